Background: an optimization exercise with open tools, aiming at small area and a short achievable clock period. Do not read the settings as production practice. RTL that was checked went through simulation tests only; none was proved equivalent to the original. Order is by start time. A run may have started before the one above it ended, and the first run may already hold edits. Some runs may be left out. An edit can pass the tests and still lose a function that they never use. No functional check of the RTL was part of runs 2 to 14 and 18 to 23.

==> flow/design.v <==
module pe#(
parameter DW = 8
)(
input clk,
input rst_n,
input clr,
input signed[DW-1:0] x_i,y_i,
output signed[DW-1:0] x_o,y_o,
output signed[2*DW:0] pe_out
);
reg signed[DW-1:0] x_reg,y_reg;
reg signed[2*DW:0] pe_reg;
wire signed[2*DW-1:0] x_mul_y = x_i * y_i ;
wire signed[2*DW:0] pe_t = x_mul_y + pe_reg;
always @(posedge clk , negedge rst_n )
	begin
		if (!rst_n) begin
			pe_reg <= 0;
			x_reg <= 0;
			y_reg <= 0;
			end
			else if (clr) begin
				pe_reg <= 0;
				x_reg <= 0;
				y_reg <= 0;
				end 
				else begin
					pe_reg <= pe_t;
					x_reg <= x_i;
					y_reg <= y_i;
					end
	end
assign x_o = x_reg;
assign y_o = y_reg;
assign pe_out = pe_reg;
endmodule
module matrix_mul_sa_pipe#(
parameter DW = 8
)(
input 				clk,
input 				rst_n,
input				start,
input signed[DW-1:0]		x_1,x_2,x_3,y_1,y_2,y_3,
output				p11_v,p1221_v,p132231_v,p3223_v,p33_v,
output signed[2*DW:0]	p_1_1,p_1_2,p_1_3,p_2_1,p_2_2,p_2_3,p_3_1,p_3_2,p_3_3
);
reg[3:0] counter,counter_1,counter_2,counter_3,counter_4;
wire signed[2*DW:0]	p_1_1_t,p_1_2_t,p_1_3_t,p_2_1_t,p_2_2_t,p_2_3_t,p_3_1_t,p_3_2_t,p_3_3_t;
wire signed[DW-1:0] p11_x,p11_y;
wire signed[DW-1:0] p12_x,p12_y;
wire signed[DW-1:0] p21_x,p21_y;
wire signed[DW-1:0] p22_x,p22_y;
wire signed[DW-1:0] p31_x;
wire signed[DW-1:0] p32_x;
wire signed[DW-1:0] p13_y;
wire signed[DW-1:0] p23_y;
always @(posedge clk , negedge rst_n)
	begin
		if (!rst_n) begin
		counter <= 0;
		counter_1 <= 0;
		counter_2 <= 0;
		counter_3 <= 0;
		counter_4 <= 0;
		end
			else if (start) 
				begin
				    counter_1 <= counter;
					counter_2 <= counter_1;
					counter_3 <= counter_2;
					counter_4 <= counter_3;
				if (counter == 3)
					counter <= 0;
						else
							counter <= counter + 1;
				end
				else
				counter <= 0;
end
assign p11_v = (counter == 3);
assign p1221_v = (counter_1 == 3);
assign p132231_v = (counter_2 == 3);
assign p3223_v = (counter_3 == 3);
assign p33_v = (counter_4 == 3);
wire p11_clr = (counter == 3) ;
wire p1221_clr = (counter_1 == 3);
wire p132231_clr = (counter_2 == 3);
wire p3223_clr = (counter_3 == 3);
wire p33_clr =  (counter_4 == 3);
pe#(.DW(DW))
    pe_11
    (
    .clk(clk),
    .rst_n(rst_n),
    .clr(p11_clr),
    .x_i(x_1),
    .y_i(y_1),
    .x_o(p11_x),
    .y_o(p11_y),
    .pe_out(p_1_1_t)
    );
pe#(.DW(DW))
    pe_12
    (
    .clk(clk),
    .rst_n(rst_n),
    .clr(p1221_clr),
    .x_i(p11_x),
    .y_i(y_2),
    .x_o(p12_x),
    .y_o(p12_y),
    .pe_out(p_1_2_t)
    );
pe#(.DW(DW))
    pe_13
    (
    .clk(clk),
    .rst_n(rst_n),
    .clr(p132231_clr),
    .x_i(p12_x),
    .y_i(y_3),
    .x_o(),
    .y_o(p13_y),
    .pe_out(p_1_3_t)
    );
pe#(.DW(DW))
    pe_21
    (
    .clk(clk),
    .rst_n(rst_n),
    .clr(p1221_clr),
    .x_i(x_2),
    .y_i(p11_y),
    .x_o(p21_x),
    .y_o(p21_y),
    .pe_out(p_2_1_t)
    );
pe#(.DW(DW))
    pe_22
    (
    .clk(clk),
    .rst_n(rst_n),
    .clr(p132231_clr),
    .x_i(p21_x),
    .y_i(p12_y),
    .x_o(p22_x),
    .y_o(p22_y),
    .pe_out(p_2_2_t)
    );
pe#(.DW(DW))
    pe_23
    (
    .clk(clk),
    .rst_n(rst_n),
    .clr(p3223_clr),
    .x_i(p22_x),
    .y_i(p13_y),
    .x_o(),
    .y_o(p23_y),
    .pe_out(p_2_3_t)
    );
pe#(.DW(DW))
    pe_31
    (
    .clk(clk),
    .rst_n(rst_n),
    .clr(p132231_clr),
    .x_i(x_3),
    .y_i(p21_y),
    .x_o(p31_x),
    .y_o(),
    .pe_out(p_3_1_t)
    );
pe#(.DW(DW))
    pe_32
    (
    .clk(clk),
    .rst_n(rst_n),
    .clr(p3223_clr),
    .x_i(p31_x),
    .y_i(p22_y),
    .x_o(p32_x),
    .y_o(),
    .pe_out(p_3_2_t)
    );
pe#(.DW(DW))
    pe_33
    (
    .clk(clk),
    .rst_n(rst_n),
    .clr(p33_clr),
    .x_i(p32_x),
    .y_i(p23_y),
    .x_o(),
    .y_o(),
    .pe_out(p_3_3_t)
    );
assign p_1_1 = (p11_v) ? p_1_1_t : 17'sb0;
assign p_1_2 = (p1221_v) ? p_1_2_t : 17'sb0;
assign p_1_3 = (p132231_v) ? p_1_3_t : 17'sb0;
assign p_2_1 = (p1221_v) ? p_2_1_t : 17'sb0;
assign p_2_2 = (p132231_v) ? p_2_2_t : 17'sb0;
assign p_2_3 = (p3223_v) ? p_2_3_t : 17'sb0;
assign p_3_1 = (p132231_v) ? p_3_1_t : 17'sb0;
assign p_3_2 = (p3223_v) ? p_3_2_t : 17'sb0;
assign p_3_3 = (p33_v) ? p_3_3_t : 17'sb0;
endmodule
==> flow/run.sh <==
#!/bin/bash
# synth_recipe.tcl (not shown) runs the flow's synth.tcl, then flattens the netlist and writes it again
# the make line also repeats each setting of config.mk as NAME=value (left out here)
make -C /OpenROAD-flow-scripts/flow DESIGN_CONFIG=/design/flow/config.mk WORK_HOME=/design/flow/orfs CLKGATE_MAP_FILE= SYNTH_SCRIPT=/design/flow/synth_recipe.tcl finish
==> flow/config.mk <==
export PLATFORM = sky130hd
export DESIGN_NAME = matrix_mul_sa_pipe
export DESIGN_NICKNAME = matrix_mul_sa_pipe
export VERILOG_FILES = /design/flow/design.v
export SDC_FILE = /design/flow/constraint.sdc
export NUM_CORES = 4
export LEC_CHECK = 0
export CAP_MARGIN = 20
export CORE_MARGIN = 2
export CORE_UTILIZATION = 40
export SLEW_MARGIN = 20
==> flow/constraint.sdc <==
create_clock -name core_clock -period 5.5 [get_ports {clk}]
set_input_delay 1.1000 -clock core_clock [delete_from_list [all_inputs] [get_ports {clk}]]
set_output_delay 1.1000 -clock core_clock [all_outputs]
set_load 0.01 [all_outputs]
==> results of run 1 <==
final cells by class:
cell class	count	area, µm²	area share [%]
clock inverters	23	294.0	0.6776
clock buffers	50	1100	2.535
well taps	1186	1484	3.420
multi-input cells	2539	27090	62.44
flip-flops and latches	269	6731	15.51
repair buffers	444	3944	9.089
inverters	730	2744	6.324
worst paths after layout:
kind | start | endpoint | depth (start not counted)
worst max-delay path | y_2[0] | pe_12.pe_reg[16]$_DFF_PN0_ | 16
worst min-delay path | counter[0]$_DFF_PN0_ | counter[0]$_DFF_PN0_ | 1
worst max register to register | pe_32.x_reg[7]$_DFF_PN0_ | pe_33.pe_reg[15]$_DFF_PN0_ | 13
worst min register to register | counter[0]$_DFF_PN0_ | counter[0]$_DFF_PN0_ | 1
max in group asynchronous | rst_n | pe_21.pe_reg[0]$_DFF_PN0_ | 2
min in group asynchronous | rst_n | pe_33.pe_reg[14]$_DFF_PN0_ | 1
cells by family after synthesis:
kind of cell / count (synthesis) / share of synthesized area (%)
AND/OR/NAND/NOR: 1106 / 15.96
XOR/XNOR: 140 / 3.327
AO/OA/AOI/OAI: 239 / 4.481
adder cells (fa/ha/maj): 1036 / 49.10
flip-flops: 269 / 18.26
multiplexers: 18 / 0.5466
buffers and inverters: 815 / 8.324
per-stage QoR:
step,TNS (ns),setup WS (ns),hold slack (ns)
2_1_floorplan,-0.03179,-0.03179,0.4546
3_3_place_gp,-9.343,-0.3920,0.4946
3_5_place_dp,-10.06,-0.4242,0.4969
4_1_cts,0,0.1883,0.5058
5_1_grt,-0.007267,-0.007267,0.5184
6_report,0,0.1893,0.5003
worst reg2reg max path: stages (launching register included):
cell and delay (ns):
dfrtp_1 0.49, and2_1 0.55, fa_1 0.56, fa_1 0.50
fa_1 0.58, fa_1 0.43, ha_1 0.29, ha_1 0.34
o211a_1 0.26, o21a_1 0.22, a21boi_1 0.15, a311o_1 0.35
a21oi_1 0.20, nor3_2 0.06
layout by cell type, fill, tap and decap left out, types with 12 or more instances in the layout:
cell type,n
a21o_1,19
a21oi_1,56
a311o_1,12
and2_1,435
and3_1,12
buf_4,230
clkbuf_16,41
clkdlybuf4s50_1,203
dfrtp_1,269
fa_1,684
ha_1,352
inv_1,720
mux2_2,16
nand2_1,234
nand2b_1,30
nand3_1,14
nor2_1,175
nor2b_1,106
nor3_1,30
nor4_1,32
o21a_1,42
o21ai_0,31
o21bai_1,17
xnor2_1,106
xor2_1,34
repair_timing:
item | in CTS | in global routing
hold buffers | 0 | 0
endpoints found under the hold margin | 0 | 0
gates resized for setup | 0 | 6
endpoints found under the setup margin | 0 | 5
per-layer routing:
metal	wire length, µm	GRT usage, %	part of all wire [%]	vias up
li1	-	-	-	11820
met4	2407	5.491	2.9	6
met2	41400	32.80	49	357
met1	37300	25.18	44	12510
met5	33	0	0.039	-
met3	3103	2.773	3.7	116
==> results.cfg, run 1 <==
[outcome]
status = complete, no violations

[synth]
yosysWarnings = 2
ys_types = 50
netlist_instances = 3623
synth-seq-cells = 269
synthArstFlopShare_pct = 100.0
yosysTopAreaCell = fa_1
synth-edff-count = 0
synth_most_common_cell = inv_1
synth_common_cells = 720 x inv_1, 684 x fa_1, 441 x and2_1
syn_area_per_cell_um2 = 10.17
synth_flop_cell = dfrtp_1
yosys-top-cells-area = fa_1 37%, dfrtp_1 18%, ha_1 12%, and2_1 7.5%, inv_1 7.3%
syn-num-nets = 4710
synth_seq_area_share_pct = 18.26
synth_top_area_share_pct = 37.15
syn-cell-area_um2 = 36860

[worst_setup_path]
worstSetupPathType = in2reg
crit_arrival_ns = 5.74
cpPeakStageDelay_ns = 0.58
critical_path_buf_inv_count = 3
reg2reg_slack_ns = 0.41
path_cells = clkdlybuf4s50_1 -> and2_2 -> inv_1 -> fa_1 -> inv_1 -> fa_1 -> fa_1 -> fa_1 -> fa_1 -> ha_1 -> o21a_1 -> o31a_1 -> o21a_1 -> o211ai_1 -> nand3_1 -> nor3b_1
end_kind = register
required_ns = 5.93
critical_path.slowest_cell = clkdlybuf4s50_1
crit_path_start_kind = input pin
cpMostUsedCell = fa_1
critical_path.max_fanout = 4
cp_top_family = adder cells

[finish]
diodes = 0
design_area_um2 = 43390
instances_no_fill = 5241
postLayoutCoreUtil_pct = 47.41
fillerInstances = 8567
area_delta_synth_final_pct = 17.73
drive_gt1_share_pct = 8.533
finalNetCount = 5111

[sta]
slew_violations = 0
finalSetupViolCount = 0
tightest_slew_ns = 0.9644
fmax_mhz = 188.3
finalCritPeriodShare_pct = 96.56
slew_headroom_pct = 35.51
min_period_ns = 5.311
grt_setup_unrepaired = true
fin_skew_ns = 0.02716
hold_viol_final = 0

[drt]
wirelength_mm = 84.24
via_per_inst = 4.733
ant_nets = 0
wl_per_cell_um = 16.07
drt_iter0_markers = 1055
dr_total_vias = 24810
drt_first_pass_iters = 5
route.detailed.drc = 0

[floorplan]
die_width_um = 307.6
initial_core_util_pct = 40.27
coreArea_um2 = 91520
die_y_um = 307.6
num_io_pins = 209
die_area_um2 = 94590
num_rows = 111

[placed_design]
gp_congestion = 0.8613
io_buffers = 208
dpl-instance-area_um2 = 41980
place_hpwl_mm = 71.26
dpl.cell_count = 5168

[clock_network]
cts_buffer_depth = 3
clk_latency_ns = 0.59
cts_sinks = 269
clock-root-buffer = clkbuf_16
cts_setup_buffers = 0
cts-htree-levels = 2
clkTransAtPathRegs_ns = 0.06
cts_tree = done
numCtsBuffers = 40

[grt]
antenna_found_initial = 5
track_usage_pct = 19.12
overflow = 0
grt_max_degree = 98
grt_pass1_vias = 27770
grt_first_pass_wirelength_mm = 144.4

[job]
max_cap_viol_count = 0

[worst_hold_path]
hold_class = reg2reg
Power of run 1 is left out: the tool's default activity adds up to more than one toggle a clock period on the data nets, which glitch-free logic cannot reach.
==> inputs of run 2 (changes only) <==
==> flow/design.v (replaced) <==
module pe (
    input                    clk,
    input                    load,
    input  signed [7:0]      a,
    input  signed [7:0]      b,
    output reg signed [16:0] acc
);
    localparam [16:0] K3 = 17'b01000001100000000;
    wire [16:0] base = load ? K3 : acc;
    wire pp1;
    wire pp2;
    wire pp3;
    wire pp4;
    wire pp5;
    wire pp6;
    wire pp7;
    wire pp8;
    wire pp9;
    wire pp10;
    wire pp11;
    wire pp12;
    wire pp13;
    wire pp14;
    wire pp15;
    wire pp16;
    wire pp17;
    wire pp18;
    wire pp19;
    wire pp20;
    wire pp21;
    wire pp22;
    wire pp23;
    wire pp24;
    wire pp25;
    wire pp26;
    wire pp27;
    wire pp28;
    wire pp29;
    wire pp30;
    wire pp31;
    wire pp32;
    wire pp33;
    wire pp34;
    wire pp35;
    wire pp36;
    wire pp37;
    wire pp38;
    wire pp39;
    wire pp40;
    wire pp41;
    wire pp42;
    wire pp43;
    wire pp44;
    wire pp45;
    wire pp46;
    wire pp47;
    wire pp48;
    wire pp49;
    wire pp50;
    wire pp51;
    wire pp52;
    wire pp53;
    wire pp54;
    wire pp55;
    wire pp56;
    wire pp57;
    wire pp58;
    wire pp59;
    wire pp60;
    wire pp61;
    wire pp62;
    wire pp63;
    wire pp64;
    wire s65;
    wire c66;
    wire s67;
    wire c68;
    wire s69;
    wire c70;
    wire s71;
    wire c72;
    wire s73;
    wire c74;
    wire s75;
    wire c76;
    wire s77;
    wire c78;
    wire s79;
    wire c80;
    wire s81;
    wire c82;
    wire s83;
    wire c84;
    wire s85;
    wire c86;
    wire s87;
    wire c88;
    wire s89;
    wire c90;
    wire s91;
    wire c92;
    wire s93;
    wire c94;
    wire s95;
    wire c96;
    wire s97;
    wire c98;
    wire s99;
    wire c100;
    wire s101;
    wire c102;
    wire s103;
    wire c104;
    wire s105;
    wire c106;
    wire s107;
    wire c108;
    wire s109;
    wire c110;
    wire s111;
    wire c112;
    wire s113;
    wire c114;
    wire s115;
    wire c116;
    wire s117;
    wire c118;
    wire s119;
    wire c120;
    wire s121;
    wire c122;
    wire s123;
    wire c124;
    wire s125;
    wire c126;
    wire s127;
    wire c128;
    wire s129;
    wire c130;
    wire s131;
    wire c132;
    wire s133;
    wire c134;
    wire s135;
    wire c136;
    wire s137;
    wire c138;
    wire s139;
    wire c140;
    wire s141;
    wire c142;
    wire s143;
    wire c144;
    wire s145;
    wire c146;
    wire s147;
    wire c148;
    wire s149;
    wire c150;
    wire s151;
    wire c152;
    wire s153;
    wire c154;
    wire s155;
    wire c156;
    wire s157;
    wire c158;
    wire s159;
    wire c160;
    wire s161;
    wire c162;
    wire s163;
    wire c164;
    wire s165;
    wire c166;
    wire s167;
    wire c168;
    wire s169;
    wire c170;
    wire s171;
    wire c172;
    wire s173;
    wire c174;
    wire s175;
    wire c176;
    assign pp1 = (a[0] & b[0]);
    assign pp2 = (a[0] & b[1]);
    assign pp3 = (a[1] & b[0]);
    assign pp4 = (a[0] & b[2]);
    assign pp5 = (a[1] & b[1]);
    assign pp6 = (a[2] & b[0]);
    assign pp7 = (a[0] & b[3]);
    assign pp8 = (a[1] & b[2]);
    assign pp9 = (a[2] & b[1]);
    assign pp10 = (a[3] & b[0]);
    assign pp11 = (a[0] & b[4]);
    assign pp12 = (a[1] & b[3]);
    assign pp13 = (a[2] & b[2]);
    assign pp14 = (a[3] & b[1]);
    assign pp15 = (a[4] & b[0]);
    assign pp16 = (a[0] & b[5]);
    assign pp17 = (a[1] & b[4]);
    assign pp18 = (a[2] & b[3]);
    assign pp19 = (a[3] & b[2]);
    assign pp20 = (a[4] & b[1]);
    assign pp21 = (a[5] & b[0]);
    assign pp22 = (a[0] & b[6]);
    assign pp23 = (a[1] & b[5]);
    assign pp24 = (a[2] & b[4]);
    assign pp25 = (a[3] & b[3]);
    assign pp26 = (a[4] & b[2]);
    assign pp27 = (a[5] & b[1]);
    assign pp28 = (a[6] & b[0]);
    assign pp29 = ~(a[0] & b[7]);
    assign pp30 = (a[1] & b[6]);
    assign pp31 = (a[2] & b[5]);
    assign pp32 = (a[3] & b[4]);
    assign pp33 = (a[4] & b[3]);
    assign pp34 = (a[5] & b[2]);
    assign pp35 = (a[6] & b[1]);
    assign pp36 = ~(a[7] & b[0]);
    assign pp37 = ~(a[1] & b[7]);
    assign pp38 = (a[2] & b[6]);
    assign pp39 = (a[3] & b[5]);
    assign pp40 = (a[4] & b[4]);
    assign pp41 = (a[5] & b[3]);
    assign pp42 = (a[6] & b[2]);
    assign pp43 = ~(a[7] & b[1]);
    assign pp44 = ~(a[2] & b[7]);
    assign pp45 = (a[3] & b[6]);
    assign pp46 = (a[4] & b[5]);
    assign pp47 = (a[5] & b[4]);
    assign pp48 = (a[6] & b[3]);
    assign pp49 = ~(a[7] & b[2]);
    assign pp50 = ~(a[3] & b[7]);
    assign pp51 = (a[4] & b[6]);
    assign pp52 = (a[5] & b[5]);
    assign pp53 = (a[6] & b[4]);
    assign pp54 = ~(a[7] & b[3]);
    assign pp55 = ~(a[4] & b[7]);
    assign pp56 = (a[5] & b[6]);
    assign pp57 = (a[6] & b[5]);
    assign pp58 = ~(a[7] & b[4]);
    assign pp59 = ~(a[5] & b[7]);
    assign pp60 = (a[6] & b[6]);
    assign pp61 = ~(a[7] & b[5]);
    assign pp62 = ~(a[6] & b[7]);
    assign pp63 = ~(a[7] & b[6]);
    assign pp64 = (a[7] & b[7]);
    assign s65 = base[5] ^ pp16;
    assign c66 = base[5] & pp16;
    assign s67 = base[6] ^ pp22 ^ pp23;
    assign c68 = (base[6] & pp22) | (base[6] & pp23) | (pp22 & pp23);
    assign s69 = pp24 ^ pp25;
    assign c70 = pp24 & pp25;
    assign s71 = base[7] ^ pp29 ^ pp30;
    assign c72 = (base[7] & pp29) | (base[7] & pp30) | (pp29 & pp30);
    assign s73 = pp31 ^ pp32 ^ pp33;
    assign c74 = (pp31 & pp32) | (pp31 & pp33) | (pp32 & pp33);
    assign s75 = pp34 ^ pp35;
    assign c76 = pp34 & pp35;
    assign s77 = base[8] ^ pp37 ^ pp38;
    assign c78 = (base[8] & pp37) | (base[8] & pp38) | (pp37 & pp38);
    assign s79 = pp39 ^ pp40 ^ pp41;
    assign c80 = (pp39 & pp40) | (pp39 & pp41) | (pp40 & pp41);
    assign s81 = pp42 ^ pp43;
    assign c82 = pp42 & pp43;
    assign s83 = base[9] ^ pp44 ^ pp45;
    assign c84 = (base[9] & pp44) | (base[9] & pp45) | (pp44 & pp45);
    assign s85 = pp46 ^ pp47 ^ pp48;
    assign c86 = (pp46 & pp47) | (pp46 & pp48) | (pp47 & pp48);
    assign s87 = base[10] ^ pp50 ^ pp51;
    assign c88 = (base[10] & pp50) | (base[10] & pp51) | (pp50 & pp51);
    assign s89 = base[3] ^ pp7;
    assign c90 = base[3] & pp7;
    assign s91 = base[4] ^ pp11 ^ pp12;
    assign c92 = (base[4] & pp11) | (base[4] & pp12) | (pp11 & pp12);
    assign s93 = pp13 ^ pp14;
    assign c94 = pp13 & pp14;
    assign s95 = pp17 ^ pp18 ^ pp19;
    assign c96 = (pp17 & pp18) | (pp17 & pp19) | (pp18 & pp19);
    assign s97 = pp20 ^ pp21 ^ s65;
    assign c98 = (pp20 & pp21) | (pp20 & s65) | (pp21 & s65);
    assign s99 = pp26 ^ pp27 ^ pp28;
    assign c100 = (pp26 & pp27) | (pp26 & pp28) | (pp27 & pp28);
    assign s101 = s67 ^ s69 ^ c66;
    assign c102 = (s67 & s69) | (s67 & c66) | (s69 & c66);
    assign s103 = pp36 ^ s71 ^ s73;
    assign c104 = (pp36 & s71) | (pp36 & s73) | (s71 & s73);
    assign s105 = s75 ^ c68 ^ c70;
    assign c106 = (s75 & c68) | (s75 & c70) | (c68 & c70);
    assign s107 = s77 ^ s79 ^ s81;
    assign c108 = (s77 & s79) | (s77 & s81) | (s79 & s81);
    assign s109 = c72 ^ c74 ^ c76;
    assign c110 = (c72 & c74) | (c72 & c76) | (c74 & c76);
    assign s111 = pp49 ^ s83 ^ s85;
    assign c112 = (pp49 & s83) | (pp49 & s85) | (s83 & s85);
    assign s113 = c78 ^ c80 ^ c82;
    assign c114 = (c78 & c80) | (c78 & c82) | (c80 & c82);
    assign s115 = pp52 ^ pp53 ^ pp54;
    assign c116 = (pp52 & pp53) | (pp52 & pp54) | (pp53 & pp54);
    assign s117 = s87 ^ c84 ^ c86;
    assign c118 = (s87 & c84) | (s87 & c86) | (c84 & c86);
    assign s119 = base[11] ^ pp55 ^ pp56;
    assign c120 = (base[11] & pp55) | (base[11] & pp56) | (pp55 & pp56);
    assign s121 = pp57 ^ pp58 ^ c88;
    assign c122 = (pp57 & pp58) | (pp57 & c88) | (pp58 & c88);
    assign s123 = base[12] ^ pp59 ^ pp60;
    assign c124 = (base[12] & pp59) | (base[12] & pp60) | (pp59 & pp60);
    assign s125 = base[2] ^ pp4;
    assign c126 = base[2] & pp4;
    assign s127 = pp8 ^ pp9 ^ pp10;
    assign c128 = (pp8 & pp9) | (pp8 & pp10) | (pp9 & pp10);
    assign s129 = pp15 ^ s91 ^ s93;
    assign c130 = (pp15 & s91) | (pp15 & s93) | (s91 & s93);
    assign s131 = s95 ^ s97 ^ c92;
    assign c132 = (s95 & s97) | (s95 & c92) | (s97 & c92);
    assign s133 = s99 ^ s101 ^ c96;
    assign c134 = (s99 & s101) | (s99 & c96) | (s101 & c96);
    assign s135 = s103 ^ s105 ^ c100;
    assign c136 = (s103 & s105) | (s103 & c100) | (s105 & c100);
    assign s137 = s107 ^ s109 ^ c104;
    assign c138 = (s107 & s109) | (s107 & c104) | (s109 & c104);
    assign s139 = s111 ^ s113 ^ c108;
    assign c140 = (s111 & s113) | (s111 & c108) | (s113 & c108);
    assign s141 = s115 ^ s117 ^ c112;
    assign c142 = (s115 & s117) | (s115 & c112) | (s117 & c112);
    assign s143 = s119 ^ s121 ^ c116;
    assign c144 = (s119 & s121) | (s119 & c116) | (s121 & c116);
    assign s145 = pp61 ^ s123 ^ c120;
    assign c146 = (pp61 & s123) | (pp61 & c120) | (s123 & c120);
    assign s147 = base[13] ^ pp62 ^ pp63;
    assign c148 = (base[13] & pp62) | (base[13] & pp63) | (pp62 & pp63);
    assign s149 = base[1] ^ pp2;
    assign c150 = base[1] & pp2;
    assign s151 = pp5 ^ pp6 ^ s125;
    assign c152 = (pp5 & pp6) | (pp5 & s125) | (pp6 & s125);
    assign s153 = s89 ^ s127 ^ c126;
    assign c154 = (s89 & s127) | (s89 & c126) | (s127 & c126);
    assign s155 = c90 ^ s129 ^ c128;
    assign c156 = (c90 & s129) | (c90 & c128) | (s129 & c128);
    assign s157 = c94 ^ s131 ^ c130;
    assign c158 = (c94 & s131) | (c94 & c130) | (s131 & c130);
    assign s159 = c98 ^ s133 ^ c132;
    assign c160 = (c98 & s133) | (c98 & c132) | (s133 & c132);
    assign s161 = c102 ^ s135 ^ c134;
    assign c162 = (c102 & s135) | (c102 & c134) | (s135 & c134);
    assign s163 = c106 ^ s137 ^ c136;
    assign c164 = (c106 & s137) | (c106 & c136) | (s137 & c136);
    assign s165 = c110 ^ s139 ^ c138;
    assign c166 = (c110 & s139) | (c110 & c138) | (s139 & c138);
    assign s167 = c114 ^ s141 ^ c140;
    assign c168 = (c114 & s141) | (c114 & c140) | (s141 & c140);
    assign s169 = c118 ^ s143 ^ c142;
    assign c170 = (c118 & s143) | (c118 & c142) | (s143 & c142);
    assign s171 = c122 ^ s145 ^ c144;
    assign c172 = (c122 & s145) | (c122 & c144) | (s145 & c144);
    assign s173 = c124 ^ s147 ^ c146;
    assign c174 = (c124 & s147) | (c124 & c146) | (s147 & c146);
    assign s175 = base[14] ^ pp64 ^ c148;
    assign c176 = (base[14] & pp64) | (base[14] & c148) | (pp64 & c148);
    wire [16:0] r0 = {base[16], base[15], s175, s173, s171, s169, s167, s165, s163, s161, s159, s157, s155, s153, s151, pp3, base[0]};
    wire [16:0] r1 = {1'b0, c176, c174, c172, c170, c168, c166, c164, c162, c160, c158, c156, c154, c152, c150, s149, pp1};
    always @(posedge clk)
        acc <= r0 + r1;
endmodule
module matrix_mul_sa_pipe #(
    parameter DW = 8
)(
    input                    clk,
    input                    rst_n,
    input                    start,
    input  signed [DW-1:0]   x_1, x_2, x_3, y_1, y_2, y_3,
    output                   p11_v, p1221_v, p132231_v, p3223_v, p33_v,
    output signed [2*DW:0]   p_1_1, p_1_2, p_1_3, p_2_1, p_2_2, p_2_3, p_3_1, p_3_2, p_3_3
);
    reg [1:0] ph;
    reg       run;
    reg       v0, v1, v2;
    always @(posedge clk or negedge rst_n) begin
        if (!rst_n) begin
            ph  <= 2'd0;
            run <= 1'b0;
            v0  <= 1'b0;
            v1  <= 1'b0;
            v2  <= 1'b0;
        end else if (start) begin
            ph  <= ph + 2'd1;
            if (ph == 2'd3) run <= 1'b1;
            v0  <= (ph == 2'd3);
            v1  <= run && (ph == 2'd0);
            v2  <= run && (ph == 2'd1);
        end
    end
    assign p11_v     = v0;
    assign p1221_v   = v1;
    assign p132231_v = v2;
    assign p3223_v   = v2;
    assign p33_v     = v2;
    reg signed [DW-1:0] x1d1, x1d2, x1d3, x2d1, x2d2, x3d1;
    reg signed [DW-1:0] y1d1, y1d2, y1d3, y2d1, y2d2, y3d1;
    always @(posedge clk) begin
        x1d1 <= x_1; x1d2 <= x1d1; x1d3 <= x1d2;
        x2d1 <= x_2; x2d2 <= x2d1;
        x3d1 <= x_3;
        y1d1 <= y_1; y1d2 <= y1d1; y1d3 <= y1d2;
        y2d1 <= y_2; y2d2 <= y2d1;
        y3d1 <= y_3;
    end
    wire ld1 = (ph == 2'd1);
    wire ld2 = (ph == 2'd2);
    wire ld3 = (ph == 2'd3);
    pe pe_11 (.clk(clk), .load(ld1), .a(x1d1), .b(y1d1), .acc(p_1_1));
    pe pe_12 (.clk(clk), .load(ld2), .a(x1d2), .b(y2d1), .acc(p_1_2));
    pe pe_13 (.clk(clk), .load(ld3), .a(x1d3), .b(y3d1), .acc(p_1_3));
    pe pe_21 (.clk(clk), .load(ld2), .a(x2d1), .b(y1d2), .acc(p_2_1));
    pe pe_22 (.clk(clk), .load(ld3), .a(x2d2), .b(y2d2), .acc(p_2_2));
    pe pe_23 (.clk(clk), .load(ld3), .a(x2d2), .b(y3d1), .acc(p_2_3));
    pe pe_31 (.clk(clk), .load(ld3), .a(x3d1), .b(y1d3), .acc(p_3_1));
    pe pe_32 (.clk(clk), .load(ld3), .a(x3d1), .b(y2d2), .acc(p_3_2));
    pe pe_33 (.clk(clk), .load(ld3), .a(x3d1), .b(y3d1), .acc(p_3_3));
endmodule
==> run 2 against run 1 <==
Net effect: still clean on timing, DRC and antenna; critical path depth decreased by 2; final cell count decreased by 24%; routed wire length decreased by 16%; area after synthesis decreased by 26%; fmax increased by 1.6%; non-clock buffer count decreased by 193; final area decreased by 27%.
==> results.cfg, run 2 <==
[clock_network]
numCtsBuffers = 36
hold_buffers = 0
cts_sinks = 255
clock-root-buffer = clkbuf_16
ctsResizeCount = 0
cts_tree = done
cts_setup_buffers = 0
clkTransAtPathRegs_ns = 0.06
cts-htree-levels = 2
clk_latency_ns = 0.56
cts_buffer_depth = 3

[placed_design]
io_buffers = 208
gp_congestion = 0.8778
place_hpwl_mm = 56.08

[synth]
synth-edff-count = 0
synth_top_area_share_pct = 32.55
syn-num-nets = 3600
yosysWarnings = 2
synth_common_cells = 452 x inv_1, 441 x fa_1, 324 x nand2_1
netlist_instances = 2888
yosys-top-cells-area = fa_1 33%, dfxtp_1 18%, ha_1 10%, and2_1 6.9%, inv_1 6.3%
ys_types = 64
synth_flop_cell = dfxtp_1
yosysTopAreaCell = fa_1
synth-seq-cells = 255
syn-cell-area_um2 = 27120
syn_area_per_cell_um2 = 9.392
synthArstFlopShare_pct = 2.353
synth_seq_area_share_pct = 18.93
synth_most_common_cell = inv_1

[sta]
min_period_ns = 5.228
tns_ns = 0
tightest_slew_ns = 1.003
finalCritPeriodShare_pct = 95.05
slew_violations = 0
slew_headroom_pct = 33.02
fin_skew_ns = 0.01965
grt_setup_unrepaired = false
fmax_mhz = 191.3
finalSetupViolCount = 0
hold_viol_final = 0

[drt]
wirelength_mm = 70.48
drt_first_pass_iters = 5
drt_iter0_markers = 1071
via_per_inst = 5.073
dr_total_vias = 20280
wl_per_cell_um = 17.63
route.detailed.drc = 0
ant_nets = 0

[worst_setup_path]
crit_path_start_kind = register
end_kind = register
crit_arrival_ns = 5.65
required_ns = 5.93
worstSetupPathType = reg2reg
reg2regPathDepth = 14
critical_path.max_fanout = 41

[floorplan]
num_io_pins = 209
initial_core_util_pct = 40.39
die_area_um2 = 69910
die_y_um = 264.4
num_rows = 95
coreArea_um2 = 67160
die_width_um = 264.4

[job]
max_cap_viol_count = 0

[finish]
drive_gt1_share_pct = 4.291
fillerInstances = 6364
finalNetCount = 3809
final_cell_mix = 452 x inv_1, 441 x fa_1, 324 x nand2_1
final_common_cell = inv_1
area_delta_synth_final_pct = 16.45

[worst_hold_path]
hold_depth = 0
hold_class = reg2reg

[grt]
grt_first_pass_wirelength_mm = 116.9
grt_max_degree = 41
track_usage_pct = 20.85
antenna_found_initial = 5
overflow = 0
grt_pass1_vias = 22030

[outcome]
status = complete, no violations
run 2: final cells by class:
| type | instances | area [µm²] | share of cell area, % |
|---|---|---|---|
| Clock buffer | 40 | 925.9 | 2.932 |
| Sequential cell | 255 | 5135 | 16.26 |
| Multi-Input combinational cell | 2101 | 19990 | 63.29 |
| Tap cell | 873 | 1092 | 3.458 |
| Inverter | 452 | 1697 | 5.372 |
| Antenna cell | 1 | 2.502 | 0.007923 |
| Timing Repair Buffer | 251 | 2430 | 7.693 |
| Clock inverter | 24 | 312.8 | 0.9904 |
run 2: critical path: stages (launching register included):
cell and delay, ns:
dfrtp_1 0.47, ha_4 0.56, buf_4 0.30, nand2b_1 0.15, fa_1 0.41, inv_1 0.09
fa_1 0.43, fa_1 0.52, fa_1 0.42, ha_1 0.39, a2111oi_0 0.44, o21ai_0 0.22
a21boi_0 0.35, o21ai_0 0.17, xor2_1 0.16
run 2: per-stage QoR:
| step | area (µm²) | setup slack [ns] | hold WS [ns] | cells | util, % |
|---|---|---|---|---|---|
| after CTS | 31580 | 0.3018 | 0.4932 | 3996 | 47.03 |
| after global placement | 30340 | 0.5132 | 0.4793 | 3932 | 45.18 |
| after floorplan | 27120 | 0.5385 | 0.3975 | 2888 | - |
| after global routing | 31580 | 0.01141 | 0.5076 | 3996 | 47.03 |
| after detailed placement | 30340 | 0.3245 | 0.4827 | 3932 | 45.18 |
| final | 31580 | 0.2722 | 0.4854 | 3997 | 47.03 |
run 2: cell families (layout without fill, tap and decap cells):
group / count (synthesis) / count (layout) / synth area share [%]
buf+inv: 532 / 767 / 7.418
xor+xnor: 120 / 120 / 3.875
fa+ha+maj: 661 / 661 / 42.70
compound gates: 373 / 373 / 8.898
simple gates: 943 / 943 / 18.03
mux: 4 / 4 / 0.1522
flops: 255 / 255 / 18.93
other cells: 0 / 1 / 0
run 2: layer usage:
metal	vias to the layer above	track usage, %	share of wire [%]
li1	9481	-	-
met1	10150	27.54	44
met2	520	34.44	47
met3	119	4.004	6.1
met4	6	6.834	3.1
met5	-	0	0.058
run 2: final timing paths:
path	slack [ns]	endpoint	start
min in group asynchronous	0.79	ph[1]$_DFFE_PN0P_	rst_n
hold reg to reg	0.49	x1d2[0]$_DFF_P_	x1d1[0]$_DFF_P_
setup / recovery	0.27	pe_13.acc[14]$_DFF_P_	ph[0]$_DFFE_PN0P_
max in group asynchronous	4.48	v2$_DFFE_PN0P_	rst_n
hold / removal	0.49	x1d2[0]$_DFF_P_	x1d1[0]$_DFF_P_
setup reg to reg	0.27	pe_13.acc[14]$_DFF_P_	ph[0]$_DFFE_PN0P_
Power of run 2 is left out for the same reason.
==> inputs of run 3 (changes only) <==
--- a/flow/design.v
+++ b/flow/design.v
@@ -407,9 +407,13 @@
         y2d1 <= y_2; y2d2 <= y2d1;
         y3d1 <= y_3;
     end
-    wire ld1 = (ph == 2'd1);
-    wire ld2 = (ph == 2'd2);
-    wire ld3 = (ph == 2'd3);
+    wire [1:0] ph_nx = start ? ph + 2'd1 : ph;
+    reg ld1, ld2, ld3;
+    always @(posedge clk) begin
+        ld1 <= (ph_nx == 2'd1);
+        ld2 <= (ph_nx == 2'd2);
+        ld3 <= (ph_nx == 2'd3);
+    end
     pe pe_11 (.clk(clk), .load(ld1), .a(x1d1), .b(y1d1), .acc(p_1_1));
     pe pe_12 (.clk(clk), .load(ld2), .a(x1d2), .b(y2d1), .acc(p_1_2));
     pe pe_13 (.clk(clk), .load(ld3), .a(x1d3), .b(y3d1), .acc(p_1_3));
--- a/flow/config.mk
+++ b/flow/config.mk
@@ -5,6 +5,7 @@
 export SDC_FILE = /design/flow/constraint.sdc
 export NUM_CORES = 4
 export LEC_CHECK = 0
+export ABC_CLOCK_PERIOD_IN_PS = 2000
 export CAP_MARGIN = 20
 export CORE_MARGIN = 2
 export CORE_UTILIZATION = 40
==> run 3 against run 2 <==
Net effect: still clean on timing, DRC and antenna; non-clock buffer count increased by 3; clock skew increased by 0.0030 ns; register-to-register slack improved by 0.37 ns; largest cell class unchanged; highest routed layer is now met4.
==> results.cfg, run 3 <==
[synth]
syn-num-nets = 3611
synthMuxAreaShare_pct = 0.07809
synth-edff-count = 0
syn-cell-area_um2 = 27240
yosysWarnings = 2
synth_flop_cell = dfxtp_1
synth_top_family_by_area = adder cells
yosys.area_share.simple_pct = 18.47
yosys-top-cells-area = fa_1 32%, dfxtp_1 19%, ha_1 10%, and2_1 6.9%, inv_1 6.0%
netlist_instances = 2900
synth_most_common_cell = fa_1
synth-seq-cells = 258
synth-xor-area-share_pct = 3.762
synth_top_area_share_pct = 32.41
synth_common_cells = 441 x fa_1, 434 x inv_1, 341 x nand2_1
yosysTopAreaCell = fa_1
ys_types = 67
synth_compound_area_share_pct = 8.939
synth_seq_area_share_pct = 19.07
yosys.area_share.adder_pct = 42.47
synthArstFlopShare_pct = 2.326
syn_area_per_cell_um2 = 9.392

[floorplan]
die_y_um = 264.9
num_io_pins = 209
die_width_um = 264.9
initial_core_util_pct = 40.49
coreArea_um2 = 67280
die_area_um2 = 70200
num_rows = 95

[placed_design]
gp_congestion = 0.8946
place_hpwl_mm = 57.83
io_buffers = 208

[clock_network]
numCtsBuffers = 36
clk_latency_ns = 0.57
cts-htree-levels = 2
cts_setup_buffers = 0
hold_buffers = 0
cts_tree = done
ctsResizeCount = 0
cts_buffer_depth = 3
clock-root-buffer = clkbuf_16
cts_sinks = 258
clkTransAtPathRegs_ns = 0.06

[sta]
grt_setup_unrepaired = false
finalCritPeriodShare_pct = 88.35
hold_viol_final = 0
tns_ns = 0
slew_violations = 0
tightest_slew_ns = 0.9774
finalSetupViolCount = 0
slew_headroom_pct = 34.75
min_period_ns = 4.859
fin_skew_ns = 0.02269
fmax_mhz = 205.8

[finish]
area_delta_synth_final_pct = 16.18
finalNetCount = 3816
final_cell_mix = 441 x fa_1, 434 x inv_1, 341 x nand2_1
drive_gt1_share_pct = 4.601
final_common_cell = fa_1

[worst_setup_path]
cpMostUsedCell = fa_1
critical_path.slowest_cell = dfxtp_1
cp_top_family = adder cells
critical_path_buf_inv_count = 2
path_cells = buf_4 -> buf_4 -> and2_1 -> ha_1 -> fa_1 -> fa_1 -> fa_1 -> ha_1 -> a21o_1 -> o41ai_1 -> o21ai_0 -> a21oi_1 -> xnor2_1
cpPeakStageDelay_ns = 0.85
worstSetupPathType = reg2reg
cp_num_cells = 13
required_ns = 6.01
critical_path.max_fanout = 17
crit_arrival_ns = 5.36
end_kind = register
crit_path_start_kind = register
reg2regPathDepth = 13

[drt]
route.detailed.drc = 0
drt_iter0_markers = 1027
via_per_inst = 5.081
drt_first_pass_iters = 5
wirelength_mm = 71.76
ant_nets = 0
wl_per_cell_um = 17.92
dr_total_vias = 20350

[grt]
grt_pass1_vias = 21980
antenna_found_initial = 0
grt_first_pass_wirelength_mm = 118.6
grt_max_degree = 49
overflow = 0
track_usage_pct = 21.16

[job]
max_cap_viol_count = 0

[worst_hold_path]
hold_class = reg2reg
hold_depth = 0

[outcome]
status = complete, no violations
[run 3: through the flow]
stage	util (%)	area [µm²]	hold WS, ns	setup slack [ns]	instances
2_1_floorplan	-	27240	0.3290	0.9367	2900
3_3_place_gp	45.23	30430	0.4613	0.7173	3940
3_5_place_dp	45.23	30430	0.4808	0.6596	3940
4_1_cts	47.03	31640	0.4848	0.6756	4003
5_1_grt	47.03	31640	0.5119	0.2922	4003
6_report	47.04	31650	0.4832	0.6406	4004
[run 3: routing by layer]
layer / track usage, % / routed length, µm / up-vias
li1: - / - / 9535
met1: 27.95 / 31520 / 10240
met2: 35.92 / 34990 / 461
met3: 3.103 / 3185 / 112
met4: 6.413 / 2061 / 0
met5: 0 / 0 / -
[run 3: worst register-to-register path, cell delays in order, from the launching register on]
cell	delay, ns
dfxtp_1	0.85
buf_4	0.26
buf_4	0.12
and2_1	0.12
ha_1	0.24
fa_1	0.50
fa_1	0.55
fa_1	0.43
ha_1	0.39
a21o_1	0.22
o41ai_1	0.59
o21ai_0	0.20
a21oi_1	0.21
xnor2_1	0.13
[run 3: worst paths after layout]
kind                            startpoint                     to  slack, ns
setup / recovery           x3d1[2]$_DFF_P_  pe_32.acc[15]$_DFF_P_       0.64
hold / removal             y2d1[6]$_DFF_P_        y2d2[6]$_DFF_P_       0.48
setup reg to reg           x3d1[2]$_DFF_P_  pe_32.acc[15]$_DFF_P_       0.64
hold reg to reg            y2d1[6]$_DFF_P_        y2d2[6]$_DFF_P_       0.48
max in group asynchronous            rst_n         v0$_DFFE_PN0P_       4.51
min in group asynchronous            rst_n        run$_DFFE_PN0P_       0.77
[run 3: cell type report]
type | count | area, µm²
timing repair buffer | 254 | 2427
fill | 6366 | 35630
sequential | 258 | 5199
inverter | 434 | 1629
clock buffer | 52 | 1031
antenna | 1 | 2.502
multi-input combinational | 2121 | 20080
clock inverter | 11 | 185.2
tap | 873 | 1092
[run 3: cell families after synthesis]
| kind of cell | count (synthesis) |
|---|---|
| AND/OR/NAND/NOR | 972 |
| adder cells (fa/ha/maj) | 660 |
| buffers and inverters | 521 |
| AO/OA/AOI/OAI | 370 |
| flip-flops | 258 |
| XOR/XNOR | 117 |
| multiplexers | 2 |
Power of run 3 is left out for the same reason.
==> inputs of run 4 (changes only) <==
--- a/flow/config.mk
+++ b/flow/config.mk
@@ -5,7 +5,6 @@
 export SDC_FILE = /design/flow/constraint.sdc
 export NUM_CORES = 4
 export LEC_CHECK = 0
-export ABC_CLOCK_PERIOD_IN_PS = 2000
 export CAP_MARGIN = 20
 export CORE_MARGIN = 2
 export CORE_UTILIZATION = 40
==> run 4 against run 3 <==
Net effect: critical path depth is the same; sequential share of layout area is the same; non-clock buffer count stayed put; die area unchanged; clock skew is the same; first-iteration DRC count stayed put; highest routed layer unchanged.
==> results.cfg, run 4 <==
[outcome]
status = complete, no violations

[drt]
drt_first_pass_iters = 5
dr_total_vias = 20350
wirelength_mm = 71.76
wl_per_cell_um = 17.92
ant_nets = 0
drt_iter0_markers = 1027
route.detailed.drc = 0
via_per_inst = 5.081

[clock_network]
cts_buffer_depth = 3
clkTransAtPathRegs_ns = 0.06
ctsResizeCount = 0
cts-htree-levels = 2
clk_latency_ns = 0.57
numCtsBuffers = 36
cts_sinks = 258
clock-root-buffer = clkbuf_16
cts_setup_buffers = 0
cts_tree = done
hold_buffers = 0

[placed_design]
gp_congestion = 0.8946
place_hpwl_mm = 57.83
io_buffers = 208

[worst_setup_path]
end_kind = register
crit_arrival_ns = 5.36
worstSetupPathType = reg2reg
required_ns = 6.01
crit_path_start_kind = register
critical_path.max_fanout = 17

[synth]
synth_common_cells = 441 x fa_1, 434 x inv_1, 341 x nand2_1
yosysTopAreaCell = fa_1
synth_top_family_by_area = adder cells
netlist_instances = 2900
yosys-top-cells-area = fa_1 32%, dfxtp_1 19%, ha_1 10%, and2_1 6.9%, inv_1 6.0%
synth_seq_area_share_pct = 19.07
synth-seq-cells = 258
synth_top_area_share_pct = 32.41
syn_area_per_cell_um2 = 9.392
syn-num-nets = 3611
syn-cell-area_um2 = 27240
synth_compound_area_share_pct = 8.939
synth-edff-count = 0
yosysWarnings = 2
synth_most_common_cell = fa_1
synth_flop_cell = dfxtp_1
synthArstFlopShare_pct = 2.326
yosys.area_share.adder_pct = 42.47
synth-xor-area-share_pct = 3.762
synthMuxAreaShare_pct = 0.07809
yosys.area_share.simple_pct = 18.47
ys_types = 67

[floorplan]
num_io_pins = 209
coreArea_um2 = 67280
initial_core_util_pct = 40.49
die_area_um2 = 70200
num_rows = 95
die_y_um = 264.9
die_width_um = 264.9

[worst_hold_path]
hold_class = reg2reg

[finish]
finalNetCount = 3816
final_cell_mix = 441 x fa_1, 434 x inv_1, 341 x nand2_1
postLayoutCoreUtil_pct = 47.04
fillerInstances = 6366
final_common_cell = fa_1
area_delta_synth_final_pct = 16.18
drive_gt1_share_pct = 4.601

[sta]
grt_setup_unrepaired = false
hold_viol_final = 0
fin_skew_ns = 0.02269
slew_violations = 0
finalCritPeriodShare_pct = 88.35
min_period_ns = 4.859
tns_ns = 0
finalSetupViolCount = 0
tightest_slew_ns = 0.9774
fmax_mhz = 205.8
holdWs_ns = 0.4832
slew_headroom_pct = 34.75

[grt]
overflow = 0
grt_max_degree = 49
grt_pass1_vias = 21980
antenna_found_initial = 0
track_usage_pct = 21.16
grt_first_pass_wirelength_mm = 118.6

[job]
max_cap_viol_count = 0
[run 4: logic make-up after synthesis]
| kind of cell | count (synthesis) |
|---|---|
| compound gates | 370 |
| xor+xnor | 117 |
| fa+ha+maj | 660 |
| buf+inv | 521 |
| flops | 258 |
| mux | 2 |
| simple gates | 972 |
[run 4: path summary, 6_finish.rpt]
check	depth (start not counted)	start	slack [ns]	to
max	13	x3d1[2]$_DFF_P_	0.64	pe_32.acc[15]$_DFF_P_
min reg2reg	0	y2d1[6]$_DFF_P_	0.48	y2d2[6]$_DFF_P_
max in group asynchronous	1	rst_n	4.51	v0$_DFFE_PN0P_
min in group asynchronous	1	rst_n	0.77	run$_DFFE_PN0P_
min	0	y2d1[6]$_DFF_P_	0.48	y2d2[6]$_DFF_P_
max reg2reg	13	x3d1[2]$_DFF_P_	0.64	pe_32.acc[15]$_DFF_P_
[run 4: area by class of cell]
| class | count | area [µm²] | area share [%] |
|---|---|---|---|
| Multi-Input combinational cell | 2121 | 20080 | 63.45 |
| Sequential cell | 258 | 5199 | 16.43 |
| Timing Repair Buffer | 254 | 2427 | 7.670 |
| Inverter | 434 | 1629 | 5.148 |
| Tap cell | 873 | 1092 | 3.452 |
| Clock buffer | 52 | 1031 | 3.258 |
| Clock inverter | 11 | 185.2 | 0.5852 |
| Antenna cell | 1 | 2.502 | 0.007908 |
[run 4: metal layers]
| layer | vias up | GRT usage (%) | wire, µm |
|---|---|---|---|
| met2 | 461 | 35.92 | 34990 |
| met4 | 0 | 6.413 | 2061 |
| li1 | 9535 | - | - |
| met5 | - | 0 | 0 |
| met1 | 10240 | 27.95 | 31520 |
| met3 | 112 | 3.103 | 3185 |
[run 4: worst max-delay path, cell delays in order (launching register included)]
cell,delay (ns)
dfxtp_1,0.85
buf_4,0.25
buf_4,0.12
and2_1,0.12
ha_1,0.24
fa_1,0.50
fa_1,0.55
fa_1,0.43
ha_1,0.39
a21o_1,0.22
o41ai_1,0.59
o21ai_0,0.20
a21oi_1,0.21
xnor2_1,0.13
[run 4: metrics by stage]
| stage | std cells | instance area (µm²) | setup slack (ns) |
|---|---|---|---|
| after floorplan | 2900 | 27240 | 0.9367 |
| after global placement | 3940 | 30430 | 0.7173 |
| after detailed placement | 3940 | 30430 | 0.6596 |
| after CTS | 4003 | 31640 | 0.6756 |
| after global routing | 4003 | 31640 | 0.2922 |
| final | 4004 | 31650 | 0.6406 |
Power of run 4 is left out for the same reason.
==> inputs of run 5 (changes only) <==
--- a/flow/config.mk
+++ b/flow/config.mk
@@ -8,4 +8,6 @@
 export CAP_MARGIN = 20
 export CORE_MARGIN = 2
 export CORE_UTILIZATION = 40
+export SETUP_SLACK_MARGIN = 2.0
 export SLEW_MARGIN = 20
+export TNS_END_PERCENT = 100
==> run 5 against run 4 <==
Net effect: sequential cell count is the same; routed wire length is 10% higher; largest cell class unchanged; worst setup slack better by 0.56 ns.
==> results.cfg, run 5 <==
[outcome]
status = complete, no violations

[sta]
fin_skew_ns = 0.02917
finalCritPeriodShare_pct = 78.25
tightest_slew_ns = 0.7008
fmax_mhz = 232.4
finalSetupViolCount = 0
slew_headroom_pct = 52.07
min_period_ns = 4.304
slew_violations = 0
holdWs_ns = 0.4251
grt_setup_unrepaired = true
tns_ns = 0
hold_viol_final = 0

[synth]
synth_seq_area_share_pct = 19.07
ys_types = 67
synth-edff-count = 0
yosys-top-cells-area = fa_1 32%, dfxtp_1 19%, ha_1 10%, and2_1 6.9%, inv_1 6.0%
synth_common_cells = 441 x fa_1, 434 x inv_1, 341 x nand2_1
synth_flop_cell = dfxtp_1
syn-num-nets = 3611
syn-cell-area_um2 = 27240
synth_most_common_cell = fa_1
synthArstFlopShare_pct = 2.326
synth-seq-cells = 258
syn_area_per_cell_um2 = 9.392
yosysTopAreaCell = fa_1
synth_top_area_share_pct = 32.41
netlist_instances = 2900
yosysWarnings = 2

[floorplan]
initial_core_util_pct = 40.49
coreArea_um2 = 67280
die_area_um2 = 70200
num_io_pins = 209
die_width_um = 264.9
num_rows = 95
die_y_um = 264.9

[worst_setup_path]
end_kind = register
critical_path.max_fanout = 7
crit_path_start_kind = register
required_ns = 6.00
crit_arrival_ns = 4.81
worstSetupPathType = reg2reg

[finish]
drive_gt1_share_pct = 22.56
area_delta_synth_final_pct = 32.38
finalNetCount = 3989
diodes = 0
fillerInstances = 5868
final_common_cell = fa_1
postLayoutCoreUtil_pct = 53.59
final_cell_mix = 417 x fa_1, 414 x inv_1, 323 x nand2_1

[placed_design]
gp_congestion = 0.8686
place_hpwl_mm = 57.61
io_buffers = 208

[worst_hold_path]
hold_class = reg2reg

[drt]
route.detailed.drc = 0
drt_iter0_markers = 1110
dr_total_vias = 21550
ant_nets = 0
wl_per_cell_um = 18.93
via_per_inst = 5.160
drt_first_pass_iters = 5
wirelength_mm = 79.05

[grt]
grt_max_degree = 28
grt_first_pass_wirelength_mm = 126.4
track_usage_pct = 22.66
grt_pass1_vias = 23510
overflow = 0
antenna_found_initial = 1

[clock_network]
numCtsBuffers = 36
cts_buffer_depth = 3
clkTransAtPathRegs_ns = 0.06
cts-htree-levels = 2
clock-root-buffer = clkbuf_16
cts_tree = done
clk_latency_ns = 0.59
cts_sinks = 258

[job]
max_cap_viol_count = 0
-- run 5: cell counts after synthesis --
Identical to the previous run, type by type.
-- run 5: worst paths after layout --
check                                     start               endpoint  slack [ns]  depth (start not counted)
worst max-delay path                ld3$_DFF_P_  pe_32.acc[15]$_DFF_P_        1.20                         15
worst min-delay path            x1d1[0]$_DFF_P_        x1d2[0]$_DFF_P_        0.43                          0
worst max register to register      ld3$_DFF_P_  pe_32.acc[15]$_DFF_P_        1.20                         15
worst min register to register  x1d1[0]$_DFF_P_        x1d2[0]$_DFF_P_        0.43                          0
max in group asynchronous                 rst_n         v0$_DFFE_PN0P_        4.53                          1
min in group asynchronous                 rst_n        ph[1]$_DFF_PN0_        0.76                          1
-- run 5: cell families after synthesis --
logic type | synth area share, %
and+or+nand+nor | 18.47
adders and majority gates | 42.47
buffers and inverters | 7.207
AOI/OAI and AO/OA | 8.939
muxes | 0.07809
DFF | 19.07
xor gates and xnor gates | 3.762
-- run 5: cell type report --
type / instances / area, µm² / area share [%]
multi-input cells: 2121 / 22590 / 62.66
repair buffers: 427 / 4179 / 11.59
well taps: 873 / 1092 / 3.029
flip-flops and latches: 258 / 5368 / 14.89
clock buffers: 48 / 1017 / 2.821
inverters: 434 / 1634 / 4.532
clock inverters: 15 / 172.7 / 0.4789
-- run 5: through the flow --
stage	worst slack [ns]	instances	instance area, µm²
6_report	1.196	4176	36060
5_1_grt	1.084	4176	36060
4_1_cts	1.226	4128	34970
3_5_place_dp	0.6857	3927	31170
3_3_place_gp	0.6937	3927	31170
2_1_floorplan	1.243	2900	28280
-- run 5: what timing repair did --
item                       in CTS  in global routing
setup endpoints to repair     108                104
gates cloned                    1                  1
setup buffers                 137                 47
hold buffers                    0                  0
pin swaps                     254                180
resized for setup             373                153
-- run 5: per-layer routing --
metal	routed length, µm	global-route usage, %
met5	11	0
met4	2577	7.421
met3	4551	4.552
met2	39600	39.64
met1	32320	27.94
-- run 5: worst max-delay path, stage by stage, from the launching register on --
cell	delay, ns
dfxtp_4	0.37
buf_12	0.15
buf_12	0.14
buf_12	0.12
or2_4	0.25
fa_1	0.46
fa_2	0.55
fa_2	0.44
fa_2	0.56
ha_4	0.22
a21oi_4	0.22
a21boi_2	0.10
o22ai_1	0.22
o21ai_1	0.12
a21oi_2	0.17
xnor2_1	0.12
Power of run 5 is left out for the same reason.
==> inputs of run 6 (changes only) <==
--- a/flow/config.mk
+++ b/flow/config.mk
@@ -8,6 +8,6 @@
 export CAP_MARGIN = 20
 export CORE_MARGIN = 2
 export CORE_UTILIZATION = 40
-export SETUP_SLACK_MARGIN = 2.0
+export SETUP_SLACK_MARGIN = 3.0
 export SLEW_MARGIN = 20
 export TNS_END_PERCENT = 100
==> run 6 against run 5 <==
Net effect: clock-buffer cell count rose by 1; hold slack improved by 0.0021 ns; final cell count fell by 0.41%; fmax fell by 0.30%; still clean; routed wire length fell by 0.42%; sequential share of layout area rose by 0.27 points; via count fell by 1.5%; register-to-register slack barely moved; first-iteration DRC count fell by 17%; largest cell class unchanged; clock skew rose by 0.0046 ns; sequential cell count did not move; utilization fell by 0.18 points.
==> results.cfg, run 6 <==
[drt]
route.detailed.drc = 0
via_per_inst = 5.102
dr_total_vias = 21220
drt_iter0_markers = 916
wirelength_mm = 78.72
ant_nets = 0
wl_per_cell_um = 18.93
drt_first_pass_iters = 5

[synth]
netlist_instances = 2900
syn-num-nets = 3611
ys_types = 67
synth-seq-cells = 258
synth_top_area_share_pct = 32.41
synth-edff-count = 0
yosys-top-cells-area = fa_1 32%, dfxtp_1 19%, ha_1 10%, and2_1 6.9%, inv_1 6.0%
synthArstFlopShare_pct = 2.326
synth_flop_cell = dfxtp_1
synth_seq_area_share_pct = 19.07
yosysTopAreaCell = fa_1
synth_common_cells = 441 x fa_1, 434 x inv_1, 341 x nand2_1
synth_most_common_cell = fa_1
syn-cell-area_um2 = 27240
yosysWarnings = 2
syn_area_per_cell_um2 = 9.392

[worst_setup_path]
cp_top_family = adder cells
crit_path_start_kind = register
critical_path.slowest_cell = fa_1
crit_arrival_ns = 4.80
cpMostUsedCell = fa_1
worstSetupPathType = reg2reg
reg2regPathDepth = 15
path_cells = buf_4 -> nand2_1 -> fa_1 -> inv_1 -> fa_1 -> inv_1 -> fa_1 -> fa_1 -> ha_2 -> and4_1 -> nand2_1 -> nor2_1 -> a2111oi_4 -> or4_1 -> o21ai_1
end_kind = register
critical_path.max_fanout = 9
cpPeakStageDelay_ns = 0.52
critical_path_buf_inv_count = 3
required_ns = 5.98
cp_num_cells = 15

[sta]
slew_headroom_pct = 63.66
tightest_slew_ns = 0.5313
slew_violations = 0
finalSetupViolCount = 0
finalCritPeriodShare_pct = 78.48
hold_viol_final = 0
fmax_mhz = 231.7
grt_setup_unrepaired = true
tns_ns = 0
fin_skew_ns = 0.03374
min_period_ns = 4.317

[clock_network]
cts_buffer_depth = 3
clkTransAtPathRegs_ns = 0.06
cts-htree-levels = 2
cts_tree = done
cts_sinks = 258
hold_buffers = 0
clock-root-buffer = clkbuf_16
clk_latency_ns = 0.58
numCtsBuffers = 35

[worst_hold_path]
hold_depth = 0
hold_class = reg2reg

[finish]
area_delta_synth_final_pct = 31.93
diodes = 0
fillerInstances = 5989
drive_gt1_share_pct = 23.95
finalNetCount = 3973
final_common_cell = fa_1
final_cell_mix = 415 x fa_1, 407 x inv_1, 327 x nand2_1

[grt]
grt_max_degree = 27
overflow = 0
grt_pass1_vias = 23130
antenna_found_initial = 2
grt_first_pass_wirelength_mm = 123.7
track_usage_pct = 22.16

[outcome]
status = complete, no violations

[placed_design]
place_hpwl_mm = 58.09
io_buffers = 208
gp_congestion = 0.8854

[job]
max_cap_viol_count = 0

[floorplan]
die_y_um = 264.9
die_width_um = 264.9
initial_core_util_pct = 40.49
coreArea_um2 = 67280
num_rows = 95
die_area_um2 = 70200
num_io_pins = 209
[run 6: metal layers]
metal  global-route usage [%]  up-vias  share of wire, %
li1                         -     9868                 -
met1                    28.09    10770                42
met2                    38.77      465                50
met3                    3.846      118               5.5
met4                    6.230        0               2.9
met5                        0        -                 0
[run 6: what timing repair did]
action                     CTS  global route
pin swaps                  127           178
setup endpoints to repair  289           126
gates cloned                 0             2
setup buffers               83            84
resized for setup          453           260
[run 6: cells by family after synthesis]
group                      synth area share [%]
AOI/OAI and AO/OA                         8.939
and+or+nand+nor                           18.47
muxes                                   0.07809
xor gates and xnor gates                  3.762
DFF                                       19.07
adders and majority gates                 42.47
buffers and inverters                     7.207
[run 6: metrics by stage]
stage | cells | setup slack, ns | utilization [%] | area, µm² | hold WS, ns
6_report | 4159 | 1.183 | 53.41 | 35930 | 0.4273
5_1_grt | 4159 | 1.026 | 53.41 | 35930 | 0.4331
4_1_cts | 4073 | 1.214 | 50.66 | 34080 | 0.4254
3_5_place_dp | 3929 | 0.7521 | 46.86 | 31530 | 0.4847
3_3_place_gp | 3929 | 0.8338 | 46.86 | 31530 | 0.4538
2_1_floorplan | 2900 | 1.243 | - | 28650 | 0.3290
[run 6: final timing paths]
kind                       slack (ns)               endpoint             from
setup / recovery                 1.18  pe_33.acc[16]$_DFF_P_  y3d1[7]$_DFF_P_
hold / removal                   0.43        x2d2[3]$_DFF_P_  x2d1[3]$_DFF_P_
setup reg to reg                 1.18  pe_33.acc[16]$_DFF_P_  y3d1[7]$_DFF_P_
hold reg to reg                  0.43        x2d2[3]$_DFF_P_  x2d1[3]$_DFF_P_
max in group asynchronous        4.51        run$_DFFE_PN0P_            rst_n
min in group asynchronous        0.78        ph[0]$_DFF_PN0_            rst_n
[run 6: cell type report]
class                           instances  area [µm²]  area share, %
Multi-Input combinational cell       2121       22800          63.44
Sequential cell                       258        5448          15.16
Timing Repair Buffer                  412        3835          10.67
Inverter                              434        1629          4.533
Tap cell                              873        1092          3.040
Clock buffer                           49       968.4          2.695
Clock inverter                         12       165.2         0.4596
[run 6: worst register-to-register path: cells and delay by family (launching register included)]
family                   cells  cell delay (ns)
AND/OR/NAND/NOR              5             1.15
buffers and inverters        3             0.29
adder cells (fa/ha/maj)      5             2.21
AO/OA/AOI/OAI                2             0.17
flip-flops                   1             0.40
Power of run 6 is left out for the same reason.
==> inputs of run 7 (changes only) <==
--- a/flow/config.mk
+++ b/flow/config.mk
@@ -8,6 +8,5 @@
 export CAP_MARGIN = 20
 export CORE_MARGIN = 2
 export CORE_UTILIZATION = 40
-export SETUP_SLACK_MARGIN = 3.0
+export CTS_BUF_LIST = sky130_fd_sc_hd__clkbuf_4
 export SLEW_MARGIN = 20
-export TNS_END_PERCENT = 100
==> run 7 against run 6 <==
Net effect: final cell count down 1.9%; routed wire length down 8.2%; worst setup slack worse by 0.55 ns; critical endpoint is now pe_32.acc[15]$_DFF_P_; clock-buffer cell count up 61; sequential share of layout area up 1.4 points; still clean; sequential cell count unchanged; critical path depth down 2.
==> results.cfg, run 7 <==
[worst_hold_path]
hold_class = reg2reg

[worst_setup_path]
worstSetupPathType = reg2reg
cp_top_family = adder cells
crit_arrival_ns = 5.66
critical_path_buf_inv_count = 2
reg2reg_slack_ns = 0.64
crit_path_start_kind = register
critical_path.max_fanout = 17
cpPeakStageDelay_ns = 0.86
end_kind = register
critical_path.slowest_cell = dfxtp_1
path_cells = buf_4 -> buf_4 -> and2_1 -> ha_1 -> fa_1 -> fa_1 -> fa_1 -> ha_1 -> a21o_1 -> o41ai_1 -> o21ai_0 -> a21oi_1 -> xnor2_1
cpMostUsedCell = fa_1
required_ns = 6.30

[clock_network]
cts_setup_buffers = 0
clk_latency_ns = 0.87
ctsResizeCount = 0
cts_tree = done
clock-root-buffer = clkbuf_4
cts-htree-levels = 3
numCtsBuffers = 80
cts_sinks = 258
clkTransAtPathRegs_ns = 0.07
cts_buffer_depth = 3
hold_buffers = 0

[grt]
grt_first_pass_wirelength_mm = 119.5
track_usage_pct = 21.41
antenna_found_initial = 2
grt_max_degree = 49
grt_pass1_vias = 22420
overflow = 0

[synth]
synth_flop_cell = dfxtp_1
ys_types = 67
synth_top_family_by_area = adder cells
synth-edff-count = 0
synth_common_cells = 441 x fa_1, 434 x inv_1, 341 x nand2_1
yosys-top-cells-area = fa_1 32%, dfxtp_1 19%, ha_1 10%, and2_1 6.9%, inv_1 6.0%
yosys.area_share.simple_pct = 18.47
yosysTopAreaCell = fa_1
synth-seq-cells = 258
yosysWarnings = 2
synth_top_area_share_pct = 32.41
syn-num-nets = 3611
synth-xor-area-share_pct = 3.762
netlist_instances = 2900
synthMuxAreaShare_pct = 0.07809
syn_area_per_cell_um2 = 9.392
yosys.area_share.adder_pct = 42.47
synth_compound_area_share_pct = 8.939
syn-cell-area_um2 = 27240
synth_seq_area_share_pct = 19.07
synthArstFlopShare_pct = 2.326
synth_most_common_cell = fa_1

[drt]
wl_per_cell_um = 17.70
route.detailed.drc = 0
drt_first_pass_iters = 5
drt_iter0_markers = 1049
wirelength_mm = 72.27
dr_total_vias = 20610
via_per_inst = 5.049
ant_nets = 0

[outcome]
status = complete, no violations

[sta]
slew_violations = 0
grt_setup_unrepaired = false
min_period_ns = 4.862
finalCritPeriodShare_pct = 88.41
slew_headroom_pct = 33.06
fin_ws_ns = 0.6376
fmax_mhz = 205.7
fin_skew_ns = 0.07150
finalSetupViolCount = 0
tns_ns = 0
tightest_slew_ns = 1.003
hold_viol_final = 0

[finish]
finalNetCount = 3860
drive_gt1_share_pct = 6.642
multi_input_area_um2 = 20080
area_delta_synth_final_pct = 15.29
instances_no_fill = 4082
final_common_cell = fa_1
fillerInstances = 6461
final_cell_mix = 441 x fa_1, 434 x inv_1, 341 x nand2_1
ff_latch_area_um2 = 5199

[floorplan]
die_width_um = 264.9
die_area_um2 = 70200
initial_core_util_pct = 40.49
num_io_pins = 209
num_rows = 95
die_y_um = 264.9
coreArea_um2 = 67280

[placed_design]
place_hpwl_mm = 57.83
gp_congestion = 0.8946
io_buffers = 208
dpl.cell_count = 3940
post-place-ws_ns = 0.6596

[job]
max_cap_viol_count = 0
-- run 7: changes by cell type in the layout (fill, tap and decap cells not counted), moves of 49 or more --
cell / before / now
dlygate4sd2_1: 158 / 0
dfxtp_1: 148 / 251
buf_6: 55 / 0
a21oi_1: 50 / 99
o21ai_0: 20 / 77
clkdlybuf4s50_1: 50 / 208
dfxtp_2: 55 / 0
ha_1: 135 / 219
ha_4: 78 / 0
buf_4: 128 / 46
clkbuf_4: 0 / 110
-- run 7: final timing paths --
path / cells after the start / start / to
max: 13 / x3d1[2]$_DFF_P_ / pe_32.acc[15]$_DFF_P_
min: 0 / y2d1[6]$_DFF_P_ / y2d2[6]$_DFF_P_
max reg2reg: 13 / x3d1[2]$_DFF_P_ / pe_32.acc[15]$_DFF_P_
min reg2reg: 0 / y2d1[6]$_DFF_P_ / y2d2[6]$_DFF_P_
max in group asynchronous: 1 / rst_n / ph[0]$_DFF_PN0_
min in group asynchronous: 1 / rst_n / v0$_DFFE_PN0P_
-- run 7: final cells by class --
cell class | instances | area share [%]
Multi-Input combinational cell | 2121 | 63.94
Clock inverter | 30 | 0.4622
Sequential cell | 258 | 16.56
Inverter | 434 | 5.188
Timing Repair Buffer | 254 | 7.730
Antenna cell | 2 | 0.01594
Clock buffer | 110 | 2.630
Tap cell | 873 | 3.478
-- run 7: layer usage --
layer	GRT usage [%]	share of wire, %
met1	27.67	43
met2	36.06	49
met3	3.614	4.9
met4	7.864	3.0
met5	0	0
-- run 7: cell families (layout without fill, tap and decap cells) --
group | after synthesis | after routing
fa+ha+maj | 660 | 660
simple gates | 972 | 972
buf+inv | 521 | 828
mux | 2 | 2
flops | 258 | 258
xor+xnor | 117 | 117
compound gates | 370 | 370
other cells | 0 | 2
-- run 7: metrics by stage --
| step | util (%) | instance area (µm²) | hold slack (ns) |
|---|---|---|---|
| 4_1_cts | 46.67 | 31400 | 0.4082 |
| 6_report | 46.68 | 31400 | 0.4637 |
| 3_5_place_dp | 45.23 | 30430 | 0.4808 |
| 5_1_grt | 46.68 | 31400 | 0.4621 |
| 2_1_floorplan | - | 27240 | 0.3290 |
| 3_3_place_gp | 45.23 | 30430 | 0.4613 |
Power of run 7 is left out for the same reason.
==> inputs of run 8 (changes only) <==
--- a/flow/config.mk
+++ b/flow/config.mk
@@ -7,6 +7,8 @@
 export LEC_CHECK = 0
 export CAP_MARGIN = 20
 export CORE_MARGIN = 2
-export CORE_UTILIZATION = 40
-export CTS_BUF_LIST = sky130_fd_sc_hd__clkbuf_4
+export CORE_UTILIZATION = 60
+export CTS_BUF_LIST = sky130_fd_sc_hd__clkbuf_8
+export CTS_CLUSTER_SIZE = 30
+export PLACE_DENSITY = 0.7
 export SLEW_MARGIN = 20
==> run 8 against run 7 <==
Net effect: still clean; die area fell by 33%; clock-buffer cell count fell by 48; final cell count fell by 8.2%; routed wire length fell by 6.9%; critical path depth rose by 2; worst setup slack got worse by 0.052 ns; hold slack got worse by 0.011 ns; sequential cell count did not move; clock skew fell by 0.054 ns; critical path type unchanged.
==> results.cfg, run 8 <==
[drt]
drt_iter0_markers = 1147
via_per_inst = 5.474
wirelength_mm = 67.27
drt_first_pass_iters = 7
route.detailed.drc = 0
ant_nets = 0
wl_per_cell_um = 17.94
dr_total_vias = 20520

[sta]
finalSetupViolCount = 0
min_period_ns = 4.914
grt_setup_unrepaired = false
tightest_slew_ns = 0.9514
finalCritPeriodShare_pct = 89.34
slew_headroom_pct = 36.49
hold_viol_final = 0
fmax_mhz = 203.5
fin_skew_ns = 0.01736
tns_ns = 0
slew_violations = 0

[clock_network]
cts_sinks = 258
ctsResizeCount = 0
clk_latency_ns = 0.66
numCtsBuffers = 49
cts_tree = done
cts_buffer_depth = 3
clock-root-buffer = clkbuf_8
clkTransAtPathRegs_ns = 0.06
hold_buffers = 0
cts-htree-levels = 2
cts_setup_buffers = 0

[synth]
yosys.area_share.simple_pct = 18.47
synth_top_family_by_area = adder cells
syn-cell-area_um2 = 27240
synth-seq-cells = 258
synth_most_common_cell = fa_1
synth_seq_area_share_pct = 19.07
ys_types = 67
synthMuxAreaShare_pct = 0.07809
syn_area_per_cell_um2 = 9.392
synth-xor-area-share_pct = 3.762
yosys.area_share.adder_pct = 42.47
yosysTopAreaCell = fa_1
netlist_instances = 2900
yosys-top-cells-area = fa_1 32%, dfxtp_1 19%, ha_1 10%, and2_1 6.9%, inv_1 6.0%
synth_top_area_share_pct = 32.41
synth-edff-count = 0
synth_common_cells = 441 x fa_1, 434 x inv_1, 341 x nand2_1
yosysWarnings = 2
synth_flop_cell = dfxtp_1
synth_compound_area_share_pct = 8.939
synthArstFlopShare_pct = 2.326
syn-num-nets = 3611

[placed_design]
gp_congestion = 0.9066
place_hpwl_mm = 52.90
io_buffers = 208

[floorplan]
initial_core_util_pct = 60.41
die_area_um2 = 47120
die_width_um = 217.1
num_rows = 78
coreArea_um2 = 45090
die_y_um = 217.1
num_io_pins = 209

[finish]
final_common_cell = inv_1
area_delta_synth_final_pct = 14.19
drive_gt1_share_pct = 4.987
finalNetCount = 3820
multi_input_area_um2 = 20080
fillerInstances = 3606
final_cell_mix = 448 x inv_1, 441 x fa_1, 341 x nand2_1
ff_latch_area_um2 = 5199

[worst_setup_path]
worstSetupPathType = reg2reg
critical_path.max_fanout = 24
crit_path_start_kind = register
end_kind = register
required_ns = 6.08
reg2regPathDepth = 15
crit_arrival_ns = 5.49

[grt]
grt_max_degree = 58
grt_pass1_vias = 21810
overflow = 0
track_usage_pct = 29.93
antenna_found_initial = 0
grt_first_pass_wirelength_mm = 112.6

[worst_hold_path]
hold_class = reg2reg
hold_depth = 0

[outcome]
status = complete, no violations

[job]
max_cap_viol_count = 0
==> run 8: cell counts after synthesis <==
Identical to the previous run, type by type.
==> run 8: final cells by class <==
| cell class | instances | area share, % |
|---|---|---|
| Multi-Input combinational cell | 2121 | 64.56 |
| Antenna cell | 1 | 0.008045 |
| Sequential cell | 258 | 16.71 |
| Clock buffer | 62 | 2.743 |
| Tap cell | 600 | 2.414 |
| Clock inverter | 28 | 0.6999 |
| Inverter | 434 | 5.238 |
| Timing Repair Buffer | 245 | 7.627 |
==> run 8: routing by layer <==
layer | GRT usage, % | share of wire [%]
met2 | 49.76 | 48
met3 | 4.780 | 6.2
met5 | 0 | 0
met1 | 40.41 | 43
met4 | 9.315 | 2.7
==> run 8: metrics by stage <==
step	std cells	cell area, µm²	worst slack (ns)	util [%]	hold WS [ns]
after floorplan	2900	27240	0.9367	-	0.3290
after global placement	3658	30030	0.8087	66.60	0.4373
after detailed placement	3658	30030	0.6618	66.60	0.4335
after CTS	3748	31100	0.6164	68.98	0.4561
after global routing	3748	31100	0.3320	68.98	0.4619
final	3749	31100	0.5861	68.98	0.4530
==> run 8: kinds of logic (layout without fill, tap and decap cells) <==
family | Yosys count | count (layout)
compound gates | 370 | 370
xor+xnor | 117 | 117
fa+ha+maj | 660 | 660
buf+inv | 521 | 769
flops | 258 | 258
mux | 2 | 2
other cells | 0 | 1
simple gates | 972 | 972
==> run 8: worst max-delay path, cell delays in order, from the launching register on <==
cell	delay (ns)
dfxtp_1	0.94
nand2_1	0.17
fa_1	0.54
inv_1	0.06
fa_1	0.47
fa_1	0.50
inv_1	0.06
fa_1	0.52
inv_1	0.05
ha_1	0.38
a21oi_1	0.22
nor2_1	0.06
o21ai_0	0.22
o21ai_0	0.18
a211oi_1	0.31
xnor2_1	0.14
==> run 8: final timing paths <==
kind,start,end,slack [ns]
max,x3d1[4]$_DFF_P_,pe_31.acc[15]$_DFF_P_,0.59
min,y2d1[4]$_DFF_P_,y2d2[4]$_DFF_P_,0.45
max reg2reg,x3d1[4]$_DFF_P_,pe_31.acc[15]$_DFF_P_,0.59
min reg2reg,y2d1[4]$_DFF_P_,y2d2[4]$_DFF_P_,0.45
max in group asynchronous,rst_n,ph[0]$_DFF_PN0_,4.59
min in group asynchronous,rst_n,v2$_DFFE_PN0P_,0.68
Power of run 8 is left out for the same reason.
==> inputs of run 9 (changes only) <==
==> flow/design.v (replaced) <==
module pe (
    input                    clk,
    input                    load,
    input  signed [7:0]      a,
    input  signed [7:0]      b,
    output reg signed [16:0] acc
);
    localparam [16:0] K3 = 17'b01000001100000000;
    wire pp1;
    wire pp2;
    wire pp3;
    wire pp4;
    wire pp5;
    wire pp6;
    wire pp7;
    wire pp8;
    wire pp9;
    wire pp10;
    wire pp11;
    wire pp12;
    wire pp13;
    wire pp14;
    wire pp15;
    wire pp16;
    wire pp17;
    wire pp18;
    wire pp19;
    wire pp20;
    wire pp21;
    wire pp22;
    wire pp23;
    wire pp24;
    wire pp25;
    wire pp26;
    wire pp27;
    wire pp28;
    wire pp29;
    wire pp30;
    wire pp31;
    wire pp32;
    wire pp33;
    wire pp34;
    wire pp35;
    wire pp36;
    wire pp37;
    wire pp38;
    wire pp39;
    wire pp40;
    wire pp41;
    wire pp42;
    wire pp43;
    wire pp44;
    wire pp45;
    wire pp46;
    wire pp47;
    wire pp48;
    wire pp49;
    wire pp50;
    wire pp51;
    wire pp52;
    wire pp53;
    wire pp54;
    wire pp55;
    wire pp56;
    wire pp57;
    wire pp58;
    wire pp59;
    wire pp60;
    wire pp61;
    wire pp62;
    wire pp63;
    wire pp64;
    wire s65;
    wire c66;
    wire s67;
    wire c68;
    wire s69;
    wire c70;
    wire s71;
    wire c72;
    wire s73;
    wire c74;
    wire s75;
    wire c76;
    wire s77;
    wire c78;
    wire s79;
    wire c80;
    wire s81;
    wire c82;
    wire s83;
    wire c84;
    wire s85;
    wire c86;
    wire s87;
    wire c88;
    wire s89;
    wire c90;
    wire s91;
    wire c92;
    wire s93;
    wire c94;
    wire s95;
    wire c96;
    wire s97;
    wire c98;
    wire s99;
    wire c100;
    wire s101;
    wire c102;
    wire s103;
    wire c104;
    wire s105;
    wire c106;
    wire s107;
    wire c108;
    wire s109;
    wire c110;
    wire s111;
    wire c112;
    wire s113;
    wire c114;
    wire s115;
    wire c116;
    wire s117;
    wire c118;
    wire s119;
    wire c120;
    wire s121;
    wire c122;
    wire s123;
    wire c124;
    wire s125;
    wire c126;
    wire s127;
    wire c128;
    wire s129;
    wire c130;
    wire s131;
    wire c132;
    wire s133;
    wire c134;
    wire s135;
    wire c136;
    wire s137;
    wire c138;
    wire s139;
    wire c140;
    wire s141;
    wire c142;
    wire s143;
    wire c144;
    wire s145;
    wire c146;
    wire s147;
    wire c148;
    wire s149;
    wire c150;
    wire s151;
    wire c152;
    wire s153;
    wire c154;
    wire s155;
    wire c156;
    wire s157;
    wire c158;
    wire s159;
    wire c160;
    wire s161;
    wire c162;
    wire s163;
    wire c164;
    wire s165;
    wire c166;
    wire s167;
    wire c168;
    wire s169;
    wire c170;
    wire s171;
    wire c172;
    wire s173;
    wire c174;
    wire s175;
    wire c176;
    reg q0_0;
    reg q0_1;
    reg q1_1;
    reg q0_2;
    reg q1_2;
    reg q0_3;
    reg q1_3;
    reg q0_4;
    reg q1_4;
    reg q0_5;
    reg q1_5;
    reg q0_6;
    reg q1_6;
    reg q0_7;
    reg q1_7;
    reg q0_8;
    reg q1_8;
    reg q0_9;
    reg q1_9;
    reg q0_10;
    reg q1_10;
    reg q0_11;
    reg q1_11;
    reg q0_12;
    reg q1_12;
    reg q0_13;
    reg q1_13;
    reg q0_14;
    reg q1_14;
    assign pp1 = a[0] & b[0];
    assign pp2 = a[0] & b[1];
    assign pp3 = a[0] & b[2];
    assign pp4 = a[0] & b[3];
    assign pp5 = a[0] & b[4];
    assign pp6 = a[0] & b[5];
    assign pp7 = a[0] & b[6];
    assign pp8 = ~(a[0] & b[7]);
    assign pp9 = a[1] & b[0];
    assign pp10 = a[1] & b[1];
    assign pp11 = a[1] & b[2];
    assign pp12 = a[1] & b[3];
    assign pp13 = a[1] & b[4];
    assign pp14 = a[1] & b[5];
    assign pp15 = a[1] & b[6];
    assign pp16 = ~(a[1] & b[7]);
    assign pp17 = a[2] & b[0];
    assign pp18 = a[2] & b[1];
    assign pp19 = a[2] & b[2];
    assign pp20 = a[2] & b[3];
    assign pp21 = a[2] & b[4];
    assign pp22 = a[2] & b[5];
    assign pp23 = a[2] & b[6];
    assign pp24 = ~(a[2] & b[7]);
    assign pp25 = a[3] & b[0];
    assign pp26 = a[3] & b[1];
    assign pp27 = a[3] & b[2];
    assign pp28 = a[3] & b[3];
    assign pp29 = a[3] & b[4];
    assign pp30 = a[3] & b[5];
    assign pp31 = a[3] & b[6];
    assign pp32 = ~(a[3] & b[7]);
    assign pp33 = a[4] & b[0];
    assign pp34 = a[4] & b[1];
    assign pp35 = a[4] & b[2];
    assign pp36 = a[4] & b[3];
    assign pp37 = a[4] & b[4];
    assign pp38 = a[4] & b[5];
    assign pp39 = a[4] & b[6];
    assign pp40 = ~(a[4] & b[7]);
    assign pp41 = a[5] & b[0];
    assign pp42 = a[5] & b[1];
    assign pp43 = a[5] & b[2];
    assign pp44 = a[5] & b[3];
    assign pp45 = a[5] & b[4];
    assign pp46 = a[5] & b[5];
    assign pp47 = a[5] & b[6];
    assign pp48 = ~(a[5] & b[7]);
    assign pp49 = a[6] & b[0];
    assign pp50 = a[6] & b[1];
    assign pp51 = a[6] & b[2];
    assign pp52 = a[6] & b[3];
    assign pp53 = a[6] & b[4];
    assign pp54 = a[6] & b[5];
    assign pp55 = a[6] & b[6];
    assign pp56 = ~(a[6] & b[7]);
    assign pp57 = ~(a[7] & b[0]);
    assign pp58 = ~(a[7] & b[1]);
    assign pp59 = ~(a[7] & b[2]);
    assign pp60 = ~(a[7] & b[3]);
    assign pp61 = ~(a[7] & b[4]);
    assign pp62 = ~(a[7] & b[5]);
    assign pp63 = ~(a[7] & b[6]);
    assign pp64 = a[7] & b[7];
    assign s65 = pp7 ^ pp14;
    assign c66 = pp7 & pp14;
    assign s67 = pp8 ^ pp15 ^ pp22;
    assign c68 = (pp8 & pp15) | (pp8 & pp22) | (pp15 & pp22);
    assign s69 = pp29 ^ pp36;
    assign c70 = pp29 & pp36;
    assign s71 = pp16 ^ pp23 ^ pp30;
    assign c72 = (pp16 & pp23) | (pp16 & pp30) | (pp23 & pp30);
    assign s73 = pp37 ^ pp44;
    assign c74 = pp37 & pp44;
    assign s75 = pp24 ^ pp31 ^ pp38;
    assign c76 = (pp24 & pp31) | (pp24 & pp38) | (pp31 & pp38);
    assign s77 = pp5 ^ pp12;
    assign c78 = pp5 & pp12;
    assign s79 = pp6 ^ pp13 ^ pp20;
    assign c80 = (pp6 & pp13) | (pp6 & pp20) | (pp13 & pp20);
    assign s81 = pp27 ^ pp34;
    assign c82 = pp27 & pp34;
    assign s83 = pp21 ^ pp28 ^ pp35;
    assign c84 = (pp21 & pp28) | (pp21 & pp35) | (pp28 & pp35);
    assign s85 = pp42 ^ pp49 ^ s65;
    assign c86 = (pp42 & pp49) | (pp42 & s65) | (pp49 & s65);
    assign s87 = pp43 ^ pp50 ^ pp57;
    assign c88 = (pp43 & pp50) | (pp43 & pp57) | (pp50 & pp57);
    assign s89 = s67 ^ s69 ^ c66;
    assign c90 = (s67 & s69) | (s67 & c66) | (s69 & c66);
    assign s91 = pp51 ^ pp58 ^ s71;
    assign c92 = (pp51 & pp58) | (pp51 & s71) | (pp58 & s71);
    assign s93 = s73 ^ c68 ^ c70;
    assign c94 = (s73 & c68) | (s73 & c70) | (c68 & c70);
    assign s95 = pp45 ^ pp52 ^ pp59;
    assign c96 = (pp45 & pp52) | (pp45 & pp59) | (pp52 & pp59);
    assign s97 = s75 ^ c72 ^ c74;
    assign c98 = (s75 & c72) | (s75 & c74) | (c72 & c74);
    assign s99 = pp32 ^ pp39 ^ pp46;
    assign c100 = (pp32 & pp39) | (pp32 & pp46) | (pp39 & pp46);
    assign s101 = pp53 ^ pp60 ^ c76;
    assign c102 = (pp53 & pp60) | (pp53 & c76) | (pp60 & c76);
    assign s103 = pp40 ^ pp47 ^ pp54;
    assign c104 = (pp40 & pp47) | (pp40 & pp54) | (pp47 & pp54);
    assign s105 = pp4 ^ pp11;
    assign c106 = pp4 & pp11;
    assign s107 = pp19 ^ pp26 ^ pp33;
    assign c108 = (pp19 & pp26) | (pp19 & pp33) | (pp26 & pp33);
    assign s109 = pp41 ^ s79 ^ s81;
    assign c110 = (pp41 & s79) | (pp41 & s81) | (s79 & s81);
    assign s111 = s83 ^ s85 ^ c80;
    assign c112 = (s83 & s85) | (s83 & c80) | (s85 & c80);
    assign s113 = s87 ^ s89 ^ c84;
    assign c114 = (s87 & s89) | (s87 & c84) | (s89 & c84);
    assign s115 = s91 ^ s93 ^ c88;
    assign c116 = (s91 & s93) | (s91 & c88) | (s93 & c88);
    assign s117 = s95 ^ s97 ^ c92;
    assign c118 = (s95 & s97) | (s95 & c92) | (s97 & c92);
    assign s119 = s99 ^ s101 ^ c96;
    assign c120 = (s99 & s101) | (s99 & c96) | (s101 & c96);
    assign s121 = pp61 ^ s103 ^ c100;
    assign c122 = (pp61 & s103) | (pp61 & c100) | (s103 & c100);
    assign s123 = pp48 ^ pp55 ^ pp62;
    assign c124 = (pp48 & pp55) | (pp48 & pp62) | (pp55 & pp62);
    assign s125 = pp3 ^ pp10;
    assign c126 = pp3 & pp10;
    assign s127 = pp18 ^ pp25 ^ s105;
    assign c128 = (pp18 & pp25) | (pp18 & s105) | (pp25 & s105);
    assign s129 = s77 ^ s107 ^ c106;
    assign c130 = (s77 & s107) | (s77 & c106) | (s107 & c106);
    assign s131 = c78 ^ s109 ^ c108;
    assign c132 = (c78 & s109) | (c78 & c108) | (s109 & c108);
    assign s133 = c82 ^ s111 ^ c110;
    assign c134 = (c82 & s111) | (c82 & c110) | (s111 & c110);
    assign s135 = c86 ^ s113 ^ c112;
    assign c136 = (c86 & s113) | (c86 & c112) | (s113 & c112);
    assign s137 = c90 ^ s115 ^ c114;
    assign c138 = (c90 & s115) | (c90 & c114) | (s115 & c114);
    assign s139 = c94 ^ s117 ^ c116;
    assign c140 = (c94 & s117) | (c94 & c116) | (s117 & c116);
    assign s141 = c98 ^ s119 ^ c118;
    assign c142 = (c98 & s119) | (c98 & c118) | (s119 & c118);
    assign s143 = c102 ^ s121 ^ c120;
    assign c144 = (c102 & s121) | (c102 & c120) | (s121 & c120);
    assign s145 = c104 ^ s123 ^ c122;
    assign c146 = (c104 & s123) | (c104 & c122) | (s123 & c122);
    assign s147 = pp56 ^ pp63 ^ c124;
    assign c148 = (pp56 & pp63) | (pp56 & c124) | (pp63 & c124);
    always @(posedge clk) begin
        q0_0 <= pp1;
        q0_1 <= pp2;
        q1_1 <= pp9;
        q0_2 <= pp17;
        q1_2 <= s125;
        q0_3 <= s127;
        q1_3 <= c126;
        q0_4 <= s129;
        q1_4 <= c128;
        q0_5 <= s131;
        q1_5 <= c130;
        q0_6 <= s133;
        q1_6 <= c132;
        q0_7 <= s135;
        q1_7 <= c134;
        q0_8 <= s137;
        q1_8 <= c136;
        q0_9 <= s139;
        q1_9 <= c138;
        q0_10 <= s141;
        q1_10 <= c140;
        q0_11 <= s143;
        q1_11 <= c142;
        q0_12 <= s145;
        q1_12 <= c144;
        q0_13 <= s147;
        q1_13 <= c146;
        q0_14 <= pp64;
        q1_14 <= c148;
    end
    wire [16:0] base = load ? K3 : acc;
    assign s149 = base[1] ^ q0_1;
    assign c150 = base[1] & q0_1;
    assign s151 = base[2] ^ q0_2 ^ q1_2;
    assign c152 = (base[2] & q0_2) | (base[2] & q1_2) | (q0_2 & q1_2);
    assign s153 = base[3] ^ q0_3 ^ q1_3;
    assign c154 = (base[3] & q0_3) | (base[3] & q1_3) | (q0_3 & q1_3);
    assign s155 = base[4] ^ q0_4 ^ q1_4;
    assign c156 = (base[4] & q0_4) | (base[4] & q1_4) | (q0_4 & q1_4);
    assign s157 = base[5] ^ q0_5 ^ q1_5;
    assign c158 = (base[5] & q0_5) | (base[5] & q1_5) | (q0_5 & q1_5);
    assign s159 = base[6] ^ q0_6 ^ q1_6;
    assign c160 = (base[6] & q0_6) | (base[6] & q1_6) | (q0_6 & q1_6);
    assign s161 = base[7] ^ q0_7 ^ q1_7;
    assign c162 = (base[7] & q0_7) | (base[7] & q1_7) | (q0_7 & q1_7);
    assign s163 = base[8] ^ q0_8 ^ q1_8;
    assign c164 = (base[8] & q0_8) | (base[8] & q1_8) | (q0_8 & q1_8);
    assign s165 = base[9] ^ q0_9 ^ q1_9;
    assign c166 = (base[9] & q0_9) | (base[9] & q1_9) | (q0_9 & q1_9);
    assign s167 = base[10] ^ q0_10 ^ q1_10;
    assign c168 = (base[10] & q0_10) | (base[10] & q1_10) | (q0_10 & q1_10);
    assign s169 = base[11] ^ q0_11 ^ q1_11;
    assign c170 = (base[11] & q0_11) | (base[11] & q1_11) | (q0_11 & q1_11);
    assign s171 = base[12] ^ q0_12 ^ q1_12;
    assign c172 = (base[12] & q0_12) | (base[12] & q1_12) | (q0_12 & q1_12);
    assign s173 = base[13] ^ q0_13 ^ q1_13;
    assign c174 = (base[13] & q0_13) | (base[13] & q1_13) | (q0_13 & q1_13);
    assign s175 = base[14] ^ q0_14 ^ q1_14;
    assign c176 = (base[14] & q0_14) | (base[14] & q1_14) | (q0_14 & q1_14);
    wire [16:0] r0 = {base[16], base[15], s175, s173, s171, s169, s167, s165, s163, s161, s159, s157, s155, s153, s151, q1_1, base[0]};
    wire [16:0] r1 = {1'b0, c176, c174, c172, c170, c168, c166, c164, c162, c160, c158, c156, c154, c152, c150, s149, q0_0};
    always @(posedge clk)
        acc <= r0 + r1;
endmodule
module matrix_mul_sa_pipe #(
    parameter DW = 8
)(
    input                    clk,
    input                    rst_n,
    input                    start,
    input  signed [DW-1:0]   x_1, x_2, x_3, y_1, y_2, y_3,
    output                   p11_v, p1221_v, p132231_v, p3223_v, p33_v,
    output signed [2*DW:0]   p_1_1, p_1_2, p_1_3, p_2_1, p_2_2, p_2_3, p_3_1, p_3_2, p_3_3
);
    reg [1:0] ph;
    reg       run;
    reg       v0, v1, v2;
    always @(posedge clk or negedge rst_n) begin
        if (!rst_n) begin
            ph  <= 2'd0;
            run <= 1'b0;
            v0  <= 1'b0;
            v1  <= 1'b0;
            v2  <= 1'b0;
        end else if (start) begin
            ph  <= ph + 2'd1;
            if (ph == 2'd3) run <= 1'b1;
            v0  <= run && (ph == 2'd0);
            v1  <= run && (ph == 2'd1);
            v2  <= run && (ph == 2'd2);
        end
    end
    assign p11_v     = v0;
    assign p1221_v   = v1;
    assign p132231_v = v2;
    assign p3223_v   = v2;
    assign p33_v     = v2;
    reg signed [DW-1:0] x1d1, x1d2, x1d3, x2d1, x2d2, x3d1;
    reg signed [DW-1:0] y1d1, y1d2, y1d3, y2d1, y2d2, y3d1;
    always @(posedge clk) begin
        x1d1 <= x_1; x1d2 <= x1d1; x1d3 <= x1d2;
        x2d1 <= x_2; x2d2 <= x2d1;
        x3d1 <= x_3;
        y1d1 <= y_1; y1d2 <= y1d1; y1d3 <= y1d2;
        y2d1 <= y_2; y2d2 <= y2d1;
        y3d1 <= y_3;
    end
    wire [1:0] ph_nx = start ? ph + 2'd1 : ph;
    reg ld1, ld2, ld3;
    always @(posedge clk) begin
        ld1 <= (ph_nx == 2'd2);
        ld2 <= (ph_nx == 2'd3);
        ld3 <= (ph_nx == 2'd0);
    end
    pe pe_11 (.clk(clk), .load(ld1), .a(x1d1), .b(y1d1), .acc(p_1_1));
    pe pe_12 (.clk(clk), .load(ld2), .a(x1d2), .b(y2d1), .acc(p_1_2));
    pe pe_13 (.clk(clk), .load(ld3), .a(x1d3), .b(y3d1), .acc(p_1_3));
    pe pe_21 (.clk(clk), .load(ld2), .a(x2d1), .b(y1d2), .acc(p_2_1));
    pe pe_22 (.clk(clk), .load(ld3), .a(x2d2), .b(y2d2), .acc(p_2_2));
    pe pe_23 (.clk(clk), .load(ld3), .a(x2d2), .b(y3d1), .acc(p_2_3));
    pe pe_31 (.clk(clk), .load(ld3), .a(x3d1), .b(y1d3), .acc(p_3_1));
    pe pe_32 (.clk(clk), .load(ld3), .a(x3d1), .b(y2d2), .acc(p_3_2));
    pe pe_33 (.clk(clk), .load(ld3), .a(x3d1), .b(y3d1), .acc(p_3_3));
endmodule
--- a/flow/config.mk
+++ b/flow/config.mk
@@ -7,8 +7,5 @@
 export LEC_CHECK = 0
 export CAP_MARGIN = 20
 export CORE_MARGIN = 2
-export CORE_UTILIZATION = 60
-export CTS_BUF_LIST = sky130_fd_sc_hd__clkbuf_8
-export CTS_CLUSTER_SIZE = 30
-export PLACE_DENSITY = 0.7
+export CORE_UTILIZATION = 40
 export SLEW_MARGIN = 20
==> run 9 against run 8 <==
Net effect: final cell count is 27% higher; still clean; critical path depth is 4 lower; largest cell class unchanged; global-route usage is 12 points lower.
==> results.cfg, run 9 <==
[worst_setup_path]
crit_path_start_kind = register
end_kind = register
critical_path.slowest_cell = dfxtp_1
worstSetupPathType = reg2reg
cpPeakStageDelay_ns = 1.01
crit_arrival_ns = 4.17
path_cells = nand2b_1 -> fa_1 -> inv_1 -> ha_1 -> nor2b_1 -> o31a_1 -> o31a_1 -> o21a_1 -> o21a_1 -> or4_1 -> o311ai_1
required_ns = 5.99
critical_path.max_fanout = 29

[sta]
grt_setup_unrepaired = false
fmax_mhz = 271.3
tns_ns = 0
hold_viol_final = 0
tightest_slew_ns = 1.059
slew_violations = 0
finalCritPeriodShare_pct = 67.01
min_period_ns = 3.686
slew_headroom_pct = 29.28
finalSetupViolCount = 0
fin_skew_ns = 0.02188

[clock_network]
hold_buffers = 0
cts-htree-levels = 3
clk_latency_ns = 0.60
cts_buffer_depth = 3
clock-root-buffer = clkbuf_16
numCtsBuffers = 66
cts_sinks = 519
ctsResizeCount = 0
clkTransAtPathRegs_ns = 0.06
cts_tree = done
cts_setup_buffers = 0

[finish]
area_delta_synth_final_pct = 16.04
final_common_cell = inv_1
drive_gt1_share_pct = 3.416
finalNetCount = 4356
diodes = 0
final_cell_mix = 764 x inv_1, 511 x dfxtp_1, 441 x fa_1

[grt]
overflow = 0
grt_max_degree = 51
grt_first_pass_wirelength_mm = 122.6
grt_pass1_vias = 23230
antenna_found_initial = 5
track_usage_pct = 17.85

[synth]
synth_common_cells = 764 x inv_1, 513 x dfxtp_1, 441 x fa_1
yosysWarnings = 2
netlist_instances = 3423
syn-num-nets = 4135
ys_types = 63
yosys-top-cells-area = dfxtp_1 31%, fa_1 26%, inv_1 8.6%, ha_1 8.2%, and2_1 7.1%
synth_seq_area_share_pct = 31.15
synth-seq-cells = 519
syn-cell-area_um2 = 33450
synth-edff-count = 0
synthArstFlopShare_pct = 1.156
synth_most_common_cell = inv_1
synth_flop_cell = dfxtp_1
syn_area_per_cell_um2 = 9.773
synth_top_area_share_pct = 30.70
yosysTopAreaCell = dfxtp_1

[floorplan]
initial_core_util_pct = 40.16
coreArea_um2 = 83290
die_width_um = 293.2
num_io_pins = 209
num_rows = 106
die_y_um = 293.2
die_area_um2 = 85960

[drt]
dr_total_vias = 22060
drt_iter0_markers = 955
wl_per_cell_um = 15.39
ant_nets = 0
via_per_inst = 4.626
route.detailed.drc = 0
wirelength_mm = 73.40
drt_first_pass_iters = 7

[placed_design]
gp_congestion = 0.8555
io_buffers = 208
place_hpwl_mm = 55.40

[job]
max_cap_viol_count = 0

[worst_hold_path]
hold_class = reg2reg

[outcome]
status = complete, no violations
## run 9: cell types whose count changed in the layout (fill, tap and decap cells not counted), sizes merged, moves of 14 or more
cell,before,now
xnor2,78,92
buf,37,12
and2,302,377
or2,30,12
nor2b,93,50
nand2,341,255
a211oi,30,7
dfxtp,252,513
nor2,70,92
clkbuf,62,93
inv,450,765
nand2b,48,111
o21ai,78,63
## run 9: worst paths after layout
kind | from | endpoint | slack [ns] | depth (start not counted)
worst max-delay path | ld2$_DFF_P_ | pe_21.acc[10]$_DFF_P_ | 1.81 | 11
worst min-delay path | pe_33.q0_0$_DFF_P_ | pe_33.acc[0]$_DFF_P_ | 0.45 | 1
worst max register to register | ld2$_DFF_P_ | pe_21.acc[10]$_DFF_P_ | 1.81 | 11
worst min register to register | pe_33.q0_0$_DFF_P_ | pe_33.acc[0]$_DFF_P_ | 0.45 | 1
max in group asynchronous | rst_n | ph[0]$_DFF_PN0_ | 4.53 | 1
min in group asynchronous | rst_n | v1$_DFFE_PN0P_ | 0.75 | 1
## run 9: layout make-up
cell class | count | area (µm²)
Multi-Input combinational cell | 2073 | 19910
Fill cell | 7951 | 44470
Timing Repair Buffer | 220 | 2172
Clock buffer | 93 | 1897
Clock inverter | 20 | 198.9
Inverter | 764 | 2868
Sequential cell | 519 | 10430
Tap cell | 1080 | 1351
## run 9: logic make-up after synthesis
group	count (synthesis)	synth area share (%)
flops	519	31.15
buf+inv	831	9.347
xor+xnor	120	3.142
simple gates	969	15.47
compound gates	323	6.272
fa+ha+maj	661	34.62
## run 9: layer usage
metal	wire length, µm	vias to the layer above	track usage [%]
met5	14	-	0.1702
met1	35110	10830	24.84
met3	3032	100	2.700
met4	1680	2	4.754
met2	33560	389	29.02
li1	-	10740	-
## run 9: metrics by stage
step / worst slack [ns] / area, µm² / instances / utilization [%] / hold WS (ns)
after floorplan: 2.090 / 33450 / 3423 / - / 0.3892
after global placement: 1.784 / 36720 / 4656 / 44.09 / 0.4388
after detailed placement: 1.795 / 36720 / 4656 / 44.09 / 0.4424
after CTS: 1.719 / 38820 / 4769 / 46.61 / 0.4540
after global routing: 1.511 / 38820 / 4769 / 46.61 / 0.4676
final: 1.814 / 38820 / 4769 / 46.61 / 0.4513
## run 9: critical path, delay by kind of cell, from the launching register on
kind            cells  cell delay (ns)
simple gates        3             0.77
fa+ha+maj           2             0.67
compound gates      5             1.05
flops               1             1.01
buf+inv             1             0.06
Power of run 9 is not shown: the default activity estimate is doubtful for this run.
==> run 10: too many edits to list; what changed since run 9 <==
flow/design.v: 486 -> 522 lines; modules unchanged: 0
  pe: edited, 426 -> 459 lines, shown in part
  matrix_mul_sa_pipe: edited, 60 -> 63 lines, not shown
==> module pe as of run 10, first 82 of 459 lines <==
module pe (
    input                    clk,
    input                    load,
    input                    nload,
    input  signed [7:0]      a,
    input  signed [7:0]      b,
    output reg signed [16:0] acc
);
    wire p2;
    wire p4;
    wire p6;
    wire p8;
    wire p10;
    wire p12;
    wire p14;
    wire p16;
    wire p18;
    wire p20;
    wire p22;
    wire p24;
    wire p26;
    wire p28;
    wire p30;
    wire p32;
    wire p34;
    wire p36;
    wire p38;
    wire p40;
    wire p42;
    wire p44;
    wire p46;
    wire p48;
    wire p50;
    wire p52;
    wire p54;
    wire p56;
    wire p58;
    wire p60;
    wire p62;
    wire p64;
    wire p66;
    wire p68;
    wire p70;
    wire p72;
    wire p74;
    wire p76;
    wire p78;
    wire p80;
    wire p82;
    wire p84;
    wire p86;
    wire p88;
    wire p90;
    wire p92;
    wire p94;
    wire p96;
    wire p98;
    wire p100;
    wire p102;
    wire p104;
    wire p106;
    wire p108;
    wire p110;
    wire p112;
    wire p114;
    wire p116;
    wire p118;
    wire p120;
    wire p122;
    wire p124;
    wire p126;
    wire p128;
    wire s131;
    wire c132;
    wire s135;
    wire c136;
    wire s139;
    wire c140;
    wire s143;
    wire c144;
    wire s147;
    wire c148;
new, not shown: flow/flow/gen.py
removed: flow/run.sh
==> flow/flow/run.sh (new file) <==
#!/bin/bash
# Layout flow: the standard synthesis, then the synthesized netlist is
# replaced by the gate-level netlist that flow/gen.py builds for the same RTL
# (same registers, names and cell types, taken from the standard synthesis),
# then the standard flow from floorplan to finish. Port buffers use
# buf_1. Falls back to the standard flow if the netlist cannot be built.
set -u
R=orfs/results/sky130hd/matrix_mul_sa_pipe/base
export BUFFER_PORTS_ARGS="-buffer_cell sky130_fd_sc_hd__buf_1"
if bash standard.sh synth > synth.log 2>&1 \
   && cp $R/1_2_yosys.v std_synth.v \
   && python3 flow/gen.py net std_synth.v gen_netlist.v > gen.log 2>&1; then
    cp gen_netlist.v $R/1_2_yosys.v
    rm -f $R/1_synth.odb $R/1_synth.sdc
    echo "using generated netlist" > flow_choice.log
else
    echo "generated netlist failed; standard flow" > flow_choice.log
fi
bash standard.sh > layout.log 2>&1
==> flow/standard.sh (new file) <==
#!/bin/bash
# synth_recipe.tcl (not shown) runs the flow's synth.tcl, then flattens the netlist and writes it again
# the make line also repeats each setting of config.mk as NAME=value (left out here)
make -C /OpenROAD-flow-scripts/flow DESIGN_CONFIG=/design/flow/config.mk WORK_HOME=/design/flow/orfs CLKGATE_MAP_FILE= SYNTH_SCRIPT=/design/flow/synth_recipe.tcl "${@:-finish}"
==> run 10 against run 9 <==
Net effect: fmax rose by 11%; critical path depth fell by 6; via count fell by 1.9%; routed wire length rose by 4.2%; highest routed layer is now met4; register-to-register slack improved by 0.37 ns; worst setup slack improved by 0.37 ns.
==> results.cfg, run 10 <==
[outcome]
status = complete, no violations

[finish]
final_common_cell = nand2_1
finalNetCount = 3829
final_cell_mix = 775 x nand2_1, 515 x dfxtp_1, 432 x fa_1
fillerInstances = 7193
area_delta_synth_final_pct = 14.18
design_area_um2 = 34160
drive_gt1_share_pct = 3.711
multi_input_area_um2 = 19300
instances_no_fill = 4367
ff_latch_area_um2 = 10480

[drt]
drt_iter0_markers = 1188
ant_nets = 0
via_per_inst = 4.957
wirelength_mm = 76.52
wl_per_cell_um = 17.52
route.detailed.drc = 0
drt_first_pass_iters = 5
dr_total_vias = 21650

[placed_design]
gp_congestion = 0.9032
dpl.cell_count = 4253
post-place-ws_ns = 2.195
io_buffers = 208
dpl-instance-area_um2 = 32070
place_hpwl_mm = 59.19

[sta]
slew_violations = 0
finalCritPeriodShare_pct = 60.21
slew_headroom_pct = 25.63
tightest_slew_ns = 1.114
finalSetupViolCount = 0
tns_ns = 0
hold_viol_final = 0
fmax_mhz = 302.0
fin_ws_ns = 2.188
grt_setup_unrepaired = false
fin_skew_ns = 0.02713
min_period_ns = 3.312

[floorplan]
initial_core_util_pct = 40.33
die_width_um = 277.5
num_io_pins = 209
coreArea_um2 = 74200
die_y_um = 277.5
die_area_um2 = 77000
num_rows = 100

[synth]
netlist_instances = 3057
yosysWarnings = 2
syn-cell-area_um2 = 29920
syn_area_per_cell_um2 = 9.787
syn-num-nets = 3540

[worst_setup_path]
crit_arrival_ns = 3.83
crit_path_start_kind = register
cpPeakStageDelay_ns = 1.05
path_cells = nand2_1 -> fa_1 -> fa_1 -> fa_1 -> fa_1
r2r_start = y3d1[5]$_DFF_P_
critical_path.max_fanout = 24
crit_path_start = y3d1[5]$_DFF_P_
required_ns = 6.02
critical_path_buf_inv_count = 0
timing.rr.end = pe_33.q0_9$_DFF_P_
worstSetupPathType = reg2reg
reg2regPathDepth = 5
end_kind = register
reg2reg_slack_ns = 2.19
cpMostUsedCell = fa_1
cp_top_family = adder cells
critical_path.slowest_cell = dfxtp_1

[clock_network]
clk_latency_ns = 0.65
cts_sinks = 522
clkTransAtPathRegs_ns = 0.06
hold_buffers = 0
cts_buffer_depth = 3
ctsResizeCount = 0
cts_tree = done
cts_setup_buffers = 0
numCtsBuffers = 60
clock-root-buffer = clkbuf_16
cts-htree-levels = 2

[grt]
grt_pass1_vias = 22980
overflow = 0
track_usage_pct = 20.20
grt_first_pass_wirelength_mm = 123.2
antenna_found_initial = 2
grt_max_degree = 33

[job]
max_cap_viol_count = 0

[worst_hold_path]
hold_class = in2async
==> run 10: stage by stage <==
stage          utilization (%)  hold slack [ns]
6_report                 46.04           0.3310
5_1_grt                  46.04           0.3244
4_1_cts                  46.03           0.3001
3_5_place_dp             43.22           0.4401
3_3_place_gp             43.22           0.4362
2_1_floorplan                -           0.3933
==> run 10: area by class of cell <==
| type | count | share of cell area [%] |
|---|---|---|
| well taps | 969 | 3.549 |
| repair buffers | 229 | 2.747 |
| clock buffers | 79 | 4.955 |
| inverters | 36 | 0.3956 |
| multi-input cells | 2497 | 56.49 |
| flip-flops and latches | 522 | 30.69 |
| clock inverters | 32 | 1.154 |
| diodes | 3 | 0.02198 |
==> run 10: worst register-to-register path, stage by stage, from the launching register on <==
cell and delay, ns:
dfxtp_1 1.05, nand2_1 0.18, fa_1 0.49, fa_1 0.55, fa_1 0.44, fa_1 0.47
==> run 10: layer usage <==
layer  track usage [%]  vias up  routed length [µm]
met5                 0        -                   0
met4             6.438        0                2336
met3             4.422      125                5102
met2             33.46      572               35980
met1             26.35    10640               33100
li1                  -    10310                   -
==> run 10: worst max-delay path by stage <==
stage / cells after the start / endpoint
finish: 5 / pe_33.q0_9$_DFF_P_
detailed placement: 5 / pe_33.q0_9$_DFF_P_
global placement: 5 / pe_33.q0_9$_DFF_P_
floorplan: 8 / pe_13.acc[15]$_DFF_P_
CTS: 5 / pe_33.q0_9$_DFF_P_
global route: 5 / pe_33.q0_9$_DFF_P_
Power of run 10 is not shown: the default activity estimate is doubtful for this run.
==> inputs of run 11 (changes only) <==
--- a/flow/config.mk
+++ b/flow/config.mk
@@ -8,4 +8,6 @@
 export CAP_MARGIN = 20
 export CORE_MARGIN = 2
 export CORE_UTILIZATION = 40
+export SETUP_SLACK_MARGIN = 2.9
 export SLEW_MARGIN = 20
+export TNS_END_PERCENT = 100
==> run 11 against run 10 <==
Net effect: still clean; worst setup slack gained 0.53 ns; sequential share of layout area is 2.2 points lower; critical path depth increased by 1; area after synthesis stayed put; via count up 4.7%; global-route usage increased by 1.5 points; highest routed layer is now met5.
==> results.cfg, run 11 <==
[outcome]
status = complete, no violations

[worst_setup_path]
crit_arrival_ns = 3.31
required_ns = 6.03
crit_path_start_kind = register
path_cells = buf_8 -> nand2_1 -> fa_2 -> fa_1 -> fa_2 -> fa_2
cpMostUsedCell = fa_2
end_kind = register
critical_path.slowest_cell = fa_2
worstSetupPathType = reg2reg
critical_path.max_fanout = 4
cpPeakStageDelay_ns = 0.55

[finish]
postLayoutCoreUtil_pct = 50.46
finalNetCount = 3986
diodes = 0
area_delta_synth_final_pct = 25.13
drive_gt1_share_pct = 18.29
final_common_cell = nand2_1
final_cell_mix = 740 x nand2_1, 450 x dfxtp_1, 391 x fa_1

[synth]
syn-num-nets = 3540
yosysWarnings = 2
netlist_instances = 3057
syn-cell-area_um2 = 29920
syn_area_per_cell_um2 = 9.787

[sta]
slew_violations = 0
tns_ns = 0
hold_viol_final = 0
fin_skew_ns = 0.03534
finalCritPeriodShare_pct = 50.56
slew_headroom_pct = 55.96
tightest_slew_ns = 0.6607
finalSetupViolCount = 0
grt_setup_unrepaired = true
min_period_ns = 2.781
fmax_mhz = 359.6

[clock_network]
cts_tree = done
numCtsBuffers = 61
cts-htree-levels = 2
clkTransAtPathRegs_ns = 0.06
clk_latency_ns = 0.66
hold_buffers = 0
cts_sinks = 522
clock-root-buffer = clkbuf_16
cts_buffer_depth = 3

[drt]
wl_per_cell_um = 19.13
wirelength_mm = 86.53
ant_nets = 0
drt_first_pass_iters = 5
dr_total_vias = 22670
drt_iter0_markers = 1394
route.detailed.drc = 0
via_per_inst = 5.013

[job]
max_cap_viol_count = 0

[grt]
antenna_found_initial = 3
overflow = 0
grt_first_pass_wirelength_mm = 130.1
track_usage_pct = 21.70
grt_pass1_vias = 23310
grt_max_degree = 47

[placed_design]
gp_congestion = 0.9113
io_buffers = 208
place_hpwl_mm = 58.93

[floorplan]
num_rows = 100
die_y_um = 277.5
num_io_pins = 209
initial_core_util_pct = 40.33
die_width_um = 277.5
coreArea_um2 = 74200
die_area_um2 = 77000

[worst_hold_path]
hold_class = in2async
run 11: final cells by class:
type,instances,area (µm²)
fill,6843,36760
tap,969,1212
multi-input combinational,2497,20790
clock inverter,29,431.7
clock buffer,85,1718
inverter,36,135.1
timing repair buffer,385,2474
sequential,522,10680
run 11: path summary, 6_finish.rpt:
kind | from | to | slack, ns | depth (start not counted)
worst max-delay path | x3d1[2]$_DFF_P_ | pe_32.q0_8$_DFF_P_ | 2.72 | 6
worst min-delay path | rst_n | v1$_DFF_PN0_ | 0.32 | 1
worst max register to register | x3d1[2]$_DFF_P_ | pe_32.q0_8$_DFF_P_ | 2.72 | 6
worst min register to register | y1d1[7]$_DFF_P_ | y1d2[7]$_DFF_P_ | 0.40 | 0
max in group asynchronous | rst_n | ph[1]$_DFF_PN0_ | 4.92 | 1
min in group core_clock | y1d1[7]$_DFF_P_ | y1d2[7]$_DFF_P_ | 0.40 | 0
run 11: worst max-delay path: cells and delay by family, from the launching register on:
| family | cells | cell delay, ns |
|---|---|---|
| flip-flops | 1 | 0.43 |
| adder cells (fa/ha/maj) | 4 | 1.96 |
| AND/OR/NAND/NOR | 1 | 0.08 |
| buffers and inverters | 1 | 0.17 |
run 11: stage by stage:
step	std cells	hold slack, ns	setup WS, ns	area, µm²
6_report	4523	0.3247	2.719	37440
2_1_floorplan	3057	0.3933	2.913	29950
5_1_grt	4523	0.3378	2.680	37440
3_3_place_gp	4247	0.4352	2.443	32060
3_5_place_dp	4247	0.4432	2.429	32060
4_1_cts	4435	0.3061	2.747	35470
run 11: repair_timing:
| item | 4_1_cts | 5_1_grt |
|---|---|---|
| pin swaps | 38 | 108 |
| resized for setup | 165 | 295 |
| endpoints found under the hold margin | 0 | 0 |
| cloned | 0 | 4 |
| setup buffers | 74 | 84 |
| endpoints found under the setup margin | 199 | 129 |
run 11: metal layers:
metal	part of all wire (%)	track usage, %
met1	43	29.37
met4	2.6	5.727
met3	6.9	4.397
met2	47	35.49
met5	0.015	0
Power of run 11 is not shown: the default activity estimate is doubtful for this run.
==> inputs of run 12 (changes only) <==
--- a/flow/config.mk
+++ b/flow/config.mk
@@ -8,6 +8,6 @@
 export CAP_MARGIN = 20
 export CORE_MARGIN = 2
 export CORE_UTILIZATION = 40
-export SETUP_SLACK_MARGIN = 2.9
+export CTS_BUF_LIST = sky130_fd_sc_hd__clkbuf_4 sky130_fd_sc_hd__clkbuf_8
+export CTS_CLUSTER_SIZE = 20
 export SLEW_MARGIN = 20
-export TNS_END_PERCENT = 100
==> run 12 against run 11 <==
Net effect: fmax decreased by 17%; final cell count is 2.0% lower; sequential cell count is the same; first-iteration DRC count down 10%; register-to-register slack worse by 0.56 ns; critical path type unchanged.
==> results.cfg, run 12 <==
[synth]
syn-cell-area_um2 = 29920
yosysWarnings = 2
syn_area_per_cell_um2 = 9.787
netlist_instances = 3057
syn-num-nets = 3540

[grt]
grt_max_degree = 33
overflow = 0
antenna_found_initial = 3
grt_first_pass_wirelength_mm = 124.4
grt_pass1_vias = 23320
track_usage_pct = 20.44

[finish]
finalNetCount = 3864
final_common_cell = nand2_1
area_delta_synth_final_pct = 14.23
final_cell_mix = 775 x nand2_1, 515 x dfxtp_1, 432 x fa_1
postLayoutCoreUtil_pct = 46.06
fillerInstances = 7222
drive_gt1_share_pct = 5.668

[clock_network]
numCtsBuffers = 95
cts_setup_buffers = 0
cts_buffer_depth = 3
cts-htree-levels = 3
cts_tree = done
clock-root-buffer = clkbuf_8
hold_buffers = 0
ctsResizeCount = 0
clk_latency_ns = 0.72
cts_sinks = 522
clkTransAtPathRegs_ns = 0.06

[worst_setup_path]
cp_num_cells = 5
r2r_start = y3d1[6]$_DFF_P_
crit_path_start = y3d1[6]$_DFF_P_
reg2regPathDepth = 5
end_kind = register
worstSetupPathType = reg2reg
timing.rr.end = pe_33.q0_9$_DFF_P_
critical_path.slowest_cell = dfxtp_1
cpMostUsedCell = fa_1
path_cells = nand2_1 -> fa_1 -> fa_1 -> fa_1 -> fa_1
critical_path.max_fanout = 24
cp_top_family = adder cells
crit_path_start_kind = register
critical_path_buf_inv_count = 0
reg2reg_slack_ns = 2.16
crit_arrival_ns = 3.92
required_ns = 6.08
cpPeakStageDelay_ns = 1.02

[placed_design]
post-place-ws_ns = 2.195
gp_congestion = 0.9032
place_hpwl_mm = 59.19
io_buffers = 208

[drt]
drt_first_pass_iters = 5
wl_per_cell_um = 17.42
dr_total_vias = 21850
via_per_inst = 4.932
wirelength_mm = 77.20
route.detailed.drc = 0
ant_nets = 0
drt_iter0_markers = 1250

[sta]
fin_skew_ns = 0.05472
grt_setup_unrepaired = false
finalCritPeriodShare_pct = 60.78
fin_ws_ns = 2.157
finalSetupViolCount = 0
slew_headroom_pct = 23.94
min_period_ns = 3.343
tns_ns = 0
tightest_slew_ns = 1.139
hold_viol_final = 0
fmax_mhz = 299.1
slew_violations = 0

[worst_hold_path]
hold_class = in2async

[floorplan]
die_area_um2 = 77000
initial_core_util_pct = 40.33
die_width_um = 277.5
num_io_pins = 209
num_rows = 100
coreArea_um2 = 74200
die_y_um = 277.5

[job]
max_cap_viol_count = 0

[outcome]
status = complete, no violations
## run 12: routing by layer
metal	up-vias	routed length [µm]	share of wire, %	GRT usage [%]
met5	-	13	0.017	0
met3	100	4971	6.4	4.801
met2	566	36660	47	33.92
li1	10420	-	-	-
met1	10770	33810	44	26.42
met4	2	1747	2.3	6.396
## run 12: how the worst max path moves through the flow
stage                                  endpoint  slack (ns)
final                        pe_33.q0_9$_DFF_P_        2.16
after global routing         pe_33.q0_9$_DFF_P_        1.99
after CTS                    pe_33.q0_9$_DFF_P_        2.17
after detailed placement     pe_33.q0_9$_DFF_P_        2.20
after global placement       pe_33.q0_9$_DFF_P_        2.25
after floorplan           pe_13.acc[15]$_DFF_P_        2.10
## run 12: stage by stage
stage / cells / hold slack, ns / cell area, µm²
after floorplan: 3057 / 0.3933 / 29920
after global routing: 4429 / 0.2435 / 34170
after CTS: 4427 / 0.2133 / 34170
after global placement: 4253 / 0.4362 / 32070
after detailed placement: 4253 / 0.4401 / 32070
final: 4431 / 0.2724 / 34180
## run 12: cell type report
cell class	instances	area, µm²	area share, %
antenna	4	10.01	0.02929
clock inverter	33	335.3	0.9811
timing repair buffer	229	938.4	2.746
sequential	522	10480	30.67
multi-input combinational	2497	19300	56.46
clock buffer	141	1765	5.165
tap	969	1212	3.547
inverter	36	135.1	0.3954
Power of run 12 is not shown: the default activity estimate is doubtful for this run.
==> inputs of run 13 (changes only) <==
==> flow/design.v (replaced) <==
module pe (
    input                    clk,
    input                    load,
    input                    nload,
    input  signed [7:0]      a,
    input         [11:0]      b,
    output reg signed [16:0] acc
);
    wire p3;
    wire p6;
    wire p9;
    wire p12;
    wire p15;
    wire p18;
    wire p21;
    wire p24;
    wire p27;
    wire p28;
    wire p31;
    wire p34;
    wire p37;
    wire p40;
    wire p43;
    wire p46;
    wire p49;
    wire p52;
    wire p55;
    wire p56;
    wire p59;
    wire p62;
    wire p65;
    wire p68;
    wire p71;
    wire p74;
    wire p77;
    wire p80;
    wire p83;
    wire p84;
    wire p87;
    wire p90;
    wire p93;
    wire p96;
    wire p99;
    wire p102;
    wire p105;
    wire p108;
    wire p111;
    wire p112;
    wire s115;
    wire c116;
    wire s119;
    wire c120;
    wire s123;
    wire c124;
    wire s127;
    wire c128;
    wire s131;
    wire c132;
    wire s135;
    wire c136;
    wire s139;
    wire c140;
    wire s143;
    wire c144;
    wire s147;
    wire c148;
    wire s151;
    wire c152;
    wire s155;
    wire c156;
    wire s159;
    wire c160;
    wire s163;
    wire c164;
    wire s167;
    wire c168;
    wire s171;
    wire c172;
    wire s175;
    wire c176;
    wire s179;
    wire c180;
    wire s183;
    wire c184;
    wire s187;
    wire c188;
    wire s191;
    wire c192;
    wire s195;
    wire c196;
    wire s199;
    wire c200;
    wire b202;
    wire b204;
    wire b206;
    wire b208;
    wire b210;
    wire b212;
    wire b214;
    wire b216;
    wire b218;
    wire b220;
    wire b222;
    wire b224;
    wire b226;
    wire b228;
    wire b230;
    wire b232;
    wire b234;
    wire s237;
    wire c238;
    wire s241;
    wire c242;
    wire s245;
    wire c246;
    wire s249;
    wire c250;
    wire s253;
    wire c254;
    wire s257;
    wire c258;
    wire s261;
    wire c262;
    wire s265;
    wire c266;
    wire s269;
    wire c270;
    wire s273;
    wire c274;
    wire s277;
    wire c278;
    wire s281;
    wire c282;
    wire s285;
    wire c286;
    wire s289;
    wire c290;
    reg q0_0;
    reg q0_1;
    reg q1_1;
    reg q0_2;
    reg q1_2;
    reg q0_3;
    reg q1_3;
    reg q0_4;
    reg q1_4;
    reg q0_5;
    reg q1_5;
    reg q0_6;
    reg q1_6;
    reg q0_7;
    reg q1_7;
    reg q0_8;
    reg q1_8;
    reg q0_9;
    reg q1_9;
    reg q0_10;
    reg q1_10;
    reg q0_11;
    reg q1_11;
    reg q0_12;
    reg q1_12;
    reg q0_13;
    reg q1_13;
    reg q0_14;
    assign p3 = (b[0] & a[0]) ^ ~b[8];
    assign p6 = ((b[0] & a[1]) | (b[4] & a[0])) ^ ~b[8];
    assign p9 = ((b[0] & a[2]) | (b[4] & a[1])) ^ ~b[8];
    assign p12 = ((b[0] & a[3]) | (b[4] & a[2])) ^ ~b[8];
    assign p15 = ((b[0] & a[4]) | (b[4] & a[3])) ^ ~b[8];
    assign p18 = ((b[0] & a[5]) | (b[4] & a[4])) ^ ~b[8];
    assign p21 = ((b[0] & a[6]) | (b[4] & a[5])) ^ ~b[8];
    assign p24 = ((b[0] & a[7]) | (b[4] & a[6])) ^ ~b[8];
    assign p27 = ~(((b[0] & a[7]) | (b[4] & a[7])) ^ ~b[8]);
    assign p28 = ~b[8];
    assign p31 = (b[1] & a[0]) ^ ~b[9];
    assign p34 = ((b[1] & a[1]) | (b[5] & a[0])) ^ ~b[9];
    assign p37 = ((b[1] & a[2]) | (b[5] & a[1])) ^ ~b[9];
    assign p40 = ((b[1] & a[3]) | (b[5] & a[2])) ^ ~b[9];
    assign p43 = ((b[1] & a[4]) | (b[5] & a[3])) ^ ~b[9];
    assign p46 = ((b[1] & a[5]) | (b[5] & a[4])) ^ ~b[9];
    assign p49 = ((b[1] & a[6]) | (b[5] & a[5])) ^ ~b[9];
    assign p52 = ((b[1] & a[7]) | (b[5] & a[6])) ^ ~b[9];
    assign p55 = ~(((b[1] & a[7]) | (b[5] & a[7])) ^ ~b[9]);
    assign p56 = ~b[9];
    assign p59 = (b[2] & a[0]) ^ ~b[10];
    assign p62 = ((b[2] & a[1]) | (b[6] & a[0])) ^ ~b[10];
    assign p65 = ((b[2] & a[2]) | (b[6] & a[1])) ^ ~b[10];
    assign p68 = ((b[2] & a[3]) | (b[6] & a[2])) ^ ~b[10];
    assign p71 = ((b[2] & a[4]) | (b[6] & a[3])) ^ ~b[10];
    assign p74 = ((b[2] & a[5]) | (b[6] & a[4])) ^ ~b[10];
    assign p77 = ((b[2] & a[6]) | (b[6] & a[5])) ^ ~b[10];
    assign p80 = ((b[2] & a[7]) | (b[6] & a[6])) ^ ~b[10];
    assign p83 = ~(((b[2] & a[7]) | (b[6] & a[7])) ^ ~b[10]);
    assign p84 = ~b[10];
    assign p87 = (b[3] & a[0]) ^ ~b[11];
    assign p90 = ((b[3] & a[1]) | (b[7] & a[0])) ^ ~b[11];
    assign p93 = ((b[3] & a[2]) | (b[7] & a[1])) ^ ~b[11];
    assign p96 = ((b[3] & a[3]) | (b[7] & a[2])) ^ ~b[11];
    assign p99 = ((b[3] & a[4]) | (b[7] & a[3])) ^ ~b[11];
    assign p102 = ((b[3] & a[5]) | (b[7] & a[4])) ^ ~b[11];
    assign p105 = ((b[3] & a[6]) | (b[7] & a[5])) ^ ~b[11];
    assign p108 = ((b[3] & a[7]) | (b[7] & a[6])) ^ ~b[11];
    assign p111 = ~(((b[3] & a[7]) | (b[7] & a[7])) ^ ~b[11]);
    assign p112 = ~b[11];
    assign s115 = p3 ^ p28;
    assign c116 = p3 & p28;
    assign s119 = p112 ^ p21;
    assign c120 = p112 & p21;
    assign s123 = p24 ^ p46;
    assign c124 = p24 & p46;
    assign s127 = p27 ^ p49;
    assign c128 = p27 & p49;
    assign s131 = p84 ^ p15;
    assign c132 = p84 & p15;
    assign s135 = p18 ^ p40;
    assign c136 = p18 & p40;
    assign s139 = p43 ^ p65 ^ p87;
    assign c140 = (p43 & p65) | (p43 & p87) | (p65 & p87);
    assign s143 = p68 ^ p90 ^ s123;
    assign c144 = (p68 & p90) | (p68 & s123) | (p90 & s123);
    assign s147 = p71 ^ p93 ^ s127;
    assign c148 = (p71 & p93) | (p71 & s127) | (p93 & s127);
    assign s151 = p52 ^ p74 ^ p96;
    assign c152 = (p52 & p74) | (p52 & p96) | (p74 & p96);
    assign s155 = p55 ^ p77;
    assign c156 = p55 & p77;
    assign s159 = p56 ^ p9;
    assign c160 = p56 & p9;
    assign s163 = p12 ^ p34;
    assign c164 = p12 & p34;
    assign s167 = p37 ^ p59 ^ s131;
    assign c168 = (p37 & p59) | (p37 & s131) | (p59 & s131);
    assign s171 = p62 ^ s135 ^ c132;
    assign c172 = (p62 & s135) | (p62 & c132) | (s135 & c132);
    assign s175 = s119 ^ c136 ^ s139;
    assign c176 = (s119 & c136) | (s119 & s139) | (c136 & s139);
    assign s179 = c120 ^ c140 ^ s143;
    assign c180 = (c120 & c140) | (c120 & s143) | (c140 & s143);
    assign s183 = c124 ^ s147 ^ c144;
    assign c184 = (c124 & s147) | (c124 & c144) | (s147 & c144);
    assign s187 = c128 ^ s151 ^ c148;
    assign c188 = (c128 & s151) | (c128 & c148) | (s151 & c148);
    assign s191 = p99 ^ s155 ^ c152;
    assign c192 = (p99 & s155) | (p99 & c152) | (s155 & c152);
    assign s195 = p80 ^ p102 ^ c156;
    assign c196 = (p80 & p102) | (p80 & c156) | (p102 & c156);
    assign s199 = p83 ^ p105;
    assign c200 = p83 & p105;
    assign b202 = acc[0] & nload;
    assign b204 = acc[1] & nload;
    assign b206 = acc[2] & nload;
    assign b208 = acc[3] & nload;
    assign b210 = acc[4] & nload;
    assign b212 = acc[5] & nload;
    assign b214 = acc[6] & nload;
    assign b216 = acc[7] & nload;
    assign b218 = acc[8] | load;
    assign b220 = acc[9] & nload;
    assign b222 = acc[10] & nload;
    assign b224 = acc[11] & nload;
    assign b226 = acc[12] & nload;
    assign b228 = acc[13] & nload;
    assign b230 = acc[14] & nload;
    assign b232 = acc[15] & nload;
    assign b234 = acc[16] | load;
    assign s237 = (~q0_1) ^ (~q1_1);
    assign c238 = (~q0_1) & (~q1_1);
    assign s241 = (~q0_2) ^ (~q1_2) ^ b206;
    assign c242 = ((~q0_2) & (~q1_2)) | ((~q0_2) & b206) | ((~q1_2) & b206);
    assign s245 = (~q0_3) ^ (~q1_3) ^ b208;
    assign c246 = ((~q0_3) & (~q1_3)) | ((~q0_3) & b208) | ((~q1_3) & b208);
    assign s249 = (~q0_4) ^ (~q1_4) ^ b210;
    assign c250 = ((~q0_4) & (~q1_4)) | ((~q0_4) & b210) | ((~q1_4) & b210);
    assign s253 = (~q0_5) ^ (~q1_5) ^ b212;
    assign c254 = ((~q0_5) & (~q1_5)) | ((~q0_5) & b212) | ((~q1_5) & b212);
    assign s257 = (~q0_6) ^ (~q1_6) ^ b214;
    assign c258 = ((~q0_6) & (~q1_6)) | ((~q0_6) & b214) | ((~q1_6) & b214);
    assign s261 = (~q0_7) ^ (~q1_7) ^ b216;
    assign c262 = ((~q0_7) & (~q1_7)) | ((~q0_7) & b216) | ((~q1_7) & b216);
    assign s265 = (~q0_8) ^ (~q1_8) ^ b218;
    assign c266 = ((~q0_8) & (~q1_8)) | ((~q0_8) & b218) | ((~q1_8) & b218);
    assign s269 = (~q0_9) ^ (~q1_9) ^ b220;
    assign c270 = ((~q0_9) & (~q1_9)) | ((~q0_9) & b220) | ((~q1_9) & b220);
    assign s273 = (~q0_10) ^ (~q1_10) ^ b222;
    assign c274 = ((~q0_10) & (~q1_10)) | ((~q0_10) & b222) | ((~q1_10) & b222);
    assign s277 = (~q0_11) ^ (~q1_11) ^ b224;
    assign c278 = ((~q0_11) & (~q1_11)) | ((~q0_11) & b224) | ((~q1_11) & b224);
    assign s281 = (~q0_12) ^ (~q1_12) ^ b226;
    assign c282 = ((~q0_12) & (~q1_12)) | ((~q0_12) & b226) | ((~q1_12) & b226);
    assign s285 = (~q0_13) ^ (~q1_13) ^ b228;
    assign c286 = ((~q0_13) & (~q1_13)) | ((~q0_13) & b228) | ((~q1_13) & b228);
    assign s289 = (~q0_14) ^ b230;
    assign c290 = (~q0_14) & b230;
    always @(posedge clk) begin
        q0_0 <= ~s115;
        q0_1 <= ~p6;
        q1_1 <= ~c116;
        q0_2 <= ~p31;
        q1_2 <= ~s159;
        q0_3 <= ~s163;
        q1_3 <= ~c160;
        q0_4 <= ~s167;
        q1_4 <= ~c164;
        q0_5 <= ~s171;
        q1_5 <= ~c168;
        q0_6 <= ~s175;
        q1_6 <= ~c172;
        q0_7 <= ~s179;
        q1_7 <= ~c176;
        q0_8 <= ~s183;
        q1_8 <= ~c180;
        q0_9 <= ~s187;
        q1_9 <= ~c184;
        q0_10 <= ~s191;
        q1_10 <= ~c188;
        q0_11 <= ~s195;
        q1_11 <= ~c192;
        q0_12 <= ~s199;
        q1_12 <= ~c196;
        q0_13 <= ~p108;
        q1_13 <= ~c200;
        q0_14 <= ~p111;
    end
    wire [16:0] r0 = {b234, b232, s289, s285, s281, s277, s273, s269, s265, s261, s257, s253, s249, s245, s241, b204, (~q0_0)};
    wire [16:0] r1 = {1'b0, c290, c286, c282, c278, c274, c270, c266, c262, c258, c254, c250, c246, c242, c238, s237, b202};
    always @(posedge clk)
        acc <= r0 + r1;
endmodule
module matrix_mul_sa_pipe #(
    parameter DW = 8
)(
    input                    clk,
    input                    rst_n,
    input                    start,
    input  signed [DW-1:0]   x_1, x_2, x_3, y_1, y_2, y_3,
    output                   p11_v, p1221_v, p132231_v, p3223_v, p33_v,
    output signed [2*DW:0]   p_1_1, p_1_2, p_1_3, p_2_1, p_2_2, p_2_3, p_3_1, p_3_2, p_3_3
);
    reg [1:0] ph;
    reg       run;
    reg       v0, v1, v2;
    always @(posedge clk or negedge rst_n) begin
        if (!rst_n) begin
            ph  <= 2'd0;
            run <= 1'b0;
            v0  <= 1'b0;
            v1  <= 1'b0;
            v2  <= 1'b0;
        end else begin
            ph  <= ph + {1'b0, start};
            run <= run | (start & (ph == 2'd3));
            v0  <= start & run & (ph == 2'd0);
            v1  <= start & run & (ph == 2'd1);
            v2  <= start & run & (ph == 2'd2);
        end
    end
    assign p11_v     = v0;
    assign p1221_v   = v1;
    assign p132231_v = v2;
    assign p3223_v   = v2;
    assign p33_v     = v2;
    reg signed [DW-1:0] x1d1, x1d2, x1d3, x2d1, x2d2, x3d1;
    reg        [11:0] y1d1, y1d2, y1d3, y2d1, y2d2, y3d1;
    wire [11:0] ye1 = {~y_1[7], ~y_1[5], ~y_1[3], ~y_1[1], ((y_1[7] ^ y_1[6]) & ~(y_1[6] ^ y_1[5])), ((y_1[5] ^ y_1[4]) & ~(y_1[4] ^ y_1[3])), ((y_1[3] ^ y_1[2]) & ~(y_1[2] ^ y_1[1])), (y_1[1] & ~y_1[0]), (y_1[6] ^ y_1[5]), (y_1[4] ^ y_1[3]), (y_1[2] ^ y_1[1]), y_1[0]};
    wire [11:0] ye2 = {~y_2[7], ~y_2[5], ~y_2[3], ~y_2[1], ((y_2[7] ^ y_2[6]) & ~(y_2[6] ^ y_2[5])), ((y_2[5] ^ y_2[4]) & ~(y_2[4] ^ y_2[3])), ((y_2[3] ^ y_2[2]) & ~(y_2[2] ^ y_2[1])), (y_2[1] & ~y_2[0]), (y_2[6] ^ y_2[5]), (y_2[4] ^ y_2[3]), (y_2[2] ^ y_2[1]), y_2[0]};
    wire [11:0] ye3 = {~y_3[7], ~y_3[5], ~y_3[3], ~y_3[1], ((y_3[7] ^ y_3[6]) & ~(y_3[6] ^ y_3[5])), ((y_3[5] ^ y_3[4]) & ~(y_3[4] ^ y_3[3])), ((y_3[3] ^ y_3[2]) & ~(y_3[2] ^ y_3[1])), (y_3[1] & ~y_3[0]), (y_3[6] ^ y_3[5]), (y_3[4] ^ y_3[3]), (y_3[2] ^ y_3[1]), y_3[0]};
    always @(posedge clk) begin
        x1d1 <= x_1; x1d2 <= x1d1; x1d3 <= x1d2;
        x2d1 <= x_2; x2d2 <= x2d1;
        x3d1 <= x_3;
        y1d1 <= ye1; y1d2 <= y1d1; y1d3 <= y1d2;
        y2d1 <= ye2; y2d2 <= y2d1;
        y3d1 <= ye3;
    end
    wire [1:0] ph_nx = ph + {1'b0, start};
    reg ld1, ld2, ld3, nld1, nld2, nld3;
    always @(posedge clk) begin
        ld1  <= (ph_nx == 2'd2);
        ld2  <= (ph_nx == 2'd3);
        ld3  <= (ph_nx == 2'd0);
        nld1 <= (ph_nx != 2'd2);
        nld2 <= (ph_nx != 2'd3);
        nld3 <= (ph_nx != 2'd0);
    end
    pe pe_11 (.clk(clk), .load(ld1), .nload(nld1), .a(x1d1), .b(y1d1), .acc(p_1_1));
    pe pe_12 (.clk(clk), .load(ld2), .nload(nld2), .a(x1d2), .b(y2d1), .acc(p_1_2));
    pe pe_13 (.clk(clk), .load(ld3), .nload(nld3), .a(x1d3), .b(y3d1), .acc(p_1_3));
    pe pe_21 (.clk(clk), .load(ld2), .nload(nld2), .a(x2d1), .b(y1d2), .acc(p_2_1));
    pe pe_22 (.clk(clk), .load(ld3), .nload(nld3), .a(x2d2), .b(y2d2), .acc(p_2_2));
    pe pe_23 (.clk(clk), .load(ld3), .nload(nld3), .a(x2d2), .b(y3d1), .acc(p_2_3));
    pe pe_31 (.clk(clk), .load(ld3), .nload(nld3), .a(x3d1), .b(y1d3), .acc(p_3_1));
    pe pe_32 (.clk(clk), .load(ld3), .nload(nld3), .a(x3d1), .b(y2d2), .acc(p_3_2));
    pe pe_33 (.clk(clk), .load(ld3), .nload(nld3), .a(x3d1), .b(y3d1), .acc(p_3_3));
endmodule
--- a/flow/flow/gen.py
+++ b/flow/flow/gen.py
@@ -21,8 +21,13 @@
 W = 17                      # accumulator width
 T1 = 2                      # rows left after stage 1
 PREFIX = "ks"                # carry-propagate adder: "ks" Kogge-Stone, "sk" Sklansky
-K = (1 << 16) + (1 << 15) + (1 << 8)
+MULT = "booth"              # "bw" Baugh-Wooley array, "booth" radix-4 Booth on b
+if MULT == "bw":
+    K = (1 << 16) + (1 << 15) + (1 << 8)          # a*b = tree + K (mod 2^17)
+else:
+    K = -((1 << 8) + (1 << 10) + (1 << 12) + (1 << 14))
 K3 = (3 * K) % (1 << W)
+BW = 12 if MULT == "booth" else 8                 # width of a stored b operand
 
 # rough delays (ns) used only to order adder inputs
 D_FA, D_HA, D_INV, D_G = 0.42, 0.25, 0.05, 0.12
@@ -155,18 +160,54 @@
     a_nets/b_nets: nets of operand bits (true polarity); acc_nets: Q nets of
     the accumulator flip-flops; regnames: callable giving register nets."""
     B = Builder(prefix)
-    # stage 1: partial products, nand2 gives a&b inverted or ~(a&b) true
     cols = [[] for _ in range(W)]
-    for i in range(8):
-        for j in range(8):
-            y = B.net()
-            if (i == 7) != (j == 7):
-                B.cell("and2_1", A=a_nets[i], B=b_nets[j], X=y)
-                r = B.rtl_assign(f"~(a[{i}] & b[{j}])", "p")
-            else:
-                B.cell("nand2_1", A=a_nets[i], B=b_nets[j], Y=y)
-                r = B.rtl_assign(f"a[{i}] & b[{j}]", "p")
-            cols[i + j].append(Sig(r, y, 1, D_G))
+    if MULT == "bw":
+        # stage 1: partial products, all carried inverted
+        for i in range(8):
+            for j in range(8):
+                y = B.net()
+                if (i == 7) != (j == 7):
+                    B.cell("and2_1", A=a_nets[i], B=b_nets[j], X=y)
+                    r = B.rtl_assign(f"~(a[{i}] & b[{j}])", "p")
+                else:
+                    B.cell("nand2_1", A=a_nets[i], B=b_nets[j], Y=y)
+                    r = B.rtl_assign(f"a[{i}] & b[{j}]", "p")
+                cols[i + j].append(Sig(r, y, 1, D_G))
+    else:
+        # radix-4 Booth: b arrives encoded as one[k] = b[k], two[k] = b[4+k],
+        # nneg[k] = b[8+k]; row k = (sel ^ neg) with sel = one & a[j] | two & a[j-1],
+        # its top bit inverted (sign extension folded into K), plus neg at 2k
+        for k in range(4):
+            one, two, nneg = b_nets[k], b_nets[4 + k], b_nets[8 + k]
+            ro, rt, rn = f"b[{k}]", f"b[{4 + k}]", f"b[{8 + k}]"
+            for j in range(9):
+                ns = B.net()
+                aj = a_nets[min(j, 7)]
+                raj = f"a[{min(j, 7)}]"
+                if j == 0:
+                    B.cell("nand2_1", A=one, B=aj, Y=ns)
+                    rsel = f"({ro} & {raj})"
+                else:
+                    am = a_nets[j - 1]
+                    B.cell("a22oi_1", A1=one, A2=aj, B1=two, B2=am, Y=ns)
+                    rsel = f"(({ro} & {raj}) | ({rt} & a[{j - 1}]))"
+                y = B.net()
+                if j < 8:
+                    # ~x = ~sel ^ neg = ~(nsel ^ nneg)
+                    B.cell("xnor2_1", A=ns, B=nneg, Y=y)
+                    r = B.rtl_assign(f"{rsel} ^ ~{rn}", "p")
+                else:
+                    # bit is ~x, carried inverted: net = x = ~sel ^ ~nneg
+                    B.cell("xor2_1", A=ns, B=nneg, X=y)
+                    r = B.rtl_assign(f"~({rsel} ^ ~{rn})", "p")
+                cols[2 * k + j].append(Sig(r, y, 1, D_G + 0.2))
+            r = B.rtl_assign(f"~{rn}", "p")
+            cols[2 * k].append(Sig(r, nneg, 1, 0.0))
+        # column 0 holds x[0][0] and neg[0]; add them here so that no stage-1
+        # register is a plain copy of an operand bit
+        s0, c0 = B.ha(cols[0][0], cols[0][1])
+        cols[0] = [s0]
+        cols[1].append(c0)
     cols = B.reduce(cols, T1)
     # registered rows: register q{k}_{c} holds the row bit, inverted when its
     # literal is inverted (so the flip-flop needs no inverter)
@@ -340,7 +381,7 @@
 def pe_template():
     """Build the PE once with placeholder nets to get its RTL."""
     a = [f"a[{i}]" for i in range(8)]
-    b = [f"b[{i}]" for i in range(8)]
+    b = [f"b[{i}]" for i in range(BW)]
     acc = [f"acc[{i}]" for i in range(W)]
     return build_pe("t_", a, b, "load", "nload", acc, lambda q: q)
 
@@ -349,10 +390,10 @@
     B, qregs, r0, r1, _ = pe_template()
     o = []
     o.append("// Generated by gen/gen.py (see gen/README.md): two-stage signed 8x8")
-    o.append("// multiply-accumulate unit. Stage 1 reduces the Baugh-Wooley partial products")
+    o.append("// multiply-accumulate unit. Stage 1 reduces the " + ("Baugh-Wooley" if MULT == "bw" else "radix-4 Booth") + " partial products")
     o.append(f"// of a*b with a Dadda tree to {T1} rows and registers them (bits marked ~ are")
     o.append("// stored inverted). Stage 2 adds the rows to base = load ? 3K : acc, where")
-    o.append("// K = 2^16 + 2^15 + 2^8 is the Baugh-Wooley constant left out of stage 1, so")
+    o.append("// K is the constant left out of stage 1, so")
     o.append("// three products after a load acc holds their exact sum (mod 2^17).")
     o.append("// nload must be ~load.")
     o.append("module pe (")
@@ -360,7 +401,7 @@
     o.append("    input                    load,")
     o.append("    input                    nload,")
     o.append("    input  signed [7:0]      a,")
-    o.append("    input  signed [7:0]      b,")
+    o.append(f"    input         [{BW - 1}:0]      b,")
     o.append("    output reg signed [16:0] acc")
     o.append(");")
     for w in B.rtl_wires:
@@ -378,7 +419,40 @@
     o.append("        acc <= r0 + r1;")
     o.append("endmodule")
     open(f"{outdir}/pe.v", "w").write("\n".join(o) + "\n")
-    open(f"{outdir}/matrix_mul_sa_pipe.v", "w").write(TOP_RTL)
+    open(f"{outdir}/matrix_mul_sa_pipe.v", "w").write(top_rtl())
+
+
+def booth_enc_exprs(y):
+    """RTL expressions of the 12 stored Booth bits of port y: one[0..3],
+    two[0..3], nneg[0..3]."""
+    one, two, nneg = [], [], []
+    for k in range(4):
+        if k == 0:
+            one.append(f"{y}[0]")
+            two.append(f"({y}[1] & ~{y}[0])")
+        else:
+            one.append(f"({y}[{2 * k}] ^ {y}[{2 * k - 1}])")
+            two.append(f"(({y}[{2 * k + 1}] ^ {y}[{2 * k}]) & ~({y}[{2 * k}] ^ {y}[{2 * k - 1}]))")
+        nneg.append(f"~{y}[{2 * k + 1}]")
+    return one + two + nneg
+
+
+def top_rtl():
+    t = TOP_RTL.replace("@BW1@", str(BW - 1))
+    if MULT == "booth":
+        enc = ["    // y operands are stored radix-4 Booth encoded: bits 3:0 one, 7:4 two,",
+               "    // 11:8 inverted sign of each digit"]
+        for i in (1, 2, 3):
+            ex = booth_enc_exprs(f"y_{i}")
+            enc.append(f"    wire [11:0] ye{i} = {{" + ", ".join(reversed(ex)) + "};")
+        t = t.replace("@YENC@", "\n".join(enc) + "\n")
+        for i in (1, 2, 3):
+            t = t.replace(f"@Y{i}@", f"ye{i}")
+    else:
+        t = t.replace("@YENC@", "")
+        for i in (1, 2, 3):
+            t = t.replace(f"@Y{i}@", f"y_{i}")
+    return t
 
 
 TOP_RTL = """// 3x3 matrix multiplier on a skewed stream, one matrix pair every 4 cycles.
@@ -420,14 +494,14 @@
 
     // operand delay lines (no reset: only values from the current stream are used)
     reg signed [DW-1:0] x1d1, x1d2, x1d3, x2d1, x2d2, x3d1;
-    reg signed [DW-1:0] y1d1, y1d2, y1d3, y2d1, y2d2, y3d1;
-    always @(posedge clk) begin
+    reg        [@BW1@:0] y1d1, y1d2, y1d3, y2d1, y2d2, y3d1;
+@YENC@    always @(posedge clk) begin
         x1d1 <= x_1; x1d2 <= x1d1; x1d3 <= x1d2;
         x2d1 <= x_2; x2d2 <= x2d1;
         x3d1 <= x_3;
-        y1d1 <= y_1; y1d2 <= y1d1; y1d3 <= y1d2;
-        y2d1 <= y_2; y2d2 <= y2d1;
-        y3d1 <= y_3;
+        y1d1 <= @Y1@; y1d2 <= y1d1; y1d3 <= y1d2;
+        y2d1 <= @Y2@; y2d2 <= y2d1;
+        y3d1 <= @Y3@;
     end
 
     // PE(i,j) accumulates from phase max(i,j) + 1 on; load strobes (and their
@@ -498,10 +572,31 @@
     # operand registers
     opq = {}
     for r, src in OPREGS:
-        opq[r] = [net(f"{r}_q{i}") for i in range(8)]
+        opq[r] = [net(f"{r}_q{i}") for i in range(BW if r[0] == "y" else 8)]
+    enc = {}
+    if MULT == "booth":
+        for yi in ("y_1", "y_2", "y_3"):
+            e = [net(f"{yi}_e{i}") for i in range(12)]
+            b = [f"{yi}[{i}]" for i in range(8)]
+            for k in range(4):
+                if k == 0:
+                    gate("buf_1", A=b[0], X=e[0])
+                    gate("nor2b_1", A=b[0], B_N=b[1], Y=e[4])
+                else:
+                    x = net(f"{yi}_x{k}")
+                    gate("xor2_1", A=b[2 * k], B=b[2 * k - 1], X=e[k])
+                    gate("xnor2_1", A=b[2 * k + 1], B=b[2 * k], Y=x)
+                    gate("nor2_1", A=e[k], B=x, Y=e[4 + k])
+                gate("inv_1", A=b[2 * k + 1], Y=e[8 + k])
+            enc[yi] = e
     for r, src in OPREGS:
-        for i in range(8):
-            d = f"{src}[{i}]" if src.startswith(("x_", "y_")) else opq[src][i]
+        for i in range(len(opq[r])):
+            if src in enc:
+                d = enc[src][i]
+            elif src.startswith(("x_", "y_")):
+                d = f"{src}[{i}]"
+            else:
+                d = opq[src][i]
             reg(f"{r}[{i}]", d, opq[r][i])
     # control
     ph = [net("ph_q0"), net("ph_q1")]
@@ -562,6 +657,19 @@
             reg(f"{name}.{q}", dnet, qnets[q])
         for c in range(W):
             reg(f"{name}.acc[{c}]", acc_d[c], acc[c])
+    # size flip-flops by fanout (the drive strength may differ from synthesis)
+    fo = {}
+    for typ, inst, pins in cells:
+        for k, v in pins.items():
+            if k not in ("X", "Y", "Q", "SUM", "COUT"):
+                fo[v] = fo.get(v, 0) + 1
+    for idx, (typ, inst, pins) in enumerate(cells):
+        if typ.startswith("dfxtp"):
+            n_ = fo.get(pins["Q"], 0)
+            if n_ > 12:
+                cells[idx] = ("dfxtp_4", inst, pins)
+            elif n_ > 5:
+                cells[idx] = ("dfxtp_2", inst, pins)
     missing = set(std) - set(regs_used)
     if missing:
         raise RuntimeError(f"standard registers not built: {sorted(missing)[:5]}")
--- a/flow/config.mk
+++ b/flow/config.mk
@@ -8,6 +8,4 @@
 export CAP_MARGIN = 20
 export CORE_MARGIN = 2
 export CORE_UTILIZATION = 40
-export CTS_BUF_LIST = sky130_fd_sc_hd__clkbuf_4 sky130_fd_sc_hd__clkbuf_8
-export CTS_CLUSTER_SIZE = 20
 export SLEW_MARGIN = 20
==> run 13 against run 12 <==
Net effect: synthesized cell count fell by 0.39%; still clean; routed wire length fell by 1.0%; fmax rose by 0.74%; die area is 0.95% lower; critical path depth rose by 4.
==> results.cfg, run 13 <==
[worst_setup_path]
path_cells = buf_4 -> nand2_1 -> fa_1 -> xor2_1 -> nand2_1 -> o21ai_1 -> a21oi_1 -> o21ai_1 -> xor2_1
cpPeakStageDelay_ns = 1.00
r2r_start = nld3$_DFF_P_
crit_path_start = nld3$_DFF_P_
critical_path.slowest_cell = dfxtp_4
critical_path_buf_inv_count = 1
timing.rr.end = pe_31.acc[15]$_DFF_P_
end_kind = register
reg2regPathDepth = 9
crit_arrival_ns = 3.84
cp_top_family = flip-flops
crit_path_start_kind = register
reg2reg_slack_ns = 2.18
critical_path.max_fanout = 80
worstSetupPathType = reg2reg
required_ns = 6.02

[outcome]
status = complete, no violations

[drt]
ant_nets = 0
dr_total_vias = 22260
wl_per_cell_um = 17.65
route.detailed.drc = 0
drt_iter0_markers = 1513
wirelength_mm = 76.41
drt_first_pass_iters = 8
via_per_inst = 5.141

[grt]
grt_first_pass_wirelength_mm = 122.3
grt_pass1_vias = 22660
track_usage_pct = 19.94
antenna_found_initial = 1
grt_max_degree = 81
overflow = 0

[clock_network]
clock-root-buffer = clkbuf_16
clk_latency_ns = 0.60
cts_sinks = 537
cts_setup_buffers = 0
cts_tree = done
hold_buffers = 0
ctsResizeCount = 0
numCtsBuffers = 66
clkTransAtPathRegs_ns = 0.06
cts_buffer_depth = 3
cts-htree-levels = 3

[job]
max_cap_viol_count = 0

[sta]
finalCritPeriodShare_pct = 60.33
fmax_mhz = 301.3
hold_viol_final = 0
tightest_slew_ns = 1.019
slew_headroom_pct = 32.09
holdWs_ns = 0.3989
grt_setup_unrepaired = false
slew_violations = 0
tns_ns = 0
fin_skew_ns = 0.02029
min_period_ns = 3.318
finalSetupViolCount = 0

[finish]
drive_gt1_share_pct = 6.768
ff_latch_area_um2 = 11050
final_cell_mix = 459 x xnor2_1, 407 x dfxtp_1, 370 x nand2_1
finalNetCount = 3584
final_common_cell = xnor2_1
area_delta_synth_final_pct = 14.12
fillerInstances = 7078
multi_input_area_um2 = 18380

[floorplan]
num_rows = 99
num_io_pins = 209
initial_core_util_pct = 40.48
die_y_um = 276.2
die_area_um2 = 76270
coreArea_um2 = 73210
die_width_um = 276.2

[synth]
syn-cell-area_um2 = 29630
syn-num-nets = 3312
yosysWarnings = 2
syn_area_per_cell_um2 = 9.731
netlist_instances = 3045

[placed_design]
gp_congestion = 0.8983
io_buffers = 208
place_hpwl_mm = 56.16

[worst_hold_path]
hold_class = in2async
## run 13: cell type report
type | instances | share of cell area (%)
antenna | 1 | 0.007400
timing repair buffer | 209 | 2.331
clock inverter | 31 | 0.9768
tap | 959 | 3.548
inverter | 48 | 0.5328
clock buffer | 89 | 5.569
sequential | 537 | 32.68
multi-input combinational | 2455 | 54.36
## run 13: through the flow
stage          instances  setup slack, ns  util (%)  area [µm²]
4_1_cts             4328            2.152     46.19       33810
5_1_grt             4328            1.852     46.19       33810
6_report            4329            2.182     46.19       33820
3_3_place_gp        4208            2.268     43.17       31600
2_1_floorplan       3045            3.030         -       29630
3_5_place_dp        4208            2.184     43.17       31600
## run 13: per-layer routing
| metal | routed length [µm] | track usage (%) | up-vias |
|---|---|---|---|
| met1 | 34150 | 26.45 | 10640 |
| met3 | 4467 | 3.558 | 123 |
| li1 | - | - | 10820 |
| met2 | 35470 | 32.65 | 672 |
| met4 | 2304 | 7.118 | 2 |
| met5 | 10 | 0 | - |
## run 13: worst reg2reg max path, delay by kind of cell, from the launching register on
| kind | cells | cell delay (ns) |
|---|---|---|
| compound gates | 3 | 0.65 |
| xor+xnor | 2 | 0.47 |
| fa+ha+maj | 1 | 0.52 |
| buf+inv | 1 | 0.38 |
| flops | 1 | 1.00 |
| simple gates | 2 | 0.23 |
## run 13: how the worst max path moves through the flow
stage,end,slack (ns),cells after the start
global route,pe_31.acc[15]$_DFF_P_,1.85,9
detailed placement,pe_31.acc[15]$_DFF_P_,2.18,9
floorplan,pe_13.acc[15]$_DFF_P_,3.03,8
CTS,pe_31.acc[15]$_DFF_P_,2.15,9
global placement,pe_31.acc[16]$_DFF_P_,2.27,9
finish,pe_31.acc[15]$_DFF_P_,2.18,9
Power of run 13 is not shown: the default activity estimate is doubtful for this run.
==> inputs of run 14 (changes only) <==
--- a/flow/config.mk
+++ b/flow/config.mk
@@ -8,4 +8,6 @@
 export CAP_MARGIN = 20
 export CORE_MARGIN = 2
 export CORE_UTILIZATION = 40
+export SETUP_SLACK_MARGIN = 3.2
 export SLEW_MARGIN = 20
+export TNS_END_PERCENT = 100
==> run 14 against run 13 <==
Net effect: area after synthesis stayed put; routed wire length is 14% higher; sequential cell count stayed put; clock skew is 0.0018 ns higher; utilization is 7.8 points higher; still clean; global-route usage is 1.1 points higher; final cell count is 4.5% higher; final area is 17% higher; non-clock buffer count is 194 higher; via count is 5.7% higher; die area stayed put; critical path type unchanged.
==> results.cfg, run 14 <==
[job]
max_cap_viol_count = 0

[clock_network]
numCtsBuffers = 66
clkTransAtPathRegs_ns = 0.06
clock-root-buffer = clkbuf_16
cts_tree = done
cts_buffer_depth = 3
clk_latency_ns = 0.61
cts-htree-levels = 3
hold_buffers = 0
cts_sinks = 537

[grt]
antenna_found_initial = 7
grt_first_pass_wirelength_mm = 127.4
grt_pass1_vias = 23020
overflow = 0
track_usage_pct = 21.02
grt_max_degree = 34

[placed_design]
io_buffers = 208
dpl.cell_count = 4208
place_hpwl_mm = 56.75
gp_congestion = 0.8713
post-place-ws_ns = 2.348

[worst_setup_path]
end_kind = register
crit_path_start_kind = register
cpPeakStageDelay_ns = 0.54
cp_num_cells = 10
path_cells = buf_4 -> buf_12 -> nand2_2 -> fa_1 -> xor2_2 -> nand2_2 -> o21ai_4 -> a21oi_4 -> o21ai_2 -> xor2_1
cpMostUsedCell = nand2_2
required_ns = 6.01
worstSetupPathType = reg2reg
crit_arrival_ns = 2.98
reg2regPathDepth = 10
critical_path.slowest_cell = fa_1
critical_path_buf_inv_count = 2
critical_path.max_fanout = 8
cp_top_family = adder cells

[sta]
finalSetupViolCount = 0
tns_ns = 0
min_period_ns = 2.464
grt_setup_unrepaired = true
fmax_mhz = 405.9
slew_headroom_pct = 48.89
holdWs_ns = 0.3515
tightest_slew_ns = 0.7641
finalCritPeriodShare_pct = 44.79
hold_viol_final = 0
fin_ws_ns = 3.036
fin_skew_ns = 0.02211
slew_violations = 0

[floorplan]
initial_core_util_pct = 40.48
coreArea_um2 = 73210
die_area_um2 = 76270
die_y_um = 276.2
die_width_um = 276.2
num_io_pins = 209
num_rows = 99

[finish]
final_common_cell = xnor2_1
diodes = 0
ff_latch_area_um2 = 11090
area_delta_synth_final_pct = 33.46
multi_input_area_um2 = 22090
finalNetCount = 3778
final_cell_mix = 454 x xnor2_1, 376 x dfxtp_1, 288 x a22oi_1
fillerInstances = 6423
instances_no_fill = 4522
drive_gt1_share_pct = 31.74

[drt]
via_per_inst = 5.203
dr_total_vias = 23530
drt_iter0_markers = 1377
route.detailed.drc = 0
drt_first_pass_iters = 6
wirelength_mm = 86.90
ant_nets = 0
wl_per_cell_um = 19.22

[worst_hold_path]
hold_class = in2async

[synth]
netlist_instances = 3045
syn-num-nets = 3312
syn_area_per_cell_um2 = 9.731
syn-cell-area_um2 = 29630
yosysWarnings = 2

[outcome]
status = complete, no violations
[run 14: what timing repair did]
item,in CTS,in global routing
pin swaps,69,209
gates cloned,4,3
endpoints found under the setup margin,163,135
resized for setup,255,550
hold endpoints to repair,0,0
buffers inserted,79,108
[run 14: worst reg2reg max path, stage by stage, from the launching register on]
cell and delay [ns]:
dfxtp_4 0.39, buf_4 0.14, buf_12 0.13, nand2_2 0.07, fa_1 0.54, xor2_2 0.31
nand2_2 0.18, o21ai_4 0.21, a21oi_4 0.06, o21ai_2 0.18, xor2_1 0.16
[run 14: per-layer routing]
| layer | share of wire, % | GRT usage, % |
|---|---|---|
| met1 | 43 | 27.83 |
| met2 | 48 | 34.82 |
| met3 | 5.7 | 4.301 |
| met4 | 2.9 | 5.969 |
| met5 | 0.079 | 0 |
[run 14: worst paths after layout]
path / startpoint / end / slack (ns)
worst max-delay path: nld3$_DFF_P_ / pe_33.acc[15]$_DFF_P_ / 3.04
worst min-delay path: rst_n / v1$_DFF_PN0_ / 0.35
worst max register to register: nld3$_DFF_P_ / pe_33.acc[15]$_DFF_P_ / 3.04
worst min register to register: y1d1[7]$_DFF_P_ / y1d2[7]$_DFF_P_ / 0.43
max in group asynchronous: rst_n / v2$_DFF_PN0_ / 4.92
min in group core_clock: y1d1[7]$_DFF_P_ / y1d2[7]$_DFF_P_ / 0.43
[run 14: stage by stage]
step / utilization [%] / area, µm²
2_1_floorplan: - / 30200
3_3_place_gp: 43.95 / 32170
3_5_place_dp: 43.95 / 32170
4_1_cts: 49.40 / 36160
5_1_grt: 54.02 / 39540
6_report: 54.02 / 39540
[run 14: area by class of cell]
type,instances,share of cell area (%)
Inverter,48,0.4556
Tap cell,959,3.034
Timing Repair Buffer,403,6.958
Clock inverter,37,1.130
Clock buffer,83,4.515
Multi-Input combinational cell,2455,55.86
Sequential cell,537,28.05
Power of run 14 is left out: the tool's default activity adds up to more than one toggle a clock period on the data nets, which glitch-free logic cannot reach.
==> inputs of run 15 (changes only) <==
--- a/flow/design.v
+++ b/flow/design.v
@@ -247,12 +247,12 @@
     assign c196 = (p80 & p102) | (p80 & c156) | (p102 & c156);
     assign s199 = p83 ^ p105;
     assign c200 = p83 & p105;
-    assign b202 = acc[0] & nload;
-    assign b204 = acc[1] & nload;
-    assign b206 = acc[2] & nload;
-    assign b208 = acc[3] & nload;
-    assign b210 = acc[4] & nload;
-    assign b212 = acc[5] & nload;
+    assign b202 = acc[0] & ~load;
+    assign b204 = acc[1] & ~load;
+    assign b206 = acc[2] & ~load;
+    assign b208 = acc[3] & ~load;
+    assign b210 = acc[4] & ~load;
+    assign b212 = acc[5] & ~load;
     assign b214 = acc[6] & nload;
     assign b216 = acc[7] & nload;
     assign b218 = acc[8] | load;
--- a/flow/flow/gen.py
+++ b/flow/flow/gen.py
@@ -223,11 +223,22 @@
             qsigs[c].append(Sig(f"({'~' if s.pol else ''}{name})", qnet, s.pol, 0.0))
     # stage 2: base, nand2/nor2 give base inverted
     cols2 = [[] for _ in range(W)]
+    # split the gates between load and nload so that each drives about half
+    ones = [c for c in range(W) if (K3 >> c) & 1]
+    zeros = [c for c in range(W) if not (K3 >> c) & 1]
+    use_ld = set(ones + zeros[:max(0, W // 2 - len(ones))])
     for c in range(W):
         y = B.net()
-        if (K3 >> c) & 1:
+        one = (K3 >> c) & 1
+        if one and c in use_ld:
             B.cell("nor2_1", A=acc_nets[c], B=ld_net, Y=y)
             r = B.rtl_assign(f"acc[{c}] | load", "b")
+        elif one:
+            B.cell("and2b_1", A_N=acc_nets[c], B=nld_net, X=y)
+            r = B.rtl_assign(f"acc[{c}] | ~nload", "b")
+        elif c in use_ld:
+            B.cell("or2b_1", A=ld_net, B_N=acc_nets[c], X=y)
+            r = B.rtl_assign(f"acc[{c}] & ~load", "b")
         else:
             B.cell("nand2_1", A=acc_nets[c], B=nld_net, Y=y)
             r = B.rtl_assign(f"acc[{c}] & nload", "b")
@@ -240,15 +251,20 @@
         bits = cols2[c]
         if len(bits) == 2:
             u, v = bits
-            gn, hn = B.net(), B.net()
+            # generate g = u & v, propagate p = u | v (prefix), half sum h = u ^ v
+            gn, pn, hn = B.net(), B.net(), B.net()
             if u.pol == 0 and v.pol == 0:
                 B.cell("nand2_1", A=u.net, B=v.net, Y=gn)
                 gs = Sig(None, gn, 1, 0)
+                B.cell("nor2_1", A=u.net, B=v.net, Y=pn)
+                ps = Sig(None, pn, 1, 0)
                 B.cell("xor2_1", A=u.net, B=v.net, X=hn)
                 hs = Sig(None, hn, 0, 0)
             elif u.pol == 1 and v.pol == 1:
                 B.cell("nor2_1", A=u.net, B=v.net, Y=gn)
                 gs = Sig(None, gn, 0, 0)
+                B.cell("nand2_1", A=u.net, B=v.net, Y=pn)
+                ps = Sig(None, pn, 0, 0)
                 B.cell("xor2_1", A=u.net, B=v.net, X=hn)
                 hs = Sig(None, hn, 0, 0)
             else:
@@ -256,10 +272,12 @@
                     u, v = v, u
                 B.cell("nor2b_1", A=v.net, B_N=u.net, Y=gn)
                 gs = Sig(None, gn, 0, 0)
+                B.cell("nand2b_1", A_N=u.net, B=v.net, Y=pn)
+                ps = Sig(None, pn, 0, 0)
                 B.cell("xnor2_1", A=u.net, B=v.net, Y=hn)
                 hs = Sig(None, hn, 0, 0)
             g.append(gs)
-            p.append(hs)
+            p.append(ps)
             h.append(hs)
         elif len(bits) == 1:
             g.append(None)
--- a/flow/config.mk
+++ b/flow/config.mk
@@ -8,6 +8,4 @@
 export CAP_MARGIN = 20
 export CORE_MARGIN = 2
 export CORE_UTILIZATION = 40
-export SETUP_SLACK_MARGIN = 3.2
 export SLEW_MARGIN = 20
-export TNS_END_PERCENT = 100
==> run 15 against run 14 <==
Net effect: fmax shrank 11%; final cell count down 1.2%; final area fell by 13%; clock-buffer cell count fell by 2; sequential cell count did not move; clock skew is 0.0042 ns lower.
==> results.cfg, run 15 <==
[outcome]
status = complete, no violations

[worst_hold_path]
hold_class = in2async

[grt]
grt_pass1_vias = 22840
grt_util_met1_pct = 27.72
track_usage_pct = 19.89
grt.met2_usage_pct = 32.19
busiest_layer = met2
antenna_found_initial = 1
overflow = 0
grt_util_met3_pct = 3.194
grt_first_pass_wirelength_mm = 123.6
grt_max_degree = 55

[worst_setup_path]
path_cells = nand2_1 -> fa_1 -> nand2_1 -> a21oi_1 -> o21ai_1 -> a21oi_1 -> o21ai_1 -> xnor2_1
required_ns = 6.01
worstSetupPathType = reg2reg
critical_path_buf_inv_count = 0
cpPeakStageDelay_ns = 0.88
critical_path.slowest_cell = dfxtp_4
cp_top_family = flip-flops
crit_path_start_kind = register
end_kind = register
crit_arrival_ns = 3.27
critical_path.max_fanout = 54

[clock_network]
numCtsBuffers = 61
ctsResizeCount = 0
cts_tree = done
clock-root-buffer = clkbuf_16
cts_buffer_depth = 3
clk_latency_ns = 0.62
cts_setup_buffers = 0
cts-htree-levels = 2
clkTransAtPathRegs_ns = 0.06
hold_buffers = 0
cts_sinks = 537

[synth]
netlist_instances = 3180
yosysWarnings = 2
syn_area_per_cell_um2 = 9.543
syn-cell-area_um2 = 30350
syn-num-nets = 3447

[finish]
diodes = 0
finalNetCount = 3713
fillerInstances = 7292
final_common_cell = xnor2_1
final_cell_mix = 459 x xnor2_1, 451 x nand2_1, 405 x dfxtp_1
area_delta_synth_final_pct = 13.68
drive_gt1_share_pct = 6.489

[sta]
slew_violations = 0
slew_headroom_pct = 44.14
finalCritPeriodShare_pct = 50.24
hold_viol_final = 0
tns_ns = 0
tightest_slew_ns = 0.8379
fmax_mhz = 361.9
min_period_ns = 2.763
finalSetupViolCount = 0
grt_setup_unrepaired = false
fin_skew_ns = 0.01793

[drt]
ant_nets = 0
via_per_inst = 5.104
drt_first_pass_iters = 5
wirelength_mm = 78.31
wl_per_cell_um = 17.53
drt_iter0_markers = 1742
dr_total_vias = 22800
route.detailed.drc = 0

[floorplan]
die_area_um2 = 78080
die_y_um = 279.4
num_io_pins = 209
coreArea_um2 = 74820
num_rows = 100
initial_core_util_pct = 40.56
die_width_um = 279.4

[placed_design]
place_hpwl_mm = 57.93
gp_congestion = 0.8837
io_buffers = 208

[job]
max_cap_viol_count = 0
-- run 15: metrics by stage --
stage / instance area, µm² / cells / worst slack [ns] / util [%] / hold WS (ns)
after global placement: 32320 / 4352 / 2.765 / 43.20 / 0.4157
after detailed placement: 32320 / 4352 / 2.750 / 43.20 / 0.4159
after floorplan: 30350 / 3180 / 3.385 / - / 0.3839
final: 34500 / 4467 / 2.737 / 46.10 / 0.3428
after CTS: 34500 / 4467 / 2.744 / 46.10 / 0.3148
after global routing: 34500 / 4467 / 2.518 / 46.10 / 0.3485
-- run 15: metal layers --
metal  vias to the layer above  share of wire (%)
li1                      11190                  -
met1                     10900                 47
met2                       607                 45
met3                        96                5.8
met4                         2                2.1
met5                         -              0.014
-- run 15: layout make-up --
type / instances / area (µm²) / share of cell area (%)
inverters: 48 / 180.2 / 0.5223
repair buffers: 208 / 780.7 / 2.263
well taps: 969 / 1212 / 3.515
multi-input cells: 2590 / 19090 / 55.34
clock inverters: 34 / 441.7 / 1.280
flip-flops and latches: 537 / 11060 / 32.05
clock buffers: 81 / 1734 / 5.027
-- run 15: worst reg2reg max path, stage by stage (launching register included) --
cell     delay, ns
dfxtp_4       0.88
nand2_1       0.24
fa_1          0.59
nand2_1       0.10
a21oi_1       0.20
o21ai_1       0.12
a21oi_1       0.27
o21ai_1       0.13
xnor2_1       0.13
-- run 15: path summary, 6_finish.rpt --
check,from,slack (ns),depth (start not counted),end
min in group core_clock,y1d1[7]$_DFF_P_,0.43,0,y1d2[7]$_DFF_P_
max in group asynchronous,rst_n,4.93,1,run$_DFF_PN0_
max,nld3$_DFF_P_,2.74,8,pe_23.acc[16]$_DFF_P_
min,rst_n,0.34,1,ph[0]$_DFF_PN0_
min reg2reg,y1d1[7]$_DFF_P_,0.43,0,y1d2[7]$_DFF_P_
max reg2reg,nld3$_DFF_P_,2.74,8,pe_23.acc[16]$_DFF_P_
Power of run 15 is not shown: the default activity estimate is doubtful for this run.
==> inputs of run 16 (changes only) <==
--- a/flow/config.mk
+++ b/flow/config.mk
@@ -8,4 +8,6 @@
 export CAP_MARGIN = 20
 export CORE_MARGIN = 2
 export CORE_UTILIZATION = 40
+export SETUP_SLACK_MARGIN = 3.15
 export SLEW_MARGIN = 20
+export TNS_END_PERCENT = 100
==> run 16 against run 15 <==
Net effect: utilization increased by 2.5 points; die area unchanged; via count increased by 2.5%.
==> results.cfg, run 16 <==
[clock_network]
clock-root-buffer = clkbuf_16
cts_sinks = 537
clk_latency_ns = 0.63
clkTransAtPathRegs_ns = 0.06
cts-htree-levels = 2
cts_buffer_depth = 3
numCtsBuffers = 61
hold_buffers = 0
cts_tree = done

[synth]
syn-cell-area_um2 = 30350
netlist_instances = 3180
syn-num-nets = 3447
yosysWarnings = 2
syn_area_per_cell_um2 = 9.543

[sta]
slew_violations = 0
slew_headroom_pct = 57.35
finalCritPeriodShare_pct = 44.53
grt_setup_unrepaired = true
tns_ns = 0
min_period_ns = 2.449
fmax_mhz = 408.3
finalSetupViolCount = 0
fin_skew_ns = 0.02299
tightest_slew_ns = 0.6397
hold_viol_final = 0

[grt]
grt_first_pass_wirelength_mm = 127.4
overflow = 0
grt_max_degree = 34
antenna_found_initial = 1
grt_pass1_vias = 23120
track_usage_pct = 20.69

[worst_setup_path]
worstSetupPathType = reg2reg
crit_arrival_ns = 2.95
critical_path.max_fanout = 11
end_kind = register
crit_path_start_kind = register
required_ns = 6.00

[drt]
wirelength_mm = 84.45
via_per_inst = 5.164
ant_nets = 0
drt_first_pass_iters = 6
wl_per_cell_um = 18.66
route.detailed.drc = 0
dr_total_vias = 23370
drt_iter0_markers = 1639

[finish]
ff_latch_area_um2 = 11070
drive_gt1_share_pct = 16.37
multi_input_area_um2 = 20300
final_cell_mix = 457 x xnor2_1, 417 x nand2_1, 391 x dfxtp_1
area_delta_synth_final_pct = 19.93
fillerInstances = 7127
final_common_cell = xnor2_1
instances_no_fill = 4525
finalNetCount = 3770

[outcome]
status = complete, no violations

[floorplan]
coreArea_um2 = 74820
die_area_um2 = 78080
num_io_pins = 209
initial_core_util_pct = 40.56
num_rows = 100
die_y_um = 279.4
die_width_um = 279.4

[placed_design]
place_hpwl_mm = 57.93
io_buffers = 208
gp_congestion = 0.8837
dpl.cell_count = 4352

[job]
max_cap_viol_count = 0

[worst_hold_path]
hold_class = in2async
run 16: routing by layer:
layer  routed length [µm]  track usage [%]
met1                37890            28.24
met4                 2213            6.801
met5                   13                0
met2                38990            33.37
met3                 5342            3.478
run 16: critical path, cell delays in order (launching register included):
cell     delay (ns)
dfxtp_4        0.42
buf_12         0.18
or2b_1         0.26
fa_2           0.63
nor2_4         0.08
a21oi_4        0.17
o21ai_1        0.10
a21oi_1        0.18
o21ai_1        0.13
xor2_1         0.16
run 16: final cells by class:
| type | count | area share (%) |
|---|---|---|
| Clock inverter | 34 | 1.214 |
| Timing Repair Buffer | 265 | 3.968 |
| Tap cell | 969 | 3.331 |
| Multi-Input combinational cell | 2590 | 55.79 |
| Sequential cell | 537 | 30.43 |
| Clock buffer | 81 | 4.765 |
| Inverter | 48 | 0.4951 |
| Antenna cell | 1 | 0.006876 |
run 16: path summary, 6_finish.rpt:
kind	startpoint	endpoint	slack, ns	cells after the start
min in group core_clock	y1d1[7]$_DFF_P_	y1d2[7]$_DFF_P_	0.43	0
min	rst_n	ph[0]$_DFF_PN0_	0.34	1
max reg2reg	ld3$_DFF_P_	pe_23.acc[12]$_DFF_P_	3.05	9
max in group asynchronous	rst_n	run$_DFF_PN0_	4.93	1
max	ld3$_DFF_P_	pe_23.acc[12]$_DFF_P_	3.05	9
min reg2reg	y1d1[7]$_DFF_P_	y1d2[7]$_DFF_P_	0.43	0
run 16: what timing repair did:
item,CTS,global route
buffers inserted,23,32
pin swaps,15,63
resized for setup,100,252
cloned,1,1
endpoints found under the setup margin,101,93
run 16: stage by stage:
stage	hold WS [ns]	instance area [µm²]	worst slack [ns]	util [%]
global route	0.3483	36390	2.998	48.64
global placement	0.4157	32320	2.765	43.20
detailed placement	0.4159	32320	2.750	43.20
floorplan	0.3839	30350	3.385	-
CTS	0.3148	35130	3.109	46.96
finish	0.3390	36390	3.051	48.64
Power of run 16 is not shown: the default activity estimate is doubtful for this run.
==> inputs of run 17 (changes only) <==
--- a/flow/config.mk
+++ b/flow/config.mk
@@ -8,6 +8,9 @@
 export CAP_MARGIN = 20
 export CORE_MARGIN = 2
 export CORE_UTILIZATION = 40
+export CTS_BUF_LIST = sky130_fd_sc_hd__clkbuf_16
+export CTS_CLUSTER_DIAMETER = 80
+export CTS_CLUSTER_SIZE = 25
 export SETUP_SLACK_MARGIN = 3.15
 export SLEW_MARGIN = 20
 export TNS_END_PERCENT = 100
==> run 17 against run 16 <==
Net effect: still clean; hold slack gained 0.027 ns; synthesized cell count stayed put; sequential share of layout area rose by 0.60 points; clock skew up 0.020 ns; clock-buffer cell count is 44 lower; critical path depth is the same; utilization fell by 0.97 points; sequential cell count unchanged; routed wire length decreased by 0.32%; worst setup slack improved by 0.042 ns; final cell count down 0.71%; die area is the same.
==> results.cfg, run 17 <==
[clock_network]
cts_buffer_depth = 3
clkTransAtPathRegs_ns = 0.08
cts-htree-levels = 2
cts_sinks = 537
hold_buffers = 0
clk_latency_ns = 0.59
numCtsBuffers = 36
cts_tree = done
clock-root-buffer = clkbuf_16

[worst_setup_path]
required_ns = 5.96
path_cells = buf_4 -> or2b_1 -> fa_2 -> nand2_1 -> a21oi_2 -> o21ai_1 -> a21oi_2 -> o21ai_1 -> xor2_1
r2r_start = ld2$_DFF_P_
crit_path_start = ld2$_DFF_P_
crit_arrival_ns = 2.87
end_kind = register
cpPeakStageDelay_ns = 0.57
critical_path_buf_inv_count = 1
cp_top_family = compound AO/OA/AOI/OAI gates
worstSetupPathType = reg2reg
critical_path.slowest_cell = fa_2
critical_path.max_fanout = 3
crit_path_start_kind = register

[placed_design]
dpl.cell_count = 4352
io_buffers = 208
gp_congestion = 0.8837
post-place-ws_ns = 2.750
place_hpwl_mm = 57.93

[worst_hold_path]
hold_class = in2async

[finish]
fillerInstances = 7196
finalNetCount = 3761
area_delta_synth_final_pct = 17.54
instances_no_fill = 4493
drive_gt1_share_pct = 16.24
final_cell_mix = 454 x xnor2_1, 417 x nand2_1, 398 x dfxtp_1
final_common_cell = xnor2_1

[synth]
yosysWarnings = 2
netlist_instances = 3180
syn-cell-area_um2 = 30350
syn_area_per_cell_um2 = 9.543
syn-num-nets = 3447

[grt]
track_usage_pct = 20.39
grt.met2_usage_pct = 32.74
busiest_layer = met2
grt_util_met3_pct = 3.686
grt_max_degree = 34
grt_util_met1_pct = 28.02
antenna_found_initial = 1
grt_pass1_vias = 22830
overflow = 0
grt_first_pass_wirelength_mm = 125.6

[sta]
finalSetupViolCount = 0
holdWs_ns = 0.3664
min_period_ns = 2.407
fin_skew_ns = 0.04251
hold_viol_final = 0
fmax_mhz = 415.5
slew_violations = 0
tightest_slew_ns = 0.6687
fin_ws_ns = 3.093
slew_headroom_pct = 55.42
grt_setup_unrepaired = true
finalCritPeriodShare_pct = 43.76
tns_ns = 0

[floorplan]
die_width_um = 279.4
num_io_pins = 209
die_area_um2 = 78080
die_y_um = 279.4
initial_core_util_pct = 40.56
num_rows = 100
coreArea_um2 = 74820

[drt]
via_per_inst = 5.172
wirelength_mm = 84.18
drt_iter0_markers = 1614
wl_per_cell_um = 18.74
dr_total_vias = 23240
drt_first_pass_iters = 9
route.detailed.drc = 0
ant_nets = 0

[job]
max_cap_viol_count = 0

[outcome]
status = complete, no violations
## run 17: cell count changes in the layout (fill, tap and decap cells not counted), moves of 9 or more
cell / change
clkbuf_8: -9
clkinv_2: -14
buf_4: +13
bufinv_16: -9
a21oi_1: -16
clkbuf_16: -25
a21oi_2: +18
clkbuf_1: -9
## run 17: path summary, 6_finish.rpt
kind / endpoint / slack, ns / cells after the start
max: pe_21.acc[13]$_DFF_P_ / 3.09 / 9
min: ph[0]$_DFF_PN0_ / 0.37 / 1
max reg2reg: pe_21.acc[13]$_DFF_P_ / 3.09 / 9
min reg2reg: y1d2[4]$_DFF_P_ / 0.42 / 0
max in group asynchronous: run$_DFF_PN0_ / 4.90 / 1
min in group core_clock: y1d2[4]$_DFF_P_ / 0.42 / 0
## run 17: cell type report
cell class / count / area, µm² / area share, %
multi-input combinational: 2590 / 20400 / 57.18
sequential: 537 / 11070 / 31.03
timing repair buffer: 281 / 1563 / 4.382
tap: 969 / 1212 / 3.399
clock buffer: 37 / 925.9 / 2.596
clock inverter: 29 / 317.8 / 0.8910
inverter: 48 / 180.2 / 0.5052
antenna: 2 / 5.005 / 0.01403
## run 17: stage by stage
step / util (%) / cell area [µm²]
global placement: 43.20 / 32320
finish: 47.67 / 35670
CTS: 45.66 / 34170
floorplan: - / 30350
global route: 47.66 / 35660
detailed placement: 43.20 / 32320
## run 17: repair_timing
action	CTS	global route
setup endpoints to repair	96	95
setup buffers	27	44
cloned	0	2
resized for setup	83	278
pin swaps	12	69
## run 17: metal layers
layer	share of wire, %	up-vias
met5	0.013	-
met4	2.8	2
met3	6.2	107
met2	46	655
met1	45	11180
li1	-	11290
Power of run 17 is not shown: the default activity estimate is doubtful for this run.
==> inputs of run 18 (changes only) <==
--- a/flow/design.v
+++ b/flow/design.v
@@ -247,12 +247,12 @@
     assign c196 = (p80 & p102) | (p80 & c156) | (p102 & c156);
     assign s199 = p83 ^ p105;
     assign c200 = p83 & p105;
-    assign b202 = acc[0] & ~load;
-    assign b204 = acc[1] & ~load;
-    assign b206 = acc[2] & ~load;
-    assign b208 = acc[3] & ~load;
-    assign b210 = acc[4] & ~load;
-    assign b212 = acc[5] & ~load;
+    assign b202 = acc[0] & nload;
+    assign b204 = acc[1] & nload;
+    assign b206 = acc[2] & nload;
+    assign b208 = acc[3] & nload;
+    assign b210 = acc[4] & nload;
+    assign b212 = acc[5] & nload;
     assign b214 = acc[6] & nload;
     assign b216 = acc[7] & nload;
     assign b218 = acc[8] | load;
@@ -383,13 +383,27 @@
         nld2 <= (ph_nx != 2'd3);
         nld3 <= (ph_nx != 2'd0);
     end
+    reg ld3r, nld3s, ld3s, nld3r;
+    always @(posedge clk or negedge rst_n) begin
+        if (!rst_n) begin
+            ld3r  <= 1'b0;
+            nld3s <= 1'b1;
+            ld3s  <= 1'b1;
+            nld3r <= 1'b0;
+        end else begin
+            ld3r  <= (ph_nx == 2'd0);
+            nld3s <= (ph_nx != 2'd0);
+            ld3s  <= (ph_nx == 2'd0);
+            nld3r <= (ph_nx != 2'd0);
+        end
+    end
     pe pe_11 (.clk(clk), .load(ld1), .nload(nld1), .a(x1d1), .b(y1d1), .acc(p_1_1));
     pe pe_12 (.clk(clk), .load(ld2), .nload(nld2), .a(x1d2), .b(y2d1), .acc(p_1_2));
     pe pe_13 (.clk(clk), .load(ld3), .nload(nld3), .a(x1d3), .b(y3d1), .acc(p_1_3));
     pe pe_21 (.clk(clk), .load(ld2), .nload(nld2), .a(x2d1), .b(y1d2), .acc(p_2_1));
     pe pe_22 (.clk(clk), .load(ld3), .nload(nld3), .a(x2d2), .b(y2d2), .acc(p_2_2));
-    pe pe_23 (.clk(clk), .load(ld3), .nload(nld3), .a(x2d2), .b(y3d1), .acc(p_2_3));
-    pe pe_31 (.clk(clk), .load(ld3), .nload(nld3), .a(x3d1), .b(y1d3), .acc(p_3_1));
-    pe pe_32 (.clk(clk), .load(ld3), .nload(nld3), .a(x3d1), .b(y2d2), .acc(p_3_2));
-    pe pe_33 (.clk(clk), .load(ld3), .nload(nld3), .a(x3d1), .b(y3d1), .acc(p_3_3));
+    pe pe_23 (.clk(clk), .load(ld3r), .nload(nld3s), .a(x2d2), .b(y3d1), .acc(p_2_3));
+    pe pe_31 (.clk(clk), .load(ld3r), .nload(nld3s), .a(x3d1), .b(y1d3), .acc(p_3_1));
+    pe pe_32 (.clk(clk), .load(ld3s), .nload(nld3r), .a(x3d1), .b(y2d2), .acc(p_3_2));
+    pe pe_33 (.clk(clk), .load(ld3s), .nload(nld3r), .a(x3d1), .b(y3d1), .acc(p_3_3));
 endmodule
--- a/flow/flow/gen.py
+++ b/flow/flow/gen.py
@@ -223,22 +223,11 @@
             qsigs[c].append(Sig(f"({'~' if s.pol else ''}{name})", qnet, s.pol, 0.0))
     # stage 2: base, nand2/nor2 give base inverted
     cols2 = [[] for _ in range(W)]
-    # split the gates between load and nload so that each drives about half
-    ones = [c for c in range(W) if (K3 >> c) & 1]
-    zeros = [c for c in range(W) if not (K3 >> c) & 1]
-    use_ld = set(ones + zeros[:max(0, W // 2 - len(ones))])
     for c in range(W):
         y = B.net()
-        one = (K3 >> c) & 1
-        if one and c in use_ld:
+        if (K3 >> c) & 1:
             B.cell("nor2_1", A=acc_nets[c], B=ld_net, Y=y)
             r = B.rtl_assign(f"acc[{c}] | load", "b")
-        elif one:
-            B.cell("and2b_1", A_N=acc_nets[c], B=nld_net, X=y)
-            r = B.rtl_assign(f"acc[{c}] | ~nload", "b")
-        elif c in use_ld:
-            B.cell("or2b_1", A=ld_net, B_N=acc_nets[c], X=y)
-            r = B.rtl_assign(f"acc[{c}] & ~load", "b")
         else:
             B.cell("nand2_1", A=acc_nets[c], B=nld_net, Y=y)
             r = B.rtl_assign(f"acc[{c}] & nload", "b")
@@ -379,17 +368,27 @@
 
 
 # ----------------------------------------------------------------------------
-PES = [  # name, a operand reg, b operand reg, load group
-    ("pe_11", "x1d1", "y1d1", 1),
-    ("pe_12", "x1d2", "y2d1", 2),
-    ("pe_13", "x1d3", "y3d1", 3),
-    ("pe_21", "x2d1", "y1d2", 2),
-    ("pe_22", "x2d2", "y2d2", 3),
-    ("pe_23", "x2d2", "y3d1", 3),
-    ("pe_31", "x3d1", "y1d3", 3),
-    ("pe_32", "x3d1", "y2d2", 3),
-    ("pe_33", "x3d1", "y3d1", 3),
+PES = [  # name, a operand reg, b operand reg, load strobe pair
+    ("pe_11", "x1d1", "y1d1", "1"),
+    ("pe_12", "x1d2", "y2d1", "2"),
+    ("pe_13", "x1d3", "y3d1", "3"),
+    ("pe_21", "x2d1", "y1d2", "2"),
+    ("pe_22", "x2d2", "y2d2", "3"),
+    ("pe_23", "x2d2", "y3d1", "3b"),
+    ("pe_31", "x3d1", "y1d3", "3b"),
+    ("pe_32", "x3d1", "y2d2", "3c"),
+    ("pe_33", "x3d1", "y3d1", "3c"),
 ]
+# load strobe pairs: (ld register, nld register, phase of ph_nx, ld reset kind,
+# nld reset kind); the 3b/3c copies of pair 3 differ only in their reset value
+# so that they stay separate registers, each driving two PEs
+STROBES = {
+    "1": ("ld1", "nld1", 2, None, None),
+    "2": ("ld2", "nld2", 3, None, None),
+    "3": ("ld3", "nld3", 0, None, None),
+    "3b": ("ld3r", "nld3s", 0, "r", "s"),
+    "3c": ("ld3s", "nld3r", 0, "s", "r"),
+}
 OPREGS = [("x1d1", "x_1"), ("x1d2", "x1d1"), ("x1d3", "x1d2"),
           ("x2d1", "x_2"), ("x2d2", "x2d1"), ("x3d1", "x_3"),
           ("y1d1", "y_1"), ("y1d2", "y1d1"), ("y1d3", "y1d2"),
@@ -534,16 +533,32 @@
         nld2 <= (ph_nx != 2'd3);
         nld3 <= (ph_nx != 2'd0);
     end
+    // copies of ld3/nld3 for the other four phase-0 PEs (fanout); they differ
+    // from each other only in their reset values, which no result depends on
+    reg ld3r, nld3s, ld3s, nld3r;
+    always @(posedge clk or negedge rst_n) begin
+        if (!rst_n) begin
+            ld3r  <= 1'b0;
+            nld3s <= 1'b1;
+            ld3s  <= 1'b1;
+            nld3r <= 1'b0;
+        end else begin
+            ld3r  <= (ph_nx == 2'd0);
+            nld3s <= (ph_nx != 2'd0);
+            ld3s  <= (ph_nx == 2'd0);
+            nld3r <= (ph_nx != 2'd0);
+        end
+    end
 
     pe pe_11 (.clk(clk), .load(ld1), .nload(nld1), .a(x1d1), .b(y1d1), .acc(p_1_1));
     pe pe_12 (.clk(clk), .load(ld2), .nload(nld2), .a(x1d2), .b(y2d1), .acc(p_1_2));
     pe pe_13 (.clk(clk), .load(ld3), .nload(nld3), .a(x1d3), .b(y3d1), .acc(p_1_3));
     pe pe_21 (.clk(clk), .load(ld2), .nload(nld2), .a(x2d1), .b(y1d2), .acc(p_2_1));
     pe pe_22 (.clk(clk), .load(ld3), .nload(nld3), .a(x2d2), .b(y2d2), .acc(p_2_2));
-    pe pe_23 (.clk(clk), .load(ld3), .nload(nld3), .a(x2d2), .b(y3d1), .acc(p_2_3));
-    pe pe_31 (.clk(clk), .load(ld3), .nload(nld3), .a(x3d1), .b(y1d3), .acc(p_3_1));
-    pe pe_32 (.clk(clk), .load(ld3), .nload(nld3), .a(x3d1), .b(y2d2), .acc(p_3_2));
-    pe pe_33 (.clk(clk), .load(ld3), .nload(nld3), .a(x3d1), .b(y3d1), .acc(p_3_3));
+    pe pe_23 (.clk(clk), .load(ld3r), .nload(nld3s), .a(x2d2), .b(y3d1), .acc(p_2_3));
+    pe pe_31 (.clk(clk), .load(ld3r), .nload(nld3s), .a(x3d1), .b(y1d3), .acc(p_3_1));
+    pe pe_32 (.clk(clk), .load(ld3s), .nload(nld3r), .a(x3d1), .b(y2d2), .acc(p_3_2));
+    pe pe_33 (.clk(clk), .load(ld3s), .nload(nld3r), .a(x3d1), .b(y3d1), .acc(p_3_3));
 endmodule
 """
 
@@ -564,16 +579,20 @@
     nets = set()
     regs_used = {}
 
-    def reg(base, d, q, reset=False):
+    def reg(base, d, q, reset=None):
         if base not in std:
             raise RuntimeError(f"register {base} not in standard synthesis")
         inst, cell = std[base]
-        want = "dfrtp" if reset else "dfxtp"
+        if reset is True:
+            reset = "r"
+        want = {None: "dfxtp", "r": "dfrtp", "s": "dfstp"}[reset]
         if not cell.startswith(f"sky130_fd_sc_hd__{want}"):
             raise RuntimeError(f"register {base} is {cell}, expected {want}")
         pins = {"CLK": "clk", "D": d, "Q": q}
-        if reset:
+        if reset == "r":
             pins["RESET_B"] = "rst_n"
+        elif reset == "s":
+            pins["SET_B"] = "rst_n"
         cells.append((cell[len("sky130_fd_sc_hd__"):], esc(inst), pins))
         regs_used[base] = True
 
@@ -640,20 +659,21 @@
     reg("v2", "v2_d", v2, True)
     gate("buf_1", A=v2, X="p3223_v")
     gate("buf_1", A=v2, X="p33_v")
-    ld = {k: net(f"ld{k}_q") for k in (1, 2, 3)}
-    nld = {k: net(f"nld{k}_q") for k in (1, 2, 3)}
-    for k in (1, 2, 3):
-        net(f"ld{k}_d")
-        net(f"nld{k}_d")
-    gate("nor2b_1", A=phd[0], B_N=phd[1], Y="ld1_d")       # ph_nx == 2
-    gate("nand2b_1", A_N=phd[0], B=phd[1], Y="nld1_d")
-    gate("and2_1", A=phd[0], B=phd[1], X="ld2_d")          # ph_nx == 3
-    gate("nand2_1", A=phd[0], B=phd[1], Y="nld2_d")
-    gate("nor2_1", A=phd[0], B=phd[1], Y="ld3_d")          # ph_nx == 0
-    gate("or2_1", A=phd[0], B=phd[1], X="nld3_d")
-    for k in (1, 2, 3):
-        reg(f"ld{k}", f"ld{k}_d", ld[k])
-        reg(f"nld{k}", f"nld{k}_d", nld[k])
+    # ph_nx == 2, 3, 0 and complements
+    for n_ in ("eq2", "ne2", "eq3", "ne3", "eq0", "ne0"):
+        net(n_)
+    gate("nor2b_1", A=phd[0], B_N=phd[1], Y="eq2")
+    gate("nand2b_1", A_N=phd[0], B=phd[1], Y="ne2")
+    gate("and2_1", A=phd[0], B=phd[1], X="eq3")
+    gate("nand2_1", A=phd[0], B=phd[1], Y="ne3")
+    gate("nor2_1", A=phd[0], B=phd[1], Y="eq0")
+    gate("or2_1", A=phd[0], B=phd[1], X="ne0")
+    ld, nld = {}, {}
+    for key, (lr, nr, ph_, lk, nk) in STROBES.items():
+        ld[key] = net(f"{lr}_q")
+        nld[key] = net(f"{nr}_q")
+        reg(lr, f"eq{ph_}", ld[key], lk)
+        reg(nr, f"ne{ph_}", nld[key], nk)
     # PEs
     outname = {"pe_11": "p_1_1", "pe_12": "p_1_2", "pe_13": "p_1_3",
                "pe_21": "p_2_1", "pe_22": "p_2_2", "pe_23": "p_2_3",
@@ -682,12 +702,12 @@
             if k not in ("X", "Y", "Q", "SUM", "COUT"):
                 fo[v] = fo.get(v, 0) + 1
     for idx, (typ, inst, pins) in enumerate(cells):
-        if typ.startswith("dfxtp"):
+        if typ.startswith(("dfxtp", "dfrtp", "dfstp")):
             n_ = fo.get(pins["Q"], 0)
             if n_ > 12:
-                cells[idx] = ("dfxtp_4", inst, pins)
+                cells[idx] = (typ[:5] + "_4", inst, pins)
             elif n_ > 5:
-                cells[idx] = ("dfxtp_2", inst, pins)
+                cells[idx] = (typ[:5] + "_2", inst, pins)
     missing = set(std) - set(regs_used)
     if missing:
         raise RuntimeError(f"standard registers not built: {sorted(missing)[:5]}")
--- a/flow/config.mk
+++ b/flow/config.mk
@@ -8,9 +8,6 @@
 export CAP_MARGIN = 20
 export CORE_MARGIN = 2
 export CORE_UTILIZATION = 40
-export CTS_BUF_LIST = sky130_fd_sc_hd__clkbuf_16
-export CTS_CLUSTER_DIAMETER = 80
-export CTS_CLUSTER_SIZE = 25
-export SETUP_SLACK_MARGIN = 3.15
+export SETUP_SLACK_MARGIN = 3.2
 export SLEW_MARGIN = 20
 export TNS_END_PERCENT = 100
==> run 18 against run 17 <==
Net effect: still clean; die area is 0.32% lower; utilization is 1.1 points higher; register-to-register slack worse by 0.09 ns; global-route usage is 0.50 points higher; hold slack better by 0.044 ns; clock skew is 0.0011 ns higher; synthesized cell count is 0.13% higher.
==> results.cfg, run 18 <==
[floorplan]
num_rows = 100
coreArea_um2 = 74700
die_width_um = 279.0
die_area_um2 = 77840
num_io_pins = 209
initial_core_util_pct = 40.49
die_y_um = 279.0

[synth]
syn_area_per_cell_um2 = 9.500
syn-cell-area_um2 = 30250
syn-num-nets = 3451
netlist_instances = 3184
yosysWarnings = 2

[job]
max_cap_viol_count = 0

[drt]
via_per_inst = 5.150
wirelength_mm = 83.85
drt_iter0_markers = 1509
drt_first_pass_iters = 6
route.detailed.drc = 0
wl_per_cell_um = 18.51
ant_nets = 0
dr_total_vias = 23330

[worst_setup_path]
required_ns = 5.99
reg2reg_slack_ns = 3.00
critical_path.max_fanout = 6
critical_path.slowest_cell = dfstp_4
worstSetupPathType = reg2reg
timing.rr.end = pe_23.acc[14]$_DFF_P_
cp_top_family = flip-flops
crit_arrival_ns = 2.99
critical_path_buf_inv_count = 1
reg2regPathDepth = 9
cpPeakStageDelay_ns = 0.67
crit_path_start_kind = register
path_cells = buf_6 -> nand2_1 -> fa_2 -> nand2_1 -> a21oi_2 -> o21ai_1 -> a21oi_2 -> o21ai_1 -> xor2_1
r2r_start = nld3s$_DFF_PN1_
end_kind = register

[placed_design]
place_hpwl_mm = 59.60
post-place-ws_ns = 2.777
gp_congestion = 0.9228
io_buffers = 208

[sta]
min_period_ns = 2.496
tns_ns = 0
tightest_slew_ns = 0.8456
fin_skew_ns = 0.04361
slew_headroom_pct = 43.62
slew_violations = 0
hold_viol_final = 0
finalCritPeriodShare_pct = 45.38
grt_setup_unrepaired = true
finalSetupViolCount = 0
fin_ws_ns = 3.004
fmax_mhz = 400.6

[worst_hold_path]
hold_class = reg2reg
min_from = x1d2[0]$_DFF_P_
worstHoldEndpoint = x1d3[0]$_DFF_P_
hold_depth = 0

[clock_network]
hold_buffers = 0
cts-htree-levels = 2
clock-root-buffer = clkbuf_16
cts_buffer_depth = 3
clk_latency_ns = 0.64
numCtsBuffers = 61
clkTransAtPathRegs_ns = 0.06
cts_tree = done
cts_sinks = 541

[grt]
antenna_found_initial = 1
grt_pass1_vias = 23100
grt_max_degree = 34
grt_first_pass_wirelength_mm = 128.4
track_usage_pct = 20.90
overflow = 0

[finish]
area_delta_synth_final_pct = 20.35
drive_gt1_share_pct = 19.38
final_cell_mix = 458 x xnor2_1, 448 x nand2_1, 378 x dfxtp_1
finalNetCount = 3775
final_common_cell = xnor2_1

[outcome]
status = complete, no violations
run 18: cell count changes in the layout (fill, tap and decap cells not counted), moves of 24 or more:
cell       previous run  this run
clkbuf_16            40        67
buf_4                55        31
buf_1               203       135
buf_2                 5        40
nand2_1             417       448
or2b_1               54         0
clkbuf_2              0        27
run 18: final cells by class:
type | count | area [µm²]
multi-input combinational | 2590 | 19980
inverter | 48 | 180.2
clock buffer | 80 | 1740
fill | 7054 | 38290
timing repair buffer | 266 | 1650
tap | 969 | 1212
sequential | 541 | 11200
clock inverter | 35 | 431.7
antenna | 1 | 2.502
run 18: what timing repair did:
action | in CTS | in global routing
setup buffers | 30 | 24
pin swaps | 10 | 59
gates cloned | 0 | 4
resized for setup | 134 | 311
endpoints found under the setup margin | 130 | 115
run 18: how the worst max path moves through the flow:
stage | start | to | slack, ns | depth (start not counted)
detailed placement | nld3s$_DFF_PN1_ | pe_31.acc[16]$_DFF_P_ | 2.78 | 8
floorplan | nld3s$_DFF_PN1_ | pe_23.acc[15]$_DFF_P_ | 3.24 | 8
CTS | nld3s$_DFF_PN1_ | pe_31.acc[16]$_DFF_P_ | 3.05 | 10
finish | nld3s$_DFF_PN1_ | pe_23.acc[14]$_DFF_P_ | 3.00 | 9
global route | nld3s$_DFF_PN1_ | pe_31.acc[15]$_DFF_P_ | 2.90 | 10
global placement | nld3s$_DFF_PN1_ | pe_31.acc[16]$_DFF_P_ | 2.84 | 8
run 18: through the flow:
step                      hold slack (ns)  util (%)  area [µm²]  std cells
after floorplan                    0.3839         -       30250       3184
after global placement             0.4210     43.14       32220       4356
after detailed placement           0.4200     43.14       32220       4356
after CTS                          0.4254     46.94       35060       4501
after global routing               0.4376     48.73       36400       4529
final                              0.4107     48.73       36400       4530
run 18: layer usage:
metal | track usage (%) | vias up | wire (µm)
met5 | 0 | - | 13
met2 | 34.17 | 631 | 38990
met1 | 28.38 | 11220 | 37510
li1 | - | 11350 | -
met3 | 3.255 | 129 | 4739
met4 | 6.562 | 2 | 2599
Power of run 18 is not shown: the default activity estimate is doubtful for this run.
==> inputs of run 19 (changes only) <==
--- a/flow/config.mk
+++ b/flow/config.mk
@@ -8,6 +8,9 @@
 export CAP_MARGIN = 20
 export CORE_MARGIN = 2
 export CORE_UTILIZATION = 40
+export CTS_BUF_LIST = sky130_fd_sc_hd__clkbuf_16
+export CTS_CLUSTER_DIAMETER = 80
+export CTS_CLUSTER_SIZE = 25
 export SETUP_SLACK_MARGIN = 3.2
 export SLEW_MARGIN = 20
 export TNS_END_PERCENT = 100
==> run 19 against run 18 <==
Net effect: final area shrank 1.9%; die area is the same; via count shrank 1.1%; critical path type unchanged.
==> results.cfg, run 19 <==
[synth]
netlist_instances = 3184
syn-num-nets = 3451
syn-cell-area_um2 = 30250
syn_area_per_cell_um2 = 9.500
yosysWarnings = 2

[placed_design]
io_buffers = 208
gp_congestion = 0.9228
place_hpwl_mm = 59.60

[worst_setup_path]
required_ns = 6.03
crit_path_start_kind = register
end_kind = register
critical_path.max_fanout = 7
worstSetupPathType = reg2reg
crit_arrival_ns = 3.07

[sta]
grt_setup_unrepaired = true
min_period_ns = 2.541
finalCritPeriodShare_pct = 46.20
hold_viol_final = 0
finalSetupViolCount = 0
fin_skew_ns = 0.04422
tightest_slew_ns = 0.8392
fmax_mhz = 393.5
slew_violations = 0
tns_ns = 0
slew_headroom_pct = 44.05

[worst_hold_path]
hold_class = reg2reg

[clock_network]
hold_buffers = 0
cts_sinks = 541
cts_buffer_depth = 3
numCtsBuffers = 36
cts_tree = done
clk_latency_ns = 0.61
cts-htree-levels = 2
clock-root-buffer = clkbuf_16
clkTransAtPathRegs_ns = 0.09

[drt]
ant_nets = 0
via_per_inst = 5.141
drt_first_pass_iters = 5
wirelength_mm = 82.83
route.detailed.drc = 0
drt_iter0_markers = 1544
dr_total_vias = 23070
wl_per_cell_um = 18.46

[finish]
drive_gt1_share_pct = 18.06
final_cell_mix = 456 x xnor2_1, 436 x nand2_1, 389 x dfxtp_1
final_common_cell = xnor2_1
area_delta_synth_final_pct = 18.03
fillerInstances = 7194
finalNetCount = 3756

[floorplan]
num_io_pins = 209
num_rows = 100
initial_core_util_pct = 40.49
die_area_um2 = 77840
die_y_um = 279.0
die_width_um = 279.0
coreArea_um2 = 74700

[job]
max_cap_viol_count = 0

[grt]
grt_first_pass_wirelength_mm = 127.5
grt_pass1_vias = 22760
overflow = 0
track_usage_pct = 20.76
antenna_found_initial = 1
grt_max_degree = 34

[outcome]
status = complete, no violations
[run 19: worst max-delay path, cell delays in order (launching register included)]
cell and delay (ns):
dfstp_4 0.64, buf_6 0.12, buf_12 0.16, nand2_1 0.08
fa_1 0.49, nand2_1 0.15, nand2_1 0.15, nor2_1 0.21
nand2_1 0.08, o21ai_1 0.24, xor2_1 0.16
[run 19: per-stage QoR]
step | cell area [µm²] | cells | setup slack, ns | util, % | hold slack (ns)
floorplan | 30250 | 3184 | 3.242 | - | 0.3839
global placement | 32220 | 4356 | 2.836 | 43.14 | 0.4210
detailed placement | 32220 | 4356 | 2.777 | 43.14 | 0.4200
CTS | 34180 | 4454 | 3.016 | 45.76 | 0.4374
global route | 35700 | 4486 | 2.876 | 47.79 | 0.4462
finish | 35700 | 4487 | 2.959 | 47.80 | 0.4350
[run 19: layout make-up]
type | instances | area, µm² | share of cell area [%]
multi-input cells | 2590 | 20260 | 56.74
inverters | 48 | 180.2 | 0.5047
well taps | 969 | 1212 | 3.396
diodes | 1 | 2.502 | 0.007009
clock buffers | 38 | 950.9 | 2.663
clock inverters | 28 | 336.6 | 0.9427
repair buffers | 272 | 1577 | 4.416
flip-flops and latches | 541 | 11180 | 31.33
[run 19: what timing repair did]
| item | 4_1_cts | 5_1_grt |
|---|---|---|
| pin swaps | 15 | 87 |
| cloned | 1 | 1 |
| buffers inserted | 31 | 31 |
| gates resized for setup | 101 | 337 |
| setup endpoints to repair | 107 | 91 |
[run 19: per-layer routing]
| layer | part of all wire, % | vias up | track usage [%] |
|---|---|---|---|
| met5 | 0 | - | 0 |
| li1 | - | 11280 | - |
| met4 | 2.5 | 0 | 5.735 |
| met1 | 45 | 11110 | 28.56 |
| met3 | 5.3 | 98 | 2.719 |
| met2 | 47 | 585 | 34.27 |
[run 19: path summary, 6_finish.rpt]
| kind | cells after the start | to | from | slack [ns] |
|---|---|---|---|---|
| worst min register to register | 0 | x1d3[0]$_DFF_P_ | x1d2[0]$_DFF_P_ | 0.44 |
| min in group asynchronous | 1 | v1$_DFF_PN0_ | rst_n | 0.57 |
| worst max register to register | 10 | pe_23.acc[9]$_DFF_P_ | nld3s$_DFF_PN1_ | 2.96 |
| worst max-delay path | 10 | pe_23.acc[9]$_DFF_P_ | nld3s$_DFF_PN1_ | 2.96 |
| worst min-delay path | 0 | x1d3[0]$_DFF_P_ | x1d2[0]$_DFF_P_ | 0.44 |
| max in group asynchronous | 1 | nld3r$_DFF_PN0_ | rst_n | 4.31 |
Power of run 19 is not shown: the default activity estimate is doubtful for this run.
==> inputs of run 20 (changes only) <==
--- a/flow/design.v
+++ b/flow/design.v
@@ -383,27 +383,20 @@
         nld2 <= (ph_nx != 2'd3);
         nld3 <= (ph_nx != 2'd0);
     end
-    reg ld3r, nld3s, ld3s, nld3r;
+    reg nld3r;
     always @(posedge clk or negedge rst_n) begin
-        if (!rst_n) begin
-            ld3r  <= 1'b0;
-            nld3s <= 1'b1;
-            ld3s  <= 1'b1;
+        if (!rst_n)
             nld3r <= 1'b0;
-        end else begin
-            ld3r  <= (ph_nx == 2'd0);
-            nld3s <= (ph_nx != 2'd0);
-            ld3s  <= (ph_nx == 2'd0);
+        else
             nld3r <= (ph_nx != 2'd0);
-        end
     end
     pe pe_11 (.clk(clk), .load(ld1), .nload(nld1), .a(x1d1), .b(y1d1), .acc(p_1_1));
     pe pe_12 (.clk(clk), .load(ld2), .nload(nld2), .a(x1d2), .b(y2d1), .acc(p_1_2));
     pe pe_13 (.clk(clk), .load(ld3), .nload(nld3), .a(x1d3), .b(y3d1), .acc(p_1_3));
     pe pe_21 (.clk(clk), .load(ld2), .nload(nld2), .a(x2d1), .b(y1d2), .acc(p_2_1));
     pe pe_22 (.clk(clk), .load(ld3), .nload(nld3), .a(x2d2), .b(y2d2), .acc(p_2_2));
-    pe pe_23 (.clk(clk), .load(ld3r), .nload(nld3s), .a(x2d2), .b(y3d1), .acc(p_2_3));
-    pe pe_31 (.clk(clk), .load(ld3r), .nload(nld3s), .a(x3d1), .b(y1d3), .acc(p_3_1));
-    pe pe_32 (.clk(clk), .load(ld3s), .nload(nld3r), .a(x3d1), .b(y2d2), .acc(p_3_2));
-    pe pe_33 (.clk(clk), .load(ld3s), .nload(nld3r), .a(x3d1), .b(y3d1), .acc(p_3_3));
+    pe pe_23 (.clk(clk), .load(ld3), .nload(nld3), .a(x2d2), .b(y3d1), .acc(p_2_3));
+    pe pe_31 (.clk(clk), .load(ld3), .nload(nld3r), .a(x3d1), .b(y1d3), .acc(p_3_1));
+    pe pe_32 (.clk(clk), .load(ld3), .nload(nld3r), .a(x3d1), .b(y2d2), .acc(p_3_2));
+    pe pe_33 (.clk(clk), .load(ld3), .nload(nld3r), .a(x3d1), .b(y3d1), .acc(p_3_3));
 endmodule
--- a/flow/flow/gen.py
+++ b/flow/flow/gen.py
@@ -20,7 +20,7 @@
 
 W = 17                      # accumulator width
 T1 = 2                      # rows left after stage 1
-PREFIX = "ks"                # carry-propagate adder: "ks" Kogge-Stone, "sk" Sklansky
+PREFIX = "sk"                # carry-propagate adder: "ks" Kogge-Stone, "sk" Sklansky
 MULT = "booth"              # "bw" Baugh-Wooley array, "booth" radix-4 Booth on b
 if MULT == "bw":
     K = (1 << 16) + (1 << 15) + (1 << 8)          # a*b = tree + K (mod 2^17)
@@ -374,20 +374,19 @@
     ("pe_13", "x1d3", "y3d1", "3"),
     ("pe_21", "x2d1", "y1d2", "2"),
     ("pe_22", "x2d2", "y2d2", "3"),
-    ("pe_23", "x2d2", "y3d1", "3b"),
+    ("pe_23", "x2d2", "y3d1", "3"),
     ("pe_31", "x3d1", "y1d3", "3b"),
-    ("pe_32", "x3d1", "y2d2", "3c"),
-    ("pe_33", "x3d1", "y3d1", "3c"),
+    ("pe_32", "x3d1", "y2d2", "3b"),
+    ("pe_33", "x3d1", "y3d1", "3b"),
 ]
-# load strobe pairs: (ld register, nld register, phase of ph_nx, ld reset kind,
-# nld reset kind); the 3b/3c copies of pair 3 differ only in their reset value
-# so that they stay separate registers, each driving two PEs
+# load strobe pairs: (ld register, nld register, phase of ph_nx, nld reset
+# kind); pair 3b shares ld3 and has its own copy of nld3 that differs only in
+# its reset value, so that it stays a separate register (fanout)
 STROBES = {
-    "1": ("ld1", "nld1", 2, None, None),
-    "2": ("ld2", "nld2", 3, None, None),
-    "3": ("ld3", "nld3", 0, None, None),
-    "3b": ("ld3r", "nld3s", 0, "r", "s"),
-    "3c": ("ld3s", "nld3r", 0, "s", "r"),
+    "1": ("ld1", "nld1", 2, None),
+    "2": ("ld2", "nld2", 3, None),
+    "3": ("ld3", "nld3", 0, None),
+    "3b": ("ld3", "nld3r", 0, "r"),
 }
 OPREGS = [("x1d1", "x_1"), ("x1d2", "x1d1"), ("x1d3", "x1d2"),
           ("x2d1", "x_2"), ("x2d2", "x2d1"), ("x3d1", "x_3"),
@@ -533,21 +532,14 @@
         nld2 <= (ph_nx != 2'd3);
         nld3 <= (ph_nx != 2'd0);
     end
-    // copies of ld3/nld3 for the other four phase-0 PEs (fanout); they differ
-    // from each other only in their reset values, which no result depends on
-    reg ld3r, nld3s, ld3s, nld3r;
+    // copy of nld3 for three of the six phase-0 PEs (fanout); it differs from
+    // nld3 only in its reset value, which no result depends on
+    reg nld3r;
     always @(posedge clk or negedge rst_n) begin
-        if (!rst_n) begin
-            ld3r  <= 1'b0;
-            nld3s <= 1'b1;
-            ld3s  <= 1'b1;
+        if (!rst_n)
             nld3r <= 1'b0;
-        end else begin
-            ld3r  <= (ph_nx == 2'd0);
-            nld3s <= (ph_nx != 2'd0);
-            ld3s  <= (ph_nx == 2'd0);
+        else
             nld3r <= (ph_nx != 2'd0);
-        end
     end
 
     pe pe_11 (.clk(clk), .load(ld1), .nload(nld1), .a(x1d1), .b(y1d1), .acc(p_1_1));
@@ -555,15 +547,18 @@
     pe pe_13 (.clk(clk), .load(ld3), .nload(nld3), .a(x1d3), .b(y3d1), .acc(p_1_3));
     pe pe_21 (.clk(clk), .load(ld2), .nload(nld2), .a(x2d1), .b(y1d2), .acc(p_2_1));
     pe pe_22 (.clk(clk), .load(ld3), .nload(nld3), .a(x2d2), .b(y2d2), .acc(p_2_2));
-    pe pe_23 (.clk(clk), .load(ld3r), .nload(nld3s), .a(x2d2), .b(y3d1), .acc(p_2_3));
-    pe pe_31 (.clk(clk), .load(ld3r), .nload(nld3s), .a(x3d1), .b(y1d3), .acc(p_3_1));
-    pe pe_32 (.clk(clk), .load(ld3s), .nload(nld3r), .a(x3d1), .b(y2d2), .acc(p_3_2));
-    pe pe_33 (.clk(clk), .load(ld3s), .nload(nld3r), .a(x3d1), .b(y3d1), .acc(p_3_3));
+    pe pe_23 (.clk(clk), .load(ld3), .nload(nld3), .a(x2d2), .b(y3d1), .acc(p_2_3));
+    pe pe_31 (.clk(clk), .load(ld3), .nload(nld3r), .a(x3d1), .b(y1d3), .acc(p_3_1));
+    pe pe_32 (.clk(clk), .load(ld3), .nload(nld3r), .a(x3d1), .b(y2d2), .acc(p_3_2));
+    pe pe_33 (.clk(clk), .load(ld3), .nload(nld3r), .a(x3d1), .b(y3d1), .acc(p_3_3));
 endmodule
 """
 
 
 # ----------------------------------------------------------------------------
+PORT_NETS = {"p11_v", "p1221_v", "p132231_v", "p3223_v", "p33_v"}
+
+
 def esc(name):
     return "\\" + name + " "
 
@@ -669,10 +664,11 @@
     gate("nor2_1", A=phd[0], B=phd[1], Y="eq0")
     gate("or2_1", A=phd[0], B=phd[1], X="ne0")
     ld, nld = {}, {}
-    for key, (lr, nr, ph_, lk, nk) in STROBES.items():
+    for key, (lr, nr, ph_, nk) in STROBES.items():
         ld[key] = net(f"{lr}_q")
         nld[key] = net(f"{nr}_q")
-        reg(lr, f"eq{ph_}", ld[key], lk)
+        if lr not in regs_used:
+            reg(lr, f"eq{ph_}", ld[key])
         reg(nr, f"ne{ph_}", nld[key], nk)
     # PEs
     outname = {"pe_11": "p_1_1", "pe_12": "p_1_2", "pe_13": "p_1_3",
@@ -695,6 +691,24 @@
             reg(f"{name}.{q}", dnet, qnets[q])
         for c in range(W):
             reg(f"{name}.acc[{c}]", acc_d[c], acc[c])
+    # drop gates whose outputs drive nothing (registers always stay)
+    outs = ("X", "Y", "SUM", "COUT")
+    while True:
+        used = set()
+        for typ, inst, pins in cells:
+            for k, v in pins.items():
+                if k not in outs and k != "Q":
+                    used.add(v)
+        keep = []
+        for cell in cells:
+            typ, inst, pins = cell
+            o_ = [v for k, v in pins.items() if k in outs]
+            if o_ and not typ.startswith("d") and not any(v in used or v in PORT_NETS or v.startswith("p_") for v in o_):
+                continue
+            keep.append(cell)
+        if len(keep) == len(cells):
+            break
+        cells[:] = keep
     # size flip-flops by fanout (the drive strength may differ from synthesis)
     fo = {}
     for typ, inst, pins in cells:
==> run 20 against run 19 <==
Net effect: still clean on timing, DRC and antenna; non-clock buffer count grew 42; worst setup slack gained 0.13 ns; global-route usage shrank 1.4 points; hold slack lost 0.0078 ns.
==> results.cfg, run 20 <==
[drt]
route.detailed.drc = 0
dr_total_vias = 21460
wirelength_mm = 76.50
drt_iter0_markers = 1314
ant_nets = 0
via_per_inst = 5.052
drt_first_pass_iters = 5
wl_per_cell_um = 18.00

[placed_design]
post-place-ws_ns = 2.635
io_buffers = 208
gp_congestion = 0.8253
dpl-instance-area_um2 = 31130
place_hpwl_mm = 50.24

[worst_setup_path]
reg2regPathDepth = 10
required_ns = 5.99
timing.rr.end = pe_33.acc[13]$_DFF_P_
critical_path.max_fanout = 13
reg2reg_slack_ns = 3.09
end_kind = register
crit_path_start_kind = register
crit_arrival_ns = 2.90
r2r_start = nld3r$_DFF_PN0_
worstSetupPathType = reg2reg

[floorplan]
num_rows = 98
die_y_um = 273.8
die_width_um = 273.8
coreArea_um2 = 71730
num_io_pins = 209
initial_core_util_pct = 40.60
die_area_um2 = 74970

[clock_network]
clkTransAtPathRegs_ns = 0.10
clk_latency_ns = 0.59
cts_buffer_depth = 3
numCtsBuffers = 34
cts_sinks = 538
cts_tree = done
cts-htree-levels = 2
clock-root-buffer = clkbuf_16

[sta]
fin_skew_ns = 0.03055
fmax_mhz = 415.2
hold_viol_final = 0
fin_ws_ns = 3.091
min_period_ns = 2.409
tns_ns = 0
tightest_slew_ns = 0.6556
grt_setup_unrepaired = true
slew_violations = 0
slew_headroom_pct = 56.15
finalCritPeriodShare_pct = 43.79
finalSetupViolCount = 0

[finish]
final_common_cell = xnor2_1
design_area_um2 = 34930
diodes = 0
area_delta_synth_final_pct = 19.97
final_cell_mix = 486 x xnor2_1, 393 x dfxtp_1, 345 x nand2_1
drive_gt1_share_pct = 18.01
finalNetCount = 3541

[grt]
grt_pass1_vias = 20680
overflow = 0
busiest_layer = met2
grt_util_met1_pct = 26.00
grt.met2_usage_pct = 31.78
grt_first_pass_wirelength_mm = 114.1
grt_max_degree = 37
antenna_found_initial = 10
track_usage_pct = 19.39
grt_util_met3_pct = 4.439

[synth]
syn-num-nets = 3196
netlist_instances = 2929
syn-cell-area_um2 = 29120
yosysWarnings = 2
syn_area_per_cell_um2 = 9.942

[job]
max_cap_viol_count = 0

[worst_hold_path]
worstHoldEndpoint = y1d2[5]$_DFF_P_
hold_class = reg2reg
min_from = y1d1[5]$_DFF_P_
hold_depth = 0

[outcome]
status = complete, no violations
-- run 20: critical path: stages (launching register included) --
cell     delay (ns)
dfrtp_4        0.52
buf_12         0.17
buf_16         0.16
nand2_1        0.08
fa_1           0.45
nand2_1        0.13
nand2_1        0.13
nor2_2         0.24
nand2_1        0.09
o21ai_1        0.17
xor2_1         0.19
-- run 20: final cells by class --
cell class                      instances  area (µm²)
Sequential cell                       538       11100
Clock buffer                           35       875.8
Fill cell                            6655       36800
Tap cell                              950        1189
Timing Repair Buffer                  314        2081
Multi-Input combinational cell       2284       18900
Clock inverter                         26       402.9
Inverter                              102       382.9
-- run 20: through the flow --
| step | hold WS, ns | instances | util [%] |
|---|---|---|---|
| 6_report | 0.4272 | 4249 | 48.70 |
| 3_5_place_dp | 0.4200 | 4082 | 43.40 |
| 3_3_place_gp | 0.4201 | 4082 | 43.40 |
| 4_1_cts | 0.4285 | 4193 | 46.55 |
| 5_1_grt | 0.4277 | 4249 | 48.70 |
| 2_1_floorplan | 0.3839 | 2929 | - |
-- run 20: timing repair --
action / 4_1_cts / 5_1_grt
gates resized for setup: 105 / 277
hold buffers: 0 / 0
setup endpoints to repair: 131 / 103
pin swaps: 25 / 119
buffers inserted: 47 / 55
cloned: 3 / 1
-- run 20: worst max path at each step --
stage | from | end | slack (ns) | cells after the start
4_1_cts | nld3r$_DFF_PN0_ | pe_31.acc[14]$_DFF_P_ | 3.14 | 10
3_5_place_dp | nld3$_DFF_P_ | pe_23.acc[12]$_DFF_P_ | 2.64 | 9
2_1_floorplan | nld3$_DFF_P_ | pe_13.acc[12]$_DFF_P_ | 3.24 | 9
5_1_grt | nld3r$_DFF_PN0_ | pe_32.acc[15]$_DFF_P_ | 2.98 | 12
3_3_place_gp | nld3$_DFF_P_ | pe_23.acc[12]$_DFF_P_ | 2.72 | 9
6_report | nld3r$_DFF_PN0_ | pe_33.acc[13]$_DFF_P_ | 3.09 | 10
-- run 20: layer usage --
| layer | vias up | part of all wire (%) |
|---|---|---|
| li1 | 10370 | - |
| met1 | 10420 | 45 |
| met2 | 540 | 46 |
| met3 | 116 | 6.5 |
| met4 | 18 | 2.4 |
| met5 | - | 0.13 |
Power of run 20 is not shown: the default activity estimate is doubtful for this run.
==> inputs of run 21 (changes only) <==
--- a/flow/flow/gen.py
+++ b/flow/flow/gen.py
@@ -20,7 +20,7 @@
 
 W = 17                      # accumulator width
 T1 = 2                      # rows left after stage 1
-PREFIX = "sk"                # carry-propagate adder: "ks" Kogge-Stone, "sk" Sklansky
+PREFIX = "ks"                # carry-propagate adder: "ks" Kogge-Stone, "sk" Sklansky
 MULT = "booth"              # "bw" Baugh-Wooley array, "booth" radix-4 Booth on b
 if MULT == "bw":
     K = (1 << 16) + (1 << 15) + (1 << 8)          # a*b = tree + K (mod 2^17)
==> run 21 against run 20 <==
Net effect: fmax rose by 1.8%; final area rose by 0.67%; clock skew fell by 0.0026 ns; register-to-register slack improved by 0.04 ns; via count rose by 7.8%; sequential share of layout area fell by 0.18 points; routed wire length rose by 11%; area after synthesis rose by 3.6%; sequential cell count did not move; die area rose by 3.5%; critical endpoint is now pe_33.acc[11]$_DFF_P_; largest cell class unchanged.
==> results.cfg, run 21 <==
[outcome]
status = complete, no violations

[synth]
syn-cell-area_um2 = 30170
syn_area_per_cell_um2 = 9.484
yosysWarnings = 2
syn-num-nets = 3448
netlist_instances = 3181

[finish]
design_area_um2 = 35170
finalNetCount = 3736
area_delta_synth_final_pct = 16.57
final_common_cell = nand2_1
final_cell_mix = 460 x nand2_1, 459 x xnor2_1, 387 x dfxtp_1
drive_gt1_share_pct = 15.91

[drt]
top_layer_used = met5
via_per_inst = 5.179
wirelength_mm = 84.86
wl_met2_mm = 39.08
drt-met1-wl_mm = 38.32
drt_first_pass_iters = 5
drt_iter0_markers = 1402
wl_per_cell_um = 19.00
wl_met3_mm = 5.149
ant_nets = 0
route.detailed.drc = 0
dr_total_vias = 23130

[clock_network]
cts-htree-levels = 2
cts_sinks = 538
clock-root-buffer = clkbuf_16
clkTransAtPathRegs_ns = 0.10
cts_buffer_depth = 3
hold_buffers = 0
cts_tree = done
clk_latency_ns = 0.59
numCtsBuffers = 35

[sta]
finalSetupViolCount = 0
slew_violations = 0
tightest_slew_ns = 0.6890
holdWs_ns = 0.4107
min_period_ns = 2.367
finalCritPeriodShare_pct = 43.03
grt_setup_unrepaired = true
tns_ns = 0
slew_headroom_pct = 53.91
hold_viol_final = 0
fin_skew_ns = 0.02798
fmax_mhz = 422.5
fin_ws_ns = 3.133

[worst_setup_path]
cpMostUsedCell = nand2_1
end_kind = register
required_ns = 6.00
crit_arrival_ns = 2.87
path_cells = buf_12 -> nand2_1 -> fa_2 -> nand2_2 -> nand2_1 -> o21ai_2 -> inv_1 -> o21ai_1 -> xor2_1
critical_path.slowest_cell = dfrtp_4
critical_path.max_fanout = 7
crit_path_start_kind = register
reg2reg_slack_ns = 3.13
worstSetupPathType = reg2reg
cpPeakStageDelay_ns = 0.57

[floorplan]
num_rows = 100
die_y_um = 278.6
num_io_pins = 209
coreArea_um2 = 74570
die_width_um = 278.6
die_area_um2 = 77630
initial_core_util_pct = 40.45

[placed_design]
gp_congestion = 0.9019
io_buffers = 208
dpl-instance-area_um2 = 32140
post-place-ws_ns = 2.839
place_hpwl_mm = 59.83

[worst_hold_path]
hold_class = reg2reg

[grt]
overflow = 0
grt_pass1_vias = 22590
track_usage_pct = 20.74
antenna_found_initial = 10
grt_max_degree = 37
grt_first_pass_wirelength_mm = 127.1

[job]
max_cap_viol_count = 0
run 21: path summary, 6_finish.rpt:
check	startpoint	end	cells after the start
setup / recovery	nld3r$_DFF_PN0_	pe_33.acc[11]$_DFF_P_	9
hold / removal	y1d1[7]$_DFF_P_	y1d2[7]$_DFF_P_	0
setup reg to reg	nld3r$_DFF_PN0_	pe_33.acc[11]$_DFF_P_	9
hold reg to reg	y1d1[7]$_DFF_P_	y1d2[7]$_DFF_P_	0
max in group asynchronous	rst_n	nld3r$_DFF_PN0_	1
min in group asynchronous	rst_n	nld3r$_DFF_PN0_	1
run 21: layout make-up:
cell class                      instances  area, µm²
Fill cell                            7219      39400
Multi-Input combinational cell       2590      20010
Sequential cell                       538      11110
Timing Repair Buffer                  256       1476
Tap cell                              969       1212
Clock buffer                           37      925.9
Clock inverter                         26      245.2
Inverter                               48      180.2
Antenna cell                            2      5.005
run 21: worst max-delay path: cells and delay by family (launching register included):
kind	cells	cell delay (ns)
buffers and inverters	2	0.26
DFF	1	0.57
adders and majority gates	1	0.50
xor gates and xnor gates	1	0.16
and+or+nand+nor	3	0.34
AOI/OAI and AO/OA	2	0.47
run 21: metrics by stage:
stage	utilization, %	cells
global placement	43.10	4353
finish	47.16	4466
floorplan	-	3181
CTS	45.08	4428
detailed placement	43.10	4353
global route	47.15	4464
run 21: per-layer routing:
layer,global-route usage (%),vias to the layer above
met4,5.776,16
li1,-,11250
met1,28.41,11180
met5,0,-
met2,33.28,565
met3,4.117,118
run 21: what timing repair did:
| action | in CTS | in global routing |
|---|---|---|
| setup buffers | 12 | 32 |
| cloned | 0 | 4 |
| pin swaps | 0 | 44 |
| setup endpoints to repair | 118 | 102 |
| gates resized for setup | 37 | 321 |
Power of run 21 is not shown: the default activity estimate is doubtful for this run.
==> inputs of run 22 (changes only) <==
--- a/flow/design.v
+++ b/flow/design.v
@@ -90,51 +90,34 @@
     wire c196;
     wire s199;
     wire c200;
-    wire b202;
-    wire b204;
-    wire b206;
-    wire b208;
-    wire b210;
-    wire b212;
-    wire b214;
-    wire b216;
-    wire b218;
-    wire b220;
-    wire b222;
-    wire b224;
-    wire b226;
-    wire b228;
-    wire b230;
-    wire b232;
-    wire b234;
-    wire s237;
-    wire c238;
-    wire s241;
-    wire c242;
-    wire s245;
-    wire c246;
-    wire s249;
-    wire c250;
+    wire s203;
+    wire c204;
+    wire s208;
+    wire c209;
+    wire s213;
+    wire c214;
+    wire s218;
+    wire c219;
+    wire s223;
+    wire c224;
+    wire s228;
+    wire c229;
+    wire s233;
+    wire c234;
+    wire s238;
+    wire c239;
+    wire s243;
+    wire c244;
+    wire s248;
+    wire c249;
     wire s253;
     wire c254;
-    wire s257;
-    wire c258;
-    wire s261;
-    wire c262;
-    wire s265;
-    wire c266;
-    wire s269;
-    wire c270;
-    wire s273;
-    wire c274;
-    wire s277;
-    wire c278;
-    wire s281;
-    wire c282;
-    wire s285;
-    wire c286;
-    wire s289;
-    wire c290;
+    wire s258;
+    wire c259;
+    wire s263;
+    wire c264;
+    wire s267;
+    wire c268;
     reg q0_0;
     reg q0_1;
     reg q1_1;
@@ -247,51 +230,34 @@
     assign c196 = (p80 & p102) | (p80 & c156) | (p102 & c156);
     assign s199 = p83 ^ p105;
     assign c200 = p83 & p105;
-    assign b202 = acc[0] & nload;
-    assign b204 = acc[1] & nload;
-    assign b206 = acc[2] & nload;
-    assign b208 = acc[3] & nload;
-    assign b210 = acc[4] & nload;
-    assign b212 = acc[5] & nload;
-    assign b214 = acc[6] & nload;
-    assign b216 = acc[7] & nload;
-    assign b218 = acc[8] | load;
-    assign b220 = acc[9] & nload;
-    assign b222 = acc[10] & nload;
-    assign b224 = acc[11] & nload;
-    assign b226 = acc[12] & nload;
-    assign b228 = acc[13] & nload;
-    assign b230 = acc[14] & nload;
-    assign b232 = acc[15] & nload;
-    assign b234 = acc[16] | load;
-    assign s237 = (~q0_1) ^ (~q1_1);
-    assign c238 = (~q0_1) & (~q1_1);
-    assign s241 = (~q0_2) ^ (~q1_2) ^ b206;
-    assign c242 = ((~q0_2) & (~q1_2)) | ((~q0_2) & b206) | ((~q1_2) & b206);
-    assign s245 = (~q0_3) ^ (~q1_3) ^ b208;
-    assign c246 = ((~q0_3) & (~q1_3)) | ((~q0_3) & b208) | ((~q1_3) & b208);
-    assign s249 = (~q0_4) ^ (~q1_4) ^ b210;
-    assign c250 = ((~q0_4) & (~q1_4)) | ((~q0_4) & b210) | ((~q1_4) & b210);
-    assign s253 = (~q0_5) ^ (~q1_5) ^ b212;
-    assign c254 = ((~q0_5) & (~q1_5)) | ((~q0_5) & b212) | ((~q1_5) & b212);
-    assign s257 = (~q0_6) ^ (~q1_6) ^ b214;
-    assign c258 = ((~q0_6) & (~q1_6)) | ((~q0_6) & b214) | ((~q1_6) & b214);
-    assign s261 = (~q0_7) ^ (~q1_7) ^ b216;
-    assign c262 = ((~q0_7) & (~q1_7)) | ((~q0_7) & b216) | ((~q1_7) & b216);
-    assign s265 = (~q0_8) ^ (~q1_8) ^ b218;
-    assign c266 = ((~q0_8) & (~q1_8)) | ((~q0_8) & b218) | ((~q1_8) & b218);
-    assign s269 = (~q0_9) ^ (~q1_9) ^ b220;
-    assign c270 = ((~q0_9) & (~q1_9)) | ((~q0_9) & b220) | ((~q1_9) & b220);
-    assign s273 = (~q0_10) ^ (~q1_10) ^ b222;
-    assign c274 = ((~q0_10) & (~q1_10)) | ((~q0_10) & b222) | ((~q1_10) & b222);
-    assign s277 = (~q0_11) ^ (~q1_11) ^ b224;
-    assign c278 = ((~q0_11) & (~q1_11)) | ((~q0_11) & b224) | ((~q1_11) & b224);
-    assign s281 = (~q0_12) ^ (~q1_12) ^ b226;
-    assign c282 = ((~q0_12) & (~q1_12)) | ((~q0_12) & b226) | ((~q1_12) & b226);
-    assign s285 = (~q0_13) ^ (~q1_13) ^ b228;
-    assign c286 = ((~q0_13) & (~q1_13)) | ((~q0_13) & b228) | ((~q1_13) & b228);
-    assign s289 = (~q0_14) ^ b230;
-    assign c290 = (~q0_14) & b230;
+    assign s203 = acc[1] ^ (~q0_1);
+    assign c204 = acc[1] & (~q0_1);
+    assign s208 = acc[2] ^ (~q0_2) ^ (~q1_2);
+    assign c209 = (acc[2] & (~q0_2)) | (acc[2] & (~q1_2)) | ((~q0_2) & (~q1_2));
+    assign s213 = acc[3] ^ (~q0_3) ^ (~q1_3);
+    assign c214 = (acc[3] & (~q0_3)) | (acc[3] & (~q1_3)) | ((~q0_3) & (~q1_3));
+    assign s218 = acc[4] ^ (~q0_4) ^ (~q1_4);
+    assign c219 = (acc[4] & (~q0_4)) | (acc[4] & (~q1_4)) | ((~q0_4) & (~q1_4));
+    assign s223 = acc[5] ^ (~q0_5) ^ (~q1_5);
+    assign c224 = (acc[5] & (~q0_5)) | (acc[5] & (~q1_5)) | ((~q0_5) & (~q1_5));
+    assign s228 = acc[6] ^ (~q0_6) ^ (~q1_6);
+    assign c229 = (acc[6] & (~q0_6)) | (acc[6] & (~q1_6)) | ((~q0_6) & (~q1_6));
+    assign s233 = acc[7] ^ (~q0_7) ^ (~q1_7);
+    assign c234 = (acc[7] & (~q0_7)) | (acc[7] & (~q1_7)) | ((~q0_7) & (~q1_7));
+    assign s238 = acc[8] ^ (~q0_8) ^ (~q1_8);
+    assign c239 = (acc[8] & (~q0_8)) | (acc[8] & (~q1_8)) | ((~q0_8) & (~q1_8));
+    assign s243 = acc[9] ^ (~q0_9) ^ (~q1_9);
+    assign c244 = (acc[9] & (~q0_9)) | (acc[9] & (~q1_9)) | ((~q0_9) & (~q1_9));
+    assign s248 = acc[10] ^ (~q0_10) ^ (~q1_10);
+    assign c249 = (acc[10] & (~q0_10)) | (acc[10] & (~q1_10)) | ((~q0_10) & (~q1_10));
+    assign s253 = acc[11] ^ (~q0_11) ^ (~q1_11);
+    assign c254 = (acc[11] & (~q0_11)) | (acc[11] & (~q1_11)) | ((~q0_11) & (~q1_11));
+    assign s258 = acc[12] ^ (~q0_12) ^ (~q1_12);
+    assign c259 = (acc[12] & (~q0_12)) | (acc[12] & (~q1_12)) | ((~q0_12) & (~q1_12));
+    assign s263 = acc[13] ^ (~q0_13) ^ (~q1_13);
+    assign c264 = (acc[13] & (~q0_13)) | (acc[13] & (~q1_13)) | ((~q0_13) & (~q1_13));
+    assign s267 = acc[14] ^ (~q0_14);
+    assign c268 = acc[14] & (~q0_14);
     always @(posedge clk) begin
         q0_0 <= ~s115;
         q0_1 <= ~p6;
@@ -322,10 +288,28 @@
         q1_13 <= ~c200;
         q0_14 <= ~p111;
     end
-    wire [16:0] r0 = {b234, b232, s289, s285, s281, s277, s273, s269, s265, s261, s257, s253, s249, s245, s241, b204, (~q0_0)};
-    wire [16:0] r1 = {1'b0, c290, c286, c282, c278, c274, c270, c266, c262, c258, c254, c250, c246, c242, c238, s237, b202};
-    always @(posedge clk)
-        acc <= r0 + r1;
+    wire [16:0] r0 = {acc[16], acc[15], s267, s263, s258, s253, s248, s243, s238, s233, s228, s223, s218, s213, s208, (~q1_1), acc[0]};
+    wire [16:0] r1 = {1'b0, c268, c264, c259, c254, c249, c244, c239, c234, c229, c224, c219, c214, c209, c204, s203, (~q0_0)};
+    wire [16:0] sum = r0 + r1;
+    always @(posedge clk) begin
+        acc[0] <= ~load & sum[0];
+        acc[1] <= ~load & sum[1];
+        acc[2] <= ~load & sum[2];
+        acc[3] <= ~load & sum[3];
+        acc[4] <= ~load & sum[4];
+        acc[5] <= ~load & sum[5];
+        acc[6] <= ~load & sum[6];
+        acc[7] <= ~load & sum[7];
+        acc[8] <= ~nload | sum[8];
+        acc[9] <= ~load & sum[9];
+        acc[10] <= ~load & sum[10];
+        acc[11] <= ~load & sum[11];
+        acc[12] <= ~load & sum[12];
+        acc[13] <= ~load & sum[13];
+        acc[14] <= ~load & sum[14];
+        acc[15] <= ~load & sum[15];
+        acc[16] <= ~nload | sum[16];
+    end
 endmodule
 module matrix_mul_sa_pipe #(
     parameter DW = 8
@@ -376,19 +360,12 @@
     wire [1:0] ph_nx = ph + {1'b0, start};
     reg ld1, ld2, ld3, nld1, nld2, nld3;
     always @(posedge clk) begin
-        ld1  <= (ph_nx == 2'd2);
-        ld2  <= (ph_nx == 2'd3);
-        ld3  <= (ph_nx == 2'd0);
-        nld1 <= (ph_nx != 2'd2);
-        nld2 <= (ph_nx != 2'd3);
-        nld3 <= (ph_nx != 2'd0);
-    end
-    reg nld3r;
-    always @(posedge clk or negedge rst_n) begin
-        if (!rst_n)
-            nld3r <= 1'b0;
-        else
-            nld3r <= (ph_nx != 2'd0);
+        ld1  <= (ph_nx == 2'd1);
+        ld2  <= (ph_nx == 2'd2);
+        ld3  <= (ph_nx == 2'd3);
+        nld1 <= (ph_nx != 2'd1);
+        nld2 <= (ph_nx != 2'd2);
+        nld3 <= (ph_nx != 2'd3);
     end
     pe pe_11 (.clk(clk), .load(ld1), .nload(nld1), .a(x1d1), .b(y1d1), .acc(p_1_1));
     pe pe_12 (.clk(clk), .load(ld2), .nload(nld2), .a(x1d2), .b(y2d1), .acc(p_1_2));
@@ -396,7 +373,7 @@
     pe pe_21 (.clk(clk), .load(ld2), .nload(nld2), .a(x2d1), .b(y1d2), .acc(p_2_1));
     pe pe_22 (.clk(clk), .load(ld3), .nload(nld3), .a(x2d2), .b(y2d2), .acc(p_2_2));
     pe pe_23 (.clk(clk), .load(ld3), .nload(nld3), .a(x2d2), .b(y3d1), .acc(p_2_3));
-    pe pe_31 (.clk(clk), .load(ld3), .nload(nld3r), .a(x3d1), .b(y1d3), .acc(p_3_1));
-    pe pe_32 (.clk(clk), .load(ld3), .nload(nld3r), .a(x3d1), .b(y2d2), .acc(p_3_2));
-    pe pe_33 (.clk(clk), .load(ld3), .nload(nld3r), .a(x3d1), .b(y3d1), .acc(p_3_3));
+    pe pe_31 (.clk(clk), .load(ld3), .nload(nld3), .a(x3d1), .b(y1d3), .acc(p_3_1));
+    pe pe_32 (.clk(clk), .load(ld3), .nload(nld3), .a(x3d1), .b(y2d2), .acc(p_3_2));
+    pe pe_33 (.clk(clk), .load(ld3), .nload(nld3), .a(x3d1), .b(y3d1), .acc(p_3_3));
 endmodule
--- a/flow/flow/gen.py
+++ b/flow/flow/gen.py
@@ -224,14 +224,7 @@
     # stage 2: base, nand2/nor2 give base inverted
     cols2 = [[] for _ in range(W)]
     for c in range(W):
-        y = B.net()
-        if (K3 >> c) & 1:
-            B.cell("nor2_1", A=acc_nets[c], B=ld_net, Y=y)
-            r = B.rtl_assign(f"acc[{c}] | load", "b")
-        else:
-            B.cell("nand2_1", A=acc_nets[c], B=nld_net, Y=y)
-            r = B.rtl_assign(f"acc[{c}] & nload", "b")
-        cols2[c].append(Sig(r, y, 1, D_G + 0.1))
+        cols2[c].append(Sig(f"acc[{c}]", acc_nets[c], 0, 0.0))
         cols2[c].extend(qsigs[c])
     cols2 = B.reduce(cols2, 2)
     # carry-propagate adder: Sklansky prefix with polarity tracking
@@ -313,26 +306,28 @@
         node = new
         lvl *= 2
     carry = [None] + [node[i][0] for i in range(n)]
+    # acc D = clr ? K3 : sum; ns = ~sum bit, then nor2(clr, ns) = ~clr & sum
+    # or nand2(nclr, ns) = clr | sum
     acc_d = []
     for c in range(W):
-        y = B.net()
         hs, cs = h[c], carry[c]
         if hs is None and cs is None:
             raise RuntimeError("constant sum bit")
         if cs is None:
-            if hs.pol == 0:
-                acc_d.append(hs.net)
-                continue
-            B.cell("inv_1", A=hs.net, Y=y)
+            ns = B.lit(hs, 1)
         elif hs is None:
-            if cs.pol == 0:
-                acc_d.append(cs.net)
-                continue
-            B.cell("inv_1", A=cs.net, Y=y)
-        elif hs.pol == cs.pol:
-            B.cell("xor2_1", A=hs.net, B=cs.net, X=y)
+            ns = B.lit(cs, 1)
+        else:
+            ns = B.net()
+            if hs.pol == cs.pol:
+                B.cell("xnor2_1", A=hs.net, B=cs.net, Y=ns)
+            else:
+                B.cell("xor2_1", A=hs.net, B=cs.net, X=ns)
+        y = B.net()
+        if (K3 >> c) & 1:
+            B.cell("nand2_1", A=nld_net, B=ns, Y=y)
         else:
-            B.cell("xnor2_1", A=hs.net, B=cs.net, Y=y)
+            B.cell("nor2_1", A=ld_net, B=ns, Y=y)
         acc_d.append(y)
     return B, qregs, r0, r1, acc_d
 
@@ -375,18 +370,15 @@
     ("pe_21", "x2d1", "y1d2", "2"),
     ("pe_22", "x2d2", "y2d2", "3"),
     ("pe_23", "x2d2", "y3d1", "3"),
-    ("pe_31", "x3d1", "y1d3", "3b"),
-    ("pe_32", "x3d1", "y2d2", "3b"),
-    ("pe_33", "x3d1", "y3d1", "3b"),
+    ("pe_31", "x3d1", "y1d3", "3"),
+    ("pe_32", "x3d1", "y2d2", "3"),
+    ("pe_33", "x3d1", "y3d1", "3"),
 ]
-# load strobe pairs: (ld register, nld register, phase of ph_nx, nld reset
-# kind); pair 3b shares ld3 and has its own copy of nld3 that differs only in
-# its reset value, so that it stays a separate register (fanout)
+# load strobe pairs: (ld register, nld register, phase of ph_nx, nld reset kind)
 STROBES = {
-    "1": ("ld1", "nld1", 2, None),
-    "2": ("ld2", "nld2", 3, None),
-    "3": ("ld3", "nld3", 0, None),
-    "3b": ("ld3", "nld3r", 0, "r"),
+    "1": ("ld1", "nld1", 1, None),
+    "2": ("ld2", "nld2", 2, None),
+    "3": ("ld3", "nld3", 3, None),
 }
 OPREGS = [("x1d1", "x_1"), ("x1d2", "x1d1"), ("x1d3", "x1d2"),
           ("x2d1", "x_2"), ("x2d2", "x2d1"), ("x3d1", "x_3"),
@@ -408,10 +400,9 @@
     o.append("// Generated by gen/gen.py (see gen/README.md): two-stage signed 8x8")
     o.append("// multiply-accumulate unit. Stage 1 reduces the " + ("Baugh-Wooley" if MULT == "bw" else "radix-4 Booth") + " partial products")
     o.append(f"// of a*b with a Dadda tree to {T1} rows and registers them (bits marked ~ are")
-    o.append("// stored inverted). Stage 2 adds the rows to base = load ? 3K : acc, where")
-    o.append("// K is the constant left out of stage 1, so")
+    o.append("// stored inverted). Stage 2 adds the rows to acc, or sets acc to 3K when load")
+    o.append("// (nload = ~load) is high, where K is the constant left out of stage 1, so")
     o.append("// three products after a load acc holds their exact sum (mod 2^17).")
-    o.append("// nload must be ~load.")
     o.append("module pe (")
     o.append("    input                    clk,")
     o.append("    input                    load,")
@@ -431,8 +422,14 @@
     o.append("    end")
     o.append("    wire [16:0] r0 = {" + ", ".join(reversed(r0)) + "};")
     o.append("    wire [16:0] r1 = {" + ", ".join(reversed(r1)) + "};")
-    o.append("    always @(posedge clk)")
-    o.append("        acc <= r0 + r1;")
+    o.append("    wire [16:0] sum = r0 + r1;")
+    o.append("    always @(posedge clk) begin")
+    for c in range(W):
+        if (K3 >> c) & 1:
+            o.append(f"        acc[{c}] <= ~nload | sum[{c}];")
+        else:
+            o.append(f"        acc[{c}] <= ~load & sum[{c}];")
+    o.append("    end")
     o.append("endmodule")
     open(f"{outdir}/pe.v", "w").write("\n".join(o) + "\n")
     open(f"{outdir}/matrix_mul_sa_pipe.v", "w").write(top_rtl())
@@ -520,26 +517,18 @@
         y3d1 <= @Y3@;
     end
 
-    // PE(i,j) accumulates from phase max(i,j) + 1 on; load strobes (and their
-    // complements) are registered from the next phase
+    // PE(i,j) accumulates in phases max(i,j) + 1 .. max(i,j) + 3; in phase
+    // max(i,j), after its result was shown, it is set to its start value. The
+    // load strobes (and their complements) are registered from the next phase.
     wire [1:0] ph_nx = ph + {1'b0, start};
     reg ld1, ld2, ld3, nld1, nld2, nld3;
     always @(posedge clk) begin
-        ld1  <= (ph_nx == 2'd2);
-        ld2  <= (ph_nx == 2'd3);
-        ld3  <= (ph_nx == 2'd0);
-        nld1 <= (ph_nx != 2'd2);
-        nld2 <= (ph_nx != 2'd3);
-        nld3 <= (ph_nx != 2'd0);
-    end
-    // copy of nld3 for three of the six phase-0 PEs (fanout); it differs from
-    // nld3 only in its reset value, which no result depends on
-    reg nld3r;
-    always @(posedge clk or negedge rst_n) begin
-        if (!rst_n)
-            nld3r <= 1'b0;
-        else
-            nld3r <= (ph_nx != 2'd0);
+        ld1  <= (ph_nx == 2'd1);
+        ld2  <= (ph_nx == 2'd2);
+        ld3  <= (ph_nx == 2'd3);
+        nld1 <= (ph_nx != 2'd1);
+        nld2 <= (ph_nx != 2'd2);
+        nld3 <= (ph_nx != 2'd3);
     end
 
     pe pe_11 (.clk(clk), .load(ld1), .nload(nld1), .a(x1d1), .b(y1d1), .acc(p_1_1));
@@ -548,9 +537,9 @@
     pe pe_21 (.clk(clk), .load(ld2), .nload(nld2), .a(x2d1), .b(y1d2), .acc(p_2_1));
     pe pe_22 (.clk(clk), .load(ld3), .nload(nld3), .a(x2d2), .b(y2d2), .acc(p_2_2));
     pe pe_23 (.clk(clk), .load(ld3), .nload(nld3), .a(x2d2), .b(y3d1), .acc(p_2_3));
-    pe pe_31 (.clk(clk), .load(ld3), .nload(nld3r), .a(x3d1), .b(y1d3), .acc(p_3_1));
-    pe pe_32 (.clk(clk), .load(ld3), .nload(nld3r), .a(x3d1), .b(y2d2), .acc(p_3_2));
-    pe pe_33 (.clk(clk), .load(ld3), .nload(nld3r), .a(x3d1), .b(y3d1), .acc(p_3_3));
+    pe pe_31 (.clk(clk), .load(ld3), .nload(nld3), .a(x3d1), .b(y1d3), .acc(p_3_1));
+    pe pe_32 (.clk(clk), .load(ld3), .nload(nld3), .a(x3d1), .b(y2d2), .acc(p_3_2));
+    pe pe_33 (.clk(clk), .load(ld3), .nload(nld3), .a(x3d1), .b(y3d1), .acc(p_3_3));
 endmodule
 """
 
@@ -655,14 +644,14 @@
     gate("buf_1", A=v2, X="p3223_v")
     gate("buf_1", A=v2, X="p33_v")
     # ph_nx == 2, 3, 0 and complements
-    for n_ in ("eq2", "ne2", "eq3", "ne3", "eq0", "ne0"):
+    for n_ in ("eq1", "ne1", "eq2", "ne2", "eq3", "ne3"):
         net(n_)
-    gate("nor2b_1", A=phd[0], B_N=phd[1], Y="eq2")
+    gate("nor2b_1", A=phd[1], B_N=phd[0], Y="eq1")         # ph_nx == 1
+    gate("nand2b_1", A_N=phd[1], B=phd[0], Y="ne1")
+    gate("nor2b_1", A=phd[0], B_N=phd[1], Y="eq2")         # ph_nx == 2
     gate("nand2b_1", A_N=phd[0], B=phd[1], Y="ne2")
-    gate("and2_1", A=phd[0], B=phd[1], X="eq3")
+    gate("and2_1", A=phd[0], B=phd[1], X="eq3")            # ph_nx == 3
     gate("nand2_1", A=phd[0], B=phd[1], Y="ne3")
-    gate("nor2_1", A=phd[0], B=phd[1], Y="eq0")
-    gate("or2_1", A=phd[0], B=phd[1], X="ne0")
     ld, nld = {}, {}
     for key, (lr, nr, ph_, nk) in STROBES.items():
         ld[key] = net(f"{lr}_q")
==> run 22 against run 21 <==
Net effect: synthesized cell count is 4.5% higher; clock-buffer cell count is 1 higher; worst setup slack improved by 0.12 ns; clock skew fell by 0.011 ns; sequential cell count shrank 1; final cell count up 3.9%; area after synthesis grew 2.4%; global-route usage decreased by 0.38 points.
==> results.cfg, run 22 <==
[grt]
track_usage_pct = 20.36
grt_pass1_vias = 23050
grt_first_pass_wirelength_mm = 127.0
antenna_found_initial = 12
overflow = 0
grt_max_degree = 61

[clock_network]
clock-root-buffer = clkbuf_16
cts_sinks = 537
hold_buffers = 0
cts_buffer_depth = 3
cts-htree-levels = 2
clkTransAtPathRegs_ns = 0.09
clk_latency_ns = 0.58
numCtsBuffers = 36
cts_tree = done

[finish]
final_cell_mix = 540 x xnor2_1, 393 x dfxtp_1, 352 x nand2_1
area_delta_synth_final_pct = 12.37
drive_gt1_share_pct = 9.038
multi_input_area_um2 = 19380
fillerInstances = 7449
finalNetCount = 3848
final_common_cell = xnor2_1
ff_latch_area_um2 = 11070

[worst_setup_path]
reg2regPathDepth = 5
path_cells = buf_1
crit_arrival_ns = 1.14
crit_path_start_kind = register
timing.rr.end = pe_33.q0_8$_DFF_P_
worstSetupPathType = reg2out
end_kind = primary output
critical_path_buf_inv_count = 1
cp_top_family = flip-flops
r2r_start = x3d1[6]$_DFF_P_
critical_path.max_fanout = 2
required_ns = 4.40
reg2reg_slack_ns = 3.31
cpPeakStageDelay_ns = 0.34
critical_path.slowest_cell = dfxtp_1

[floorplan]
coreArea_um2 = 76200
initial_core_util_pct = 40.53
num_rows = 101
num_io_pins = 209
die_width_um = 281.9
die_y_um = 281.9
die_area_um2 = 79450

[synth]
netlist_instances = 3324
yosysWarnings = 2
syn_area_per_cell_um2 = 9.291
syn-cell-area_um2 = 30880
syn-num-nets = 3591

[drt]
wl_met2_mm = 39.15
drt_iter0_markers = 1719
drt_first_pass_iters = 5
wirelength_mm = 82.24
route.detailed.drc = 0
via_per_inst = 4.978
wl_per_cell_um = 17.73
drt-met1-wl_mm = 35.93
dr_total_vias = 23090
top_layer_used = met5
wl_met3_mm = 5.350
ant_nets = 0

[sta]
min_period_ns = 2.245
slew_headroom_pct = 44.10
finalSetupViolCount = 0
finalCritPeriodShare_pct = 40.82
holdWs_ns = 0.3699
fin_skew_ns = 0.01701
fmax_mhz = 445.5
tightest_slew_ns = 0.8385
tns_ns = 0
slew_violations = 0
grt_setup_unrepaired = true
hold_viol_final = 0

[outcome]
status = complete, no violations

[worst_hold_path]
hold_class = in2async

[placed_design]
io_buffers = 208
gp_congestion = 0.8985
place_hpwl_mm = 60.54

[job]
max_cap_viol_count = 0
run 22: cell count changes in the layout (fill, tap and decap cells not counted), moves of 31 or more:
cell,change
nor2b_1,+73
o21ai_1,+33
a21oi_2,-45
nand2_2,-41
nor2_2,-51
xnor2_1,+81
a21oi_1,+58
xor2_1,-81
nand2_1,-108
inv_1,+145
nor2_1,+131
o21ai_2,-31
run 22: metrics by stage:
step                      util, %  cells  area, µm²  setup slack [ns]
final                       45.54   4639      34710             3.255
after global routing        45.54   4638      34700             3.156
after CTS                   44.94   4623      34240             3.186
after detailed placement    43.23   4558      32940             3.137
after global placement      43.23   4558      32940             3.149
after floorplan                 -   3324      30880             3.460
run 22: worst max-delay path by stage:
| stage | start | end | slack, ns | depth (start not counted) |
|---|---|---|---|---|
| 3_3_place_gp | pe_23.acc[2]$_DFF_P_ | pe_23.acc[15]$_DFF_P_ | 3.15 | 9 |
| 2_1_floorplan | x3d1[7]$_DFF_P_ | pe_33.q0_8$_DFF_P_ | 3.46 | 5 |
| 6_report | pe_23.acc[3]$_DFF_P_ | p_2_3[3] | 3.26 | 1 |
| 3_5_place_dp | pe_23.acc[2]$_DFF_P_ | pe_23.acc[15]$_DFF_P_ | 3.14 | 9 |
| 4_1_cts | pe_23.acc[15]$_DFF_P_ | p_2_3[15] | 3.19 | 1 |
| 5_1_grt | pe_12.acc[3]$_DFF_P_ | pe_12.acc[16]$_DFF_P_ | 3.16 | 9 |
run 22: layout make-up:
cell class / count / area share (%)
diodes: 2 / 0.01442
well taps: 1030 / 3.713
repair buffers: 224 / 2.888
inverters: 192 / 2.077
clock buffers: 38 / 2.740
flip-flops and latches: 537 / 31.89
multi-input cells: 2590 / 55.83
clock inverters: 26 / 0.8400
run 22: layer usage:
layer	vias to the layer above	GRT usage (%)
met1	10890	26.90
met5	-	0
met3	102	4.392
li1	11460	-
met4	18	4.514
met2	623	34.07
run 22: what timing repair did:
action	in CTS	in global routing
setup endpoints to repair	33	77
hold endpoints to repair	0	0
setup buffers	1	14
pin swaps	0	4
resized for setup	31	95
Power of run 22 is not shown: the default activity estimate is doubtful for this run.
==> inputs of run 23 (changes only) <==
--- a/flow/flow/run.sh
+++ b/flow/flow/run.sh
@@ -3,10 +3,10 @@
 # replaced by the gate-level netlist that flow/gen.py builds for the same RTL
 # (same registers, names and cell types, taken from the standard synthesis),
 # then the standard flow from floorplan to finish. Port buffers use
-# buf_1. Falls back to the standard flow if the netlist cannot be built.
+# buf_2. Falls back to the standard flow if the netlist cannot be built.
 set -u
 R=orfs/results/sky130hd/matrix_mul_sa_pipe/base
-export BUFFER_PORTS_ARGS="-buffer_cell sky130_fd_sc_hd__buf_1"
+export BUFFER_PORTS_ARGS="-buffer_cell sky130_fd_sc_hd__buf_2"
 if bash standard.sh synth > synth.log 2>&1 \
    && cp $R/1_2_yosys.v std_synth.v \
    && python3 flow/gen.py net std_synth.v gen_netlist.v > gen.log 2>&1; then
--- a/flow/flow/gen.py
+++ b/flow/flow/gen.py
@@ -20,7 +20,8 @@
 
 W = 17                      # accumulator width
 T1 = 2                      # rows left after stage 1
-PREFIX = "ks"                # carry-propagate adder: "ks" Kogge-Stone, "sk" Sklansky
+PREFIX = "hc"                # carry-propagate adder: "ks" Kogge-Stone, "sk" Sklansky,
+                             # "hc" Han-Carlson
 MULT = "booth"              # "bw" Baugh-Wooley array, "booth" radix-4 Booth on b
 if MULT == "bw":
     K = (1 << 16) + (1 << 15) + (1 << 8)          # a*b = tree + K (mod 2^17)
@@ -303,8 +304,14 @@
                 new[i] = combine(node[i], node[(i // lvl) * lvl - 1])
             elif PREFIX == "ks" and i >= lvl:
                 new[i] = combine(node[i], node[i - lvl])
+            elif PREFIX == "hc" and i % 2 == 1 and i >= lvl:
+                new[i] = combine(node[i], node[i - lvl])
         node = new
         lvl *= 2
+    if PREFIX == "hc":
+        # Han-Carlson: odd bits went through Kogge-Stone; even bits take one more level
+        for i in range(2, n, 2):
+            node[i] = combine(node[i], node[i - 1])
     carry = [None] + [node[i][0] for i in range(n)]
     # acc D = clr ? K3 : sum; ns = ~sum bit, then nor2(clr, ns) = ~clr & sum
     # or nand2(nclr, ns) = clr | sum
--- a/flow/config.mk
+++ b/flow/config.mk
@@ -7,10 +7,10 @@
 export LEC_CHECK = 0
 export CAP_MARGIN = 20
 export CORE_MARGIN = 2
-export CORE_UTILIZATION = 40
+export CORE_UTILIZATION = 60
 export CTS_BUF_LIST = sky130_fd_sc_hd__clkbuf_16
 export CTS_CLUSTER_DIAMETER = 80
 export CTS_CLUSTER_SIZE = 25
-export SETUP_SLACK_MARGIN = 3.2
+export SETUP_SLACK_MARGIN = 3.25
 export SLEW_MARGIN = 20
 export TNS_END_PERCENT = 100
==> run 23 against run 22 <==
Net effect: non-clock buffer count rose by 78; sequential cell count did not move; final cell count fell by 13%; sequential share of layout area rose by 0.56 points; utilization rose by 25 points; still clean; area after synthesis fell by 4.3%.
==> results.cfg, run 23 <==
[worst_setup_path]
end_kind = primary output
critical_path.slowest_cell = dfrtp_1
critical_path.max_fanout = 3
critical_path_buf_inv_count = 1
cpPeakStageDelay_ns = 0.39
crit_path_start_kind = register
path_cells = buf_2
cp_top_family = flip-flops
crit_arrival_ns = 1.17
required_ns = 4.40
worstSetupPathType = reg2out

[sta]
slew_headroom_pct = 55.75
hold_viol_final = 0
fmax_mhz = 439.9
fin_skew_ns = 0.04279
grt_setup_unrepaired = true
tightest_slew_ns = 0.6637
min_period_ns = 2.273
finalCritPeriodShare_pct = 41.33
slew_violations = 0
tns_ns = 0
finalSetupViolCount = 0

[clock_network]
hold_buffers = 0
numCtsBuffers = 31
cts_sinks = 537
clock-root-buffer = clkbuf_16
clk_latency_ns = 0.64
cts_tree = done
clkTransAtPathRegs_ns = 0.10
cts_buffer_depth = 3
cts-htree-levels = 1

[drt]
via_per_inst = 5.532
ant_nets = 0
dr_total_vias = 22350
drt_iter0_markers = 1423
wl_per_cell_um = 18.34
route.detailed.drc = 0
drt_first_pass_iters = 6
wirelength_mm = 74.08

[placed_design]
io_buffers = 208
dpl.cell_count = 3886
dpl-instance-area_um2 = 31410
place_hpwl_mm = 50.70
gp_congestion = 0.8827

[worst_hold_path]
hold_class = in2async

[finish]
final_cell_mix = 495 x xnor2_1, 297 x dfxtp_1, 288 x a22oi_1
multi_input_area_um2 = 18700
design_area_um2 = 34510
final_common_cell = xnor2_1
ff_latch_area_um2 = 11200
finalNetCount = 3615
drive_gt1_share_pct = 24.37
area_delta_synth_final_pct = 16.81
fillerInstances = 3837
instances_no_fill = 4040

[grt]
grt_max_degree = 50
track_usage_pct = 28.02
overflow = 0
antenna_found_initial = 10
grt_pass1_vias = 22250
grt_first_pass_wirelength_mm = 114.1

[floorplan]
die_width_um = 225.9
initial_core_util_pct = 60.61
coreArea_um2 = 48750
num_rows = 81
num_io_pins = 209
die_y_um = 225.9
die_area_um2 = 51030

[synth]
syn-cell-area_um2 = 29540
syn_area_per_cell_um2 = 9.789
yosysWarnings = 2
syn-num-nets = 3285
netlist_instances = 3018

[job]
max_cap_viol_count = 0

[outcome]
status = complete, no violations
## run 23: what timing repair did
action                     4_1_cts  5_1_grt
setup endpoints to repair      130      143
pin swaps                       14      163
buffers inserted                34       59
resized for setup              153      256
## run 23: layer usage
layer	GRT usage, %	wire length (µm)
met2	47.15	35430
met1	37.20	30780
met4	8.780	2902
met3	4.320	4813
met5	0	151
## run 23: layout make-up
class / instances / share of cell area, %
clock inverter: 26 / 0.6562
antenna: 3 / 0.02175
multi-input combinational: 2284 / 54.17
inverter: 192 / 2.088
clock buffer: 32 / 2.320
timing repair buffer: 302 / 5.873
sequential: 537 / 32.46
tap: 664 / 2.407
## run 23: final timing paths
kind                                      start                     to  slack [ns]  depth (start not counted)
max                                v2$_DFF_PN0_              p132231_v        3.23                          1
min                                       rst_n        ph[0]$_DFF_PN0_        0.25                          1
max reg2reg                pe_13.acc[8]$_DFF_P_  pe_13.acc[11]$_DFF_P_        3.26                         10
min reg2reg                        nld1$_DFF_P_   pe_11.acc[8]$_DFF_P_        0.43                          1
max in group asynchronous                 rst_n        ph[0]$_DFF_PN0_        5.10                          1
min in group core_clock            nld1$_DFF_P_   pe_11.acc[8]$_DFF_P_        0.43                          1
## run 23: per-stage QoR
step	util, %	hold slack, ns	setup WS [ns]
2_1_floorplan	-	0.3582	3.320
3_3_place_gp	64.42	0.3998	3.096
3_5_place_dp	64.42	0.4007	3.066
4_1_cts	67.89	0.2282	3.195
5_1_grt	70.78	0.2485	3.133
6_report	70.80	0.2492	3.227
Power of run 23 is not shown: the default activity estimate is doubtful for this run.
==> inputs of run 24 (changes only) <==
==> flow/design.v (replaced) <==
module pe (
    input                    clk,
    input                    load,
    input                    nload,
    input  signed [7:0]      a,
    input         [11:0]      b,
    output reg signed [16:0] acc
);
    wire p3;
    wire p6;
    wire p9;
    wire p12;
    wire p15;
    wire p18;
    wire p21;
    wire p24;
    wire p27;
    wire p30;
    wire p33;
    wire p36;
    wire p39;
    wire p42;
    wire p45;
    wire p48;
    wire p51;
    wire p54;
    wire p57;
    wire p60;
    wire p63;
    wire p66;
    wire p69;
    wire p72;
    wire p75;
    wire p78;
    wire p81;
    wire p84;
    wire p87;
    wire p90;
    wire p93;
    wire p96;
    wire p99;
    wire p102;
    wire p105;
    wire p108;
    wire s111;
    wire c112;
    wire s115;
    wire c116;
    wire s119;
    wire c120;
    wire s123;
    wire c124;
    wire s127;
    wire c128;
    wire s131;
    wire c132;
    wire s135;
    wire c136;
    wire s139;
    wire c140;
    wire s143;
    wire c144;
    wire s147;
    wire c148;
    wire s151;
    wire c152;
    wire s155;
    wire c156;
    wire s159;
    wire c160;
    wire s163;
    wire c164;
    wire s167;
    wire c168;
    wire s171;
    wire c172;
    wire s175;
    wire c176;
    wire s179;
    wire c180;
    wire s183;
    wire c184;
    wire s187;
    wire c188;
    wire s191;
    wire c192;
    wire s195;
    wire c196;
    wire s199;
    wire c200;
    wire s203;
    wire c204;
    wire s207;
    wire c208;
    wire s211;
    wire c212;
    wire s215;
    wire c216;
    wire s219;
    wire c220;
    wire s223;
    wire c224;
    wire s227;
    wire c228;
    wire s231;
    wire c232;
    wire s235;
    wire c236;
    wire s239;
    wire c240;
    wire s243;
    wire c244;
    wire s247;
    wire c248;
    wire s251;
    wire c252;
    reg q0_0;
    reg q0_1;
    reg q1_1;
    reg q0_2;
    reg q1_2;
    reg q0_3;
    reg q1_3;
    reg q0_4;
    reg q1_4;
    reg q0_5;
    reg q1_5;
    reg q0_6;
    reg q1_6;
    reg q0_7;
    reg q1_7;
    reg q0_8;
    reg q1_8;
    reg q0_9;
    reg q1_9;
    reg q0_10;
    reg q1_10;
    reg q0_11;
    reg q1_11;
    reg q0_12;
    reg q1_12;
    reg q0_13;
    reg q1_13;
    reg q0_14;
    assign p3 = (b[0] & a[0]) ^ b[8];
    assign p6 = ((b[0] & a[1]) | (b[4] & a[0])) ^ b[8];
    assign p9 = ((b[0] & a[2]) | (b[4] & a[1])) ^ b[8];
    assign p12 = ((b[0] & a[3]) | (b[4] & a[2])) ^ b[8];
    assign p15 = ((b[0] & a[4]) | (b[4] & a[3])) ^ b[8];
    assign p18 = ((b[0] & a[5]) | (b[4] & a[4])) ^ b[8];
    assign p21 = ((b[0] & a[6]) | (b[4] & a[5])) ^ b[8];
    assign p24 = ((b[0] & a[7]) | (b[4] & a[6])) ^ b[8];
    assign p27 = ~(((b[0] & a[7]) | (b[4] & a[7])) ^ b[8]);
    assign p30 = (b[1] & a[0]) ^ b[9];
    assign p33 = ((b[1] & a[1]) | (b[5] & a[0])) ^ b[9];
    assign p36 = ((b[1] & a[2]) | (b[5] & a[1])) ^ b[9];
    assign p39 = ((b[1] & a[3]) | (b[5] & a[2])) ^ b[9];
    assign p42 = ((b[1] & a[4]) | (b[5] & a[3])) ^ b[9];
    assign p45 = ((b[1] & a[5]) | (b[5] & a[4])) ^ b[9];
    assign p48 = ((b[1] & a[6]) | (b[5] & a[5])) ^ b[9];
    assign p51 = ((b[1] & a[7]) | (b[5] & a[6])) ^ b[9];
    assign p54 = ~(((b[1] & a[7]) | (b[5] & a[7])) ^ b[9]);
    assign p57 = (b[2] & a[0]) ^ b[10];
    assign p60 = ((b[2] & a[1]) | (b[6] & a[0])) ^ b[10];
    assign p63 = ((b[2] & a[2]) | (b[6] & a[1])) ^ b[10];
    assign p66 = ((b[2] & a[3]) | (b[6] & a[2])) ^ b[10];
    assign p69 = ((b[2] & a[4]) | (b[6] & a[3])) ^ b[10];
    assign p72 = ((b[2] & a[5]) | (b[6] & a[4])) ^ b[10];
    assign p75 = ((b[2] & a[6]) | (b[6] & a[5])) ^ b[10];
    assign p78 = ((b[2] & a[7]) | (b[6] & a[6])) ^ b[10];
    assign p81 = ~(((b[2] & a[7]) | (b[6] & a[7])) ^ b[10]);
    assign p84 = (b[3] & a[0]) ^ b[11];
    assign p87 = ((b[3] & a[1]) | (b[7] & a[0])) ^ b[11];
    assign p90 = ((b[3] & a[2]) | (b[7] & a[1])) ^ b[11];
    assign p93 = ((b[3] & a[3]) | (b[7] & a[2])) ^ b[11];
    assign p96 = ((b[3] & a[4]) | (b[7] & a[3])) ^ b[11];
    assign p99 = ((b[3] & a[5]) | (b[7] & a[4])) ^ b[11];
    assign p102 = ((b[3] & a[6]) | (b[7] & a[5])) ^ b[11];
    assign p105 = ((b[3] & a[7]) | (b[7] & a[6])) ^ b[11];
    assign p108 = ~(((b[3] & a[7]) | (b[7] & a[7])) ^ b[11]);
    assign s111 = p3 ^ b[8];
    assign c112 = p3 & b[8];
    assign s115 = b[11] ^ p21;
    assign c116 = b[11] & p21;
    assign s119 = p24 ^ p45;
    assign c120 = p24 & p45;
    assign s123 = p27 ^ p48;
    assign c124 = p27 & p48;
    assign s127 = b[10] ^ p15;
    assign c128 = b[10] & p15;
    assign s131 = p18 ^ p39;
    assign c132 = p18 & p39;
    assign s135 = p42 ^ p63 ^ p84;
    assign c136 = (p42 & p63) | (p42 & p84) | (p63 & p84);
    assign s139 = p66 ^ p87 ^ s119;
    assign c140 = (p66 & p87) | (p66 & s119) | (p87 & s119);
    assign s143 = p69 ^ p90 ^ s123;
    assign c144 = (p69 & p90) | (p69 & s123) | (p90 & s123);
    assign s147 = p51 ^ p72 ^ p93;
    assign c148 = (p51 & p72) | (p51 & p93) | (p72 & p93);
    assign s151 = p54 ^ p75;
    assign c152 = p54 & p75;
    assign s155 = b[9] ^ p9;
    assign c156 = b[9] & p9;
    assign s159 = p12 ^ p33;
    assign c160 = p12 & p33;
    assign s163 = p36 ^ p57 ^ s127;
    assign c164 = (p36 & p57) | (p36 & s127) | (p57 & s127);
    assign s167 = p60 ^ s131 ^ c128;
    assign c168 = (p60 & s131) | (p60 & c128) | (s131 & c128);
    assign s171 = s115 ^ c132 ^ s135;
    assign c172 = (s115 & c132) | (s115 & s135) | (c132 & s135);
    assign s175 = c116 ^ c136 ^ s139;
    assign c176 = (c116 & c136) | (c116 & s139) | (c136 & s139);
    assign s179 = c120 ^ s143 ^ c140;
    assign c180 = (c120 & s143) | (c120 & c140) | (s143 & c140);
    assign s183 = c124 ^ s147 ^ c144;
    assign c184 = (c124 & s147) | (c124 & c144) | (s147 & c144);
    assign s187 = p96 ^ s151 ^ c148;
    assign c188 = (p96 & s151) | (p96 & c148) | (s151 & c148);
    assign s191 = p78 ^ p99 ^ c152;
    assign c192 = (p78 & p99) | (p78 & c152) | (p99 & c152);
    assign s195 = p81 ^ p102;
    assign c196 = p81 & p102;
    assign s199 = acc[1] ^ (q0_1);
    assign c200 = acc[1] & (q0_1);
    assign s203 = acc[2] ^ (q0_2) ^ (q1_2);
    assign c204 = (acc[2] & (q0_2)) | (acc[2] & (q1_2)) | ((q0_2) & (q1_2));
    assign s207 = acc[3] ^ (q0_3) ^ (q1_3);
    assign c208 = (acc[3] & (q0_3)) | (acc[3] & (q1_3)) | ((q0_3) & (q1_3));
    assign s211 = acc[4] ^ (q0_4) ^ (q1_4);
    assign c212 = (acc[4] & (q0_4)) | (acc[4] & (q1_4)) | ((q0_4) & (q1_4));
    assign s215 = acc[5] ^ (q0_5) ^ (q1_5);
    assign c216 = (acc[5] & (q0_5)) | (acc[5] & (q1_5)) | ((q0_5) & (q1_5));
    assign s219 = acc[6] ^ (q0_6) ^ (q1_6);
    assign c220 = (acc[6] & (q0_6)) | (acc[6] & (q1_6)) | ((q0_6) & (q1_6));
    assign s223 = acc[7] ^ (q0_7) ^ (q1_7);
    assign c224 = (acc[7] & (q0_7)) | (acc[7] & (q1_7)) | ((q0_7) & (q1_7));
    assign s227 = acc[8] ^ (q0_8) ^ (q1_8);
    assign c228 = (acc[8] & (q0_8)) | (acc[8] & (q1_8)) | ((q0_8) & (q1_8));
    assign s231 = acc[9] ^ (q0_9) ^ (q1_9);
    assign c232 = (acc[9] & (q0_9)) | (acc[9] & (q1_9)) | ((q0_9) & (q1_9));
    assign s235 = acc[10] ^ (q0_10) ^ (q1_10);
    assign c236 = (acc[10] & (q0_10)) | (acc[10] & (q1_10)) | ((q0_10) & (q1_10));
    assign s239 = acc[11] ^ (q0_11) ^ (q1_11);
    assign c240 = (acc[11] & (q0_11)) | (acc[11] & (q1_11)) | ((q0_11) & (q1_11));
    assign s243 = acc[12] ^ (q0_12) ^ (q1_12);
    assign c244 = (acc[12] & (q0_12)) | (acc[12] & (q1_12)) | ((q0_12) & (q1_12));
    assign s247 = acc[13] ^ (q0_13) ^ (q1_13);
    assign c248 = (acc[13] & (q0_13)) | (acc[13] & (q1_13)) | ((q0_13) & (q1_13));
    assign s251 = acc[14] ^ (q0_14);
    assign c252 = acc[14] & (q0_14);
    always @(posedge clk) begin
        q0_0 <= s111;
        q0_1 <= p6;
        q1_1 <= c112;
        q0_2 <= p30;
        q1_2 <= s155;
        q0_3 <= s159;
        q1_3 <= c156;
        q0_4 <= s163;
        q1_4 <= c160;
        q0_5 <= s167;
        q1_5 <= c164;
        q0_6 <= s171;
        q1_6 <= c168;
        q0_7 <= s175;
        q1_7 <= c172;
        q0_8 <= s179;
        q1_8 <= c176;
        q0_9 <= s183;
        q1_9 <= c180;
        q0_10 <= s187;
        q1_10 <= c184;
        q0_11 <= s191;
        q1_11 <= c188;
        q0_12 <= s195;
        q1_12 <= c192;
        q0_13 <= p105;
        q1_13 <= c196;
        q0_14 <= p108;
    end
    wire [16:0] r0 = {acc[16], acc[15], s251, s247, s243, s239, s235, s231, s227, s223, s219, s215, s211, s207, s203, (q1_1), acc[0]};
    wire [16:0] r1 = {1'b0, c252, c248, c244, c240, c236, c232, c228, c224, c220, c216, c212, c208, c204, c200, s199, (q0_0)};
    wire [16:0] sum = r0 + r1;
    always @(posedge clk) begin
        acc[0] <= ~load & sum[0];
        acc[1] <= ~load & sum[1];
        acc[2] <= ~load & sum[2];
        acc[3] <= ~load & sum[3];
        acc[4] <= ~load & sum[4];
        acc[5] <= ~load & sum[5];
        acc[6] <= ~load & sum[6];
        acc[7] <= ~load & sum[7];
        acc[8] <= ~nload | sum[8];
        acc[9] <= ~load & sum[9];
        acc[10] <= ~load & sum[10];
        acc[11] <= ~load & sum[11];
        acc[12] <= ~load & sum[12];
        acc[13] <= ~load & sum[13];
        acc[14] <= ~load & sum[14];
        acc[15] <= ~load & sum[15];
        acc[16] <= ~nload | sum[16];
    end
endmodule
module matrix_mul_sa_pipe #(
    parameter DW = 8
)(
    input                    clk,
    input                    rst_n,
    input                    start,
    input  signed [DW-1:0]   x_1, x_2, x_3, y_1, y_2, y_3,
    output                   p11_v, p1221_v, p132231_v, p3223_v, p33_v,
    output signed [2*DW:0]   p_1_1, p_1_2, p_1_3, p_2_1, p_2_2, p_2_3, p_3_1, p_3_2, p_3_3
);
    reg [1:0] ph;
    reg       run;
    reg       v0, v1, v2;
    always @(posedge clk or negedge rst_n) begin
        if (!rst_n) begin
            ph  <= 2'd0;
            run <= 1'b0;
            v0  <= 1'b0;
            v1  <= 1'b0;
            v2  <= 1'b0;
        end else begin
            ph  <= ph + {1'b0, start};
            run <= run | (start & (ph == 2'd3));
            v0  <= start & run & (ph == 2'd0);
            v1  <= start & run & (ph == 2'd1);
            v2  <= start & run & (ph == 2'd2);
        end
    end
    assign p11_v     = v0;
    assign p1221_v   = v1;
    assign p132231_v = v2;
    assign p3223_v   = v2;
    assign p33_v     = v2;
    reg signed [DW-1:0] x1d1, x1d2, x1d3, x2d1, x2d2, x3d1;
    reg        [11:0] y1d1, y1d2, y1d3, y2d1, y2d2, y3d1;
    wire [11:0] ye1 = {y_1[7], y_1[5], y_1[3], y_1[1], ((y_1[7] ^ y_1[6]) & ~(y_1[6] ^ y_1[5])), ((y_1[5] ^ y_1[4]) & ~(y_1[4] ^ y_1[3])), ((y_1[3] ^ y_1[2]) & ~(y_1[2] ^ y_1[1])), (y_1[1] & ~y_1[0]), (y_1[6] ^ y_1[5]), (y_1[4] ^ y_1[3]), (y_1[2] ^ y_1[1]), y_1[0]};
    wire [11:0] ye2 = {y_2[7], y_2[5], y_2[3], y_2[1], ((y_2[7] ^ y_2[6]) & ~(y_2[6] ^ y_2[5])), ((y_2[5] ^ y_2[4]) & ~(y_2[4] ^ y_2[3])), ((y_2[3] ^ y_2[2]) & ~(y_2[2] ^ y_2[1])), (y_2[1] & ~y_2[0]), (y_2[6] ^ y_2[5]), (y_2[4] ^ y_2[3]), (y_2[2] ^ y_2[1]), y_2[0]};
    wire [11:0] ye3 = {y_3[7], y_3[5], y_3[3], y_3[1], ((y_3[7] ^ y_3[6]) & ~(y_3[6] ^ y_3[5])), ((y_3[5] ^ y_3[4]) & ~(y_3[4] ^ y_3[3])), ((y_3[3] ^ y_3[2]) & ~(y_3[2] ^ y_3[1])), (y_3[1] & ~y_3[0]), (y_3[6] ^ y_3[5]), (y_3[4] ^ y_3[3]), (y_3[2] ^ y_3[1]), y_3[0]};
    always @(posedge clk) begin
        x1d1 <= x_1; x1d2 <= x1d1; x1d3 <= x1d2;
        x2d1 <= x_2; x2d2 <= x2d1;
        x3d1 <= x_3;
        y1d1 <= ye1; y1d2 <= y1d1; y1d3 <= y1d2;
        y2d1 <= ye2; y2d2 <= y2d1;
        y3d1 <= ye3;
    end
    wire [1:0] ph_nx = ph + {1'b0, start};
    reg ld1, ld2, ld3, nld1, nld2, nld3;
    always @(posedge clk) begin
        ld1  <= (ph_nx == 2'd1);
        ld2  <= (ph_nx == 2'd2);
        ld3  <= (ph_nx == 2'd3);
        nld1 <= (ph_nx != 2'd1);
        nld2 <= (ph_nx != 2'd2);
        nld3 <= (ph_nx != 2'd3);
    end
    pe pe_11 (.clk(clk), .load(ld1), .nload(nld1), .a(x1d1), .b(y1d1), .acc(p_1_1));
    pe pe_12 (.clk(clk), .load(ld2), .nload(nld2), .a(x1d2), .b(y2d1), .acc(p_1_2));
    pe pe_13 (.clk(clk), .load(ld3), .nload(nld3), .a(x1d3), .b(y3d1), .acc(p_1_3));
    pe pe_21 (.clk(clk), .load(ld2), .nload(nld2), .a(x2d1), .b(y1d2), .acc(p_2_1));
    pe pe_22 (.clk(clk), .load(ld3), .nload(nld3), .a(x2d2), .b(y2d2), .acc(p_2_2));
    pe pe_23 (.clk(clk), .load(ld3), .nload(nld3), .a(x2d2), .b(y3d1), .acc(p_2_3));
    pe pe_31 (.clk(clk), .load(ld3), .nload(nld3), .a(x3d1), .b(y1d3), .acc(p_3_1));
    pe pe_32 (.clk(clk), .load(ld3), .nload(nld3), .a(x3d1), .b(y2d2), .acc(p_3_2));
    pe pe_33 (.clk(clk), .load(ld3), .nload(nld3), .a(x3d1), .b(y3d1), .acc(p_3_3));
endmodule
--- a/flow/flow/run.sh
+++ b/flow/flow/run.sh
@@ -3,10 +3,10 @@
 # replaced by the gate-level netlist that flow/gen.py builds for the same RTL
 # (same registers, names and cell types, taken from the standard synthesis),
 # then the standard flow from floorplan to finish. Port buffers use
-# buf_2. Falls back to the standard flow if the netlist cannot be built.
+# buf_1. Falls back to the standard flow if the netlist cannot be built.
 set -u
 R=orfs/results/sky130hd/matrix_mul_sa_pipe/base
-export BUFFER_PORTS_ARGS="-buffer_cell sky130_fd_sc_hd__buf_2"
+export BUFFER_PORTS_ARGS="-buffer_cell sky130_fd_sc_hd__buf_1"
 if bash standard.sh synth > synth.log 2>&1 \
    && cp $R/1_2_yosys.v std_synth.v \
    && python3 flow/gen.py net std_synth.v gen_netlist.v > gen.log 2>&1; then
--- a/flow/flow/gen.py
+++ b/flow/flow/gen.py
@@ -176,10 +176,10 @@
                 cols[i + j].append(Sig(r, y, 1, D_G))
     else:
         # radix-4 Booth: b arrives encoded as one[k] = b[k], two[k] = b[4+k],
-        # nneg[k] = b[8+k]; row k = (sel ^ neg) with sel = one & a[j] | two & a[j-1],
+        # neg[k] = b[8+k]; row k = (sel ^ neg) with sel = one & a[j] | two & a[j-1],
         # its top bit inverted (sign extension folded into K), plus neg at 2k
         for k in range(4):
-            one, two, nneg = b_nets[k], b_nets[4 + k], b_nets[8 + k]
+            one, two, neg = b_nets[k], b_nets[4 + k], b_nets[8 + k]
             ro, rt, rn = f"b[{k}]", f"b[{4 + k}]", f"b[{8 + k}]"
             for j in range(9):
                 ns = B.net()
@@ -194,16 +194,15 @@
                     rsel = f"(({ro} & {raj}) | ({rt} & a[{j - 1}]))"
                 y = B.net()
                 if j < 8:
-                    # ~x = ~sel ^ neg = ~(nsel ^ nneg)
-                    B.cell("xnor2_1", A=ns, B=nneg, Y=y)
-                    r = B.rtl_assign(f"{rsel} ^ ~{rn}", "p")
+                    # x = sel ^ neg = ~(nsel ^ neg)
+                    B.cell("xnor2_1", A=ns, B=neg, Y=y)
+                    r = B.rtl_assign(f"{rsel} ^ {rn}", "p")
                 else:
-                    # bit is ~x, carried inverted: net = x = ~sel ^ ~nneg
-                    B.cell("xor2_1", A=ns, B=nneg, X=y)
-                    r = B.rtl_assign(f"~({rsel} ^ ~{rn})", "p")
-                cols[2 * k + j].append(Sig(r, y, 1, D_G + 0.2))
-            r = B.rtl_assign(f"~{rn}", "p")
-            cols[2 * k].append(Sig(r, nneg, 1, 0.0))
+                    # the top bit enters inverted: ~x = nsel ^ neg
+                    B.cell("xor2_1", A=ns, B=neg, X=y)
+                    r = B.rtl_assign(f"~({rsel} ^ {rn})", "p")
+                cols[2 * k + j].append(Sig(r, y, 0, D_G + 0.2))
+            cols[2 * k].append(Sig(rn, neg, 0, 0.0))
         # column 0 holds x[0][0] and neg[0]; add them here so that no stage-1
         # register is a plain copy of an operand bit
         s0, c0 = B.ha(cols[0][0], cols[0][1])
@@ -444,7 +443,7 @@
 
 def booth_enc_exprs(y):
     """RTL expressions of the 12 stored Booth bits of port y: one[0..3],
-    two[0..3], nneg[0..3]."""
+    two[0..3], neg[0..3]."""
     one, two, nneg = [], [], []
     for k in range(4):
         if k == 0:
@@ -453,7 +452,7 @@
         else:
             one.append(f"({y}[{2 * k}] ^ {y}[{2 * k - 1}])")
             two.append(f"(({y}[{2 * k + 1}] ^ {y}[{2 * k}]) & ~({y}[{2 * k}] ^ {y}[{2 * k - 1}]))")
-        nneg.append(f"~{y}[{2 * k + 1}]")
+        nneg.append(f"{y}[{2 * k + 1}]")
     return one + two + nneg
 
 
@@ -461,7 +460,7 @@
     t = TOP_RTL.replace("@BW1@", str(BW - 1))
     if MULT == "booth":
         enc = ["    // y operands are stored radix-4 Booth encoded: bits 3:0 one, 7:4 two,",
-               "    // 11:8 inverted sign of each digit"]
+               "    // 11:8 sign of each digit"]
         for i in (1, 2, 3):
             ex = booth_enc_exprs(f"y_{i}")
             enc.append(f"    wire [11:0] ye{i} = {{" + ", ".join(reversed(ex)) + "};")
@@ -607,15 +606,15 @@
             e = [net(f"{yi}_e{i}") for i in range(12)]
             b = [f"{yi}[{i}]" for i in range(8)]
             for k in range(4):
+                e[8 + k] = b[2 * k + 1]          # sign bits are stored as they come
                 if k == 0:
-                    gate("buf_1", A=b[0], X=e[0])
+                    e[0] = b[0]
                     gate("nor2b_1", A=b[0], B_N=b[1], Y=e[4])
                 else:
                     x = net(f"{yi}_x{k}")
                     gate("xor2_1", A=b[2 * k], B=b[2 * k - 1], X=e[k])
                     gate("xnor2_1", A=b[2 * k + 1], B=b[2 * k], Y=x)
                     gate("nor2_1", A=e[k], B=x, Y=e[4 + k])
-                gate("inv_1", A=b[2 * k + 1], Y=e[8 + k])
             enc[yi] = e
     for r, src in OPREGS:
         for i in range(len(opq[r])):
--- a/flow/config.mk
+++ b/flow/config.mk
@@ -7,10 +7,10 @@
 export LEC_CHECK = 0
 export CAP_MARGIN = 20
 export CORE_MARGIN = 2
-export CORE_UTILIZATION = 60
+export CORE_UTILIZATION = 40
 export CTS_BUF_LIST = sky130_fd_sc_hd__clkbuf_16
 export CTS_CLUSTER_DIAMETER = 80
 export CTS_CLUSTER_SIZE = 25
-export SETUP_SLACK_MARGIN = 3.25
+export SETUP_SLACK_MARGIN = 3.2
 export SLEW_MARGIN = 20
 export TNS_END_PERCENT = 100
==> run 24 against run 23 <==
Net effect: final cell count is 1.3% lower; clock-buffer cell count rose by 6; non-clock buffer count decreased by 75; critical path depth is the same; die area increased by 44%; synthesized cell count down 8.5%; still clean.
==> results.cfg, run 24 <==
[worst_setup_path]
crit_arrival_ns = 1.15
end_kind = primary output
crit_path_start_kind = register
worstSetupPathType = reg2out
critical_path.slowest_cell = dfxtp_2
critical_path_buf_inv_count = 1
cpPeakStageDelay_ns = 0.40
path_cells = buf_1
cp_top_family = flip-flops
critical_path.max_fanout = 2
required_ns = 4.40

[drt]
drt_iter0_markers = 1400
via_per_inst = 5.071
dr_total_vias = 20230
route.detailed.drc = 0
wirelength_mm = 71.87
wl_per_cell_um = 18.02
drt_first_pass_iters = 6
ant_nets = 0

[floorplan]
coreArea_um2 = 70270
initial_core_util_pct = 40.57
num_rows = 97
die_width_um = 271.0
die_y_um = 271.0
num_io_pins = 209
die_area_um2 = 73420

[clock_network]
hold_buffers = 0
cts_sinks = 537
numCtsBuffers = 34
cts-htree-levels = 2
clk_latency_ns = 0.59
cts_buffer_depth = 3
clkTransAtPathRegs_ns = 0.09
cts_tree = done
clock-root-buffer = clkbuf_16

[synth]
syn_area_per_cell_um2 = 10.33
yosysWarnings = 2
syn-cell-area_um2 = 28510
syn-num-nets = 3135
netlist_instances = 2760

[outcome]
status = complete, no violations

[finish]
drive_gt1_share_pct = 12.21
design_area_um2 = 32280
final_common_cell = xnor2_1
fillerInstances = 6674
final_cell_mix = 387 x xnor2_1, 365 x nor2_1, 347 x dfxtp_1
finalNetCount = 3396
area_delta_synth_final_pct = 13.24

[grt]
antenna_found_initial = 5
grt_max_degree = 63
grt_first_pass_wirelength_mm = 110.6
track_usage_pct = 18.94
overflow = 0
grt_pass1_vias = 20140

[sta]
slew_headroom_pct = 48.69
tns_ns = 0
fin_skew_ns = 0.02034
grt_setup_unrepaired = true
slew_violations = 0
tightest_slew_ns = 0.7697
finalSetupViolCount = 0
finalCritPeriodShare_pct = 40.97
min_period_ns = 2.253
fmax_mhz = 443.8
hold_viol_final = 0

[placed_design]
io_buffers = 208
dpl-instance-area_um2 = 30470
gp_congestion = 0.8413
place_hpwl_mm = 50.25

[job]
max_cap_viol_count = 0

[worst_hold_path]
hold_class = in2async
-- run 24: cell count changes in the layout (fill, tap and decap cells not counted), moves of 68 or more --
cell and change:
a21oi_2 -80, buf_4 -88, buf_1 +168, xnor2_1 -108, nor2b_1 -68, o21ai_1 +123, inv_1 -145, or2_1 -90
buf_2 -146, nor2_1 +80, ha_1 +108
-- run 24: layout make-up --
class,count,area [µm²],area share [%]
Antenna cell,2,5.005,0.01550
Clock buffer,38,950.9,2.946
Clock inverter,24,216.5,0.6705
Inverter,45,168.9,0.5232
Multi-Input combinational cell,2176,17560,54.38
Sequential cell,537,11130,34.47
Tap cell,940,1176,3.643
Timing Repair Buffer,227,1084,3.356
-- run 24: metal layers --
metal  global-route usage, %  wire length (µm)  share of wire, %
met5                       0                34             0.047
met2                   31.63             33920                47
met3                   3.319              4647               6.5
met4                   4.711              1574               2.2
met1                   25.37             31690                44
-- run 24: timing repair --
action | 4_1_cts | 5_1_grt
endpoints found under the setup margin | 78 | 105
gates resized for setup | 71 | 106
pin swaps | 0 | 4
hold endpoints to repair | 0 | 0
buffers inserted | 2 | 16
-- run 24: path summary, 6_finish.rpt --
check / endpoint / slack (ns) / start / cells past startpoint
setup / recovery: p_2_1[8] / 3.25 / pe_21.acc[8]$_DFF_P_ / 1
hold / removal: v1$_DFF_PN0_ / 0.38 / rst_n / 1
setup reg to reg: pe_13.q0_8$_DFF_P_ / 3.26 / y3d1[0]$_DFF_P_ / 5
hold reg to reg: pe_11.acc[16]$_DFF_P_ / 0.41 / nld1$_DFF_P_ / 1
max in group asynchronous: ph[0]$_DFF_PN0_ / 4.86 / rst_n / 1
min in group core_clock: pe_11.acc[16]$_DFF_P_ / 0.41 / nld1$_DFF_P_ / 1
-- run 24: per-stage QoR --
stage | utilization (%) | setup slack, ns | std cells | hold slack [ns]
6_report | 45.94 | 3.247 | 3989 | 0.3752
5_1_grt | 45.93 | 3.157 | 3987 | 0.3603
4_1_cts | 45.19 | 3.189 | 3971 | 0.3366
3_5_place_dp | 43.35 | 3.119 | 3907 | 0.3932
3_3_place_gp | 43.35 | 3.165 | 3907 | 0.3908
2_1_floorplan | - | 3.349 | 2760 | 0.3582
Power of run 24 is not shown: the default activity estimate is doubtful for this run.
==> inputs of run 25 (changes only) <==
--- a/flow/flow/run.sh
+++ b/flow/flow/run.sh
@@ -3,10 +3,10 @@
 # replaced by the gate-level netlist that flow/gen.py builds for the same RTL
 # (same registers, names and cell types, taken from the standard synthesis),
 # then the standard flow from floorplan to finish. Port buffers use
-# buf_1. Falls back to the standard flow if the netlist cannot be built.
+# buf_2. Falls back to the standard flow if the netlist cannot be built.
 set -u
 R=orfs/results/sky130hd/matrix_mul_sa_pipe/base
-export BUFFER_PORTS_ARGS="-buffer_cell sky130_fd_sc_hd__buf_1"
+export BUFFER_PORTS_ARGS="-buffer_cell sky130_fd_sc_hd__buf_2"
 if bash standard.sh synth > synth.log 2>&1 \
    && cp $R/1_2_yosys.v std_synth.v \
    && python3 flow/gen.py net std_synth.v gen_netlist.v > gen.log 2>&1; then
--- a/flow/config.mk
+++ b/flow/config.mk
@@ -11,6 +11,6 @@
 export CTS_BUF_LIST = sky130_fd_sc_hd__clkbuf_16
 export CTS_CLUSTER_DIAMETER = 80
 export CTS_CLUSTER_SIZE = 25
-export SETUP_SLACK_MARGIN = 3.2
+export SETUP_SLACK_MARGIN = 3.3
 export SLEW_MARGIN = 20
 export TNS_END_PERCENT = 100
==> run 25 against run 24 <==
Net effect: still clean on timing, DRC and antenna; die area is the same; sequential share of layout area down 1.5 points; area after synthesis unchanged; final area grew 7.3%; synthesized cell count did not move; clock-buffer cell count down 1; fmax down 0.50%; non-clock buffer count grew 86; utilization rose by 3.3 points; global-route usage grew 1.3 points.
==> results.cfg, run 25 <==
[placed_design]
gp_congestion = 0.8916
io_buffers = 208
place_hpwl_mm = 52.73

[clock_network]
cts_sinks = 537
clk_latency_ns = 0.58
numCtsBuffers = 34
cts_tree = done
clkTransAtPathRegs_ns = 0.09
cts-htree-levels = 2
cts_buffer_depth = 3
hold_buffers = 0
clock-root-buffer = clkbuf_16

[worst_setup_path]
crit_path_start_kind = register
reg2regPathDepth = 6
required_ns = 5.96
critical_path.max_fanout = 6
worstSetupPathType = reg2reg
crit_path_start = x3d1[6]$_DFF_P_
r2r_start = x3d1[6]$_DFF_P_
end_kind = register
crit_arrival_ns = 2.72

[floorplan]
initial_core_util_pct = 40.57
die_width_um = 271.0
die_y_um = 271.0
num_rows = 97
num_io_pins = 209
coreArea_um2 = 70270
die_area_um2 = 73420

[synth]
yosysWarnings = 2
syn-cell-area_um2 = 28510
syn-num-nets = 3135
netlist_instances = 2760
syn_area_per_cell_um2 = 10.33

[sta]
fin_skew_ns = 0.02284
slew_violations = 0
tns_ns = 0
slew_headroom_pct = 42.71
tightest_slew_ns = 0.8594
hold_viol_final = 0
grt_setup_unrepaired = true
fmax_mhz = 441.6
finalCritPeriodShare_pct = 41.17
min_period_ns = 2.265
finalSetupViolCount = 0

[drt]
route.detailed.drc = 0
wl_per_cell_um = 18.87
drt_iter0_markers = 1297
drt_first_pass_iters = 5
ant_nets = 0
dr_total_vias = 21290
wirelength_mm = 76.88
via_per_inst = 5.226

[grt]
grt_max_degree = 70
grt_pass1_vias = 21900
grt_first_pass_wirelength_mm = 118.6
overflow = 0
antenna_found_initial = 4
track_usage_pct = 20.23

[finish]
final_common_cell = xnor2_1
area_delta_synth_final_pct = 21.47
drive_gt1_share_pct = 29.18
finalNetCount = 3482
final_cell_mix = 387 x xnor2_1, 275 x nor2_1, 275 x a22oi_1

[job]
max_cap_viol_count = 0

[worst_hold_path]
hold_class = in2async

[outcome]
status = complete, no violations
-- run 25: what timing repair did --
action                                  4_1_cts  5_1_grt
resized for setup                           304      309
endpoints found under the setup margin      214      161
pin swaps                                     1       61
setup buffers                                52       52
-- run 25: worst paths after layout --
check / end / slack, ns
setup / recovery: pe_31.q0_8$_DFF_P_ / 3.24
hold / removal: run$_DFF_PN0_ / 0.34
setup reg to reg: pe_31.q0_8$_DFF_P_ / 3.24
hold reg to reg: pe_11.acc[16]$_DFF_P_ / 0.41
max in group asynchronous: ph[0]$_DFF_PN0_ / 5.00
min in group core_clock: pe_11.acc[16]$_DFF_P_ / 0.41
-- run 25: stage by stage --
stage | hold WS [ns] | setup WS, ns | cell area (µm²) | cells | util [%]
final | 0.3436 | 3.235 | 34630 | 4074 | 49.28
after CTS | 0.3094 | 3.236 | 33200 | 4020 | 47.24
after global placement | 0.3836 | 3.116 | 30730 | 3907 | 43.72
after floorplan | 0.3582 | 3.349 | 28510 | 2760 | -
after global routing | 0.3249 | 3.134 | 34630 | 4072 | 49.27
after detailed placement | 0.3819 | 3.081 | 30730 | 3907 | 43.72
-- run 25: final cells by class --
class                      count  area, µm²
tap                          940       1176
timing repair buffer         313       2474
antenna                        2      5.005
clock inverter                24      211.5
clock buffer                  37      925.9
inverter                      45      168.9
multi-input combinational   2176      18270
sequential                   537      11400
fill                        6299      35640
-- run 25: critical path, stage by stage (launching register included) --
cell	delay, ns
dfxtp_4	0.41
buf_12	0.15
a22oi_2	0.19
xnor2_1	0.14
ha_1	0.27
fa_1	0.53
fa_2	0.44
-- run 25: layer usage --
layer	part of all wire, %	wire length, µm	GRT usage, %	vias up
li1	-	-	-	10030
met1	42	31950	25.34	10510
met2	50	38150	35.32	605
met3	5.6	4298	3.399	145
met4	3.2	2461	6.455	4
met5	0.030	23	0	-
Power of run 25 is not shown: the default activity estimate is doubtful for this run.
==> inputs of run 26 (changes only) <==
--- a/flow/flow/run.sh
+++ b/flow/flow/run.sh
@@ -3,10 +3,10 @@
 # replaced by the gate-level netlist that flow/gen.py builds for the same RTL
 # (same registers, names and cell types, taken from the standard synthesis),
 # then the standard flow from floorplan to finish. Port buffers use
-# buf_2. Falls back to the standard flow if the netlist cannot be built.
+# buf_1. Falls back to the standard flow if the netlist cannot be built.
 set -u
 R=orfs/results/sky130hd/matrix_mul_sa_pipe/base
-export BUFFER_PORTS_ARGS="-buffer_cell sky130_fd_sc_hd__buf_2"
+export BUFFER_PORTS_ARGS="-buffer_cell sky130_fd_sc_hd__buf_1"
 if bash standard.sh synth > synth.log 2>&1 \
    && cp $R/1_2_yosys.v std_synth.v \
    && python3 flow/gen.py net std_synth.v gen_netlist.v > gen.log 2>&1; then
--- a/flow/config.mk
+++ b/flow/config.mk
@@ -11,6 +11,6 @@
 export CTS_BUF_LIST = sky130_fd_sc_hd__clkbuf_16
 export CTS_CLUSTER_DIAMETER = 80
 export CTS_CLUSTER_SIZE = 25
-export SETUP_SLACK_MARGIN = 3.3
+export SETUP_SLACK_MARGIN = 3.1
 export SLEW_MARGIN = 20
 export TNS_END_PERCENT = 100
==> run 26 against run 25 <==
Net effect: still clean on timing, DRC and antenna; register-to-register slack lost 0.04 ns; clock-buffer cell count grew 1; critical path depth shrank 5; fmax shrank 2.6%; die area is the same; sequential share of layout area grew 1.9 points; global-route usage shrank 1.3 points; final area shrank 8.3%; critical path type is now reg2out; critical endpoint is now p_1_1[12]; highest routed layer unchanged.
==> results.cfg, run 26 <==
[outcome]
status = complete, no violations

[worst_hold_path]
hold_class = in2async

[drt]
drt_iter0_markers = 1374
dr_total_vias = 19980
ant_nets = 0
wirelength_mm = 69.33
route.detailed.drc = 0
via_per_inst = 5.030
drt_first_pass_iters = 6
wl_per_cell_um = 17.45

[clock_network]
clock-root-buffer = clkbuf_16
numCtsBuffers = 34
cts_sinks = 537
cts_tree = done
clk_latency_ns = 0.58
cts-htree-levels = 2
clkTransAtPathRegs_ns = 0.10
hold_buffers = 0
cts_buffer_depth = 3

[worst_setup_path]
cp_top_family = flip-flops
cpPeakStageDelay_ns = 0.46
worstSetupPathType = reg2out
critical_path.slowest_cell = dfxtp_1
path_cells = buf_1
required_ns = 4.40
crit_arrival_ns = 1.23
end_kind = primary output
critical_path.max_fanout = 2
critical_path_buf_inv_count = 1
crit_path_start_kind = register

[grt]
overflow = 0
grt_pass1_vias = 20110
track_usage_pct = 18.90
grt_max_degree = 63
grt_first_pass_wirelength_mm = 110.5
antenna_found_initial = 5

[synth]
syn-cell-area_um2 = 28510
yosysWarnings = 2
syn-num-nets = 3135
syn_area_per_cell_um2 = 10.33
netlist_instances = 2760

[sta]
finalSetupViolCount = 0
finalCritPeriodShare_pct = 42.29
holdWs_ns = 0.3761
tightest_slew_ns = 0.7673
tns_ns = 0
hold_viol_final = 0
slew_headroom_pct = 48.85
fin_skew_ns = 0.02030
slew_violations = 0
grt_setup_unrepaired = true
min_period_ns = 2.326
fmax_mhz = 429.9

[finish]
fillerInstances = 6730
final_common_cell = dfxtp_1
final_cell_mix = 406 x dfxtp_1, 387 x xnor2_1, 377 x nor2_1
finalNetCount = 3380
postLayoutCoreUtil_pct = 45.18
area_delta_synth_final_pct = 11.35
drive_gt1_share_pct = 6.895
instances_no_fill = 3972

[placed_design]
dpl.cell_count = 3907
gp_congestion = 0.8413
place_hpwl_mm = 50.25
io_buffers = 208

[floorplan]
coreArea_um2 = 70270
die_area_um2 = 73420
die_y_um = 271.0
num_io_pins = 209
die_width_um = 271.0
num_rows = 97
initial_core_util_pct = 40.57

[job]
max_cap_viol_count = 0
[run 26: path summary, 6_finish.rpt]
check                                       from               endpoint  slack [ns]  depth (start not counted)
max in group asynchronous                  rst_n        ph[0]$_DFF_PN0_        4.86                          1
hold reg to reg                     nld1$_DFF_P_  pe_11.acc[16]$_DFF_P_        0.41                          1
hold / removal                             rst_n           v1$_DFF_PN0_        0.38                          1
setup / recovery           pe_11.acc[12]$_DFF_P_              p_1_1[12]        3.17                          1
min in group core_clock             nld1$_DFF_P_  pe_11.acc[16]$_DFF_P_        0.41                          1
setup reg to reg                 y3d1[4]$_DFF_P_     pe_13.q0_8$_DFF_P_        3.20                          5
[run 26: repair_timing]
item                                    CTS  global route
resized for setup                         1            23
setup buffers                             1             1
endpoints found under the setup margin    2            33
hold endpoints to repair                  0             0
[run 26: cell type report]
| type | instances | area [µm²] | share of cell area (%) |
|---|---|---|---|
| Multi-Input combinational cell | 2176 | 17360 | 54.69 |
| Clock inverter | 24 | 216.5 | 0.6819 |
| Antenna cell | 1 | 2.502 | 0.007883 |
| Clock buffer | 38 | 950.9 | 2.995 |
| Sequential cell | 537 | 11050 | 34.82 |
| Tap cell | 940 | 1176 | 3.705 |
| Timing Repair Buffer | 211 | 815.8 | 2.570 |
| Inverter | 45 | 168.9 | 0.5321 |
[run 26: through the flow]
step	setup slack (ns)	cell area, µm²
6_report	3.174	31750
5_1_grt	3.056	31740
4_1_cts	3.105	31650
3_5_place_dp	3.119	30470
3_3_place_gp	3.165	30470
2_1_floorplan	3.349	28510
[run 26: per-layer routing]
metal	global-route usage (%)	part of all wire, %	up-vias
li1	-	-	9818
met1	25.35	44	9577
met2	31.54	47	483
met3	3.319	6.0	96
met4	4.682	2.2	6
met5	0	0.049	-
Power of run 26 is not shown: the default activity estimate is doubtful for this run.
==> inputs of run 27 (changes only) <==
--- a/flow/config.mk
+++ b/flow/config.mk
@@ -8,9 +8,9 @@
 export CAP_MARGIN = 20
 export CORE_MARGIN = 2
 export CORE_UTILIZATION = 40
-export CTS_BUF_LIST = sky130_fd_sc_hd__clkbuf_16
-export CTS_CLUSTER_DIAMETER = 80
-export CTS_CLUSTER_SIZE = 25
-export SETUP_SLACK_MARGIN = 3.1
+export CTS_BUF_LIST = sky130_fd_sc_hd__clkbuf_8
+export CTS_CLUSTER_DIAMETER = 60
+export CTS_CLUSTER_SIZE = 16
+export SETUP_SLACK_MARGIN = 3.2
 export SLEW_MARGIN = 20
 export TNS_END_PERCENT = 100
==> run 27 against run 26 <==
Net effect: via count up 4.6%; clock skew up 0.013 ns; sequential share of layout area down 1.8 points; final cell count up 3.9%; utilization up 3.8 points; global-route usage up 0.43 points; critical path type is now reg2reg; register-to-register slack better by 0.02 ns; critical path depth up 4; still clean on timing, DRC and antenna; non-clock buffer count up 121; highest routed layer unchanged; clock-buffer cell count up 20; worst setup slack better by 0.051 ns.
==> results.cfg, run 27 <==
[drt]
via_per_inst = 5.067
wl_met3_mm = 4.386
drt-met1-wl_mm = 31.95
dr_total_vias = 20900
top_layer_used = met5
ant_nets = 0
wl_met2_mm = 34.99
route.detailed.drc = 0
wl_per_cell_um = 17.79
wirelength_mm = 73.40
drt_iter0_markers = 1341
drt_first_pass_iters = 5

[worst_setup_path]
critical_path_buf_inv_count = 0
critical_path.max_fanout = 24
reg2regPathDepth = 5
crit_arrival_ns = 2.84
cp_top_family = adder cells
cpMostUsedCell = fa_1
cpPeakStageDelay_ns = 0.55
required_ns = 6.06
worstSetupPathType = reg2reg
critical_path.slowest_cell = dfxtp_4
cp_num_cells = 5
crit_path_start_kind = register
end_kind = register
path_cells = a22oi_1 -> xor2_1 -> ha_1 -> fa_1 -> fa_1

[floorplan]
num_rows = 97
num_io_pins = 209
die_y_um = 271.0
die_area_um2 = 73420
coreArea_um2 = 70270
die_width_um = 271.0
initial_core_util_pct = 40.57

[clock_network]
hold_buffers = 0
clkTransAtPathRegs_ns = 0.10
cts-htree-levels = 2
numCtsBuffers = 51
clock-root-buffer = clkbuf_8
cts_buffer_depth = 3
clk_latency_ns = 0.68
cts_sinks = 537
cts_tree = done

[sta]
grt_setup_unrepaired = true
tns_ns = 0
slew_headroom_pct = 47.43
fmax_mhz = 439.4
min_period_ns = 2.276
slew_violations = 0
fin_skew_ns = 0.03308
tightest_slew_ns = 0.7885
hold_viol_final = 0
finalSetupViolCount = 0
finalCritPeriodShare_pct = 41.37

[finish]
finalNetCount = 3518
drive_gt1_share_pct = 26.12
final_cell_mix = 387 x xnor2_1, 311 x nor2_1, 288 x a22oi_1
area_delta_synth_final_pct = 20.65
final_common_cell = xnor2_1

[grt]
overflow = 0
grt_pass1_vias = 20880
grt_max_degree = 63
grt_first_pass_wirelength_mm = 113.1
track_usage_pct = 19.33
antenna_found_initial = 5

[job]
max_cap_viol_count = 0

[placed_design]
gp_congestion = 0.8413
place_hpwl_mm = 50.25
io_buffers = 208

[synth]
netlist_instances = 2760
syn-num-nets = 3135
yosysWarnings = 2
syn_area_per_cell_um2 = 10.33
syn-cell-area_um2 = 28510

[worst_hold_path]
hold_class = in2async

[outcome]
status = complete, no violations
==> run 27: cell count changes in the layout (fill, tap and decap cells not counted), sizes merged <==
| cell | delta |
|---|---|
| buf | +117 |
| bufinv | +3 |
| clkbuf | +24 |
| clkinvlp | +3 |
| diode | +2 |
| inv | +4 |
==> run 27: cell type report <==
| class | count | area [µm²] |
|---|---|---|
| antenna | 3 | 7.507 |
| clock buffer | 58 | 798.3 |
| clock inverter | 34 | 342.8 |
| fill | 6453 | 35880 |
| inverter | 45 | 168.9 |
| multi-input combinational | 2176 | 17920 |
| sequential | 537 | 11340 |
| tap | 940 | 1176 |
| timing repair buffer | 332 | 2640 |
==> run 27: metal layers <==
layer	up-vias	GRT usage, %
li1	10110	-
met3	126	3.195
met1	10120	25.52
met2	536	32.55
met5	-	0
met4	4	5.539
==> run 27: final timing paths <==
check / start / endpoint / slack, ns
worst max-delay path: y3d1[4]$_DFF_P_ / pe_13.q0_8$_DFF_P_ / 3.22
worst min-delay path: rst_n / ph[1]$_DFF_PN0_ / 0.29
worst max register to register: y3d1[4]$_DFF_P_ / pe_13.q0_8$_DFF_P_ / 3.22
worst min register to register: nld1$_DFF_P_ / pe_11.acc[16]$_DFF_P_ / 0.41
max in group asynchronous: rst_n / v1$_DFF_PN0_ / 4.95
min in group core_clock: nld1$_DFF_P_ / pe_11.acc[16]$_DFF_P_ / 0.41
==> run 27: stage by stage <==
| stage | setup WS (ns) | area, µm² | hold WS, ns | util (%) | instances |
|---|---|---|---|---|---|
| 3_5_place_dp | 3.119 | 30470 | 0.3932 | 43.35 | 3907 |
| 4_1_cts | 3.125 | 33530 | 0.2226 | 47.72 | 4106 |
| 3_3_place_gp | 3.165 | 30470 | 0.3908 | 43.35 | 3907 |
| 5_1_grt | 3.121 | 34390 | 0.2626 | 48.94 | 4123 |
| 2_1_floorplan | 3.349 | 28510 | 0.3582 | - | 2760 |
| 6_report | 3.224 | 34400 | 0.2914 | 48.95 | 4125 |
==> run 27: timing repair <==
action | 4_1_cts | 5_1_grt
pin swaps | 0 | 28
setup buffers | 107 | 16
endpoints found under the hold margin | 0 | 0
gates resized for setup | 466 | 205
endpoints found under the setup margin | 170 | 123
Power of run 27 is not shown: the default activity estimate is doubtful for this run.
==> inputs of run 28 (changes only) <==
--- a/flow/config.mk
+++ b/flow/config.mk
@@ -7,10 +7,10 @@
 export LEC_CHECK = 0
 export CAP_MARGIN = 20
 export CORE_MARGIN = 2
-export CORE_UTILIZATION = 40
-export CTS_BUF_LIST = sky130_fd_sc_hd__clkbuf_8
-export CTS_CLUSTER_DIAMETER = 60
-export CTS_CLUSTER_SIZE = 16
+export CORE_UTILIZATION = 50
+export CTS_BUF_LIST = sky130_fd_sc_hd__clkbuf_16
+export CTS_CLUSTER_DIAMETER = 80
+export CTS_CLUSTER_SIZE = 25
 export SETUP_SLACK_MARGIN = 3.2
 export SLEW_MARGIN = 20
 export TNS_END_PERCENT = 100
==> run 28 against run 27 <==
Net effect: routed wire length decreased by 2.8%; fmax up 0.14%; critical path type unchanged; die area shrank 20%; still clean on timing, DRC and antenna; hold slack better by 0.028 ns; sequential share of layout area rose by 1.9 points.
==> results.cfg, run 28 <==
[drt]
wl_met3_mm = 4.233
drt_iter0_markers = 1469
wl_per_cell_um = 18.76
drt_first_pass_iters = 6
ant_nets = 0
top_layer_used = met5
drt-met1-wl_mm = 29.68
via_per_inst = 5.444
dr_total_vias = 20710
wl_met2_mm = 35.64
route.detailed.drc = 0
wirelength_mm = 71.36

[floorplan]
coreArea_um2 = 56390
die_width_um = 242.8
initial_core_util_pct = 50.56
die_y_um = 242.8
die_area_um2 = 58940
num_io_pins = 209
num_rows = 87

[synth]
yosysWarnings = 2
netlist_instances = 2760
syn-num-nets = 3135
syn_area_per_cell_um2 = 10.33
syn-cell-area_um2 = 28510

[outcome]
status = complete, no violations

[finish]
finalNetCount = 3394
final_common_cell = xnor2_1
area_delta_synth_final_pct = 12.92
drive_gt1_share_pct = 16.79
final_cell_mix = 387 x xnor2_1, 360 x nor2_1, 294 x dfxtp_1
fillerInstances = 4945
postLayoutCoreUtil_pct = 57.09

[sta]
fin_skew_ns = 0.02782
hold_viol_final = 0
tns_ns = 0
grt_setup_unrepaired = true
finalCritPeriodShare_pct = 41.32
min_period_ns = 2.273
tightest_slew_ns = 0.8282
finalSetupViolCount = 0
fmax_mhz = 440.0
slew_headroom_pct = 44.79
holdWs_ns = 0.3189
slew_violations = 0

[placed_design]
io_buffers = 208
gp_congestion = 0.8520
place_hpwl_mm = 50.60

[worst_setup_path]
critical_path.slowest_cell = fa_1
reg2regPathDepth = 6
critical_path.max_fanout = 6
worstSetupPathType = reg2reg
timing.rr.end = pe_32.q0_8$_DFF_P_
crit_path_start_kind = register
cpMostUsedCell = fa_1
required_ns = 6.01
crit_arrival_ns = 2.78
end_kind = register
cpPeakStageDelay_ns = 0.51
path_cells = buf_12 -> a22oi_1 -> xor2_1 -> ha_1 -> fa_1 -> fa_1
reg2reg_slack_ns = 3.23
r2r_start = x3d1[7]$_DFF_P_

[grt]
track_usage_pct = 23.39
grt_pass1_vias = 20880
overflow = 0
grt_first_pass_wirelength_mm = 111.2
grt_max_degree = 64
antenna_found_initial = 9

[clock_network]
cts_sinks = 537
clock-root-buffer = clkbuf_16
clkTransAtPathRegs_ns = 0.09
numCtsBuffers = 31
hold_buffers = 0
clk_latency_ns = 0.63
cts_buffer_depth = 3
cts-htree-levels = 1
cts_tree = done

[worst_hold_path]
hold_class = in2async

[job]
max_cap_viol_count = 0
==> run 28: worst max path at each step <==
stage,from,end,slack (ns),cells after the start
finish,x3d1[7]$_DFF_P_,pe_32.q0_8$_DFF_P_,3.23,6
global route,pe_33.acc[5]$_DFF_P_,pe_33.acc[13]$_DFF_P_,3.11,9
CTS,pe_23.acc[10]$_DFF_P_,p_2_3[10],3.13,1
detailed placement,x3d1[7]$_DFF_P_,pe_33.q0_8$_DFF_P_,3.12,5
global placement,x3d1[7]$_DFF_P_,pe_33.q0_8$_DFF_P_,3.17,5
floorplan,x3d1[7]$_DFF_P_,pe_33.q0_8$_DFF_P_,3.35,5
==> run 28: per-layer routing <==
metal  GRT usage, %  vias up
met5              0        -
met4          6.839       12
met3          3.870      116
met2          40.63      580
met1          29.92    10130
li1               -     9866
==> run 28: per-stage QoR <==
stage / instance area, µm² / worst slack, ns / instances
after floorplan: 28510 / 3.349 / 2760
after global routing: 32190 / 3.106 / 3802
after global placement: 30240 / 3.165 / 3723
final: 32190 / 3.227 / 3803
after CTS: 31530 / 3.134 / 3782
after detailed placement: 30240 / 3.124 / 3723
==> run 28: timing repair <==
item | CTS | global route
pin swaps | 0 | 7
gates resized for setup | 164 | 178
buffers inserted | 1 | 18
setup endpoints to repair | 133 | 168
==> run 28: cell type report <==
type                       count  area, µm²  share of cell area, %
multi-input combinational   2176      17590                  54.65
sequential                   537      11230                  34.89
timing repair buffer         228       1200                  3.727
tap                          756      945.9                  2.938
clock buffer                  32      800.8                  2.488
clock inverter                26      245.2                 0.7618
inverter                      45      168.9                 0.5247
antenna                        3      7.507                0.02332
==> run 28: worst max-delay path: cells and delay by family (launching register included) <==
kind                       cells  cell delay [ns]
AOI/OAI and AO/OA              1             0.08
xor gates and xnor gates       1             0.18
adders and majority gates      3             1.24
buffers and inverters          1             0.18
DFF                            1             0.47
Power of run 28 is not shown: the default activity estimate is doubtful for this run.
==> inputs of run 29 (changes only) <==
--- a/flow/config.mk
+++ b/flow/config.mk
@@ -7,10 +7,10 @@
 export LEC_CHECK = 0
 export CAP_MARGIN = 20
 export CORE_MARGIN = 2
-export CORE_UTILIZATION = 50
+export CORE_UTILIZATION = 40
 export CTS_BUF_LIST = sky130_fd_sc_hd__clkbuf_16
-export CTS_CLUSTER_DIAMETER = 80
-export CTS_CLUSTER_SIZE = 25
-export SETUP_SLACK_MARGIN = 3.2
+export CTS_CLUSTER_DIAMETER = 70
+export CTS_CLUSTER_SIZE = 20
+export SETUP_SLACK_MARGIN = 3.25
 export SLEW_MARGIN = 20
 export TNS_END_PERCENT = 100
==> run 29 against run 28 <==
Net effect: hold slack better by 0.042 ns; sequential cell count unchanged; first-iteration DRC count decreased by 2.7%; synthesized cell count unchanged; clock skew decreased by 0.0046 ns; register-to-register slack better by 0.02 ns; non-clock buffer count grew 9; critical path type unchanged; largest cell class unchanged.
==> results.cfg, run 29 <==
[worst_setup_path]
r2r_start = x3d1[7]$_DFF_P_
crit_path_start_kind = register
critical_path.max_fanout = 8
required_ns = 5.95
end_kind = register
reg2reg_slack_ns = 3.25
crit_arrival_ns = 2.71
timing.rr.end = pe_32.q0_8$_DFF_P_
reg2regPathDepth = 6
worstSetupPathType = reg2reg

[placed_design]
gp_congestion = 0.8413
place_hpwl_mm = 50.25
post-place-ws_ns = 3.119
io_buffers = 208
dpl-instance-area_um2 = 30470

[synth]
syn-num-nets = 3135
netlist_instances = 2760
yosysWarnings = 2
syn_area_per_cell_um2 = 10.33
syn-cell-area_um2 = 28510

[grt]
grt_max_degree = 63
grt_first_pass_wirelength_mm = 112.1
overflow = 0
antenna_found_initial = 4
grt_pass1_vias = 20280
track_usage_pct = 19.27

[sta]
fin_ws_ns = 3.246
slew_violations = 0
slew_headroom_pct = 47.53
finalSetupViolCount = 0
min_period_ns = 2.254
tightest_slew_ns = 0.7870
holdWs_ns = 0.3611
tns_ns = 0
fin_skew_ns = 0.02317
finalCritPeriodShare_pct = 40.98
fmax_mhz = 443.6
hold_viol_final = 0
grt_setup_unrepaired = true

[drt]
wl_per_cell_um = 18.15
drt_first_pass_iters = 5
ant_nets = 0
drt_iter0_markers = 1429
dr_total_vias = 20330
via_per_inst = 5.072
wirelength_mm = 72.75
route.detailed.drc = 0

[clock_network]
clock-root-buffer = clkbuf_16
cts_buffer_depth = 3
numCtsBuffers = 40
clk_latency_ns = 0.59
cts_sinks = 537
clkTransAtPathRegs_ns = 0.08
cts-htree-levels = 2
hold_buffers = 0
cts_tree = done

[floorplan]
initial_core_util_pct = 40.57
num_io_pins = 209
coreArea_um2 = 70270
die_area_um2 = 73420
die_y_um = 271.0
num_rows = 97
die_width_um = 271.0

[finish]
area_delta_synth_final_pct = 15.84
finalNetCount = 3412
final_common_cell = xnor2_1
drive_gt1_share_pct = 19.25
final_cell_mix = 387 x xnor2_1, 337 x nor2_1, 293 x dfxtp_1
design_area_um2 = 33020

[outcome]
status = complete, no violations

[worst_hold_path]
hold_class = in2async

[job]
max_cap_viol_count = 0
## run 29: area by class of cell
| class | count | area, µm² |
|---|---|---|
| fillers | 6600 | 37250 |
| multi-input cells | 2176 | 17750 |
| flip-flops and latches | 537 | 11250 |
| repair buffers | 237 | 1326 |
| well taps | 940 | 1176 |
| clock buffers | 42 | 1051 |
| clock inverters | 28 | 294.0 |
| inverters | 45 | 168.9 |
| diodes | 4 | 10.01 |
## run 29: metrics by stage
step           utilization, %  std cells
5_1_grt                 46.98       4005
3_3_place_gp            43.35       3907
6_report                47.00       4009
3_5_place_dp            43.35       3907
2_1_floorplan               -       2760
4_1_cts                 45.97       3987
## run 29: how the worst max path moves through the flow
| stage | start | to | cells past startpoint |
|---|---|---|---|
| floorplan | x3d1[7]$_DFF_P_ | pe_33.q0_8$_DFF_P_ | 5 |
| global placement | x3d1[7]$_DFF_P_ | pe_33.q0_8$_DFF_P_ | 5 |
| detailed placement | x3d1[7]$_DFF_P_ | pe_33.q0_8$_DFF_P_ | 5 |
| CTS | pe_12.acc[11]$_DFF_P_ | p_1_2[11] | 1 |
| global route | pe_33.acc[5]$_DFF_P_ | pe_33.acc[15]$_DFF_P_ | 9 |
| finish | x3d1[7]$_DFF_P_ | pe_32.q0_8$_DFF_P_ | 6 |
## run 29: repair_timing
action	4_1_cts	5_1_grt
buffers inserted	10	18
gates resized for setup	249	171
pin swaps	0	18
setup endpoints to repair	171	126
## run 29: layer usage
metal	track usage, %	wire length [µm]
met1	26.11	32380
met2	32.29	34380
met3	2.192	4027
met4	5.714	1941
met5	0	13
## run 29: critical path: stages, from the launching register on
cell and delay (ns):
dfxtp_4 0.41, buf_12 0.15, a22oi_1 0.22, xor2_1 0.18
ha_1 0.26, fa_1 0.51, fa_1 0.41
Power of run 29 is not shown: the default activity estimate is doubtful for this run.
==> inputs of run 30 (changes only) <==
--- a/flow/flow/gen.py
+++ b/flow/flow/gen.py
@@ -20,7 +20,7 @@
 
 W = 17                      # accumulator width
 T1 = 2                      # rows left after stage 1
-PREFIX = "hc"                # carry-propagate adder: "ks" Kogge-Stone, "sk" Sklansky,
+PREFIX = "sk"                # carry-propagate adder: "ks" Kogge-Stone, "sk" Sklansky,
                              # "hc" Han-Carlson
 MULT = "booth"              # "bw" Baugh-Wooley array, "booth" radix-4 Booth on b
 if MULT == "bw":
--- a/flow/config.mk
+++ b/flow/config.mk
@@ -9,8 +9,8 @@
 export CORE_MARGIN = 2
 export CORE_UTILIZATION = 40
 export CTS_BUF_LIST = sky130_fd_sc_hd__clkbuf_16
-export CTS_CLUSTER_DIAMETER = 70
-export CTS_CLUSTER_SIZE = 20
-export SETUP_SLACK_MARGIN = 3.25
+export CTS_CLUSTER_DIAMETER = 80
+export CTS_CLUSTER_SIZE = 25
+export SETUP_SLACK_MARGIN = 3.2
 export SLEW_MARGIN = 20
 export TNS_END_PERCENT = 100
==> run 30 against run 29 <==
Net effect: clock-buffer cell count decreased by 5; first-iteration DRC count shrank 22%; clock skew is 0.0063 ns lower; final cell count up 1.4%; via count shrank 0.70%; still clean on timing, DRC and antenna; non-clock buffer count up 11; highest routed layer is now met4.
==> results.cfg, run 30 <==
[drt]
ant_nets = 0
wirelength_mm = 70.18
route.detailed.drc = 0
drt_first_pass_iters = 5
wl_per_cell_um = 17.27
via_per_inst = 4.968
dr_total_vias = 20190
drt_iter0_markers = 1115

[finish]
diodes = 0
finalNetCount = 3463
drive_gt1_share_pct = 12.59
ff_latch_area_um2 = 11120
final_cell_mix = 360 x dfxtp_1, 351 x xnor2_1, 337 x nor2_1
multi_input_area_um2 = 17700
area_delta_synth_final_pct = 14.14
fillerInstances = 6813
final_common_cell = dfxtp_1

[floorplan]
coreArea_um2 = 71360
initial_core_util_pct = 40.34
num_rows = 98
die_y_um = 272.3
die_width_um = 272.3
num_io_pins = 209
die_area_um2 = 74140

[synth]
syn-num-nets = 3180
syn-cell-area_um2 = 28790
netlist_instances = 2805
syn_area_per_cell_um2 = 10.26
yosysWarnings = 2

[clock_network]
cts_tree = done
cts_buffer_depth = 3
numCtsBuffers = 35
cts-htree-levels = 2
hold_buffers = 0
clock-root-buffer = clkbuf_16
clk_latency_ns = 0.58
cts_sinks = 537
clkTransAtPathRegs_ns = 0.09

[worst_hold_path]
hold_class = in2async

[grt]
grt_pass1_vias = 20000
grt.met2_usage_pct = 30.46
grt_util_met1_pct = 25.14
busiest_layer = met2
grt_max_degree = 55
grt_first_pass_wirelength_mm = 109.7
track_usage_pct = 18.50
grt_util_met3_pct = 3.033
overflow = 0
antenna_found_initial = 1

[worst_setup_path]
path_cells = clkbuf_4
critical_path_buf_inv_count = 1
timing.rr.end = pe_32.q0_8$_DFF_P_
required_ns = 4.40
cpPeakStageDelay_ns = 0.37
r2r_start = x3d1[7]$_DFF_P_
reg2regPathDepth = 5
critical_path.slowest_cell = dfxtp_1
critical_path.max_fanout = 2
crit_path_start_kind = register
reg2reg_slack_ns = 3.25
cp_top_family = flip-flops
worstSetupPathType = reg2out
end_kind = primary output
crit_arrival_ns = 1.15

[placed_design]
gp_congestion = 0.8343
place_hpwl_mm = 48.66
post-place-ws_ns = 2.942
io_buffers = 208

[sta]
fin_ws_ns = 3.250
grt_setup_unrepaired = true
slew_headroom_pct = 55.19
min_period_ns = 2.250
finalCritPeriodShare_pct = 40.92
finalSetupViolCount = 0
slew_violations = 0
hold_viol_final = 0
tightest_slew_ns = 0.6721
tns_ns = 0
fmax_mhz = 444.4
fin_skew_ns = 0.01687

[outcome]
status = complete, no violations

[job]
max_cap_viol_count = 0
==> run 30: through the flow <==
step | hold slack [ns] | cell area [µm²] | utilization (%) | instances
after floorplan | 0.3582 | 28790 | - | 2805
after global placement | 0.3736 | 30760 | 43.10 | 3962
after detailed placement | 0.3669 | 30760 | 43.10 | 3962
after CTS | 0.3460 | 32250 | 45.20 | 4029
after global routing | 0.3711 | 32860 | 46.05 | 4064
final | 0.3812 | 32860 | 46.05 | 4064
==> run 30: worst max-delay path by stage <==
stage,start,to,cells after the start,slack [ns]
floorplan,x3d1[7]$_DFF_P_,pe_33.q0_8$_DFF_P_,5,3.35
global placement,pe_22.acc[2]$_DFF_P_,pe_22.acc[12]$_DFF_P_,9,3.00
detailed placement,pe_22.acc[2]$_DFF_P_,pe_22.acc[12]$_DFF_P_,9,2.94
CTS,pe_32.acc[12]$_DFF_P_,p_3_2[12],1,3.20
global route,pe_33.q1_7$_DFF_P_,pe_33.acc[12]$_DFF_P_,9,3.15
finish,pe_32.acc[13]$_DFF_P_,p_3_2[13],1,3.25
==> run 30: cell type report <==
cell class	count	share of cell area [%]
Multi-Input combinational cell	2176	53.86
Sequential cell	537	33.83
Timing Repair Buffer	248	3.804
Tap cell	950	3.617
Clock buffer	37	2.818
Clock inverter	26	1.051
Inverter	90	1.028
==> run 30: metal layers <==
layer / vias to the layer above / routed length, µm
li1: 9981 / -
met2: 432 / 32950
met4: 0 / 1685
met3: 80 / 3694
met1: 9698 / 31850
met5: - / 0
==> run 30: repair_timing <==
item,CTS,global route
setup buffers,4,35
setup endpoints to repair,146,125
hold endpoints to repair,0,0
resized for setup,83,104
pin swaps,0,35
cloned,0,0
Power of run 30 is not shown: the default activity estimate is doubtful for this run.
==> inputs of run 31 (changes only) <==
--- a/flow/flow/gen.py
+++ b/flow/flow/gen.py
@@ -20,7 +20,7 @@
 
 W = 17                      # accumulator width
 T1 = 2                      # rows left after stage 1
-PREFIX = "sk"                # carry-propagate adder: "ks" Kogge-Stone, "sk" Sklansky,
+PREFIX = "hc"                # carry-propagate adder: "ks" Kogge-Stone, "sk" Sklansky,
                              # "hc" Han-Carlson
 MULT = "booth"              # "bw" Baugh-Wooley array, "booth" radix-4 Booth on b
 if MULT == "bw":
@@ -713,10 +713,8 @@
     for idx, (typ, inst, pins) in enumerate(cells):
         if typ.startswith(("dfxtp", "dfrtp", "dfstp")):
             n_ = fo.get(pins["Q"], 0)
-            if n_ > 12:
+            if n_ > 100:
                 cells[idx] = (typ[:5] + "_4", inst, pins)
-            elif n_ > 5:
-                cells[idx] = (typ[:5] + "_2", inst, pins)
     missing = set(std) - set(regs_used)
     if missing:
         raise RuntimeError(f"standard registers not built: {sorted(missing)[:5]}")
==> run 31 against run 30 <==
Net effect: routed wire length up 0.24%; utilization rose by 0.24 points; register-to-register slack got worse by 0.03 ns; final area is 1.5% lower; area after synthesis decreased by 1.9%; clock-buffer cell count fell by 6; sequential share of layout area increased by 0.64 points; clock skew rose by 0.0044 ns; critical endpoint is now pe_33.acc[9]$_DFF_P_; largest cell class unchanged.
==> results.cfg, run 31 <==
[floorplan]
num_rows = 97
initial_core_util_pct = 40.39
die_y_um = 269.7
die_width_um = 269.7
coreArea_um2 = 69910
num_io_pins = 209
die_area_um2 = 72730

[worst_setup_path]
crit_arrival_ns = 2.76
reg2regPathDepth = 9
timing.rr.end = pe_33.acc[9]$_DFF_P_
critical_path_buf_inv_count = 1
crit_path_start_kind = register
cp_top_family = compound AO/OA/AOI/OAI gates
r2r_start = pe_33.acc[3]$_DFF_P_
reg2reg_slack_ns = 3.22
cp-endpoint = pe_33.acc[9]$_DFF_P_
critical_path.max_fanout = 4
required_ns = 5.99
cpPeakStageDelay_ns = 0.61
worstSetupPathType = reg2reg
cpMostUsedCell = o21ai_1
critical_path.slowest_cell = fa_1
path_cells = fa_1 -> nor2_2 -> o21ai_1 -> a21oi_2 -> o21ai_1 -> inv_1 -> o21ai_1 -> xnor2_1 -> nor2_1
cp_num_cells = 9
crit_path_start = pe_33.acc[3]$_DFF_P_
end_kind = register

[clock_network]
clock-root-buffer = clkbuf_16
cts-htree-levels = 1
cts_tree = done
hold_buffers = 0
clkTransAtPathRegs_ns = 0.10
cts_buffer_depth = 3
numCtsBuffers = 31
clk_latency_ns = 0.63
cts_sinks = 537

[drt]
drt_iter0_markers = 1337
drt_first_pass_iters = 5
wirelength_mm = 70.34
dr_total_vias = 20140
via_per_inst = 5.057
route.detailed.drc = 0
wl_per_cell_um = 17.66
ant_nets = 0

[synth]
syn-cell-area_um2 = 28240
syn-num-nets = 3135
yosysWarnings = 2
syn_area_per_cell_um2 = 10.23
netlist_instances = 2760

[grt]
grt_first_pass_wirelength_mm = 109.1
overflow = 0
track_usage_pct = 18.74
antenna_found_initial = 5
grt_pass1_vias = 19370
grt_max_degree = 67

[finish]
drive_gt1_share_pct = 15.69
finalNetCount = 3395
area_delta_synth_final_pct = 14.60
final_common_cell = xnor2_1
final_cell_mix = 387 x xnor2_1, 359 x nor2_1, 340 x dfxtp_1

[placed_design]
place_hpwl_mm = 51.15
io_buffers = 208
gp_congestion = 0.8392

[sta]
fin_skew_ns = 0.02131
finalSetupViolCount = 0
slew_violations = 0
fmax_mhz = 439.0
min_period_ns = 2.278
grt_setup_unrepaired = true
tns_ns = 0
slew_headroom_pct = 47.42
tightest_slew_ns = 0.7887
hold_viol_final = 0
finalCritPeriodShare_pct = 41.41

[worst_hold_path]
hold_class = in2async

[job]
max_cap_viol_count = 0

[outcome]
status = complete, no violations
[run 31: how the worst min path moves through the flow]
stage | startpoint | end | slack, ns | cells past startpoint
detailed placement | nld1$_DFF_P_ | pe_11.acc[16]$_DFF_P_ | 0.37 | 1
finish | rst_n | ph[0]$_DFF_PN0_ | 0.34 | 1
floorplan | nld1$_DFF_P_ | pe_11.acc[16]$_DFF_P_ | 0.36 | 1
CTS | rst_n | ph[1]$_DFF_PN0_ | 0.31 | 1
global placement | nld1$_DFF_P_ | pe_11.acc[8]$_DFF_P_ | 0.38 | 1
global route | rst_n | ph[1]$_DFF_PN0_ | 0.33 | 1
[run 31: layout make-up]
class / count / area (µm²)
Antenna cell: 3 / 7.507
Sequential cell: 537 / 11150
Inverter: 45 / 168.9
Multi-Input combinational cell: 2176 / 17600
Clock inverter: 22 / 222.7
Timing Repair Buffer: 229 / 1250
Fill cell: 6682 / 37550
Clock buffer: 31 / 775.7
Tap cell: 940 / 1176
[run 31: timing repair]
action | CTS | global route
resized for setup | 294 | 177
setup buffers | 1 | 13
pin swaps | 0 | 2
setup endpoints to repair | 221 | 154
endpoints found under the hold margin | 0 | 0
[run 31: layer usage]
metal	wire, µm	part of all wire, %	vias to the layer above	track usage, %
met5	42	0.060	-	0
met4	1773	2.5	6	5.044
li1	-	-	9854	-
met2	32940	47	537	30.62
met3	3785	5.4	84	2.583
met1	31800	45	9662	26.04
[run 31: stage by stage]
| step | worst slack [ns] | hold WS (ns) | cell area (µm²) | cells | util (%) |
|---|---|---|---|---|---|
| finish | 3.222 | 0.3384 | 32360 | 3983 | 46.29 |
| global route | 3.097 | 0.3250 | 32350 | 3981 | 46.28 |
| CTS | 3.200 | 0.3133 | 31720 | 3967 | 45.38 |
| detailed placement | 2.896 | 0.3748 | 30260 | 3913 | 43.29 |
| global placement | 2.934 | 0.3776 | 30260 | 3913 | 43.29 |
| floorplan | 3.219 | 0.3582 | 28260 | 2760 | - |
Power of run 31 is not shown: the default activity estimate is doubtful for this run.
==> inputs of run 32 (changes only) <==
--- a/flow/flow/gen.py
+++ b/flow/flow/gen.py
@@ -713,8 +713,10 @@
     for idx, (typ, inst, pins) in enumerate(cells):
         if typ.startswith(("dfxtp", "dfrtp", "dfstp")):
             n_ = fo.get(pins["Q"], 0)
-            if n_ > 100:
+            if n_ > 20:
                 cells[idx] = (typ[:5] + "_4", inst, pins)
+            elif n_ > 10:
+                cells[idx] = (typ[:5] + "_2", inst, pins)
     missing = set(std) - set(regs_used)
     if missing:
         raise RuntimeError(f"standard registers not built: {sorted(missing)[:5]}")
--- a/flow/config.mk
+++ b/flow/config.mk
@@ -11,6 +11,7 @@
 export CTS_BUF_LIST = sky130_fd_sc_hd__clkbuf_16
 export CTS_CLUSTER_DIAMETER = 80
 export CTS_CLUSTER_SIZE = 25
+export PLACE_DENSITY = 0.7
 export SETUP_SLACK_MARGIN = 3.2
 export SLEW_MARGIN = 20
 export TNS_END_PERCENT = 100
==> run 32 against run 31 <==
Net effect: final area about the same; hold slack about the same; via count up 1.2%; critical path depth down 8; critical path type is now reg2out; highest routed layer unchanged.
==> results.cfg, run 32 <==
[grt]
grt_pass1_vias = 20090
track_usage_pct = 18.56
busiest_layer = met2
grt_util_met3_pct = 4.214
grt_util_met1_pct = 24.66
overflow = 0
grt.met2_usage_pct = 30.44
grt_max_degree = 63
antenna_found_initial = 4
grt_first_pass_wirelength_mm = 109.7

[floorplan]
die_width_um = 270.3
die_y_um = 270.3
num_rows = 97
coreArea_um2 = 70150
die_area_um2 = 73070
initial_core_util_pct = 40.44
num_io_pins = 209

[sta]
finalSetupViolCount = 0
finalCritPeriodShare_pct = 40.90
fmax_mhz = 444.6
slew_headroom_pct = 48.48
tns_ns = 0
fin_skew_ns = 0.01847
grt_setup_unrepaired = true
slew_violations = 0
min_period_ns = 2.249
hold_viol_final = 0
tightest_slew_ns = 0.7727

[clock_network]
cts_buffer_depth = 3
clk_latency_ns = 0.62
hold_buffers = 0
clock-root-buffer = clkbuf_16
cts_sinks = 537
cts_tree = done
numCtsBuffers = 31
clkTransAtPathRegs_ns = 0.09
cts-htree-levels = 1

[synth]
netlist_instances = 2760
syn-num-nets = 3135
yosysWarnings = 2
syn-cell-area_um2 = 28370
syn_area_per_cell_um2 = 10.28

[finish]
drive_gt1_share_pct = 15.82
final_common_cell = xnor2_1
instances_no_fill = 3982
area_delta_synth_final_pct = 14.12
design_area_um2 = 32380
fillerInstances = 6645
multi_input_area_um2 = 17560
postLayoutCoreUtil_pct = 46.15
final_cell_mix = 387 x xnor2_1, 366 x nor2_1, 329 x dfxtp_1
finalNetCount = 3394
ff_latch_area_um2 = 11160

[outcome]
status = complete, no violations

[placed_design]
place_hpwl_mm = 50.59
io_buffers = 208
dpl-instance-area_um2 = 30330
dpl.cell_count = 3907
gp_congestion = 0.8780

[drt]
drt_first_pass_iters = 5
route.detailed.drc = 0
wirelength_mm = 70.33
drt_iter0_markers = 1385
ant_nets = 0
via_per_inst = 5.120
wl_per_cell_um = 17.66
dr_total_vias = 20390

[worst_setup_path]
required_ns = 4.40
crit_path_start_kind = register
cpPeakStageDelay_ns = 0.38
end_kind = primary output
critical_path.max_fanout = 2
crit_arrival_ns = 1.15
worstSetupPathType = reg2out
cp_top_family = flip-flops
critical_path.slowest_cell = dfxtp_2
path_cells = buf_2
critical_path_buf_inv_count = 1

[job]
max_cap_viol_count = 0

[worst_hold_path]
hold_class = in2async
[run 32: final cells by class]
| cell class | instances | area share [%] |
|---|---|---|
| multi-input combinational | 2176 | 54.25 |
| sequential | 537 | 34.46 |
| timing repair buffer | 228 | 3.830 |
| tap | 940 | 3.633 |
| clock buffer | 32 | 2.473 |
| clock inverter | 23 | 0.8270 |
| inverter | 45 | 0.5217 |
| antenna | 1 | 0.007729 |
[run 32: repair_timing]
item | CTS | global route
resized for setup | 235 | 171
pin swaps | 0 | 6
buffers inserted | 2 | 17
setup endpoints to repair | 152 | 158
[run 32: final timing paths]
path,slack [ns],cells past startpoint,endpoint,start
worst max-delay path,3.25,1,p_2_2[12],pe_22.acc[12]$_DFF_P_
worst min-delay path,0.34,1,run$_DFF_PN0_,rst_n
worst max register to register,3.27,9,pe_21.acc[13]$_DFF_P_,pe_21.acc[5]$_DFF_P_
worst min register to register,0.43,1,pe_11.acc[8]$_DFF_P_,nld1$_DFF_P_
max in group asynchronous,4.93,1,v1$_DFF_PN0_,rst_n
min in group core_clock,0.43,1,pe_11.acc[8]$_DFF_P_,nld1$_DFF_P_
[run 32: stage by stage]
step                      setup slack [ns]  hold WS (ns)
after detailed placement             3.116        0.4199
after CTS                            3.137        0.3161
final                                3.251        0.3382
after floorplan                      3.344        0.3582
after global placement               3.157        0.4262
after global routing                 3.088        0.3288
[run 32: per-layer routing]
| metal | share of wire [%] | wire (µm) |
|---|---|---|
| met1 | 43 | 30330 |
| met2 | 47 | 32970 |
| met5 | 0.055 | 39 |
| met4 | 2.5 | 1736 |
| met3 | 7.5 | 5253 |
Power of run 32 is not shown: the default activity estimate is doubtful for this run.
==> inputs of run 33 (changes only) <==
--- a/flow/config.mk
+++ b/flow/config.mk
@@ -11,7 +11,6 @@
 export CTS_BUF_LIST = sky130_fd_sc_hd__clkbuf_16
 export CTS_CLUSTER_DIAMETER = 80
 export CTS_CLUSTER_SIZE = 25
-export PLACE_DENSITY = 0.7
 export SETUP_SLACK_MARGIN = 3.2
 export SLEW_MARGIN = 20
 export TNS_END_PERCENT = 100
==> run 33 against run 32 <==
Net effect: non-clock buffer count up 1; clock skew up 0.0064 ns; largest cell class unchanged; final cell count about the same.
==> results.cfg, run 33 <==
[sta]
min_period_ns = 2.258
slew_violations = 0
holdWs_ns = 0.3475
slew_headroom_pct = 42.16
fmax_mhz = 443.0
tightest_slew_ns = 0.8676
grt_setup_unrepaired = true
finalCritPeriodShare_pct = 41.05
finalSetupViolCount = 0
hold_viol_final = 0
tns_ns = 0
fin_skew_ns = 0.02489

[worst_setup_path]
critical_path.max_fanout = 3
cp-endpoint = p132231_v
reg2reg_slack_ns = 3.28
end_kind = primary output
cp_top_family = flip-flops
crit_path_start_kind = register
reg2regPathDepth = 5
cp_num_cells = 1
critical_path.slowest_cell = dfrtp_1
path_cells = clkbuf_2
cpPeakStageDelay_ns = 0.41
crit_arrival_ns = 1.16
crit_path_start = v2$_DFF_PN0_
timing.rr.end = pe_21.q0_8$_DFF_P_
r2r_start = y1d2[5]$_DFF_P_
required_ns = 4.40
worstSetupPathType = reg2out
critical_path_buf_inv_count = 1

[grt]
grt_max_degree = 71
track_usage_pct = 18.65
overflow = 0
grt_first_pass_wirelength_mm = 110.0
grt_pass1_vias = 19700
antenna_found_initial = 3

[floorplan]
die_width_um = 270.3
die_y_um = 270.3
die_area_um2 = 73070
num_rows = 97
coreArea_um2 = 70150
initial_core_util_pct = 40.44
num_io_pins = 209

[synth]
netlist_instances = 2760
syn_area_per_cell_um2 = 10.28
syn-cell-area_um2 = 28370
yosysWarnings = 2
syn-num-nets = 3135

[clock_network]
cts_buffer_depth = 3
hold_buffers = 0
clkTransAtPathRegs_ns = 0.09
cts_sinks = 537
cts-htree-levels = 1
clk_latency_ns = 0.62
clock-root-buffer = clkbuf_16
numCtsBuffers = 31
cts_tree = done

[finish]
area_delta_synth_final_pct = 13.95
final_cell_mix = 387 x xnor2_1, 353 x nor2_1, 330 x dfxtp_1
diodes = 0
finalNetCount = 3395
final_common_cell = xnor2_1
drive_gt1_share_pct = 15.49

[drt]
wirelength_mm = 69.97
wl_per_cell_um = 17.58
ant_nets = 0
route.detailed.drc = 0
via_per_inst = 5.003
drt_first_pass_iters = 5
drt_iter0_markers = 1109
dr_total_vias = 19910

[outcome]
status = complete, no violations

[placed_design]
io_buffers = 208
place_hpwl_mm = 50.60
gp_congestion = 0.8700

[job]
max_cap_viol_count = 0

[worst_hold_path]
hold_class = in2async
[run 33: timing repair]
action / CTS / global route
setup endpoints to repair: 142 / 171
pin swaps: 0 / 8
buffers inserted: 2 / 18
resized for setup: 199 / 195
[run 33: layout make-up]
type / instances / area, µm²
fill: 6781 / 37820
tap: 940 / 1176
clock inverter: 21 / 220.2
timing repair buffer: 229 / 1214
inverter: 45 / 168.9
multi-input combinational: 2176 / 17590
sequential: 537 / 11160
clock buffer: 32 / 800.8
[run 33: metal layers]
metal  GRT usage, %  routed length, µm  vias to the layer above
met2          29.77              32380                      464
met1          26.56              32450                     9509
met4          5.089               1730                        6
met3          2.400               3365                       82
li1               -                  -                     9850
met5              0                 41                        -
[run 33: stage by stage]
stage | std cells | cell area (µm²) | util (%) | setup WS (ns)
6_report | 3980 | 32330 | 46.08 | 3.242
5_1_grt | 3980 | 32330 | 46.08 | 3.095
4_1_cts | 3962 | 31650 | 45.12 | 3.145
3_5_place_dp | 3907 | 30330 | 43.23 | 3.148
3_3_place_gp | 3907 | 30330 | 43.23 | 3.172
2_1_floorplan | 2760 | 28370 | - | 3.344
[run 33: worst min-delay path by stage]
stage	slack, ns	endpoint
2_1_floorplan	0.36	pe_11.acc[16]$_DFF_P_
3_3_place_gp	0.39	pe_11.acc[16]$_DFF_P_
3_5_place_dp	0.39	pe_11.acc[16]$_DFF_P_
4_1_cts	0.32	run$_DFF_PN0_
5_1_grt	0.35	v0$_DFF_PN0_
6_report	0.35	v0$_DFF_PN0_
Power of run 33 is not shown: the default activity estimate is doubtful for this run.
==> inputs of run 34 (changes only) <==
--- a/flow/flow/run.sh
+++ b/flow/flow/run.sh
@@ -3,10 +3,11 @@
 # replaced by the gate-level netlist that flow/gen.py builds for the same RTL
 # (same registers, names and cell types, taken from the standard synthesis),
 # then the standard flow from floorplan to finish. Port buffers use
-# buf_1. Falls back to the standard flow if the netlist cannot be built.
+# buf_1; clock tree synthesis runs without dummy loads. Falls back to the standard flow if the netlist cannot be built.
 set -u
 R=orfs/results/sky130hd/matrix_mul_sa_pipe/base
 export BUFFER_PORTS_ARGS="-buffer_cell sky130_fd_sc_hd__buf_1"
+export CTS_ARGS="-sink_clustering_enable -repair_clock_nets -sink_clustering_size 25 -sink_clustering_max_diameter 80 -buf_list sky130_fd_sc_hd__clkbuf_16 -dont_use_dummy_load"
 if bash standard.sh synth > synth.log 2>&1 \
    && cp $R/1_2_yosys.v std_synth.v \
    && python3 flow/gen.py net std_synth.v gen_netlist.v > gen.log 2>&1; then
==> run 34 against run 33 <==
Net effect: sequential cell count did not move; register-to-register slack got worse by 0.02 ns; still clean on timing, DRC and antenna; routed wire length fell by 0.27%; sequential share of layout area rose by 0.20 points; critical path depth did not move; die area did not move; clock skew rose by 0.016 ns; area after synthesis did not move; synthesized cell count did not move; hold slack improved by 0.027 ns.
==> results.cfg, run 34 <==
[drt]
route.detailed.drc = 0
top_layer_used = met5
dr_total_vias = 19940
wl_met2_mm = 32.12
via_per_inst = 5.033
wirelength_mm = 69.78
drt_iter0_markers = 1046
ant_nets = 0
wl_met3_mm = 3.488
drt-met1-wl_mm = 32.37
wl_per_cell_um = 17.61
drt_first_pass_iters = 5

[sta]
finalCritPeriodShare_pct = 40.92
finalSetupViolCount = 0
tightest_slew_ns = 0.8505
hold_viol_final = 0
fin_skew_ns = 0.04079
slew_violations = 0
fmax_mhz = 444.3
tns_ns = 0
min_period_ns = 2.251
slew_headroom_pct = 43.30
grt_setup_unrepaired = true

[worst_setup_path]
crit_path_start = pe_12.acc[11]$_DFF_P_
critical_path.max_fanout = 2
r2r_start = x2d1[6]$_DFF_P_
end_kind = primary output
critical_path.slowest_cell = dfxtp_4
reg2reg_slack_ns = 3.26
required_ns = 4.40
cp_top_family = flip-flops
worstSetupPathType = reg2out
path_cells = buf_2
critical_path_buf_inv_count = 1
crit_path_start_kind = register
crit_arrival_ns = 1.15
cpPeakStageDelay_ns = 0.39
timing.rr.end = pe_21.q0_7$_DFF_P_
reg2regPathDepth = 5

[floorplan]
die_y_um = 270.3
die_width_um = 270.3
num_rows = 97
initial_core_util_pct = 40.44
num_io_pins = 209
coreArea_um2 = 70150
die_area_um2 = 73070

[finish]
final_common_cell = xnor2_1
multi_input_area_um2 = 17590
drive_gt1_share_pct = 14.21
ff_latch_area_um2 = 11120
area_delta_synth_final_pct = 12.90
fillerInstances = 6801
finalNetCount = 3397
final_cell_mix = 387 x xnor2_1, 354 x nor2_1, 347 x dfxtp_1

[clock_network]
clock-root-buffer = clkbuf_16
cts_tree = done
clk_latency_ns = 0.61
cts-htree-levels = 1
numCtsBuffers = 31
clkTransAtPathRegs_ns = 0.10
cts_sinks = 537
hold_buffers = 0
cts_buffer_depth = 3

[grt]
track_usage_pct = 18.68
overflow = 0
grt_first_pass_wirelength_mm = 110.0
grt_max_degree = 71
grt_pass1_vias = 19690
antenna_found_initial = 3

[synth]
syn-cell-area_um2 = 28370
netlist_instances = 2760
syn_area_per_cell_um2 = 10.28
syn-num-nets = 3135
yosysWarnings = 2

[job]
max_cap_viol_count = 0

[outcome]
status = complete, no violations

[placed_design]
io_buffers = 208
gp_congestion = 0.8700
place_hpwl_mm = 50.60

[worst_hold_path]
hold_class = in2async
==> run 34: cell types whose count changed in the layout (fill, tap and decap cells not counted), moves of 6 or more <==
| cell | previous run | this run |
|---|---|---|
| dfxtp_4 | 50 | 43 |
| dfxtp_1 | 330 | 347 |
| buf_1 | 92 | 104 |
| dfxtp_2 | 151 | 141 |
| buf_4 | 31 | 25 |
==> run 34: repair_timing <==
action,in CTS,in global routing
setup endpoints to repair,126,161
buffers inserted,5,17
resized for setup,168,183
pin swaps,0,6
==> run 34: stage by stage <==
step	hold slack [ns]	cell area [µm²]	util [%]	setup WS [ns]	std cells
2_1_floorplan	0.3582	28370	-	3.344	2760
3_3_place_gp	0.3927	30330	43.23	3.172	3907
3_5_place_dp	0.3881	30330	43.23	3.148	3907
4_1_cts	0.3444	31390	44.74	3.157	3943
5_1_grt	0.3732	32020	45.65	3.106	3960
6_report	0.3741	32030	45.66	3.249	3962
==> run 34: how the worst max path moves through the flow <==
| stage | cells past startpoint | to | slack (ns) |
|---|---|---|---|
| after floorplan | 5 | pe_32.q0_8$_DFF_P_ | 3.34 |
| after detailed placement | 5 | pe_32.q0_8$_DFF_P_ | 3.15 |
| final | 1 | p_1_2[11] | 3.25 |
| after global placement | 5 | pe_12.q0_8$_DFF_P_ | 3.17 |
| after global routing | 9 | pe_33.acc[15]$_DFF_P_ | 3.11 |
| after CTS | 1 | p_1_2[7] | 3.16 |
==> run 34: area by class of cell <==
type	count	area share (%)
Tap cell	940	3.672
Antenna cell	2	0.01563
Clock buffer	31	2.422
Sequential cell	537	34.71
Timing Repair Buffer	231	3.727
Inverter	45	0.5274
Multi-Input combinational cell	2176	54.92
==> run 34: metal layers <==
| layer | up-vias | global-route usage, % |
|---|---|---|
| li1 | 9829 | - |
| met1 | 9529 | 26.47 |
| met2 | 494 | 29.98 |
| met3 | 84 | 2.436 |
| met4 | 4 | 5.031 |
| met5 | - | 0 |
Power of run 34 is not shown: the default activity estimate is doubtful for this run.
==> inputs of run 35 (changes only) <==
--- a/flow/flow/run.sh
+++ b/flow/flow/run.sh
@@ -7,7 +7,7 @@
 set -u
 R=orfs/results/sky130hd/matrix_mul_sa_pipe/base
 export BUFFER_PORTS_ARGS="-buffer_cell sky130_fd_sc_hd__buf_1"
-export CTS_ARGS="-sink_clustering_enable -repair_clock_nets -sink_clustering_size 25 -sink_clustering_max_diameter 80 -buf_list sky130_fd_sc_hd__clkbuf_16 -dont_use_dummy_load"
+export CTS_ARGS="-sink_clustering_enable -repair_clock_nets -sink_clustering_size 20 -sink_clustering_max_diameter 50 -buf_list sky130_fd_sc_hd__clkbuf_16 -dont_use_dummy_load -sink_clustering_buffer sky130_fd_sc_hd__clkbuf_8"
 if bash standard.sh synth > synth.log 2>&1 \
    && cp $R/1_2_yosys.v std_synth.v \
    && python3 flow/gen.py net std_synth.v gen_netlist.v > gen.log 2>&1; then
==> run 35 against run 34 <==
Net effect: still clean; global-route usage is 0.32 points higher; clock-buffer cell count is 35 higher; worst setup slack worse by 0.0026 ns; final area hardly changed; area after synthesis stayed put; sequential cell count stayed put; critical path depth stayed put; fmax is 0.11% lower; critical endpoint unchanged.
==> results.cfg, run 35 <==
[floorplan]
coreArea_um2 = 70150
die_y_um = 270.3
initial_core_util_pct = 40.44
die_area_um2 = 73070
num_rows = 97
die_width_um = 270.3
num_io_pins = 209

[clock_network]
clock-root-buffer = clkbuf_16
cts-htree-levels = 3
cts_tree = done
numCtsBuffers = 66
clk_latency_ns = 0.60
cts_sinks = 537
clkTransAtPathRegs_ns = 0.09
cts_buffer_depth = 3

[placed_design]
io_buffers = 208
gp_congestion = 0.8700
dpl-instance-area_um2 = 30330
place_hpwl_mm = 50.60
post-place-ws_ns = 3.148

[finish]
area_delta_synth_final_pct = 12.81
final_cell_mix = 422 x dfxtp_1, 387 x xnor2_1, 353 x nor2_1
diodes = 0
drive_gt1_share_pct = 10.11
final_common_cell = dfxtp_1
fillerInstances = 6832
finalNetCount = 3433
postLayoutCoreUtil_pct = 45.62
design_area_um2 = 32000

[worst_setup_path]
critical_path.max_fanout = 2
worstSetupPathType = reg2out
end_kind = primary output
critical_path_buf_inv_count = 1
path_cells = buf_2
required_ns = 4.40
crit_path_start_kind = register
critical_path.slowest_cell = dfxtp_2
crit_arrival_ns = 1.15
cpPeakStageDelay_ns = 0.41
cp_top_family = flip-flops

[sta]
fmax_mhz = 443.8
hold_viol_final = 0
slew_headroom_pct = 42.50
tns_ns = 0
fin_ws_ns = 3.247
grt_setup_unrepaired = true
min_period_ns = 2.253
fin_skew_ns = 0.06911
tightest_slew_ns = 0.8625
finalSetupViolCount = 0
slew_violations = 0
finalCritPeriodShare_pct = 40.97

[synth]
yosysWarnings = 2
syn-num-nets = 3135
syn-cell-area_um2 = 28370
netlist_instances = 2760
syn_area_per_cell_um2 = 10.28

[drt]
route.detailed.drc = 0
via_per_inst = 5.013
dr_total_vias = 20030
wirelength_mm = 70.09
drt_first_pass_iters = 5
ant_nets = 0
wl_per_cell_um = 17.54
drt_iter0_markers = 1028

[grt]
grt_max_degree = 71
grt_pass1_vias = 19860
overflow = 0
antenna_found_initial = 3
grt_first_pass_wirelength_mm = 110.5
track_usage_pct = 19.00

[worst_hold_path]
hold_class = in2async

[job]
max_cap_viol_count = 0

[outcome]
status = complete, no violations
run 35: cell types whose count changed in the layout (fill, tap and decap cells not counted), sizes merged:
cell	change
diode	-2
buf	+19
clkbuf	+17
run 35: layer usage:
metal	GRT usage [%]	vias to the layer above	part of all wire, %	wire length (µm)
met1	26.12	9550	46	32120
met2	30.19	505	46	32460
met3	3.485	84	5.4	3770
li1	-	9885	-	-
met5	0	-	0.058	41
met4	6.223	6	2.4	1703
run 35: path summary, 6_finish.rpt:
path | from | endpoint | slack [ns] | depth (start not counted)
max in group asynchronous | rst_n | v2$_DFF_PN0_ | 4.87 | 1
min reg2reg | y1d1[4]$_DFF_P_ | y1d2[4]$_DFF_P_ | 0.42 | 0
max reg2reg | pe_23.acc[2]$_DFF_P_ | pe_23.acc[9]$_DFF_P_ | 3.28 | 9
min | rst_n | v0$_DFF_PN0_ | 0.39 | 1
min in group core_clock | y1d1[4]$_DFF_P_ | y1d2[4]$_DFF_P_ | 0.42 | 0
max | pe_12.acc[11]$_DFF_P_ | p_1_2[11] | 3.25 | 1
run 35: area by class of cell:
type	instances	area, µm²	area share, %
repair buffers	232	1066	3.331
flip-flops and latches	537	11000	34.37
clock buffers	66	1010	3.155
well taps	940	1176	3.675
inverters	45	168.9	0.5278
multi-input cells	2176	17580	54.94
run 35: through the flow:
| step | cells | hold slack (ns) |
|---|---|---|
| 3_3_place_gp | 3907 | 0.3927 |
| 4_1_cts | 3977 | 0.3638 |
| 3_5_place_dp | 3907 | 0.3881 |
| 2_1_floorplan | 2760 | 0.3582 |
| 6_report | 3996 | 0.3876 |
| 5_1_grt | 3996 | 0.3967 |
run 35: repair_timing:
item,4_1_cts,5_1_grt
hold buffers,0,0
pin swaps,0,9
resized for setup,50,127
setup endpoints to repair,47,109
buffers inserted,4,19
Power of run 35 is not shown: the default activity estimate is doubtful for this run.
==> inputs of run 36 (changes only) <==
--- a/flow/flow/run.sh
+++ b/flow/flow/run.sh
@@ -7,7 +7,7 @@
 set -u
 R=orfs/results/sky130hd/matrix_mul_sa_pipe/base
 export BUFFER_PORTS_ARGS="-buffer_cell sky130_fd_sc_hd__buf_1"
-export CTS_ARGS="-sink_clustering_enable -repair_clock_nets -sink_clustering_size 20 -sink_clustering_max_diameter 50 -buf_list sky130_fd_sc_hd__clkbuf_16 -dont_use_dummy_load -sink_clustering_buffer sky130_fd_sc_hd__clkbuf_8"
+export CTS_ARGS="-sink_clustering_enable -repair_clock_nets -sink_clustering_size 16 -sink_clustering_max_diameter 55 -buf_list sky130_fd_sc_hd__clkbuf_16 -dont_use_dummy_load -sink_clustering_buffer sky130_fd_sc_hd__clkbuf_8"
 if bash standard.sh synth > synth.log 2>&1 \
    && cp $R/1_2_yosys.v std_synth.v \
    && python3 flow/gen.py net std_synth.v gen_netlist.v > gen.log 2>&1; then
==> run 36 against run 35 <==
Net effect: via count down 0.17%; die area is the same; critical endpoint is now p_3_3[13]; sequential share of layout area increased by 0.21 points; routed wire length is 0.16% lower.
==> results.cfg, run 36 <==
[worst_setup_path]
end_kind = primary output
cpPeakStageDelay_ns = 0.41
path_cells = buf_1
critical_path.max_fanout = 2
required_ns = 4.40
worstSetupPathType = reg2out
crit_path_start = pe_33.acc[13]$_DFF_P_
r2r_start = pe_23.acc[3]$_DFF_P_
cp-endpoint = p_3_3[13]
crit_path_start_kind = register
timing.rr.end = pe_23.acc[15]$_DFF_P_
crit_arrival_ns = 1.15
reg2regPathDepth = 9
critical_path_buf_inv_count = 1
cp_top_family = flip-flops
reg2reg_slack_ns = 3.29
critical_path.slowest_cell = dfxtp_1
cp_num_cells = 1

[finish]
final_cell_mix = 403 x dfxtp_1, 387 x xnor2_1, 353 x nor2_1
area_delta_synth_final_pct = 12.36
diodes = 0
finalNetCount = 3422
drive_gt1_share_pct = 11.00
final_common_cell = dfxtp_1
postLayoutCoreUtil_pct = 45.44
instances_no_fill = 3985

[clock_network]
clock-root-buffer = clkbuf_16
clkTransAtPathRegs_ns = 0.08
cts_tree = done
numCtsBuffers = 54
cts_sinks = 537
hold_buffers = 0
cts_buffer_depth = 3
clk_latency_ns = 0.59
cts-htree-levels = 2

[grt]
grt_pass1_vias = 19820
overflow = 0
grt_first_pass_wirelength_mm = 110.4
antenna_found_initial = 3
grt_max_degree = 71
track_usage_pct = 18.86

[sta]
fmax_mhz = 444.1
tns_ns = 0
finalCritPeriodShare_pct = 40.94
finalSetupViolCount = 0
tightest_slew_ns = 0.8715
hold_viol_final = 0
slew_violations = 0
min_period_ns = 2.252
fin_skew_ns = 0.05532
grt_setup_unrepaired = true
slew_headroom_pct = 41.90

[placed_design]
io_buffers = 208
dpl.cell_count = 3907
gp_congestion = 0.8700
place_hpwl_mm = 50.60

[floorplan]
coreArea_um2 = 70150
die_y_um = 270.3
num_io_pins = 209
die_area_um2 = 73070
die_width_um = 270.3
initial_core_util_pct = 40.44
num_rows = 97

[synth]
syn-num-nets = 3135
syn_area_per_cell_um2 = 10.28
syn-cell-area_um2 = 28370
netlist_instances = 2760
yosysWarnings = 2

[drt]
wirelength_mm = 69.98
dr_total_vias = 20000
drt_first_pass_iters = 5
via_per_inst = 5.018
ant_nets = 0
route.detailed.drc = 0
drt_iter0_markers = 1049
wl_per_cell_um = 17.56

[worst_hold_path]
hold_class = in2async

[outcome]
status = complete, no violations

[job]
max_cap_viol_count = 0
[run 36: repair_timing]
item,4_1_cts,5_1_grt
endpoints found under the setup margin,56,127
hold endpoints to repair,0,0
buffers inserted,4,20
pin swaps,0,6
gates resized for setup,58,156
[run 36: area by class of cell]
cell class              count  area (µm²)
repair buffers            233        1095
multi-input cells        2176       17610
clock buffers              54       799.5
inverters                  45       168.9
flip-flops and latches    537       11020
well taps                 940        1176
fillers                  6851       38270
[run 36: metrics by stage]
step           hold WS, ns  setup WS (ns)  cell area, µm²
2_1_floorplan       0.3582          3.344           28370
3_3_place_gp        0.3927          3.172           30330
3_5_place_dp        0.3881          3.148           30330
4_1_cts             0.3725          3.170           31260
5_1_grt             0.4051          3.096           31880
6_report            0.4087          3.248           31880
[run 36: worst min path at each step]
stage	from	end	slack [ns]	cells after the start
finish	rst_n	v0$_DFF_PN0_	0.41	1
global route	rst_n	v0$_DFF_PN0_	0.41	1
CTS	rst_n	run$_DFF_PN0_	0.37	1
detailed placement	nld1$_DFF_P_	pe_11.acc[16]$_DFF_P_	0.39	1
global placement	nld1$_DFF_P_	pe_11.acc[16]$_DFF_P_	0.39	1
floorplan	nld1$_DFF_P_	pe_11.acc[16]$_DFF_P_	0.36	1
[run 36: routing by layer]
metal	part of all wire (%)	vias to the layer above	global-route usage, %
li1	-	9859	-
met1	46	9527	26.16
met2	46	495	30.04
met3	5.3	108	3.254
met4	2.9	6	5.757
met5	0.049	-	0
Power of run 36 is not shown: the default activity estimate is doubtful for this run.
==> inputs of run 37 (changes only) <==
--- a/flow/flow/run.sh
+++ b/flow/flow/run.sh
@@ -3,7 +3,9 @@
 # replaced by the gate-level netlist that flow/gen.py builds for the same RTL
 # (same registers, names and cell types, taken from the standard synthesis),
 # then the standard flow from floorplan to finish. Port buffers use
-# buf_1; clock tree synthesis runs without dummy loads. Falls back to the standard flow if the netlist cannot be built.
+# buf_1; clock tree synthesis uses clkbuf_8 sink buffers, small clusters and
+# no dummy loads. Falls back to the standard flow if the netlist cannot be
+# built.
 set -u
 R=orfs/results/sky130hd/matrix_mul_sa_pipe/base
 export BUFFER_PORTS_ARGS="-buffer_cell sky130_fd_sc_hd__buf_1"
==> run 37 against run 36 <==
Net effect: register-to-register slack hardly changed; clock skew stayed put; final area stayed put; via count stayed put; sequential cell count stayed put; final cell count stayed put; clock-buffer cell count stayed put.
==> results.cfg, run 37 <==
[floorplan]
die_width_um = 270.3
num_rows = 97
die_y_um = 270.3
initial_core_util_pct = 40.44
coreArea_um2 = 70150
num_io_pins = 209
die_area_um2 = 73070

[worst_setup_path]
critical_path.max_fanout = 2
end_kind = primary output
crit_path_start_kind = register
path_cells = buf_1
critical_path.slowest_cell = dfxtp_1
required_ns = 4.40
worstSetupPathType = reg2out
cp_top_family = flip-flops
reg2reg_slack_ns = 3.29
reg2regPathDepth = 9
cpPeakStageDelay_ns = 0.41
critical_path_buf_inv_count = 1
timing.rr.end = pe_23.acc[15]$_DFF_P_
r2r_start = pe_23.acc[3]$_DFF_P_
crit_arrival_ns = 1.15

[drt]
drt_iter0_markers = 1049
ant_nets = 0
wirelength_mm = 69.98
via_per_inst = 5.018
wl_per_cell_um = 17.56
drt_first_pass_iters = 5
dr_total_vias = 20000
route.detailed.drc = 0

[sta]
fin_skew_ns = 0.05532
min_period_ns = 2.252
slew_violations = 0
finalSetupViolCount = 0
hold_viol_final = 0
slew_headroom_pct = 41.90
tns_ns = 0
tightest_slew_ns = 0.8715
finalCritPeriodShare_pct = 40.94
fmax_mhz = 444.1
grt_setup_unrepaired = true

[worst_hold_path]
hold_class = in2async

[placed_design]
dpl.cell_count = 3907
gp_congestion = 0.8700
io_buffers = 208
dpl-instance-area_um2 = 30330
place_hpwl_mm = 50.60

[grt]
grt_util_met1_pct = 26.16
overflow = 0
grt_first_pass_wirelength_mm = 110.4
grt_max_degree = 71
grt_pass1_vias = 19820
grt.met2_usage_pct = 30.04
antenna_found_initial = 3
busiest_layer = met2
track_usage_pct = 18.86
grt_util_met3_pct = 3.254

[clock_network]
cts_tree = done
clk_latency_ns = 0.59
cts-htree-levels = 2
numCtsBuffers = 54
clkTransAtPathRegs_ns = 0.08
clock-root-buffer = clkbuf_16
hold_buffers = 0
cts_sinks = 537
cts_buffer_depth = 3

[synth]
syn-num-nets = 3135
syn-cell-area_um2 = 28370
syn_area_per_cell_um2 = 10.28
netlist_instances = 2760
yosysWarnings = 2

[finish]
instances_no_fill = 3985
diodes = 0
finalNetCount = 3422
final_common_cell = dfxtp_1
area_delta_synth_final_pct = 12.36
final_cell_mix = 403 x dfxtp_1, 387 x xnor2_1, 353 x nor2_1
fillerInstances = 6851
drive_gt1_share_pct = 11.00
design_area_um2 = 31880

[job]
max_cap_viol_count = 0

[outcome]
status = complete, no violations
==> run 37: how the worst max path moves through the flow <==
stage / endpoint / startpoint / slack (ns) / cells after the start
global placement: pe_12.q0_8$_DFF_P_ / y2d1[0]$_DFF_P_ / 3.17 / 5
floorplan: pe_32.q0_8$_DFF_P_ / x3d1[7]$_DFF_P_ / 3.34 / 5
detailed placement: pe_32.q0_8$_DFF_P_ / x3d1[7]$_DFF_P_ / 3.15 / 5
global route: pe_23.acc[11]$_DFF_P_ / pe_23.acc[3]$_DFF_P_ / 3.10 / 9
finish: p_3_3[13] / pe_33.acc[13]$_DFF_P_ / 3.25 / 1
CTS: p_1_2[7] / pe_12.acc[7]$_DFF_P_ / 3.17 / 1
==> run 37: repair_timing <==
item,in CTS,in global routing
pin swaps,0,6
setup buffers,4,20
endpoints found under the setup margin,56,127
resized for setup,58,156
cloned,0,0
==> run 37: through the flow <==
step / utilization [%] / worst slack, ns / hold WS [ns]
detailed placement: 43.23 / 3.148 / 0.3881
global placement: 43.23 / 3.172 / 0.3927
CTS: 44.55 / 3.170 / 0.3725
finish: 45.44 / 3.248 / 0.4087
global route: 45.44 / 3.096 / 0.4051
floorplan: - / 3.344 / 0.3582
==> run 37: layout make-up <==
| type | count | area (µm²) | share of cell area, % |
|---|---|---|---|
| tap | 940 | 1176 | 3.690 |
| multi-input combinational | 2176 | 17610 | 55.26 |
| clock buffer | 54 | 799.5 | 2.508 |
| sequential | 537 | 11020 | 34.58 |
| inverter | 45 | 168.9 | 0.5299 |
| timing repair buffer | 233 | 1095 | 3.435 |
==> run 37: routing by layer <==
| layer | share of wire, % | wire [µm] | vias to the layer above |
|---|---|---|---|
| li1 | - | - | 9859 |
| met2 | 46 | 32060 | 495 |
| met1 | 46 | 32110 | 9527 |
| met5 | 0.049 | 34 | - |
| met3 | 5.3 | 3740 | 108 |
| met4 | 2.9 | 2032 | 6 |
Power of run 37 is not shown: the default activity estimate is doubtful for this run.
==> inputs of run 38 (changes only) <==
==> flow/flow/run.sh (replaced) <==
#!/bin/bash
# Layout flow: the standard synthesis, then the synthesized netlist is
# replaced by the gate-level netlist that flow/gen.py builds for the same RTL
# (same registers, names and cell types, taken from the standard synthesis),
# then the standard flow from floorplan to finish. Port buffers use
# buf_1; clock tree synthesis uses clkbuf_4 sink buffers, small clusters and
# no dummy loads. Falls back to the standard flow if the netlist cannot be
# built.
set -u
R=orfs/results/sky130hd/matrix_mul_sa_pipe/base
export BUFFER_PORTS_ARGS="-buffer_cell sky130_fd_sc_hd__buf_1"
export CTS_ARGS="-sink_clustering_enable -repair_clock_nets -sink_clustering_size 12 -sink_clustering_max_diameter 45 -buf_list sky130_fd_sc_hd__clkbuf_16 -dont_use_dummy_load -sink_clustering_buffer sky130_fd_sc_hd__clkbuf_4"
if bash standard.sh synth > synth.log 2>&1 \
   && cp $R/1_2_yosys.v std_synth.v \
   && python3 flow/gen.py net std_synth.v gen_netlist.v > gen.log 2>&1; then
    cp gen_netlist.v $R/1_2_yosys.v
    rm -f $R/1_synth.odb $R/1_synth.sdc
    echo "using generated netlist" > flow_choice.log
else
    echo "generated netlist failed; standard flow" > flow_choice.log
fi
bash standard.sh > layout.log 2>&1
==> run 38 against run 37 <==
Net effect: critical endpoint is now p_3_3[9]; hold slack got worse by 0.015 ns; sequential cell count unchanged; fmax is 0.30% higher; sequential share of layout area rose by 0.13 points; clock-buffer cell count rose by 25; die area is the same; utilization unchanged; critical path depth did not move; synthesized cell count stayed put; final area did not move.
==> results.cfg, run 38 <==
[drt]
drt_first_pass_iters = 5
via_per_inst = 5.027
wl_met2_mm = 32.35
drt_iter0_markers = 1018
ant_nets = 0
wl_per_cell_um = 17.58
drt-met1-wl_mm = 32.40
wirelength_mm = 70.41
dr_total_vias = 20140
top_layer_used = met5
route.detailed.drc = 0
wl_met3_mm = 3.544

[finish]
drive_gt1_share_pct = 12.52
finalNetCount = 3443
area_delta_synth_final_pct = 12.36
diodes = 0
ff_latch_area_um2 = 11070
fillerInstances = 6863
final_common_cell = xnor2_1
multi_input_area_um2 = 17620
final_cell_mix = 387 x xnor2_1, 385 x dfxtp_1, 351 x nor2_1

[floorplan]
die_area_um2 = 73070
initial_core_util_pct = 40.44
die_width_um = 270.3
die_y_um = 270.3
num_io_pins = 209
coreArea_um2 = 70150
num_rows = 97

[sta]
fmax_mhz = 445.5
min_period_ns = 2.245
finalSetupViolCount = 0
slew_violations = 0
grt_setup_unrepaired = true
tns_ns = 0
hold_viol_final = 0
slew_headroom_pct = 43.15
fin_skew_ns = 0.06993
finalCritPeriodShare_pct = 40.81
tightest_slew_ns = 0.8528

[worst_setup_path]
required_ns = 4.40
cp_top_family = flip-flops
cpPeakStageDelay_ns = 0.40
critical_path_buf_inv_count = 1
crit_arrival_ns = 1.14
critical_path.slowest_cell = dfxtp_2
reg2reg_slack_ns = 3.30
path_cells = buf_1
critical_path.max_fanout = 2
crit_path_start_kind = register
timing.rr.end = pe_31.q0_8$_DFF_P_
reg2regPathDepth = 4
r2r_start = y1d3[9]$_DFF_P_
end_kind = primary output
worstSetupPathType = reg2out

[clock_network]
cts_sinks = 537
cts_tree = done
numCtsBuffers = 79
cts-htree-levels = 3
clk_latency_ns = 0.60
cts_buffer_depth = 3
clkTransAtPathRegs_ns = 0.10
hold_buffers = 0
clock-root-buffer = clkbuf_16

[synth]
syn_area_per_cell_um2 = 10.28
syn-cell-area_um2 = 28370
netlist_instances = 2760
syn-num-nets = 3135
yosysWarnings = 2

[worst_hold_path]
min_from = y2d1[1]$_DFF_P_
hold_depth = 0
hold_class = reg2reg
worstHoldEndpoint = y2d2[1]$_DFF_P_

[grt]
grt_pass1_vias = 20040
track_usage_pct = 19.01
antenna_found_initial = 3
grt_max_degree = 71
grt_first_pass_wirelength_mm = 110.7
overflow = 0

[placed_design]
place_hpwl_mm = 50.60
io_buffers = 208
gp_congestion = 0.8700

[outcome]
status = complete, no violations

[job]
max_cap_viol_count = 0
==> run 38: timing repair <==
| item | 4_1_cts | 5_1_grt |
|---|---|---|
| resized for setup | 96 | 160 |
| pin swaps | 0 | 5 |
| buffers inserted | 3 | 17 |
| setup endpoints to repair | 78 | 125 |
| endpoints found under the hold margin | 0 | 0 |
==> run 38: final cells by class <==
cell class / count / area share (%)
clock buffer: 79 / 2.355
inverter: 45 / 0.5299
multi-input combinational: 2176 / 55.28
sequential: 537 / 34.71
tap: 940 / 3.690
timing repair buffer: 229 / 3.427
==> run 38: per-stage QoR <==
stage / utilization (%) / area (µm²) / instances / setup WS, ns / hold slack, ns
finish: 45.44 / 31880 / 4006 / 3.255 / 0.3938
floorplan: - / 28370 / 2760 / 3.344 / 0.3582
global placement: 43.23 / 30330 / 3907 / 3.172 / 0.3927
global route: 45.44 / 31880 / 4006 / 3.106 / 0.3955
CTS: 44.55 / 31250 / 3989 / 3.151 / 0.3633
detailed placement: 43.23 / 30330 / 3907 / 3.148 / 0.3881
==> run 38: how the worst max path moves through the flow <==
stage,from,cells past startpoint,endpoint
global placement,y2d1[0]$_DFF_P_,5,pe_12.q0_8$_DFF_P_
detailed placement,x3d1[7]$_DFF_P_,5,pe_32.q0_8$_DFF_P_
finish,pe_33.acc[9]$_DFF_P_,1,p_3_3[9]
global route,pe_33.acc[9]$_DFF_P_,9,pe_33.acc[13]$_DFF_P_
floorplan,x3d1[7]$_DFF_P_,5,pe_32.q0_8$_DFF_P_
CTS,pe_12.acc[7]$_DFF_P_,1,p_1_2[7]
==> run 38: metal layers <==
metal	track usage [%]	vias up
met4	6.906	6
met5	0	-
li1	-	9926
met1	26.14	9560
met2	30.01	520
met3	3.307	126
Power of run 38 is not shown: the default activity estimate is doubtful for this run.
==> inputs of run 39 (changes only) <==
==> flow/flow/run.sh (replaced) <==
#!/bin/bash
# Layout flow: the standard synthesis, then the synthesized netlist is
# replaced by the gate-level netlist that flow/gen.py builds for the same RTL
# (same registers, names and cell types, taken from the standard synthesis),
# then the standard flow from floorplan to finish. Port buffers use
# buf_1; clock tree synthesis uses clkbuf_8 sink buffers, small clusters and
# no dummy loads. Falls back to the standard flow if the netlist cannot be
# built.
set -u
R=orfs/results/sky130hd/matrix_mul_sa_pipe/base
export BUFFER_PORTS_ARGS="-buffer_cell sky130_fd_sc_hd__buf_1"
export CTS_ARGS="-sink_clustering_enable -repair_clock_nets -sink_clustering_size 16 -sink_clustering_max_diameter 55 -buf_list sky130_fd_sc_hd__clkbuf_16 -dont_use_dummy_load -sink_clustering_buffer sky130_fd_sc_hd__clkbuf_8"
if bash standard.sh synth > synth.log 2>&1 \
   && cp $R/1_2_yosys.v std_synth.v \
   && python3 flow/gen.py net std_synth.v gen_netlist.v > gen.log 2>&1; then
    cp gen_netlist.v $R/1_2_yosys.v
    rm -f $R/1_synth.odb $R/1_synth.sdc
    echo "using generated netlist" > flow_choice.log
else
    echo "generated netlist failed; standard flow" > flow_choice.log
fi
bash standard.sh > layout.log 2>&1
--- a/flow/flow/gen.py
+++ b/flow/flow/gen.py
@@ -240,7 +240,8 @@
                 gs = Sig(None, gn, 1, 0)
                 B.cell("nor2_1", A=u.net, B=v.net, Y=pn)
                 ps = Sig(None, pn, 1, 0)
-                B.cell("xor2_1", A=u.net, B=v.net, X=hn)
+                # h = (u | v) & ~(u & v) = ~np & ng
+                B.cell("nor2b_1", A=pn, B_N=gn, Y=hn)
                 hs = Sig(None, hn, 0, 0)
             elif u.pol == 1 and v.pol == 1:
                 B.cell("nor2_1", A=u.net, B=v.net, Y=gn)
==> run 39 against run 38 <==
Net effect: still clean; utilization shrank 0.20 points; area after synthesis decreased by 1.2%; global-route usage up 0.075 points; sequential cell count stayed put; register-to-register slack got worse by 0.06 ns; die area shrank 1.1%; worst setup slack worse by 0.011 ns; critical endpoint is now pe_31.acc[16]$_DFF_P_.
==> results.cfg, run 39 <==
[grt]
track_usage_pct = 19.08
grt_pass1_vias = 19640
grt_first_pass_wirelength_mm = 108.3
grt_max_degree = 64
antenna_found_initial = 3
overflow = 0

[sta]
slew_headroom_pct = 48.07
fin_ws_ns = 3.244
finalSetupViolCount = 0
slew_violations = 0
finalCritPeriodShare_pct = 41.02
tightest_slew_ns = 0.7790
tns_ns = 0
hold_viol_final = 0
min_period_ns = 2.256
fmax_mhz = 443.2
fin_skew_ns = 0.05722
grt_setup_unrepaired = true

[floorplan]
die_area_um2 = 72240
die_width_um = 268.8
num_rows = 97
initial_core_util_pct = 40.25
num_io_pins = 209
coreArea_um2 = 69660
die_y_um = 268.8

[clock_network]
cts-htree-levels = 2
numCtsBuffers = 56
clock-root-buffer = clkbuf_16
clkTransAtPathRegs_ns = 0.07
cts_buffer_depth = 3
hold_buffers = 0
cts_sinks = 537
clk_latency_ns = 0.59
cts_tree = done

[worst_setup_path]
reg2reg_slack_ns = 3.24
end_kind = register
crit_path_start_kind = register
timing.rr.end = pe_31.acc[16]$_DFF_P_
crit_arrival_ns = 2.69
reg2regPathDepth = 8
critical_path.max_fanout = 3
r2r_start = pe_31.acc[5]$_DFF_P_
worstSetupPathType = reg2reg
required_ns = 5.93

[drt]
dr_total_vias = 20180
drt_iter0_markers = 1473
drt_first_pass_iters = 7
via_per_inst = 5.050
wl_per_cell_um = 17.67
route.detailed.drc = 0
wirelength_mm = 70.61
ant_nets = 0

[finish]
instances_no_fill = 3996
final_cell_mix = 414 x dfxtp_1, 387 x xnor2_1, 365 x nor2_1
drive_gt1_share_pct = 10.35
finalNetCount = 3430
area_delta_synth_final_pct = 12.38
final_common_cell = dfxtp_1

[synth]
syn-num-nets = 3144
netlist_instances = 2769
syn-cell-area_um2 = 28040
yosysWarnings = 2
syn_area_per_cell_um2 = 10.13

[worst_hold_path]
hold_depth = 1
min_from = nld1$_DFF_P_
worstHoldEndpoint = pe_11.acc[16]$_DFF_P_
hold_class = reg2reg

[placed_design]
place_hpwl_mm = 50.54
io_buffers = 208
dpl.cell_count = 3916
gp_congestion = 0.8326
post-place-ws_ns = 3.102

[outcome]
status = complete, no violations

[job]
max_cap_viol_count = 0
## run 39: critical path: stages, from the launching register on
cell     delay [ns]
dfxtp_1        0.34
fa_1           0.49
nor2_1         0.21
o21ai_1        0.16
a21oi_1        0.30
o21ai_2        0.13
a21oi_1        0.22
xor2_1         0.20
nand2_1        0.07
## run 39: how the worst max path moves through the flow
stage	start	to	slack (ns)	depth (start not counted)
floorplan	x3d1[7]$_DFF_P_	pe_32.q0_8$_DFF_P_	3.34	5
global placement	x3d1[7]$_DFF_P_	pe_33.q0_8$_DFF_P_	3.17	5
detailed placement	x3d1[7]$_DFF_P_	pe_33.q0_8$_DFF_P_	3.10	5
CTS	x3d1[7]$_DFF_P_	pe_33.q0_8$_DFF_P_	3.17	5
global route	pe_32.acc[3]$_DFF_P_	pe_32.acc[15]$_DFF_P_	3.13	9
finish	pe_31.acc[5]$_DFF_P_	pe_31.acc[16]$_DFF_P_	3.24	8
## run 39: through the flow
step	hold slack, ns	cell area (µm²)	util, %
global route	0.3815	31510	45.23
CTS	0.3640	30930	44.40
floorplan	0.3582	28040	-
global placement	0.3922	30000	43.06
detailed placement	0.3883	30000	43.06
finish	0.3800	31510	45.24
## run 39: final cells by class
| class | count | area (µm²) |
|---|---|---|
| diodes | 3 | 7.507 |
| well taps | 940 | 1176 |
| multi-input cells | 2185 | 17250 |
| clock buffers | 56 | 827.0 |
| fillers | 6885 | 38150 |
| inverters | 45 | 168.9 |
| flip-flops and latches | 537 | 11010 |
| repair buffers | 230 | 1075 |
## run 39: repair_timing
action,CTS,global route
resized for setup,52,141
hold endpoints to repair,0,0
setup endpoints to repair,60,124
pin swaps,0,5
setup buffers,2,19
## run 39: routing by layer
layer	GRT usage (%)	vias up	wire, µm
met3	3.160	121	4229
li1	-	9903	-
met1	25.61	9638	31010
met4	6.486	2	2280
met5	0	-	8
met2	31.24	514	33090
Power of run 39 is not shown: the default activity estimate is doubtful for this run.
==> inputs of run 40 (changes only) <==
--- a/flow/flow/run.sh
+++ b/flow/flow/run.sh
@@ -3,12 +3,12 @@
 # replaced by the gate-level netlist that flow/gen.py builds for the same RTL
 # (same registers, names and cell types, taken from the standard synthesis),
 # then the standard flow from floorplan to finish. Port buffers use
-# buf_1; clock tree synthesis uses clkbuf_8 sink buffers, small clusters and
+# buf_2; clock tree synthesis uses clkbuf_8 sink buffers, small clusters and
 # no dummy loads. Falls back to the standard flow if the netlist cannot be
 # built.
 set -u
 R=orfs/results/sky130hd/matrix_mul_sa_pipe/base
-export BUFFER_PORTS_ARGS="-buffer_cell sky130_fd_sc_hd__buf_1"
+export BUFFER_PORTS_ARGS="-buffer_cell sky130_fd_sc_hd__buf_2"
 export CTS_ARGS="-sink_clustering_enable -repair_clock_nets -sink_clustering_size 16 -sink_clustering_max_diameter 55 -buf_list sky130_fd_sc_hd__clkbuf_16 -dont_use_dummy_load -sink_clustering_buffer sky130_fd_sc_hd__clkbuf_8"
 if bash standard.sh synth > synth.log 2>&1 \
    && cp $R/1_2_yosys.v std_synth.v \
--- a/flow/flow/gen.py
+++ b/flow/flow/gen.py
@@ -240,8 +240,7 @@
                 gs = Sig(None, gn, 1, 0)
                 B.cell("nor2_1", A=u.net, B=v.net, Y=pn)
                 ps = Sig(None, pn, 1, 0)
-                # h = (u | v) & ~(u & v) = ~np & ng
-                B.cell("nor2b_1", A=pn, B_N=gn, Y=hn)
+                B.cell("xor2_1", A=u.net, B=v.net, X=hn)
                 hs = Sig(None, hn, 0, 0)
             elif u.pol == 1 and v.pol == 1:
                 B.cell("nor2_1", A=u.net, B=v.net, Y=gn)
==> run 40 against run 39 <==
Net effect: critical endpoint is now p_2_1[9]; synthesized cell count decreased by 0.33%; via count rose by 1.4%; die area up 1.1%; clock skew decreased by 0.0036 ns; utilization up 0.32 points.
==> results.cfg, run 40 <==
[outcome]
status = complete, no violations

[placed_design]
io_buffers = 208
place_hpwl_mm = 53.23
post-place-ws_ns = 3.078
gp_congestion = 0.8992

[clock_network]
cts_tree = done
clock-root-buffer = clkbuf_16
hold_buffers = 0
clkTransAtPathRegs_ns = 0.07
cts_sinks = 537
cts-htree-levels = 2
numCtsBuffers = 50
clk_latency_ns = 0.59
cts_buffer_depth = 3

[synth]
yosysWarnings = 2
netlist_instances = 2760
syn-num-nets = 3135
syn_area_per_cell_um2 = 10.28
syn-cell-area_um2 = 28370

[finish]
postLayoutCoreUtil_pct = 45.55
final_common_cell = dfxtp_1
finalNetCount = 3409
drive_gt1_share_pct = 15.80
final_cell_mix = 419 x dfxtp_1, 387 x xnor2_1, 357 x nor2_1
fillerInstances = 6649
area_delta_synth_final_pct = 12.64

[worst_setup_path]
critical_path.max_fanout = 2
cpPeakStageDelay_ns = 0.42
crit_path_start_kind = register
crit_arrival_ns = 1.14
cp_top_family = flip-flops
critical_path_buf_inv_count = 1
worstSetupPathType = reg2out
required_ns = 4.40
path_cells = buf_2
critical_path.slowest_cell = dfxtp_1
end_kind = primary output

[grt]
grt_pass1_vias = 20910
grt_first_pass_wirelength_mm = 115.4
grt_max_degree = 61
antenna_found_initial = 4
track_usage_pct = 19.61
overflow = 0

[sta]
fin_skew_ns = 0.05363
finalSetupViolCount = 0
hold_viol_final = 0
grt_setup_unrepaired = true
finalCritPeriodShare_pct = 40.78
holdWs_ns = 0.3717
tightest_slew_ns = 0.6991
tns_ns = 0
slew_headroom_pct = 53.39
min_period_ns = 2.243
fmax_mhz = 445.9
fin_ws_ns = 3.257
slew_violations = 0

[floorplan]
coreArea_um2 = 70150
num_io_pins = 209
die_area_um2 = 73070
die_width_um = 270.3
num_rows = 97
die_y_um = 270.3
initial_core_util_pct = 40.44

[drt]
route.detailed.drc = 0
wirelength_mm = 73.13
wl_per_cell_um = 18.41
drt_first_pass_iters = 5
ant_nets = 0
via_per_inst = 5.151
drt_iter0_markers = 1314
dr_total_vias = 20460

[worst_hold_path]
hold_class = in2async

[job]
max_cap_viol_count = 0
==> run 40: changes by cell type in the layout (fill, tap and decap cells not counted), sizes merged <==
| cell | before | now |
|---|---|---|
| nor2b | 149 | 5 |
| xor2 | 101 | 245 |
| clkbuf | 72 | 53 |
| nor2 | 387 | 378 |
| buf | 214 | 221 |
| diode | 3 | 1 |
==> run 40: per-stage QoR <==
step	instances	cell area, µm²
4_1_cts	3960	31400
5_1_grt	3972	31950
6_report	3973	31960
3_5_place_dp	3907	30590
2_1_floorplan	2760	28370
3_3_place_gp	3907	30590
==> run 40: path summary, 6_finish.rpt <==
check / slack [ns] / endpoint / from / depth (start not counted)
max in group asynchronous: 4.98 / v2$_DFF_PN0_ / rst_n / 1
min: 0.37 / v1$_DFF_PN0_ / rst_n / 1
min reg2reg: 0.42 / x2d2[7]$_DFF_P_ / x2d1[7]$_DFF_P_ / 0
min in group core_clock: 0.42 / x2d2[7]$_DFF_P_ / x2d1[7]$_DFF_P_ / 0
max reg2reg: 3.26 / pe_31.q0_8$_DFF_P_ / x3d1[7]$_DFF_P_ / 5
max: 3.26 / p_2_1[9] / pe_21.acc[9]$_DFF_P_ / 1
==> run 40: layer usage <==
metal  part of all wire, %  vias to the layer above  track usage [%]  routed length [µm]
li1                      -                     9818                -                   -
met3                   5.6                      130            3.610                4084
met5                 0.056                        -                0                  41
met2                    48                      533            32.61               34880
met4                   2.8                        6            6.223                2072
met1                    44                     9976            25.81               32050
==> run 40: layout make-up <==
type	count	area (µm²)	area share [%]
flip-flops and latches	537	11000	34.43
well taps	940	1176	3.681
inverters	45	168.9	0.5286
clock buffers	50	744.5	2.330
repair buffers	224	1237	3.872
diodes	1	2.502	0.007831
multi-input cells	2176	17620	55.15
==> run 40: what timing repair did <==
action / CTS / global route
cloned: 0 / 0
setup endpoints to repair: 38 / 104
resized for setup: 27 / 136
pin swaps: 0 / 7
buffers inserted: 3 / 12
Power of run 40 is not shown: the default activity estimate is doubtful for this run.
==> inputs of run 41 (changes only) <==
--- a/flow/config.mk
+++ b/flow/config.mk
@@ -11,6 +11,6 @@
 export CTS_BUF_LIST = sky130_fd_sc_hd__clkbuf_16
 export CTS_CLUSTER_DIAMETER = 80
 export CTS_CLUSTER_SIZE = 25
-export SETUP_SLACK_MARGIN = 3.2
+export SETUP_SLACK_MARGIN = 3.28
 export SLEW_MARGIN = 20
 export TNS_END_PERCENT = 100
==> run 41 against run 40 <==
Net effect: hold slack worse by 0.0024 ns; synthesized cell count did not move; largest cell class unchanged; sequential share of layout area decreased by 0.65 points; sequential cell count did not move; final area is 4.2% higher; critical path depth up 5; clock-buffer cell count is the same; clock skew barely moved; global-route usage increased by 0.39 points; die area is the same; fmax fell by 0.67%; still clean on timing, DRC and antenna.
==> results.cfg, run 41 <==
[outcome]
status = complete, no violations

[clock_network]
cts_sinks = 537
cts_buffer_depth = 3
clk_latency_ns = 0.59
numCtsBuffers = 50
cts-htree-levels = 2
hold_buffers = 0
clock-root-buffer = clkbuf_16
clkTransAtPathRegs_ns = 0.10
cts_tree = done

[floorplan]
die_y_um = 270.3
die_area_um2 = 73070
initial_core_util_pct = 40.44
num_rows = 97
num_io_pins = 209
die_width_um = 270.3
coreArea_um2 = 70150

[finish]
ff_latch_area_um2 = 11240
fillerInstances = 6551
final_common_cell = xnor2_1
area_delta_synth_final_pct = 17.31
drive_gt1_share_pct = 24.89
finalNetCount = 3442
final_cell_mix = 386 x xnor2_1, 310 x dfxtp_1, 298 x nor2_1
multi_input_area_um2 = 18150

[sta]
holdWs_ns = 0.3693
slew_violations = 0
fin_ws_ns = 3.242
finalCritPeriodShare_pct = 41.06
fmax_mhz = 442.9
fin_skew_ns = 0.05320
finalSetupViolCount = 0
hold_viol_final = 0
grt_setup_unrepaired = true
tightest_slew_ns = 0.7006
tns_ns = 0
slew_headroom_pct = 53.29
min_period_ns = 2.258

[worst_setup_path]
crit_path_start_kind = register
critical_path.slowest_cell = fa_1
cpMostUsedCell = fa_1
cp-endpoint = pe_33.q0_7$_DFF_P_
end_kind = register
critical_path.max_fanout = 5
crit_path_start = x3d1[7]$_DFF_P_
required_ns = 5.94
timing.rr.end = pe_33.q0_7$_DFF_P_
crit_arrival_ns = 2.70
cpPeakStageDelay_ns = 0.51
reg2regPathDepth = 6
worstSetupPathType = reg2reg
reg2reg_slack_ns = 3.24
path_cells = buf_4 -> a22oi_2 -> xnor2_1 -> ha_1 -> fa_1 -> fa_1
r2r_start = x3d1[7]$_DFF_P_

[drt]
wl_met2_mm = 35.85
wl_per_cell_um = 18.68
top_layer_used = met5
wl_met3_mm = 3.982
drt_first_pass_iters = 5
wirelength_mm = 74.82
route.detailed.drc = 0
drt_iter0_markers = 1159
via_per_inst = 5.171
ant_nets = 0
dr_total_vias = 20710
drt-met1-wl_mm = 32.55

[placed_design]
gp_congestion = 0.8992
io_buffers = 208
post-place-ws_ns = 3.078
place_hpwl_mm = 53.23

[grt]
overflow = 0
grt_pass1_vias = 21130
grt_max_degree = 61
antenna_found_initial = 4
grt_first_pass_wirelength_mm = 117.2
track_usage_pct = 20.00

[synth]
syn-num-nets = 3135
syn_area_per_cell_um2 = 10.28
syn-cell-area_um2 = 28370
yosysWarnings = 2
netlist_instances = 2760

[job]
max_cap_viol_count = 0

[worst_hold_path]
hold_class = in2async
## run 41: final cells by class
type	instances	area share, %
antenna	1	0.007519
clock buffer	50	2.237
inverter	45	0.5075
multi-input combinational	2176	54.53
sequential	537	33.78
tap	940	3.534
timing repair buffer	257	5.410
## run 41: how the worst min path moves through the flow
stage | from | end | cells past startpoint
after global placement | nld1$_DFF_P_ | pe_11.acc[16]$_DFF_P_ | 1
after CTS | rst_n | run$_DFF_PN0_ | 1
after global routing | rst_n | v1$_DFF_PN0_ | 1
after floorplan | nld1$_DFF_P_ | pe_11.acc[16]$_DFF_P_ | 1
final | rst_n | run$_DFF_PN0_ | 1
after detailed placement | nld1$_DFF_P_ | pe_11.acc[16]$_DFF_P_ | 1
## run 41: critical path, delay by kind of cell, from the launching register on
family          cells  cell delay, ns
compound gates      1            0.20
xor+xnor            1            0.15
fa+ha+maj           3            1.20
buf+inv             1            0.19
flops               1            0.37
## run 41: per-layer routing
metal  global-route usage (%)  up-vias
met4                    6.615        6
met5                        0        -
li1                         -     9899
met1                    26.22    10110
met2                    33.25      548
met3                    3.698      154
## run 41: per-stage QoR
stage | utilization, % | area [µm²] | std cells
2_1_floorplan | - | 28370 | 2760
6_report | 47.44 | 33280 | 4006
3_5_place_dp | 43.60 | 30590 | 3907
5_1_grt | 47.44 | 33280 | 4005
3_3_place_gp | 43.60 | 30590 | 3907
4_1_cts | 45.67 | 32040 | 3974
## run 41: repair_timing
action	in CTS	in global routing
gates resized for setup	230	308
pin swaps	2	54
buffers inserted	17	31
endpoints found under the setup margin	189	167
Power of run 41 is not shown: the default activity estimate is doubtful for this run.

==> afterwards: timing with drivers on the ports <==
The results above use ideal ports. As a check the final layouts listed here were re-extracted and re-timed, cells and wires unchanged. Step 1, drivers: a clkbuf_16 drives clk and a buf_2 each remaining input, both assumed. Step 2 also shifts input and output timing later by t, the mid clock arrival at the registers, as if the neighbouring blocks saw the same clock. a / b / c = ideal / step 1 / step 2; a / b = the first two.
run | t, ns | setup WS [ns] | worst setup path at the end
run 1 | 0.645 | 0.189 / 0.206 / -0.439 | input to register
run 2 | 0.611 | 0.272 / 0.272 / 0.272 | register to register
run 3 | 0.623 | 0.641 / 0.641 / 0.641 | register to register
run 4 | 0.623 | 0.641 / 0.641 / 0.641 | register to register
run 5 | 0.633 | 1.196 / 1.196 / 1.196 | register to register
run 6 | 0.623 | 1.183 / 1.183 / 1.183 | register to register
run 7 | 0.893 | 0.638 / 0.638 / 0.638 | register to register
run 8 | 0.710 | 0.586 / 0.586 / 0.586 | register to register
run 9 | 0.655 | 1.814 / 1.814 / 1.814 | register to register
run 10 | 0.703 | 2.188 / 2.188 / 2.188 | register to register
run 11 | 0.705 | 2.719 / 2.719 / 2.719 | register to register
run 12 | 0.760 | 2.157 / 2.157 / 2.157 | register to register
run 13 | 0.653 | 2.182 / 2.182 / 2.182 | register to register
run 14 | 0.663 | 3.036 / 3.036 / 3.036 | register to register
run 15 | 0.673 | 2.737 / 2.737 / 2.737 | register to register
run 16 | 0.676 | 3.051 / 3.051 / 3.051 | register to register
run 17 | 0.634 | 3.093 / 3.093 / 3.093 | register to register
run 18 | 0.681 | 3.004 / 3.004 / 3.004 | register to register
run 19 | 0.655 | 2.959 / 2.959 / 2.959 | register to register
run 20 | 0.629 | 3.091 / 3.091 / 3.091 | register to register
run 21 | 0.639 | 3.133 / 3.133 / 3.123 | input to register
run 22 | 0.637 | 3.255 / 3.192 / 3.307 | register to register
run 23 | 0.682 | 3.227 / 3.168 / 3.259 | register to register
run 24 | 0.633 | 3.247 / 3.189 / 3.255 | register to register
run 25 | 0.630 | 3.235 / 3.235 / 3.235 | register to register
run 26 | 0.632 | 3.174 / 3.116 / 3.201 | register to register
run 27 | 0.715 | 3.224 / 3.170 / 3.224 | register to register
run 28 | 0.679 | 3.227 / 3.178 / 3.227 | register to register
run 29 | 0.641 | 3.246 / 3.223 / 3.246 | register to register
run 30 | 0.630 | 3.250 / 3.188 / 3.252 | register to register
run 31 | 0.684 | 3.222 / 3.183 / 3.222 | register to register
run 32 | 0.676 | 3.251 / 3.190 / 3.269 | register to register
run 33 | 0.667 | 3.242 / 3.184 / 3.280 | register to register
run 34 | 0.653 | 3.249 / 3.191 / 3.263 | register to register
run 35 | 0.623 | 3.247 / 3.187 / 3.277 | register to register
run 36 | 0.615 | 3.248 / 3.190 / 3.293 | register to register
run 37 | 0.615 | 3.248 / 3.190 / 3.293 | register to register
run 38 | 0.633 | 3.255 / 3.193 / 3.297 | register to register
run 39 | 0.628 | 3.244 / 3.183 / 3.244 | register to register
run 40 | 0.617 | 3.257 / 3.198 / 3.264 | register to register
run 41 | 0.619 | 3.242 / 3.242 / 3.242 | register to register
Met with ideal ports but missed after step 2: setup timing in run 1. The setup slack of run 1, which loses most, moves by +0.017 ns with the drivers and by -0.628 ns with both steps.
